From an optimization exercise on the open Yosys and OpenROAD flow, aimed at small area and a short achievable clock period; shortcuts taken in it are not production practice. RTL that was checked went through simulation tests only; none was proved equivalent to the original. The runs stand in the order in which they began. Some may have run side by side, so a run need not build on the results above it, and the first need not be the original design. The series may have gaps, and a smaller design here may also do less where the tests do not look. Function not checked in runs 3 to 6, 9 to 13 and 21: the RTL went through the layout flow alone.

===== flow/design.v =====
`timescale 1ns / 1ps
module NCO_Update_Mu #(
    parameter MU_WIDTH = 10,         
    parameter MU_FRAC  = 9
)(
    input  wire                      clk,
    input  wire                      rst,
    input  wire signed [15:0]        v_k_in,       
    output reg  [MU_WIDTH-1:0]       mu,           
    output reg                       underflow
);
    localparam signed [MU_WIDTH-1:0] HALF = 10'sd256;  
    localparam        [MU_WIDTH-1:0] ONE  = 10'd512;   
    wire signed [MU_WIDTH-1:0] v_k_scaled = v_k_in >>> (15 - MU_FRAC);   
    reg signed [MU_WIDTH:0] mu_sum;
    always @(posedge clk or posedge rst) begin
    if (rst) begin
        mu         <= 10'd154;   
        underflow  <= 1'b0;
        mu_sum     <= 0;
    end else begin
        mu_sum <= $signed({1'b0, mu}) + HALF + v_k_scaled;
        if (mu_sum >= ONE) begin
            mu        <= mu_sum - ONE;
            underflow <= 1'b1;
        end else begin
            mu        <= mu_sum[MU_WIDTH-1:0];
            underflow <= 1'b0;
        end
    end
end
endmodule
`timescale 1ns / 1ps
module Loop_Filter_PI #(
    parameter DATA_WIDTH   = 16,     
    parameter COEFF_WIDTH  = 16,     
    parameter ACC_WIDTH    = 32      
)(
    input  wire                         clk,
    input  wire                         rst,
    input  wire                         zs_valid,            
    input  wire signed [DATA_WIDTH-1:0] e_k_zs,              
    output reg  signed [DATA_WIDTH-1:0] v_k                  
);
    localparam signed [COEFF_WIDTH-1:0] K1 = 16'sh0020;   
    localparam signed [COEFF_WIDTH-1:0] K2 = 16'sh0004;   
    reg signed [ACC_WIDTH-1:0] integrator_accum;
    always @(posedge clk or posedge rst) begin
        if (rst) begin
            integrator_accum <= 0;
            v_k              <= 0;
        end else begin
            if (zs_valid) begin
                integrator_accum <= integrator_accum + (e_k_zs * K2);
                v_k <= ((e_k_zs * K1) + integrator_accum) >>> 15;
            end else begin
                v_k <= v_k;
            end
        end
    end
endmodule
`timescale 1ns / 1ps
module Piecewise_Parabolic_Interpolator #(  
    parameter DATA_WIDTH = 16,
    parameter MU_WIDTH   = 10,   
    parameter MU_FRAC    = 9
)(
    input  wire                         clk,
    input  wire                         rst,
    input  wire signed [DATA_WIDTH-1:0] I_in,
    input  wire signed [DATA_WIDTH-1:0] Q_in,
    input  wire signed [MU_WIDTH-1:0]   mu,   
    output reg  signed [DATA_WIDTH-1:0] I_interp,
    output reg  signed [DATA_WIDTH-1:0] Q_interp,
    output reg                          valid_out   
);
    localparam signed [15:0] ALPHA = 16'sh4000;   
    localparam signed [15:0] BETA  = 16'sh4000;   
    reg signed [DATA_WIDTH-1:0] I_reg [0:3];
    reg signed [DATA_WIDTH-1:0] Q_reg [0:3];
    reg [1:0] warmup_counter;
    integer i;
    always @(posedge clk or posedge rst) begin
        if (rst) begin
            for (i = 0; i < 4; i = i + 1) begin
                I_reg[i] <= 0;
                Q_reg[i] <= 0;
            end
            warmup_counter <= 0;
            valid_out <= 0;
        end else begin
            I_reg[0] <= I_reg[1];
            I_reg[1] <= I_reg[2];
            I_reg[2] <= I_reg[3];
            I_reg[3] <= I_in;
            Q_reg[0] <= Q_reg[1];
            Q_reg[1] <= Q_reg[2];
            Q_reg[2] <= Q_reg[3];
            Q_reg[3] <= Q_in;
            if (warmup_counter < 3)
                warmup_counter <= warmup_counter + 1;
            valid_out <= (warmup_counter >= 3);
        end
    end
    wire signed [15:0] mu_frac = mu;   
    wire signed [31:0] mu_sq   = (mu_frac * mu_frac) >>> MU_FRAC;   
    wire signed [31:0] p21_I = ((I_reg[2] - I_reg[0]) * ALPHA) >>> 15;
    wire signed [31:0] p22_I = ((I_reg[3] - I_reg[1]) * BETA)  >>> 15;
    wire signed [31:0] parab_I = (mu_sq * (p21_I + p22_I)) >>> MU_FRAC;
    wire signed [31:0] linear_I = ((mu_frac * (I_reg[2] - I_reg[1])) >>> (MU_FRAC + 1));
    wire signed [31:0] interp_sum_I = parab_I + linear_I + (I_reg[2] <<< 15);
    wire signed [31:0] p21_Q = ((Q_reg[2] - Q_reg[0]) * ALPHA) >>> 15;
    wire signed [31:0] p22_Q = ((Q_reg[3] - Q_reg[1]) * BETA)  >>> 15;
    wire signed [31:0] parab_Q = (mu_sq * (p21_Q + p22_Q)) >>> MU_FRAC;
    wire signed [31:0] linear_Q = ((mu_frac * (Q_reg[2] - Q_reg[1])) >>> (MU_FRAC + 1));
    wire signed [31:0] interp_sum_Q = parab_Q + linear_Q + (Q_reg[2] <<< 15);
    always @(posedge clk or posedge rst) begin
        if (rst) begin
            I_interp <= 0;
            Q_interp <= 0;
        end else begin
            I_interp <= interp_sum_I[30:15];
            Q_interp <= interp_sum_Q[30:15];
        end
    end
endmodule
`timescale 1ns / 1ps
module Zero_Stuffer #(
    parameter DATA_WIDTH = 16
)(
    input  wire                         clk,
    input  wire                         rst,
    input  wire signed [DATA_WIDTH-1:0] e_k,         
    input  wire                         underflow,   
    output reg  signed [DATA_WIDTH-1:0] e_k_zs,      
    output reg                          zs_valid     
);
    always @(posedge clk or posedge rst) begin
        if (rst) begin
            e_k_zs   <= 0;
            zs_valid <= 0;
        end else begin
            if (underflow) begin
                e_k_zs   <= e_k;
                zs_valid <= 1;
            end else begin
                e_k_zs   <= 0;
                zs_valid <= e_k_zs;
            end
        end
    end
endmodule
`timescale 1ns / 1ps
module ZCTED #(
    parameter DATA_WIDTH = 16
)(
    input  wire                         clk,
    input  wire                         rst,
    input  wire                         valid_in,       
    input  wire signed [DATA_WIDTH-1:0] I_interp,       
    output reg  signed [DATA_WIDTH-1:0] e_k,            
    output reg                          zcted_valid     
);
    reg signed [DATA_WIDTH-1:0] I_d1, I_d2;
    wire signed [1:0] sgn_I_now = (I_interp > 0) ? 2'sd1 :
                                  (I_interp < 0) ? -2'sd1 : 2'sd0;
    wire signed [1:0] sgn_I_d2  = (I_d2 > 0) ? 2'sd1 :
                                  (I_d2 < 0) ? -2'sd1 : 2'sd0;
    wire signed [DATA_WIDTH-1:0] mult_error = I_d1 * (sgn_I_now - sgn_I_d2);
    reg [1:0] valid_count;
    always @(posedge clk or posedge rst) begin
        if (rst) begin
            I_d1         <= 0;
            I_d2         <= 0;
            e_k          <= 0;
            zcted_valid  <= 0;
            valid_count  <= 0;
        end else if (valid_in) begin
            I_d2 <= I_d1;
            I_d1 <= I_interp;
            e_k  <= mult_error;
            if (valid_count < 2)
                valid_count <= valid_count + 1;
            zcted_valid <= (valid_count >= 2);
        end
    end
endmodule
`timescale 1ns / 1ps
module QPSK_Symbol_Timing_Sync_Top #(
    parameter DATA_WIDTH   = 16,    
    parameter MU_WIDTH     = 10,    
    parameter MU_FRAC      = 9,
    parameter COEFF_WIDTH  = 16,    
    parameter ACC_WIDTH    = 32     
)(
    input  wire                         clk,
    input  wire                         rst,
    input  wire signed [DATA_WIDTH-1:0] I_in,
    input  wire signed [DATA_WIDTH-1:0] Q_in,
    output reg  signed [DATA_WIDTH-1:0] I_out,
    output reg  signed [DATA_WIDTH-1:0] Q_out,
    output reg                          valid_out   
);
    wire signed [DATA_WIDTH-1:0] I_interp, Q_interp;
    wire                          interp_valid;
    wire signed [DATA_WIDTH-1:0] e_k;
    wire                          zcted_valid;
    wire signed [DATA_WIDTH-1:0] e_k_zs;
    wire                          zs_valid;
    wire signed [15:0]           v_k;
    wire [MU_WIDTH-1:0]          mu;
    wire                          underflow;
    wire signed [DATA_WIDTH-1:0] I_interp_zcted = interp_valid ? I_interp : 0;
    wire signed [DATA_WIDTH-1:0] e_k_gated = (zcted_valid && underflow) ? e_k : 0;
    Piecewise_Parabolic_Interpolator #(
        .DATA_WIDTH(DATA_WIDTH),
        .MU_WIDTH(MU_WIDTH),
        .MU_FRAC(MU_FRAC)
    ) interpolator_inst (
        .clk(clk),
        .rst(rst),
        .I_in(I_in),
        .Q_in(Q_in),
        .mu(mu),
        .I_interp(I_interp),
        .Q_interp(Q_interp),
        .valid_out(interp_valid)
    );
    ZCTED #(
        .DATA_WIDTH(DATA_WIDTH)
    ) zcted_inst (
        .clk(clk),
        .rst(rst),
        .valid_in(interp_valid),
        .I_interp(I_interp_zcted),
        .e_k(e_k),
        .zcted_valid(zcted_valid)
    );
    Zero_Stuffer #(
        .DATA_WIDTH(DATA_WIDTH)
    ) zs_inst (
        .clk(clk),
        .rst(rst),
        .e_k(e_k_gated),
        .underflow(underflow),
        .e_k_zs(e_k_zs),
        .zs_valid(zs_valid)
    );
    Loop_Filter_PI #(
        .DATA_WIDTH(DATA_WIDTH),
        .COEFF_WIDTH(COEFF_WIDTH),
        .ACC_WIDTH(ACC_WIDTH)
    ) loop_filter_inst (
        .clk(clk),
        .rst(rst),
        .zs_valid(zs_valid),
        .e_k_zs(e_k_zs),
        .v_k(v_k)
    );
    NCO_Update_Mu #(
        .MU_WIDTH(MU_WIDTH),
        .MU_FRAC(MU_FRAC)
    ) nco_update_inst (
        .clk(clk),
        .rst(rst),
        .v_k_in(v_k),          
        .mu(mu),
        .underflow(underflow)
    );
reg signed [DATA_WIDTH-1:0] I_out_reg, Q_out_reg;
always @(posedge clk or posedge rst) begin
    if (rst) begin
        I_out_reg <= 0;
        Q_out_reg <= 0;
        valid_out <= 0;
    end else if (underflow) begin
        I_out_reg <= I_interp;
        Q_out_reg <= Q_interp;
        valid_out <= 1'b1;
    end else begin
        valid_out <= 1'b0;
    end
end
always @(*) begin
    I_out = I_out_reg;
    Q_out = Q_out_reg;
end
endmodule

===== flow/run.sh =====
#!/bin/bash
# synth_recipe.tcl (not shown) runs the flow's synth.tcl, then flattens the netlist and writes it again
# the make line also repeats each setting of config.mk as NAME=value (left out here)
make -C /OpenROAD-flow-scripts/flow DESIGN_CONFIG=/design/flow/config.mk WORK_HOME=/design/flow/orfs CLKGATE_MAP_FILE= SYNTH_SCRIPT=/design/flow/synth_recipe.tcl finish

===== flow/config.mk =====
export PLATFORM = sky130hd
export DESIGN_NAME = QPSK_Symbol_Timing_Sync_Top
export DESIGN_NICKNAME = QPSK_Symbol_Timing_Sync_Top
export VERILOG_FILES = /design/flow/design.v
export SDC_FILE = /design/flow/constraint.sdc
export NUM_CORES = 4
export LEC_CHECK = 0
export CAP_MARGIN = 20
export CORE_MARGIN = 2
export CORE_UTILIZATION = 40
export SLEW_MARGIN = 20

===== flow/constraint.sdc =====
create_clock -name core_clock -period 14.0 [get_ports {clk}]
set_input_delay 2.8000 -clock core_clock [delete_from_list [all_inputs] [get_ports {clk}]]
set_output_delay 2.8000 -clock core_clock [all_outputs]
set_load 0.01 [all_outputs]

==> reports/results.ini, run 1 <==
[critical_path]
cpMostUsedCell = fa_1
crit_path_max_fanout = 6
slowest_stage = dfstp_2
crit_arrival_ps = 13840
slowest_delay_ps = 560
required_ps = 14440
endpoint_kind = flop
crit_path_start_kind = flop
cp_top_family = adder cells
crit_buf_inv = 9
path_class = flop to flop

[timing]
min_period_ps = 13410
worst_pin_slew_ps = 1130
finalMaxSlewViolations = 0
clock_skew_ps = 40.6
fin_ws_ps = 595
slew_headroom = 0.243
setup-violations-final = 0
hold_viol = 0
period_share = 0.958
max_freq_ghz = 0.0746

[final_layout]
drive_above_1_share = 0.0760
final_util = 0.443
antenna_cells = 0
seq_area_mm2 = 0.00814
num-fill-cells = 11943
nets = 6754
syn_to_final_growth_pct = 9.97
multi_input_area_mm2 = 0.0378

[clock_network]
clock_path_buffers = 3
cts_buffers = 39
cts_hold_buf = 0
h-tree-depth = 2
clockRootBuffer = clkbuf_16
cts.sinks = 325
path_clk_slew_ps = 50
clock_latency_ps = 600
cts_tree = done

[yosys]
ys.flop_type = dfrtp_1
synth.cell_area_mm2 = 0.0499
yosysWarnings = 8
synthTopCellsByArea = fa_1 (30%), dfrtp_1 (16%), ha_1 (14%)
synth-edff-count = 0
ys_types = 91
seq_area_frac_synth = 0.163
netlist.area_leader.share = 0.296
synth-seq-cells = 325
synth_largest_area_cell = fa_1
synthArstFlopShare = 1.00
avgSynthCellArea_um2 = 9.35
synth_cells = 5335

[route]
vias = 36962
drtIter0Drc = 2046
drt-total-wl_um = 125000
drtPass1Iterations = 21
routedWlPerCell_um = 17.6
drc_errors = 0
via_per_inst = 5.22
ant_nets = 0

[global_route]
grtUsageTotal = 0.200
grt_max_degree = 150
grt_pass1_wl_um = 205000
grt_pass1_vias = 38479
grt_antenna_before_repair = 1
grt_overflow = 0

[min_path]
hold_class = flop to flop

[place]
dp_hpwl_um = 101000
place_ws_ps = -213
io_buffers = 66
gp_congestion = 0.899

[floorplanning]
io_pins = 67
core_region_area_mm2 = 0.124
fp.dieH_um = 357
rows = 129
die-area_mm2 = 0.128
initial_core_util = 0.403
die_width_um = 357

[run]
cap_violations = 0

[outcome]
outcome = finished clean

[logic make-up (layout without fill, tap and decap cells)]
kind of cell | count (synthesis) | after routing | synth area share
xor gates and xnor gates | 308 | 308 | 0.0541
and+or+nand+nor | 1434 | 1434 | 0.135
adders and majority gates | 1303 | 1303 | 0.438
AOI/OAI and AO/OA | 713 | 713 | 0.0988
muxes | 108 | 108 | 0.0243
buffers and inverters | 1144 | 1255 | 0.0869
DFF | 325 | 325 | 0.163
[final timing paths]
kind                                                          to                      start  slack (ps)  depth (start not counted)
setup reg to reg                  interpolator_inst.I_interp[15]      nco_update_inst.mu[1]         590                         55
min in group asynchronous  loop_filter_inst.integrator_accum[23]                        rst        2780                          2
hold reg to reg                            nco_update_inst.mu[6]  nco_update_inst.mu_sum[6]         350                          0
setup / recovery                  interpolator_inst.I_interp[15]      nco_update_inst.mu[1]         590                         55
hold / removal                             nco_update_inst.mu[6]  nco_update_inst.mu_sum[6]         350                          0
max in group asynchronous          interpolator_inst.Q_reg[0][3]                        rst        9680                          3
[synthesized netlist by cell type, drive strengths merged, types with 7 or more instances]
cell type	n
a2111oi	12
a211o	15
a211oi	25
a21boi	7
a21o	85
a21oi	191
a311oi	14
a31o	7
a31oi	35
and2	131
and3	63
buf	24
clkbuf	127
dfrtp	321
fa	737
ha	566
inv	987
mux2	102
nand2	456
nand2b	84
nand3	85
nand4	22
nor2	376
nor2b	57
nor3	72
nor4	20
o211ai	31
o21a	34
o21ai	106
o21bai	41
o221ai	10
o22ai	7
o311a	10
o311ai	11
o31a	11
o31ai	13
or2	24
or3	21
xnor2	228
xor2	80
[worst register-to-register path: cells and delay by family, from the launching register on]
| family | cells | cell delay, ps |
|---|---|---|
| fa+ha+maj | 14 | 6020 |
| flops | 1 | 560 |
| buf+inv | 9 | 850 |
| simple gates | 6 | 770 |
| compound gates | 22 | 4460 |
| xor+xnor | 4 | 560 |
[what timing repair did]
item,in CTS,in global routing
buffers inserted,0,28
pin swaps,0,22
gates cloned,0,2
setup endpoints to repair,3,21
gates resized for setup,8,78
[through the flow]
step / std cells / cell area (um^2) / setup TNS, ps / hold WS [ps]
floorplan: 5335 / 49900 / 0 / 331
global placement: 6983 / 52900 / 0 / 339
detailed placement: 6983 / 52900 / -292 / 336
CTS: 7053 / 54300 / 0 / 349
global route: 7083 / 54900 / -114 / 354
finish: 7083 / 54900 / 0 / 346
[layout make-up]
type,count,share of cell area
well taps,1637,0.0373
multi-input cells,3866,0.689
clock inverters,21,0.00447
clock buffers,49,0.0196
inverters,993,0.0681
flip-flops and latches,325,0.148
repair buffers,192,0.0328
[placed cells by master (no fill, tap or decap), drive strengths merged, types with 20 or more instances in the layout]
| cell | n |
|---|---|
| inv | 989 |
| fa | 737 |
| ha | 566 |
| nand2 | 456 |
| nor2 | 376 |
| dfrtp | 321 |
| xnor2 | 228 |
| a21oi | 191 |
| and2 | 131 |
| buf | 124 |
| o21ai | 106 |
| mux2 | 102 |
| nand3 | 85 |
| a21o | 85 |
| nand2b | 84 |
| xor2 | 80 |
| nor3 | 72 |
| clkdlybuf4s50 | 66 |
| and3 | 63 |
| nor2b | 57 |
| clkbuf | 51 |
| o21bai | 41 |
| a31oi | 35 |
| o21a | 34 |
| o211ai | 31 |
| a211oi | 25 |
| or2 | 24 |
| nand4 | 22 |
| or3 | 21 |
| nor4 | 20 |
| clkinv | 20 |
[routing by layer]
layer / vias to the layer above / part of all wire / GRT usage
met2: 905 / 0.49 / 0.345
met5: - / 0 / 0
met4: 0 / 0.024 / 0.0463
met3: 168 / 0.049 / 0.0216
li1: 17293 / - / -
met1: 18596 / 0.44 / 0.271
Power of run 1 is not shown: default switching activity piles up to over one toggle a cycle in this logic, so the estimate is an artifact.
==> inputs of run 2 (changes only) <==
==> flow/design.v (replaced) <==
module interp_core (
    input  wire [4:0]  aone, atwo, aneg,
    input  wire [4:0]  bone, btwo, bneg,
    input  wire [16:0] S,
    input  wire [16:0] D,
    output wire [2:0]  c
);
    wire w0 = ((aone[0] & S[0]) ^ aneg[0]);
    wire w1 = (((aone[0] & S[1]) | (atwo[0] & S[0])) ^ aneg[0]);
    wire w2 = (((aone[0] & S[2]) | (atwo[0] & S[1])) ^ aneg[0]);
    wire w3 = (((aone[0] & S[3]) | (atwo[0] & S[2])) ^ aneg[0]);
    wire w4 = (((aone[0] & S[4]) | (atwo[0] & S[3])) ^ aneg[0]);
    wire w5 = (((aone[0] & S[5]) | (atwo[0] & S[4])) ^ aneg[0]);
    wire w6 = (((aone[0] & S[6]) | (atwo[0] & S[5])) ^ aneg[0]);
    wire w7 = (((aone[0] & S[7]) | (atwo[0] & S[6])) ^ aneg[0]);
    wire w8 = (((aone[0] & S[8]) | (atwo[0] & S[7])) ^ aneg[0]);
    wire w9 = (((aone[0] & S[9]) | (atwo[0] & S[8])) ^ aneg[0]);
    wire w10 = (((aone[0] & S[10]) | (atwo[0] & S[9])) ^ aneg[0]);
    wire w11 = (((aone[0] & S[11]) | (atwo[0] & S[10])) ^ aneg[0]);
    wire w12 = (((aone[0] & S[12]) | (atwo[0] & S[11])) ^ aneg[0]);
    wire w13 = (((aone[0] & S[13]) | (atwo[0] & S[12])) ^ aneg[0]);
    wire w14 = (((aone[0] & S[14]) | (atwo[0] & S[13])) ^ aneg[0]);
    wire w15 = (((aone[0] & S[15]) | (atwo[0] & S[14])) ^ aneg[0]);
    wire w16 = (((aone[0] & S[16]) | (atwo[0] & S[15])) ^ aneg[0]);
    wire w17 = ~(((aone[0] & S[16]) | (atwo[0] & S[16])) ^ aneg[0]);
    wire w18 = ((aone[1] & S[0]) ^ aneg[1]);
    wire w19 = (((aone[1] & S[1]) | (atwo[1] & S[0])) ^ aneg[1]);
    wire w20 = (((aone[1] & S[2]) | (atwo[1] & S[1])) ^ aneg[1]);
    wire w21 = (((aone[1] & S[3]) | (atwo[1] & S[2])) ^ aneg[1]);
    wire w22 = (((aone[1] & S[4]) | (atwo[1] & S[3])) ^ aneg[1]);
    wire w23 = (((aone[1] & S[5]) | (atwo[1] & S[4])) ^ aneg[1]);
    wire w24 = (((aone[1] & S[6]) | (atwo[1] & S[5])) ^ aneg[1]);
    wire w25 = (((aone[1] & S[7]) | (atwo[1] & S[6])) ^ aneg[1]);
    wire w26 = (((aone[1] & S[8]) | (atwo[1] & S[7])) ^ aneg[1]);
    wire w27 = (((aone[1] & S[9]) | (atwo[1] & S[8])) ^ aneg[1]);
    wire w28 = (((aone[1] & S[10]) | (atwo[1] & S[9])) ^ aneg[1]);
    wire w29 = (((aone[1] & S[11]) | (atwo[1] & S[10])) ^ aneg[1]);
    wire w30 = (((aone[1] & S[12]) | (atwo[1] & S[11])) ^ aneg[1]);
    wire w31 = (((aone[1] & S[13]) | (atwo[1] & S[12])) ^ aneg[1]);
    wire w32 = (((aone[1] & S[14]) | (atwo[1] & S[13])) ^ aneg[1]);
    wire w33 = (((aone[1] & S[15]) | (atwo[1] & S[14])) ^ aneg[1]);
    wire w34 = (((aone[1] & S[16]) | (atwo[1] & S[15])) ^ aneg[1]);
    wire w35 = ~(((aone[1] & S[16]) | (atwo[1] & S[16])) ^ aneg[1]);
    wire w36 = ((aone[2] & S[0]) ^ aneg[2]);
    wire w37 = (((aone[2] & S[1]) | (atwo[2] & S[0])) ^ aneg[2]);
    wire w38 = (((aone[2] & S[2]) | (atwo[2] & S[1])) ^ aneg[2]);
    wire w39 = (((aone[2] & S[3]) | (atwo[2] & S[2])) ^ aneg[2]);
    wire w40 = (((aone[2] & S[4]) | (atwo[2] & S[3])) ^ aneg[2]);
    wire w41 = (((aone[2] & S[5]) | (atwo[2] & S[4])) ^ aneg[2]);
    wire w42 = (((aone[2] & S[6]) | (atwo[2] & S[5])) ^ aneg[2]);
    wire w43 = (((aone[2] & S[7]) | (atwo[2] & S[6])) ^ aneg[2]);
    wire w44 = (((aone[2] & S[8]) | (atwo[2] & S[7])) ^ aneg[2]);
    wire w45 = (((aone[2] & S[9]) | (atwo[2] & S[8])) ^ aneg[2]);
    wire w46 = (((aone[2] & S[10]) | (atwo[2] & S[9])) ^ aneg[2]);
    wire w47 = (((aone[2] & S[11]) | (atwo[2] & S[10])) ^ aneg[2]);
    wire w48 = (((aone[2] & S[12]) | (atwo[2] & S[11])) ^ aneg[2]);
    wire w49 = (((aone[2] & S[13]) | (atwo[2] & S[12])) ^ aneg[2]);
    wire w50 = (((aone[2] & S[14]) | (atwo[2] & S[13])) ^ aneg[2]);
    wire w51 = (((aone[2] & S[15]) | (atwo[2] & S[14])) ^ aneg[2]);
    wire w52 = (((aone[2] & S[16]) | (atwo[2] & S[15])) ^ aneg[2]);
    wire w53 = ~(((aone[2] & S[16]) | (atwo[2] & S[16])) ^ aneg[2]);
    wire w54 = ((aone[3] & S[0]) ^ aneg[3]);
    wire w55 = (((aone[3] & S[1]) | (atwo[3] & S[0])) ^ aneg[3]);
    wire w56 = (((aone[3] & S[2]) | (atwo[3] & S[1])) ^ aneg[3]);
    wire w57 = (((aone[3] & S[3]) | (atwo[3] & S[2])) ^ aneg[3]);
    wire w58 = (((aone[3] & S[4]) | (atwo[3] & S[3])) ^ aneg[3]);
    wire w59 = (((aone[3] & S[5]) | (atwo[3] & S[4])) ^ aneg[3]);
    wire w60 = (((aone[3] & S[6]) | (atwo[3] & S[5])) ^ aneg[3]);
    wire w61 = (((aone[3] & S[7]) | (atwo[3] & S[6])) ^ aneg[3]);
    wire w62 = (((aone[3] & S[8]) | (atwo[3] & S[7])) ^ aneg[3]);
    wire w63 = (((aone[3] & S[9]) | (atwo[3] & S[8])) ^ aneg[3]);
    wire w64 = (((aone[3] & S[10]) | (atwo[3] & S[9])) ^ aneg[3]);
    wire w65 = (((aone[3] & S[11]) | (atwo[3] & S[10])) ^ aneg[3]);
    wire w66 = (((aone[3] & S[12]) | (atwo[3] & S[11])) ^ aneg[3]);
    wire w67 = (((aone[3] & S[13]) | (atwo[3] & S[12])) ^ aneg[3]);
    wire w68 = (((aone[3] & S[14]) | (atwo[3] & S[13])) ^ aneg[3]);
    wire w69 = (((aone[3] & S[15]) | (atwo[3] & S[14])) ^ aneg[3]);
    wire w70 = (((aone[3] & S[16]) | (atwo[3] & S[15])) ^ aneg[3]);
    wire w71 = ~(((aone[3] & S[16]) | (atwo[3] & S[16])) ^ aneg[3]);
    wire w72 = (aone[4] & S[0]);
    wire w73 = ((aone[4] & S[1]) | (atwo[4] & S[0]));
    wire w74 = ((aone[4] & S[2]) | (atwo[4] & S[1]));
    wire w75 = ((aone[4] & S[3]) | (atwo[4] & S[2]));
    wire w76 = ((aone[4] & S[4]) | (atwo[4] & S[3]));
    wire w77 = ((aone[4] & S[5]) | (atwo[4] & S[4]));
    wire w78 = ((aone[4] & S[6]) | (atwo[4] & S[5]));
    wire w79 = ((aone[4] & S[7]) | (atwo[4] & S[6]));
    wire w80 = ((aone[4] & S[8]) | (atwo[4] & S[7]));
    wire w81 = ((aone[4] & S[9]) | (atwo[4] & S[8]));
    wire w82 = ((aone[4] & S[10]) | (atwo[4] & S[9]));
    wire w83 = ((aone[4] & S[11]) | (atwo[4] & S[10]));
    wire w84 = ((aone[4] & S[12]) | (atwo[4] & S[11]));
    wire w85 = ((aone[4] & S[13]) | (atwo[4] & S[12]));
    wire w86 = ((aone[4] & S[14]) | (atwo[4] & S[13]));
    wire w87 = ((aone[4] & S[15]) | (atwo[4] & S[14]));
    wire w88 = ((aone[4] & S[16]) | (atwo[4] & S[15]));
    wire w89 = ~((aone[4] & S[16]) | (atwo[4] & S[16]));
    wire w90 = ((bone[0] & D[0]) ^ bneg[0]);
    wire w91 = (((bone[0] & D[1]) | (btwo[0] & D[0])) ^ bneg[0]);
    wire w92 = (((bone[0] & D[2]) | (btwo[0] & D[1])) ^ bneg[0]);
    wire w93 = (((bone[0] & D[3]) | (btwo[0] & D[2])) ^ bneg[0]);
    wire w94 = (((bone[0] & D[4]) | (btwo[0] & D[3])) ^ bneg[0]);
    wire w95 = (((bone[0] & D[5]) | (btwo[0] & D[4])) ^ bneg[0]);
    wire w96 = (((bone[0] & D[6]) | (btwo[0] & D[5])) ^ bneg[0]);
    wire w97 = (((bone[0] & D[7]) | (btwo[0] & D[6])) ^ bneg[0]);
    wire w98 = (((bone[0] & D[8]) | (btwo[0] & D[7])) ^ bneg[0]);
    wire w99 = (((bone[0] & D[9]) | (btwo[0] & D[8])) ^ bneg[0]);
    wire w100 = (((bone[0] & D[10]) | (btwo[0] & D[9])) ^ bneg[0]);
    wire w101 = (((bone[0] & D[11]) | (btwo[0] & D[10])) ^ bneg[0]);
    wire w102 = (((bone[0] & D[12]) | (btwo[0] & D[11])) ^ bneg[0]);
    wire w103 = (((bone[0] & D[13]) | (btwo[0] & D[12])) ^ bneg[0]);
    wire w104 = (((bone[0] & D[14]) | (btwo[0] & D[13])) ^ bneg[0]);
    wire w105 = (((bone[0] & D[15]) | (btwo[0] & D[14])) ^ bneg[0]);
    wire w106 = (((bone[0] & D[16]) | (btwo[0] & D[15])) ^ bneg[0]);
    wire w107 = ~(((bone[0] & D[16]) | (btwo[0] & D[16])) ^ bneg[0]);
    wire w108 = ((bone[1] & D[0]) ^ bneg[1]);
    wire w109 = (((bone[1] & D[1]) | (btwo[1] & D[0])) ^ bneg[1]);
    wire w110 = (((bone[1] & D[2]) | (btwo[1] & D[1])) ^ bneg[1]);
    wire w111 = (((bone[1] & D[3]) | (btwo[1] & D[2])) ^ bneg[1]);
    wire w112 = (((bone[1] & D[4]) | (btwo[1] & D[3])) ^ bneg[1]);
    wire w113 = (((bone[1] & D[5]) | (btwo[1] & D[4])) ^ bneg[1]);
    wire w114 = (((bone[1] & D[6]) | (btwo[1] & D[5])) ^ bneg[1]);
    wire w115 = (((bone[1] & D[7]) | (btwo[1] & D[6])) ^ bneg[1]);
    wire w116 = (((bone[1] & D[8]) | (btwo[1] & D[7])) ^ bneg[1]);
    wire w117 = (((bone[1] & D[9]) | (btwo[1] & D[8])) ^ bneg[1]);
    wire w118 = (((bone[1] & D[10]) | (btwo[1] & D[9])) ^ bneg[1]);
    wire w119 = (((bone[1] & D[11]) | (btwo[1] & D[10])) ^ bneg[1]);
    wire w120 = (((bone[1] & D[12]) | (btwo[1] & D[11])) ^ bneg[1]);
    wire w121 = (((bone[1] & D[13]) | (btwo[1] & D[12])) ^ bneg[1]);
    wire w122 = (((bone[1] & D[14]) | (btwo[1] & D[13])) ^ bneg[1]);
    wire w123 = (((bone[1] & D[15]) | (btwo[1] & D[14])) ^ bneg[1]);
    wire w124 = (((bone[1] & D[16]) | (btwo[1] & D[15])) ^ bneg[1]);
    wire w125 = ~(((bone[1] & D[16]) | (btwo[1] & D[16])) ^ bneg[1]);
    wire w126 = ((bone[2] & D[0]) ^ bneg[2]);
    wire w127 = (((bone[2] & D[1]) | (btwo[2] & D[0])) ^ bneg[2]);
    wire w128 = (((bone[2] & D[2]) | (btwo[2] & D[1])) ^ bneg[2]);
    wire w129 = (((bone[2] & D[3]) | (btwo[2] & D[2])) ^ bneg[2]);
    wire w130 = (((bone[2] & D[4]) | (btwo[2] & D[3])) ^ bneg[2]);
    wire w131 = (((bone[2] & D[5]) | (btwo[2] & D[4])) ^ bneg[2]);
    wire w132 = (((bone[2] & D[6]) | (btwo[2] & D[5])) ^ bneg[2]);
    wire w133 = (((bone[2] & D[7]) | (btwo[2] & D[6])) ^ bneg[2]);
    wire w134 = (((bone[2] & D[8]) | (btwo[2] & D[7])) ^ bneg[2]);
    wire w135 = (((bone[2] & D[9]) | (btwo[2] & D[8])) ^ bneg[2]);
    wire w136 = (((bone[2] & D[10]) | (btwo[2] & D[9])) ^ bneg[2]);
    wire w137 = (((bone[2] & D[11]) | (btwo[2] & D[10])) ^ bneg[2]);
    wire w138 = (((bone[2] & D[12]) | (btwo[2] & D[11])) ^ bneg[2]);
    wire w139 = (((bone[2] & D[13]) | (btwo[2] & D[12])) ^ bneg[2]);
    wire w140 = (((bone[2] & D[14]) | (btwo[2] & D[13])) ^ bneg[2]);
    wire w141 = (((bone[2] & D[15]) | (btwo[2] & D[14])) ^ bneg[2]);
    wire w142 = (((bone[2] & D[16]) | (btwo[2] & D[15])) ^ bneg[2]);
    wire w143 = ~(((bone[2] & D[16]) | (btwo[2] & D[16])) ^ bneg[2]);
    wire w144 = ((bone[3] & D[0]) ^ bneg[3]);
    wire w145 = (((bone[3] & D[1]) | (btwo[3] & D[0])) ^ bneg[3]);
    wire w146 = (((bone[3] & D[2]) | (btwo[3] & D[1])) ^ bneg[3]);
    wire w147 = (((bone[3] & D[3]) | (btwo[3] & D[2])) ^ bneg[3]);
    wire w148 = (((bone[3] & D[4]) | (btwo[3] & D[3])) ^ bneg[3]);
    wire w149 = (((bone[3] & D[5]) | (btwo[3] & D[4])) ^ bneg[3]);
    wire w150 = (((bone[3] & D[6]) | (btwo[3] & D[5])) ^ bneg[3]);
    wire w151 = (((bone[3] & D[7]) | (btwo[3] & D[6])) ^ bneg[3]);
    wire w152 = (((bone[3] & D[8]) | (btwo[3] & D[7])) ^ bneg[3]);
    wire w153 = (((bone[3] & D[9]) | (btwo[3] & D[8])) ^ bneg[3]);
    wire w154 = (((bone[3] & D[10]) | (btwo[3] & D[9])) ^ bneg[3]);
    wire w155 = (((bone[3] & D[11]) | (btwo[3] & D[10])) ^ bneg[3]);
    wire w156 = (((bone[3] & D[12]) | (btwo[3] & D[11])) ^ bneg[3]);
    wire w157 = (((bone[3] & D[13]) | (btwo[3] & D[12])) ^ bneg[3]);
    wire w158 = (((bone[3] & D[14]) | (btwo[3] & D[13])) ^ bneg[3]);
    wire w159 = (((bone[3] & D[15]) | (btwo[3] & D[14])) ^ bneg[3]);
    wire w160 = (((bone[3] & D[16]) | (btwo[3] & D[15])) ^ bneg[3]);
    wire w161 = ~(((bone[3] & D[16]) | (btwo[3] & D[16])) ^ bneg[3]);
    wire w162 = ((bone[4] & D[0]) ^ bneg[4]);
    wire w163 = (((bone[4] & D[1]) | (btwo[4] & D[0])) ^ bneg[4]);
    wire w164 = (((bone[4] & D[2]) | (btwo[4] & D[1])) ^ bneg[4]);
    wire w165 = (((bone[4] & D[3]) | (btwo[4] & D[2])) ^ bneg[4]);
    wire w166 = (((bone[4] & D[4]) | (btwo[4] & D[3])) ^ bneg[4]);
    wire w167 = (((bone[4] & D[5]) | (btwo[4] & D[4])) ^ bneg[4]);
    wire w168 = (((bone[4] & D[6]) | (btwo[4] & D[5])) ^ bneg[4]);
    wire w169 = (((bone[4] & D[7]) | (btwo[4] & D[6])) ^ bneg[4]);
    wire w170 = (((bone[4] & D[8]) | (btwo[4] & D[7])) ^ bneg[4]);
    wire w171 = (((bone[4] & D[9]) | (btwo[4] & D[8])) ^ bneg[4]);
    wire w172 = (((bone[4] & D[10]) | (btwo[4] & D[9])) ^ bneg[4]);
    wire w173 = (((bone[4] & D[11]) | (btwo[4] & D[10])) ^ bneg[4]);
    wire w174 = (((bone[4] & D[12]) | (btwo[4] & D[11])) ^ bneg[4]);
    wire w175 = (((bone[4] & D[13]) | (btwo[4] & D[12])) ^ bneg[4]);
    wire w176 = (((bone[4] & D[14]) | (btwo[4] & D[13])) ^ bneg[4]);
    wire w177 = (((bone[4] & D[15]) | (btwo[4] & D[14])) ^ bneg[4]);
    wire w178 = (((bone[4] & D[16]) | (btwo[4] & D[15])) ^ bneg[4]);
    wire w179 = ~(((bone[4] & D[16]) | (btwo[4] & D[16])) ^ bneg[4]);
    wire s0 = w2 ^ w18 ^ aneg[1];
    wire k0 = (w2 & w18) | (aneg[1] & (w2 ^ w18));
    wire s1 = w3 ^ w19 ^ k0;
    wire k1 = (w3 & w19) | (k0 & (w3 ^ w19));
    wire s2 = w4 ^ w20 ^ w36;
    wire k2 = (w4 & w20) | (w36 & (w4 ^ w20));
    wire s3 = aneg[2] ^ s2 ^ k1;
    wire k3 = (aneg[2] & s2) | (k1 & (aneg[2] ^ s2));
    wire s4 = w5 ^ w21 ^ w37;
    wire k4 = (w5 & w21) | (w37 & (w5 ^ w21));
    wire s5 = k2 ^ s4 ^ k3;
    wire k5 = (k2 & s4) | (k3 & (k2 ^ s4));
    wire s6 = w6 ^ w22 ^ w38;
    wire k6 = (w6 & w22) | (w38 & (w6 ^ w22));
    wire s7 = w54 ^ aneg[3] ^ k4;
    wire k7 = (w54 & aneg[3]) | (k4 & (w54 ^ aneg[3]));
    wire s8 = s6 ^ s7 ^ k5;
    wire k8 = (s6 & s7) | (k5 & (s6 ^ s7));
    wire s9 = w7 ^ w23 ^ w39;
    wire k9 = (w7 & w23) | (w39 & (w7 ^ w23));
    wire s10 = w55 ^ k6 ^ s9;
    wire k10 = (w55 & k6) | (s9 & (w55 ^ k6));
    wire s11 = k7 ^ s10 ^ k8;
    wire k11 = (k7 & s10) | (k8 & (k7 ^ s10));
    wire s12 = w8 ^ w24 ^ w40;
    wire k12 = (w8 & w24) | (w40 & (w8 ^ w24));
    wire s13 = w56 ^ w72 ^ k9;
    wire k13 = (w56 & w72) | (k9 & (w56 ^ w72));
    wire s14 = s12 ^ k10 ^ s13;
    wire k14 = (s12 & k10) | (s13 & (s12 ^ k10));
    wire s15 = w92 ^ w108 ^ bneg[1];
    wire k15 = (w92 & w108) | (bneg[1] & (w92 ^ w108));
    wire s16 = w93 ^ w109 ^ k15;
    wire k16 = (w93 & w109) | (k15 & (w93 ^ w109));
    wire s17 = w94 ^ w110 ^ w126;
    wire k17 = (w94 & w110) | (w126 & (w94 ^ w110));
    wire s18 = bneg[2] ^ s17 ^ k16;
    wire k18 = (bneg[2] & s17) | (k16 & (bneg[2] ^ s17));
    wire s19 = w95 ^ w111 ^ w127;
    wire k19 = (w95 & w111) | (w127 & (w95 ^ w111));
    wire s20 = k17 ^ s19 ^ k18;
    wire k20 = (k17 & s19) | (k18 & (k17 ^ s19));
    wire s21 = w96 ^ w112 ^ w128;
    wire k21 = (w96 & w112) | (w128 & (w96 ^ w112));
    wire s22 = w144 ^ bneg[3] ^ k19;
    wire k22 = (w144 & bneg[3]) | (k19 & (w144 ^ bneg[3]));
    wire s23 = s21 ^ s22 ^ k20;
    wire k23 = (s21 & s22) | (k20 & (s21 ^ s22));
    wire s24 = w97 ^ w113 ^ w129;
    wire k24 = (w97 & w113) | (w129 & (w97 ^ w113));
    wire s25 = w145 ^ k21 ^ s24;
    wire k25 = (w145 & k21) | (s24 & (w145 ^ k21));
    wire s26 = k22 ^ s25 ^ k23;
    wire k26 = (k22 & s25) | (k23 & (k22 ^ s25));
    wire s27 = w98 ^ w114 ^ w130;
    wire k27 = (w98 & w114) | (w130 & (w98 ^ w114));
    wire s28 = w146 ^ w162 ^ bneg[4];
    wire k28 = (w146 & w162) | (bneg[4] & (w146 ^ w162));
    wire s29 = k24 ^ s27 ^ s28;
    wire k29 = (k24 & s27) | (s28 & (k24 ^ s27));
    wire s30 = k25 ^ s29 ^ k26;
    wire k30 = (k25 & s29) | (k26 & (k25 ^ s29));
    wire s31 = w99 ^ w115 ^ w131;
    wire k31 = (w99 & w115) | (w131 & (w99 ^ w115));
    wire s32 = w147 ^ w163 ^ k27;
    wire k32 = (w147 & w163) | (k27 & (w147 ^ w163));
    wire s33 = k28 ^ s31 ^ k29;
    wire k33 = (k28 & s31) | (k29 & (k28 ^ s31));
    wire s34 = s32 ^ s33 ^ k30;
    wire k34 = (s32 & s33) | (k30 & (s32 ^ s33));
    wire [10:0] cpa_a = {1'b0, k11, s11, s8, s5, s3, s1, s0, w1, w0, 1'b0} + {1'b0, s14, 1'b0, 1'b0, 1'b0, 1'b0, 1'b0, 1'b0, 1'b0, aneg[0], 1'b0};
    wire [10:0] cpa_b = {1'b0, s34, s30, s26, s23, s20, s18, s16, s15, w91, w90} + {1'b0, 1'b0, 1'b0, 1'b0, 1'b0, 1'b0, 1'b0, 1'b0, 1'b0, 1'b0, bneg[0]};
    wire s35 = w9 ^ w25 ^ w41;
    wire k35 = (w9 & w25) | (w41 & (w9 ^ w25));
    wire s36 = w57 ^ w73 ^ w100;
    wire k36 = (w57 & w73) | (w100 & (w57 ^ w73));
    wire s37 = w116 ^ w132 ^ w148;
    wire k37 = (w116 & w132) | (w148 & (w116 ^ w132));
    wire s38 = w164 ^ k12 ^ k31;
    wire k38 = (w164 & k12) | (k31 & (w164 ^ k12));
    wire s39 = s35 ^ s36 ^ s37;
    wire k39 = (s35 & s36) | (s37 & (s35 ^ s36));
    wire s40 = k13 ^ k32 ^ s38;
    wire k40 = (k13 & k32) | (s38 & (k13 ^ k32));
    wire s41 = s39 ^ k14 ^ k33;
    wire k41 = (s39 & k14) | (k33 & (s39 ^ k14));
    wire s42 = s40 ^ s41 ^ k34;
    wire k42 = (s40 & s41) | (k34 & (s40 ^ s41));
    wire s43 = cpa_a[10] ^ s42 ^ cpa_b[10];
    wire k43 = (cpa_a[10] & s42) | (cpa_b[10] & (cpa_a[10] ^ s42));
    wire s44 = w10 ^ w26 ^ w42;
    wire k44 = (w10 & w26) | (w42 & (w10 ^ w26));
    wire s45 = w58 ^ w74 ^ w101;
    wire k45 = (w58 & w74) | (w101 & (w58 ^ w74));
    wire s46 = w117 ^ w133 ^ w149;
    wire k46 = (w117 & w133) | (w149 & (w117 ^ w133));
    wire s47 = w165 ^ k35 ^ k36;
    wire k47 = (w165 & k35) | (k36 & (w165 ^ k35));
    wire s48 = k37 ^ s44 ^ s45;
    wire k48 = (k37 & s44) | (s45 & (k37 ^ s44));
    wire s49 = s46 ^ k38 ^ k39;
    wire k49 = (s46 & k38) | (k39 & (s46 ^ k38));
    wire s50 = s47 ^ s48 ^ k40;
    wire k50 = (s47 & s48) | (k40 & (s47 ^ s48));
    wire s51 = s49 ^ k41 ^ s50;
    wire k51 = (s49 & k41) | (s50 & (s49 ^ k41));
    wire s52 = s51 ^ k42 ^ k43;
    wire k52 = (s51 & k42) | (k43 & (s51 ^ k42));
    wire s53 = w11 ^ w27 ^ w43;
    wire k53 = (w11 & w27) | (w43 & (w11 ^ w27));
    wire s54 = w59 ^ w75 ^ w102;
    wire k54 = (w59 & w75) | (w102 & (w59 ^ w75));
    wire s55 = w118 ^ w134 ^ w150;
    wire k55 = (w118 & w134) | (w150 & (w118 ^ w134));
    wire s56 = w166 ^ k44 ^ k45;
    wire k56 = (w166 & k44) | (k45 & (w166 ^ k44));
    wire s57 = k46 ^ s53 ^ s54;
    wire k57 = (k46 & s53) | (s54 & (k46 ^ s53));
    wire s58 = s55 ^ k47 ^ k48;
    wire k58 = (s55 & k47) | (k48 & (s55 ^ k47));
    wire s59 = s56 ^ s57 ^ k49;
    wire k59 = (s56 & s57) | (k49 & (s56 ^ s57));
    wire s60 = s58 ^ k50 ^ s59;
    wire k60 = (s58 & k50) | (s59 & (s58 ^ k50));
    wire s61 = k51 ^ s60 ^ k52;
    wire k61 = (k51 & s60) | (k52 & (k51 ^ s60));
    wire s62 = w12 ^ w28 ^ w44;
    wire k62 = (w12 & w28) | (w44 & (w12 ^ w28));
    wire s63 = w60 ^ w76 ^ w103;
    wire k63 = (w60 & w76) | (w103 & (w60 ^ w76));
    wire s64 = w119 ^ w135 ^ w151;
    wire k64 = (w119 & w135) | (w151 & (w119 ^ w135));
    wire s65 = w167 ^ k53 ^ k54;
    wire k65 = (w167 & k53) | (k54 & (w167 ^ k53));
    wire s66 = k55 ^ s62 ^ s63;
    wire k66 = (k55 & s62) | (s63 & (k55 ^ s62));
    wire s67 = s64 ^ k56 ^ k57;
    wire k67 = (s64 & k56) | (k57 & (s64 ^ k56));
    wire s68 = s65 ^ s66 ^ k58;
    wire k68 = (s65 & s66) | (k58 & (s65 ^ s66));
    wire s69 = s67 ^ k59 ^ s68;
    wire k69 = (s67 & k59) | (s68 & (s67 ^ k59));
    wire s70 = k60 ^ s69 ^ k61;
    wire k70 = (k60 & s69) | (k61 & (k60 ^ s69));
    wire s71 = w13 ^ w29 ^ w45;
    wire k71 = (w13 & w29) | (w45 & (w13 ^ w29));
    wire s72 = w61 ^ w77 ^ w104;
    wire k72 = (w61 & w77) | (w104 & (w61 ^ w77));
    wire s73 = w120 ^ w136 ^ w152;
    wire k73 = (w120 & w136) | (w152 & (w120 ^ w136));
    wire s74 = w168 ^ k62 ^ k63;
    wire k74 = (w168 & k62) | (k63 & (w168 ^ k62));
    wire s75 = k64 ^ s71 ^ s72;
    wire k75 = (k64 & s71) | (s72 & (k64 ^ s71));
    wire s76 = s73 ^ k65 ^ k66;
    wire k76 = (s73 & k65) | (k66 & (s73 ^ k65));
    wire s77 = s74 ^ s75 ^ k67;
    wire k77 = (s74 & s75) | (k67 & (s74 ^ s75));
    wire s78 = s76 ^ k68 ^ s77;
    wire k78 = (s76 & k68) | (s77 & (s76 ^ k68));
    wire s79 = k69 ^ s78 ^ k70;
    wire k79 = (k69 & s78) | (k70 & (k69 ^ s78));
    wire s80 = w14 ^ w30 ^ w46;
    wire k80 = (w14 & w30) | (w46 & (w14 ^ w30));
    wire s81 = w62 ^ w78 ^ w105;
    wire k81 = (w62 & w78) | (w105 & (w62 ^ w78));
    wire s82 = w121 ^ w137 ^ w153;
    wire k82 = (w121 & w137) | (w153 & (w121 ^ w137));
    wire s83 = w169 ^ k71 ^ k72;
    wire k83 = (w169 & k71) | (k72 & (w169 ^ k71));
    wire s84 = k73 ^ s80 ^ s81;
    wire k84 = (k73 & s80) | (s81 & (k73 ^ s80));
    wire s85 = s82 ^ k74 ^ k75;
    wire k85 = (s82 & k74) | (k75 & (s82 ^ k74));
    wire s86 = s83 ^ s84 ^ k76;
    wire k86 = (s83 & s84) | (k76 & (s83 ^ s84));
    wire s87 = s85 ^ k77 ^ s86;
    wire k87 = (s85 & k77) | (s86 & (s85 ^ k77));
    wire s88 = k78 ^ s87 ^ k79;
    wire k88 = (k78 & s87) | (k79 & (k78 ^ s87));
    wire s89 = w15 ^ w31 ^ w47;
    wire k89 = (w15 & w31) | (w47 & (w15 ^ w31));
    wire s90 = w63 ^ w79 ^ w106;
    wire k90 = (w63 & w79) | (w106 & (w63 ^ w79));
    wire s91 = w122 ^ w138 ^ w154;
    wire k91 = (w122 & w138) | (w154 & (w122 ^ w138));
    wire s92 = w170 ^ k80 ^ k81;
    wire k92 = (w170 & k80) | (k81 & (w170 ^ k80));
    wire s93 = k82 ^ s89 ^ s90;
    wire k93 = (k82 & s89) | (s90 & (k82 ^ s89));
    wire s94 = s91 ^ k83 ^ k84;
    wire k94 = (s91 & k83) | (k84 & (s91 ^ k83));
    wire s95 = s92 ^ s93 ^ k85;
    wire k95 = (s92 & s93) | (k85 & (s92 ^ s93));
    wire s96 = s94 ^ k86 ^ s95;
    wire k96 = (s94 & k86) | (s95 & (s94 ^ k86));
    wire s97 = k87 ^ s96 ^ k88;
    wire k97 = (k87 & s96) | (k88 & (k87 ^ s96));
    wire s98 = w16 ^ w32 ^ w48;
    wire k98 = (w16 & w32) | (w48 & (w16 ^ w32));
    wire s99 = w64 ^ w80 ^ w107;
    wire k99 = (w64 & w80) | (w107 & (w64 ^ w80));
    wire s100 = w123 ^ w139 ^ w155;
    wire k100 = (w123 & w139) | (w155 & (w123 ^ w139));
    wire s101 = w171 ^ k89 ^ k90;
    wire k101 = (w171 & k89) | (k90 & (w171 ^ k89));
    wire s102 = k91 ^ s98 ^ s99;
    wire k102 = (k91 & s98) | (s99 & (k91 ^ s98));
    wire s103 = s100 ^ k92 ^ k93;
    wire k103 = (s100 & k92) | (k93 & (s100 ^ k92));
    wire s104 = s101 ^ s102 ^ k94;
    wire k104 = (s101 & s102) | (k94 & (s101 ^ s102));
    wire s105 = s103 ^ k95 ^ s104;
    wire k105 = (s103 & k95) | (s104 & (s103 ^ k95));
    wire s106 = k96 ^ s105 ^ k97;
    wire k106 = (k96 & s105) | (k97 & (k96 ^ s105));
    wire s107 = w17 ^ w33 ^ w49;
    wire k107 = (w17 & w33) | (w49 & (w17 ^ w33));
    wire s108 = w65 ^ w81 ^ w124;
    wire k108 = (w65 & w81) | (w124 & (w65 ^ w81));
    wire s109 = w140 ^ w156 ^ w172;
    wire k109 = (w140 & w156) | (w172 & (w140 ^ w156));
    wire s110 = k98 ^ k99 ^ k100;
    wire k110 = (k98 & k99) | (k100 & (k98 ^ k99));
    wire s111 = s107 ^ s108 ^ s109;
    wire k111 = (s107 & s108) | (s109 & (s107 ^ s108));
    wire s112 = k101 ^ k102 ^ s110;
    wire k112 = (k101 & k102) | (s110 & (k101 ^ k102));
    wire s113 = s111 ^ k103 ^ s112;
    wire k113 = (s111 & k103) | (s112 & (s111 ^ k103));
    wire s114 = k104 ^ s113 ^ k105;
    wire k114 = (k104 & s113) | (k105 & (k104 ^ s113));
    wire s115 = w34 ^ w50 ^ w66;
    wire k115 = (w34 & w50) | (w66 & (w34 ^ w50));
    wire s116 = w82 ^ w125 ^ w141;
    wire k116 = (w82 & w125) | (w141 & (w82 ^ w125));
    wire s117 = w157 ^ w173 ^ k107;
    wire k117 = (w157 & w173) | (k107 & (w157 ^ w173));
    wire s118 = k108 ^ k109 ^ s115;
    wire k118 = (k108 & k109) | (s115 & (k108 ^ k109));
    wire s119 = s116 ^ k110 ^ k111;
    wire k119 = (s116 & k110) | (k111 & (s116 ^ k110));
    wire s120 = s117 ^ s118 ^ k112;
    wire k120 = (s117 & s118) | (k112 & (s117 ^ s118));
    wire s121 = s119 ^ k113 ^ s120;
    wire k121 = (s119 & k113) | (s120 & (s119 ^ k113));
    wire s122 = w35 ^ w51 ^ w67;
    wire k122 = (w35 & w51) | (w67 & (w35 ^ w51));
    wire s123 = w83 ^ w142 ^ w158;
    wire k123 = (w83 & w142) | (w158 & (w83 ^ w142));
    wire s124 = w174 ^ k115 ^ k116;
    wire k124 = (w174 & k115) | (k116 & (w174 ^ k115));
    wire s125 = s122 ^ s123 ^ k117;
    wire k125 = (s122 & s123) | (k117 & (s122 ^ s123));
    wire s126 = k118 ^ s124 ^ k119;
    wire k126 = (k118 & s124) | (k119 & (k118 ^ s124));
    wire s127 = s125 ^ k120 ^ s126;
    wire k127 = (s125 & k120) | (s126 & (s125 ^ k120));
    wire s128 = w52 ^ w68 ^ w84;
    wire k128 = (w52 & w68) | (w84 & (w52 ^ w68));
    wire s129 = w143 ^ w159 ^ w175;
    wire k129 = (w143 & w159) | (w175 & (w143 ^ w159));
    wire s130 = k122 ^ k123 ^ s128;
    wire k130 = (k122 & k123) | (s128 & (k122 ^ k123));
    wire s131 = s129 ^ k124 ^ s130;
    wire k131 = (s129 & k124) | (s130 & (s129 ^ k124));
    wire s132 = k125 ^ s131 ^ k126;
    wire k132 = (k125 & s131) | (k126 & (k125 ^ s131));
    wire s133 = w53 ^ w69 ^ w85;
    wire k133 = (w53 & w69) | (w85 & (w53 ^ w69));
    wire s134 = w160 ^ w176 ^ k128;
    wire k134 = (w160 & w176) | (k128 & (w160 ^ w176));
    wire s135 = k129 ^ s133 ^ k130;
    wire k135 = (k129 & s133) | (k130 & (k129 ^ s133));
    wire s136 = s134 ^ k131 ^ s135;
    wire k136 = (s134 & k131) | (s135 & (s134 ^ k131));
    wire s137 = w70 ^ w86 ^ w161;
    wire k137 = (w70 & w86) | (w161 & (w70 ^ w86));
    wire s138 = w177 ^ k133 ^ s137;
    wire k138 = (w177 & k133) | (s137 & (w177 ^ k133));
    wire s139 = k134 ^ s138 ^ k135;
    wire k139 = (k134 & s138) | (k135 & (k134 ^ s138));
    wire s140 = w71 ^ w87 ^ w178;
    wire k140 = (w71 & w87) | (w178 & (w71 ^ w87));
    wire s141 = k137 ^ s140 ^ k138;
    wire k141 = (k137 & s140) | (k138 & (k137 ^ s140));
    wire s142 = w88 ^ w179 ^ k140;
    wire k142 = (w88 & w179) | (k140 & (w88 ^ w179));
    wire [17:0] hsum = {1'b0, w89, k141, k139, k136, k132, k127, k121, k114, k106, s106, s97, s88, s79, s70, s61, s52, s43} + {1'b0, k142, s142, s141, s139, s136, s132, s127, s121, s114, 1'b0, 1'b0, 1'b0, 1'b0, 1'b0, 1'b0, 1'b0, 1'b0} + 18'd131200;
    assign c = hsum[17:15];
endmodule
`timescale 1ns / 1ps
module QPSK_Symbol_Timing_Sync_Top #(
    parameter DATA_WIDTH   = 16,
    parameter MU_WIDTH     = 10,
    parameter MU_FRAC      = 9,
    parameter COEFF_WIDTH  = 16,
    parameter ACC_WIDTH    = 32
)(
    input  wire                         clk,
    input  wire                         rst,
    input  wire signed [DATA_WIDTH-1:0] I_in,
    input  wire signed [DATA_WIDTH-1:0] Q_in,
    output wire signed [DATA_WIDTH-1:0] I_out,
    output wire signed [DATA_WIDTH-1:0] Q_out,
    output reg                          valid_out
);
    reg        [9:0]  mu;
    reg signed [10:0] mu_sum;
    reg               uf;
    reg signed [9:0]  vk;        
    wire [9:0] mu_next = {mu_sum[10] & ~mu_sum[9], mu_sum[8:0]};
    always @(posedge clk or posedge rst) begin
        if (rst) begin
            mu     <= 10'd154;
            mu_sum <= 11'sd0;
            uf     <= 1'b0;
        end else begin
            mu_sum <= $signed({1'b0, mu}) + 11'sd256 + vk;
            uf     <= mu_sum[10] | mu_sum[9];
            mu     <= mu_next;
        end
    end
    wire [10:0] mx = {mu, 1'b0};
    wire [4:0]  bone, btwo, bneg;
    genvar k;
    generate for (k = 0; k < 5; k = k + 1) begin : benc
        assign bneg[k] = mx[2*k+2];
        assign bone[k] = mx[2*k+1] ^ mx[2*k];
        assign btwo[k] = (mx[2*k+2] & ~mx[2*k+1] & ~mx[2*k]) | (~mx[2*k+2] & mx[2*k+1] & mx[2*k]);
    end endgenerate
    wire signed [9:0]  musn = mu_next;
    wire        [18:0] mu2n = musn * musn;
    wire        [9:0]  q    = mu2n[18:9];            
    wire        [10:0] qx   = {q, 1'b0};
    reg  [4:0] aone, atwo, aneg;
    integer j;
    always @(posedge clk) begin
        for (j = 0; j < 4; j = j + 1) begin
            aneg[j] <= qx[2*j+2];
            aone[j] <= qx[2*j+1] ^ qx[2*j];
            atwo[j] <= (qx[2*j+2] & ~qx[2*j+1] & ~qx[2*j]) | (~qx[2*j+2] & qx[2*j+1] & qx[2*j]);
        end
        aneg[4] <= 1'b0;
        aone[4] <= q[8] ^ q[7];
        atwo[4] <= q[9] | (q[8] & q[7]);
    end
    reg signed [15:0] xi1, xi2, xi3, pi22;
    reg signed [15:0] xq1, xq2, xq3, pq22;
    reg signed [16:0] si, di, sq, dq;
    reg signed [2:0]  ci, cq;
    wire signed [16:0] hi_full = $signed({I_in[15], I_in}) - $signed({xi2[15], xi2});
    wire signed [16:0] hq_full = $signed({Q_in[15], Q_in}) - $signed({xq2[15], xq2});
    wire signed [15:0] hi = hi_full[16:1];
    wire signed [15:0] hq = hq_full[16:1];
    always @(posedge clk or posedge rst) begin
        if (rst) begin
            xi3 <= 16'sd0;
            xq3 <= 16'sd0;
        end else begin
            xi3 <= I_in;
            xq3 <= Q_in;
        end
    end
    always @(posedge clk) begin
        xi2  <= xi3;  xi1 <= xi2;
        xq2  <= xq3;  xq1 <= xq2;
        pi22 <= hi;
        pq22 <= hq;
        si   <= pi22 + hi;
        sq   <= pq22 + hq;
        di   <= xi3 - xi2;
        dq   <= xq3 - xq2;
    end
    wire [2:0] ci_n, cq_n;
    interp_core core_i (.aone(aone), .atwo(atwo), .aneg(aneg),
                        .bone(bone), .btwo(btwo), .bneg(bneg),
                        .S(si), .D(di), .c(ci_n));
    interp_core core_q (.aone(aone), .atwo(atwo), .aneg(aneg),
                        .bone(bone), .btwo(btwo), .bneg(bneg),
                        .S(sq), .D(dq), .c(cq_n));
    always @(posedge clk) begin
        ci <= ci_n;
        cq <= cq_n;
    end
    wire signed [15:0] I_interp = xi1 + ci;
    wire signed [15:0] Q_interp = xq1 + cq;
    reg signed [15:0] i_d1;      
    reg        [1:0]  s2;        
    reg signed [15:0] e_k;
    reg signed [15:0] q_o;
    reg        [2:0]  cnt;       
    wire now_p = ~I_interp[15] & (|I_interp);
    wire now_n = I_interp[15];
    wire signed [2:0] d = $signed({1'b0, now_p}) - $signed({1'b0, now_n})
                        - $signed({1'b0, s2[1]}) + $signed({1'b0, s2[0]});
    always @(posedge clk) begin
        i_d1 <= I_interp;
        q_o  <= Q_interp;
        s2   <= {~i_d1[15] & (|i_d1), i_d1[15]};
        e_k  <= i_d1 * d;
    end
    always @(posedge clk or posedge rst) begin
        if (rst)
            cnt <= 3'd0;
        else if (cnt != 3'd7)
            cnt <= cnt + 3'd1;
    end
    wire zcted_valid = (cnt == 3'd7);
    reg signed [15:0] e_k_zs;
    reg               zs_valid;
    always @(posedge clk)
        e_k_zs <= (uf & zcted_valid) ? e_k : 16'sd0;
    always @(posedge clk or posedge rst) begin
        if (rst)
            zs_valid <= 1'b0;
        else
            zs_valid <= uf | e_k_zs[0];
    end
    reg signed [28:0] integ;     
    wire signed [25:0] vsum = $signed(integ[28:3]) + e_k_zs;
    always @(posedge clk or posedge rst) begin
        if (rst) begin
            integ <= 29'sd0;
            vk    <= 10'sd0;
        end else if (zs_valid) begin
            integ <= integ + e_k_zs;
            vk    <= vsum[25:16];
        end
    end
    always @(posedge clk or posedge rst) begin
        if (rst)
            valid_out <= 1'b0;
        else
            valid_out <= uf;
    end
    assign I_out = i_d1;
    assign Q_out = q_o;
endmodule
==> run 2 against run 1 <==
First-iteration DRC count up 11%. Maximum frequency rose by 44%. Still clean on timing, DRC and antenna. Register-to-register slack gained 4100 ps. Via count is 22% lower. Non-clock buffer count is 62 lower. Synthesized cell count decreased by 23%. Design area decreased by 29%. Critical path depth is 23 lower. Clock-buffer cell count rose by 10. Largest cell class unchanged. Setup slack better by 4100 ps.
==> reports/results.ini, run 2 <==
[final_layout]
syn_to_final_growth_pct = 8.18
top_register = integ
final_common_cell = inv_1
final_cell_mix = inv_1 (385), fa_1 (363), nor2_1 (298)
num-fill-cells = 8780  ; -26%
largest_register_ffs = 29
drive_above_1_share = 0.0534  ; -0.0226
nets = 4665  ; -31%

[clock_network]
cts-resized-gates = 0  ; -8
cts.sinks = 348  ; +7.1%
path_clk_slew_ps = 60  ; about the same
cts_buffers = 42  ; +7.7%
clockRootBuffer = clkbuf_16
h-tree-depth = 2  ; unchanged
cts_tree = done
clock_latency_ps = 580  ; -20 ps
postCtsSetupBuffers = 0  ; unchanged
clock_path_buffers = 3  ; unchanged
cts_hold_buf = 0  ; unchanged

[critical_path]
crit_arrival_ps = 9800  ; -4040 ps
crit_path_start_kind = flop
path_class = flop to flop
endpoint_kind = flop
crit_path_max_fanout = 76  ; +70
cpMostUsedCell = fa_1
slowest_delay_ps = 650  ; +90 ps
reg2reg_depth = 32  ; -42%
required_ps = 14520  ; +80 ps
slowest_stage = and2_1

[timing]
finalMaxSlewViolations = 0  ; unchanged
hold_viol = 0  ; unchanged
worst_pin_slew_ps = 951  ; -176 ps
slew_headroom = 0.366  ; +0.122
clock_skew_ps = 33.8  ; -6.78 ps
period_share = 0.663  ; -0.294
max_freq_ghz = 0.108  ; +44%
setup-violations-final = 0  ; unchanged
fin_ws_ps = 4720  ; +4120 ps
rsz0062_at_grt = no
tns_ps = 0  ; unchanged
min_period_ps = 9280  ; -4120 ps

[route]
vias = 28846  ; -22%
drtIter0Drc = 2263  ; +11%
ant_nets = 0  ; unchanged
route.met2.wl_um = 41100  ; -32%
drt-met1-wl_um = 42600  ; -22%
wl_met3_um = 4810  ; -22%
routedWlPerCell_um = 17.5  ; -0.46%
drc_errors = 0  ; unchanged
drt-total-wl_um = 90900  ; -27%
routed.top_layer = met4
drtPass1Iterations = 6  ; -71%
via_per_inst = 5.56  ; +6.6%

[yosys]
yosysMostFrequentCell = inv_1
synth-seq-cells = 348  ; +7.1%
synth_cells = 4117  ; -23%
yosys-top-cells-count = inv_1 (386), fa_1 (363), nor2_1 (302)
ys_types = 74  ; -19%
netlist.area_leader.share = 0.201  ; -0.0951
synthTopCellsByArea = fa_1 (20%), dfxtp_1 (14%), ha_1 (10%)
yosysWarnings = 1  ; -7
synth_largest_area_cell = fa_1
seq_area_frac_synth = 0.206  ; +0.0429
ys.flop_type = dfxtp_1
synth-edff-count = 0  ; unchanged
synthArstFlopShare = 0.282  ; -0.718
avgSynthCellArea_um2 = 8.80  ; -5.9%
synth.cell_area_mm2 = 0.0362  ; -27%

[place]
gp_congestion = 0.827  ; -8.0%
dp_hpwl_um = 64800  ; -36%
place_ws_ps = 4750  ; +4960 ps
io_buffers = 66  ; unchanged

[min_path]
min_delay_path_depth = 0  ; unchanged
hold_class = flop to flop

[global_route]
grt_pass1_wl_um = 151000  ; -26%
grtUsageTotal = 0.197  ; -0.00334
grt_pass1_vias = 27687  ; -28%
grt_max_degree = 95  ; -37%
grt_antenna_before_repair = 1  ; unchanged
grt_overflow = 0  ; unchanged

[floorplanning]
die-area_mm2 = 0.0930  ; -27%
die_width_um = 305  ; -15%
core_region_area_mm2 = 0.0899  ; -27%
fp.dieH_um = 305  ; -15%
io_pins = 67  ; unchanged
rows = 110  ; -15%
initial_core_util = 0.403  ; about the same

[run]
cap_violations = 0  ; unchanged

[outcome]
outcome = finished clean

==> run 2: changes by cell type after synthesis, sizes merged, moves of 74 or more <==
cell,delta
o22ai,+119
a22oi,+178
and2,-79
dfrtp,-227
clkbuf,+156
nand2,-272
a21oi,+88
ha,-274
fa,-374
inv,-601
nor2,-74
dfxtp,+250
==> run 2: metal layers <==
layer | track usage | vias to the layer above
li1 | - | 13963
met5 | 0 | -
met1 | 0.281 | 13973
met2 | 0.312 | 786
met4 | 0.0570 | 0
met3 | 0.0248 | 124
==> run 2: per-stage QoR <==
step           hold WS, ps  instances  utilization  area, um^2
6_report               350       5186        0.436       39200
2_1_floorplan          331       4117            -       36200
3_5_place_dp           337       5108        0.419       37700
5_1_grt                356       5186        0.436       39200
4_1_cts                351       5185        0.436       39200
3_3_place_gp           338       5108        0.419       37700
==> run 2: area by class of cell <==
class                      count  area [um^2]  share of cell area
inverter                     388         1460              0.0372
antenna                        1         2.50           0.0000639
tap                         1176         1470              0.0376
clock inverter                18          284             0.00725
clock buffer                  59         1220              0.0310
sequential                   348         7480               0.191
timing repair buffer         130         1140              0.0291
multi-input combinational   3066        26100               0.667
==> run 2: worst paths after layout <==
kind                              start   endpoint  slack, ps
worst max-delay path              mu[3]      ci[1]       4720
worst min-delay path            xq2[10]    xq1[10]        350
worst max register to register    mu[3]      ci[1]       4720
worst min register to register  xq2[10]    xq1[10]        350
max in group asynchronous           rst      mu[5]      10120
min in group asynchronous           rst  valid_out       2740
==> run 2: critical path: cells and delay by family, from the launching register on <==
kind                       cells  cell delay (ps)
AOI/OAI and AO/OA             15             2440
and+or+nand+nor                2              750
buffers and inverters          4             1070
adders and majority gates     11             4430
DFF                            1              510
==> run 2: cells by family after synthesis <==
group                      Yosys count  share of synthesized area
and+or+nand+nor                    924                      0.123
xor gates and xnor gates           315                     0.0762
buffers and inverters              703                     0.0728
muxes                               50                     0.0150
adders and majority gates          687                      0.310
DFF                                348                      0.206
AOI/OAI and AO/OA                 1090                      0.197
Power of run 2 is left out for the same reason.
==> inputs of run 3 (changes only) <==
==> flow/design.v (replaced) <==
`timescale 1ns / 1ps
module add_sk #(
    parameter N = 16
)(
    input  wire [N-1:0] a,
    input  wire [N-1:0] b,
    input  wire         ci,
    output wire [N-1:0] s,
    output wire         co
);
    localparam L = (N > 1) ? $clog2(N) : 1;
    wire [N-1:0] p  = a ^ b;
    wire [N-1:0] g  = a & b;
    wire [N-1:0] g0 = {g[N-1:1], g[0] | (p[0] & ci)};
    wire [N-1:0] p0 = {p[N-1:1], 1'b0};
    genvar l, i;
    generate
        for (l = 0; l < L; l = l + 1) begin : lv
            wire [N-1:0] gi, pi, go, po;
            if (l == 0) begin : first
                assign gi = g0;
                assign pi = p0;
            end else begin : next
                assign gi = lv[l-1].go;
                assign pi = lv[l-1].po;
            end
            for (i = 0; i < N; i = i + 1) begin : bt
                if ((i >> l) & 1) begin : cmb
                    assign go[i] = gi[i] | (pi[i] & gi[((i >> l) << l) - 1]);
                    assign po[i] = pi[i] & pi[((i >> l) << l) - 1];
                end else begin : pas
                    assign go[i] = gi[i];
                    assign po[i] = pi[i];
                end
            end
        end
    endgenerate
    wire [N-1:0] gl = lv[L-1].go;
    wire [N-1:0] c  = {gl[N-2:0], ci};
    assign s  = p ^ c;
    assign co = gl[N-1];
endmodule
module interp_core (
    input  wire [4:0]  aone, atwo, aneg,
    input  wire [4:0]  bone, btwo, bneg,
    input  wire [16:0] S,
    input  wire [16:0] D,
    output wire [2:0]  c
);
    wire w0 = ((aone[0] & S[0]) ^ aneg[0]);
    wire w1 = (((aone[0] & S[1]) | (atwo[0] & S[0])) ^ aneg[0]);
    wire w2 = (((aone[0] & S[2]) | (atwo[0] & S[1])) ^ aneg[0]);
    wire w3 = (((aone[0] & S[3]) | (atwo[0] & S[2])) ^ aneg[0]);
    wire w4 = (((aone[0] & S[4]) | (atwo[0] & S[3])) ^ aneg[0]);
    wire w5 = (((aone[0] & S[5]) | (atwo[0] & S[4])) ^ aneg[0]);
    wire w6 = (((aone[0] & S[6]) | (atwo[0] & S[5])) ^ aneg[0]);
    wire w7 = (((aone[0] & S[7]) | (atwo[0] & S[6])) ^ aneg[0]);
    wire w8 = (((aone[0] & S[8]) | (atwo[0] & S[7])) ^ aneg[0]);
    wire w9 = (((aone[0] & S[9]) | (atwo[0] & S[8])) ^ aneg[0]);
    wire w10 = (((aone[0] & S[10]) | (atwo[0] & S[9])) ^ aneg[0]);
    wire w11 = (((aone[0] & S[11]) | (atwo[0] & S[10])) ^ aneg[0]);
    wire w12 = (((aone[0] & S[12]) | (atwo[0] & S[11])) ^ aneg[0]);
    wire w13 = (((aone[0] & S[13]) | (atwo[0] & S[12])) ^ aneg[0]);
    wire w14 = (((aone[0] & S[14]) | (atwo[0] & S[13])) ^ aneg[0]);
    wire w15 = (((aone[0] & S[15]) | (atwo[0] & S[14])) ^ aneg[0]);
    wire w16 = (((aone[0] & S[16]) | (atwo[0] & S[15])) ^ aneg[0]);
    wire w17 = ~(((aone[0] & S[16]) | (atwo[0] & S[16])) ^ aneg[0]);
    wire w18 = ((aone[1] & S[0]) ^ aneg[1]);
    wire w19 = (((aone[1] & S[1]) | (atwo[1] & S[0])) ^ aneg[1]);
    wire w20 = (((aone[1] & S[2]) | (atwo[1] & S[1])) ^ aneg[1]);
    wire w21 = (((aone[1] & S[3]) | (atwo[1] & S[2])) ^ aneg[1]);
    wire w22 = (((aone[1] & S[4]) | (atwo[1] & S[3])) ^ aneg[1]);
    wire w23 = (((aone[1] & S[5]) | (atwo[1] & S[4])) ^ aneg[1]);
    wire w24 = (((aone[1] & S[6]) | (atwo[1] & S[5])) ^ aneg[1]);
    wire w25 = (((aone[1] & S[7]) | (atwo[1] & S[6])) ^ aneg[1]);
    wire w26 = (((aone[1] & S[8]) | (atwo[1] & S[7])) ^ aneg[1]);
    wire w27 = (((aone[1] & S[9]) | (atwo[1] & S[8])) ^ aneg[1]);
    wire w28 = (((aone[1] & S[10]) | (atwo[1] & S[9])) ^ aneg[1]);
    wire w29 = (((aone[1] & S[11]) | (atwo[1] & S[10])) ^ aneg[1]);
    wire w30 = (((aone[1] & S[12]) | (atwo[1] & S[11])) ^ aneg[1]);
    wire w31 = (((aone[1] & S[13]) | (atwo[1] & S[12])) ^ aneg[1]);
    wire w32 = (((aone[1] & S[14]) | (atwo[1] & S[13])) ^ aneg[1]);
    wire w33 = (((aone[1] & S[15]) | (atwo[1] & S[14])) ^ aneg[1]);
    wire w34 = (((aone[1] & S[16]) | (atwo[1] & S[15])) ^ aneg[1]);
    wire w35 = ~(((aone[1] & S[16]) | (atwo[1] & S[16])) ^ aneg[1]);
    wire w36 = ((aone[2] & S[0]) ^ aneg[2]);
    wire w37 = (((aone[2] & S[1]) | (atwo[2] & S[0])) ^ aneg[2]);
    wire w38 = (((aone[2] & S[2]) | (atwo[2] & S[1])) ^ aneg[2]);
    wire w39 = (((aone[2] & S[3]) | (atwo[2] & S[2])) ^ aneg[2]);
    wire w40 = (((aone[2] & S[4]) | (atwo[2] & S[3])) ^ aneg[2]);
    wire w41 = (((aone[2] & S[5]) | (atwo[2] & S[4])) ^ aneg[2]);
    wire w42 = (((aone[2] & S[6]) | (atwo[2] & S[5])) ^ aneg[2]);
    wire w43 = (((aone[2] & S[7]) | (atwo[2] & S[6])) ^ aneg[2]);
    wire w44 = (((aone[2] & S[8]) | (atwo[2] & S[7])) ^ aneg[2]);
    wire w45 = (((aone[2] & S[9]) | (atwo[2] & S[8])) ^ aneg[2]);
    wire w46 = (((aone[2] & S[10]) | (atwo[2] & S[9])) ^ aneg[2]);
    wire w47 = (((aone[2] & S[11]) | (atwo[2] & S[10])) ^ aneg[2]);
    wire w48 = (((aone[2] & S[12]) | (atwo[2] & S[11])) ^ aneg[2]);
    wire w49 = (((aone[2] & S[13]) | (atwo[2] & S[12])) ^ aneg[2]);
    wire w50 = (((aone[2] & S[14]) | (atwo[2] & S[13])) ^ aneg[2]);
    wire w51 = (((aone[2] & S[15]) | (atwo[2] & S[14])) ^ aneg[2]);
    wire w52 = (((aone[2] & S[16]) | (atwo[2] & S[15])) ^ aneg[2]);
    wire w53 = ~(((aone[2] & S[16]) | (atwo[2] & S[16])) ^ aneg[2]);
    wire w54 = ((aone[3] & S[0]) ^ aneg[3]);
    wire w55 = (((aone[3] & S[1]) | (atwo[3] & S[0])) ^ aneg[3]);
    wire w56 = (((aone[3] & S[2]) | (atwo[3] & S[1])) ^ aneg[3]);
    wire w57 = (((aone[3] & S[3]) | (atwo[3] & S[2])) ^ aneg[3]);
    wire w58 = (((aone[3] & S[4]) | (atwo[3] & S[3])) ^ aneg[3]);
    wire w59 = (((aone[3] & S[5]) | (atwo[3] & S[4])) ^ aneg[3]);
    wire w60 = (((aone[3] & S[6]) | (atwo[3] & S[5])) ^ aneg[3]);
    wire w61 = (((aone[3] & S[7]) | (atwo[3] & S[6])) ^ aneg[3]);
    wire w62 = (((aone[3] & S[8]) | (atwo[3] & S[7])) ^ aneg[3]);
    wire w63 = (((aone[3] & S[9]) | (atwo[3] & S[8])) ^ aneg[3]);
    wire w64 = (((aone[3] & S[10]) | (atwo[3] & S[9])) ^ aneg[3]);
    wire w65 = (((aone[3] & S[11]) | (atwo[3] & S[10])) ^ aneg[3]);
    wire w66 = (((aone[3] & S[12]) | (atwo[3] & S[11])) ^ aneg[3]);
    wire w67 = (((aone[3] & S[13]) | (atwo[3] & S[12])) ^ aneg[3]);
    wire w68 = (((aone[3] & S[14]) | (atwo[3] & S[13])) ^ aneg[3]);
    wire w69 = (((aone[3] & S[15]) | (atwo[3] & S[14])) ^ aneg[3]);
    wire w70 = (((aone[3] & S[16]) | (atwo[3] & S[15])) ^ aneg[3]);
    wire w71 = ~(((aone[3] & S[16]) | (atwo[3] & S[16])) ^ aneg[3]);
    wire w72 = (aone[4] & S[0]);
    wire w73 = ((aone[4] & S[1]) | (atwo[4] & S[0]));
    wire w74 = ((aone[4] & S[2]) | (atwo[4] & S[1]));
    wire w75 = ((aone[4] & S[3]) | (atwo[4] & S[2]));
    wire w76 = ((aone[4] & S[4]) | (atwo[4] & S[3]));
    wire w77 = ((aone[4] & S[5]) | (atwo[4] & S[4]));
    wire w78 = ((aone[4] & S[6]) | (atwo[4] & S[5]));
    wire w79 = ((aone[4] & S[7]) | (atwo[4] & S[6]));
    wire w80 = ((aone[4] & S[8]) | (atwo[4] & S[7]));
    wire w81 = ((aone[4] & S[9]) | (atwo[4] & S[8]));
    wire w82 = ((aone[4] & S[10]) | (atwo[4] & S[9]));
    wire w83 = ((aone[4] & S[11]) | (atwo[4] & S[10]));
    wire w84 = ((aone[4] & S[12]) | (atwo[4] & S[11]));
    wire w85 = ((aone[4] & S[13]) | (atwo[4] & S[12]));
    wire w86 = ((aone[4] & S[14]) | (atwo[4] & S[13]));
    wire w87 = ((aone[4] & S[15]) | (atwo[4] & S[14]));
    wire w88 = ((aone[4] & S[16]) | (atwo[4] & S[15]));
    wire w89 = ~((aone[4] & S[16]) | (atwo[4] & S[16]));
    wire w90 = ((bone[0] & D[0]) ^ bneg[0]);
    wire w91 = (((bone[0] & D[1]) | (btwo[0] & D[0])) ^ bneg[0]);
    wire w92 = (((bone[0] & D[2]) | (btwo[0] & D[1])) ^ bneg[0]);
    wire w93 = (((bone[0] & D[3]) | (btwo[0] & D[2])) ^ bneg[0]);
    wire w94 = (((bone[0] & D[4]) | (btwo[0] & D[3])) ^ bneg[0]);
    wire w95 = (((bone[0] & D[5]) | (btwo[0] & D[4])) ^ bneg[0]);
    wire w96 = (((bone[0] & D[6]) | (btwo[0] & D[5])) ^ bneg[0]);
    wire w97 = (((bone[0] & D[7]) | (btwo[0] & D[6])) ^ bneg[0]);
    wire w98 = (((bone[0] & D[8]) | (btwo[0] & D[7])) ^ bneg[0]);
    wire w99 = (((bone[0] & D[9]) | (btwo[0] & D[8])) ^ bneg[0]);
    wire w100 = (((bone[0] & D[10]) | (btwo[0] & D[9])) ^ bneg[0]);
    wire w101 = (((bone[0] & D[11]) | (btwo[0] & D[10])) ^ bneg[0]);
    wire w102 = (((bone[0] & D[12]) | (btwo[0] & D[11])) ^ bneg[0]);
    wire w103 = (((bone[0] & D[13]) | (btwo[0] & D[12])) ^ bneg[0]);
    wire w104 = (((bone[0] & D[14]) | (btwo[0] & D[13])) ^ bneg[0]);
    wire w105 = (((bone[0] & D[15]) | (btwo[0] & D[14])) ^ bneg[0]);
    wire w106 = (((bone[0] & D[16]) | (btwo[0] & D[15])) ^ bneg[0]);
    wire w107 = (((bone[0] & D[16]) | (btwo[0] & D[16])) ^ bneg[0]);
    wire w108 = ~w107;
    wire w109 = ((bone[1] & D[0]) ^ bneg[1]);
    wire w110 = (((bone[1] & D[1]) | (btwo[1] & D[0])) ^ bneg[1]);
    wire w111 = (((bone[1] & D[2]) | (btwo[1] & D[1])) ^ bneg[1]);
    wire w112 = (((bone[1] & D[3]) | (btwo[1] & D[2])) ^ bneg[1]);
    wire w113 = (((bone[1] & D[4]) | (btwo[1] & D[3])) ^ bneg[1]);
    wire w114 = (((bone[1] & D[5]) | (btwo[1] & D[4])) ^ bneg[1]);
    wire w115 = (((bone[1] & D[6]) | (btwo[1] & D[5])) ^ bneg[1]);
    wire w116 = (((bone[1] & D[7]) | (btwo[1] & D[6])) ^ bneg[1]);
    wire w117 = (((bone[1] & D[8]) | (btwo[1] & D[7])) ^ bneg[1]);
    wire w118 = (((bone[1] & D[9]) | (btwo[1] & D[8])) ^ bneg[1]);
    wire w119 = (((bone[1] & D[10]) | (btwo[1] & D[9])) ^ bneg[1]);
    wire w120 = (((bone[1] & D[11]) | (btwo[1] & D[10])) ^ bneg[1]);
    wire w121 = (((bone[1] & D[12]) | (btwo[1] & D[11])) ^ bneg[1]);
    wire w122 = (((bone[1] & D[13]) | (btwo[1] & D[12])) ^ bneg[1]);
    wire w123 = (((bone[1] & D[14]) | (btwo[1] & D[13])) ^ bneg[1]);
    wire w124 = (((bone[1] & D[15]) | (btwo[1] & D[14])) ^ bneg[1]);
    wire w125 = (((bone[1] & D[16]) | (btwo[1] & D[15])) ^ bneg[1]);
    wire w126 = ~(((bone[1] & D[16]) | (btwo[1] & D[16])) ^ bneg[1]);
    wire w127 = ((bone[2] & D[0]) ^ bneg[2]);
    wire w128 = (((bone[2] & D[1]) | (btwo[2] & D[0])) ^ bneg[2]);
    wire w129 = (((bone[2] & D[2]) | (btwo[2] & D[1])) ^ bneg[2]);
    wire w130 = (((bone[2] & D[3]) | (btwo[2] & D[2])) ^ bneg[2]);
    wire w131 = (((bone[2] & D[4]) | (btwo[2] & D[3])) ^ bneg[2]);
    wire w132 = (((bone[2] & D[5]) | (btwo[2] & D[4])) ^ bneg[2]);
    wire w133 = (((bone[2] & D[6]) | (btwo[2] & D[5])) ^ bneg[2]);
    wire w134 = (((bone[2] & D[7]) | (btwo[2] & D[6])) ^ bneg[2]);
    wire w135 = (((bone[2] & D[8]) | (btwo[2] & D[7])) ^ bneg[2]);
    wire w136 = (((bone[2] & D[9]) | (btwo[2] & D[8])) ^ bneg[2]);
    wire w137 = (((bone[2] & D[10]) | (btwo[2] & D[9])) ^ bneg[2]);
    wire w138 = (((bone[2] & D[11]) | (btwo[2] & D[10])) ^ bneg[2]);
    wire w139 = (((bone[2] & D[12]) | (btwo[2] & D[11])) ^ bneg[2]);
    wire w140 = (((bone[2] & D[13]) | (btwo[2] & D[12])) ^ bneg[2]);
    wire w141 = (((bone[2] & D[14]) | (btwo[2] & D[13])) ^ bneg[2]);
    wire w142 = (((bone[2] & D[15]) | (btwo[2] & D[14])) ^ bneg[2]);
    wire w143 = (((bone[2] & D[16]) | (btwo[2] & D[15])) ^ bneg[2]);
    wire w144 = ~(((bone[2] & D[16]) | (btwo[2] & D[16])) ^ bneg[2]);
    wire w145 = ((bone[3] & D[0]) ^ bneg[3]);
    wire w146 = (((bone[3] & D[1]) | (btwo[3] & D[0])) ^ bneg[3]);
    wire w147 = (((bone[3] & D[2]) | (btwo[3] & D[1])) ^ bneg[3]);
    wire w148 = (((bone[3] & D[3]) | (btwo[3] & D[2])) ^ bneg[3]);
    wire w149 = (((bone[3] & D[4]) | (btwo[3] & D[3])) ^ bneg[3]);
    wire w150 = (((bone[3] & D[5]) | (btwo[3] & D[4])) ^ bneg[3]);
    wire w151 = (((bone[3] & D[6]) | (btwo[3] & D[5])) ^ bneg[3]);
    wire w152 = (((bone[3] & D[7]) | (btwo[3] & D[6])) ^ bneg[3]);
    wire w153 = (((bone[3] & D[8]) | (btwo[3] & D[7])) ^ bneg[3]);
    wire w154 = (((bone[3] & D[9]) | (btwo[3] & D[8])) ^ bneg[3]);
    wire w155 = (((bone[3] & D[10]) | (btwo[3] & D[9])) ^ bneg[3]);
    wire w156 = (((bone[3] & D[11]) | (btwo[3] & D[10])) ^ bneg[3]);
    wire w157 = (((bone[3] & D[12]) | (btwo[3] & D[11])) ^ bneg[3]);
    wire w158 = (((bone[3] & D[13]) | (btwo[3] & D[12])) ^ bneg[3]);
    wire w159 = (((bone[3] & D[14]) | (btwo[3] & D[13])) ^ bneg[3]);
    wire w160 = (((bone[3] & D[15]) | (btwo[3] & D[14])) ^ bneg[3]);
    wire w161 = (((bone[3] & D[16]) | (btwo[3] & D[15])) ^ bneg[3]);
    wire w162 = ~(((bone[3] & D[16]) | (btwo[3] & D[16])) ^ bneg[3]);
    wire w163 = ((bone[4] & D[0]) ^ bneg[4]);
    wire w164 = (((bone[4] & D[1]) | (btwo[4] & D[0])) ^ bneg[4]);
    wire w165 = (((bone[4] & D[2]) | (btwo[4] & D[1])) ^ bneg[4]);
    wire w166 = (((bone[4] & D[3]) | (btwo[4] & D[2])) ^ bneg[4]);
    wire w167 = (((bone[4] & D[4]) | (btwo[4] & D[3])) ^ bneg[4]);
    wire w168 = (((bone[4] & D[5]) | (btwo[4] & D[4])) ^ bneg[4]);
    wire w169 = (((bone[4] & D[6]) | (btwo[4] & D[5])) ^ bneg[4]);
    wire w170 = (((bone[4] & D[7]) | (btwo[4] & D[6])) ^ bneg[4]);
    wire w171 = (((bone[4] & D[8]) | (btwo[4] & D[7])) ^ bneg[4]);
    wire w172 = (((bone[4] & D[9]) | (btwo[4] & D[8])) ^ bneg[4]);
    wire w173 = (((bone[4] & D[10]) | (btwo[4] & D[9])) ^ bneg[4]);
    wire w174 = (((bone[4] & D[11]) | (btwo[4] & D[10])) ^ bneg[4]);
    wire w175 = (((bone[4] & D[12]) | (btwo[4] & D[11])) ^ bneg[4]);
    wire w176 = (((bone[4] & D[13]) | (btwo[4] & D[12])) ^ bneg[4]);
    wire w177 = (((bone[4] & D[14]) | (btwo[4] & D[13])) ^ bneg[4]);
    wire w178 = (((bone[4] & D[15]) | (btwo[4] & D[14])) ^ bneg[4]);
    wire w179 = (((bone[4] & D[16]) | (btwo[4] & D[15])) ^ bneg[4]);
    wire w180 = ~(((bone[4] & D[16]) | (btwo[4] & D[16])) ^ bneg[4]);
    wire hs0 = w6 ^ w22;
    wire hk0 = w6 & w22;
    wire hs1 = w7 ^ w23;
    wire hk1 = w7 & w23;
    wire s0 = w8 ^ w24 ^ w40;
    wire k0 = (w8 & w24) | (w40 & (w8 ^ w24));
    wire hs2 = w4 ^ w20;
    wire hk2 = w4 & w20;
    wire hs3 = w5 ^ w21;
    wire hk3 = w5 & w21;
    wire s1 = w38 ^ w54 ^ aneg[3];
    wire k1 = (w38 & w54) | (aneg[3] & (w38 ^ w54));
    wire s2 = w39 ^ w55 ^ hk0;
    wire k2 = (w39 & w55) | (hk0 & (w39 ^ w55));
    wire s3 = w56 ^ w72 ^ hk1;
    wire k3 = (w56 & w72) | (hk1 & (w56 ^ w72));
    wire hs4 = w2 ^ w18;
    wire hk4 = w2 & w18;
    wire hs5 = w3 ^ w19;
    wire hk5 = w3 & w19;
    wire s4 = w36 ^ aneg[2] ^ hs2;
    wire k4 = (w36 & aneg[2]) | (hs2 & (w36 ^ aneg[2]));
    wire s5 = w37 ^ hk2 ^ hs3;
    wire k5 = (w37 & hk2) | (hs3 & (w37 ^ hk2));
    wire s6 = hk3 ^ hs0 ^ s1;
    wire k6 = (hk3 & hs0) | (s1 & (hk3 ^ hs0));
    wire s7 = hs1 ^ k1 ^ s2;
    wire k7 = (hs1 & k1) | (s2 & (hs1 ^ k1));
    wire s8 = s0 ^ k2 ^ s3;
    wire k8 = (s0 & k2) | (s3 & (s0 ^ k2));
    wire hs6 = k0 ^ k3;
    wire hk6 = k0 & k3;
    wire hs7 = w96 ^ w113;
    wire hk7 = w96 & w113;
    wire hs8 = w97 ^ w114;
    wire hk8 = w97 & w114;
    wire s9 = w98 ^ w115 ^ w131;
    wire k9 = (w98 & w115) | (w131 & (w98 ^ w115));
    wire hs9 = w147 ^ w163;
    wire hk9 = w147 & w163;
    wire s10 = w99 ^ w116 ^ w132;
    wire k10 = (w99 & w116) | (w132 & (w99 ^ w116));
    wire hs10 = w148 ^ w164;
    wire hk10 = w148 & w164;
    wire hs11 = w94 ^ w111;
    wire hk11 = w94 & w111;
    wire hs12 = w95 ^ w112;
    wire hk12 = w95 & w112;
    wire s11 = w129 ^ w145 ^ bneg[3];
    wire k11 = (w129 & w145) | (bneg[3] & (w129 ^ w145));
    wire s12 = w130 ^ w146 ^ hk7;
    wire k12 = (w130 & w146) | (hk7 & (w130 ^ w146));
    wire s13 = bneg[4] ^ hk8 ^ hs9;
    wire k13 = (bneg[4] & hk8) | (hs9 & (bneg[4] ^ hk8));
    wire s14 = hk9 ^ hs10 ^ k9;
    wire k14 = (hk9 & hs10) | (k9 & (hk9 ^ hs10));
    wire hs13 = w92 ^ w109;
    wire hk13 = w92 & w109;
    wire hs14 = w93 ^ w110;
    wire hk14 = w93 & w110;
    wire s15 = w127 ^ bneg[2] ^ hs11;
    wire k15 = (w127 & bneg[2]) | (hs11 & (w127 ^ bneg[2]));
    wire s16 = w128 ^ hk11 ^ hs12;
    wire k16 = (w128 & hk11) | (hs12 & (w128 ^ hk11));
    wire s17 = hk12 ^ hs7 ^ s11;
    wire k17 = (hk12 & hs7) | (s11 & (hk12 ^ hs7));
    wire s18 = hs8 ^ k11 ^ s12;
    wire k18 = (hs8 & k11) | (s12 & (hs8 ^ k11));
    wire s19 = s9 ^ k12 ^ s13;
    wire k19 = (s9 & k12) | (s13 & (s9 ^ k12));
    wire s20 = s10 ^ k13 ^ s14;
    wire k20 = (s10 & k13) | (s14 & (s10 ^ k13));
    wire s21 = hk10 ^ k10 ^ k14;
    wire k21 = (hk10 & k10) | (k14 & (hk10 ^ k10));
    wire w181 = 1'b0 & 1'b0;
    wire w182 = w0 & aneg[0];
    wire w183 = w1 & 1'b0;
    wire w184 = hs4 & aneg[1];
    wire w185 = hk4 & hs5;
    wire w186 = hk5 & s4;
    wire w187 = k4 & s5;
    wire w188 = k5 & s6;
    wire w189 = k6 & s7;
    wire w190 = k7 & s8;
    wire w191 = 1'b0 | 1'b0;
    wire w192 = w0 | aneg[0];
    wire w193 = w1 | 1'b0;
    wire w194 = hs4 | aneg[1];
    wire w195 = hk4 | hs5;
    wire w196 = hk5 | s4;
    wire w197 = k4 | s5;
    wire w198 = k5 | s6;
    wire w199 = k6 | s7;
    wire w200 = k7 | s8;
    wire w201 = w182 | (w192 & w181);
    wire w202 = w192 & w191;
    wire w203 = w184 | (w194 & w183);
    wire w204 = w194 & w193;
    wire w205 = w186 | (w196 & w185);
    wire w206 = w196 & w195;
    wire w207 = w188 | (w198 & w187);
    wire w208 = w198 & w197;
    wire w209 = w190 | (w200 & w189);
    wire w210 = w200 & w199;
    wire w211 = w203 | (w204 & w201);
    wire w212 = w204 & w202;
    wire w213 = w207 | (w208 & w205);
    wire w214 = w208 & w206;
    wire w215 = w213 | (w214 & w211);
    wire w216 = w214 & w212;
    wire w217 = w209 | (w210 & w215);
    wire w218 = w210 & w216;
    wire w219 = w90 & bneg[0];
    wire w220 = w91 & 1'b0;
    wire w221 = hs13 & bneg[1];
    wire w222 = hk13 & hs14;
    wire w223 = hk14 & s15;
    wire w224 = k15 & s16;
    wire w225 = k16 & s17;
    wire w226 = k17 & s18;
    wire w227 = k18 & s19;
    wire w228 = k19 & s20;
    wire w229 = w90 | bneg[0];
    wire w230 = w91 | 1'b0;
    wire w231 = hs13 | bneg[1];
    wire w232 = hk13 | hs14;
    wire w233 = hk14 | s15;
    wire w234 = k15 | s16;
    wire w235 = k16 | s17;
    wire w236 = k17 | s18;
    wire w237 = k18 | s19;
    wire w238 = k19 | s20;
    wire w239 = w220 | (w230 & w219);
    wire w240 = w230 & w229;
    wire w241 = w222 | (w232 & w221);
    wire w242 = w232 & w231;
    wire w243 = w224 | (w234 & w223);
    wire w244 = w234 & w233;
    wire w245 = w226 | (w236 & w225);
    wire w246 = w236 & w235;
    wire w247 = w228 | (w238 & w227);
    wire w248 = w238 & w237;
    wire w249 = w241 | (w242 & w239);
    wire w250 = w242 & w240;
    wire w251 = w245 | (w246 & w243);
    wire w252 = w246 & w244;
    wire w253 = w251 | (w252 & w249);
    wire w254 = w252 & w250;
    wire w255 = w247 | (w248 & w253);
    wire w256 = w248 & w254;
    wire s22 = w9 ^ w25 ^ w41;
    wire k22 = (w9 & w25) | (w41 & (w9 ^ w25));
    wire hs15 = w57 ^ w73;
    wire hk15 = w57 & w73;
    wire hs16 = w10 ^ w26;
    wire hk16 = w10 & w26;
    wire s23 = hs15 ^ w100 ^ w117;
    wire k23 = (hs15 & w100) | (w117 & (hs15 ^ w100));
    wire s24 = w133 ^ w149 ^ w165;
    wire k24 = (w133 & w149) | (w165 & (w133 ^ w149));
    wire s25 = w42 ^ w58 ^ w74;
    wire k25 = (w42 & w58) | (w74 & (w42 ^ w58));
    wire s26 = hk15 ^ hs16 ^ w101;
    wire k26 = (hk15 & hs16) | (w101 & (hk15 ^ hs16));
    wire s27 = w118 ^ w134 ^ w150;
    wire k27 = (w118 & w134) | (w150 & (w118 ^ w134));
    wire s28 = w11 ^ w27 ^ w43;
    wire k28 = (w11 & w27) | (w43 & (w11 ^ w27));
    wire s29 = w59 ^ w75 ^ hk16;
    wire k29 = (w59 & w75) | (hk16 & (w59 ^ w75));
    wire hs17 = w102 ^ w119;
    wire hk17 = w102 & w119;
    wire s30 = w12 ^ w28 ^ w44;
    wire k30 = (w12 & w28) | (w44 & (w12 ^ w28));
    wire s31 = w60 ^ w76 ^ w103;
    wire k31 = (w60 & w76) | (w103 & (w60 ^ w76));
    wire s32 = w13 ^ w29 ^ w45;
    wire k32 = (w13 & w29) | (w45 & (w13 ^ w29));
    wire hs18 = w61 ^ w77;
    wire hk18 = w61 & w77;
    wire s33 = w14 ^ w30 ^ w46;
    wire k33 = (w14 & w30) | (w46 & (w14 ^ w30));
    wire hs19 = w62 ^ w78;
    wire hk19 = w62 & w78;
    wire s34 = w15 ^ w31 ^ w47;
    wire k34 = (w15 & w31) | (w47 & (w15 ^ w31));
    wire hs20 = w63 ^ w79;
    wire hk20 = w63 & w79;
    wire s35 = w16 ^ w32 ^ w48;
    wire k35 = (w16 & w32) | (w48 & (w16 ^ w32));
    wire hs21 = w64 ^ w80;
    wire hk21 = w64 & w80;
    wire s36 = w17 ^ w33 ^ w49;
    wire k36 = (w17 & w33) | (w49 & (w17 ^ w33));
    wire hs22 = w65 ^ w81;
    wire hk22 = w65 & w81;
    wire hs23 = w34 ^ w50;
    wire hk23 = w34 & w50;
    wire s37 = s22 ^ s23 ^ s24;
    wire k37 = (s22 & s23) | (s24 & (s22 ^ s23));
    wire hs24 = hs6 ^ k8;
    wire hk24 = hs6 & k8;
    wire s38 = w166 ^ k22 ^ s25;
    wire k38 = (w166 & k22) | (s25 & (w166 ^ k22));
    wire s39 = k23 ^ k24 ^ s26;
    wire k39 = (k23 & k24) | (s26 & (k23 ^ k24));
    wire hs25 = s27 ^ hk6;
    wire hk25 = s27 & hk6;
    wire s40 = w135 ^ w151 ^ w167;
    wire k40 = (w135 & w151) | (w167 & (w135 ^ w151));
    wire s41 = k25 ^ s28 ^ hs17;
    wire k41 = (k25 & s28) | (hs17 & (k25 ^ s28));
    wire s42 = k26 ^ k27 ^ s29;
    wire k42 = (k26 & k27) | (s29 & (k26 ^ k27));
    wire s43 = w120 ^ w136 ^ w152;
    wire k43 = (w120 & w136) | (w152 & (w120 ^ w136));
    wire s44 = w168 ^ k28 ^ s30;
    wire k44 = (w168 & k28) | (s30 & (w168 ^ k28));
    wire s45 = hk17 ^ k29 ^ s31;
    wire k45 = (hk17 & k29) | (s31 & (hk17 ^ k29));
    wire s46 = hs18 ^ w104 ^ w121;
    wire k46 = (hs18 & w104) | (w121 & (hs18 ^ w104));
    wire s47 = w137 ^ w153 ^ w169;
    wire k47 = (w137 & w153) | (w169 & (w137 ^ w153));
    wire s48 = k30 ^ s32 ^ k31;
    wire k48 = (k30 & s32) | (k31 & (k30 ^ s32));
    wire s49 = hk18 ^ hs19 ^ w105;
    wire k49 = (hk18 & hs19) | (w105 & (hk18 ^ hs19));
    wire s50 = w122 ^ w138 ^ w154;
    wire k50 = (w122 & w138) | (w154 & (w122 ^ w138));
    wire s51 = w170 ^ k32 ^ s33;
    wire k51 = (w170 & k32) | (s33 & (w170 ^ k32));
    wire s52 = hk19 ^ hs20 ^ w106;
    wire k52 = (hk19 & hs20) | (w106 & (hk19 ^ hs20));
    wire s53 = w123 ^ w139 ^ w155;
    wire k53 = (w123 & w139) | (w155 & (w123 ^ w139));
    wire s54 = w171 ^ k33 ^ s34;
    wire k54 = (w171 & k33) | (s34 & (w171 ^ k33));
    wire s55 = hk20 ^ hs21 ^ w107;
    wire k55 = (hk20 & hs21) | (w107 & (hk20 ^ hs21));
    wire s56 = w124 ^ w140 ^ w156;
    wire k56 = (w124 & w140) | (w156 & (w124 ^ w140));
    wire s57 = w172 ^ k34 ^ s35;
    wire k57 = (w172 & k34) | (s35 & (w172 ^ k34));
    wire s58 = hk21 ^ hs22 ^ w108;
    wire k58 = (hk21 & hs22) | (w108 & (hk21 ^ hs22));
    wire s59 = w125 ^ w141 ^ w157;
    wire k59 = (w125 & w141) | (w157 & (w125 ^ w141));
    wire s60 = w173 ^ k35 ^ s36;
    wire k60 = (w173 & k35) | (s36 & (w173 ^ k35));
    wire s61 = w66 ^ w82 ^ hk22;
    wire k61 = (w66 & w82) | (hk22 & (w66 ^ w82));
    wire s62 = hs23 ^ w126 ^ w142;
    wire k62 = (hs23 & w126) | (w142 & (hs23 ^ w126));
    wire s63 = w158 ^ w174 ^ k36;
    wire k63 = (w158 & w174) | (k36 & (w158 ^ w174));
    wire s64 = w35 ^ w51 ^ w67;
    wire k64 = (w35 & w51) | (w67 & (w35 ^ w51));
    wire s65 = w83 ^ hk23 ^ w143;
    wire k65 = (w83 & hk23) | (w143 & (w83 ^ hk23));
    wire hs26 = w159 ^ w175;
    wire hk26 = w159 & w175;
    wire s66 = w52 ^ w68 ^ w84;
    wire k66 = (w52 & w68) | (w84 & (w52 ^ w68));
    wire hs27 = w144 ^ w160;
    wire hk27 = w144 & w160;
    wire hs28 = w53 ^ w69;
    wire hk28 = w53 & w69;
    wire s67 = s37 ^ hs24 ^ k20;
    wire k67 = (s37 & hs24) | (k20 & (s37 ^ hs24));
    wire s68 = s38 ^ hs25 ^ k37;
    wire k68 = (s38 & hs25) | (k37 & (s38 ^ hs25));
    wire hs29 = s39 ^ hk24;
    wire hk29 = s39 & hk24;
    wire s69 = s40 ^ k38 ^ hk25;
    wire k69 = (s40 & k38) | (hk25 & (s40 ^ k38));
    wire s70 = s41 ^ k39 ^ s42;
    wire k70 = (s41 & k39) | (s42 & (s41 ^ k39));
    wire s71 = k40 ^ s43 ^ k41;
    wire k71 = (k40 & s43) | (k41 & (k40 ^ s43));
    wire s72 = s44 ^ k42 ^ s45;
    wire k72 = (s44 & k42) | (s45 & (s44 ^ k42));
    wire s73 = k43 ^ s46 ^ s47;
    wire k73 = (k43 & s46) | (s47 & (k43 ^ s46));
    wire s74 = k44 ^ s48 ^ k45;
    wire k74 = (k44 & s48) | (k45 & (k44 ^ s48));
    wire s75 = k46 ^ k47 ^ s49;
    wire k75 = (k46 & k47) | (s49 & (k46 ^ k47));
    wire s76 = s50 ^ s51 ^ k48;
    wire k76 = (s50 & s51) | (k48 & (s50 ^ s51));
    wire s77 = k49 ^ k50 ^ s52;
    wire k77 = (k49 & k50) | (s52 & (k49 ^ k50));
    wire s78 = s53 ^ k51 ^ s54;
    wire k78 = (s53 & k51) | (s54 & (s53 ^ k51));
    wire s79 = k52 ^ k53 ^ s55;
    wire k79 = (k52 & k53) | (s55 & (k52 ^ k53));
    wire s80 = s56 ^ k54 ^ s57;
    wire k80 = (s56 & k54) | (s57 & (s56 ^ k54));
    wire s81 = k55 ^ k56 ^ s58;
    wire k81 = (k55 & k56) | (s58 & (k55 ^ k56));
    wire s82 = s59 ^ k57 ^ s60;
    wire k82 = (s59 & k57) | (s60 & (s59 ^ k57));
    wire s83 = k58 ^ k59 ^ s61;
    wire k83 = (k58 & k59) | (s61 & (k58 ^ k59));
    wire s84 = s62 ^ k60 ^ s63;
    wire k84 = (s62 & k60) | (s63 & (s62 ^ k60));
    wire s85 = s64 ^ hs26 ^ k61;
    wire k85 = (s64 & hs26) | (k61 & (s64 ^ hs26));
    wire s86 = k62 ^ k63 ^ s65;
    wire k86 = (k62 & k63) | (s65 & (k62 ^ k63));
    wire s87 = w176 ^ k64 ^ s66;
    wire k87 = (w176 & k64) | (s66 & (w176 ^ k64));
    wire s88 = hk26 ^ hs27 ^ k65;
    wire k88 = (hk26 & hs27) | (k65 & (hk26 ^ hs27));
    wire s89 = w85 ^ hs28 ^ w161;
    wire k89 = (w85 & hs28) | (w161 & (w85 ^ hs28));
    wire s90 = w177 ^ k66 ^ hk27;
    wire k90 = (w177 & k66) | (hk27 & (w177 ^ k66));
    wire s91 = w70 ^ w86 ^ hk28;
    wire k91 = (w70 & w86) | (hk28 & (w70 ^ w86));
    wire hs30 = w162 ^ w178;
    wire hk30 = w162 & w178;
    wire hs31 = w71 ^ w87;
    wire hk31 = w71 & w87;
    wire hs32 = s21 ^ w217;
    wire hk32 = s21 & w217;
    wire s92 = k21 ^ hs29 ^ s68;
    wire k92 = (k21 & hs29) | (s68 & (k21 ^ hs29));
    wire s93 = hk29 ^ s69 ^ k68;
    wire k93 = (hk29 & s69) | (k68 & (hk29 ^ s69));
    wire s94 = k69 ^ s71 ^ k70;
    wire k94 = (k69 & s71) | (k70 & (k69 ^ s71));
    wire s95 = s73 ^ k71 ^ k72;
    wire k95 = (s73 & k71) | (k72 & (s73 ^ k71));
    wire s96 = k73 ^ s75 ^ k74;
    wire k96 = (k73 & s75) | (k74 & (k73 ^ s75));
    wire s97 = k75 ^ s77 ^ k76;
    wire k97 = (k75 & s77) | (k76 & (k75 ^ s77));
    wire s98 = k77 ^ s79 ^ k78;
    wire k98 = (k77 & s79) | (k78 & (k77 ^ s79));
    wire s99 = k79 ^ s81 ^ k80;
    wire k99 = (k79 & s81) | (k80 & (k79 ^ s81));
    wire s100 = k81 ^ s83 ^ k82;
    wire k100 = (k81 & s83) | (k82 & (k81 ^ s83));
    wire s101 = k83 ^ s85 ^ k84;
    wire k101 = (k83 & s85) | (k84 & (k83 ^ s85));
    wire s102 = s87 ^ k85 ^ s88;
    wire k102 = (s87 & k85) | (s88 & (s87 ^ k85));
    wire s103 = s89 ^ k87 ^ s90;
    wire k103 = (s89 & k87) | (s90 & (s89 ^ k87));
    wire s104 = hs30 ^ k89 ^ s91;
    wire k104 = (hs30 & k89) | (s91 & (hs30 ^ k89));
    wire s105 = hs31 ^ w179 ^ hk30;
    wire k105 = (hs31 & w179) | (hk30 & (hs31 ^ w179));
    wire hs33 = w88 ^ hk31;
    wire hk33 = w88 & hk31;
    wire hs34 = s67 ^ hs32;
    wire hk34 = s67 & hs32;
    wire s106 = k67 ^ s92 ^ hk32;
    wire k106 = (k67 & s92) | (hk32 & (k67 ^ s92));
    wire s107 = s70 ^ k92 ^ s93;
    wire k107 = (s70 & k92) | (s93 & (s70 ^ k92));
    wire s108 = s72 ^ k93 ^ s94;
    wire k108 = (s72 & k93) | (s94 & (s72 ^ k93));
    wire s109 = s74 ^ k94 ^ s95;
    wire k109 = (s74 & k94) | (s95 & (s74 ^ k94));
    wire s110 = s76 ^ k95 ^ s96;
    wire k110 = (s76 & k95) | (s96 & (s76 ^ k95));
    wire s111 = s78 ^ k96 ^ s97;
    wire k111 = (s78 & k96) | (s97 & (s78 ^ k96));
    wire s112 = s80 ^ k97 ^ s98;
    wire k112 = (s80 & k97) | (s98 & (s80 ^ k97));
    wire s113 = s82 ^ k98 ^ s99;
    wire k113 = (s82 & k98) | (s99 & (s82 ^ k98));
    wire s114 = s84 ^ k99 ^ s100;
    wire k114 = (s84 & k99) | (s100 & (s84 ^ k99));
    wire s115 = s86 ^ k100 ^ s101;
    wire k115 = (s86 & k100) | (s101 & (s86 ^ k100));
    wire s116 = k86 ^ s102 ^ k101;
    wire k116 = (k86 & s102) | (k101 & (k86 ^ s102));
    wire s117 = k88 ^ s103 ^ k102;
    wire k117 = (k88 & s103) | (k102 & (k88 ^ s103));
    wire s118 = k90 ^ s104 ^ k103;
    wire k118 = (k90 & s104) | (k103 & (k90 ^ s104));
    wire s119 = k91 ^ s105 ^ k104;
    wire k119 = (k91 & s105) | (k104 & (k91 ^ s105));
    wire s120 = w180 ^ hs33 ^ k105;
    wire k120 = (w180 & hs33) | (k105 & (w180 ^ hs33));
    wire hs35 = w89 ^ hk33;
    wire hk35 = w89 & hk33;
    wire w257 = hs34 & w255;
    wire w258 = hk34 & s106;
    wire w259 = k106 & s107;
    wire w260 = k107 & s108;
    wire w261 = k108 & s109;
    wire w262 = k109 & s110;
    wire w263 = k110 & s111;
    wire w264 = k111 & s112;
    wire w265 = k112 & s113;
    wire w266 = k113 & s114;
    wire w267 = k114 & s115;
    wire w268 = k115 & s116;
    wire w269 = k116 & s117;
    wire w270 = k117 & s118;
    wire w271 = k118 & s119;
    wire w272 = hs34 | w255;
    wire w273 = hk34 | s106;
    wire w274 = k106 | s107;
    wire w275 = k107 | s108;
    wire w276 = k108 | s109;
    wire w277 = k109 | s110;
    wire w278 = k110 | s111;
    wire w279 = k111 | s112;
    wire w280 = k112 | s113;
    wire w281 = k113 | s114;
    wire w282 = k114 | s115;
    wire w283 = k115 | s116;
    wire w284 = k116 | s117;
    wire w285 = k117 | s118;
    wire w286 = k118 | s119;
    wire w287 = w258 | (w273 & w257);
    wire w288 = w273 & w272;
    wire w289 = w260 | (w275 & w259);
    wire w290 = w275 & w274;
    wire w291 = w262 | (w277 & w261);
    wire w292 = w277 & w276;
    wire w293 = w264 | (w279 & w263);
    wire w294 = w279 & w278;
    wire w295 = w266 | (w281 & w265);
    wire w296 = w281 & w280;
    wire w297 = w268 | (w283 & w267);
    wire w298 = w283 & w282;
    wire w299 = w270 | (w285 & w269);
    wire w300 = w285 & w284;
    wire w301 = w289 | (w290 & w287);
    wire w302 = w290 & w288;
    wire w303 = w293 | (w294 & w291);
    wire w304 = w294 & w292;
    wire w305 = w297 | (w298 & w295);
    wire w306 = w298 & w296;
    wire w307 = w271 | (w286 & w299);
    wire w308 = w286 & w300;
    wire w309 = w303 | (w304 & w301);
    wire w310 = w304 & w302;
    wire w311 = w307 | (w308 & w305);
    wire w312 = w308 & w306;
    wire w313 = w311 | (w312 & w309);
    wire w314 = w312 & w310;
    wire [2:0] ra = {hk35, k120, k119};
    wire [2:0] rb = {1'b0, hs35, s120};
    wire [2:0] c0 = ra + rb + 3'd4;
    wire [2:0] c1 = ra + rb + 3'd5;
    assign c = w313 ? c1 : c0;
endmodule
`timescale 1ns / 1ps
module interp_chan (
    input  wire               clk,
    input  wire               rst,
    input  wire signed [15:0] x_in,
    input  wire [4:0]         aone, atwo, aneg,    
    input  wire [4:0]         bone, btwo, bneg,    
    output wire signed [15:0] x_interp
);
    reg signed [15:0] x3, x2, x1;    
    reg signed [15:0] h;             
    reg signed [16:0] S;             
    reg signed [16:0] D;             
    reg        [2:0]  c;
    always @(posedge clk or posedge rst) begin
        if (rst)
            x3 <= 16'sd0;
        else
            x3 <= x_in;
    end
    wire [15:0] inh = {x_in[15], x_in[15:1]};
    wire [15:0] x2h = {x2[15], x2[15:1]};
    wire        hci = x_in[0] | ~x2[0];
    wire [15:0] h_n;
    wire [16:0] zm, s_n, d_n;
    wire [2:0]  c_n;
    add_sk #(16) u_h (.a(inh), .b(~x2h), .ci(hci), .s(h_n), .co());
    add_sk #(17) u_z (.a({h[15], h}), .b(~{x2h[15], x2h}), .ci(1'b0), .s(zm), .co());
    add_sk #(17) u_s (.a(zm), .b({inh[15], inh}), .ci(hci), .s(s_n), .co());
    add_sk #(17) u_d (.a({x3[15], x3}), .b(~{x2[15], x2}), .ci(1'b1), .s(d_n), .co());
    interp_core u_core (.aone(aone), .atwo(atwo), .aneg(aneg),
                        .bone(bone), .btwo(btwo), .bneg(bneg),
                        .S(S), .D(D), .c(c_n));
    always @(posedge clk) begin
        x2 <= x3;
        x1 <= x2;
        h  <= h_n;
        S  <= s_n;
        D  <= d_n;
        c  <= c_n;
    end
    add_sk #(16) u_i (.a(x1), .b({{13{c[2]}}, c}), .ci(1'b0), .s(x_interp), .co());
endmodule
`timescale 1ns / 1ps
module QPSK_Symbol_Timing_Sync_Top #(
    parameter DATA_WIDTH   = 16,
    parameter MU_WIDTH     = 10,
    parameter MU_FRAC      = 9,
    parameter COEFF_WIDTH  = 16,
    parameter ACC_WIDTH    = 32
)(
    input  wire                         clk,
    input  wire                         rst,
    input  wire signed [DATA_WIDTH-1:0] I_in,
    input  wire signed [DATA_WIDTH-1:0] Q_in,
    output wire signed [DATA_WIDTH-1:0] I_out,
    output wire signed [DATA_WIDTH-1:0] Q_out,
    output reg                          valid_out
);
    reg        [9:0]  mu;
    reg signed [10:0] mu_sum;
    reg               uf;
    reg signed [9:0]  vk;        
    wire [9:0]  mu_next = {mu_sum[10] & ~mu_sum[9], mu_sum[8:0]};
    wire [10:0] mu_half = {1'b0, mu} + 11'd256;
    wire [10:0] ms_n;
    add_sk #(11) u_ms (.a(mu_half), .b({vk[9], vk}), .ci(1'b0), .s(ms_n), .co());
    always @(posedge clk or posedge rst) begin
        if (rst) begin
            mu     <= 10'd154;
            mu_sum <= 11'sd0;
            uf     <= 1'b0;
        end else begin
            mu_sum <= ms_n;
            uf     <= mu_sum[10] | mu_sum[9];
            mu     <= mu_next;
        end
    end
    wire [10:0] mx = {mu, 1'b0};
    wire [4:0]  bone, btwo, bneg;
    genvar k;
    generate for (k = 0; k < 5; k = k + 1) begin : benc
        assign bneg[k] = mx[2*k+2];
        assign bone[k] = mx[2*k+1] ^ mx[2*k];
        assign btwo[k] = (mx[2*k+2] & ~mx[2*k+1] & ~mx[2*k]) | (~mx[2*k+2] & mx[2*k+1] & mx[2*k]);
    end endgenerate
    wire signed [9:0]  musn = mu_next;
    wire        [18:0] mu2n = musn * musn;
    wire        [9:0]  q    = mu2n[18:9];            
    wire        [10:0] qx   = {q, 1'b0};
    reg  [4:0] aone, atwo, aneg;
    integer j;
    always @(posedge clk) begin
        for (j = 0; j < 4; j = j + 1) begin
            aneg[j] <= qx[2*j+2];
            aone[j] <= qx[2*j+1] ^ qx[2*j];
            atwo[j] <= (qx[2*j+2] & ~qx[2*j+1] & ~qx[2*j]) | (~qx[2*j+2] & qx[2*j+1] & qx[2*j]);
        end
        aneg[4] <= 1'b0;
        aone[4] <= q[8] ^ q[7];
        atwo[4] <= q[9] | (q[8] & q[7]);
    end
    wire signed [15:0] I_interp, Q_interp;
    interp_chan u_chi (.clk(clk), .rst(rst), .x_in(I_in),
                       .aone(aone), .atwo(atwo), .aneg(aneg),
                       .bone(bone), .btwo(btwo), .bneg(bneg), .x_interp(I_interp));
    interp_chan u_chq (.clk(clk), .rst(rst), .x_in(Q_in),
                       .aone(aone), .atwo(atwo), .aneg(aneg),
                       .bone(bone), .btwo(btwo), .bneg(bneg), .x_interp(Q_interp));
    reg signed [15:0] i_d1;      
    reg               s2p, s2n;  
    reg signed [15:0] e_k;
    reg signed [15:0] q_o;
    reg        [2:0]  cnt;       
    wire now_p = ~I_interp[15] & (|I_interp);
    wire now_n = I_interp[15];
    wire d_two  = (now_p & s2n) | (now_n & s2p);
    wire d_one  = ((now_p | now_n) & ~s2p & ~s2n) | (~now_p & ~now_n & (s2p | s2n));
    wire d_neg  = (now_n & ~s2n) | (~now_p & ~now_n & s2p);
    wire [15:0] e_mag = d_two ? {i_d1[14:0], 1'b0} : (d_one ? i_d1 : 16'd0);
    wire [15:0] e_n;
    add_sk #(16) u_e (.a(e_mag ^ {16{d_neg}}), .b(16'd0), .ci(d_neg), .s(e_n), .co());
    always @(posedge clk) begin
        i_d1 <= I_interp;
        q_o  <= Q_interp;
        s2p  <= ~i_d1[15] & (|i_d1);
        s2n  <= i_d1[15];
        e_k  <= e_n;
    end
    always @(posedge clk or posedge rst) begin
        if (rst)
            cnt <= 3'd0;
        else if (cnt != 3'd7)
            cnt <= cnt + 3'd1;
    end
    wire zcted_valid = (cnt == 3'd7);
    reg signed [15:0] e_k_zs;
    reg               zs_valid;
    always @(posedge clk)
        e_k_zs <= (uf & zcted_valid) ? e_k : 16'sd0;
    always @(posedge clk or posedge rst) begin
        if (rst)
            zs_valid <= 1'b0;
        else
            zs_valid <= uf | e_k_zs[0];
    end
    reg  [28:0] integ;           
    wire [28:0] integ_n;
    wire [25:0] vsum;
    add_sk #(29) u_int (.a(integ), .b({{13{e_k_zs[15]}}, e_k_zs}), .ci(1'b0), .s(integ_n), .co());
    add_sk #(26) u_v   (.a(integ[28:3]), .b({{10{e_k_zs[15]}}, e_k_zs}), .ci(1'b0), .s(vsum), .co());
    always @(posedge clk or posedge rst) begin
        if (rst) begin
            integ <= 29'd0;
            vk    <= 10'sd0;
        end else if (zs_valid) begin
            integ <= integ_n;
            vk    <= vsum[25:16];
        end
    end
    always @(posedge clk or posedge rst) begin
        if (rst)
            valid_out <= 1'b0;
        else
            valid_out <= uf;
    end
    assign I_out = i_d1;
    assign Q_out = q_o;
endmodule
==> run 3 against run 2 <==
Still clean. Wire length down 0.23%. Global-route usage increased by 0.097 points. Setup slack improved by 2100 ps. Clock skew rose by 1.3 ps. Sequential cell count did not move. Design area decreased by 0.66%. Critical path type unchanged. Highest routed layer unchanged.
==> reports/results.ini, run 3 <==
[yosys]
netlist.area_leader.share = 0.203  ; +0.00218
yosysMostFrequentCell = inv_1
avgSynthCellArea_um2 = 8.90  ; +1.1%
ys.flop_type = dfxtp_1
synth_cells = 4061  ; -1.4%
seq_area_frac_synth = 0.207  ; +0.000528
ys_types = 92  ; +24%
synth_largest_area_cell = fa_1
synth-edff-count = 0  ; unchanged
yosys-top-cells-count = inv_1 (547), fa_1 (366), ha_1 (321)
yosysWarnings = 2  ; +1
synthArstFlopShare = 0.282  ; unchanged
synth-seq-cells = 348  ; unchanged
synth.cell_area_mm2 = 0.0361  ; -0.26%
synthTopCellsByArea = fa_1 (20%), dfxtp_1 (14%), ha_1 (11%)

[place]
dp_hpwl_um = 65300  ; +0.79%
gp_congestion = 0.856  ; +3.5%
dp.cells = 5054  ; -1.1%
io_buffers = 66  ; unchanged

[route]
drtIter0Drc = 2044  ; -9.7%
drt-total-wl_um = 90700  ; -0.23%
routedWlPerCell_um = 17.7  ; +0.86%
drc_errors = 0  ; unchanged
drtPass1Iterations = 6  ; unchanged
via_per_inst = 5.45  ; -2.0%
vias = 27952  ; -3.1%
ant_nets = 0  ; unchanged

[final_layout]
antenna_cells = 0  ; -1
fin_cells = 5130  ; -1.1%
syn_to_final_growth_pct = 7.73
largest_register_ffs = 29  ; unchanged
num-fill-cells = 8854  ; +0.84%
seq_area_mm2 = 0.00747  ; about the same
multi_input_area_mm2 = 0.0255  ; -2.4%
top_register = integ
nets = 4642  ; -0.49%
final_common_cell = inv_1
final_cell_mix = inv_1 (546), fa_1 (366), ha_1 (321)
drive_above_1_share = 0.0465  ; -0.00684

[timing]
slew_headroom = 0.322  ; -0.0437
rsz0062_at_grt = no
min_period_ps = 7190  ; -2090 ps
setup-violations-final = 0  ; unchanged
period_share = 0.514  ; -0.150
max_freq_ghz = 0.139  ; +29%
finalMaxSlewViolations = 0  ; unchanged
clock_skew_ps = 35.1  ; +1.32 ps
tns_ps = 0  ; unchanged
worst_pin_slew_ps = 1010  ; +59.4 ps
hold_viol = 0  ; unchanged

[clock_network]
postCtsSetupBuffers = 0  ; unchanged
clock_path_buffers = 3  ; unchanged
clock_latency_ps = 590  ; about the same
cts.sinks = 348  ; unchanged
path_clk_slew_ps = 70  ; about the same
cts_buffers = 41  ; -2.4%
cts_tree = done
clockRootBuffer = clkbuf_16
cts_hold_buf = 0  ; unchanged
h-tree-depth = 2  ; unchanged
cts-resized-gates = 0  ; unchanged

[floorplanning]
core_region_area_mm2 = 0.0897  ; -0.15%
io_pins = 67  ; unchanged
rows = 110  ; unchanged
fp.dieH_um = 305  ; -0.13%
die_width_um = 305  ; -0.13%
die-area_mm2 = 0.0927  ; -0.25%
initial_core_util = 0.403  ; -0.000414

[critical_path]
crit_end = u_chi.c[0]
worstSetupStartpoint = mu[9]
crit_arrival_ps = 7620  ; -2180 ps
path_class = flop to flop
required_ps = 14430  ; -90 ps
crit_path_max_fanout = 34  ; -55%
crit_path_start_kind = flop
r2r-start = mu[9]
r2r-end = u_chi.c[0]
endpoint_kind = flop
reg2reg_depth = 22  ; -31%
r2r_setup_slack_ps = 6810  ; +2090 ps

[run]
cap_violations = 0  ; unchanged

[global_route]
grt_overflow = 0  ; unchanged
grtUsageTotal = 0.198  ; +0.000968
grt_pass1_vias = 27722  ; +0.13%
grt_max_degree = 78  ; -18%
grt_antenna_before_repair = 2  ; +1
grt_pass1_wl_um = 150000  ; -0.84%

[min_path]
hold_start = u_chq.x2[14]
hold_class = flop to flop

[outcome]
outcome = finished clean

-- run 3: changes by cell type after synthesis, moves of 22 or more --
cell	change
a21oi_1	-97
a22oi_1	+31
clkbuf_1	-22
ha_1	+29
inv_1	+161
nand2_1	-25
nand2b_1	-25
nand3_1	-24
o21a_1	+31
o21ai_0	-25
o22ai_1	-34
xor2_1	+24
-- run 3: worst min-delay path by stage --
stage | depth (start not counted) | endpoint
final | 0 | u_chq.x1[14]
after global routing | 0 | u_chq.x1[6]
after CTS | 0 | u_chq.x1[14]
after detailed placement | 0 | u_chq.x1[14]
after global placement | 0 | u_chq.x1[13]
after floorplan | 0 | u_chi.x1[10]
-- run 3: cell type report --
type                            instances  area share
Inverter                              551      0.0532
Clock buffer                           56      0.0293
Timing Repair Buffer                  110      0.0255
Multi-Input combinational cell       2869       0.655
Sequential cell                       348       0.192
Tap cell                             1176      0.0378
Clock inverter                         20     0.00678
-- run 3: metrics by stage --
stage	setup WS, ps	hold WS (ps)	util	instance area [um^2]
floorplan	8120	331	-	36100
global placement	6950	335	0.418	37500
detailed placement	6890	336	0.418	37500
CTS	6860	350	0.434	38900
global route	6330	360	0.434	38900
finish	6810	351	0.434	38900
-- run 3: metal layers --
layer | GRT usage | wire (um) | vias up
met1 | 0.270 | 40900 | 13635
met2 | 0.332 | 42800 | 751
met4 | 0.0486 | 2020 | 0
met3 | 0.0257 | 5080 | 115
met5 | 0 | 0 | -
li1 | - | - | 13451
-- run 3: logic make-up after synthesis --
family	share of synthesized area
flops	0.207
fa+ha+maj	0.319
buf+inv	0.0878
xor+xnor	0.0832
compound gates	0.184
simple gates	0.105
mux	0.0150
-- run 3: critical path, stage by stage (launching register included) --
cell and delay, ps:
dfrtp_1 320, buf_4 420, clkinv_1 870, ha_1 530, mux2_2 580, a22oi_1 320, xnor2_1 110, fa_1 500
inv_1 50, fa_1 340, inv_1 70, fa_1 400, inv_1 80, fa_1 400, inv_1 80, fa_1 430
nand3_1 80, o21ai_0 90, a311oi_1 420, o2111ai_1 280, and3_1 290, nor4b_1 250, a311oi_1 80
Power of run 3 is left out for the same reason.
==> inputs of run 4 (changes only) <==
--- a/flow/design.v
+++ b/flow/design.v
@@ -1 +1,221 @@
+module mu_square (
+    input  wire [9:0] m,
+    output wire [9:0] q
+);
+    wire w0 = m[0] & m[1];
+    wire w1 = m[0] & m[2];
+    wire w2 = m[0] & m[3];
+    wire w3 = m[0] & m[4];
+    wire w4 = m[0] & m[5];
+    wire w5 = m[0] & m[6];
+    wire w6 = m[0] & m[7];
+    wire w7 = m[0] & m[8];
+    wire w8 = ~(m[9] & m[0]);
+    wire w9 = m[1] & m[2];
+    wire w10 = m[1] & m[3];
+    wire w11 = m[1] & m[4];
+    wire w12 = m[1] & m[5];
+    wire w13 = m[1] & m[6];
+    wire w14 = m[1] & m[7];
+    wire w15 = m[1] & m[8];
+    wire w16 = ~(m[9] & m[1]);
+    wire w17 = m[2] & m[3];
+    wire w18 = m[2] & m[4];
+    wire w19 = m[2] & m[5];
+    wire w20 = m[2] & m[6];
+    wire w21 = m[2] & m[7];
+    wire w22 = m[2] & m[8];
+    wire w23 = ~(m[9] & m[2]);
+    wire w24 = m[3] & m[4];
+    wire w25 = m[3] & m[5];
+    wire w26 = m[3] & m[6];
+    wire w27 = m[3] & m[7];
+    wire w28 = m[3] & m[8];
+    wire w29 = ~(m[9] & m[3]);
+    wire w30 = m[4] & m[5];
+    wire w31 = m[4] & m[6];
+    wire w32 = m[4] & m[7];
+    wire w33 = m[4] & m[8];
+    wire w34 = ~(m[9] & m[4]);
+    wire w35 = m[5] & m[6];
+    wire w36 = m[5] & m[7];
+    wire w37 = m[5] & m[8];
+    wire w38 = ~(m[9] & m[5]);
+    wire w39 = m[6] & m[7];
+    wire w40 = m[6] & m[8];
+    wire w41 = ~(m[9] & m[6]);
+    wire w42 = m[7] & m[8];
+    wire w43 = ~(m[9] & m[7]);
+    wire w44 = ~(m[9] & m[8]);
+    wire hs0 = w8 ^ w15;
+    wire hk0 = w8 & w15;
+    wire hs1 = w6 ^ w13;
+    wire hk1 = w6 & w13;
+    wire hs2 = w7 ^ w14;
+    wire hk2 = w7 & w14;
+    wire s0 = w21 ^ w26 ^ w30;
+    wire k0 = (w21 & w26) | (w30 & (w21 ^ w26));
+    wire hs3 = m[5] ^ 1'b1;
+    wire hk3 = m[5] & 1'b1;
+    wire s1 = w16 ^ w22 ^ w27;
+    wire k1 = (w16 & w22) | (w27 & (w16 ^ w22));
+    wire hs4 = w31 ^ hk0;
+    wire hk4 = w31 & hk0;
+    wire s2 = w23 ^ w28 ^ w32;
+    wire k2 = (w23 & w28) | (w32 & (w23 ^ w28));
+    wire hs5 = w35 ^ m[6];
+    wire hk5 = w35 & m[6];
+    wire hs6 = w29 ^ w33;
+    wire hk6 = w29 & w33;
+    wire hs7 = w34 ^ w37;
+    wire hk7 = w34 & w37;
+    wire hs8 = w4 ^ w11;
+    wire hk8 = w4 & w11;
+    wire hs9 = w5 ^ w12;
+    wire hk9 = w5 & w12;
+    wire s3 = w19 ^ w24 ^ m[4];
+    wire k3 = (w19 & w24) | (m[4] & (w19 ^ w24));
+    wire s4 = w20 ^ w25 ^ hk1;
+    wire k4 = (w20 & w25) | (hk1 & (w20 ^ w25));
+    wire s5 = hk2 ^ hs3 ^ hs0;
+    wire k5 = (hk2 & hs3) | (hs0 & (hk2 ^ hs3));
+    wire s6 = hk3 ^ k0 ^ s1;
+    wire k6 = (hk3 & k0) | (s1 & (hk3 ^ k0));
+    wire s7 = hs5 ^ k1 ^ hk4;
+    wire k7 = (hs5 & k1) | (hk4 & (hs5 ^ k1));
+    wire s8 = w36 ^ hk5 ^ hs6;
+    wire k8 = (w36 & hk5) | (hs6 & (w36 ^ hk5));
+    wire s9 = w39 ^ m[7] ^ hk6;
+    wire k9 = (w39 & m[7]) | (hk6 & (w39 ^ m[7]));
+    wire hs10 = w38 ^ w40;
+    wire hk10 = w38 & w40;
+    wire hs11 = w41 ^ w42;
+    wire hk11 = w41 & w42;
+    wire hs12 = w2 ^ w9;
+    wire hk12 = w2 & w9;
+    wire hs13 = w3 ^ w10;
+    wire hk13 = w3 & w10;
+    wire s10 = w17 ^ m[3] ^ hs8;
+    wire k10 = (w17 & m[3]) | (hs8 & (w17 ^ m[3]));
+    wire s11 = w18 ^ hk8 ^ hs9;
+    wire k11 = (w18 & hk8) | (hs9 & (w18 ^ hk8));
+    wire s12 = hk9 ^ hs1 ^ s3;
+    wire k12 = (hk9 & hs1) | (s3 & (hk9 ^ hs1));
+    wire s13 = hs2 ^ k3 ^ s4;
+    wire k13 = (hs2 & k3) | (s4 & (hs2 ^ k3));
+    wire s14 = s0 ^ k4 ^ s5;
+    wire k14 = (s0 & k4) | (s5 & (s0 ^ k4));
+    wire s15 = hs4 ^ k5 ^ s6;
+    wire k15 = (hs4 & k5) | (s6 & (hs4 ^ k5));
+    wire s16 = s2 ^ k6 ^ s7;
+    wire k16 = (s2 & k6) | (s7 & (s2 ^ k6));
+    wire s17 = k2 ^ s8 ^ k7;
+    wire k17 = (k2 & s8) | (k7 & (k2 ^ s8));
+    wire s18 = hs7 ^ k8 ^ s9;
+    wire k18 = (hs7 & k8) | (s9 & (hs7 ^ k8));
+    wire s19 = hk7 ^ hs10 ^ k9;
+    wire k19 = (hk7 & hs10) | (k9 & (hk7 ^ hs10));
+    wire s20 = m[8] ^ hk10 ^ hs11;
+    wire k20 = (m[8] & hk10) | (hs11 & (m[8] ^ hk10));
+    wire hs14 = w43 ^ hk11;
+    wire hk14 = w43 & hk11;
+    wire hs15 = w44 ^ m[9];
+    wire hk15 = w44 & m[9];
+    wire w45 = m[0] & 1'b0;
+    wire w46 = 1'b0 & 1'b0;
+    wire w47 = w0 & m[1];
+    wire w48 = w1 & 1'b0;
+    wire w49 = hs12 & m[2];
+    wire w50 = hk12 & hs13;
+    wire w51 = hk13 & s10;
+    wire w52 = k10 & s11;
+    wire w53 = k11 & s12;
+    wire w54 = m[0] | 1'b0;
+    wire w55 = 1'b0 | 1'b0;
+    wire w56 = w0 | m[1];
+    wire w57 = w1 | 1'b0;
+    wire w58 = hs12 | m[2];
+    wire w59 = hk12 | hs13;
+    wire w60 = hk13 | s10;
+    wire w61 = k10 | s11;
+    wire w62 = k11 | s12;
+    wire w63 = w46 | (w55 & w45);
+    wire w64 = w55 & w54;
+    wire w65 = w48 | (w57 & w47);
+    wire w66 = w57 & w56;
+    wire w67 = w50 | (w59 & w49);
+    wire w68 = w59 & w58;
+    wire w69 = w52 | (w61 & w51);
+    wire w70 = w61 & w60;
+    wire w71 = w65 | (w66 & w63);
+    wire w72 = w66 & w64;
+    wire w73 = w69 | (w70 & w67);
+    wire w74 = w70 & w68;
+    wire w75 = w73 | (w74 & w71);
+    wire w76 = w74 & w72;
+    wire w77 = w53 | (w62 & w75);
+    wire w78 = w62 & w76;
+    wire w79 = k12 & s13;
+    wire w80 = k13 & s14;
+    wire w81 = k14 & s15;
+    wire w82 = k15 & s16;
+    wire w83 = k16 & s17;
+    wire w84 = k17 & s18;
+    wire w85 = k18 & s19;
+    wire w86 = k19 & s20;
+    wire w87 = k20 & hs14;
+    wire w88 = hk14 & hs15;
+    wire w89 = k12 ^ s13;
+    wire w90 = k13 ^ s14;
+    wire w91 = k14 ^ s15;
+    wire w92 = k15 ^ s16;
+    wire w93 = k16 ^ s17;
+    wire w94 = k17 ^ s18;
+    wire w95 = k18 ^ s19;
+    wire w96 = k19 ^ s20;
+    wire w97 = k20 ^ hs14;
+    wire w98 = hk14 ^ hs15;
+    wire w99 = w79 | (w89 & w77);
+    wire w100 = w80 | (w90 & w99);
+    wire w101 = w90 & 1'b0;
+    wire w102 = w82 | (w92 & w81);
+    wire w103 = w92 & w91;
+    wire w104 = w84 | (w94 & w83);
+    wire w105 = w94 & w93;
+    wire w106 = w86 | (w96 & w85);
+    wire w107 = w96 & w95;
+    wire w108 = w88 | (w98 & w87);
+    wire w109 = w98 & w97;
+    wire w110 = w81 | (w91 & w100);
+    wire w111 = w91 & w101;
+    wire w112 = w102 | (w103 & w100);
+    wire w113 = w103 & w101;
+    wire w114 = w85 | (w95 & w104);
+    wire w115 = w95 & w105;
+    wire w116 = w106 | (w107 & w104);
+    wire w117 = w107 & w105;
+    wire w118 = w83 | (w93 & w112);
+    wire w119 = w93 & w113;
+    wire w120 = w104 | (w105 & w112);
+    wire w121 = w105 & w113;
+    wire w122 = w114 | (w115 & w112);
+    wire w123 = w115 & w113;
+    wire w124 = w116 | (w117 & w112);
+    wire w125 = w117 & w113;
+    wire w126 = w87 | (w97 & w124);
+    wire w127 = w97 & w125;
+    wire w128 = w108 | (w109 & w124);
+    wire w129 = w109 & w125;
+    wire w130 = w89 ^ w77;
+    wire w131 = w90 ^ w99;
+    wire w132 = w91 ^ w100;
+    wire w133 = w92 ^ w110;
+    wire w134 = w93 ^ w112;
+    wire w135 = w94 ^ w118;
+    wire w136 = w95 ^ w120;
+    wire w137 = w96 ^ w122;
+    wire w138 = w97 ^ w124;
+    wire w139 = w98 ^ w126;
+    assign q = {w139, w138, w137, w136, w135, w134, w133, w132, w131, w130};
+endmodule
 `timescale 1ns / 1ps
@@ -691,3 +911,5 @@
     input  wire [4:0]         bone, btwo, bneg,    
-    output wire signed [15:0] x_interp
+    output wire signed [15:0] x_interp,
+    output wire signed [15:0] x1_o,
+    output wire        [2:0]  c_o
 );
@@ -726,2 +948,4 @@
     add_sk #(16) u_i (.a(x1), .b({{13{c[2]}}, c}), .ci(1'b0), .s(x_interp), .co());
+    assign x1_o = x1;
+    assign c_o  = c;
 endmodule
@@ -748,2 +972,3 @@
     wire [9:0]  mu_next = {mu_sum[10] & ~mu_sum[9], mu_sum[8:0]};
+    integer j;
     wire [10:0] mu_half = {1'b0, mu} + 11'd256;
@@ -762,16 +987,15 @@
     end
-    wire [10:0] mx = {mu, 1'b0};
-    wire [4:0]  bone, btwo, bneg;
-    genvar k;
-    generate for (k = 0; k < 5; k = k + 1) begin : benc
-        assign bneg[k] = mx[2*k+2];
-        assign bone[k] = mx[2*k+1] ^ mx[2*k];
-        assign btwo[k] = (mx[2*k+2] & ~mx[2*k+1] & ~mx[2*k]) | (~mx[2*k+2] & mx[2*k+1] & mx[2*k]);
-    end endgenerate
-    wire signed [9:0]  musn = mu_next;
-    wire        [18:0] mu2n = musn * musn;
-    wire        [9:0]  q    = mu2n[18:9];            
+    wire [10:0] mx = {mu_next, 1'b0};
+    reg  [4:0]  bone, btwo, bneg;
+    always @(posedge clk) begin
+        for (j = 0; j < 5; j = j + 1) begin
+            bneg[j] <= mx[2*j+2];
+            bone[j] <= mx[2*j+1] ^ mx[2*j];
+            btwo[j] <= (mx[2*j+2] & ~mx[2*j+1] & ~mx[2*j]) | (~mx[2*j+2] & mx[2*j+1] & mx[2*j]);
+        end
+    end
+    wire        [9:0]  q;                            
+    mu_square u_sq (.m(mu_next), .q(q));
     wire        [10:0] qx   = {q, 1'b0};
     reg  [4:0] aone, atwo, aneg;
-    integer j;
     always @(posedge clk) begin
@@ -786,16 +1010,25 @@
     end
-    wire signed [15:0] I_interp, Q_interp;
+    wire signed [15:0] I_interp, Q_interp, xi1;
+    wire        [2:0]  ci;
     interp_chan u_chi (.clk(clk), .rst(rst), .x_in(I_in),
                        .aone(aone), .atwo(atwo), .aneg(aneg),
-                       .bone(bone), .btwo(btwo), .bneg(bneg), .x_interp(I_interp));
+                       .bone(bone), .btwo(btwo), .bneg(bneg), .x_interp(I_interp),
+                       .x1_o(xi1), .c_o(ci));
     interp_chan u_chq (.clk(clk), .rst(rst), .x_in(Q_in),
                        .aone(aone), .atwo(atwo), .aneg(aneg),
-                       .bone(bone), .btwo(btwo), .bneg(bneg), .x_interp(Q_interp));
+                       .bone(bone), .btwo(btwo), .bneg(bneg), .x_interp(Q_interp),
+                       .x1_o(), .c_o());
     reg signed [15:0] i_d1;      
     reg               s2p, s2n;  
-    reg signed [15:0] e_k;
+    reg        [15:0] e_k;       
+    reg               e_kn;
     reg signed [15:0] q_o;
     reg        [2:0]  cnt;       
-    wire now_p = ~I_interp[15] & (|I_interp);
-    wire now_n = I_interp[15];
+    wire       x1_small = (xi1[15:3] == 13'd0) | (xi1[15:3] == 13'h1fff);
+    wire [3:0] y4    = xi1[3:0] + {ci[2], ci};
+    wire       now_z = x1_small & (y4 == 4'd0);
+    wire [2:0] lo2   = {1'b0, xi1[1:0]} + {1'b0, ci[1:0]};
+    wire       c15   = ci[2] ? ~((xi1[14:2] == 13'd0) & ~lo2[2]) : (lo2[2] & (&xi1[14:2]));
+    wire       now_n = xi1[15] ^ ci[2] ^ c15;
+    wire       now_p = ~now_n & ~now_z;
     wire d_two  = (now_p & s2n) | (now_n & s2p);
@@ -804,4 +1037,4 @@
     wire [15:0] e_mag = d_two ? {i_d1[14:0], 1'b0} : (d_one ? i_d1 : 16'd0);
-    wire [15:0] e_n;
-    add_sk #(16) u_e (.a(e_mag ^ {16{d_neg}}), .b(16'd0), .ci(d_neg), .s(e_n), .co());
+    wire e_min = d_two ? (i_d1[14:0] == 15'h4000) : (i_d1 == 16'h8000);
+    wire e_neg = d_neg & ~e_min;
     always @(posedge clk) begin
@@ -811,3 +1044,4 @@
         s2n  <= i_d1[15];
-        e_k  <= e_n;
+        e_k  <= e_mag ^ {16{e_neg}};
+        e_kn <= e_neg;
     end
@@ -820,6 +1054,9 @@
     wire zcted_valid = (cnt == 3'd7);
-    reg signed [15:0] e_k_zs;
+    reg        [15:0] e_k_zs;    
+    reg               zneg;
     reg               zs_valid;
-    always @(posedge clk)
-        e_k_zs <= (uf & zcted_valid) ? e_k : 16'sd0;
+    always @(posedge clk) begin
+        e_k_zs <= (uf & zcted_valid) ? e_k : 16'd0;
+        zneg   <= uf & zcted_valid & e_kn;
+    end
     always @(posedge clk or posedge rst) begin
@@ -828,3 +1065,3 @@
         else
-            zs_valid <= uf | e_k_zs[0];
+            zs_valid <= uf | (e_k_zs[0] ^ zneg);
     end
@@ -833,4 +1070,4 @@
     wire [25:0] vsum;
-    add_sk #(29) u_int (.a(integ), .b({{13{e_k_zs[15]}}, e_k_zs}), .ci(1'b0), .s(integ_n), .co());
-    add_sk #(26) u_v   (.a(integ[28:3]), .b({{10{e_k_zs[15]}}, e_k_zs}), .ci(1'b0), .s(vsum), .co());
+    add_sk #(29) u_int (.a(integ), .b({{13{e_k_zs[15]}}, e_k_zs}), .ci(zneg), .s(integ_n), .co());
+    add_sk #(26) u_v   (.a(integ[28:3]), .b({{10{e_k_zs[15]}}, e_k_zs}), .ci(zneg), .s(vsum), .co());
     always @(posedge clk or posedge rst) begin
--- a/flow/config.mk
+++ b/flow/config.mk
@@ -7,2 +7,3 @@
 export LEC_CHECK = 0
+export ABC_AREA = 1
 export CAP_MARGIN = 20
==> run 4 against run 3 <==
Final cell count down 4.2%. Worst hold slack worse by 3.2 ps. Sequential share of layout area up 2.6 points. Still clean. Area after synthesis down 10%. Critical path depth up 1. Global-route usage up 0.24 points. Design area down 8.1%. Largest cell class unchanged.
==> reports/results.ini, run 4 <==
[route]
ant_nets = 0  ; unchanged
via_per_inst = 5.05  ; -7.4%
drtPass1Iterations = 6  ; unchanged
drtIter0Drc = 1719  ; -16%
routedWlPerCell_um = 16.7  ; -5.8%
drt-total-wl_um = 81900  ; -9.8%
drc_errors = 0  ; unchanged
vias = 24808  ; -11%

[timing]
tns_ps = 0  ; unchanged
setup-violations-final = 0  ; unchanged
rsz0062_at_grt = no
clock_skew_ps = 50.6  ; +15.5 ps
slew_headroom = 0.408  ; +0.0860
worst_pin_slew_ps = 883  ; -128 ps
period_share = 0.410  ; -0.104
hold_viol = 0  ; unchanged
min_period_ps = 5740  ; -1450 ps
max_freq_ghz = 0.174  ; +25%
finalMaxSlewViolations = 0  ; unchanged

[clock_network]
clock_latency_ps = 620  ; +30 ps
postCtsSetupBuffers = 0  ; unchanged
cts.sinks = 365  ; +4.9%
cts_hold_buf = 0  ; unchanged
cts-resized-gates = 0  ; unchanged
cts_tree = done
clockRootBuffer = clkbuf_16
h-tree-depth = 2  ; unchanged
clock_path_buffers = 3  ; unchanged
path_clk_slew_ps = 70  ; about the same
cts_buffers = 43  ; +4.9%

[yosys]
synth_fa_ha_area_frac = 0.310  ; -0.00892
synth_largest_area_cell = fa_1
synth_top_family_by_area = adder cells
synth.cell_area_mm2 = 0.0324  ; -10%
yosysMostFrequentCell = inv_1
synthTopCellsByArea = fa_1 (19%), dfxtp_1 (16%), ha_1 (12%)
synthArstFlopShare = 0.268  ; -0.0131
avgSynthCellArea_um2 = 8.53  ; -4.1%
netlist.area_leader.share = 0.195  ; -0.00821
ys.flop_type = dfxtp_1
ys_types = 49  ; -47%
synth_cells = 3799  ; -6.5%
synth-edff-count = 0  ; unchanged
synth-seq-cells = 365  ; +4.9%
yosys.area_share.simple = 0.110  ; +0.00558
synthMuxAreaShare = 0.00170  ; -0.0133
synth_xor_area_frac = 0.122  ; +0.0384
yosys-top-cells-count = inv_1 (696), nand2_1 (559), xor2_1 (382)
yosysWarnings = 2  ; unchanged
seq_area_frac_synth = 0.241  ; +0.0342
synth_compound_area_frac = 0.112  ; -0.0713

[critical_path]
crit_arrival_ps = 6230  ; -1390 ps
crit_path_max_fanout = 25  ; -26%
required_ps = 14490  ; +60 ps
r2r-end = u_chq.c[2]
crit_path_start_kind = flop
r2r-start = aneg[1]
path_class = flop to flop
worstSetupStartpoint = aneg[1]
endpoint_kind = flop
r2r_setup_slack_ps = 8260  ; +1450 ps
reg2reg_depth = 23  ; +4.5%

[global_route]
grt_antenna_before_repair = 0  ; -2
grt_pass1_wl_um = 133000  ; -11%
grt_pass1_vias = 24875  ; -10%
grt_max_degree = 53  ; -32%
grtUsageTotal = 0.200  ; +0.00245
grt_overflow = 0  ; unchanged

[floorplanning]
rows = 104  ; -5.5%
fp.dieH_um = 289  ; -5.2%
core_region_area_mm2 = 0.0804  ; -10%
die-area_mm2 = 0.0833  ; -10%
initial_core_util = 0.403  ; about the same
die_width_um = 289  ; -5.2%
io_pins = 67  ; unchanged

[final_layout]
seq_area_mm2 = 0.00781  ; +4.5%
final_area_mm2 = 0.0358  ; -8.1%
top_register = integ
antenna_cells = 0  ; unchanged
num-fill-cells = 7938  ; -10%
syn_to_final_growth_pct = 10.4
final_cell_mix = inv_1 (694), nand2_1 (559), xor2_1 (382)
multi_input_area_mm2 = 0.0213  ; -17%
drive_above_1_share = 0.0386  ; -0.00789
nets = 4470  ; -3.7%
largest_register_ffs = 29  ; unchanged
final_common_cell = inv_1

[min_path]
min_delay_path_depth = 0  ; unchanged
min_to = u_chi.x2[0]
hold_class = flop to flop
hold_start = u_chi.x3[0]

[place]
place_area_mm2 = 0.0342  ; -8.9%
gp_congestion = 0.879  ; +2.7%
dp_hpwl_um = 60900  ; -6.7%
io_buffers = 66  ; unchanged

[outcome]
outcome = finished clean

[run]
cap_violations = 0  ; unchanged

## run 4: layout make-up
cell class / count / area share
multi-input cells: 2550 / 0.594
flip-flops and latches: 365 / 0.218
inverters: 765 / 0.0803
well taps: 1060 / 0.0371
clock buffers: 53 / 0.0328
repair buffers: 97 / 0.0250
clock inverters: 26 / 0.0123
## run 4: metrics by stage
| step | cells | util | hold slack, ps | setup WS [ps] |
|---|---|---|---|---|
| finish | 4916 | 0.445 | 348 | 8260 |
| detailed placement | 4837 | 0.425 | 336 | 7660 |
| CTS | 4916 | 0.445 | 339 | 8180 |
| floorplan | 3799 | - | 331 | 8640 |
| global placement | 4837 | 0.425 | 334 | 7690 |
| global route | 4916 | 0.445 | 353 | 7910 |
## run 4: cells by family after synthesis
| family | count (synthesis) |
|---|---|
| AOI/OAI and AO/OA | 612 |
| and+or+nand+nor | 869 |
| muxes | 5 |
| buffers and inverters | 884 |
| DFF | 365 |
| xor gates and xnor gates | 450 |
| adders and majority gates | 614 |
## run 4: layer usage
metal	vias up	share of wire	GRT usage
met4	0	0.031	0.0657
li1	12163	-	-
met1	11798	0.45	0.273
met2	688	0.46	0.329
met5	-	0	0.000568
met3	159	0.059	0.0271
## run 4: worst max-delay path by stage
stage	to	slack, ps	cells after the start
final	u_chq.c[2]	8260	23
after global routing	u_chq.c[2]	7910	17
after CTS	u_chq.c[0]	8180	17
after detailed placement	u_chq.h[9]	7660	12
after global placement	u_chq.h[8]	7690	12
after floorplan	cnt[0]	8640	1
## run 4: critical path, stage by stage, from the launching register on
cell and delay [ps]:
dfxtp_1 310, buf_4 400, clkinv_1 840, xor2_1 420, fa_1 530, inv_1 60, fa_1 530, ha_1 240
ha_1 270, inv_1 50, fa_1 500, inv_1 50, fa_1 460, o21a_1 190, nand2_1 60, nand2_1 40
nand2_1 50, nand2_1 70, nand2_1 70, nand2_1 80, nand2_1 130, nand2_1 100, nand2_1 90, nand2_1 50
Power of run 4 is left out for the same reason.
--- run 5: outline of the changes from run 4 ---
flow/design.v: 1090 -> 1128 lines; modules unchanged: 2
  interp_core: edited, 642 -> 399 lines, shown in part
  interp_btree: new, 273 lines, not shown
  interp_chan: edited, 46 -> 54 lines
  QPSK_Symbol_Timing_Sync_Top: edited, 138 -> 138 lines
==> module interp_core as of run 5, first 32 of 399 lines <==
module interp_core (
    input  wire [4:0]  aone, atwo, aneg,
    input  wire [16:0] S,
    input  wire [17:0] hb0, hb1,
    input  wire        cb,
    output wire [2:0]  c
);
    wire w0 = ((aone[0] & S[0]) ^ aneg[0]);
    wire w1 = (((aone[0] & S[1]) | (atwo[0] & S[0])) ^ aneg[0]);
    wire w2 = (((aone[0] & S[2]) | (atwo[0] & S[1])) ^ aneg[0]);
    wire w3 = (((aone[0] & S[3]) | (atwo[0] & S[2])) ^ aneg[0]);
    wire w4 = (((aone[0] & S[4]) | (atwo[0] & S[3])) ^ aneg[0]);
    wire w5 = (((aone[0] & S[5]) | (atwo[0] & S[4])) ^ aneg[0]);
    wire w6 = (((aone[0] & S[6]) | (atwo[0] & S[5])) ^ aneg[0]);
    wire w7 = (((aone[0] & S[7]) | (atwo[0] & S[6])) ^ aneg[0]);
    wire w8 = (((aone[0] & S[8]) | (atwo[0] & S[7])) ^ aneg[0]);
    wire w9 = (((aone[0] & S[9]) | (atwo[0] & S[8])) ^ aneg[0]);
    wire w10 = (((aone[0] & S[10]) | (atwo[0] & S[9])) ^ aneg[0]);
    wire w11 = (((aone[0] & S[11]) | (atwo[0] & S[10])) ^ aneg[0]);
    wire w12 = (((aone[0] & S[12]) | (atwo[0] & S[11])) ^ aneg[0]);
    wire w13 = (((aone[0] & S[13]) | (atwo[0] & S[12])) ^ aneg[0]);
    wire w14 = (((aone[0] & S[14]) | (atwo[0] & S[13])) ^ aneg[0]);
    wire w15 = (((aone[0] & S[15]) | (atwo[0] & S[14])) ^ aneg[0]);
    wire w16 = (((aone[0] & S[16]) | (atwo[0] & S[15])) ^ aneg[0]);
    wire w17 = ~(((aone[0] & S[16]) | (atwo[0] & S[16])) ^ aneg[0]);
    wire w18 = ((aone[1] & S[0]) ^ aneg[1]);
    wire w19 = (((aone[1] & S[1]) | (atwo[1] & S[0])) ^ aneg[1]);
    wire w20 = (((aone[1] & S[2]) | (atwo[1] & S[1])) ^ aneg[1]);
    wire w21 = (((aone[1] & S[3]) | (atwo[1] & S[2])) ^ aneg[1]);
    wire w22 = (((aone[1] & S[4]) | (atwo[1] & S[3])) ^ aneg[1]);
    wire w23 = (((aone[1] & S[5]) | (atwo[1] & S[4])) ^ aneg[1]);
    wire w24 = (((aone[1] & S[6]) | (atwo[1] & S[5])) ^ aneg[1]);
==> module interp_chan, changes in run 5 <==
@@ -13,3 +13,5 @@
     reg signed [16:0] S;             
-    reg signed [16:0] D;             
+    reg signed [16:0] Dn;            
+    reg        [17:0] hb0, hb1;      
+    reg               cb;            
     reg        [2:0]  c;
@@ -30,6 +32,9 @@
     add_sk #(17) u_s (.a(zm), .b({inh[15], inh}), .ci(hci), .s(s_n), .co());
-    add_sk #(17) u_d (.a({x3[15], x3}), .b(~{x2[15], x2}), .ci(1'b1), .s(d_n), .co());
-    interp_core u_core (.aone(aone), .atwo(atwo), .aneg(aneg),
-                        .bone(bone), .btwo(btwo), .bneg(bneg),
-                        .S(S), .D(D), .c(c_n));
+    add_sk #(17) u_d (.a({x_in[15], x_in}), .b(~{x3[15], x3}), .ci(1'b1), .s(d_n), .co());
+    wire [17:0] hb0_n, hb1_n;
+    wire        cb_n;
+    interp_btree u_bt (.bone(bone), .btwo(btwo), .bneg(bneg), .D(Dn),
+                       .hb0(hb0_n), .hb1(hb1_n), .cb(cb_n));
+    interp_core u_core (.aone(aone), .atwo(atwo), .aneg(aneg), .S(S),
+                        .hb0(hb0), .hb1(hb1), .cb(cb), .c(c_n));
     always @(posedge clk) begin
@@ -39,3 +44,6 @@
         S  <= s_n;
-        D  <= d_n;
+        Dn  <= d_n;
+        hb0 <= hb0_n;
+        hb1 <= hb1_n;
+        cb  <= cb_n;
         c  <= c_n;
==> module QPSK_Symbol_Timing_Sync_Top, changes in run 5 <==
@@ -35,3 +35,3 @@
     end
-    wire [10:0] mx = {mu_next, 1'b0};
+    wire [10:0] mx = {ms_n[10] & ~ms_n[9], ms_n[8:0], 1'b0};
     reg  [4:0]  bone, btwo, bneg;
--- a/flow/config.mk
+++ b/flow/config.mk
@@ -8,5 +8,5 @@
 export ABC_AREA = 1
-export CAP_MARGIN = 20
+export CAP_MARGIN = 60
 export CORE_MARGIN = 2
-export CORE_UTILIZATION = 40
-export SLEW_MARGIN = 20
+export CORE_UTILIZATION = 55
+export SLEW_MARGIN = 60
==> run 5 against run 4 <==
Non-clock buffer count is 4 higher. Global-route usage up 7.2 points. Synthesized cell count up 1.8%. Critical endpoint is now u_chq.h[8]. Highest routed layer unchanged.
==> reports/results.ini, run 5 <==
[outcome]
outcome = finished clean

[critical_path]
cpMostUsedCell = fa_1
worstSetupStartpoint = Q_in[0]
crit_buf_inv = 3  ; -2
cp_top_family = adder cells
required_ps = 14490  ; about the same
r2r-start = atwo[0]
endpoint_kind = flop
crit_chain = clkdlybuf4s50_1 -> nor2_1 -> fa_1 -> fa_1 -> nor2_1 -> a211oi_2 -> o21ai_0 -> a21oi_1 -> o21bai_1 -> inv_1 -> fa_1 -> inv_1
slowest_delay_ps = 550  ; -290 ps
path_class = input port to flop
crit_path_max_fanout = 4  ; -84%
crit_path_start_kind = input port
crit_arrival_ps = 6130  ; -100 ps
slowest_stage = fa_1

[yosys]
synthArstFlopShare = 0.228  ; -0.0401
seq_area_frac_synth = 0.268  ; +0.0272
ys.flop_type = dfxtp_1
synth-edff-count = 0  ; unchanged
synth_cells = 3866  ; +1.8%
avgSynthCellArea_um2 = 8.77  ; +2.8%
yosysWarnings = 2  ; unchanged
synth_largest_area_cell = dfxtp_1
synth.cell_area_mm2 = 0.0339  ; +4.6%
ys_types = 57  ; +16%
synth-seq-cells = 429  ; +18%
yosys-top-cells-count = inv_1 (688), nand2_1 (530), xor2_1 (388)
yosysMostFrequentCell = inv_1
synthTopCellsByArea = dfxtp_1 (20%), fa_1 (19%), ha_1 (11%)
netlist.area_leader.share = 0.195  ; +0.000859

[final_layout]
final_cell_mix = inv_1 (681), nand2_1 (529), xor2_1 (388)
largest_register_ffs = 29  ; unchanged
syn_to_final_growth_pct = 9.33
final_util = 0.604  ; +0.159
nets = 4558  ; +2.0%
drive_above_1_share = 0.0429  ; +0.00427
top_register = integ
final_area_mm2 = 0.0371  ; +3.6%
final_common_cell = inv_1
antenna_cells = 0  ; unchanged

[place]
gp_congestion = 0.922  ; +5.0%
place_area_mm2 = 0.0354  ; +3.6%
io_buffers = 66  ; unchanged
dp_hpwl_um = 64600  ; +6.1%

[global_route]
grt_pass1_wl_um = 138000  ; +3.8%
grt_pass1_vias = 26143  ; +5.1%
grt_max_degree = 67  ; +26%
grt_antenna_before_repair = 3  ; +3
grtUsageTotal = 0.272  ; +0.0720
grt_overflow = 0  ; unchanged

[timing]
slew_headroom = 0.577  ; +0.170
finalMaxSlewViolations = 0  ; unchanged
rsz0062_at_grt = no
max_freq_ghz = 0.177  ; +1.6%
worst_pin_slew_ps = 624  ; -259 ps
tns_ps = 0  ; unchanged
setup-violations-final = 0  ; unchanged
min_period_ps = 5650  ; -92.1 ps
hold_viol = 0  ; unchanged
period_share = 0.403  ; -0.00658
clock_skew_ps = 28.4  ; -22.2 ps

[clock_network]
clockRootBuffer = clkbuf_16
clock_latency_ps = 610  ; about the same
cts_tree = done
cts-resized-gates = 0  ; unchanged
cts.sinks = 429  ; +18%
cts_hold_buf = 0  ; unchanged
h-tree-depth = 2  ; unchanged
clock_path_buffers = 3  ; unchanged
path_clk_slew_ps = 60  ; about the same
postCtsSetupBuffers = 0  ; unchanged
cts_buffers = 48  ; +12%

[floorplanning]
fp.dieH_um = 252  ; -13%
rows = 91  ; -13%
initial_core_util = 0.552  ; +0.149
io_pins = 67  ; unchanged
core_region_area_mm2 = 0.0614  ; -24%
die_width_um = 252  ; -13%
die-area_mm2 = 0.0636  ; -24%

[min_path]
hold_class = flop to flop
hold_start = u_chq.x2[4]

[run]
cap_violations = 0  ; unchanged

[route]
drt-total-wl_um = 84400  ; +3.1%
routedWlPerCell_um = 17.9  ; +7.2%
drtIter0Drc = 1951  ; +13%
vias = 25712  ; +3.6%
drc_errors = 0  ; unchanged
drtPass1Iterations = 6  ; unchanged
ant_nets = 0  ; unchanged
via_per_inst = 5.44  ; +7.8%

[run 5: cells by family after synthesis]
family / Yosys count / share of synthesized area
xor+xnor: 457 / 0.118
fa+ha+maj: 625 / 0.300
flops: 429 / 0.268
simple gates: 848 / 0.103
buf+inv: 878 / 0.0980
mux: 5 / 0.00162
compound gates: 624 / 0.110
[run 5: area by class of cell]
class                      instances  area, um^2
sequential                       429        9090
clock inverter                    22         251
timing repair buffer             101         958
clock buffer                      67        1390
tap                              790         988
fill                            5394       24300
inverter                         760        2870
multi-input combinational       2559       21500
[run 5: through the flow]
step	worst slack, ps	hold WS [ps]	std cells
after floorplan	8640	331	3866
after global placement	7740	347	4636
after detailed placement	7730	340	4638
after CTS	8360	352	4727
after global routing	8170	363	4728
final	8350	352	4728
[run 5: routing by layer]
| metal | part of all wire | track usage |
|---|---|---|
| met5 | 0 | 0 |
| met4 | 0.021 | 0.0708 |
| met3 | 0.062 | 0.0400 |
| met2 | 0.45 | 0.429 |
| met1 | 0.47 | 0.393 |
[run 5: worst paths after layout]
check,end,slack (ps),depth (start not counted)
max,u_chq.h[8],8350,12
min,u_chq.x1[4],350,0
max reg2reg,u_chi.c[2],8990,20
min reg2reg,u_chq.x1[4],350,0
max in group asynchronous,mu[7],10510,4
min in group asynchronous,u_chi.x3[0],2590,2
Power of run 5 is left out for the same reason.
==> inputs of run 6 (changes only) <==
--- a/flow/config.mk
+++ b/flow/config.mk
@@ -8,5 +8,5 @@
 export ABC_AREA = 1
-export CAP_MARGIN = 60
+export CAP_MARGIN = 20
 export CORE_MARGIN = 2
-export CORE_UTILIZATION = 55
-export SLEW_MARGIN = 60
+export CORE_UTILIZATION = 40
+export SLEW_MARGIN = 20
==> run 6 against run 5 <==
Still clean. Global-route usage down 8.2 points. Die area up 37%. Final cell count up 7.1%. Clock-buffer cell count down 9. Highest routed layer unchanged.
==> reports/results.ini, run 6 <==
[outcome]
outcome = finished clean

[critical_path]
reg2reg_depth = 18  ; -10%
endpoint_kind = flop
crit_arrival_ps = 6230  ; +100 ps
crit_path_start_kind = input port
required_ps = 14440  ; -50 ps
slowest_delay_ps = 510  ; -40 ps
crit_chain = clkdlybuf4s50_1 -> nor2_1 -> fa_1 -> fa_1 -> nor2_1 -> a211oi_1 -> o21ai_0 -> a21oi_1 -> o21bai_1 -> inv_1 -> fa_1 -> xnor2_1
slowest_stage = clkdlybuf4s50_1
cp_top_family = adder cells
path_class = input port to flop
crit_path_max_fanout = 4  ; unchanged
worst-path-stages = 12  ; unchanged
cpMostUsedCell = fa_1
crit_buf_inv = 2  ; -1

[route]
via_per_inst = 4.97  ; -8.6%
drt-total-wl_um = 81200  ; -3.9%
routedWlPerCell_um = 16.0  ; -10%
vias = 25193  ; -2.0%
drtPass1Iterations = 5  ; -1
ant_nets = 0  ; unchanged
drc_errors = 0  ; unchanged
drtIter0Drc = 1691  ; -13%

[floorplanning]
die_width_um = 295  ; +17%
io_pins = 67  ; unchanged
fp.dieH_um = 295  ; +17%
core_region_area_mm2 = 0.0838  ; +37%
rows = 106  ; +16%
die-area_mm2 = 0.0871  ; +37%
initial_core_util = 0.404  ; -0.148

[final_layout]
nets = 4552  ; -0.13%
drive_above_1_share = 0.0394  ; -0.00350
top_register = integ
syn_to_final_growth_pct = 10.3
antenna_cells = 0  ; unchanged
final_cell_mix = inv_1 (687), nand2_1 (530), xor2_1 (388)
final_util = 0.446  ; -0.158
num-fill-cells = 8268  ; +53%
final_area_mm2 = 0.0374  ; +0.89%
final_common_cell = inv_1
largest_register_ffs = 29  ; unchanged

[place]
dp_hpwl_um = 61300  ; -5.2%
io_buffers = 66  ; unchanged
gp_congestion = 0.866  ; -6.1%
place_ws_ps = 7640  ; -90.1 ps
place_area_mm2 = 0.0357  ; +0.99%

[timing]
min_period_ps = 5790  ; +140 ps
rsz0062_at_grt = no
period_share = 0.413  ; +0.00997
finalMaxSlewViolations = 0  ; unchanged
fin_ws_ps = 8210  ; -140 ps
setup-violations-final = 0  ; unchanged
hold_viol = 0  ; unchanged
worst_pin_slew_ps = 1090  ; +463 ps
clock_skew_ps = 55.3  ; +26.9 ps
tns_ps = 0  ; unchanged
max_freq_ghz = 0.173  ; -2.4%
slew_headroom = 0.275  ; -0.303

[clock_network]
cts_buffers = 48  ; unchanged
clockRootBuffer = clkbuf_16
cts.sinks = 429  ; unchanged
postCtsSetupBuffers = 0  ; unchanged
cts-resized-gates = 0  ; unchanged
clock_latency_ps = 610  ; about the same
cts_tree = done
clock_path_buffers = 3  ; unchanged
cts_hold_buf = 0  ; unchanged
path_clk_slew_ps = 60  ; about the same
h-tree-depth = 2  ; unchanged

[run]
cap_violations = 0  ; unchanged

[yosys]
synth_top_family_by_area = adder cells
yosysWarnings = 2  ; unchanged
synth-edff-count = 0  ; unchanged
synthArstFlopShare = 0.228  ; unchanged
ys.flop_type = dfxtp_1
synthMuxAreaShare = 0.00162  ; unchanged
synth_cells = 3866  ; unchanged
seq_area_frac_synth = 0.268  ; unchanged
avgSynthCellArea_um2 = 8.77  ; unchanged
yosys-top-cells-count = inv_1 (688), nand2_1 (530), xor2_1 (388)
synth_fa_ha_area_frac = 0.300  ; unchanged
netlist.area_leader.share = 0.195  ; unchanged
synth_xor_area_frac = 0.118  ; unchanged
synth_largest_area_cell = dfxtp_1
synth-seq-cells = 429  ; unchanged
synthTopCellsByArea = dfxtp_1 (20%), fa_1 (19%), ha_1 (11%)
yosys.area_share.simple = 0.103  ; unchanged
synth.cell_area_mm2 = 0.0339  ; unchanged
ys_types = 57  ; unchanged
synth_compound_area_frac = 0.110  ; unchanged
yosysMostFrequentCell = inv_1

[min_path]
hold_class = flop to flop
min_delay_path_depth = 0  ; unchanged

[global_route]
grt_max_degree = 71  ; +6.0%
grtUsageTotal = 0.191  ; -0.0816
grt_antenna_before_repair = 0  ; -3
grt_overflow = 0  ; unchanged
grt_pass1_vias = 25017  ; -4.3%
grt_pass1_wl_um = 134000  ; -3.2%

==> run 6: cell counts after synthesis <==
No cell type changed its count.
==> run 6: cells by family (layout without fill, tap and decap cells) <==
logic type      count (synthesis)  count (layout)
mux                             5               5
simple gates                  848             848
flops                         429             429
buf+inv                       878             944
compound gates                624             624
fa+ha+maj                     625             625
xor+xnor                      457             457
==> run 6: layout make-up <==
type / instances / area, um^2 / area share
clock buffer: 58 / 1300 / 0.0348
sequential: 429 / 9090 / 0.243
tap: 1134 / 1420 / 0.0379
multi-input combinational: 2559 / 21500 / 0.575
timing repair buffer: 95 / 878 / 0.0235
clock inverter: 31 / 355 / 0.00950
inverter: 760 / 2860 / 0.0764
==> run 6: routing by layer <==
layer  up-vias  wire length [um]  GRT usage
met2       648             35800      0.299
met1     11996             39000      0.275
met4         0              2050     0.0561
met3       122              4360     0.0234
li1      12427                 -          -
met5         -                 0          0
==> run 6: worst paths after layout <==
kind / startpoint / endpoint / slack (ps)
worst max-delay path: Q_in[0] / u_chq.h[9] / 8210
worst min-delay path: u_chi.x2[6] / u_chi.x1[6] / 350
worst max register to register: mu_sum[9] / atwo[4] / 9040
worst min register to register: u_chi.x2[6] / u_chi.x1[6] / 350
max in group asynchronous: rst / integ[24] / 10150
min in group asynchronous: rst / u_chi.x3[5] / 2560
==> run 6: metrics by stage <==
stage,std cells,hold slack [ps]
floorplan,3866,331
global placement,4977,337
detailed placement,4977,335
CTS,5066,350
global route,5066,365
finish,5066,349
Power of run 6 is left out for the same reason.
## Run 7: large edit since run 6, in outline
flow/design.v: 1128 -> 1090 lines; modules unchanged: 1
  add_sk: edited, 41 -> 41 lines
  interp_core: edited, 399 -> 642 lines, shown in part
  interp_chan: edited, 54 -> 46 lines
  QPSK_Symbol_Timing_Sync_Top: edited, 138 -> 138 lines
  removed: interp_btree
==> module add_sk, changes in run 7 <==
@@ -9,3 +9,3 @@
 );
-    localparam L = (N > 1) ? $clog2(N) : 1;
+    localparam L = (N > 16) ? 5 : (N > 8) ? 4 : (N > 4) ? 3 : (N > 2) ? 2 : 1;
     wire [N-1:0] p  = a ^ b;
==> module interp_core, changes in run 7, first 32 of 793 lines <==
@@ -2,5 +2,5 @@
     input  wire [4:0]  aone, atwo, aneg,
+    input  wire [4:0]  bone, btwo, bneg,
     input  wire [16:0] S,
-    input  wire [17:0] hb0, hb1,
-    input  wire        cb,
+    input  wire [16:0] D,
     output wire [2:0]  c
@@ -97,2 +97,93 @@
     wire w89 = ~((aone[4] & S[16]) | (atwo[4] & S[16]));
+    wire w90 = ((bone[0] & D[0]) ^ bneg[0]);
+    wire w91 = (((bone[0] & D[1]) | (btwo[0] & D[0])) ^ bneg[0]);
+    wire w92 = (((bone[0] & D[2]) | (btwo[0] & D[1])) ^ bneg[0]);
+    wire w93 = (((bone[0] & D[3]) | (btwo[0] & D[2])) ^ bneg[0]);
+    wire w94 = (((bone[0] & D[4]) | (btwo[0] & D[3])) ^ bneg[0]);
+    wire w95 = (((bone[0] & D[5]) | (btwo[0] & D[4])) ^ bneg[0]);
+    wire w96 = (((bone[0] & D[6]) | (btwo[0] & D[5])) ^ bneg[0]);
+    wire w97 = (((bone[0] & D[7]) | (btwo[0] & D[6])) ^ bneg[0]);
+    wire w98 = (((bone[0] & D[8]) | (btwo[0] & D[7])) ^ bneg[0]);
+    wire w99 = (((bone[0] & D[9]) | (btwo[0] & D[8])) ^ bneg[0]);
+    wire w100 = (((bone[0] & D[10]) | (btwo[0] & D[9])) ^ bneg[0]);
+    wire w101 = (((bone[0] & D[11]) | (btwo[0] & D[10])) ^ bneg[0]);
+    wire w102 = (((bone[0] & D[12]) | (btwo[0] & D[11])) ^ bneg[0]);
+    wire w103 = (((bone[0] & D[13]) | (btwo[0] & D[12])) ^ bneg[0]);
+    wire w104 = (((bone[0] & D[14]) | (btwo[0] & D[13])) ^ bneg[0]);
+    wire w105 = (((bone[0] & D[15]) | (btwo[0] & D[14])) ^ bneg[0]);
+    wire w106 = (((bone[0] & D[16]) | (btwo[0] & D[15])) ^ bneg[0]);
+    wire w107 = (((bone[0] & D[16]) | (btwo[0] & D[16])) ^ bneg[0]);
+    wire w108 = ~w107;
+    wire w109 = ((bone[1] & D[0]) ^ bneg[1]);
+    wire w110 = (((bone[1] & D[1]) | (btwo[1] & D[0])) ^ bneg[1]);
+    wire w111 = (((bone[1] & D[2]) | (btwo[1] & D[1])) ^ bneg[1]);
==> module interp_chan as of run 7 <==
module interp_chan (
    input  wire               clk,
    input  wire               rst,
    input  wire signed [15:0] x_in,
    input  wire [4:0]         aone, atwo, aneg,    
    input  wire [4:0]         bone, btwo, bneg,    
    output wire signed [15:0] x_interp,
    output wire signed [15:0] x1_o,
    output wire        [2:0]  c_o
);
    reg signed [15:0] x3, x2, x1;    
    reg signed [15:0] h;             
    reg signed [16:0] S;             
    reg signed [16:0] D;             
    reg        [2:0]  c;
    always @(posedge clk or posedge rst) begin
        if (rst)
            x3 <= 16'sd0;
        else
            x3 <= x_in;
    end
    wire [15:0] inh = {x_in[15], x_in[15:1]};
    wire [15:0] x2h = {x2[15], x2[15:1]};
    wire        hci = x_in[0] | ~x2[0];
    wire [15:0] h_n;
    wire [16:0] zm, s_n, d_n;
    wire [2:0]  c_n;
    add_sk #(16) u_h (.a(inh), .b(~x2h), .ci(hci), .s(h_n), .co());
    add_sk #(17) u_z (.a({h[15], h}), .b(~{x2h[15], x2h}), .ci(1'b0), .s(zm), .co());
    add_sk #(17) u_s (.a(zm), .b({inh[15], inh}), .ci(hci), .s(s_n), .co());
    add_sk #(17) u_d (.a({x3[15], x3}), .b(~{x2[15], x2}), .ci(1'b1), .s(d_n), .co());
    interp_core u_core (.aone(aone), .atwo(atwo), .aneg(aneg),
                        .bone(bone), .btwo(btwo), .bneg(bneg),
                        .S(S), .D(D), .c(c_n));
    always @(posedge clk) begin
        x2 <= x3;
        x1 <= x2;
        h  <= h_n;
        S  <= s_n;
        D  <= d_n;
        c  <= c_n;
    end
    add_sk #(16) u_i (.a(x1), .b({{13{c[2]}}, c}), .ci(1'b0), .s(x_interp), .co());
    assign x1_o = x1;
    assign c_o  = c;
endmodule
==> module QPSK_Symbol_Timing_Sync_Top, changes in run 7 <==
@@ -35,3 +35,3 @@
     end
-    wire [10:0] mx = {ms_n[10] & ~ms_n[9], ms_n[8:0], 1'b0};
+    wire [10:0] mx = {mu_next, 1'b0};
     reg  [4:0]  bone, btwo, bneg;
==> run 7 against run 6 <==
Via count fell by 1.5%. Largest cell class unchanged. Still clean on timing, DRC and antenna. Maximum frequency up 0.83%. Utilization decreased by 0.12 points. Wire length grew 0.86%. Die area shrank 4.4%. Setup slack better by 47 ps. Final cell count down 3.0%.
==> reports/results.ini, run 7 <==
[critical_path]
crit_buf_inv = 5  ; +3
crit_path_max_fanout = 25  ; +21
path_class = flop to flop
crit_path_start_kind = flop
slowest_delay_ps = 840  ; +330 ps
r2r-end = u_chq.c[2]
slowest_stage = clkinv_1
worst-path-stages = 23  ; +11
r2r-start = aneg[1]
endpoint_kind = flop
cpMostUsedCell = nand2_1
reg2reg_depth = 23  ; +5
required_ps = 14490  ; +50 ps
crit_arrival_ps = 6230  ; about the same
r2r_setup_slack_ps = 8260  ; -780 ps
crit_chain = buf_4 -> clkinv_1 -> xor2_1 -> fa_1 -> inv_1 -> fa_1 -> ha_1 -> ha_1 -> inv_1 -> fa_1 -> inv_1 -> fa_1 -> o21a_1 -> nand2_1 -> nand2_1 -> nand2_1 -> nand2_1 -> nand2_1 -> nand2_1 -> nand2_1 -> nand2_1 -> nand2_1 -> nand2_1
cp_top_family = adder cells

[yosys]
netlist.area_leader.share = 0.195  ; -0.000859
ys_types = 49  ; -14%
synthTopCellsByArea = fa_1 (19%), dfxtp_1 (16%), ha_1 (12%)
synth_fa_ha_area_frac = 0.310  ; +0.00962
yosysMostFrequentCell = inv_1
synth.cell_area_mm2 = 0.0324  ; -4.4%
yosys-top-cells-count = inv_1 (696), nand2_1 (559), xor2_1 (382)
synthMuxAreaShare = 0.00170  ; +0.0000750
yosys.area_share.simple = 0.110  ; +0.00697
synth-seq-cells = 365  ; -15%
synth_xor_area_frac = 0.122  ; +0.00334
synth-edff-count = 0  ; unchanged
synthArstFlopShare = 0.268  ; +0.0401
seq_area_frac_synth = 0.241  ; -0.0272
yosysWarnings = 2  ; unchanged
ys.flop_type = dfxtp_1
synth_largest_area_cell = fa_1
synth_top_family_by_area = adder cells
synth_compound_area_frac = 0.112  ; +0.00201
synth_cells = 3799  ; -1.7%
avgSynthCellArea_um2 = 8.53  ; -2.7%

[final_layout]
final_util = 0.445  ; -0.00122
largest_register_ffs = 29  ; unchanged
drive_above_1_share = 0.0386  ; -0.000779
final_common_cell = inv_1
antenna_cells = 0  ; unchanged
syn_to_final_growth_pct = 10.4  ; about the same
final_cell_mix = inv_1 (694), nand2_1 (559), xor2_1 (382)
top_register = integ
nets = 4470  ; -1.8%

[floorplanning]
die-area_mm2 = 0.0833  ; -4.4%
rows = 104  ; -1.9%
core_region_area_mm2 = 0.0804  ; -4.1%
die_width_um = 289  ; -2.2%
io_pins = 67  ; unchanged
fp.dieH_um = 289  ; -2.2%
initial_core_util = 0.403  ; -0.00149

[global_route]
grtUsageTotal = 0.200  ; +0.00959
grt_pass1_vias = 24875  ; -0.57%
grt_pass1_wl_um = 133000  ; -0.49%
grt_max_degree = 53  ; -25%
grt_overflow = 0  ; unchanged
grt_antenna_before_repair = 0  ; unchanged

[timing]
clock_skew_ps = 50.6  ; -4.71 ps
finalMaxSlewViolations = 0  ; unchanged
period_share = 0.410  ; -0.00339
hold_viol = 0  ; unchanged
tns_ps = 0  ; unchanged
setup-violations-final = 0  ; unchanged
max_freq_ghz = 0.174  ; +0.83%
worst_pin_slew_ps = 883  ; -204 ps
rsz0062_at_grt = no
min_period_ps = 5740  ; -47.5 ps
slew_headroom = 0.408  ; +0.133

[route]
drtIter0Drc = 1719  ; +1.7%
vias = 24808  ; -1.5%
drc_errors = 0  ; unchanged
ant_nets = 0  ; unchanged
via_per_inst = 5.05  ; +1.5%
routedWlPerCell_um = 16.7  ; +3.9%
drtPass1Iterations = 6  ; +1
drt-total-wl_um = 81900  ; +0.86%

[clock_network]
cts_buffers = 43  ; -10%
cts_tree = done
clock_path_buffers = 3  ; unchanged
clockRootBuffer = clkbuf_16
cts-resized-gates = 0  ; unchanged
h-tree-depth = 2  ; unchanged
postCtsSetupBuffers = 0  ; unchanged
path_clk_slew_ps = 70  ; about the same
cts_hold_buf = 0  ; unchanged
clock_latency_ps = 620  ; about the same
cts.sinks = 365  ; -15%

[min_path]
hold_start = u_chi.x3[0]
hold_class = flop to flop
min_delay_path_depth = 0  ; unchanged
min_to = u_chi.x2[0]

[place]
gp_congestion = 0.879  ; +1.5%
dp_hpwl_um = 60900  ; -0.61%
io_buffers = 66  ; unchanged

[outcome]
outcome = finished clean

[run]
cap_violations = 0  ; unchanged

run 7: cell families (layout without fill, tap and decap cells):
family / count (synthesis) / count (layout)
buffers and inverters: 884 / 941
AND/OR/NAND/NOR: 869 / 869
adder cells (fa/ha/maj): 614 / 614
AO/OA/AOI/OAI: 612 / 612
XOR/XNOR: 450 / 450
flip-flops: 365 / 365
multiplexers: 5 / 5
run 7: final cells by class:
class | instances | area (um^2)
Timing Repair Buffer | 97 | 893
Tap cell | 1060 | 1330
Sequential cell | 365 | 7810
Clock inverter | 26 | 440
Clock buffer | 53 | 1170
Multi-Input combinational cell | 2550 | 21300
Inverter | 765 | 2870
Fill cell | 7938 | 44600
run 7: how the worst max path moves through the flow:
stage | start | end | slack [ps]
after floorplan | rst | cnt[0] | 8640
after global placement | Q_in[0] | u_chq.h[8] | 7690
after detailed placement | Q_in[0] | u_chq.h[9] | 7660
after CTS | aneg[1] | u_chq.c[0] | 8180
after global routing | aneg[1] | u_chq.c[2] | 7910
final | aneg[1] | u_chq.c[2] | 8260
run 7: routing by layer:
layer  vias to the layer above  wire (um)  global-route usage
met5                         -          0            0.000568
met4                         0       2500              0.0657
met3                       159       4870              0.0271
met2                       688      37700               0.329
met1                     11798      36800               0.273
li1                      12163          -                   -
run 7: per-stage QoR:
stage	hold WS [ps]	instances	setup WS (ps)	instance area [um^2]
floorplan	331	3799	8640	32400
global placement	334	4837	7690	34200
detailed placement	336	4837	7660	34200
CTS	339	4916	8180	35800
global route	353	4916	7910	35800
finish	348	4916	8260	35800
Power of run 7 is left out for the same reason.
==> inputs of run 8 (changes only) <==
==> flow/flow/run.sh (new file) <==
#!/bin/bash
# Standard synthesis and layout, with timing repair aimed at a shorter
# period than the clock (the constraints themselves are unchanged).
set -euo pipefail
bash standard.sh synth > synth.log 2>&1
bash standard.sh SETUP_SLACK_MARGIN=9 finish > layout.log 2>&1
==> flow/standard.sh (new file) <==
#!/bin/bash
# synth_recipe.tcl (not shown) runs the flow's synth.tcl, then flattens the netlist and writes it again
# the make line also repeats each setting of config.mk as NAME=value (left out here)
make -C /OpenROAD-flow-scripts/flow DESIGN_CONFIG=/design/flow/config.mk WORK_HOME=/design/flow/orfs CLKGATE_MAP_FILE= SYNTH_SCRIPT=/design/flow/synth_recipe.tcl "${@:-finish}"
removed: flow/run.sh
==> run 8 against run 7 <==
Global-route usage up 0.23 points. Setup slack improved by 860 ps. Sequential share of layout area decreased by 0.34 points. Critical path depth rose by 2. Non-clock buffer count is 42 higher. Wire length is 1.7% higher. Maximum frequency rose by 18%. Register-to-register slack better by 860 ps. Area after synthesis is the same. Die area unchanged. Sequential cell count unchanged.
==> reports/results.ini, run 8 <==
[outcome]
outcome = finished clean

[place]
place_area_mm2 = 0.0342  ; +0.23%
io_buffers = 66  ; unchanged
dp_hpwl_um = 61000  ; +0.19%
place_ws_ps = 7870  ; +206 ps
gp_congestion = 0.875  ; -0.36%

[clock_network]
cts_tree = done
cts_buffers = 45  ; +4.7%
clock_latency_ps = 600  ; -20 ps
cts.sinks = 365  ; unchanged
path_clk_slew_ps = 60  ; about the same
clock_path_buffers = 3  ; unchanged
cts_hold_buf = 0  ; unchanged
clockRootBuffer = clkbuf_16
h-tree-depth = 2  ; unchanged

[critical_path]
crit_end = u_chi.c[1]
r2r-start = aone[1]
r2r-end = u_chi.c[1]
r2r_setup_slack_ps = 9130  ; +860 ps
worstSetupStartpoint = aone[1]
crit_path_max_fanout = 8  ; -68%
endpoint_kind = flop
crit_path_start_kind = flop
reg2reg_depth = 25  ; +8.7%
crit_arrival_ps = 5360  ; -870 ps
path_class = flop to flop
required_ps = 14490  ; about the same

[yosys]
yosysMostFrequentCell = inv_1
synth_cells = 3799  ; unchanged
netlist.area_leader.share = 0.195  ; unchanged
synth-edff-count = 0  ; unchanged
yosysWarnings = 2  ; unchanged
synth.cell_area_mm2 = 0.0324  ; unchanged
yosys-top-cells-count = inv_1 (696), nand2_1 (559), xor2_1 (382)
synth_top_family_by_area = adder cells
synth_compound_area_frac = 0.112  ; unchanged
synth-seq-cells = 365  ; unchanged
ys.flop_type = dfxtp_1
ys_types = 49  ; unchanged
synthArstFlopShare = 0.268  ; unchanged
synth_fa_ha_area_frac = 0.310  ; unchanged
seq_area_frac_synth = 0.241  ; unchanged
synth_largest_area_cell = fa_1
synth_xor_area_frac = 0.122  ; unchanged
avgSynthCellArea_um2 = 8.53  ; unchanged
yosys.area_share.simple = 0.110  ; unchanged
synthMuxAreaShare = 0.00170  ; unchanged
synthTopCellsByArea = fa_1 (19%), dfxtp_1 (16%), ha_1 (12%)

[global_route]
grt_max_degree = 59  ; +11%
grt_pass1_vias = 25062  ; +0.75%
grt_antenna_before_repair = 0  ; unchanged
grt_pass1_wl_um = 134000  ; +0.83%
grt_overflow = 0  ; unchanged
grtUsageTotal = 0.202  ; +0.00226

[floorplanning]
io_pins = 67  ; unchanged
rows = 104  ; unchanged
die_width_um = 289  ; unchanged
initial_core_util = 0.403  ; unchanged
die-area_mm2 = 0.0833  ; unchanged
core_region_area_mm2 = 0.0804  ; unchanged
fp.dieH_um = 289  ; unchanged

[final_layout]
antenna_cells = 0  ; unchanged
top_register = integ
largest_register_ffs = 29  ; unchanged
seq_area_mm2 = 0.00783  ; +0.24%
multi_input_area_mm2 = 0.0214  ; +0.68%
drive_above_1_share = 0.0674  ; +0.0287
final_area_mm2 = 0.0364  ; +1.8%
final_common_cell = inv_1
final_cell_mix = inv_1 (683), nand2_1 (554), xor2_1 (382)
num-fill-cells = 7934  ; -0.050%
nets = 4514  ; +0.98%
syn_to_final_growth_pct = 12.4

[route]
drc_errors = 0  ; unchanged
drt-total-wl_um = 83300  ; +1.7%
routedWlPerCell_um = 16.8  ; +0.76%
drtIter0Drc = 1835  ; +6.7%
via_per_inst = 5.04  ; -0.17%
ant_nets = 0  ; unchanged
vias = 25002  ; +0.78%
drtPass1Iterations = 6  ; unchanged

[timing]
tns_ps = 0  ; unchanged
clock_skew_ps = 33.4  ; -17.2 ps
setup-violations-final = 0  ; unchanged
worst_pin_slew_ps = 905  ; +22.8 ps
min_period_ps = 4870  ; -864 ps
period_share = 0.348  ; -0.0617
rsz0062_at_grt = yes
fin_worst_hold_slack_ps = 350  ; +2.28 ps
fin_ws_ps = 9130  ; +864 ps
finalMaxSlewViolations = 0  ; unchanged
hold_viol = 0  ; unchanged
slew_headroom = 0.396  ; -0.0124
max_freq_ghz = 0.205  ; +18%

[run]
cap_violations = 0  ; unchanged

[min_path]
hold_start = u_chi.x2[15]
hold_class = flop to flop

==> run 8: cell types whose count changed in the layout (fill, tap and decap cells not counted), sizes merged <==
| cell | change |
|---|---|
| buf | +40 |
| bufinv | -6 |
| clkbuf | +19 |
| clkdlybuf4s50 | -4 |
| clkinv | -10 |
| clkinvlp | +19 |
| dlygate4sd2 | +1 |
| dlymetal6s2s | +1 |
| inv | -13 |
==> run 8: layer usage <==
metal | vias to the layer above | track usage | wire length, um
li1 | 12260 | - | -
met1 | 11826 | 0.268 | 36700
met2 | 749 | 0.334 | 38000
met3 | 167 | 0.0355 | 5480
met4 | 0 | 0.0695 | 3050
met5 | - | 0 | 0
==> run 8: cells by family after synthesis <==
logic type      count (synthesis)
buf+inv                       884
simple gates                  869
fa+ha+maj                     614
compound gates                612
xor+xnor                      450
flops                         365
mux                             5
==> run 8: how the worst min path moves through the flow <==
stage	cells after the start	slack (ps)	end
after floorplan	0	330	u_chi.x1[10]
final	0	350	u_chi.x1[15]
after global placement	0	340	u_chq.x1[14]
after CTS	0	350	u_chq.x1[11]
after detailed placement	0	340	u_chq.x1[11]
after global routing	0	360	u_chq.x1[6]
==> run 8: final cells by class <==
| class | instances | area share |
|---|---|---|
| Timing Repair Buffer | 139 | 0.0366 |
| Clock inverter | 16 | 0.00591 |
| Inverter | 765 | 0.0817 |
| Clock buffer | 68 | 0.0371 |
| Sequential cell | 365 | 0.215 |
| Multi-Input combinational cell | 2550 | 0.588 |
| Tap cell | 1060 | 0.0364 |
==> run 8: through the flow <==
| step | instances | utilization |
|---|---|---|
| detailed placement | 4839 | 0.426 |
| global route | 4963 | 0.453 |
| finish | 4963 | 0.453 |
| CTS | 4947 | 0.449 |
| global placement | 4838 | 0.426 |
| floorplan | 3799 | - |
==> run 8: worst max-delay path: stages, from the launching register on <==
cell	delay, ps
dfxtp_4	390
clkinvlp_4	230
buf_12	230
buf_4	140
o22ai_2	130
xor2_1	100
ha_1	210
fa_1	380
ha_1	210
ha_1	290
fa_1	500
inv_1	50
fa_1	480
inv_1	50
fa_1	460
o21a_1	200
nand2_1	60
nand2_1	40
nand2_1	50
nand2_1	70
nand2_1	80
nand2_1	110
nand2_2	130
nand2_1	90
nand2_1	70
nand2_1	40
==> run 8: repair_timing <==
action                                  in CTS  in global routing
resized for setup                           37                 60
endpoints found under the setup margin      27                 20
cloned                                       0                  2
pin swaps                                    8                 18
buffers inserted                            24                 14
Power of run 8 is left out for the same reason.
## Run 9: large edit since run 8, in outline
flow/design.v: 1090 -> 1152 lines; modules unchanged: 1
  add_sk: edited, 41 -> 46 lines
  add_c3: new, 18 lines
  interp_core: edited, 642 -> 399 lines, shown in part
  interp_btree: new, 273 lines, not shown
  interp_chan: edited, 46 -> 58 lines
  QPSK_Symbol_Timing_Sync_Top: edited, 138 -> 135 lines, not shown
==> module add_sk, changes in run 9 <==
@@ -13,3 +13,2 @@
     wire [N-1:0] g0 = {g[N-1:1], g[0] | (p[0] & ci)};
-    wire [N-1:0] p0 = {p[N-1:1], 1'b0};
     genvar l, i;
@@ -20,3 +19,3 @@
                 assign gi = g0;
-                assign pi = p0;
+                assign pi = p;
             end else begin : next
@@ -26,3 +25,9 @@
             for (i = 0; i < N; i = i + 1) begin : bt
-                if ((i >> l) & 1) begin : cmb
+                if (i == 1 && l == 0) begin : one
+                    assign go[i] = g[1] | (p[1] & g[0]) | (p[1] & p[0] & ci);
+                    assign po[i] = 1'b0;
+                end else if (i == (1 << l) && l > 0) begin : pow
+                    assign go[i] = g[i] | (p[i] & g[i-1]) | (p[i] & p[i-1] & gi[i-2]);
+                    assign po[i] = 1'b0;
+                end else if ((i >> l) & 1) begin : cmb
                     assign go[i] = gi[i] | (pi[i] & gi[((i >> l) << l) - 1]);
==> module add_c3 as of run 9 <==
module add_c3 (
    input  wire [15:0] x,
    input  wire [2:0]  c,
    output wire [15:0] s
);
    wire [2:0] lo  = {1'b0, x[1:0]} + {1'b0, c[1:0]};
    wire       inc = lo[2] & ~c[2];
    wire       dec = ~lo[2] & c[2];
    assign s[1:0] = lo[1:0];
    genvar i;
    generate for (i = 2; i < 16; i = i + 1) begin : up
        if (i == 2) begin : b0
            assign s[i] = x[i] ^ (inc | dec);
        end else begin : bn
            assign s[i] = x[i] ^ ((inc & (&x[i-1:2])) | (dec & ~(|x[i-1:2])));
        end
    end endgenerate
endmodule
==> module interp_core as of run 9, first 32 of 399 lines <==
module interp_core (
    input  wire [4:0]  aone, atwo, aneg,
    input  wire [16:0] S,
    input  wire [17:0] hb0, hb1,
    input  wire        cb,
    output wire [2:0]  c
);
    wire w0 = ((aone[0] & S[0]) ^ aneg[0]);
    wire w1 = (((aone[0] & S[1]) | (atwo[0] & S[0])) ^ aneg[0]);
    wire w2 = (((aone[0] & S[2]) | (atwo[0] & S[1])) ^ aneg[0]);
    wire w3 = (((aone[0] & S[3]) | (atwo[0] & S[2])) ^ aneg[0]);
    wire w4 = (((aone[0] & S[4]) | (atwo[0] & S[3])) ^ aneg[0]);
    wire w5 = (((aone[0] & S[5]) | (atwo[0] & S[4])) ^ aneg[0]);
    wire w6 = (((aone[0] & S[6]) | (atwo[0] & S[5])) ^ aneg[0]);
    wire w7 = (((aone[0] & S[7]) | (atwo[0] & S[6])) ^ aneg[0]);
    wire w8 = (((aone[0] & S[8]) | (atwo[0] & S[7])) ^ aneg[0]);
    wire w9 = (((aone[0] & S[9]) | (atwo[0] & S[8])) ^ aneg[0]);
    wire w10 = (((aone[0] & S[10]) | (atwo[0] & S[9])) ^ aneg[0]);
    wire w11 = (((aone[0] & S[11]) | (atwo[0] & S[10])) ^ aneg[0]);
    wire w12 = (((aone[0] & S[12]) | (atwo[0] & S[11])) ^ aneg[0]);
    wire w13 = (((aone[0] & S[13]) | (atwo[0] & S[12])) ^ aneg[0]);
    wire w14 = (((aone[0] & S[14]) | (atwo[0] & S[13])) ^ aneg[0]);
    wire w15 = (((aone[0] & S[15]) | (atwo[0] & S[14])) ^ aneg[0]);
    wire w16 = (((aone[0] & S[16]) | (atwo[0] & S[15])) ^ aneg[0]);
    wire w17 = ~(((aone[0] & S[16]) | (atwo[0] & S[16])) ^ aneg[0]);
    wire w18 = ((aone[1] & S[0]) ^ aneg[1]);
    wire w19 = (((aone[1] & S[1]) | (atwo[1] & S[0])) ^ aneg[1]);
    wire w20 = (((aone[1] & S[2]) | (atwo[1] & S[1])) ^ aneg[1]);
    wire w21 = (((aone[1] & S[3]) | (atwo[1] & S[2])) ^ aneg[1]);
    wire w22 = (((aone[1] & S[4]) | (atwo[1] & S[3])) ^ aneg[1]);
    wire w23 = (((aone[1] & S[5]) | (atwo[1] & S[4])) ^ aneg[1]);
    wire w24 = (((aone[1] & S[6]) | (atwo[1] & S[5])) ^ aneg[1]);
==> module interp_chan as of run 9 <==
module interp_chan (
    input  wire               clk,
    input  wire               rst,
    input  wire signed [15:0] x_in,
    input  wire [4:0]         aone_n, atwo_n, aneg_n,  
    input  wire [4:0]         bone_n, btwo_n, bneg_n,  
    output wire signed [15:0] x_interp,
    output wire signed [15:0] x1_o,
    output wire        [2:0]  c_o
);
    reg signed [15:0] x3, x2, x1;    
    reg signed [15:0] h;             
    reg signed [16:0] S;             
    reg signed [16:0] Dn;            
    reg        [17:0] hb0, hb1;      
    reg               cb;            
    reg        [2:0]  c;
    reg        [4:0]  aone, atwo, aneg;    
    reg        [4:0]  bone, btwo, bneg;
    always @(posedge clk or posedge rst) begin
        if (rst)
            x3 <= 16'sd0;
        else
            x3 <= x_in;
    end
    wire [15:0] inh = {x_in[15], x_in[15:1]};
    wire [15:0] x2h = {x2[15], x2[15:1]};
    wire        hci = x_in[0] | ~x2[0];
    wire [15:0] h_n;
    wire [16:0] zm, s_n, d_n;
    wire [2:0]  c_n;
    add_sk #(16) u_h (.a(inh), .b(~x2h), .ci(hci), .s(h_n), .co());
    add_sk #(17) u_z (.a({h[15], h}), .b(~{x2h[15], x2h}), .ci(1'b0), .s(zm), .co());
    add_sk #(17) u_s (.a(zm), .b({inh[15], inh}), .ci(hci), .s(s_n), .co());
    add_sk #(17) u_d (.a({x_in[15], x_in}), .b(~{x3[15], x3}), .ci(1'b1), .s(d_n), .co());
    wire [17:0] hb0_n, hb1_n;
    wire        cb_n;
    interp_btree u_bt (.bone(bone), .btwo(btwo), .bneg(bneg), .D(Dn),
                       .hb0(hb0_n), .hb1(hb1_n), .cb(cb_n));
    interp_core u_core (.aone(aone), .atwo(atwo), .aneg(aneg), .S(S),
                        .hb0(hb0), .hb1(hb1), .cb(cb), .c(c_n));
    always @(posedge clk) begin
        aone <= aone_n;  atwo <= atwo_n;  aneg <= aneg_n;
        bone <= bone_n;  btwo <= btwo_n;  bneg <= bneg_n;
        x2 <= x3;
        x1 <= x2;
        h  <= h_n;
        S  <= s_n;
        Dn  <= d_n;
        hb0 <= hb0_n;
        hb1 <= hb1_n;
        cb  <= cb_n;
        c  <= c_n;
    end
    add_c3 u_i (.x(x1), .c(c), .s(x_interp));
    assign x1_o = x1;
    assign c_o  = c;
endmodule
--- a/flow/flow/run.sh
+++ b/flow/flow/run.sh
@@ -5,2 +5,2 @@
 bash standard.sh synth > synth.log 2>&1
-bash standard.sh SETUP_SLACK_MARGIN=9 finish > layout.log 2>&1
+bash standard.sh SETUP_SLACK_MARGIN=9.5 finish > layout.log 2>&1
==> run 9 against run 8 <==
Design area is 5.3% higher. Sequential cell count up 64. Register-to-register slack better by 550 ps. Clock-buffer cell count decreased by 1. Critical path depth shrank 24. Synthesized cell count is 4.6% higher. Largest cell class unchanged. Wire length up 1.2%. Via count up 4.9%. First-iteration DRC count rose by 2.2%. Area after synthesis rose by 4.8%. Sequential share of layout area rose by 2.3 points.
==> reports/results.ini, run 9 <==
[outcome]
outcome = finished clean

[timing]
period_share = 0.318  ; -0.0298
tns_ps = 0  ; unchanged
hold_viol = 0  ; unchanged
finalMaxSlewViolations = 0  ; unchanged
max_freq_ghz = 0.224  ; +9.4%
rsz0062_at_grt = no
worst_pin_slew_ps = 988  ; +82.9 ps
slew_headroom = 0.341  ; -0.0544
setup-violations-final = 0  ; unchanged
clock_skew_ps = 39.4  ; +5.91 ps
min_period_ps = 4460  ; -418 ps

[yosys]
synth_cells = 3974  ; +4.6%
synthTopCellsByArea = dfxtp_1 (20%), fa_1 (16%), ha_1 (11%)
synth_largest_area_cell = dfxtp_1
synth-edff-count = 0  ; unchanged
yosys.area_share.simple = 0.117  ; +0.00663
ys.flop_type = dfxtp_1
synthMuxAreaShare = 0.00129  ; -0.000409
yosysMostFrequentCell = inv_1
yosys-top-cells-count = inv_1 (672), nand2_1 (540), xor2_1 (427)
synth_xor_area_frac = 0.131  ; +0.00906
synth_top_family_by_area = adder cells
avgSynthCellArea_um2 = 8.54  ; +0.15%
seq_area_frac_synth = 0.268  ; +0.0268
synth-seq-cells = 429  ; +18%
yosysWarnings = 2  ; unchanged
synth_fa_ha_area_frac = 0.272  ; -0.0381
synthArstFlopShare = 0.228  ; -0.0401
synth_compound_area_frac = 0.115  ; +0.00240
ys_types = 59  ; +20%
synth.cell_area_mm2 = 0.0340  ; +4.8%
netlist.area_leader.share = 0.195  ; +0.000586

[min_path]
hold_class = flop to flop
min_to = u_chq.x1[5]
hold_start = u_chq.x2[5]
min_delay_path_depth = 0  ; unchanged

[route]
drt-total-wl_um = 84300  ; +1.2%
drtIter0Drc = 1876  ; +2.2%
drc_errors = 0  ; unchanged
ant_nets = 0  ; unchanged
via_per_inst = 5.02  ; -0.39%
routedWlPerCell_um = 16.1  ; -3.9%
vias = 26225  ; +4.9%
drtPass1Iterations = 5  ; -1

[critical_path]
endpoint_kind = output pin
path_class = flop to output pin
crit_buf_inv = 1  ; -4
slowest_stage = clkdlybuf4s50_1
required_ps = 11200  ; -3290 ps
r2r_setup_slack_ps = 9680  ; +550 ps
r2r-start = u_chq.atwo[2]
cp_top_family = buffers and inverters
reg2reg_depth = 18  ; -28%
crit_path_start_kind = flop
crit_arrival_ps = 1660  ; -3700 ps
crit_chain = clkdlybuf4s50_1
crit_path_max_fanout = 5  ; -3
r2r-end = u_chq.c[1]
slowest_delay_ps = 630  ; +130 ps

[run]
cap_violations = 0  ; unchanged

[floorplanning]
die_width_um = 295  ; +2.3%
rows = 106  ; +1.9%
initial_core_util = 0.405  ; +0.00206
io_pins = 67  ; unchanged
core_region_area_mm2 = 0.0838  ; +4.2%
die-area_mm2 = 0.0872  ; +4.7%
fp.dieH_um = 295  ; +2.3%

[global_route]
grt_pass1_vias = 25895  ; +3.3%
grt_overflow = 0  ; unchanged
grt_antenna_before_repair = 1  ; +1
grtUsageTotal = 0.195  ; -0.00755
grt_pass1_wl_um = 137000  ; +2.0%
grt_max_degree = 67  ; +14%

[final_layout]
final_common_cell = inv_1
syn_to_final_growth_pct = 13.0
nets = 4660  ; +3.2%
top_register = integ
largest_register_ffs = 29  ; unchanged
fin_cells = 5226  ; +5.3%
final_cell_mix = inv_1 (662), nand2_1 (536), xor2_1 (427)
drive_above_1_share = 0.0716  ; +0.00422
antenna_cells = 0  ; unchanged

[clock_network]
h-tree-depth = 2  ; unchanged
cts_tree = done
clock_latency_ps = 610  ; about the same
cts_buffers = 50  ; +11%
cts.sinks = 429  ; +18%
clock_path_buffers = 3  ; unchanged
cts_hold_buf = 0  ; unchanged
path_clk_slew_ps = 60  ; about the same
clockRootBuffer = clkbuf_16

[place]
dp_hpwl_um = 62200  ; +1.9%
dp.cells = 5084  ; +5.1%
io_buffers = 66  ; unchanged
gp_congestion = 0.858  ; -1.9%

==> run 9: cell count changes in the layout (fill, tap and decap cells not counted), moves of 10 or more <==
cell and delta:
a21oi_1 +28, buf_4 +11, dfxtp_1 +63, fa_1 -35, fa_2 -10, inv_1 -21
nand2_1 -18, nand3_1 +49, nand4_1 +10, nor2_1 +17, or2_2 +15, xor2_1 +45
==> run 9: cell type report <==
cell class / instances / area (um^2)
timing repair inverter: 3 / 20.0
multi-input combinational: 2684 / 21800
tap: 1134 / 1420
clock inverter: 27 / 377
clock buffer: 67 / 1480
inverter: 741 / 2840
sequential: 429 / 9110
timing repair buffer: 141 / 1300
fill: 8192 / 45500
==> run 9: worst max path at each step <==
stage,from,cells after the start,to,slack (ps)
2_1_floorplan,I_in[2],11,u_chi.h[14],9520
3_3_place_gp,Q_in[2],12,u_chq.h[14],8680
3_5_place_dp,Q_in[2],12,u_chq.h[14],8650
4_1_cts,I_in[1],12,u_chi.Dn[14],9500
5_1_grt,mu_sum[10],19,u_chq.atwo[4],9480
6_report,i_d1[14],1,I_out[14],9540
==> run 9: logic make-up (layout without fill, tap and decap cells) <==
kind of cell	Yosys count	count (layout)
buffers and inverters	861	979
DFF	429	429
AOI/OAI and AO/OA	656	656
and+or+nand+nor	944	944
xor gates and xnor gates	504	504
muxes	4	4
adders and majority gates	576	576
==> run 9: what timing repair did <==
action,CTS,global route
endpoints found under the setup margin,43,48
pin swaps,1,14
gates resized for setup,34,62
setup buffers,13,31
gates cloned,2,1
==> run 9: worst reg2reg max path, cell delays in order (launching register included) <==
cell        delay (ps)
dfxtp_1            410
clkinvlp_4         190
buf_4              220
o22ai_1            170
xor2_1             210
fa_1               490
fa_1               400
fa_1               510
fa_1               470
nor2_2             150
a21oi_1             50
inv_1               50
nor2_1              40
a221oi_1           240
nand2_1            140
nand2_1            140
nand2_1            110
nand2_1             70
nand2_1            130
==> run 9: per-layer routing <==
metal / up-vias / routed length (um) / GRT usage
met5: - / 0 / 0
met4: 0 / 1600 / 0.0489
met3: 104 / 5290 / 0.0357
met2: 655 / 38200 / 0.310
met1: 12516 / 39300 / 0.273
li1: 12950 / - / -
==> run 9: through the flow <==
step	worst slack [ps]	hold WS [ps]	utilization	cell area [um^2]
after floorplan	9520	331	-	34000
after global placement	8680	336	0.427	35800
after detailed placement	8650	337	0.427	35800
after CTS	9500	350	0.452	37900
after global routing	9480	362	0.458	38400
final	9540	347	0.458	38400
Power of run 9 is left out for the same reason.
==> inputs of run 10 (changes only) <==
--- a/flow/flow/run.sh
+++ b/flow/flow/run.sh
@@ -5,2 +5,2 @@
 bash standard.sh synth > synth.log 2>&1
-bash standard.sh SETUP_SLACK_MARGIN=9.5 finish > layout.log 2>&1
+bash standard.sh SETUP_SLACK_MARGIN=10.5 finish > layout.log 2>&1
==> run 10 against run 9 <==
Wire length up 6.9%. Area after synthesis stayed put. Clock-buffer cell count shrank 5. First-iteration DRC count shrank 11%. Non-clock buffer count up 114. Global-route usage increased by 1.2 points. Design area up 7.9%. Sequential share of layout area decreased by 1.5 points. Via count rose by 3.4%. Register-to-register slack improved by 140 ps. Critical path depth increased by 18. Sequential cell count is the same. Highest routed layer unchanged.
==> reports/results.ini, run 10 <==
[yosys]
synthTopCellsByArea = dfxtp_1 (20%), fa_1 (16%), ha_1 (11%)
synth-seq-cells = 429  ; unchanged
synth_fa_ha_area_frac = 0.272  ; unchanged
synth.cell_area_mm2 = 0.0340  ; unchanged
synth_cells = 3974  ; unchanged
synth_largest_area_cell = dfxtp_1
seq_area_frac_synth = 0.268  ; unchanged
netlist.area_leader.share = 0.195  ; unchanged
ys.flop_type = dfxtp_1
avgSynthCellArea_um2 = 8.54  ; unchanged
synthArstFlopShare = 0.228  ; unchanged
ys_types = 59  ; unchanged
synth_top_family_by_area = adder cells
yosys-top-cells-count = inv_1 (672), nand2_1 (540), xor2_1 (427)
yosysWarnings = 2  ; unchanged
yosys.area_share.simple = 0.117  ; unchanged
synthMuxAreaShare = 0.00129  ; unchanged
synth-edff-count = 0  ; unchanged
yosysMostFrequentCell = inv_1
synth_compound_area_frac = 0.115  ; unchanged
synth_xor_area_frac = 0.131  ; unchanged

[timing]
rsz0062_at_grt = yes
hold_viol = 0  ; unchanged
worst_pin_slew_ps = 861  ; -127 ps
slew_headroom = 0.424  ; +0.0826
max_freq_ghz = 0.239  ; +6.7%
tns_ps = 0  ; unchanged
setup-violations-final = 0  ; unchanged
min_period_ps = 4180  ; -281 ps
clock_skew_ps = 40.7  ; +1.38 ps
finalMaxSlewViolations = 0  ; unchanged
period_share = 0.298  ; -0.0200
fin_worst_hold_slack_ps = 350  ; +2.74 ps

[floorplanning]
initial_core_util = 0.405  ; unchanged
die-area_mm2 = 0.0872  ; unchanged
io_pins = 67  ; unchanged
core_region_area_mm2 = 0.0838  ; unchanged
fp.dieH_um = 295  ; unchanged
die_width_um = 295  ; unchanged
rows = 106  ; unchanged

[critical_path]
r2r_setup_slack_ps = 9820  ; +140 ps
required_ps = 14500  ; +3300 ps
path_class = flop to flop
reg2reg_depth = 19  ; +1
crit_chain = buf_6 -> nand2_1 -> inv_1 -> fa_1 -> inv_2 -> fa_2 -> inv_2 -> fa_2 -> ha_4 -> nand2_2 -> o21ai_2 -> nand3_1 -> nand2_2 -> a21o_1 -> a21oi_2 -> fa_1 -> inv_2 -> ha_4 -> or2_4
slowest_stage = fa_2
crit_arrival_ps = 4680  ; +3020 ps
crit_path_start_kind = flop
r2r-end = u_chq.atwo[4]
cpMostUsedCell = inv_2
endpoint_kind = flop
r2r-start = mu_sum[2]
crit_path_max_fanout = 4  ; -1
slowest_delay_ps = 540  ; -90 ps

[route]
drtPass1Iterations = 6  ; +1
via_per_inst = 5.08  ; +1.3%
vias = 27127  ; +3.4%
routedWlPerCell_um = 16.9  ; +4.7%
drc_errors = 0  ; unchanged
drt-total-wl_um = 90100  ; +6.9%
ant_nets = 0  ; unchanged
drtIter0Drc = 1661  ; -11%

[place]
io_buffers = 66  ; unchanged
dp_hpwl_um = 62500  ; +0.55%
place_area_mm2 = 0.0366  ; +2.3%
gp_congestion = 0.874  ; +1.8%

[final_layout]
syn_to_final_growth_pct = 21.9
final_area_mm2 = 0.0414  ; +7.9%
final_cell_mix = inv_1 (643), nand2_1 (490), xor2_1 (418)
top_register = integ
nets = 4774  ; +2.4%
drive_above_1_share = 0.191  ; +0.119
antenna_cells = 0  ; unchanged
final_common_cell = inv_1
num-fill-cells = 7821  ; -4.5%
largest_register_ffs = 29  ; unchanged

[clock_network]
clock_path_buffers = 3  ; unchanged
path_clk_slew_ps = 60  ; about the same
cts_hold_buf = 0  ; unchanged
h-tree-depth = 2  ; unchanged
cts_tree = done
cts.sinks = 429  ; unchanged
clock_latency_ps = 610  ; about the same
cts_buffers = 49  ; -2.0%
clockRootBuffer = clkbuf_16

[global_route]
grt_pass1_vias = 26939  ; +4.0%
grt_overflow = 0  ; unchanged
grt_max_degree = 64  ; -4.5%
grtUsageTotal = 0.207  ; +0.0120
grt_antenna_before_repair = 1  ; unchanged
grt_pass1_wl_um = 145000  ; +6.0%

[min_path]
min_delay_path_depth = 0  ; unchanged
min_to = u_chq.x1[7]
hold_start = u_chq.x2[7]
hold_class = flop to flop

[run]
cap_violations = 0  ; unchanged

[outcome]
outcome = finished clean

[run 10: final cells by class]
| cell class | instances | area (um^2) | share of cell area |
|---|---|---|---|
| Clock buffer | 62 | 1360 | 0.0327 |
| Timing Repair inverter | 4 | 32.5 | 0.000786 |
| Tap cell | 1134 | 1420 | 0.0343 |
| Inverter | 741 | 2980 | 0.0721 |
| Multi-Input combinational cell | 2684 | 23500 | 0.568 |
| Clock inverter | 28 | 290 | 0.00701 |
| Sequential cell | 429 | 9210 | 0.223 |
| Timing Repair Buffer | 255 | 2580 | 0.0623 |
[run 10: timing repair]
| item | in CTS | in global routing |
|---|---|---|
| gates resized for setup | 612 | 139 |
| pin swaps | 117 | 105 |
| gates cloned | 9 | 0 |
| buffers inserted | 110 | 46 |
| endpoints found under the setup margin | 211 | 151 |
[run 10: per-stage QoR]
stage	cells	util	setup WS [ps]
floorplan	3974	-	9740
global placement	5082	0.436	8820
detailed placement	5082	0.436	8770
CTS	5291	0.483	9820
global route	5337	0.494	9690
finish	5337	0.494	9820
[run 10: per-layer routing]
layer / part of all wire / up-vias / track usage
met2: 0.46 / 690 / 0.331
met1: 0.46 / 13089 / 0.288
met3: 0.059 / 155 / 0.0344
met4: 0.026 / 0 / 0.0574
met5: 0 / - / 0
li1: - / 13193 / -
[run 10: cells by family after synthesis]
group,Yosys count
AO/OA/AOI/OAI,656
XOR/XNOR,504
adder cells (fa/ha/maj),576
buffers and inverters,861
flip-flops,429
multiplexers,4
AND/OR/NAND/NOR,944
[run 10: critical path, delay by kind of cell, from the launching register on]
family,cells,cell delay (ps)
AO/OA/AOI/OAI,3,380
adder cells (fa/ha/maj),6,2430
buffers and inverters,5,320
flip-flops,1,440
AND/OR/NAND/NOR,5,500
[run 10: worst max path at each step]
stage	cells past startpoint	slack [ps]	endpoint	start
detailed placement	12	8770	u_chq.h[14]	Q_in[2]
floorplan	11	9740	u_chi.h[14]	I_in[2]
finish	19	9820	u_chq.atwo[4]	mu_sum[2]
CTS	18	9820	u_chq.atwo[4]	mu_sum[9]
global route	18	9690	u_chq.atwo[4]	mu_sum[9]
global placement	12	8820	u_chq.h[14]	Q_in[2]
Power of run 10 is left out for the same reason.
--- run 11: outline of the changes from run 10 ---
flow/design.v: 1152 -> 1113 lines; modules unchanged: 3
  interp_core: edited, 399 -> 642 lines, shown in part
  interp_chan: edited, 58 -> 46 lines
  QPSK_Symbol_Timing_Sync_Top: edited, 135 -> 138 lines
  removed: interp_btree
==> module interp_core, changes in run 11, first 32 of 793 lines <==
@@ -2,5 +2,5 @@
     input  wire [4:0]  aone, atwo, aneg,
+    input  wire [4:0]  bone, btwo, bneg,
     input  wire [16:0] S,
-    input  wire [17:0] hb0, hb1,
-    input  wire        cb,
+    input  wire [16:0] D,
     output wire [2:0]  c
@@ -97,2 +97,93 @@
     wire w89 = ~((aone[4] & S[16]) | (atwo[4] & S[16]));
+    wire w90 = ((bone[0] & D[0]) ^ bneg[0]);
+    wire w91 = (((bone[0] & D[1]) | (btwo[0] & D[0])) ^ bneg[0]);
+    wire w92 = (((bone[0] & D[2]) | (btwo[0] & D[1])) ^ bneg[0]);
+    wire w93 = (((bone[0] & D[3]) | (btwo[0] & D[2])) ^ bneg[0]);
+    wire w94 = (((bone[0] & D[4]) | (btwo[0] & D[3])) ^ bneg[0]);
+    wire w95 = (((bone[0] & D[5]) | (btwo[0] & D[4])) ^ bneg[0]);
+    wire w96 = (((bone[0] & D[6]) | (btwo[0] & D[5])) ^ bneg[0]);
+    wire w97 = (((bone[0] & D[7]) | (btwo[0] & D[6])) ^ bneg[0]);
+    wire w98 = (((bone[0] & D[8]) | (btwo[0] & D[7])) ^ bneg[0]);
+    wire w99 = (((bone[0] & D[9]) | (btwo[0] & D[8])) ^ bneg[0]);
+    wire w100 = (((bone[0] & D[10]) | (btwo[0] & D[9])) ^ bneg[0]);
+    wire w101 = (((bone[0] & D[11]) | (btwo[0] & D[10])) ^ bneg[0]);
+    wire w102 = (((bone[0] & D[12]) | (btwo[0] & D[11])) ^ bneg[0]);
+    wire w103 = (((bone[0] & D[13]) | (btwo[0] & D[12])) ^ bneg[0]);
+    wire w104 = (((bone[0] & D[14]) | (btwo[0] & D[13])) ^ bneg[0]);
+    wire w105 = (((bone[0] & D[15]) | (btwo[0] & D[14])) ^ bneg[0]);
+    wire w106 = (((bone[0] & D[16]) | (btwo[0] & D[15])) ^ bneg[0]);
+    wire w107 = (((bone[0] & D[16]) | (btwo[0] & D[16])) ^ bneg[0]);
+    wire w108 = ~w107;
+    wire w109 = ((bone[1] & D[0]) ^ bneg[1]);
+    wire w110 = (((bone[1] & D[1]) | (btwo[1] & D[0])) ^ bneg[1]);
+    wire w111 = (((bone[1] & D[2]) | (btwo[1] & D[1])) ^ bneg[1]);
==> module interp_chan as of run 11 <==
module interp_chan (
    input  wire               clk,
    input  wire               rst,
    input  wire signed [15:0] x_in,
    input  wire [4:0]         aone, atwo, aneg,    
    input  wire [4:0]         bone, btwo, bneg,    
    output wire signed [15:0] x_interp,
    output wire signed [15:0] x1_o,
    output wire        [2:0]  c_o
);
    reg signed [15:0] x3, x2, x1;    
    reg signed [16:0] S;             
    reg signed [16:0] D;             
    reg        [2:0]  c;
    always @(posedge clk or posedge rst) begin
        if (rst)
            x3 <= 16'sd0;
        else
            x3 <= x_in;
    end
    wire [15:0] inh = {x_in[15], x_in[15:1]};
    wire [16:0] x1h = {x1[15], x1[15], x1[15:1]};
    wire [16:0] x2h = {x2[15], x2[15], x2[15:1]};
    wire [16:0] x3h = {x3[15], x3[15], x3[15:1]};
    wire [16:0] za  = x3h ^ ~x1h ^ ~x2h;
    wire [16:0] zb  = (x3h & ~x1h) | (~x2h & (x3h ^ ~x1h));
    wire        hci = x_in[0] | ~x2[0];
    wire [16:0] zm, s_n, d_n;
    wire [2:0]  c_n;
    add_sk #(17) u_z (.a(za), .b({zb[15:0], 1'b0}), .ci(x3[0] | ~x1[0]), .s(zm), .co());
    add_sk #(17) u_s (.a(zm), .b({inh[15], inh}), .ci(hci), .s(s_n), .co());
    add_sk #(17) u_d (.a({x3[15], x3}), .b(~{x2[15], x2}), .ci(1'b1), .s(d_n), .co());
    interp_core u_core (.aone(aone), .atwo(atwo), .aneg(aneg),
                        .bone(bone), .btwo(btwo), .bneg(bneg),
                        .S(S), .D(D), .c(c_n));
    always @(posedge clk) begin
        x2 <= x3;
        x1 <= x2;
        S  <= s_n;
        D  <= d_n;
        c  <= c_n;
    end
    add_c3 u_i (.x(x1), .c(c), .s(x_interp));
    assign x1_o = x1;
    assign c_o  = c;
endmodule
==> module QPSK_Symbol_Timing_Sync_Top, changes in run 11 <==
@@ -20,2 +20,3 @@
     wire [9:0]  mu_next = {mu_sum[10] & ~mu_sum[9], mu_sum[8:0]};
+    integer j;
     wire [10:0] mu_half = {1'b0, mu} + 11'd256;
@@ -34,23 +35,25 @@
     end
-    wire [10:0] mx = {ms_n[10] & ~ms_n[9], ms_n[8:0], 1'b0};
-    wire [4:0]  bone_n, btwo_n, bneg_n;
-    wire [9:0]  q;                                   
+    wire [10:0] mx = {mu_next, 1'b0};
+    reg  [4:0]  bone, btwo, bneg;
+    always @(posedge clk) begin
+        for (j = 0; j < 5; j = j + 1) begin
+            bneg[j] <= mx[2*j+2];
+            bone[j] <= mx[2*j+1] ^ mx[2*j];
+            btwo[j] <= (mx[2*j+2] & ~mx[2*j+1] & ~mx[2*j]) | (~mx[2*j+2] & mx[2*j+1] & mx[2*j]);
+        end
+    end
+    wire        [9:0]  q;                            
     mu_square u_sq (.m(mu_next), .q(q));
-    wire [10:0] qx = {q, 1'b0};
-    wire [4:0]  aone_n, atwo_n, aneg_n;
-    genvar k;
-    generate for (k = 0; k < 5; k = k + 1) begin : enc
-        assign bneg_n[k] = mx[2*k+2];
-        assign bone_n[k] = mx[2*k+1] ^ mx[2*k];
-        assign btwo_n[k] = (mx[2*k+2] & ~mx[2*k+1] & ~mx[2*k]) | (~mx[2*k+2] & mx[2*k+1] & mx[2*k]);
-        if (k < 4) begin : lo
-            assign aneg_n[k] = qx[2*k+2];
-            assign aone_n[k] = qx[2*k+1] ^ qx[2*k];
-            assign atwo_n[k] = (qx[2*k+2] & ~qx[2*k+1] & ~qx[2*k]) | (~qx[2*k+2] & qx[2*k+1] & qx[2*k]);
-        end else begin : hi
-            assign aneg_n[k] = 1'b0;
-            assign aone_n[k] = q[8] ^ q[7];
-            assign atwo_n[k] = q[9] | (q[8] & q[7]);
+    wire        [10:0] qx   = {q, 1'b0};
+    reg  [4:0] aone, atwo, aneg;
+    always @(posedge clk) begin
+        for (j = 0; j < 4; j = j + 1) begin
+            aneg[j] <= qx[2*j+2];
+            aone[j] <= qx[2*j+1] ^ qx[2*j];
+            atwo[j] <= (qx[2*j+2] & ~qx[2*j+1] & ~qx[2*j]) | (~qx[2*j+2] & qx[2*j+1] & qx[2*j]);
         end
-    end endgenerate
+        aneg[4] <= 1'b0;
+        aone[4] <= q[8] ^ q[7];
+        atwo[4] <= q[9] | (q[8] & q[7]);
+    end
     wire signed [15:0] I_interp, Q_interp, xi1;
@@ -58,8 +61,8 @@
     interp_chan u_chi (.clk(clk), .rst(rst), .x_in(I_in),
-                       .aone_n(aone_n), .atwo_n(atwo_n), .aneg_n(aneg_n),
-                       .bone_n(bone_n), .btwo_n(btwo_n), .bneg_n(bneg_n), .x_interp(I_interp),
+                       .aone(aone), .atwo(atwo), .aneg(aneg),
+                       .bone(bone), .btwo(btwo), .bneg(bneg), .x_interp(I_interp),
                        .x1_o(xi1), .c_o(ci));
     interp_chan u_chq (.clk(clk), .rst(rst), .x_in(Q_in),
-                       .aone_n(aone_n), .atwo_n(atwo_n), .aneg_n(aneg_n),
-                       .bone_n(bone_n), .btwo_n(btwo_n), .bneg_n(bneg_n), .x_interp(Q_interp),
+                       .aone(aone), .atwo(atwo), .aneg(aneg),
+                       .bone(bone), .btwo(btwo), .bneg(bneg), .x_interp(Q_interp),
                        .x1_o(), .c_o());
--- a/flow/flow/run.sh
+++ b/flow/flow/run.sh
@@ -5,2 +5,2 @@
 bash standard.sh synth > synth.log 2>&1
-bash standard.sh SETUP_SLACK_MARGIN=10.5 finish > layout.log 2>&1
+bash standard.sh SETUP_SLACK_MARGIN=9.5 finish > layout.log 2>&1
==> run 11 against run 10 <==
Global-route usage increased by 1.3 points. Maximum frequency decreased by 11%. Clock-buffer cell count decreased by 11. Die area decreased by 6.6%. Critical path type unchanged. Critical endpoint is now u_chq.c[1]. Highest routed layer is now met5.
==> reports/results.ini, run 11 <==
[timing]
worst_pin_slew_ps = 813  ; -48.0 ps
hold_viol = 0  ; unchanged
clock_skew_ps = 24.9  ; -15.9 ps
rsz0062_at_grt = yes
tns_ps = 0  ; unchanged
finalMaxSlewViolations = 0  ; unchanged
min_period_ps = 4670  ; +498 ps
period_share = 0.334  ; +0.0356
setup-violations-final = 0  ; unchanged
slew_headroom = 0.458  ; +0.0339
max_freq_ghz = 0.214  ; -11%
fin_worst_hold_slack_ps = 389  ; +38.8 ps

[place]
place_area_mm2 = 0.0334  ; -8.7%
io_buffers = 66  ; unchanged
dp_hpwl_um = 63500  ; +1.6%
dp.cells = 4877  ; -4.0%
gp_congestion = 0.866  ; -0.94%

[yosys]
yosys-top-cells-count = inv_1 (736), nand2_1 (566), xor2_1 (407)
synthTopCellsByArea = fa_1 (19%), dfxtp_1 (15%), xor2_1 (11%)
yosysWarnings = 2  ; unchanged
synthArstFlopShare = 0.294  ; +0.0659
synth.cell_area_mm2 = 0.0317  ; -6.7%
synth-edff-count = 0  ; unchanged
seq_area_frac_synth = 0.226  ; -0.0415
synth_largest_area_cell = fa_1
ys_types = 53  ; -10%
avgSynthCellArea_um2 = 8.22  ; -3.8%
yosysMostFrequentCell = inv_1
netlist.area_leader.share = 0.187  ; -0.00815
synth_cells = 3856  ; -3.0%
synth-seq-cells = 333  ; -22%
ys.flop_type = dfxtp_1

[floorplanning]
io_pins = 67  ; unchanged
die_width_um = 285  ; -3.4%
core_region_area_mm2 = 0.0787  ; -6.1%
fp.dieH_um = 285  ; -3.4%
initial_core_util = 0.402  ; -0.00267
die-area_mm2 = 0.0815  ; -6.6%
rows = 103  ; -2.8%

[route]
routedWlPerCell_um = 17.6  ; +4.1%
wl_met3_um = 5890  ; +11%
drc_errors = 0  ; unchanged
drt-total-wl_um = 88700  ; -1.6%
via_per_inst = 5.11  ; +0.52%
drtPass1Iterations = 8  ; +2
drtIter0Drc = 1728  ; +4.0%
drt-met1-wl_um = 38900  ; -5.4%
ant_nets = 0  ; unchanged
routed.top_layer = met5
route.met2.wl_um = 40500  ; -2.0%
vias = 25780  ; -5.0%

[critical_path]
endpoint_kind = flop
crit_path_max_fanout = 6  ; +2
path_class = flop to flop
reg2reg_depth = 25  ; +6
r2r-end = u_chq.c[1]
r2r-start = aone[1]
required_ps = 14460  ; -40 ps
crit_path_start_kind = flop
r2r_setup_slack_ps = 9330  ; -500 ps
crit_arrival_ps = 5140  ; +460 ps

[min_path]
hold_start = u_chq.x3[0]
min_delay_path_depth = 0  ; unchanged
min_to = u_chq.x2[0]
hold_class = flop to flop

[global_route]
grt_pass1_vias = 25574  ; -5.1%
grt_pass1_wl_um = 142000  ; -2.4%
grtUsageTotal = 0.220  ; +0.0128
grt_antenna_before_repair = 5  ; +4
grt_overflow = 0  ; unchanged
grt_max_degree = 62  ; -3.1%

[clock_network]
cts_tree = done
path_clk_slew_ps = 60  ; about the same
clock_path_buffers = 3  ; unchanged
cts_buffers = 37  ; -24%
cts.sinks = 333  ; -22%
clock_latency_ps = 570  ; -40 ps
h-tree-depth = 2  ; unchanged
clockRootBuffer = clkbuf_16
cts_hold_buf = 0  ; unchanged

[final_layout]
final_area_mm2 = 0.0365  ; -12%
syn_to_final_growth_pct = 15.3
final_cell_mix = inv_1 (707), nand2_1 (557), xor2_1 (400)
nets = 4562  ; -4.4%
drive_above_1_share = 0.109  ; -0.0817
final_common_cell = inv_1
top_register = integ
antenna_cells = 0  ; unchanged
fin_cells = 5046  ; -5.5%
largest_register_ffs = 29  ; unchanged

[outcome]
outcome = finished clean

[run]
cap_violations = 0  ; unchanged

[run 11: changes by cell type in the layout (fill, tap and decap cells not counted), sizes merged, moves of 27 or more]
| cell | delta |
|---|---|
| nand2 | +27 |
| inv | +50 |
| ha | -41 |
| buf | -117 |
| dfxtp | -96 |
| clkdlybuf4s50 | +63 |
[run 11: worst max-delay path: stages (launching register included)]
cell and delay [ps]:
dfxtp_4 390, buf_12 120, clkinvlp_4 90, buf_4 170, o22ai_2 140, xor2_1 180
ha_2 220, fa_2 480, fa_2 370, ha_1 210, ha_1 280, inv_1 50
fa_1 470, inv_1 50, fa_1 530, o21a_1 110, nand2_1 50, nand2_1 60
nand2_1 50, nand2_1 50, nand2_1 50, nand2_1 70, nand2_2 100, buf_4 170
nand3_1 60, nand2_1 50
[run 11: cells by family (layout without fill, tap and decap cells)]
kind of cell	after synthesis	count (layout)	share of synthesized area
multiplexers	7	7	0.00241
AND/OR/NAND/NOR	938	938	0.124
AO/OA/AOI/OAI	621	621	0.117
adder cells (fa/ha/maj)	561	561	0.292
buffers and inverters	934	1074	0.112
flip-flops	333	333	0.226
XOR/XNOR	462	462	0.128
[run 11: timing repair]
item,CTS,global route
resized for setup,184,86
cloned,9,1
setup buffers,63,28
pin swaps,35,40
setup endpoints to repair,19,20
[run 11: worst max path at each step]
stage | cells after the start | start | end
after floorplan | 23 | aneg[3] | u_chi.c[0]
after global placement | 22 | bneg[2] | u_chi.c[0]
after detailed placement | 22 | bneg[2] | u_chi.c[1]
after CTS | 21 | aone[2] | u_chi.c[1]
after global routing | 25 | aone[1] | u_chq.c[2]
final | 25 | aone[1] | u_chq.c[1]
[run 11: per-stage QoR]
stage,utilization,worst slack [ps]
floorplan,-,9510
finish,0.464,9330
global placement,0.424,8370
CTS,0.456,9350
global route,0.464,9100
detailed placement,0.424,8360
[run 11: layout make-up]
cell class | instances | area, um^2
Clock inverter | 17 | 190
Sequential cell | 333 | 7240
Clock buffer | 51 | 1050
Timing Repair Buffer | 191 | 1990
Fill cell | 7593 | 42200
Multi-Input combinational cell | 2589 | 21500
Inverter | 811 | 3220
Tap cell | 1050 | 1310
Timing Repair inverter | 4 | 30.0
[run 11: metal layers]
metal  up-vias  GRT usage
li1      12458          -
met1     12286      0.293
met2       810      0.358
met3       216     0.0372
met4        10     0.0825
met5         -          0
Power of run 11 is left out for the same reason.
==> inputs of run 12 (changes only) <==
==> flow/flow/run.sh (replaced) <==
#!/bin/bash
# Standard synthesis, then the standard layout with plain buffers on the
# ports and timing repair aimed at a shorter period than the clock (the
# constraints themselves are unchanged).
set -euo pipefail
bash standard.sh synth > synth.log 2>&1
export BUFFER_PORTS_ARGS="-buffer_cell sky130_fd_sc_hd__buf_2"
bash standard.sh SETUP_SLACK_MARGIN=9.8 finish > layout.log 2>&1
==> run 12 against run 11 <==
Largest cell class unchanged. Critical path depth is 6 lower. Non-clock buffer count decreased by 24. Final cell count decreased by 0.30%. Highest routed layer unchanged. Design area shrank 0.89%. Worst hold slack got worse by 3.1 ps.
==> reports/results.ini, run 12 <==
[outcome]
outcome = finished clean

[route]
ant_nets = 0  ; unchanged
drtPass1Iterations = 5  ; -3
drc_errors = 0  ; unchanged
via_per_inst = 5.11  ; about the same
routedWlPerCell_um = 17.9  ; +1.8%
drt-total-wl_um = 90000  ; +1.5%
drtIter0Drc = 1840  ; +6.5%
vias = 25705  ; -0.29%

[critical_path]
slowest_stage = fa_1
required_ps = 14470  ; about the same
slowest_delay_ps = 520  ; about the same
crit_arrival_ps = 5040  ; -100 ps
endpoint_kind = flop
path_class = flop to flop
cpMostUsedCell = fa_1
crit_chain = buf_12 -> clkinv_8 -> xor2_1 -> fa_1 -> inv_1 -> fa_1 -> inv_1 -> fa_1 -> fa_1 -> inv_1 -> fa_1 -> o211ai_1 -> a21oi_1 -> a211oi_2 -> nand2_4 -> nand2_4 -> nand2_2 -> nand2_1 -> nand2_1
crit_path_max_fanout = 27  ; +21
crit_path_start_kind = flop

[timing]
min_period_ps = 4560  ; -111 ps
rsz0062_at_grt = yes
max_freq_ghz = 0.219  ; +2.4%
worst_pin_slew_ps = 965  ; +152 ps
tns_ps = 0  ; unchanged
slew_headroom = 0.356  ; -0.101
hold_viol = 0  ; unchanged
clock_skew_ps = 27.3  ; +2.38 ps
period_share = 0.326  ; -0.00795
finalMaxSlewViolations = 0  ; unchanged
setup-violations-final = 0  ; unchanged

[clock_network]
h-tree-depth = 2  ; unchanged
clock_latency_ps = 580  ; about the same
cts_hold_buf = 0  ; unchanged
clockRootBuffer = clkbuf_16
cts_tree = done
path_clk_slew_ps = 60  ; about the same
cts.sinks = 333  ; unchanged
clock_path_buffers = 3  ; unchanged
cts_buffers = 39  ; +5.4%

[place]
dp_hpwl_um = 65100  ; +2.5%
gp_congestion = 0.933  ; +7.8%
io_buffers = 66  ; unchanged

[global_route]
grt_pass1_wl_um = 143000  ; +0.71%
grt_pass1_vias = 25577  ; +0.012%
grt_overflow = 0  ; unchanged
grt_max_degree = 61  ; -1.6%
grt_antenna_before_repair = 5  ; unchanged
grtUsageTotal = 0.222  ; +0.00196

[yosys]
synthMuxAreaShare = 0.00241  ; unchanged
synth_fa_ha_area_frac = 0.292  ; unchanged
yosysMostFrequentCell = inv_1
seq_area_frac_synth = 0.226  ; unchanged
netlist.area_leader.share = 0.187  ; unchanged
synth_compound_area_frac = 0.117  ; unchanged
synth_top_family_by_area = adder cells
ys_types = 53  ; unchanged
synthTopCellsByArea = fa_1 (19%), dfxtp_1 (15%), xor2_1 (11%)
synth-edff-count = 0  ; unchanged
synth_cells = 3856  ; unchanged
avgSynthCellArea_um2 = 8.22  ; unchanged
synth_largest_area_cell = fa_1
yosysWarnings = 2  ; unchanged
synth_xor_area_frac = 0.128  ; unchanged
yosys-top-cells-count = inv_1 (736), nand2_1 (566), xor2_1 (407)
ys.flop_type = dfxtp_1
synth-seq-cells = 333  ; unchanged
yosys.area_share.simple = 0.124  ; unchanged
synth.cell_area_mm2 = 0.0317  ; unchanged
synthArstFlopShare = 0.294  ; unchanged

[floorplanning]
rows = 103  ; unchanged
initial_core_util = 0.402  ; unchanged
die-area_mm2 = 0.0815  ; unchanged
core_region_area_mm2 = 0.0787  ; unchanged
fp.dieH_um = 285  ; unchanged
die_width_um = 285  ; unchanged
io_pins = 67  ; unchanged

[final_layout]
largest_register_ffs = 29  ; unchanged
num-fill-cells = 7651  ; +0.76%
final_common_cell = inv_1
syn_to_final_growth_pct = 14.2
top_register = integ
final_cell_mix = inv_1 (713), nand2_1 (550), xor2_1 (403)
drive_above_1_share = 0.123  ; +0.0140
nets = 4544  ; -0.39%

[min_path]
hold_class = flop to flop

[run]
cap_violations = 0  ; unchanged

==> run 12: cell types whose count changed in the layout (fill, tap and decap cells not counted), moves of 8 or more <==
cell and change:
o22ai_1 +9, ha_1 -9, buf_2 +66, buf_4 -18, clkinvlp_4 -12, inv_2 -8, clkdlybuf4s50_1 -64, ha_4 +8
==> run 12: layout make-up <==
class	count	area (um^2)	share of cell area
multi-input cells	2589	21600	0.596
flip-flops and latches	333	7240	0.200
inverters	811	3250	0.0899
repair buffers	167	1400	0.0386
well taps	1050	1310	0.0363
clock buffers	56	1110	0.0307
clock inverters	16	249	0.00688
repair inverters	8	55.1	0.00152
diodes	1	2.50	0.0000691
==> run 12: cells by family after synthesis <==
| logic type | after synthesis |
|---|---|
| simple gates | 938 |
| buf+inv | 934 |
| compound gates | 621 |
| fa+ha+maj | 561 |
| xor+xnor | 462 |
| flops | 333 |
| mux | 7 |
==> run 12: timing repair <==
action | 4_1_cts | 5_1_grt
resized for setup | 189 | 47
pin swaps | 33 | 31
gates cloned | 11 | 1
buffers inserted | 59 | 17
endpoints found under the hold margin | 0 | 0
setup endpoints to repair | 18 | 15
==> run 12: worst max-delay path, delay by kind of cell, from the launching register on <==
kind	cells	cell delay [ps]
xor+xnor	1	210
buf+inv	5	570
fa+ha+maj	5	2370
flops	1	360
compound gates	3	540
simple gates	5	400
==> run 12: worst paths after layout <==
check	start	endpoint	slack, ps	cells past startpoint
setup reg to reg	aneg[1]	u_chi.c[1]	9440	19
setup / recovery	aneg[1]	u_chi.c[1]	9440	19
hold reg to reg	u_chi.x2[6]	u_chi.x1[6]	390	0
hold / removal	u_chi.x2[6]	u_chi.x1[6]	390	0
min in group asynchronous	rst	integ[25]	2360	2
max in group asynchronous	rst	u_chq.x3[3]	10160	3
==> run 12: metrics by stage <==
step           instances  hold WS (ps)   util  cell area [um^2]  setup slack [ps]
6_report            5031           386  0.460             36200              9440
5_1_grt             5030           397  0.460             36200              9230
4_1_cts             5012           393  0.455             35900              9500
3_5_place_dp        4870           385  0.423             33300              8760
3_3_place_gp        4870           382  0.423             33300              8810
2_1_floorplan       3856           362      -             32200              9740
==> run 12: per-layer routing <==
layer  up-vias  share of wire  GRT usage
met5         -        0.00042          0
met4         6          0.053      0.105
met3       251          0.068     0.0344
met2       878           0.46      0.358
met1     12115           0.42      0.291
li1      12455              -          -
Power of run 12 is left out for the same reason.
==> inputs of run 13 (changes only) <==
--- a/flow/config.mk
+++ b/flow/config.mk
@@ -12 +12,2 @@
 export SLEW_MARGIN = 20
+export TNS_END_PERCENT = 20
==> run 13 against run 12 <==
Non-clock buffer count is 3 lower. Synthesized cell count unchanged. Register-to-register slack got worse by 90 ps. Sequential share of layout area up 0.12 points. Worst hold slack better by 4.0 ps. Wire length fell by 0.68%. Critical endpoint is now u_chi.c[2].
==> reports/results.ini, run 13 <==
[critical_path]
path_class = flop to flop
cp_top_family = adder cells
crit_chain = inv_1 -> o22ai_1 -> xor2_1 -> ha_1 -> fa_1 -> inv_1 -> fa_1 -> fa_1 -> fa_1 -> inv_1 -> nand3_1 -> o21ai_0 -> a31oi_4 -> nor2_2 -> a2111oi_4 -> buf_4 -> nand2_4 -> nand2_1 -> nand2_1
required_ps = 14430  ; -40 ps
cpMostUsedCell = fa_1
crit_path_max_fanout = 6  ; -78%
crit_path_start_kind = flop
slowest_delay_ps = 550  ; +30 ps
slowest_stage = fa_1
crit_buf_inv = 4  ; -1
endpoint_kind = flop
crit_arrival_ps = 5080  ; +40 ps

[yosys]
synth_cells = 3856  ; unchanged
synth-edff-count = 0  ; unchanged
synth_largest_area_cell = fa_1
ys.flop_type = dfxtp_1
yosys.area_share.simple = 0.124  ; unchanged
synth-seq-cells = 333  ; unchanged
synthArstFlopShare = 0.294  ; unchanged
synth_compound_area_frac = 0.117  ; unchanged
netlist.area_leader.share = 0.187  ; unchanged
synth_xor_area_frac = 0.128  ; unchanged
synth.cell_area_mm2 = 0.0317  ; unchanged
avgSynthCellArea_um2 = 8.22  ; unchanged
synth_fa_ha_area_frac = 0.292  ; unchanged
seq_area_frac_synth = 0.226  ; unchanged
yosysWarnings = 2  ; unchanged
synthMuxAreaShare = 0.00241  ; unchanged
synthTopCellsByArea = fa_1 (19%), dfxtp_1 (15%), xor2_1 (11%)
yosys-top-cells-count = inv_1 (736), nand2_1 (566), xor2_1 (407)
synth_top_family_by_area = adder cells
ys_types = 53  ; unchanged
yosysMostFrequentCell = inv_1

[floorplanning]
initial_core_util = 0.402  ; unchanged
die_width_um = 285  ; unchanged
fp.dieH_um = 285  ; unchanged
die-area_mm2 = 0.0815  ; unchanged
rows = 103  ; unchanged
io_pins = 67  ; unchanged
core_region_area_mm2 = 0.0787  ; unchanged

[final_layout]
final_area_mm2 = 0.0359  ; -0.92%
final_cell_mix = inv_1 (715), nand2_1 (556), xor2_1 (403)
nets = 4535  ; -0.20%
drive_above_1_share = 0.108  ; -0.0145
syn_to_final_growth_pct = 13.2
fin_cells = 5021  ; -0.20%
seq_area_mm2 = 0.00722  ; -0.31%
top_register = integ
num-fill-cells = 7721  ; +0.91%
largest_register_ffs = 29  ; unchanged
final_common_cell = inv_1
multi_input_area_mm2 = 0.0214  ; -1.0%

[timing]
fin_ws_ps = 9350  ; -85.3 ps
slew_headroom = 0.345  ; -0.0110
rsz0062_at_grt = yes
setup-violations-final = 0  ; unchanged
clock_skew_ps = 22.8  ; -4.45 ps
min_period_ps = 4650  ; +85.3 ps
hold_viol = 0  ; unchanged
tns_ps = 0  ; unchanged
max_freq_ghz = 0.215  ; -1.8%
period_share = 0.332  ; +0.00609
worst_pin_slew_ps = 982  ; +16.5 ps
finalMaxSlewViolations = 0  ; unchanged

[route]
routedWlPerCell_um = 17.8  ; -0.49%
ant_nets = 0  ; unchanged
drt-total-wl_um = 89400  ; -0.68%
drc_errors = 0  ; unchanged
via_per_inst = 5.16  ; +0.99%
drtIter0Drc = 1924  ; +4.6%
vias = 25908  ; +0.79%
drtPass1Iterations = 5  ; unchanged

[place]
dp_hpwl_um = 63200  ; -3.0%
dp.cells = 4879  ; +0.18%
gp_congestion = 0.889  ; -4.7%
io_buffers = 66  ; unchanged
place_ws_ps = 8240  ; -526 ps
place_area_mm2 = 0.0331  ; -0.64%

[global_route]
grtUsageTotal = 0.219  ; -0.00213
grt_pass1_wl_um = 142000  ; -0.74%
grt_max_degree = 64  ; +4.9%
grt_pass1_vias = 25771  ; +0.76%
grt_antenna_before_repair = 5  ; unchanged
grt_overflow = 0  ; unchanged

[clock_network]
path_clk_slew_ps = 70  ; about the same
cts_tree = done
clock_latency_ps = 540  ; -40 ps
clock_path_buffers = 3  ; unchanged
cts.sinks = 333  ; unchanged
h-tree-depth = 2  ; unchanged
clockRootBuffer = clkbuf_16
cts_buffers = 37  ; -5.1%

[min_path]
hold_class = flop to flop

[run]
cap_violations = 0  ; unchanged

[outcome]
outcome = finished clean

## run 13: changes by cell type in the layout (fill, tap and decap cells not counted), sizes merged
cell	before	now
buf	163	158
bufbuf	4	6
clkbuf	56	49
clkinv	64	70
clkinvlp	22	16
diode	1	2
inv	745	744
## run 13: worst paths after layout
check	from	endpoint	slack (ps)	cells after the start
setup reg to reg	u_chi.S[16]	u_chi.c[2]	9350	19
setup / recovery	u_chi.S[16]	u_chi.c[2]	9350	19
min in group asynchronous	rst	integ[27]	2410	2
hold reg to reg	u_chq.x2[6]	u_chq.x1[6]	390	0
hold / removal	u_chq.x2[6]	u_chq.x1[6]	390	0
max in group asynchronous	rst	u_chi.x3[8]	10120	3
## run 13: cell type report
class	instances	share of cell area
sequential	333	0.201
clock buffer	49	0.0294
clock inverter	19	0.00642
timing repair buffer	164	0.0414
multi-input combinational	2589	0.596
antenna	2	0.000140
tap	1050	0.0366
timing repair inverter	4	0.000837
inverter	811	0.0883
## run 13: logic make-up after synthesis
| kind of cell | Yosys count |
|---|---|
| AOI/OAI and AO/OA | 621 |
| xor gates and xnor gates | 462 |
| adders and majority gates | 561 |
| buffers and inverters | 934 |
| DFF | 333 |
| muxes | 7 |
| and+or+nand+nor | 938 |
## run 13: stage by stage
stage           util  hold WS [ps]
3_5_place_dp   0.420           382
5_1_grt        0.455           398
2_1_floorplan      -           362
3_3_place_gp   0.420           383
4_1_cts        0.452           391
6_report       0.455           390
## run 13: per-layer routing
| metal | up-vias | share of wire | GRT usage |
|---|---|---|---|
| met2 | 852 | 0.46 | 0.359 |
| li1 | 12420 | - | - |
| met5 | - | 0.00051 | 0 |
| met3 | 213 | 0.079 | 0.0478 |
| met4 | 8 | 0.041 | 0.0810 |
| met1 | 12415 | 0.42 | 0.285 |
## run 13: timing repair
item | CTS | global route
cloned | 10 | 0
setup buffers | 55 | 7
endpoints found under the setup margin | 23 | 27
gates resized for setup | 186 | 46
hold buffers | 0 | 0
pin swaps | 33 | 36
Power of run 13 is left out for the same reason.
## Run 14: large edit since run 13, in outline
flow/design.v: 1113 -> 1239 lines; modules unchanged: 2
  mu_square: edited, 220 -> 315 lines, not shown
  interp_core: edited, 642 -> 399 lines, shown in part
  interp_btree: new, 273 lines, not shown
  interp_chan: edited, 46 -> 58 lines
  QPSK_Symbol_Timing_Sync_Top: edited, 138 -> 127 lines
==> module interp_core as of run 14, first 32 of 399 lines <==
module interp_core (
    input  wire [4:0]  aone, atwo, aneg,
    input  wire [16:0] S,
    input  wire [17:0] hb0, hb1,
    input  wire        cb,
    output wire [2:0]  c
);
    wire w0 = ((aone[0] & S[0]) ^ aneg[0]);
    wire w1 = (((aone[0] & S[1]) | (atwo[0] & S[0])) ^ aneg[0]);
    wire w2 = (((aone[0] & S[2]) | (atwo[0] & S[1])) ^ aneg[0]);
    wire w3 = (((aone[0] & S[3]) | (atwo[0] & S[2])) ^ aneg[0]);
    wire w4 = (((aone[0] & S[4]) | (atwo[0] & S[3])) ^ aneg[0]);
    wire w5 = (((aone[0] & S[5]) | (atwo[0] & S[4])) ^ aneg[0]);
    wire w6 = (((aone[0] & S[6]) | (atwo[0] & S[5])) ^ aneg[0]);
    wire w7 = (((aone[0] & S[7]) | (atwo[0] & S[6])) ^ aneg[0]);
    wire w8 = (((aone[0] & S[8]) | (atwo[0] & S[7])) ^ aneg[0]);
    wire w9 = (((aone[0] & S[9]) | (atwo[0] & S[8])) ^ aneg[0]);
    wire w10 = (((aone[0] & S[10]) | (atwo[0] & S[9])) ^ aneg[0]);
    wire w11 = (((aone[0] & S[11]) | (atwo[0] & S[10])) ^ aneg[0]);
    wire w12 = (((aone[0] & S[12]) | (atwo[0] & S[11])) ^ aneg[0]);
    wire w13 = (((aone[0] & S[13]) | (atwo[0] & S[12])) ^ aneg[0]);
    wire w14 = (((aone[0] & S[14]) | (atwo[0] & S[13])) ^ aneg[0]);
    wire w15 = (((aone[0] & S[15]) | (atwo[0] & S[14])) ^ aneg[0]);
    wire w16 = (((aone[0] & S[16]) | (atwo[0] & S[15])) ^ aneg[0]);
    wire w17 = ~(((aone[0] & S[16]) | (atwo[0] & S[16])) ^ aneg[0]);
    wire w18 = ((aone[1] & S[0]) ^ aneg[1]);
    wire w19 = (((aone[1] & S[1]) | (atwo[1] & S[0])) ^ aneg[1]);
    wire w20 = (((aone[1] & S[2]) | (atwo[1] & S[1])) ^ aneg[1]);
    wire w21 = (((aone[1] & S[3]) | (atwo[1] & S[2])) ^ aneg[1]);
    wire w22 = (((aone[1] & S[4]) | (atwo[1] & S[3])) ^ aneg[1]);
    wire w23 = (((aone[1] & S[5]) | (atwo[1] & S[4])) ^ aneg[1]);
    wire w24 = (((aone[1] & S[6]) | (atwo[1] & S[5])) ^ aneg[1]);
==> module interp_chan as of run 14 <==
module interp_chan (
    input  wire               clk,
    input  wire               rst,
    input  wire signed [15:0] x_in,
    input  wire [4:0]         aone_n, atwo_n, aneg_n,  
    input  wire [4:0]         bone_n, btwo_n, bneg_n,  
    output wire signed [15:0] x_interp,
    output wire signed [15:0] x1_o,
    output wire        [2:0]  c_o
);
    reg signed [15:0] x3, x2, x1;    
    reg signed [16:0] S;             
    reg signed [16:0] Dn;            
    reg        [17:0] hb0, hb1;      
    reg               cb;            
    reg        [2:0]  c;
    reg        [4:0]  aone, atwo, aneg;    
    reg        [4:0]  bone, btwo, bneg;
    always @(posedge clk or posedge rst) begin
        if (rst)
            x3 <= 16'sd0;
        else
            x3 <= x_in;
    end
    wire [15:0] inh = {x_in[15], x_in[15:1]};
    wire [16:0] x1h = {x1[15], x1[15], x1[15:1]};
    wire [16:0] x2h = {x2[15], x2[15], x2[15:1]};
    wire [16:0] x3h = {x3[15], x3[15], x3[15:1]};
    wire [16:0] za  = x3h ^ ~x1h ^ ~x2h;
    wire [16:0] zb  = (x3h & ~x1h) | (~x2h & (x3h ^ ~x1h));
    wire        hci = x_in[0] | ~x2[0];
    wire [16:0] zm, s_n, d_n;
    wire [2:0]  c_n;
    add_sk #(17) u_z (.a(za), .b({zb[15:0], 1'b0}), .ci(x3[0] | ~x1[0]), .s(zm), .co());
    add_sk #(17) u_s (.a(zm), .b({inh[15], inh}), .ci(hci), .s(s_n), .co());
    add_sk #(17) u_d (.a({x_in[15], x_in}), .b(~{x3[15], x3}), .ci(1'b1), .s(d_n), .co());
    wire [17:0] hb0_n, hb1_n;
    wire        cb_n;
    interp_btree u_bt (.bone(bone), .btwo(btwo), .bneg(bneg), .D(Dn),
                       .hb0(hb0_n), .hb1(hb1_n), .cb(cb_n));
    interp_core u_core (.aone(aone), .atwo(atwo), .aneg(aneg), .S(S),
                        .hb0(hb0), .hb1(hb1), .cb(cb), .c(c_n));
    always @(posedge clk) begin
        aone <= aone_n;  atwo <= atwo_n;  aneg <= aneg_n;
        bone <= bone_n;  btwo <= btwo_n;  bneg <= bneg_n;
        x2 <= x3;
        x1 <= x2;
        S  <= s_n;
        Dn  <= d_n;
        hb0 <= hb0_n;
        hb1 <= hb1_n;
        cb  <= cb_n;
        c  <= c_n;
    end
    add_c3 u_i (.x(x1), .c(c), .s(x_interp));
    assign x1_o = x1;
    assign c_o  = c;
endmodule
==> module QPSK_Symbol_Timing_Sync_Top, changes in run 14 <==
@@ -18,5 +18,5 @@
     reg               uf;
+    reg               mu_nx9;    
     reg signed [9:0]  vk;        
     wire [9:0]  mu_next = {mu_sum[10] & ~mu_sum[9], mu_sum[8:0]};
-    integer j;
     wire [10:0] mu_half = {1'b0, mu} + 11'd256;
@@ -28,2 +28,3 @@
             mu_sum <= 11'sd0;
+            mu_nx9 <= 1'b0;
             uf     <= 1'b0;
@@ -31,2 +32,3 @@
             mu_sum <= ms_n;
+            mu_nx9 <= ms_n[10] & ~ms_n[9];
             uf     <= mu_sum[10] | mu_sum[9];
@@ -35,25 +37,12 @@
     end
-    wire [10:0] mx = {mu_next, 1'b0};
-    reg  [4:0]  bone, btwo, bneg;
-    always @(posedge clk) begin
-        for (j = 0; j < 5; j = j + 1) begin
-            bneg[j] <= mx[2*j+2];
-            bone[j] <= mx[2*j+1] ^ mx[2*j];
-            btwo[j] <= (mx[2*j+2] & ~mx[2*j+1] & ~mx[2*j]) | (~mx[2*j+2] & mx[2*j+1] & mx[2*j]);
-        end
-    end
-    wire        [9:0]  q;                            
-    mu_square u_sq (.m(mu_next), .q(q));
-    wire        [10:0] qx   = {q, 1'b0};
-    reg  [4:0] aone, atwo, aneg;
-    always @(posedge clk) begin
-        for (j = 0; j < 4; j = j + 1) begin
-            aneg[j] <= qx[2*j+2];
-            aone[j] <= qx[2*j+1] ^ qx[2*j];
-            atwo[j] <= (qx[2*j+2] & ~qx[2*j+1] & ~qx[2*j]) | (~qx[2*j+2] & qx[2*j+1] & qx[2*j]);
-        end
-        aneg[4] <= 1'b0;
-        aone[4] <= q[8] ^ q[7];
-        atwo[4] <= q[9] | (q[8] & q[7]);
-    end
+    wire [10:0] mx = {ms_n[10] & ~ms_n[9], ms_n[8:0], 1'b0};
+    wire [4:0]  aone_n, atwo_n, aneg_n;
+    mu_square u_sq (.m({mu_nx9, mu_sum[8:0]}), .aone(aone_n), .atwo(atwo_n), .aneg(aneg_n));
+    wire [4:0]  bone_n, btwo_n, bneg_n;
+    genvar k;
+    generate for (k = 0; k < 5; k = k + 1) begin : enc
+        assign bneg_n[k] = mx[2*k+2];
+        assign bone_n[k] = mx[2*k+1] ^ mx[2*k];
+        assign btwo_n[k] = (mx[2*k+2] & ~mx[2*k+1] & ~mx[2*k]) | (~mx[2*k+2] & mx[2*k+1] & mx[2*k]);
+    end endgenerate
     wire signed [15:0] I_interp, Q_interp, xi1;
@@ -61,8 +50,8 @@
     interp_chan u_chi (.clk(clk), .rst(rst), .x_in(I_in),
-                       .aone(aone), .atwo(atwo), .aneg(aneg),
-                       .bone(bone), .btwo(btwo), .bneg(bneg), .x_interp(I_interp),
+                       .aone_n(aone_n), .atwo_n(atwo_n), .aneg_n(aneg_n),
+                       .bone_n(bone_n), .btwo_n(btwo_n), .bneg_n(bneg_n), .x_interp(I_interp),
                        .x1_o(xi1), .c_o(ci));
     interp_chan u_chq (.clk(clk), .rst(rst), .x_in(Q_in),
-                       .aone(aone), .atwo(atwo), .aneg(aneg),
-                       .bone(bone), .btwo(btwo), .bneg(bneg), .x_interp(Q_interp),
+                       .aone_n(aone_n), .atwo_n(atwo_n), .aneg_n(aneg_n),
+                       .bone_n(bone_n), .btwo_n(btwo_n), .bneg_n(bneg_n), .x_interp(Q_interp),
                        .x1_o(), .c_o());
--- a/flow/config.mk
+++ b/flow/config.mk
@@ -12,2 +12 @@
 export SLEW_MARGIN = 20
-export TNS_END_PERCENT = 20
==> run 14 against run 13 <==
Still clean. Critical path depth decreased by 2. Sequential share of layout area increased by 2.3 points. Final cell count is 2.8% higher. Non-clock buffer count rose by 3. Area after synthesis grew 5.6%. Global-route usage down 2.1 points. Worst hold slack got worse by 35 ps.
==> reports/results.ini, run 14 <==
[global_route]
grt_pass1_wl_um = 138000  ; -2.6%
grt_max_degree = 69  ; +7.8%
grtUsageTotal = 0.198  ; -0.0210
grt_overflow = 0  ; unchanged
grt_pass1_vias = 25804  ; +0.13%
grt_antenna_before_repair = 0  ; -5

[critical_path]
r2r-start = u_chq.aone[1]
crit_path_max_fanout = 4  ; -2
cpMostUsedCell = fa_1
worstSetupStartpoint = u_chq.aone[1]
slowest_delay_ps = 500  ; -50 ps
endpoint_kind = flop
r2r_setup_slack_ps = 9910  ; +560 ps
required_ps = 14510  ; +80 ps
reg2reg_depth = 17  ; -2
r2r-end = u_chq.c[1]
path_class = flop to flop
crit_arrival_ps = 4600  ; -480 ps
crit_path_start_kind = flop
slowest_stage = fa_1
crit_chain = clkinvlp_4 -> buf_6 -> o22ai_2 -> xor2_1 -> fa_1 -> fa_2 -> inv_2 -> fa_1 -> fa_1 -> inv_1 -> o21a_1 -> a31oi_1 -> o211ai_1 -> a41oi_2 -> buf_4 -> nand3_2 -> nand2_2

[final_layout]
num-fill-cells = 8007  ; +3.7%
drive_above_1_share = 0.114  ; +0.00555
final_common_cell = inv_1
multi_input_area_mm2 = 0.0221  ; +3.4%
syn_to_final_growth_pct = 13.7
largest_register_ffs = 29  ; unchanged
nets = 4658  ; +2.7%
seq_area_mm2 = 0.00852  ; +18%
top_register = integ
final_cell_mix = inv_1 (694), nand2_1 (542), xor2_1 (409)
final_util = 0.457  ; +0.00197

[min_path]
hold_start = u_chq.x2[0]
min_to = u_chq.x1[0]
hold_class = flop to flop
min_delay_path_depth = 0  ; unchanged

[timing]
max_freq_ghz = 0.245  ; +14%
tns_ps = 0  ; unchanged
setup-violations-final = 0  ; unchanged
min_period_ps = 4090  ; -561 ps
hold_viol = 0  ; unchanged
period_share = 0.292  ; -0.0401
fin_ws_ps = 9910  ; +561 ps
slew_headroom = 0.392  ; +0.0466
worst_pin_slew_ps = 912  ; -70.0 ps
rsz0062_at_grt = yes
finalMaxSlewViolations = 0  ; unchanged
clock_skew_ps = 53.9  ; +31.1 ps

[route]
drt-total-wl_um = 85200  ; -4.7%
drtIter0Drc = 1524  ; -21%
ant_nets = 0  ; unchanged
via_per_inst = 5.02  ; -2.6%
drc_errors = 0  ; unchanged
drtPass1Iterations = 5  ; unchanged
vias = 25946  ; +0.15%
routedWlPerCell_um = 16.5  ; -7.4%

[yosys]
ys.flop_type = dfxtp_1
ys_types = 58  ; +9.4%
synthTopCellsByArea = dfxtp_1 (18%), fa_1 (18%), xor2_1 (11%)
netlist.area_leader.share = 0.179  ; -0.00805
yosys-top-cells-count = inv_1 (710), nand2_1 (553), xor2_1 (415)
yosysWarnings = 2  ; unchanged
synth-edff-count = 0  ; unchanged
synth_largest_area_cell = dfxtp_1
seq_area_frac_synth = 0.253  ; +0.0272
synth-seq-cells = 398  ; +20%
synthArstFlopShare = 0.249  ; -0.0456
synth.cell_area_mm2 = 0.0334  ; +5.6%
synth_cells = 3945  ; +2.3%
yosysMostFrequentCell = inv_1
avgSynthCellArea_um2 = 8.48  ; +3.2%

[clock_network]
cts_hold_buf = 0  ; unchanged
clock_latency_ps = 620  ; +80 ps
h-tree-depth = 2  ; unchanged
cts_buffers = 48  ; +30%
path_clk_slew_ps = 60  ; about the same
cts_tree = done
clockRootBuffer = clkbuf_16
cts.sinks = 398  ; +20%
clock_path_buffers = 3  ; unchanged

[floorplanning]
die-area_mm2 = 0.0859  ; +5.5%
io_pins = 67  ; unchanged
core_region_area_mm2 = 0.0832  ; +5.6%
initial_core_util = 0.402  ; about the same
fp.dieH_um = 293  ; +2.7%
rows = 106  ; +2.9%
die_width_um = 293  ; +2.7%

[outcome]
outcome = finished clean

[place]
io_buffers = 66  ; unchanged
place_ws_ps = 9150  ; +918 ps
dp_hpwl_um = 62500  ; -1.0%
gp_congestion = 0.865  ; -2.7%

[run]
cap_violations = 0  ; unchanged

## run 14: cell types whose count changed in the layout (fill, tap and decap cells not counted), sizes merged, moves of 18 or more
cell	change
clkinvlp	+21
inv	-24
clkbuf	+22
dfxtp	+64
clkinv	-28
o21ai	+18
## run 14: metal layers
metal | vias up | share of wire | GRT usage
li1 | 12792 | - | -
met1 | 12272 | 0.45 | 0.275
met2 | 742 | 0.45 | 0.314
met3 | 140 | 0.069 | 0.0359
met4 | 0 | 0.029 | 0.0609
met5 | - | 0 | 0
## run 14: worst max-delay path by stage
stage | slack, ps | cells past startpoint | endpoint
after floorplan | 9730 | 11 | u_chq.Dn[15]
after global placement | 9200 | 17 | u_chq.c[2]
after detailed placement | 9150 | 18 | u_chi.c[2]
after CTS | 9800 | 18 | u_chq.c[1]
after global routing | 9730 | 24 | u_chq.S[16]
final | 9910 | 17 | u_chq.c[1]
## run 14: critical path, delay by kind of cell, from the launching register on
kind / cells / cell delay, ps
fa+ha+maj: 4 / 1710
compound gates: 5 / 950
buf+inv: 5 / 590
flops: 1 / 370
xor+xnor: 1 / 200
simple gates: 2 / 160
## run 14: area by class of cell
class,count,area share
antenna,1,0.0000658
clock buffer,69,0.0377
clock inverter,19,0.00789
inverter,781,0.0802
multi-input combinational,2644,0.581
sequential,398,0.224
tap,1080,0.0355
timing repair buffer,167,0.0331
timing repair inverter,5,0.000987
## run 14: what timing repair did
action / 4_1_cts / 5_1_grt
gates resized for setup: 34 / 140
cloned: 4 / 3
setup buffers: 17 / 51
pin swaps: 1 / 31
setup endpoints to repair: 12 / 23
## run 14: cells by family (layout without fill, tap and decap cells)
logic type | Yosys count | count (layout) | share of synthesized area
mux | 5 | 5 | 0.00161
compound gates | 641 | 641 | 0.114
xor+xnor | 483 | 483 | 0.128
buf+inv | 903 | 1041 | 0.103
flops | 398 | 398 | 0.253
simple gates | 936 | 936 | 0.117
other cells | 0 | 1 | 0
fa+ha+maj | 579 | 579 | 0.284
## run 14: per-stage QoR
stage | cell area (um^2) | instances | hold slack, ps
2_1_floorplan | 33700 | 3945 | 331
5_1_grt | 38000 | 5163 | 370
4_1_cts | 37100 | 5108 | 354
3_5_place_dp | 35100 | 4999 | 343
3_3_place_gp | 35100 | 4999 | 341
6_report | 38000 | 5164 | 355
Power of run 14 is left out for the same reason.
==> inputs of run 15 (changes only) <==
--- a/flow/design.v
+++ b/flow/design.v
@@ -2,3 +2,3 @@
     input  wire [9:0] m,
-    output wire [4:0] aone, atwo, aneg
+    output wire [9:0] q
 );
@@ -177,3 +177,3 @@
     wire w98 = hk14 ^ hs15;
-    wire w99 = w79 | (w89 & 1'b0);
+    wire w99 = w79 | (w89 & w77);
     wire w100 = w80 | (w90 & w99);
@@ -208,3 +208,3 @@
     wire w129 = w109 & w125;
-    wire w130 = w89 ^ 1'b0;
+    wire w130 = w89 ^ w77;
     wire w131 = w90 ^ w99;
@@ -218,98 +218,3 @@
     wire w139 = w98 ^ w126;
-    wire w140 = w130 ^ 1'b0;
-    wire w141 = (w131 & ~w130 & ~1'b0) | (~w131 & w130 & 1'b0);
-    wire w142 = w132 ^ w131;
-    wire w143 = (w133 & ~w132 & ~w131) | (~w133 & w132 & w131);
-    wire w144 = w134 ^ w133;
-    wire w145 = (w135 & ~w134 & ~w133) | (~w135 & w134 & w133);
-    wire w146 = w136 ^ w135;
-    wire w147 = (w137 & ~w136 & ~w135) | (~w137 & w136 & w135);
-    wire w148 = w138 ^ w137;
-    wire w149 = w139 | (w138 & w137);
-    wire w150 = k12 & s13;
-    wire w151 = k13 & s14;
-    wire w152 = k14 & s15;
-    wire w153 = k15 & s16;
-    wire w154 = k16 & s17;
-    wire w155 = k17 & s18;
-    wire w156 = k18 & s19;
-    wire w157 = k19 & s20;
-    wire w158 = k20 & hs14;
-    wire w159 = hk14 & hs15;
-    wire w160 = k12 ^ s13;
-    wire w161 = k13 ^ s14;
-    wire w162 = k14 ^ s15;
-    wire w163 = k15 ^ s16;
-    wire w164 = k16 ^ s17;
-    wire w165 = k17 ^ s18;
-    wire w166 = k18 ^ s19;
-    wire w167 = k19 ^ s20;
-    wire w168 = k20 ^ hs14;
-    wire w169 = hk14 ^ hs15;
-    wire w170 = w150 | (w160 & 1'b1);
-    wire w171 = w151 | (w161 & w170);
-    wire w172 = w161 & 1'b0;
-    wire w173 = w153 | (w163 & w152);
-    wire w174 = w163 & w162;
-    wire w175 = w155 | (w165 & w154);
-    wire w176 = w165 & w164;
-    wire w177 = w157 | (w167 & w156);
-    wire w178 = w167 & w166;
-    wire w179 = w159 | (w169 & w158);
-    wire w180 = w169 & w168;
-    wire w181 = w152 | (w162 & w171);
-    wire w182 = w162 & w172;
-    wire w183 = w173 | (w174 & w171);
-    wire w184 = w174 & w172;
-    wire w185 = w156 | (w166 & w175);
-    wire w186 = w166 & w176;
-    wire w187 = w177 | (w178 & w175);
-    wire w188 = w178 & w176;
-    wire w189 = w154 | (w164 & w183);
-    wire w190 = w164 & w184;
-    wire w191 = w175 | (w176 & w183);
-    wire w192 = w176 & w184;
-    wire w193 = w185 | (w186 & w183);
-    wire w194 = w186 & w184;
-    wire w195 = w187 | (w188 & w183);
-    wire w196 = w188 & w184;
-    wire w197 = w158 | (w168 & w195);
-    wire w198 = w168 & w196;
-    wire w199 = w179 | (w180 & w195);
-    wire w200 = w180 & w196;
-    wire w201 = w160 ^ 1'b1;
-    wire w202 = w161 ^ w170;
-    wire w203 = w162 ^ w171;
-    wire w204 = w163 ^ w181;
-    wire w205 = w164 ^ w183;
-    wire w206 = w165 ^ w189;
-    wire w207 = w166 ^ w191;
-    wire w208 = w167 ^ w193;
-    wire w209 = w168 ^ w195;
-    wire w210 = w169 ^ w197;
-    wire w211 = w201 ^ 1'b0;
-    wire w212 = (w202 & ~w201 & ~1'b0) | (~w202 & w201 & 1'b0);
-    wire w213 = w203 ^ w202;
-    wire w214 = (w204 & ~w203 & ~w202) | (~w204 & w203 & w202);
-    wire w215 = w205 ^ w204;
-    wire w216 = (w206 & ~w205 & ~w204) | (~w206 & w205 & w204);
-    wire w217 = w207 ^ w206;
-    wire w218 = (w208 & ~w207 & ~w206) | (~w208 & w207 & w206);
-    wire w219 = w209 ^ w208;
-    wire w220 = w210 | (w209 & w208);
-    assign aone[0] = w77 ? w211 : w140;
-    assign atwo[0] = w77 ? w212 : w141;
-    assign aneg[0] = w77 ? w202 : w131;
-    assign aone[1] = w77 ? w213 : w142;
-    assign atwo[1] = w77 ? w214 : w143;
-    assign aneg[1] = w77 ? w204 : w133;
-    assign aone[2] = w77 ? w215 : w144;
-    assign atwo[2] = w77 ? w216 : w145;
-    assign aneg[2] = w77 ? w206 : w135;
-    assign aone[3] = w77 ? w217 : w146;
-    assign atwo[3] = w77 ? w218 : w147;
-    assign aneg[3] = w77 ? w208 : w137;
-    assign aone[4] = w77 ? w219 : w148;
-    assign atwo[4] = w77 ? w220 : w149;
-    assign aneg[4] = 1'b0;
+    assign q = {w139, w138, w137, w136, w135, w134, w133, w132, w131, w130};
 endmodule
@@ -1130,3 +1035,2 @@
     reg               uf;
-    reg               mu_nx9;    
     reg signed [9:0]  vk;        
@@ -1140,3 +1044,2 @@
             mu_sum <= 11'sd0;
-            mu_nx9 <= 1'b0;
             uf     <= 1'b0;
@@ -1144,3 +1047,2 @@
             mu_sum <= ms_n;
-            mu_nx9 <= ms_n[10] & ~ms_n[9];
             uf     <= mu_sum[10] | mu_sum[9];
@@ -1150,5 +1052,7 @@
     wire [10:0] mx = {ms_n[10] & ~ms_n[9], ms_n[8:0], 1'b0};
-    wire [4:0]  aone_n, atwo_n, aneg_n;
-    mu_square u_sq (.m({mu_nx9, mu_sum[8:0]}), .aone(aone_n), .atwo(atwo_n), .aneg(aneg_n));
     wire [4:0]  bone_n, btwo_n, bneg_n;
+    wire [9:0]  q;                                   
+    mu_square u_sq (.m(mu_next), .q(q));
+    wire [10:0] qx = {q, 1'b0};
+    wire [4:0]  aone_n, atwo_n, aneg_n;
     genvar k;
@@ -1158,2 +1062,11 @@
         assign btwo_n[k] = (mx[2*k+2] & ~mx[2*k+1] & ~mx[2*k]) | (~mx[2*k+2] & mx[2*k+1] & mx[2*k]);
+        if (k < 4) begin : lo
+            assign aneg_n[k] = qx[2*k+2];
+            assign aone_n[k] = qx[2*k+1] ^ qx[2*k];
+            assign atwo_n[k] = (qx[2*k+2] & ~qx[2*k+1] & ~qx[2*k]) | (~qx[2*k+2] & qx[2*k+1] & qx[2*k]);
+        end else begin : hi
+            assign aneg_n[k] = 1'b0;
+            assign aone_n[k] = q[8] ^ q[7];
+            assign atwo_n[k] = q[9] | (q[8] & q[7]);
+        end
     end endgenerate
==> run 15 against run 14 <==
Critical path depth rose by 4. Still clean. Area after synthesis is 0.88% lower. Largest cell class unchanged. Setup slack worse by 110 ps. Design area shrank 0.61%. Clock-buffer cell count is 7 lower. Final cell count down 0.76%. Register-to-register slack got worse by 110 ps. Die area is 0.87% lower. Sequential cell count is 1 lower. Worst hold slack about the same.
==> reports/results.ini, run 15 <==
[critical_path]
slowest_stage = fa_1
crit_path_max_fanout = 9  ; +5
crit_arrival_ps = 4690  ; +90 ps
cpMostUsedCell = nand2_1
crit_chain = clkinvlp_4 -> buf_12 -> buf_4 -> o22ai_1 -> xor2_1 -> ha_1 -> inv_1 -> fa_1 -> inv_1 -> fa_1 -> fa_1 -> nor2_2 -> a21oi_1 -> inv_1 -> nor2_2 -> a221oi_2 -> nand2_1 -> nand2_1 -> nand2_1 -> nand2_1 -> nand2_1
worstSetupStartpoint = u_chq.aone[3]
crit_path_start_kind = flop
crit_buf_inv = 6  ; +1
required_ps = 14490  ; -20 ps
crit_end = u_chi.c[2]
slowest_delay_ps = 540  ; +40 ps
reg2reg_depth = 21  ; +4
worst-path-stages = 21  ; +4
endpoint_kind = flop
r2r_setup_slack_ps = 9800  ; -110 ps
r2r-end = u_chi.c[2]
cp_top_family = adder cells
r2r-start = u_chq.aone[3]
path_class = flop to flop

[place]
place_ws_ps = 9080  ; -78.6 ps
io_buffers = 66  ; unchanged
dp_hpwl_um = 61000  ; -2.5%
gp_congestion = 0.860  ; -0.65%
dp.cells = 4943  ; -1.1%

[yosys]
synthArstFlopShare = 0.247  ; -0.00189
synth_xor_area_frac = 0.122  ; -0.00528
synth-seq-cells = 397  ; -0.25%
synth_compound_area_frac = 0.117  ; +0.00290
ys.flop_type = dfxtp_1
synth_cells = 3899  ; -1.2%
synth_top_family_by_area = adder cells
seq_area_frac_synth = 0.255  ; +0.00149
synth_fa_ha_area_frac = 0.283  ; -0.000503
yosys.area_share.simple = 0.115  ; -0.00202
netlist.area_leader.share = 0.181  ; +0.00159
synth-edff-count = 0  ; unchanged
synth.cell_area_mm2 = 0.0332  ; -0.88%
yosysWarnings = 2  ; unchanged
synthMuxAreaShare = 0.00230  ; +0.000694
synth_largest_area_cell = dfxtp_1
yosysMostFrequentCell = inv_1
avgSynthCellArea_um2 = 8.50  ; +0.29%
ys_types = 60  ; +3.4%
synthTopCellsByArea = dfxtp_1 (18%), fa_1 (18%), xor2_1 (11%)
yosys-top-cells-count = inv_1 (724), nand2_1 (518), xor2_1 (410)

[global_route]
grtUsageTotal = 0.198  ; -0.000651
grt_overflow = 0  ; unchanged
grt_pass1_wl_um = 136000  ; -1.1%
grt_max_degree = 68  ; -1.4%
grt_antenna_before_repair = 0  ; unchanged
grt_pass1_vias = 25505  ; -1.2%

[outcome]
outcome = finished clean

[run]
cap_violations = 0  ; unchanged

[final_layout]
final_util = 0.460  ; +0.00300
antenna_cells = 0  ; -1
nets = 4620  ; -0.82%
top_register = integ
final_cell_mix = inv_1 (704), nand2_1 (504), xor2_1 (407)
drive_above_1_share = 0.123  ; +0.00942
final_common_cell = inv_1
syn_to_final_growth_pct = 14.0
fin_cells = 5125  ; -0.76%
largest_register_ffs = 29  ; unchanged

[timing]
rsz0062_at_grt = yes
setup-violations-final = 0  ; unchanged
period_share = 0.300  ; +0.00797
min_period_ps = 4200  ; +112 ps
max_freq_ghz = 0.238  ; -2.7%
finalMaxSlewViolations = 0  ; unchanged
worst_pin_slew_ps = 1130  ; +215 ps
fin_ws_ps = 9800  ; -112 ps
clock_skew_ps = 38.7  ; -15.2 ps
hold_viol = 0  ; unchanged
tns_ps = 0  ; unchanged
slew_headroom = 0.248  ; -0.144

[clock_network]
cts.sinks = 397  ; -0.25%
path_clk_slew_ps = 60  ; about the same
clockRootBuffer = clkbuf_16
h-tree-depth = 2  ; unchanged
clock_latency_ps = 600  ; -20 ps
cts_buffers = 50  ; +4.2%
cts_tree = done
clock_path_buffers = 3  ; unchanged

[floorplanning]
die_width_um = 292  ; -0.43%
fp.dieH_um = 292  ; -0.43%
io_pins = 67  ; unchanged
die-area_mm2 = 0.0852  ; -0.87%
rows = 105  ; -0.94%
initial_core_util = 0.404  ; +0.00155
core_region_area_mm2 = 0.0821  ; -1.3%

[route]
ant_nets = 0  ; unchanged
drc_errors = 0  ; unchanged
via_per_inst = 5.04  ; +0.39%
drtIter0Drc = 1931  ; +27%
vias = 25850  ; -0.37%
drtPass1Iterations = 5  ; unchanged
routedWlPerCell_um = 16.5  ; about the same
drt-total-wl_um = 84400  ; -0.83%

[min_path]
hold_class = flop to flop

## run 15: cells by family after synthesis
kind of cell               after synthesis
AOI/OAI and AO/OA                      647
xor gates and xnor gates               463
adders and majority gates              573
buffers and inverters                  916
DFF                                    397
muxes                                    7
and+or+nand+nor                        896
## run 15: worst min-delay path by stage
stage	startpoint	endpoint	cells after the start
6_report	u_chi.x2[0]	u_chi.x1[0]	0
3_3_place_gp	u_chi.x2[0]	u_chi.x1[0]	0
5_1_grt	u_chq.x3[10]	u_chq.x2[10]	0
4_1_cts	u_chi.x2[0]	u_chi.x1[0]	0
2_1_floorplan	u_chi.x2[0]	u_chi.x1[0]	0
3_5_place_dp	u_chi.x2[0]	u_chi.x1[0]	0
## run 15: timing repair
action,4_1_cts,5_1_grt
resized for setup,52,98
setup buffers,37,44
hold buffers,0,0
pin swaps,13,30
setup endpoints to repair,8,21
cloned,5,3
## run 15: per-layer routing
layer / vias to the layer above / share of wire / GRT usage / wire (um)
met5: - / 0 / 0 / 0
met2: 691 / 0.45 / 0.311 / 37700
li1: 12692 / - / - / -
met4: 0 / 0.022 / 0.0507 / 1830
met1: 12338 / 0.46 / 0.280 / 39100
met3: 129 / 0.068 / 0.0359 / 5780
## run 15: stage by stage
stage	instance area, um^2	hold WS [ps]
after floorplan	33400	331
after global placement	34800	341
after detailed placement	34800	348
after CTS	37000	358
after global routing	37800	371
final	37800	355
## run 15: final cells by class
class                           count  area, um^2
Fill cell                        7894       44300
Timing Repair Buffer              176        1330
Clock inverter                     31         365
Tap cell                         1070        1340
Timing Repair inverter              6        42.5
Clock buffer                       62        1430
Multi-Input combinational cell   2586       21700
Inverter                          797        3120
Sequential cell                   397        8490
Power of run 15 is left out for the same reason.
==> inputs of run 16 (changes only) <==
==> flow/design.v: back to that of run 14 <==
--- a/flow/flow/run.sh
+++ b/flow/flow/run.sh
@@ -7,2 +7,2 @@
 export BUFFER_PORTS_ARGS="-buffer_cell sky130_fd_sc_hd__buf_2"
-bash standard.sh SETUP_SLACK_MARGIN=9.8 finish > layout.log 2>&1
+bash standard.sh SETUP_SLACK_MARGIN=10.0 finish > layout.log 2>&1
--- a/flow/config.mk
+++ b/flow/config.mk
@@ -10,3 +10,3 @@
 export CORE_MARGIN = 2
-export CORE_UTILIZATION = 40
+export CORE_UTILIZATION = 55
 export SLEW_MARGIN = 20
==> run 16 against run 15 <==
Still clean on timing, DRC and antenna. Register-to-register slack better by 150 ps. Clock skew decreased by 7.5 ps. Global-route usage grew 8.6 points. Worst hold slack gained 6.9 ps. Critical path depth decreased by 3. Maximum frequency up 3.6%. Sequential cell count is 1 higher. First-iteration DRC count is 2.9% higher. Design area up 1.6%. Area after synthesis increased by 0.89%. Wire length up 5.7%.
==> reports/results.ini, run 16 <==
[outcome]
outcome = finished clean

[clock_network]
cts_buffers = 49  ; -2.0%
cts_tree = done
clock_path_buffers = 3  ; unchanged
h-tree-depth = 2  ; unchanged
clockRootBuffer = clkbuf_16
clock_latency_ps = 610  ; about the same
cts.sinks = 398  ; +0.25%
path_clk_slew_ps = 60  ; about the same

[global_route]
grt_pass1_wl_um = 143000  ; +4.8%
grt_overflow = 0  ; unchanged
grt_antenna_before_repair = 0  ; unchanged
grtUsageTotal = 0.284  ; +0.0862
grt_max_degree = 61  ; -10%
grt_pass1_vias = 27115  ; +6.3%

[floorplanning]
die-area_mm2 = 0.0628  ; -26%
core_region_area_mm2 = 0.0602  ; -27%
io_pins = 67  ; unchanged
fp.dieH_um = 251  ; -14%
initial_core_util = 0.555  ; +0.151
die_width_um = 251  ; -14%
rows = 90  ; -14%

[final_layout]
syn_to_final_growth_pct = 14.8
final_common_cell = inv_1
num-fill-cells = 5159  ; -35%
drive_above_1_share = 0.146  ; +0.0227
seq_area_mm2 = 0.00854  ; +0.57%
multi_input_area_mm2 = 0.0225  ; +4.0%
largest_register_ffs = 29  ; unchanged
nets = 4681  ; +1.3%
top_register = integ
fin_cells = 4892  ; -4.5%
final_cell_mix = inv_1 (688), nand2_1 (523), xor2_1 (407)

[yosys]
synth_compound_area_frac = 0.114  ; -0.00290
yosysWarnings = 2  ; unchanged
netlist.area_leader.share = 0.179  ; -0.00159
synthMuxAreaShare = 0.00161  ; -0.000694
yosysMostFrequentCell = inv_1
ys.flop_type = dfxtp_1
synthTopCellsByArea = dfxtp_1 (18%), fa_1 (18%), xor2_1 (11%)
synth_cells = 3945  ; +1.2%
synth_fa_ha_area_frac = 0.284  ; +0.000503
seq_area_frac_synth = 0.253  ; -0.00149
synth-seq-cells = 398  ; +0.25%
synth_largest_area_cell = dfxtp_1
synth.cell_area_mm2 = 0.0334  ; +0.89%
ys_types = 58  ; -3.3%
synth_xor_area_frac = 0.128  ; +0.00528
synth-edff-count = 0  ; unchanged
synth_top_family_by_area = adder cells
synthArstFlopShare = 0.249  ; +0.00189
yosys-top-cells-count = inv_1 (710), nand2_1 (553), xor2_1 (415)
yosys.area_share.simple = 0.117  ; +0.00202
avgSynthCellArea_um2 = 8.48  ; -0.29%

[timing]
max_freq_ghz = 0.247  ; +3.6%
min_period_ps = 4050  ; -145 ps
hold_viol = 0  ; unchanged
clock_skew_ps = 31.2  ; -7.50 ps
tns_ps = 0  ; unchanged
period_share = 0.289  ; -0.0104
finalMaxSlewViolations = 0  ; unchanged
slew_headroom = 0.229  ; -0.0186
setup-violations-final = 0  ; unchanged
rsz0062_at_grt = yes
worst_pin_slew_ps = 1150  ; +27.9 ps

[critical_path]
crit_path_start_kind = flop
slowest_stage = fa_1
path_class = flop to flop
crit_chain = clkinvlp_4 -> buf_12 -> o22ai_2 -> xor2_1 -> fa_2 -> fa_2 -> fa_1 -> fa_1 -> nor2_1 -> a21oi_1 -> inv_1 -> nor2_2 -> a221oi_2 -> nand2_4 -> nand2_4 -> nand2_4 -> nand2_2 -> nand2_2
crit_arrival_ps = 4540  ; -150 ps
crit_path_max_fanout = 16  ; +7
crit_buf_inv = 3  ; -3
required_ps = 14490  ; about the same
worstSetupStartpoint = u_chq.aone[2]
r2r-start = u_chq.aone[2]
cp_top_family = adder cells
cpMostUsedCell = nand2_4
endpoint_kind = flop
slowest_delay_ps = 500  ; -40 ps

[run]
cap_violations = 0  ; unchanged

[place]
dp.cells = 4698  ; -5.0%
dp_hpwl_um = 65400  ; +7.3%
gp_congestion = 0.926  ; +7.7%
io_buffers = 66  ; unchanged

[route]
vias = 27001  ; +4.5%
drtPass1Iterations = 6  ; +1
drc_errors = 0  ; unchanged
drt-total-wl_um = 89300  ; +5.7%
drtIter0Drc = 1987  ; +2.9%
routedWlPerCell_um = 18.2  ; +11%
ant_nets = 0  ; unchanged
via_per_inst = 5.52  ; +9.4%

[min_path]
hold_start = u_chi.x2[12]
hold_class = flop to flop

## run 16: cell count changes in the layout (fill, tap and decap cells not counted), sizes merged, moves of 6 or more
cell,before,now
xnor2,53,67
buf,173,186
a31oi,14,22
nand2,543,556
xor2,410,416
inv,731,722
nor2,132,152
clkinv,55,69
clkinvlp,43,21
## run 16: cell type report
cell class                      count  area share
Timing Repair Buffer              188      0.0385
Inverter                          781      0.0796
Timing Repair inverter              6     0.00117
Clock inverter                     31      0.0100
Sequential cell                   398       0.222
Multi-Input combinational cell   2644       0.587
Tap cell                          782      0.0255
Antenna cell                        1   0.0000652
Clock buffer                       61      0.0355
## run 16: per-stage QoR
| stage | worst slack (ps) | util | hold slack (ps) | instance area [um^2] |
|---|---|---|---|---|
| floorplan | 9730 | - | 331 | 33800 |
| global placement | 9420 | 0.577 | 346 | 34800 |
| detailed placement | 9290 | 0.577 | 351 | 34800 |
| CTS | 9990 | 0.619 | 362 | 37300 |
| global route | 9750 | 0.637 | 366 | 38400 |
| finish | 9950 | 0.637 | 362 | 38400 |
## run 16: logic make-up (layout without fill, tap and decap cells)
kind of cell               count (synthesis)  count (layout)
AOI/OAI and AO/OA                        641             641
buffers and inverters                    903            1067
and+or+nand+nor                          936             936
adders and majority gates                579             579
muxes                                      5               5
other                                      0               1
DFF                                      398             398
xor gates and xnor gates                 483             483
## run 16: final timing paths
| path | endpoint | slack, ps | cells past startpoint |
|---|---|---|---|
| max | u_chq.c[2] | 9950 | 18 |
| min | u_chi.x1[12] | 360 | 0 |
| max reg2reg | u_chq.c[2] | 9950 | 18 |
| min reg2reg | u_chi.x1[12] | 360 | 0 |
| max in group asynchronous | mu_nx9 | 10720 | 3 |
| min in group asynchronous | integ[2] | 2170 | 2 |
## run 16: per-layer routing
metal | vias to the layer above | wire length [um] | GRT usage
li1 | 12857 | - | -
met1 | 13078 | 41000 | 0.405
met2 | 862 | 39600 | 0.444
met3 | 204 | 5990 | 0.0452
met4 | 0 | 2620 | 0.0857
met5 | - | 0 | 0
## run 16: repair_timing
action	CTS	global route
setup buffers	40	52
cloned	7	1
gates resized for setup	133	161
hold buffers	0	0
pin swaps	11	68
setup endpoints to repair	23	46
Power of run 16 is left out for the same reason.
==> inputs of run 17 (changes only) <==
--- a/flow/flow/run.sh
+++ b/flow/flow/run.sh
@@ -7,2 +7,2 @@
 export BUFFER_PORTS_ARGS="-buffer_cell sky130_fd_sc_hd__buf_2"
-bash standard.sh SETUP_SLACK_MARGIN=10.0 finish > layout.log 2>&1
+bash standard.sh SETUP_SLACK_MARGIN=9.8 finish > layout.log 2>&1
--- a/flow/config.mk
+++ b/flow/config.mk
@@ -7,6 +7,6 @@
 export LEC_CHECK = 0
-export ABC_AREA = 1
+export ABC_AREA = 0
 export CAP_MARGIN = 20
 export CORE_MARGIN = 2
-export CORE_UTILIZATION = 55
+export CORE_UTILIZATION = 40
 export SLEW_MARGIN = 20
==> run 17 against run 16 <==
Highest routed layer is now met5. First-iteration DRC count fell by 29%. Register-to-register slack got worse by 630 ps. Maximum frequency fell by 13%. Via count fell by 12%. Final cell count fell by 7.5%. Global-route usage fell by 9.7 points. Wire length fell by 11%.
==> reports/results.ini, run 17 <==
[outcome]
outcome = finished clean

[clock_network]
clock_path_buffers = 3  ; unchanged
cts_hold_buf = 0  ; unchanged
cts_tree = done
h-tree-depth = 2  ; unchanged
clock_latency_ps = 590  ; -20 ps
cts_buffers = 45  ; -8.2%
clockRootBuffer = clkbuf_16
path_clk_slew_ps = 70  ; about the same
cts.sinks = 398  ; unchanged

[timing]
rsz0062_at_grt = yes
max_freq_ghz = 0.214  ; -13%
worst_pin_slew_ps = 1060  ; -97.3 ps
hold_viol = 0  ; unchanged
setup-violations-final = 0  ; unchanged
slew_headroom = 0.295  ; +0.0657
tns_ps = 0  ; unchanged
finalMaxSlewViolations = 0  ; unchanged
clock_skew_ps = 27.0  ; -4.21 ps
period_share = 0.334  ; +0.0448
min_period_ps = 4680  ; +628 ps

[yosys]
avgSynthCellArea_um2 = 9.72  ; +15%
netlist.area_leader.share = 0.181  ; +0.00164
yosysMostFrequentCell = inv_1
yosys-top-cells-count = inv_1 (426), xnor2_1 (353), a22oi_1 (308)
yosysWarnings = 2  ; unchanged
synth_cells = 3411  ; -14%
ys.flop_type = dfxtp_1
synth-seq-cells = 398  ; unchanged
synth-edff-count = 0  ; unchanged
ys_types = 85  ; +47%
synth_largest_area_cell = dfxtp_1
synthArstFlopShare = 0.249  ; unchanged
seq_area_frac_synth = 0.256  ; +0.00231
synth.cell_area_mm2 = 0.0331  ; -0.91%
synthTopCellsByArea = dfxtp_1 (18%), fa_1 (18%), ha_1 (11%)

[route]
ant_nets = 0  ; unchanged
vias = 23730  ; -12%
drtIter0Drc = 1403  ; -29%
drt-met1-wl_um = 36700  ; -11%
drtPass1Iterations = 5  ; -1
route.met2.wl_um = 37300  ; -5.9%
drt-total-wl_um = 79600  ; -11%
wl_met3_um = 3730  ; -38%
via_per_inst = 5.25  ; -5.0%
routed.top_layer = met5
routedWlPerCell_um = 17.6  ; -3.6%
drc_errors = 0  ; unchanged

[min_path]
hold_class = flop to flop

[global_route]
grt_antenna_before_repair = 1  ; +1
grt_pass1_wl_um = 130000  ; -9.4%
grt_max_degree = 64  ; +4.9%
grt_overflow = 0  ; unchanged
grtUsageTotal = 0.187  ; -0.0974
grt_pass1_vias = 23973  ; -12%

[final_layout]
nets = 4032  ; -14%
drive_above_1_share = 0.162  ; +0.0155
final_common_cell = inv_1
antenna_cells = 0  ; -1
final_cell_mix = inv_1 (413), xnor2_1 (339), a22oi_1 (282)
top_register = integ
syn_to_final_growth_pct = 14.8  ; about the same
final_util = 0.463  ; -0.174
largest_register_ffs = 29  ; unchanged

[critical_path]
cpMostUsedCell = fa_1
crit_arrival_ps = 5160  ; +620 ps
slowest_delay_ps = 550  ; +50 ps
endpoint_kind = flop
crit_chain = buf_12 -> a22oi_2 -> xnor2_2 -> fa_1 -> inv_1 -> fa_1 -> inv_1 -> fa_1 -> fa_1 -> inv_1 -> maj3_2 -> o221ai_4 -> o221ai_2 -> o21a_1 -> a311oi_2 -> a211o_1 -> mux2_4
crit_path_start_kind = flop
required_ps = 14480  ; about the same
slowest_stage = fa_1
path_class = flop to flop
crit_path_max_fanout = 16  ; unchanged

[floorplanning]
die-area_mm2 = 0.0852  ; +36%
die_width_um = 292  ; +16%
io_pins = 67  ; unchanged
initial_core_util = 0.404  ; -0.152
core_region_area_mm2 = 0.0821  ; +36%
fp.dieH_um = 292  ; +16%
rows = 105  ; +17%

[place]
gp_congestion = 0.830  ; -10%
dp_hpwl_um = 56400  ; -14%
io_buffers = 66  ; unchanged

[run]
cap_violations = 0  ; unchanged

run 17: cell type report:
cell class | instances | area [um^2]
flip-flops and latches | 398 | 8560
clock inverters | 20 | 234
inverters | 427 | 1630
fillers | 7658 | 44100
multi-input cells | 2369 | 23400
repair buffers | 178 | 1630
clock buffers | 62 | 1290
well taps | 1070 | 1340
run 17: repair_timing:
action                                  4_1_cts  5_1_grt
pin swaps                                    69       54
endpoints found under the setup margin       34       36
gates cloned                                  8        0
resized for setup                           177      107
buffers inserted                             53       20
run 17: final timing paths:
path                                     end  slack (ps)     startpoint  cells past startpoint
max in group asynchronous          mu_sum[1]       10210            rst                      3
worst max register to register    u_chi.c[1]        9320  u_chq.aone[0]                     17
min in group asynchronous        u_chq.x3[6]        2400            rst                      2
worst max-delay path              u_chi.c[1]        9320  u_chq.aone[0]                     17
worst min-delay path            u_chq.x2[12]         340   u_chq.x3[12]                      0
worst min register to register  u_chq.x2[12]         340   u_chq.x3[12]                      0
run 17: logic make-up after synthesis:
logic type | Yosys count | synth area share
AOI/OAI and AO/OA | 747 | 0.159
and+or+nand+nor | 486 | 0.0740
DFF | 398 | 0.256
xor gates and xnor gates | 500 | 0.133
adders and majority gates | 593 | 0.291
buffers and inverters | 644 | 0.0740
muxes | 43 | 0.0142
run 17: worst max-delay path: cells and delay by family (launching register included):
| family | cells | cell delay (ps) |
|---|---|---|
| compound gates | 6 | 1210 |
| mux | 1 | 300 |
| fa+ha+maj | 5 | 2290 |
| xor+xnor | 1 | 110 |
| flops | 1 | 350 |
| buf+inv | 4 | 310 |
run 17: metrics by stage:
step	cells	setup slack [ps]	instance area [um^2]	hold slack [ps]
final	4524	9320	38100	342
after global routing	4524	9170	38100	349
after CTS	4504	9350	37500	345
after detailed placement	4361	8710	34600	332
after global placement	4361	8810	34600	327
after floorplan	3411	9200	33800	324
run 17: routing by layer:
metal,global-route usage,vias up
li1,-,11515
met1,0.256,11574
met2,0.309,530
met3,0.0249,109
met4,0.0512,2
met5,0,-
Power of run 17 is left out for the same reason.
==> inputs of run 18 (changes only) <==
--- a/flow/config.mk
+++ b/flow/config.mk
@@ -7,6 +7,6 @@
 export LEC_CHECK = 0
-export ABC_AREA = 0
-export CAP_MARGIN = 20
+export ABC_AREA = 1
+export CAP_MARGIN = 0
 export CORE_MARGIN = 2
-export CORE_UTILIZATION = 40
-export SLEW_MARGIN = 20
+export CORE_UTILIZATION = 55
+export SLEW_MARGIN = 0
==> run 18 against run 17 <==
Worst hold slack improved by 19 ps. First-iteration DRC count is 51% higher. Via count is 13% higher. Design area down 0.58%. Die area decreased by 26%. Setup slack improved by 560 ps. Global-route usage is 9.3 points higher. Wire length increased by 12%. Area after synthesis increased by 0.91%. Maximum frequency grew 14%. Critical endpoint is now u_chi.c[0]. Highest routed layer is now met4.
==> reports/results.ini, run 18 <==
[route]
drtPass1Iterations = 8  ; +3
drtIter0Drc = 2120  ; +51%
vias = 26849  ; +13%
drt-total-wl_um = 89300  ; +12%
via_per_inst = 5.49  ; +4.7%
drc_errors = 0  ; unchanged
routedWlPerCell_um = 18.3  ; +3.9%
ant_nets = 0  ; unchanged

[floorplanning]
die_width_um = 251  ; -14%
die-area_mm2 = 0.0628  ; -26%
initial_core_util = 0.555  ; +0.152
io_pins = 67  ; unchanged
rows = 90  ; -14%
core_region_area_mm2 = 0.0602  ; -27%
fp.dieH_um = 251  ; -14%

[yosys]
avgSynthCellArea_um2 = 8.48  ; -13%
yosys-top-cells-count = inv_1 (710), nand2_1 (553), xor2_1 (415)
synth-edff-count = 0  ; unchanged
synth-seq-cells = 398  ; unchanged
synthTopCellsByArea = dfxtp_1 (18%), fa_1 (18%), xor2_1 (11%)
ys_types = 58  ; -32%
yosysMostFrequentCell = inv_1
netlist.area_leader.share = 0.179  ; -0.00164
synth_cells = 3945  ; +16%
synth.cell_area_mm2 = 0.0334  ; +0.91%
synthArstFlopShare = 0.249  ; unchanged
synth_largest_area_cell = dfxtp_1
yosysWarnings = 2  ; unchanged
seq_area_frac_synth = 0.253  ; -0.00231
ys.flop_type = dfxtp_1

[final_layout]
drive_above_1_share = 0.124  ; -0.0380
top_register = integ
num-fill-cells = 5212  ; -32%
seq_area_mm2 = 0.00854  ; -0.25%
multi_input_area_mm2 = 0.0221  ; -5.3%
syn_to_final_growth_pct = 13.1
nets = 4682  ; +16%
final_cell_mix = inv_1 (694), nand2_1 (541), xor2_1 (408)
largest_register_ffs = 29  ; unchanged
final_util = 0.628  ; +0.165
final_common_cell = inv_1

[place]
gp_congestion = 0.928  ; +12%
io_buffers = 66  ; unchanged
dp_hpwl_um = 65500  ; +16%

[timing]
clock_skew_ps = 14.7  ; -12.2 ps
rsz0062_at_grt = yes
setup-violations-final = 0  ; unchanged
slew_headroom = 0.179  ; -0.116
finalMaxSlewViolations = 0  ; unchanged
max_freq_ghz = 0.243  ; +14%
hold_viol = 0  ; unchanged
tns_ps = 0  ; unchanged
worst_pin_slew_ps = 1230  ; +172 ps
period_share = 0.294  ; -0.0401
min_period_ps = 4120  ; -562 ps

[outcome]
outcome = finished clean

[critical_path]
r2r-end = u_chi.c[0]
reg2reg_depth = 18  ; +1
worstSetupStartpoint = u_chq.aone[1]
path_class = flop to flop
required_ps = 14530  ; +50 ps
endpoint_kind = flop
crit_path_max_fanout = 16  ; unchanged
crit_arrival_ps = 4650  ; -510 ps
r2r_setup_slack_ps = 9880  ; +560 ps
crit_path_start_kind = flop
r2r-start = u_chq.aone[1]

[global_route]
grt_pass1_wl_um = 141000  ; +8.5%
grt_overflow = 0  ; unchanged
grt_pass1_vias = 26618  ; +11%
grt_antenna_before_repair = 0  ; -1
grt_max_degree = 68  ; +6.3%
grtUsageTotal = 0.280  ; +0.0934

[clock_network]
path_clk_slew_ps = 60  ; about the same
h-tree-depth = 2  ; unchanged
clock_latency_ps = 580  ; about the same
cts_buffers = 46  ; +2.2%
clock_path_buffers = 3  ; unchanged
clockRootBuffer = clkbuf_16
cts_tree = done
cts.sinks = 398  ; unchanged

[run]
cap_violations = 0  ; unchanged

[min_path]
min_to = u_chq.x1[0]
hold_start = u_chq.x2[0]
min_delay_path_depth = 0  ; unchanged
hold_class = flop to flop

## run 18: cell count changes after synthesis, sizes merged, moves of 120 or more
cell | before | now
nand2 | 108 | 556
a22oi | 308 | 1
nand3 | 35 | 155
xnor2 | 354 | 67
o22ai | 8 | 322
inv | 426 | 719
xor2 | 145 | 416
## run 18: what timing repair did
action,CTS,global route
gates resized for setup,49,154
hold endpoints to repair,0,0
gates cloned,6,7
hold buffers,0,0
pin swaps,0,42
setup buffers,23,69
setup endpoints to repair,12,20
## run 18: final cells by class
type,instances,area share
diodes,1,0.0000661
clock buffers,57,0.0342
clock inverters,26,0.00840
inverters,781,0.0814
multi-input cells,2644,0.585
flip-flops and latches,398,0.226
well taps,782,0.0259
repair buffers,187,0.0375
repair inverters,11,0.00185
## run 18: metal layers
metal | global-route usage | vias up | share of wire
met5 | 0 | - | 0
met4 | 0.0879 | 0 | 0.033
met3 | 0.0481 | 195 | 0.078
met2 | 0.430 | 971 | 0.43
met1 | 0.403 | 12828 | 0.46
li1 | - | 12855 | -
## run 18: worst max-delay path by stage
stage	to	slack, ps	cells past startpoint
6_report	u_chi.c[0]	9880	18
5_1_grt	u_chq.c[1]	9700	21
4_1_cts	u_chq.aone[2]	9800	13
3_5_place_dp	u_chq.c[0]	9350	17
3_3_place_gp	u_chq.c[2]	9370	20
2_1_floorplan	u_chq.Dn[15]	9730	11
## run 18: through the flow
| stage | cell area (um^2) | cells | hold WS [ps] | setup slack, ps |
|---|---|---|---|---|
| 6_report | 37800 | 4887 | 360 | 9880 |
| 3_3_place_gp | 34700 | 4698 | 346 | 9370 |
| 4_1_cts | 36700 | 4810 | 364 | 9800 |
| 5_1_grt | 37800 | 4886 | 366 | 9700 |
| 3_5_place_dp | 34700 | 4698 | 352 | 9350 |
| 2_1_floorplan | 33700 | 3945 | 331 | 9730 |
## run 18: kinds of logic after synthesis
group,Yosys count,share of synthesized area
and+or+nand+nor,936,0.117
buffers and inverters,903,0.103
AOI/OAI and AO/OA,641,0.114
adders and majority gates,579,0.284
xor gates and xnor gates,483,0.128
DFF,398,0.253
muxes,5,0.00161
## run 18: critical path, cell delays in order, from the launching register on
cell and delay [ps]:
dfxtp_4 400, clkinvlp_4 110, buf_12 170, o22ai_2 170, xor2_1 210, fa_1 470, fa_2 370, inv_2 60
fa_1 430, fa_1 540, inv_2 50, o21ai_2 160, a211oi_2 70, a311oi_2 260, nor2_1 90, nor2_2 230
buf_4 160, nand3_2 60, nand2_1 60
Power of run 18 is left out for the same reason.
==> inputs of run 19 (changes only) <==
--- a/flow/flow/run.sh
+++ b/flow/flow/run.sh
@@ -7,2 +7,2 @@
 export BUFFER_PORTS_ARGS="-buffer_cell sky130_fd_sc_hd__buf_2"
-bash standard.sh SETUP_SLACK_MARGIN=9.8 finish > layout.log 2>&1
+bash standard.sh SETUP_SLACK_MARGIN=9.9 finish > layout.log 2>&1
--- a/flow/config.mk
+++ b/flow/config.mk
@@ -10,3 +10,3 @@
 export CORE_MARGIN = 2
-export CORE_UTILIZATION = 55
+export CORE_UTILIZATION = 40
 export SLEW_MARGIN = 0
==> run 19 against run 18 <==
Clock skew increased by 33 ps. Global-route usage fell by 8.2 points. Final cell count increased by 6.3%. Critical path depth shrank 17. Clock-buffer cell count up 8. Wire length shrank 3.2%. Critical endpoint is now I_out[14]. Largest cell class unchanged. Critical path type is now flop to output pin. Register-to-register slack improved by 30 ps. Still clean.
==> reports/results.ini, run 19 <==
[yosys]
avgSynthCellArea_um2 = 8.48  ; unchanged
ys.flop_type = dfxtp_1
synth-edff-count = 0  ; unchanged
synth_largest_area_cell = dfxtp_1
netlist.area_leader.share = 0.179  ; unchanged
seq_area_frac_synth = 0.253  ; unchanged
ys_types = 58  ; unchanged
synth_cells = 3945  ; unchanged
synthTopCellsByArea = dfxtp_1 (18%), fa_1 (18%), xor2_1 (11%)
synth-seq-cells = 398  ; unchanged
yosys-top-cells-count = inv_1 (710), nand2_1 (553), xor2_1 (415)
synthArstFlopShare = 0.249  ; unchanged
yosysWarnings = 2  ; unchanged
synth.cell_area_mm2 = 0.0334  ; unchanged
yosysMostFrequentCell = inv_1

[clock_network]
clock_latency_ps = 620  ; +40 ps
h-tree-depth = 2  ; unchanged
cts.sinks = 398  ; unchanged
path_clk_slew_ps = 70  ; about the same
cts_tree = done
cts_buffers = 50  ; +8.7%
clockRootBuffer = clkbuf_16
clock_path_buffers = 3  ; unchanged

[outcome]
outcome = finished clean

[global_route]
grt_max_degree = 61  ; -10%
grt_overflow = 0  ; unchanged
grtUsageTotal = 0.198  ; -0.0823
grt_antenna_before_repair = 0  ; unchanged
grt_pass1_wl_um = 137000  ; -2.4%
grt_pass1_vias = 25834  ; -2.9%

[floorplanning]
initial_core_util = 0.402  ; -0.153
core_region_area_mm2 = 0.0832  ; +38%
fp.dieH_um = 293  ; +17%
die-area_mm2 = 0.0859  ; +37%
die_width_um = 293  ; +17%
rows = 106  ; +18%
io_pins = 67  ; unchanged

[route]
via_per_inst = 5.06  ; -7.9%
drtPass1Iterations = 6  ; -2
vias = 26300  ; -2.0%
ant_nets = 0  ; unchanged
drt-total-wl_um = 86400  ; -3.2%
drc_errors = 0  ; unchanged
drtIter0Drc = 1728  ; -18%
routedWlPerCell_um = 16.6  ; -9.0%

[final_layout]
drive_above_1_share = 0.131  ; +0.00745
final_common_cell = inv_1
syn_to_final_growth_pct = 14.9
largest_register_ffs = 29  ; unchanged
nets = 4687  ; +0.11%
final_util = 0.462  ; -0.166
top_register = integ
final_cell_mix = inv_1 (693), nand2_1 (533), xor2_1 (405)
num-fill-cells = 7937  ; +52%

[place]
gp_congestion = 0.866  ; -6.6%
io_buffers = 66  ; unchanged
dp_hpwl_um = 62200  ; -5.1%

[critical_path]
crit_arrival_ps = 1280  ; -3370 ps
slowest_delay_ps = 480  ; -60 ps
endpoint_kind = output pin
crit_chain = buf_2
crit_buf_inv = 1  ; -4
required_ps = 11200  ; -3330 ps
slowest_stage = dfxtp_1
path_class = flop to output pin
crit_path_start_kind = flop
crit_path_max_fanout = 5  ; -11
cp_top_family = flip-flops

[run]
cap_violations = 0  ; unchanged

[timing]
hold_viol = 0  ; unchanged
min_period_ps = 4080  ; -33.8 ps
tns_ps = 0  ; unchanged
worst_pin_slew_ps = 1100  ; -132 ps
period_share = 0.292  ; -0.00241
max_freq_ghz = 0.245  ; +0.83%
slew_headroom = 0.267  ; +0.0880
rsz0062_at_grt = yes
finalMaxSlewViolations = 0  ; unchanged
clock_skew_ps = 47.6  ; +32.9 ps
setup-violations-final = 0  ; unchanged

[min_path]
hold_class = flop to flop

run 19: cell counts after synthesis:
No cell type changed its count.
run 19: area by class of cell:
cell class	count	area, um^2	area share
Inverter	781	3060	0.0797
Antenna cell	2	5.00	0.000130
Timing Repair Buffer	192	1480	0.0386
Sequential cell	398	8530	0.222
Multi-Input combinational cell	2644	22300	0.579
Tap cell	1080	1350	0.0352
Clock buffer	65	1410	0.0367
Timing Repair inverter	7	45.0	0.00117
Clock inverter	28	270	0.00704
run 19: kinds of logic after synthesis:
family                   after synthesis  synth area share
adder cells (fa/ha/maj)              579             0.284
flip-flops                           398             0.253
buffers and inverters                903             0.103
AND/OR/NAND/NOR                      936             0.117
multiplexers                           5           0.00161
AO/OA/AOI/OAI                        641             0.114
XOR/XNOR                             483             0.128
run 19: repair_timing:
item / CTS / global route
resized for setup: 58 / 175
endpoints found under the setup margin: 17 / 75
hold buffers: 0 / 0
setup buffers: 29 / 63
gates cloned: 4 / 7
pin swaps: 1 / 59
endpoints found under the hold margin: 0 / 0
run 19: metrics by stage:
stage	instances	hold slack [ps]	worst slack (ps)	instance area, um^2
after floorplan	3945	331	9730	33700
after detailed placement	4999	341	9320	35100
after CTS	5125	354	9890	37200
final	5197	355	9920	38400
after global placement	4999	339	9370	35100
after global routing	5195	362	9760	38400
run 19: routing by layer:
metal  wire length, um  track usage  up-vias
li1                  -            -    12888
met3              5510       0.0309      164
met1             38900        0.272    12459
met5                 0            0        -
met4              2490       0.0555        0
met2             39500        0.323      789
run 19: worst paths after layout:
path | start | end | slack [ps] | depth (start not counted)
worst max register to register | u_chq.aone[1] | u_chq.c[0] | 9920 | 18
worst min register to register | u_chq.x2[0] | u_chq.x1[0] | 350 | 0
max in group asynchronous | rst | mu_nx9 | 10430 | 3
worst max-delay path | i_d1[14] | I_out[14] | 9920 | 1
min in group asynchronous | rst | valid_out | 2370 | 2
worst min-delay path | u_chq.x2[0] | u_chq.x1[0] | 350 | 0
run 19: worst reg2reg max path, stage by stage (launching register included):
cell and delay, ps:
dfxtp_4 390, clkinvlp_4 150, buf_4 180, o22ai_2 170, xor2_1 120, fa_2 550
inv_1 50, fa_1 360, inv_1 80, fa_1 430, fa_2 540, inv_1 50
o21ai_0 160, a31oi_1 110, o211ai_1 220, a41oi_2 100, buf_4 200, nand3_1 70
nand2_1 60
Power of run 19 is left out for the same reason.
==> inputs of run 20 (changes only) <==
--- a/flow/flow/run.sh
+++ b/flow/flow/run.sh
@@ -7,2 +7,2 @@
 export BUFFER_PORTS_ARGS="-buffer_cell sky130_fd_sc_hd__buf_2"
-bash standard.sh SETUP_SLACK_MARGIN=9.9 finish > layout.log 2>&1
+bash standard.sh SETUP_SLACK_MARGIN=9.8 finish > layout.log 2>&1
==> run 20 against run 19 <==
Area after synthesis unchanged. Wire length down 1.3%. First-iteration DRC count down 9.6%. Global-route usage up 0.073 points. Still clean on timing, DRC and antenna. Register-to-register slack about the same.
==> reports/results.ini, run 20 <==
[yosys]
synth_cells = 3945  ; unchanged
synthArstFlopShare = 0.249  ; unchanged
ys.flop_type = dfxtp_1
yosysWarnings = 2  ; unchanged
synthTopCellsByArea = dfxtp_1 (18%), fa_1 (18%), xor2_1 (11%)
netlist.area_leader.share = 0.179  ; unchanged
avgSynthCellArea_um2 = 8.48  ; unchanged
seq_area_frac_synth = 0.253  ; unchanged
synth_largest_area_cell = dfxtp_1
synth-seq-cells = 398  ; unchanged
synth.cell_area_mm2 = 0.0334  ; unchanged
synth-edff-count = 0  ; unchanged
yosysMostFrequentCell = inv_1
ys_types = 58  ; unchanged
yosys-top-cells-count = inv_1 (710), nand2_1 (553), xor2_1 (415)

[timing]
period_share = 0.292  ; +0.000604
max_freq_ghz = 0.244  ; -0.21%
min_period_ps = 4090  ; +8.46 ps
hold_viol = 0  ; unchanged
tns_ps = 0  ; unchanged
worst_pin_slew_ps = 1140  ; +40.0 ps
rsz0062_at_grt = yes
setup-violations-final = 0  ; unchanged
clock_skew_ps = 50.8  ; +3.16 ps
slew_headroom = 0.240  ; -0.0267
finalMaxSlewViolations = 0  ; unchanged

[floorplanning]
rows = 106  ; unchanged
io_pins = 67  ; unchanged
core_region_area_mm2 = 0.0832  ; unchanged
fp.dieH_um = 293  ; unchanged
die-area_mm2 = 0.0859  ; unchanged
initial_core_util = 0.402  ; unchanged
die_width_um = 293  ; unchanged

[global_route]
met2_usage = 0.314  ; -0.00821
grt_overflow = 0  ; unchanged
grt.busiest_layer = met2
grtUsageMet1 = 0.275  ; +0.00370
grt_pass1_wl_um = 138000  ; +0.61%
grt_max_degree = 69  ; +13%
use_met3 = 0.0359  ; +0.00507
grt_antenna_before_repair = 0  ; unchanged
grt_pass1_vias = 25804  ; -0.12%
grtUsageTotal = 0.198  ; +0.000734

[min_path]
hold_start = u_chq.x2[0]
hold_class = flop to flop

[route]
drt-total-wl_um = 85300  ; -1.3%
ant_nets = 0  ; unchanged
drtIter0Drc = 1562  ; -9.6%
drtPass1Iterations = 5  ; -1
vias = 25944  ; -1.4%
drc_errors = 0  ; unchanged
routedWlPerCell_um = 16.5  ; -0.70%
via_per_inst = 5.02  ; -0.72%

[clock_network]
path_clk_slew_ps = 60  ; about the same
cts.sinks = 398  ; unchanged
cts_tree = done
h-tree-depth = 2  ; unchanged
cts_buffers = 48  ; -4.0%
cts_hold_buf = 0  ; unchanged
clock_path_buffers = 3  ; unchanged
clock_latency_ps = 610  ; about the same
clockRootBuffer = clkbuf_16

[place]
gp_congestion = 0.865  ; -0.10%
dp_hpwl_um = 62500  ; +0.52%
io_buffers = 66  ; unchanged

[final_layout]
nets = 4657  ; -0.64%
top_register = integ
syn_to_final_growth_pct = 13.7
num-fill-cells = 8009  ; +0.91%
drive_above_1_share = 0.114  ; -0.0173
final_common_cell = inv_1
final_cell_mix = inv_1 (694), nand2_1 (542), xor2_1 (409)
largest_register_ffs = 29  ; unchanged

[run]
cap_violations = 0  ; unchanged

[critical_path]
crit_end = I_out[6]
r2r-start = u_chq.aone[1]
r2r-end = u_chq.c[1]
crit_arrival_ps = 1290  ; about the same
crit_path_max_fanout = 4  ; -1
worstSetupStartpoint = i_d1[6]
crit_buf_inv = 1  ; unchanged
required_ps = 11200  ; about the same
crit_chain = buf_2
cp_top_family = flip-flops
endpoint_kind = output pin
crit_path_start_kind = flop
r2r_setup_slack_ps = 9910  ; about the same
worst-path-stages = 1  ; unchanged
reg2reg_depth = 17  ; -1
slowest_delay_ps = 490  ; about the same
path_class = flop to output pin
slowest_stage = dfxtp_1

[outcome]
outcome = finished clean

==> run 20: logic make-up (layout without fill, tap and decap cells) <==
logic type / after synthesis / count (layout) / share of synthesized area
adders and majority gates: 579 / 579 / 0.284
and+or+nand+nor: 936 / 936 / 0.117
xor gates and xnor gates: 483 / 483 / 0.128
muxes: 5 / 5 / 0.00161
buffers and inverters: 903 / 1040 / 0.103
other: 0 / 2 / 0
DFF: 398 / 398 / 0.253
AOI/OAI and AO/OA: 641 / 641 / 0.114
==> run 20: final cells by class <==
class                      instances  area [um^2]  area share
antenna                            2         5.00    0.000132
clock buffer                      69         1430      0.0377
clock inverter                    19          300     0.00790
inverter                         781         3050      0.0803
multi-input combinational       2644        22100       0.581
sequential                       398         8520       0.224
tap                             1080         1350      0.0355
timing repair buffer             166         1230      0.0324
timing repair inverter             5         37.5    0.000987
==> run 20: per-stage QoR <==
stage	std cells	util	instance area, um^2	hold WS, ps	setup WS [ps]
2_1_floorplan	3945	-	33700	331	9730
3_3_place_gp	4999	0.422	35100	341	9200
3_5_place_dp	4999	0.422	35100	343	9150
4_1_cts	5108	0.446	37100	354	9800
5_1_grt	5162	0.457	38000	370	9730
6_report	5164	0.457	38000	355	9910
==> run 20: worst min-delay path by stage <==
stage | endpoint | slack (ps) | cells past startpoint
after floorplan | u_chi.x1[0] | 330 | 0
after global placement | u_chq.x1[0] | 340 | 0
after detailed placement | u_chq.x1[0] | 340 | 0
after CTS | u_chq.x1[0] | 350 | 0
after global routing | u_chq.x1[0] | 370 | 0
final | u_chq.x1[0] | 350 | 0
==> run 20: layer usage <==
layer	share of wire	wire length, um
met1	0.45	38500
met2	0.45	38500
met3	0.068	5810
met4	0.029	2460
met5	0	0
==> run 20: repair_timing <==
action,in CTS,in global routing
buffers inserted,17,51
setup endpoints to repair,12,23
pin swaps,1,31
cloned,4,3
gates resized for setup,34,140
Power of run 20 is left out for the same reason.
==> inputs of run 21 (changes only) <==
--- a/flow/design.v
+++ b/flow/design.v
@@ -547,200 +547,200 @@
     wire w127 = w119 & w125;
-    wire s9 = w9 ^ w25 ^ w41;
-    wire k9 = (w9 & w25) | (w41 & (w9 ^ w25));
-    wire s10 = w57 ^ w73 ^ hb0[0];
-    wire k10 = (w57 & w73) | (hb0[0] & (w57 ^ w73));
-    wire hs7 = hb1[0] ^ cb;
-    wire hk7 = hb1[0] & cb;
-    wire s11 = w10 ^ w26 ^ w42;
-    wire k11 = (w10 & w26) | (w42 & (w10 ^ w26));
-    wire s12 = w58 ^ w74 ^ hb0[1];
-    wire k12 = (w58 & w74) | (hb0[1] & (w58 ^ w74));
-    wire hs8 = hb1[1] ^ k9;
-    wire hk8 = hb1[1] & k9;
-    wire s13 = w11 ^ w27 ^ w43;
-    wire k13 = (w11 & w27) | (w43 & (w11 ^ w27));
-    wire s14 = w59 ^ w75 ^ hb0[2];
-    wire k14 = (w59 & w75) | (hb0[2] & (w59 ^ w75));
-    wire s15 = w12 ^ w28 ^ w44;
-    wire k15 = (w12 & w28) | (w44 & (w12 ^ w28));
-    wire hs9 = w60 ^ w76;
-    wire hk9 = w60 & w76;
-    wire s16 = w13 ^ w29 ^ w45;
-    wire k16 = (w13 & w29) | (w45 & (w13 ^ w29));
-    wire hs10 = w61 ^ w77;
-    wire hk10 = w61 & w77;
-    wire s17 = w14 ^ w30 ^ w46;
-    wire k17 = (w14 & w30) | (w46 & (w14 ^ w30));
-    wire hs11 = w62 ^ w78;
-    wire hk11 = w62 & w78;
-    wire s18 = w15 ^ w31 ^ w47;
-    wire k18 = (w15 & w31) | (w47 & (w15 ^ w31));
-    wire hs12 = w63 ^ w79;
-    wire hk12 = w63 & w79;
-    wire s19 = w16 ^ w32 ^ w48;
-    wire k19 = (w16 & w32) | (w48 & (w16 ^ w32));
-    wire hs13 = w64 ^ w80;
-    wire hk13 = w64 & w80;
-    wire s20 = w17 ^ w33 ^ w49;
-    wire k20 = (w17 & w33) | (w49 & (w17 ^ w33));
-    wire hs14 = w65 ^ w81;
-    wire hk14 = w65 & w81;
-    wire s21 = w34 ^ w50 ^ w66;
-    wire k21 = (w34 & w50) | (w66 & (w34 ^ w50));
-    wire hs15 = w35 ^ w51;
-    wire hk15 = w35 & w51;
-    wire s22 = hs7 ^ s10 ^ s9;
-    wire k22 = (hs7 & s10) | (s9 & (hs7 ^ s10));
-    wire s23 = hk7 ^ k10 ^ s11;
-    wire k23 = (hk7 & k10) | (s11 & (hk7 ^ k10));
-    wire hs16 = s12 ^ hs8;
-    wire hk16 = s12 & hs8;
-    wire s24 = hb1[2] ^ k11 ^ k12;
-    wire k24 = (hb1[2] & k11) | (k12 & (hb1[2] ^ k11));
-    wire s25 = s13 ^ s14 ^ hk8;
-    wire k25 = (s13 & s14) | (hk8 & (s13 ^ s14));
-    wire s26 = hb0[3] ^ hb1[3] ^ hs9;
-    wire k26 = (hb0[3] & hb1[3]) | (hs9 & (hb0[3] ^ hb1[3]));
-    wire s27 = k13 ^ k14 ^ s15;
-    wire k27 = (k13 & k14) | (s15 & (k13 ^ k14));
-    wire s28 = hb0[4] ^ hb1[4] ^ hk9;
-    wire k28 = (hb0[4] & hb1[4]) | (hk9 & (hb0[4] ^ hb1[4]));
-    wire s29 = hs10 ^ k15 ^ s16;
-    wire k29 = (hs10 & k15) | (s16 & (hs10 ^ k15));
-    wire s30 = hb0[5] ^ hb1[5] ^ hk10;
-    wire k30 = (hb0[5] & hb1[5]) | (hk10 & (hb0[5] ^ hb1[5]));
-    wire s31 = hs11 ^ k16 ^ s17;
-    wire k31 = (hs11 & k16) | (s17 & (hs11 ^ k16));
-    wire s32 = hb0[6] ^ hb1[6] ^ hk11;
-    wire k32 = (hb0[6] & hb1[6]) | (hk11 & (hb0[6] ^ hb1[6]));
-    wire s33 = hs12 ^ k17 ^ s18;
-    wire k33 = (hs12 & k17) | (s18 & (hs12 ^ k17));
-    wire s34 = hb0[7] ^ hb1[7] ^ hk12;
-    wire k34 = (hb0[7] & hb1[7]) | (hk12 & (hb0[7] ^ hb1[7]));
-    wire s35 = hs13 ^ k18 ^ s19;
-    wire k35 = (hs13 & k18) | (s19 & (hs13 ^ k18));
-    wire s36 = hb0[8] ^ hb1[8] ^ hk13;
-    wire k36 = (hb0[8] & hb1[8]) | (hk13 & (hb0[8] ^ hb1[8]));
-    wire s37 = hs14 ^ k19 ^ s20;
-    wire k37 = (hs14 & k19) | (s20 & (hs14 ^ k19));
-    wire s38 = w82 ^ hb0[9] ^ hb1[9];
-    wire k38 = (w82 & hb0[9]) | (hb1[9] & (w82 ^ hb0[9]));
-    wire s39 = hk14 ^ k20 ^ s21;
-    wire k39 = (hk14 & k20) | (s21 & (hk14 ^ k20));
-    wire s40 = w67 ^ w83 ^ hb0[10];
-    wire k40 = (w67 & w83) | (hb0[10] & (w67 ^ w83));
-    wire s41 = hb1[10] ^ hs15 ^ k21;
-    wire k41 = (hb1[10] & hs15) | (k21 & (hb1[10] ^ hs15));
-    wire s42 = w52 ^ w68 ^ w84;
-    wire k42 = (w52 & w68) | (w84 & (w52 ^ w68));
-    wire s43 = hb0[11] ^ hb1[11] ^ hk15;
-    wire k43 = (hb0[11] & hb1[11]) | (hk15 & (hb0[11] ^ hb1[11]));
-    wire s44 = w53 ^ w69 ^ w85;
-    wire k44 = (w53 & w69) | (w85 & (w53 ^ w69));
-    wire hs17 = hb0[12] ^ hb1[12];
-    wire hk17 = hb0[12] & hb1[12];
-    wire s45 = w70 ^ w86 ^ hb0[13];
-    wire k45 = (w70 & w86) | (hb0[13] & (w70 ^ w86));
-    wire hs18 = w71 ^ w87;
-    wire hk18 = w71 & w87;
-    wire hs19 = hs6 ^ s22;
-    wire hk19 = hs6 & s22;
-    wire s46 = hk6 ^ k22 ^ s23;
-    wire k46 = (hk6 & k22) | (s23 & (hk6 ^ k22));
-    wire s47 = k23 ^ s24 ^ hk16;
-    wire k47 = (k23 & s24) | (hk16 & (k23 ^ s24));
-    wire s48 = k24 ^ s26 ^ s27;
-    wire k48 = (k24 & s26) | (s27 & (k24 ^ s26));
-    wire s49 = k26 ^ s28 ^ k27;
-    wire k49 = (k26 & s28) | (k27 & (k26 ^ s28));
-    wire s50 = k28 ^ s30 ^ k29;
-    wire k50 = (k28 & s30) | (k29 & (k28 ^ s30));
-    wire s51 = k30 ^ s32 ^ k31;
-    wire k51 = (k30 & s32) | (k31 & (k30 ^ s32));
-    wire s52 = k32 ^ s34 ^ k33;
-    wire k52 = (k32 & s34) | (k33 & (k32 ^ s34));
-    wire s53 = k34 ^ s36 ^ k35;
-    wire k53 = (k34 & s36) | (k35 & (k34 ^ s36));
-    wire s54 = s38 ^ k36 ^ k37;
-    wire k54 = (s38 & k36) | (k37 & (s38 ^ k36));
-    wire s55 = k38 ^ s40 ^ k39;
-    wire k55 = (k38 & s40) | (k39 & (k38 ^ s40));
-    wire s56 = k40 ^ s42 ^ s43;
-    wire k56 = (k40 & s42) | (s43 & (k40 ^ s42));
-    wire s57 = hs17 ^ k42 ^ s44;
-    wire k57 = (hs17 & k42) | (s44 & (hs17 ^ k42));
-    wire s58 = hb1[13] ^ hk17 ^ k44;
-    wire k58 = (hb1[13] & hk17) | (k44 & (hb1[13] ^ hk17));
-    wire s59 = hb0[14] ^ hb1[14] ^ hs18;
-    wire k59 = (hb0[14] & hb1[14]) | (hs18 & (hb0[14] ^ hb1[14]));
-    wire s60 = w88 ^ hb0[15] ^ hb1[15];
-    wire k60 = (w88 & hb0[15]) | (hb1[15] & (w88 ^ hb0[15]));
-    wire hs20 = w89 ^ hb0[16];
-    wire hk20 = w89 & hb0[16];
-    wire hs21 = k8 ^ hs19;
-    wire hk21 = k8 & hs19;
-    wire s61 = hs16 ^ hk19 ^ s46;
-    wire k61 = (hs16 & hk19) | (s46 & (hs16 ^ hk19));
-    wire s62 = s25 ^ k46 ^ s47;
-    wire k62 = (s25 & k46) | (s47 & (s25 ^ k46));
-    wire s63 = k25 ^ k47 ^ s48;
-    wire k63 = (k25 & k47) | (s48 & (k25 ^ k47));
-    wire s64 = s29 ^ k48 ^ s49;
-    wire k64 = (s29 & k48) | (s49 & (s29 ^ k48));
-    wire s65 = s31 ^ k49 ^ s50;
-    wire k65 = (s31 & k49) | (s50 & (s31 ^ k49));
-    wire s66 = s33 ^ k50 ^ s51;
-    wire k66 = (s33 & k50) | (s51 & (s33 ^ k50));
-    wire s67 = s35 ^ k51 ^ s52;
-    wire k67 = (s35 & k51) | (s52 & (s35 ^ k51));
-    wire s68 = s37 ^ k52 ^ s53;
-    wire k68 = (s37 & k52) | (s53 & (s37 ^ k52));
-    wire s69 = s39 ^ k53 ^ s54;
-    wire k69 = (s39 & k53) | (s54 & (s39 ^ k53));
-    wire s70 = s41 ^ k54 ^ s55;
-    wire k70 = (s41 & k54) | (s55 & (s41 ^ k54));
-    wire s71 = k41 ^ s56 ^ k55;
-    wire k71 = (k41 & s56) | (k55 & (k41 ^ s56));
-    wire s72 = k43 ^ s57 ^ k56;
-    wire k72 = (k43 & s57) | (k56 & (k43 ^ s57));
-    wire s73 = s45 ^ k57 ^ s58;
-    wire k73 = (s45 & k57) | (s58 & (s45 ^ k57));
-    wire s74 = k45 ^ k58 ^ s59;
-    wire k74 = (k45 & k58) | (s59 & (k45 ^ k58));
-    wire s75 = hk18 ^ s60 ^ k59;
-    wire k75 = (hk18 & s60) | (k59 & (hk18 ^ s60));
-    wire s76 = hb1[16] ^ hs20 ^ k60;
-    wire k76 = (hb1[16] & hs20) | (k60 & (hb1[16] ^ hs20));
-    wire s77 = hb0[17] ^ hb1[17] ^ hk20;
-    wire k77 = (hb0[17] & hb1[17]) | (hk20 & (hb0[17] ^ hb1[17]));
-    wire w128 = hs21 & w126;
-    wire w129 = hk21 & s61;
-    wire w130 = k61 & s62;
-    wire w131 = k62 & s63;
-    wire w132 = k63 & s64;
-    wire w133 = k64 & s65;
-    wire w134 = k65 & s66;
-    wire w135 = k66 & s67;
-    wire w136 = k67 & s68;
-    wire w137 = k68 & s69;
-    wire w138 = k69 & s70;
-    wire w139 = k70 & s71;
-    wire w140 = k71 & s72;
-    wire w141 = k72 & s73;
-    wire w142 = k73 & s74;
-    wire w143 = hs21 | w126;
-    wire w144 = hk21 | s61;
-    wire w145 = k61 | s62;
-    wire w146 = k62 | s63;
-    wire w147 = k63 | s64;
-    wire w148 = k64 | s65;
-    wire w149 = k65 | s66;
-    wire w150 = k66 | s67;
-    wire w151 = k67 | s68;
-    wire w152 = k68 | s69;
-    wire w153 = k69 | s70;
-    wire w154 = k70 | s71;
-    wire w155 = k71 | s72;
-    wire w156 = k72 | s73;
-    wire w157 = k73 | s74;
+    wire hs7 = w9 ^ w25;
+    wire hk7 = w9 & w25;
+    wire s9 = w41 ^ w57 ^ w73;
+    wire k9 = (w41 & w57) | (w73 & (w41 ^ w57));
+    wire hs8 = hb0[0] ^ hb1[0];
+    wire hk8 = hb0[0] & hb1[0];
+    wire s10 = w10 ^ w26 ^ w42;
+    wire k10 = (w10 & w26) | (w42 & (w10 ^ w26));
+    wire s11 = w58 ^ w74 ^ hb0[1];
+    wire k11 = (w58 & w74) | (hb0[1] & (w58 ^ w74));
+    wire hs9 = hb1[1] ^ hk7;
+    wire hk9 = hb1[1] & hk7;
+    wire s12 = w11 ^ w27 ^ w43;
+    wire k12 = (w11 & w27) | (w43 & (w11 ^ w27));
+    wire s13 = w59 ^ w75 ^ hb0[2];
+    wire k13 = (w59 & w75) | (hb0[2] & (w59 ^ w75));
+    wire s14 = w12 ^ w28 ^ w44;
+    wire k14 = (w12 & w28) | (w44 & (w12 ^ w28));
+    wire hs10 = w60 ^ w76;
+    wire hk10 = w60 & w76;
+    wire s15 = w13 ^ w29 ^ w45;
+    wire k15 = (w13 & w29) | (w45 & (w13 ^ w29));
+    wire hs11 = w61 ^ w77;
+    wire hk11 = w61 & w77;
+    wire s16 = w14 ^ w30 ^ w46;
+    wire k16 = (w14 & w30) | (w46 & (w14 ^ w30));
+    wire hs12 = w62 ^ w78;
+    wire hk12 = w62 & w78;
+    wire s17 = w15 ^ w31 ^ w47;
+    wire k17 = (w15 & w31) | (w47 & (w15 ^ w31));
+    wire hs13 = w63 ^ w79;
+    wire hk13 = w63 & w79;
+    wire s18 = w16 ^ w32 ^ w48;
+    wire k18 = (w16 & w32) | (w48 & (w16 ^ w32));
+    wire hs14 = w64 ^ w80;
+    wire hk14 = w64 & w80;
+    wire s19 = w17 ^ w33 ^ w49;
+    wire k19 = (w17 & w33) | (w49 & (w17 ^ w33));
+    wire hs15 = w65 ^ w81;
+    wire hk15 = w65 & w81;
+    wire s20 = w34 ^ w50 ^ w66;
+    wire k20 = (w34 & w50) | (w66 & (w34 ^ w50));
+    wire hs16 = w35 ^ w51;
+    wire hk16 = w35 & w51;
+    wire s21 = cb ^ hs8 ^ hs7;
+    wire k21 = (cb & hs8) | (hs7 & (cb ^ hs8));
+    wire s22 = hk8 ^ k9 ^ s10;
+    wire k22 = (hk8 & k9) | (s10 & (hk8 ^ k9));
+    wire hs17 = s11 ^ hs9;
+    wire hk17 = s11 & hs9;
+    wire s23 = hb1[2] ^ k10 ^ k11;
+    wire k23 = (hb1[2] & k10) | (k11 & (hb1[2] ^ k10));
+    wire s24 = hk9 ^ s12 ^ s13;
+    wire k24 = (hk9 & s12) | (s13 & (hk9 ^ s12));
+    wire s25 = hb0[3] ^ hb1[3] ^ hs10;
+    wire k25 = (hb0[3] & hb1[3]) | (hs10 & (hb0[3] ^ hb1[3]));
+    wire s26 = k12 ^ k13 ^ s14;
+    wire k26 = (k12 & k13) | (s14 & (k12 ^ k13));
+    wire s27 = hb0[4] ^ hb1[4] ^ hk10;
+    wire k27 = (hb0[4] & hb1[4]) | (hk10 & (hb0[4] ^ hb1[4]));
+    wire s28 = hs11 ^ k14 ^ s15;
+    wire k28 = (hs11 & k14) | (s15 & (hs11 ^ k14));
+    wire s29 = hb0[5] ^ hb1[5] ^ hk11;
+    wire k29 = (hb0[5] & hb1[5]) | (hk11 & (hb0[5] ^ hb1[5]));
+    wire s30 = hs12 ^ k15 ^ s16;
+    wire k30 = (hs12 & k15) | (s16 & (hs12 ^ k15));
+    wire s31 = hb0[6] ^ hb1[6] ^ hk12;
+    wire k31 = (hb0[6] & hb1[6]) | (hk12 & (hb0[6] ^ hb1[6]));
+    wire s32 = hs13 ^ k16 ^ s17;
+    wire k32 = (hs13 & k16) | (s17 & (hs13 ^ k16));
+    wire s33 = hb0[7] ^ hb1[7] ^ hk13;
+    wire k33 = (hb0[7] & hb1[7]) | (hk13 & (hb0[7] ^ hb1[7]));
+    wire s34 = hs14 ^ k17 ^ s18;
+    wire k34 = (hs14 & k17) | (s18 & (hs14 ^ k17));
+    wire s35 = hb0[8] ^ hb1[8] ^ hk14;
+    wire k35 = (hb0[8] & hb1[8]) | (hk14 & (hb0[8] ^ hb1[8]));
+    wire s36 = hs15 ^ k18 ^ s19;
+    wire k36 = (hs15 & k18) | (s19 & (hs15 ^ k18));
+    wire s37 = w82 ^ hb0[9] ^ hb1[9];
+    wire k37 = (w82 & hb0[9]) | (hb1[9] & (w82 ^ hb0[9]));
+    wire s38 = hk15 ^ k19 ^ s20;
+    wire k38 = (hk15 & k19) | (s20 & (hk15 ^ k19));
+    wire s39 = w67 ^ w83 ^ hb0[10];
+    wire k39 = (w67 & w83) | (hb0[10] & (w67 ^ w83));
+    wire s40 = hb1[10] ^ hs16 ^ k20;
+    wire k40 = (hb1[10] & hs16) | (k20 & (hb1[10] ^ hs16));
+    wire s41 = w52 ^ w68 ^ w84;
+    wire k41 = (w52 & w68) | (w84 & (w52 ^ w68));
+    wire s42 = hb0[11] ^ hb1[11] ^ hk16;
+    wire k42 = (hb0[11] & hb1[11]) | (hk16 & (hb0[11] ^ hb1[11]));
+    wire s43 = w53 ^ w69 ^ w85;
+    wire k43 = (w53 & w69) | (w85 & (w53 ^ w69));
+    wire hs18 = hb0[12] ^ hb1[12];
+    wire hk18 = hb0[12] & hb1[12];
+    wire s44 = w70 ^ w86 ^ hb0[13];
+    wire k44 = (w70 & w86) | (hb0[13] & (w70 ^ w86));
+    wire hs19 = w71 ^ w87;
+    wire hk19 = w71 & w87;
+    wire hs20 = s9 ^ s21;
+    wire hk20 = s9 & s21;
+    wire s45 = k21 ^ hs17 ^ hk6;
+    wire k45 = (k21 & hs17) | (hk6 & (k21 ^ hs17));
+    wire s46 = hk17 ^ k22 ^ s23;
+    wire k46 = (hk17 & k22) | (s23 & (hk17 ^ k22));
+    wire s47 = k23 ^ s25 ^ k24;
+    wire k47 = (k23 & s25) | (k24 & (k23 ^ s25));
+    wire s48 = k25 ^ s27 ^ k26;
+    wire k48 = (k25 & s27) | (k26 & (k25 ^ s27));
+    wire s49 = k27 ^ s29 ^ k28;
+    wire k49 = (k27 & s29) | (k28 & (k27 ^ s29));
+    wire s50 = k29 ^ s31 ^ k30;
+    wire k50 = (k29 & s31) | (k30 & (k29 ^ s31));
+    wire s51 = k31 ^ s33 ^ k32;
+    wire k51 = (k31 & s33) | (k32 & (k31 ^ s33));
+    wire s52 = k33 ^ s35 ^ k34;
+    wire k52 = (k33 & s35) | (k34 & (k33 ^ s35));
+    wire s53 = s37 ^ k35 ^ k36;
+    wire k53 = (s37 & k35) | (k36 & (s37 ^ k35));
+    wire s54 = k37 ^ s39 ^ k38;
+    wire k54 = (k37 & s39) | (k38 & (k37 ^ s39));
+    wire s55 = k39 ^ s41 ^ s42;
+    wire k55 = (k39 & s41) | (s42 & (k39 ^ s41));
+    wire s56 = hs18 ^ k41 ^ s43;
+    wire k56 = (hs18 & k41) | (s43 & (hs18 ^ k41));
+    wire s57 = hb1[13] ^ hk18 ^ k43;
+    wire k57 = (hb1[13] & hk18) | (k43 & (hb1[13] ^ hk18));
+    wire s58 = hb0[14] ^ hb1[14] ^ hs19;
+    wire k58 = (hb0[14] & hb1[14]) | (hs19 & (hb0[14] ^ hb1[14]));
+    wire s59 = w88 ^ hb0[15] ^ hb1[15];
+    wire k59 = (w88 & hb0[15]) | (hb1[15] & (w88 ^ hb0[15]));
+    wire hs21 = w89 ^ hb0[16];
+    wire hk21 = w89 & hb0[16];
+    wire hs22 = hs6 ^ hs20;
+    wire hk22 = hs6 & hs20;
+    wire s60 = s22 ^ hk20 ^ s45;
+    wire k60 = (s22 & hk20) | (s45 & (s22 ^ hk20));
+    wire s61 = s24 ^ k45 ^ s46;
+    wire k61 = (s24 & k45) | (s46 & (s24 ^ k45));
+    wire s62 = s26 ^ k46 ^ s47;
+    wire k62 = (s26 & k46) | (s47 & (s26 ^ k46));
+    wire s63 = s28 ^ k47 ^ s48;
+    wire k63 = (s28 & k47) | (s48 & (s28 ^ k47));
+    wire s64 = s30 ^ k48 ^ s49;
+    wire k64 = (s30 & k48) | (s49 & (s30 ^ k48));
+    wire s65 = s32 ^ k49 ^ s50;
+    wire k65 = (s32 & k49) | (s50 & (s32 ^ k49));
+    wire s66 = s34 ^ k50 ^ s51;
+    wire k66 = (s34 & k50) | (s51 & (s34 ^ k50));
+    wire s67 = s36 ^ k51 ^ s52;
+    wire k67 = (s36 & k51) | (s52 & (s36 ^ k51));
+    wire s68 = s38 ^ k52 ^ s53;
+    wire k68 = (s38 & k52) | (s53 & (s38 ^ k52));
+    wire s69 = s40 ^ k53 ^ s54;
+    wire k69 = (s40 & k53) | (s54 & (s40 ^ k53));
+    wire s70 = k40 ^ s55 ^ k54;
+    wire k70 = (k40 & s55) | (k54 & (k40 ^ s55));
+    wire s71 = k42 ^ s56 ^ k55;
+    wire k71 = (k42 & s56) | (k55 & (k42 ^ s56));
+    wire s72 = s44 ^ k56 ^ s57;
+    wire k72 = (s44 & k56) | (s57 & (s44 ^ k56));
+    wire s73 = k44 ^ k57 ^ s58;
+    wire k73 = (k44 & k57) | (s58 & (k44 ^ k57));
+    wire s74 = hk19 ^ s59 ^ k58;
+    wire k74 = (hk19 & s59) | (k58 & (hk19 ^ s59));
+    wire s75 = hb1[16] ^ hs21 ^ k59;
+    wire k75 = (hb1[16] & hs21) | (k59 & (hb1[16] ^ hs21));
+    wire s76 = hb0[17] ^ hb1[17] ^ hk21;
+    wire k76 = (hb0[17] & hb1[17]) | (hk21 & (hb0[17] ^ hb1[17]));
+    wire w128 = hs22 & k8;
+    wire w129 = hk22 & s60;
+    wire w130 = k60 & s61;
+    wire w131 = k61 & s62;
+    wire w132 = k62 & s63;
+    wire w133 = k63 & s64;
+    wire w134 = k64 & s65;
+    wire w135 = k65 & s66;
+    wire w136 = k66 & s67;
+    wire w137 = k67 & s68;
+    wire w138 = k68 & s69;
+    wire w139 = k69 & s70;
+    wire w140 = k70 & s71;
+    wire w141 = k71 & s72;
+    wire w142 = k72 & s73;
+    wire w143 = hs22 | k8;
+    wire w144 = hk22 | s60;
+    wire w145 = k60 | s61;
+    wire w146 = k61 | s62;
+    wire w147 = k62 | s63;
+    wire w148 = k63 | s64;
+    wire w149 = k64 | s65;
+    wire w150 = k65 | s66;
+    wire w151 = k66 | s67;
+    wire w152 = k67 | s68;
+    wire w153 = k68 | s69;
+    wire w154 = k69 | s70;
+    wire w155 = k70 | s71;
+    wire w156 = k71 | s72;
+    wire w157 = k72 | s73;
     wire w158 = w129 | (w144 & w128);
@@ -773,7 +773,8 @@
     wire w185 = w183 & w181;
-    wire [2:0] ra = {k76, k75, k74};
-    wire [2:0] rb = {s77, s76, s75};
+    wire w186 = w184 | (w185 & w126);
+    wire [2:0] ra = {k75, k74, k73};
+    wire [2:0] rb = {s76, s75, s74};
     wire [2:0] c0 = ra + rb + 3'd4;
     wire [2:0] c1 = ra + rb + 3'd5;
-    assign c = w184 ? c1 : c0;
+    assign c = w186 ? c1 : c0;
 endmodule
==> run 21 against run 20 <==
Sequential share of layout area fell by 0.12 points. Setup slack better by 20 ps. Die area rose by 1.8%. Critical path type is now flop to flop. Critical path depth rose by 16. Final cell count up 4.5%. First-iteration DRC count rose by 22%. Clock-buffer cell count is 1 higher. Worst hold slack got worse by 6.5 ps. Synthesized cell count grew 4.8%. Non-clock buffer count shrank 17.
==> reports/results.ini, run 21 <==
[timing]
min_period_ps = 4070  ; -19.8 ps
finalMaxSlewViolations = 0  ; unchanged
max_freq_ghz = 0.245  ; +0.49%
tns_ps = 0  ; unchanged
period_share = 0.291  ; -0.00141
hold_viol = 0  ; unchanged
fin_worst_hold_slack_ps = 348  ; -6.53 ps
setup-violations-final = 0  ; unchanged
worst_pin_slew_ps = 1160  ; +24.3 ps
rsz0062_at_grt = yes
clock_skew_ps = 15.1  ; -35.7 ps
slew_headroom = 0.224  ; -0.0162

[critical_path]
crit_path_max_fanout = 4  ; unchanged
cpMostUsedCell = inv_1
crit_path_start_kind = flop
crit_arrival_ps = 4530  ; +3240 ps
cp_top_family = adder cells
slowest_stage = fa_2
required_ps = 14460  ; +3260 ps
path_class = flop to flop
crit_chain = nand2_1 -> inv_1 -> fa_1 -> inv_1 -> fa_1 -> inv_1 -> fa_2 -> inv_1 -> ha_1 -> nand2_2 -> o21ai_4 -> a21oi_1 -> fa_1 -> inv_1 -> ha_1 -> o21ai_1 -> o21ai_0
slowest_delay_ps = 550  ; +60 ps
crit_buf_inv = 5  ; +4
endpoint_kind = flop

[run]
cap_violations = 0  ; unchanged

[global_route]
grt_overflow = 0  ; unchanged
grt_antenna_before_repair = 0  ; unchanged
grtUsageTotal = 0.202  ; +0.00376
grt_max_degree = 58  ; -16%
grt_pass1_vias = 26402  ; +2.3%
grt_pass1_wl_um = 141000  ; +2.3%

[route]
drtPass1Iterations = 6  ; +1
ant_nets = 0  ; unchanged
wl_met3_um = 5750  ; -0.93%
route.met2.wl_um = 38800  ; +0.69%
via_per_inst = 5.02  ; -0.13%
drt-met1-wl_um = 41200  ; +7.2%
routedWlPerCell_um = 16.3  ; -1.3%
vias = 27073  ; +4.4%
drc_errors = 0  ; unchanged
drtIter0Drc = 1906  ; +22%
drt-total-wl_um = 87900  ; +3.1%
routed.top_layer = met4

[yosys]
netlist.area_leader.share = 0.176  ; -0.00326
yosysWarnings = 2  ; unchanged
yosys-top-cells-count = inv_1 (730), nand2_1 (672), xor2_1 (409)
synth_largest_area_cell = dfxtp_1
synth_cells = 4136  ; +4.8%
ys.flop_type = dfxtp_1
yosysMostFrequentCell = inv_1
synth-seq-cells = 398  ; unchanged
seq_area_frac_synth = 0.249  ; -0.00461
synth.cell_area_mm2 = 0.0341  ; +1.9%
avgSynthCellArea_um2 = 8.24  ; -2.8%
synthMuxAreaShare = 0.00187  ; +0.000265
yosys.area_share.simple = 0.137  ; +0.0201
synth_compound_area_frac = 0.115  ; +0.00130
synth_fa_ha_area_frac = 0.278  ; -0.00561
synth-edff-count = 0  ; unchanged
synth_xor_area_frac = 0.116  ; -0.0117
ys_types = 55  ; -5.2%
synth_top_family_by_area = adder cells
synthArstFlopShare = 0.249  ; unchanged
synthTopCellsByArea = dfxtp_1 (18%), fa_1 (17%), xor2_1 (11%)

[clock_network]
clockRootBuffer = clkbuf_16
clock_latency_ps = 610  ; about the same
h-tree-depth = 2  ; unchanged
cts_hold_buf = 0  ; unchanged
cts_tree = done
cts_buffers = 47  ; -2.1%
clock_path_buffers = 3  ; unchanged
path_clk_slew_ps = 60  ; about the same
cts.sinks = 398  ; unchanged

[floorplanning]
io_pins = 67  ; unchanged
initial_core_util = 0.402  ; about the same
core_region_area_mm2 = 0.0847  ; +1.9%
die-area_mm2 = 0.0875  ; +1.8%
fp.dieH_um = 296  ; +0.91%
rows = 107  ; +0.94%
die_width_um = 296  ; +0.91%

[place]
gp_congestion = 0.863  ; -0.29%
io_buffers = 66  ; unchanged
dp_hpwl_um = 64600  ; +3.4%
dp.cells = 5252  ; +5.1%

[final_layout]
nets = 4825  ; +3.6%
top_register = integ
largest_register_ffs = 29  ; unchanged
fin_cells = 5396  ; +4.5%
final_util = 0.451  ; -0.00582
final_common_cell = inv_1
final_cell_mix = inv_1 (724), nand2_1 (668), xor2_1 (405)
drive_above_1_share = 0.0903  ; -0.0233
syn_to_final_growth_pct = 12.3

[outcome]
outcome = finished clean

[min_path]
hold_class = flop to flop

## run 21: cell count changes after synthesis, sizes merged, moves of 14 or more
cell / before / now
xnor2: 67 / 42
a21oi: 130 / 155
inv: 719 / 737
nand3: 155 / 197
nand2: 556 / 680
or2: 23 / 9
## run 21: metrics by stage
| stage | setup slack, ps | cell area, um^2 |
|---|---|---|
| after floorplan | 9800 | 34100 |
| after global placement | 9170 | 35600 |
| after detailed placement | 9090 | 35600 |
| after CTS | 9740 | 37400 |
| after global routing | 9740 | 38200 |
| final | 9930 | 38200 |
## run 21: cell type report
| class | instances | area, um^2 |
|---|---|---|
| flip-flops and latches | 398 | 8520 |
| fillers | 8334 | 46500 |
| inverters | 800 | 3110 |
| diodes | 1 | 2.50 |
| repair buffers | 149 | 1190 |
| clock inverters | 18 | 221 |
| repair inverters | 2 | 12.5 |
| well taps | 1144 | 1430 |
| clock buffers | 70 | 1390 |
| multi-input cells | 2814 | 22400 |
## run 21: worst reg2reg max path, delay by kind of cell, from the launching register on
kind,cells,cell delay [ps]
AO/OA/AOI/OAI,4,550
adder cells (fa/ha/maj),6,2570
buffers and inverters,5,250
flip-flops,1,410
AND/OR/NAND/NOR,2,140
## run 21: path summary, 6_finish.rpt
check / start / to / slack [ps] / cells after the start
setup / recovery: mu_nx9 / u_chq.atwo[4] / 9930 / 17
hold / removal: u_chi.x2[0] / u_chi.x1[0] / 350 / 0
setup reg to reg: mu_nx9 / u_chq.atwo[4] / 9930 / 17
hold reg to reg: u_chi.x2[0] / u_chi.x1[0] / 350 / 0
max in group asynchronous: rst / mu_sum[7] / 10310 / 4
min in group asynchronous: rst / integ[4] / 2420 / 3
## run 21: kinds of logic (layout without fill, tap and decap cells)
| family | Yosys count | in the layout |
|---|---|---|
| flops | 398 | 398 |
| mux | 6 | 6 |
| compound gates | 670 | 670 |
| simple gates | 1108 | 1108 |
| xor+xnor | 451 | 451 |
| other cells | 0 | 1 |
| fa+ha+maj | 579 | 579 |
| buf+inv | 924 | 1039 |
## run 21: metal layers
layer,GRT usage,vias to the layer above
met5,0,-
met2,0.316,715
met4,0.0560,0
met3,0.0359,123
li1,-,13380
met1,0.286,12855
## run 21: timing repair
item	4_1_cts	5_1_grt
resized for setup	53	122
endpoints found under the setup margin	13	20
endpoints found under the hold margin	0	0
gates cloned	1	4
pin swaps	3	20
setup buffers	11	39
Power of run 21 is left out for the same reason.
==> inputs of run 22 (changes only) <==
==> flow/design.v: back to that of run 14 <==
--- a/flow/config.mk
+++ b/flow/config.mk
@@ -11,2 +11,4 @@
 export CORE_UTILIZATION = 40
+export CTS_BUF_LIST = sky130_fd_sc_hd__clkbuf_8
+export CTS_CLUSTER_SIZE = 20
 export SLEW_MARGIN = 0
==> run 22 against run 21 <==
Still clean. Synthesized cell count down 4.6%. Non-clock buffer count grew 14. Final cell count shrank 3.4%. First-iteration DRC count shrank 13%. Design area down 0.95%. Utilization up 0.43 points. Setup slack got worse by 98 ps. Worst hold slack worse by 25 ps. Critical path type is now flop to output pin. Critical endpoint is now I_out[12]. Largest cell class unchanged.
==> reports/results.ini, run 22 <==
[timing]
clock_skew_ps = 57.4  ; +42.3 ps
period_share = 0.298  ; +0.00701
min_period_ps = 4170  ; +98.2 ps
tns_ps = 0  ; unchanged
rsz0062_at_grt = yes
worst_pin_slew_ps = 1110  ; -50.6 ps
setup-violations-final = 0  ; unchanged
finalMaxSlewViolations = 0  ; unchanged
hold_viol = 0  ; unchanged
slew_headroom = 0.258  ; +0.0338
max_freq_ghz = 0.240  ; -2.4%

[global_route]
grt_antenna_before_repair = 1  ; +1
grt_overflow = 0  ; unchanged
grt_pass1_wl_um = 139000  ; -1.3%
grt_pass1_vias = 26107  ; -1.1%
grt_max_degree = 69  ; +19%
grtUsageTotal = 0.201  ; -0.00150

[yosys]
synth_compound_area_frac = 0.114  ; -0.00130
synth-edff-count = 0  ; unchanged
synth_cells = 3945  ; -4.6%
synth_top_family_by_area = adder cells
yosysWarnings = 2  ; unchanged
yosys.area_share.simple = 0.117  ; -0.0201
synthArstFlopShare = 0.249  ; unchanged
yosysMostFrequentCell = inv_1
netlist.area_leader.share = 0.179  ; +0.00326
synthTopCellsByArea = dfxtp_1 (18%), fa_1 (18%), xor2_1 (11%)
yosys-top-cells-count = inv_1 (710), nand2_1 (553), xor2_1 (415)
ys.flop_type = dfxtp_1
seq_area_frac_synth = 0.253  ; +0.00461
avgSynthCellArea_um2 = 8.48  ; +2.9%
synth_fa_ha_area_frac = 0.284  ; +0.00561
ys_types = 58  ; +5.5%
synth_xor_area_frac = 0.128  ; +0.0117
synthMuxAreaShare = 0.00161  ; -0.000265
synth_largest_area_cell = dfxtp_1
synth-seq-cells = 398  ; unchanged
synth.cell_area_mm2 = 0.0334  ; -1.8%

[clock_network]
clock_path_buffers = 3  ; unchanged
clockRootBuffer = clkbuf_8
clock_latency_ps = 700  ; +90 ps
path_clk_slew_ps = 60  ; about the same
h-tree-depth = 3  ; +1
cts_tree = done
cts_buffers = 75  ; +60%
cts.sinks = 398  ; unchanged

[route]
drtPass1Iterations = 7  ; +1
drc_errors = 0  ; unchanged
drtIter0Drc = 1657  ; -13%
via_per_inst = 5.04  ; +0.44%
vias = 26260  ; -3.0%
routedWlPerCell_um = 16.4  ; +0.53%
ant_nets = 0  ; unchanged
drt-total-wl_um = 85400  ; -2.9%

[final_layout]
top_register = integ
num-fill-cells = 8035  ; -3.6%
syn_to_final_growth_pct = 13.3
largest_register_ffs = 29  ; unchanged
drive_above_1_share = 0.124  ; +0.0334
final_common_cell = inv_1
nets = 4683  ; -2.9%
final_cell_mix = inv_1 (710), nand2_1 (544), xor2_1 (410)

[floorplanning]
io_pins = 67  ; unchanged
fp.dieH_um = 293  ; -0.90%
core_region_area_mm2 = 0.0832  ; -1.9%
rows = 106  ; -0.93%
initial_core_util = 0.402  ; about the same
die_width_um = 293  ; -0.90%
die-area_mm2 = 0.0859  ; -1.8%

[min_path]
min_to = u_chi.x1[14]
hold_class = flop to flop
min_delay_path_depth = 0  ; unchanged
hold_start = u_chi.x2[14]

[critical_path]
endpoint_kind = output pin
slowest_delay_ps = 480  ; -70 ps
crit_chain = buf_2
r2r-end = u_chi.c[2]
slowest_stage = dfxtp_1
r2r-start = u_chq.aone[1]
reg2reg_depth = 18  ; +1
crit_path_start_kind = flop
crit_arrival_ps = 1370  ; -3160 ps
r2r_setup_slack_ps = 9900  ; -30 ps
required_ps = 11200  ; -3260 ps
crit_buf_inv = 1  ; -4
cp_top_family = flip-flops
crit_path_max_fanout = 4  ; unchanged
path_class = flop to output pin

[place]
io_buffers = 66  ; unchanged
gp_congestion = 0.865  ; +0.29%
dp_hpwl_um = 62500  ; -3.3%

[run]
cap_violations = 0  ; unchanged

[outcome]
outcome = finished clean

[run 22: timing repair]
action / in CTS / in global routing
gates cloned: 4 / 4
endpoints found under the setup margin: 16 / 25
pin swaps: 0 / 25
hold buffers: 0 / 0
resized for setup: 37 / 138
setup buffers: 18 / 48
[run 22: layer usage]
layer | track usage | vias to the layer above | part of all wire
met5 | 0 | - | 0
met1 | 0.281 | 12449 | 0.45
met4 | 0.0594 | 0 | 0.023
met3 | 0.0337 | 143 | 0.069
li1 | - | 12863 | -
met2 | 0.318 | 805 | 0.46
[run 22: worst max-delay path by stage]
stage | slack [ps] | startpoint | to | depth (start not counted)
2_1_floorplan | 9730 | Q_in[1] | u_chq.Dn[15] | 11
3_3_place_gp | 9200 | u_chq.aneg[1] | u_chq.c[2] | 17
3_5_place_dp | 9150 | u_chq.aneg[1] | u_chi.c[2] | 18
4_1_cts | 9800 | i_d1[13] | I_out[13] | 1
5_1_grt | 9710 | u_chq.aone[1] | u_chi.c[1] | 18
6_report | 9830 | i_d1[12] | I_out[12] | 1
[run 22: cell families (layout without fill, tap and decap cells)]
logic type | Yosys count | count (layout)
other | 0 | 2
and+or+nand+nor | 936 | 936
xor gates and xnor gates | 483 | 483
DFF | 398 | 398
adders and majority gates | 579 | 579
AOI/OAI and AO/OA | 641 | 641
buffers and inverters | 903 | 1087
muxes | 5 | 5
[run 22: layout make-up]
class | count | area, um^2 | share of cell area
Timing Repair inverter | 7 | 45.0 | 0.00119
Tap cell | 1080 | 1350 | 0.0357
Clock inverter | 50 | 464 | 0.0123
Clock buffer | 86 | 1180 | 0.0312
Multi-Input combinational cell | 2644 | 22100 | 0.582
Sequential cell | 398 | 8520 | 0.225
Antenna cell | 2 | 5.00 | 0.000132
Timing Repair Buffer | 163 | 1180 | 0.0311
Inverter | 781 | 3070 | 0.0810
[run 22: through the flow]
step                setup slack (ps)  area [um^2]  cells   util  hold slack, ps
floorplan                       9730        33700   3945      -             331
global placement                9200        35100   4999  0.422             341
detailed placement              9150        35100   4999  0.422             343
CTS                             9800        37000   5157  0.445             317
global route                    9710        37900   5210  0.456             334
finish                          9830        37900   5211  0.456             323
Power of run 22 is left out for the same reason.
==> inputs of run 23 (changes only) <==
--- a/flow/config.mk
+++ b/flow/config.mk
@@ -11,4 +11,3 @@
 export CORE_UTILIZATION = 40
-export CTS_BUF_LIST = sky130_fd_sc_hd__clkbuf_8
-export CTS_CLUSTER_SIZE = 20
+export CTS_BUF_LIST = sky130_fd_sc_hd__clkbuf_4 sky130_fd_sc_hd__clkbuf_8
 export SLEW_MARGIN = 0
==> run 23 against run 22 <==
Design area grew 0.63%. Setup slack gained 45 ps. Maximum frequency grew 1.1%. Final cell count grew 0.15%. Highest routed layer unchanged.
==> reports/results.ini, run 23 <==
[outcome]
outcome = finished clean

[min_path]
hold_class = flop to flop
min_to = u_chi.x1[14]
min_delay_path_depth = 0  ; unchanged
hold_start = u_chi.x2[14]

[critical_path]
endpoint_kind = output pin
crit_path_start_kind = flop
crit_arrival_ps = 1330  ; -40 ps
crit_path_max_fanout = 5  ; +1
slowest_delay_ps = 440  ; -40 ps
reg2reg_depth = 17  ; -1
r2r_setup_slack_ps = 9910  ; about the same
r2r-end = u_chi.c[2]
r2r-start = u_chi.S[15]
crit_buf_inv = 1  ; unchanged
slowest_stage = dfxtp_1
cp_top_family = flip-flops
crit_chain = buf_2
required_ps = 11200  ; about the same
path_class = flop to output pin

[route]
drt-total-wl_um = 86100  ; +0.84%
routed.top_layer = met4
vias = 26203  ; -0.22%
wl_met3_um = 5570  ; -5.3%
drtPass1Iterations = 5  ; -2
drt-met1-wl_um = 39100  ; +1.5%
route.met2.wl_um = 39500  ; +1.5%
drtIter0Drc = 1563  ; -5.7%
drc_errors = 0  ; unchanged
routedWlPerCell_um = 16.5  ; +0.69%
via_per_inst = 5.02  ; -0.37%
ant_nets = 0  ; unchanged

[clock_network]
clock_latency_ps = 700  ; about the same
h-tree-depth = 3  ; unchanged
cts_tree = done
cts.sinks = 398  ; unchanged
cts_hold_buf = 0  ; unchanged
cts_buffers = 75  ; unchanged
clockRootBuffer = clkbuf_8
path_clk_slew_ps = 60  ; about the same
clock_path_buffers = 3  ; unchanged

[timing]
finalMaxSlewViolations = 0  ; unchanged
worst_pin_slew_ps = 1120  ; +11.5 ps
tns_ps = 0  ; unchanged
min_period_ps = 4130  ; -44.9 ps
rsz0062_at_grt = yes
slew_headroom = 0.250  ; -0.00766
max_freq_ghz = 0.242  ; +1.1%
setup-violations-final = 0  ; unchanged
period_share = 0.295  ; -0.00320
clock_skew_ps = 47.7  ; -9.64 ps
hold_viol = 0  ; unchanged

[final_layout]
final_common_cell = inv_1
nets = 4690  ; +0.15%
final_area_mm2 = 0.0381  ; +0.63%
multi_input_area_mm2 = 0.0221  ; +0.20%
syn_to_final_growth_pct = 14.0
final_cell_mix = inv_1 (693), nand2_1 (545), xor2_1 (408)
top_register = integ
num-fill-cells = 7989  ; -0.57%
drive_above_1_share = 0.131  ; +0.00704
largest_register_ffs = 29  ; unchanged
seq_area_mm2 = 0.00853  ; +0.10%

[yosys]
synth-edff-count = 0  ; unchanged
ys_types = 58  ; unchanged
synthTopCellsByArea = dfxtp_1 (18%), fa_1 (18%), xor2_1 (11%)
yosysWarnings = 2  ; unchanged
synth_cells = 3945  ; unchanged
yosys-top-cells-count = inv_1 (710), nand2_1 (553), xor2_1 (415)
synthArstFlopShare = 0.249  ; unchanged
synth.cell_area_mm2 = 0.0334  ; unchanged
avgSynthCellArea_um2 = 8.48  ; unchanged
yosysMostFrequentCell = inv_1
seq_area_frac_synth = 0.253  ; unchanged
netlist.area_leader.share = 0.179  ; unchanged
ys.flop_type = dfxtp_1
synth-seq-cells = 398  ; unchanged
synth_largest_area_cell = dfxtp_1

[global_route]
grtUsageTotal = 0.201  ; +0.000347
grt_overflow = 0  ; unchanged
grt_pass1_vias = 26027  ; -0.31%
grt_pass1_wl_um = 139000  ; -0.12%
grt_max_degree = 69  ; unchanged
grt_antenna_before_repair = 1  ; unchanged

[floorplanning]
die_width_um = 293  ; unchanged
rows = 106  ; unchanged
core_region_area_mm2 = 0.0832  ; unchanged
initial_core_util = 0.402  ; unchanged
fp.dieH_um = 293  ; unchanged
io_pins = 67  ; unchanged
die-area_mm2 = 0.0859  ; unchanged

[place]
dp_hpwl_um = 62500  ; unchanged
place_area_mm2 = 0.0351  ; unchanged
io_buffers = 66  ; unchanged
gp_congestion = 0.865  ; unchanged

[run]
cap_violations = 0  ; unchanged

## run 23: cell families (layout without fill, tap and decap cells)
group | Yosys count | count (layout) | share of synthesized area
AND/OR/NAND/NOR | 936 | 936 | 0.117
buffers and inverters | 903 | 1094 | 0.103
AO/OA/AOI/OAI | 641 | 641 | 0.114
adder cells (fa/ha/maj) | 579 | 579 | 0.284
XOR/XNOR | 483 | 483 | 0.128
flip-flops | 398 | 398 | 0.253
multiplexers | 5 | 5 | 0.00161
other | 0 | 3 | 0
## run 23: final cells by class
class                   instances  share of cell area
multi-input cells            2644               0.580
flip-flops and latches        398               0.224
inverters                     781              0.0804
well taps                    1080              0.0354
clock buffers                 102              0.0344
repair buffers                170              0.0335
clock inverters                34              0.0112
repair inverters                7             0.00118
diodes                          3            0.000197
## run 23: per-stage QoR
stage	setup WS [ps]	utilization	std cells	hold slack [ps]
floorplan	9730	-	3945	331
global placement	9200	0.422	4999	341
detailed placement	9150	0.422	4999	343
CTS	9800	0.446	5157	335
global route	9750	0.458	5217	343
finish	9870	0.458	5219	346
## run 23: how the worst max path moves through the flow
stage / from / end / slack (ps) / cells past startpoint
floorplan: Q_in[1] / u_chq.Dn[15] / 9730 / 11
finish: i_d1[15] / I_out[15] / 9870 / 1
CTS: i_d1[5] / I_out[5] / 9800 / 1
global route: u_chi.S[15] / u_chi.c[1] / 9750 / 17
detailed placement: u_chq.aneg[1] / u_chi.c[2] / 9150 / 18
global placement: u_chq.aneg[1] / u_chq.c[2] / 9200 / 17
## run 23: what timing repair did
action	in CTS	in global routing
pin swaps	0	27
resized for setup	42	144
buffers inserted	18	53
gates cloned	4	6
setup endpoints to repair	20	24
## run 23: per-layer routing
| metal | GRT usage | vias up |
|---|---|---|
| li1 | - | 12872 |
| met1 | 0.281 | 12458 |
| met2 | 0.318 | 743 |
| met3 | 0.0348 | 130 |
| met4 | 0.0599 | 0 |
| met5 | 0 | - |
Power of run 23 is left out for the same reason.
==> inputs of run 24 (changes only) <==
--- a/flow/flow/run.sh
+++ b/flow/flow/run.sh
@@ -7,2 +7,2 @@
 export BUFFER_PORTS_ARGS="-buffer_cell sky130_fd_sc_hd__buf_2"
-bash standard.sh SETUP_SLACK_MARGIN=9.8 finish > layout.log 2>&1
+bash standard.sh SETUP_SLACK_MARGIN=9.8 SKIP_GATE_CLONING=1 finish > layout.log 2>&1
--- a/flow/config.mk
+++ b/flow/config.mk
@@ -11,3 +11,2 @@
 export CORE_UTILIZATION = 40
-export CTS_BUF_LIST = sky130_fd_sc_hd__clkbuf_4 sky130_fd_sc_hd__clkbuf_8
 export SLEW_MARGIN = 0
==> run 24 against run 23 <==
Sequential share of layout area barely moved. Register-to-register slack barely moved. Wire length fell by 1.3%. Global-route usage fell by 0.24 points. Critical path type is now flop to flop. Largest cell class unchanged.
==> reports/results.ini, run 24 <==
[outcome]
outcome = finished clean

[critical_path]
crit_arrival_ps = 4550  ; +3220 ps
endpoint_kind = flop
path_class = flop to flop
crit_path_max_fanout = 10  ; +5
required_ps = 14460  ; +3260 ps
crit_path_start_kind = flop
reg2reg_depth = 17  ; unchanged

[global_route]
grt_pass1_vias = 25840  ; -0.72%
grt_overflow = 0  ; unchanged
grtUsageTotal = 0.199  ; -0.00244
grt_antenna_before_repair = 1  ; unchanged
grt_pass1_wl_um = 138000  ; -0.70%
grt_max_degree = 69  ; unchanged

[final_layout]
top_register = integ
drive_above_1_share = 0.113  ; -0.0181
final_cell_mix = inv_1 (698), nand2_1 (544), xor2_1 (408)
final_common_cell = inv_1
syn_to_final_growth_pct = 13.6
nets = 4656  ; -0.72%
largest_register_ffs = 29  ; unchanged

[yosys]
yosysWarnings = 2  ; unchanged
ys.flop_type = dfxtp_1
synth-seq-cells = 398  ; unchanged
synth_cells = 3945  ; unchanged
synth_largest_area_cell = dfxtp_1
netlist.area_leader.share = 0.179  ; unchanged
yosys-top-cells-count = inv_1 (710), nand2_1 (553), xor2_1 (415)
synth-edff-count = 0  ; unchanged
synthArstFlopShare = 0.249  ; unchanged
synthTopCellsByArea = dfxtp_1 (18%), fa_1 (18%), xor2_1 (11%)
seq_area_frac_synth = 0.253  ; unchanged
avgSynthCellArea_um2 = 8.48  ; unchanged
synth.cell_area_mm2 = 0.0334  ; unchanged
ys_types = 58  ; unchanged
yosysMostFrequentCell = inv_1

[place]
place_ws_ps = 9150  ; unchanged
io_buffers = 66  ; unchanged
gp_congestion = 0.865  ; unchanged
dp_hpwl_um = 62500  ; unchanged

[route]
routedWlPerCell_um = 16.5  ; -0.21%
drtIter0Drc = 1603  ; +2.6%
drtPass1Iterations = 5  ; unchanged
vias = 26013  ; -0.73%
via_per_inst = 5.04  ; +0.37%
drt-total-wl_um = 85000  ; -1.3%
ant_nets = 0  ; unchanged
drc_errors = 0  ; unchanged

[timing]
fin_ws_ps = 9920  ; +43.1 ps
clock_skew_ps = 54.5  ; +6.80 ps
period_share = 0.292  ; -0.00308
tns_ps = 0  ; unchanged
worst_pin_slew_ps = 1120  ; +0.606 ps
fin_worst_hold_slack_ps = 355  ; +8.34 ps
min_period_ps = 4080  ; -43.1 ps
slew_headroom = 0.250  ; -0.000404
rsz0062_at_grt = yes
finalMaxSlewViolations = 0  ; unchanged
setup-violations-final = 0  ; unchanged
max_freq_ghz = 0.245  ; +1.1%
hold_viol = 0  ; unchanged

[floorplanning]
die-area_mm2 = 0.0859  ; unchanged
rows = 106  ; unchanged
core_region_area_mm2 = 0.0832  ; unchanged
die_width_um = 293  ; unchanged
io_pins = 67  ; unchanged
fp.dieH_um = 293  ; unchanged
initial_core_util = 0.402  ; unchanged

[clock_network]
cts_tree = done
clockRootBuffer = clkbuf_16
clock_latency_ps = 620  ; -80 ps
clock_path_buffers = 3  ; unchanged
path_clk_slew_ps = 60  ; about the same
cts.sinks = 398  ; unchanged
cts_buffers = 48  ; -36%
h-tree-depth = 2  ; -1
cts_hold_buf = 0  ; unchanged

[run]
cap_violations = 0  ; unchanged

[min_path]
min_delay_path_depth = 0  ; unchanged
hold_class = flop to flop

run 24: stage by stage:
step | area, um^2 | std cells | util
floorplan | 33700 | 3945 | -
global placement | 35100 | 4999 | 0.422
detailed placement | 35100 | 4999 | 0.422
CTS | 37100 | 5109 | 0.446
global route | 38000 | 5161 | 0.457
finish | 38000 | 5162 | 0.457
run 24: logic make-up (layout without fill, tap and decap cells):
logic type | count (synthesis) | after routing | share of synthesized area
flip-flops | 398 | 398 | 0.253
AO/OA/AOI/OAI | 641 | 641 | 0.114
AND/OR/NAND/NOR | 936 | 936 | 0.117
adder cells (fa/ha/maj) | 579 | 579 | 0.284
XOR/XNOR | 483 | 483 | 0.128
multiplexers | 5 | 5 | 0.00161
buffers and inverters | 903 | 1039 | 0.103
other | 0 | 1 | 0
run 24: repair_timing:
| action | 4_1_cts | 5_1_grt |
|---|---|---|
| buffers inserted | 22 | 52 |
| setup endpoints to repair | 12 | 23 |
| gates resized for setup | 28 | 140 |
| pin swaps | 1 | 23 |
run 24: worst max-delay path, cell delays in order, from the launching register on:
cell and delay (ps):
dfxtp_4 360, clkinvlp_4 100, buf_4 180, o22ai_2 180, xor2_1 220, fa_1 470, fa_2 340, inv_1 70
fa_1 420, fa_1 500, inv_1 50, o21a_1 170, a31oi_1 200, o211ai_1 110, a41oi_2 280, nand2_1 150
nand2_1 80, nand2_1 50
run 24: path summary, 6_finish.rpt:
check	startpoint	slack [ps]	end
worst max-delay path	u_chq.aone[1]	9920	u_chq.c[2]
worst min register to register	u_chq.x2[0]	350	u_chq.x1[0]
worst min-delay path	u_chq.x2[0]	350	u_chq.x1[0]
worst max register to register	u_chq.aone[1]	9920	u_chq.c[2]
min in group asynchronous	rst	2470	integ[4]
max in group asynchronous	rst	10320	u_chq.x3[15]
run 24: layout make-up:
class	count	area [um^2]
clock inverters	19	300
multi-input cells	2644	22100
flip-flops and latches	398	8520
diodes	1	2.50
inverters	781	3060
clock buffers	69	1430
fillers	8010	45200
well taps	1080	1350
repair buffers	170	1240
run 24: layer usage:
metal	global-route usage	vias up	share of wire
li1	-	12793	-
met1	0.276	12345	0.45
met2	0.315	735	0.46
met3	0.0345	138	0.067
met4	0.0600	2	0.026
met5	0	-	0.00012
Power of run 24 is left out for the same reason.
==> inputs of run 25 (changes only) <==
--- a/flow/flow/run.sh
+++ b/flow/flow/run.sh
@@ -7,2 +7,2 @@
 export BUFFER_PORTS_ARGS="-buffer_cell sky130_fd_sc_hd__buf_2"
-bash standard.sh SETUP_SLACK_MARGIN=9.8 SKIP_GATE_CLONING=1 finish > layout.log 2>&1
+bash standard.sh SETUP_SLACK_MARGIN=9.8 REMOVE_ABC_BUFFERS=1 finish > layout.log 2>&1
==> run 25 against run 24 <==
Still clean on timing, DRC and antenna. Via count is 0.81% higher. Utilization down 0.25 points. Area after synthesis did not move. Global-route usage down 0.078 points. Wire length up 0.27%. Design area fell by 0.55%. Maximum frequency fell by 1.6%. Register-to-register slack got worse by 70 ps. Sequential cell count unchanged. Sequential share of layout area grew 0.13 points. Clock-buffer cell count down 4. Critical path depth is 4 higher. Critical path type unchanged.
==> reports/results.ini, run 25 <==
[place]
dp.cells = 4996  ; -0.060%
dp_hpwl_um = 62900  ; +0.64%
io_buffers = 66  ; unchanged
place_ws_ps = 9010  ; -143 ps
gp_congestion = 0.870  ; +0.53%

[yosys]
synth.cell_area_mm2 = 0.0334  ; unchanged
yosys-top-cells-count = inv_1 (710), nand2_1 (553), xor2_1 (415)
yosysWarnings = 2  ; unchanged
synth-seq-cells = 398  ; unchanged
seq_area_frac_synth = 0.253  ; unchanged
synth_cells = 3945  ; unchanged
synthTopCellsByArea = dfxtp_1 (18%), fa_1 (18%), xor2_1 (11%)
netlist.area_leader.share = 0.179  ; unchanged
synth-edff-count = 0  ; unchanged
yosysMostFrequentCell = inv_1
avgSynthCellArea_um2 = 8.48  ; unchanged
ys_types = 58  ; unchanged
synthArstFlopShare = 0.249  ; unchanged
synth_largest_area_cell = dfxtp_1
ys.flop_type = dfxtp_1

[route]
drtPass1Iterations = 6  ; +1
drtIter0Drc = 1662  ; +3.7%
drc_errors = 0  ; unchanged
via_per_inst = 5.07  ; +0.65%
drt-total-wl_um = 85200  ; +0.27%
routedWlPerCell_um = 16.5  ; +0.12%
vias = 26223  ; +0.81%
ant_nets = 0  ; unchanged

[timing]
clock_skew_ps = 27.3  ; -27.2 ps
period_share = 0.296  ; +0.00470
slew_headroom = 0.160  ; -0.0895
fin_ws_ps = 9850  ; -65.8 ps
worst_pin_slew_ps = 1260  ; +134 ps
setup-violations-final = 0  ; unchanged
hold_viol = 0  ; unchanged
tns_ps = 0  ; unchanged
min_period_ps = 4150  ; +65.8 ps
max_freq_ghz = 0.241  ; -1.6%
finalMaxSlewViolations = 0  ; unchanged
rsz0062_at_grt = yes

[final_layout]
final_cell_mix = inv_1 (695), nand2_1 (539), xor2_1 (407)
final_common_cell = inv_1
top_register = integ
largest_register_ffs = 29  ; unchanged
nets = 4664  ; +0.17%
final_util = 0.454  ; -0.00250
fin_cells = 5170  ; +0.15%
drive_above_1_share = 0.108  ; -0.00465
syn_to_final_growth_pct = 13.0
antenna_cells = 0  ; -1

[clock_network]
cts_buffers = 47  ; -2.1%
clock_path_buffers = 3  ; unchanged
cts.sinks = 398  ; unchanged
clock_latency_ps = 610  ; about the same
h-tree-depth = 2  ; unchanged
cts_tree = done
clockRootBuffer = clkbuf_16
path_clk_slew_ps = 60  ; about the same

[critical_path]
path_class = flop to flop
cp_top_family = adder cells
required_ps = 14480  ; +20 ps
crit_chain = clkinvlp_4 -> buf_12 -> buf_6 -> o22ai_4 -> xor2_2 -> fa_1 -> inv_2 -> fa_1 -> inv_2 -> fa_1 -> fa_1 -> o21ai_1 -> inv_1 -> nand2_1 -> nand2_2 -> nand2_1 -> nand2_1 -> nand2_2 -> nand2_2 -> nand2_1 -> nand2_1
endpoint_kind = flop
slowest_delay_ps = 540  ; +40 ps
crit_path_max_fanout = 7  ; -3
r2r-start = u_chq.aone[2]
crit_path_start_kind = flop
slowest_stage = fa_1
crit_arrival_ps = 4630  ; +80 ps
worstSetupStartpoint = u_chq.aone[2]
cpMostUsedCell = nand2_1
crit_buf_inv = 6  ; +2

[outcome]
outcome = finished clean

[global_route]
grt_pass1_wl_um = 138000  ; -0.45%
grt_pass1_vias = 25656  ; -0.71%
grt_max_degree = 57  ; -17%
grt_overflow = 0  ; unchanged
grtUsageTotal = 0.198  ; -0.000783
grt_antenna_before_repair = 1  ; unchanged

[floorplanning]
rows = 106  ; unchanged
die_width_um = 293  ; unchanged
core_region_area_mm2 = 0.0832  ; unchanged
fp.dieH_um = 293  ; unchanged
io_pins = 67  ; unchanged
die-area_mm2 = 0.0859  ; unchanged
initial_core_util = 0.402  ; unchanged

[min_path]
hold_class = flop to flop
hold_start = u_chi.x2[0]

[run]
cap_violations = 0  ; unchanged

-- run 25: cell counts after synthesis --
No cell type changed its count.
-- run 25: what timing repair did --
action                                 4_1_cts  5_1_grt
endpoints found under the hold margin        0        0
hold buffers                                 0        0
gates resized for setup                     58      142
setup endpoints to repair                   32       41
pin swaps                                    2       40
buffers inserted                            24       53
gates cloned                                 7        2
-- run 25: cells by family (layout without fill, tap and decap cells) --
logic type	count (synthesis)	count (layout)	synth area share
xor+xnor	483	483	0.128
flops	398	398	0.253
fa+ha+maj	579	579	0.284
simple gates	936	936	0.117
buf+inv	903	1048	0.103
compound gates	641	641	0.114
mux	5	5	0.00161
-- run 25: metal layers --
metal / global-route usage / routed length [um]
met1: 0.285 / 40600
met3: 0.0277 / 4650
met2: 0.308 / 37600
met5: 0 / 0
met4: 0.0588 / 2320
-- run 25: final cells by class --
class | count | area, um^2
clock inverters | 23 | 313
inverters | 781 | 3030
fillers | 7945 | 45400
flip-flops and latches | 398 | 8520
repair buffers | 171 | 1260
well taps | 1080 | 1350
repair inverters | 8 | 57.6
clock buffers | 65 | 1300
multi-input cells | 2644 | 22000
-- run 25: worst paths after layout --
path / slack [ps] / cells past startpoint / end
max: 9850 / 21 / u_chq.c[2]
min: 360 / 0 / u_chi.x1[0]
max reg2reg: 9850 / 21 / u_chq.c[2]
min reg2reg: 360 / 0 / u_chi.x1[0]
max in group asynchronous: 10390 / 3 / mu_nx9
min in group asynchronous: 2280 / 2 / integ[1]
-- run 25: stage by stage --
| stage | instance area, um^2 | hold WS (ps) |
|---|---|---|
| floorplan | 32900 | 331 |
| finish | 37800 | 360 |
| global placement | 34800 | 340 |
| global route | 37800 | 369 |
| CTS | 36800 | 357 |
| detailed placement | 34800 | 344 |
Power of run 25 is left out for the same reason.
==> inputs of run 26 (changes only) <==
==> flow/flow/run.sh (replaced) <==
#!/bin/bash
# Standard synthesis; then full-adder polarities chosen so that fewer
# inverters sit between full adders (flow/polar.py, registers untouched);
# then the standard layout with plain buffers on the ports and timing repair
# aimed at a shorter period than the clock (the constraints themselves are
# unchanged).
set -euo pipefail
bash standard.sh synth > synth.log 2>&1
R=orfs/results/${FLOW_PLATFORM:-sky130hd}/QPSK_Symbol_Timing_Sync_Top/base
cp "$R/1_2_yosys.v" "$R/1_2_yosys.std.v"
python3 flow/polar.py "$R/1_2_yosys.std.v" "$R/1_2_yosys.v" > polar.log 2>&1
export BUFFER_PORTS_ARGS="-buffer_cell sky130_fd_sc_hd__buf_2"
bash standard.sh SETUP_SLACK_MARGIN=9.8 finish > layout.log 2>&1
==> flow/flow/polar.py (new file) <==
#!/usr/bin/env python3
"""Remove inverters between full adders by choosing each full adder's
polarity: a full adder is self-dual, FA(~a, ~b, ~c) = (~sum, ~carry), so a
full adder may take its three inputs inverted and hand on inverted outputs.
Reads a flat gate-level netlist of sky130_fd_sc_hd cells (as Yosys writes
it), picks polarities greedily so that fewer signals need an inverter,
rewires every input pin to the source signal or to one shared inverter of
it, and writes the netlist back.  Registers and all other cells keep their
names and types.

usage: polar.py NETLIST_IN NETLIST_OUT
"""
import re
import sys
import collections

CELL_RE = re.compile(r'^(\s*)(sky130_fd_sc_hd__\w+)\s+(\S+)\s*\((.*?)\);\s*$', re.S | re.M)
PIN_RE = re.compile(r'\.(\w+)\(([^()]*)\)')
OUT_PINS = {'X', 'Y', 'SUM', 'COUT', 'Q', 'Q_N', 'HI', 'LO'}


def is_inv(t):
    return re.match(r'sky130_fd_sc_hd__(inv|clkinv)_\d+$', t) is not None


def is_fa(t):
    return re.match(r'sky130_fd_sc_hd__fa_\d+$', t) is not None


def main():
    src, dst = sys.argv[1], sys.argv[2]
    txt = open(src).read()
    mod_start = txt.index('module ')
    mod_end = txt.index('endmodule', mod_start)
    header_end = txt.index(';', mod_start) + 1
    ports = set()
    for m in re.finditer(r'^\s*(input|output|inout)\s+(\[[^\]]*\]\s*)?(\w+)\s*;', txt[mod_start:mod_end], re.M):
        ports.add(m.group(3))

    cells = []
    for m in CELL_RE.finditer(txt, mod_start, mod_end):
        typ, name, conns = m.group(2), m.group(3), m.group(4)
        pins = [(p, n.strip()) for p, n in PIN_RE.findall(conns)]
        cells.append({'type': typ, 'name': name, 'pins': pins, 'span': m.span(), 'indent': m.group(1)})

    def base(net):
        return re.sub(r'\[\d+\]$', '', net).lstrip('\\').strip()

    drv = {}
    for i, c in enumerate(cells):
        for p, n in c['pins']:
            if p in OUT_PINS:
                assert n not in drv, n
                drv[n] = i
    # an inverter that drives a port must stay as it is
    for i, c in enumerate(cells):
        if is_inv(c['type']):
            y = dict(c['pins'])['Y']
            if base(y) in ports:
                sys.stderr.write(f"inverter {c['name']} drives port net {y}: leaving netlist unchanged\n")
                open(dst, 'w').write(txt)
                return

    def resolve(net):
        par = 0
        while net in drv and is_inv(cells[drv[net]]['type']):
            net = dict(cells[drv[net]]['pins'])['A']
            par ^= 1
        return net, par

    sinks = []          # (cell, pin index, source net, parity)
    for i, c in enumerate(cells):
        if is_inv(c['type']):
            continue
        for k, (p, n) in enumerate(c['pins']):
            if p in OUT_PINS or n == '':
                continue
            s, par = resolve(n)
            sinks.append((i, k, s, par))

    fas = [i for i, c in enumerate(cells) if is_fa(c['type'])]
    flip = [0] * len(cells)
    fa_src = {}
    for s in set(x[2] for x in sinks):
        d = drv.get(s)
        fa_src[s] = d if d is not None and is_fa(cells[d]['type']) else None

    # sinks grouped by source, and the sources each full adder touches
    by_src = collections.defaultdict(list)
    for x in sinks:
        by_src[x[2]].append(x)
    touch = collections.defaultdict(set)
    for x in sinks:
        if is_fa(cells[x[0]]['type']):
            touch[x[0]].add(x[2])
    for s, d in fa_src.items():
        if d is not None:
            touch[d].add(s)

    def needs(s):
        d = fa_src[s]
        sf = flip[d] if d is not None else 0
        for (i, k, _, par) in by_src[s]:
            if par ^ sf ^ (flip[i] if is_fa(cells[i]['type']) else 0):
                return True
        return False

    for _ in range(20):
        changed = False
        for f in fas:
            before = sum(needs(s) for s in touch[f])
            flip[f] ^= 1
            after = sum(needs(s) for s in touch[f])
            if after < before:
                changed = True
            else:
                flip[f] ^= 1
        if not changed:
            break

    n_old = sum(1 for c in cells if is_inv(c['type']))
    # rewire
    inv_of = {}
    new_cells = []
    new_wires = []
    for (i, k, s, par) in sinks:
        d = fa_src[s]
        q = par ^ (flip[d] if d is not None else 0) ^ (flip[i] if is_fa(cells[i]['type']) else 0)
        if q:
            if s not in inv_of:
                w = f"polnet_{len(inv_of)}"
                inv_of[s] = w
                new_wires.append(w)
                sa = s + (' ' if s.startswith(chr(92)) else '')
                new_cells.append(f"  sky130_fd_sc_hd__inv_1 polinv_{len(inv_of) - 1} (\n    .A({sa}),\n    .Y({w})\n  );\n")
            net = inv_of[s]
        else:
            net = s
        p, _ = cells[i]['pins'][k]
        cells[i]['pins'][k] = (p, net)

    out = []
    pos = 0
    for c in cells:
        a, b = c['span']
        out.append(txt[pos:a])
        if not is_inv(c['type']):
            body = ",\n".join(f"    .{p}({n}{' ' if n.startswith(chr(92)) else ''})" for p, n in c['pins'])
            out.append(f"{c['indent']}{c['type']} {c['name']} (\n{body}\n  );")
        pos = b
    out.append(txt[pos:mod_end])
    out.append("".join(new_cells))
    out.append(txt[mod_end:])
    res = "".join(out)
    # declare the new nets after the port list
    decl = "".join(f"  wire {w};\n" for w in new_wires)
    res = res[:header_end] + "\n" + decl + res[header_end:]
    open(dst, 'w').write(res)
    sys.stderr.write(f"polar: {len(fas)} full adders, {sum(flip[f] for f in fas)} flipped; "
                     f"inverters {n_old} -> {len(inv_of)}\n")


if __name__ == "__main__":
    main()
==> run 26 against run 25 <==
Critical path depth is 3 lower. Final cell count is 4.5% lower. Die area down 2.3%. Clock-buffer cell count up 1. Highest routed layer unchanged. First-iteration DRC count grew 3.5%. Global-route usage shrank 0.22 points. Utilization increased by 0.47 points. Critical path type unchanged. Critical endpoint is now u_chq.c[1]. Sequential share of layout area rose by 0.42 points. Design area decreased by 2.0%.
==> reports/results.ini, run 26 <==
[critical_path]
r2r-start = u_chq.aneg[0]
reg2reg_depth = 18  ; -14%
r2r-end = u_chq.c[1]
crit_chain = buf_12 -> clkinvlp_4 -> xor2_1 -> fa_1 -> inv_1 -> fa_1 -> fa_1 -> fa_1 -> nand2_1 -> o21ai_0 -> o21ai_1 -> nand2_2 -> nand2_2 -> nand2_2 -> nand2_4 -> nand2_2 -> nand2_2 -> nand2_1
required_ps = 14450  ; -30 ps
crit_arrival_ps = 4540  ; -90 ps
crit_path_start_kind = flop
crit_buf_inv = 3  ; -3
slowest_delay_ps = 570  ; +30 ps
cpMostUsedCell = nand2_2
path_class = flop to flop
slowest_stage = fa_1
crit_path_max_fanout = 27  ; +20
r2r_setup_slack_ps = 9900  ; +50 ps
cp_top_family = adder cells
endpoint_kind = flop

[route]
via_per_inst = 5.13  ; +1.1%
drc_errors = 0  ; unchanged
drt-total-wl_um = 83000  ; -2.6%
drtIter0Drc = 1720  ; +3.5%
vias = 25314  ; -3.5%
drtPass1Iterations = 6  ; unchanged
routedWlPerCell_um = 16.8  ; +2.0%
ant_nets = 0  ; unchanged

[min_path]
hold_start = u_chq.x2[4]
min_delay_path_depth = 0  ; unchanged
hold_class = flop to flop
min_to = u_chq.x1[4]

[final_layout]
nets = 4450  ; -4.6%
final_common_cell = inv_1
final_cell_mix = inv_1 (562), nand2_1 (536), xor2_1 (409)
antenna_cells = 0  ; unchanged
drive_above_1_share = 0.110  ; +0.00207
top_register = integ
syn_to_final_growth_pct = 13.4
largest_register_ffs = 29  ; unchanged

[clock_network]
clockRootBuffer = clkbuf_16
clock_latency_ps = 610  ; about the same
cts_tree = done
cts.sinks = 398  ; unchanged
clock_path_buffers = 3  ; unchanged
cts_buffers = 48  ; +2.1%
path_clk_slew_ps = 60  ; about the same
h-tree-depth = 2  ; unchanged

[global_route]
grt_overflow = 0  ; unchanged
grt_antenna_before_repair = 1  ; unchanged
grt_pass1_wl_um = 134000  ; -2.5%
grtUsageTotal = 0.196  ; -0.00223
grt_pass1_vias = 25109  ; -2.1%
grt_max_degree = 68  ; +19%

[outcome]
outcome = finished clean

[timing]
rsz0062_at_grt = yes
min_period_ps = 4100  ; -52.3 ps
hold_viol = 0  ; unchanged
max_freq_ghz = 0.244  ; +1.3%
fin_worst_hold_slack_ps = 345  ; -15.1 ps
finalMaxSlewViolations = 0  ; unchanged
worst_pin_slew_ps = 1120  ; -136 ps
clock_skew_ps = 61.4  ; +34.1 ps
period_share = 0.293  ; -0.00374
setup-violations-final = 0  ; unchanged
slew_headroom = 0.251  ; +0.0905
tns_ps = 0  ; unchanged

[place]
io_buffers = 66  ; unchanged
gp_congestion = 0.882  ; +1.4%
dp_hpwl_um = 60600  ; -3.7%

[floorplanning]
initial_core_util = 0.405  ; +0.00281
die-area_mm2 = 0.0840  ; -2.3%
rows = 104  ; -1.9%
io_pins = 67  ; unchanged
fp.dieH_um = 290  ; -1.1%
die_width_um = 290  ; -1.1%
core_region_area_mm2 = 0.0807  ; -3.0%

[yosys]
synth.cell_area_mm2 = 0.0327  ; -2.3%
avgSynthCellArea_um2 = 8.74  ; +3.1%
synth_cells = 3740  ; -5.2%
yosysWarnings = 2  ; unchanged

[run]
cap_violations = 0  ; unchanged

run 26: cell type report:
cell class                      count  area (um^2)
Clock buffer                       66         1380
Clock inverter                     24          275
Fill cell                        7778        43600
Inverter                          576         2200
Multi-Input combinational cell   2644        22100
Sequential cell                   398         8510
Tap cell                         1060         1330
Timing Repair Buffer              165         1240
Timing Repair inverter              4         30.0
run 26: timing repair:
| action | CTS | global route |
|---|---|---|
| gates cloned | 4 | 2 |
| pin swaps | 0 | 39 |
| buffers inserted | 15 | 51 |
| setup endpoints to repair | 12 | 23 |
| hold buffers | 0 | 0 |
| resized for setup | 33 | 107 |
run 26: worst max path at each step:
stage	startpoint	cells after the start	end
3_3_place_gp	u_chq.aone[1]	17	u_chi.c[1]
4_1_cts	u_chq.aone[3]	20	u_chq.c[1]
6_report	u_chq.aneg[0]	18	u_chq.c[1]
2_1_floorplan	Q_in[1]	11	u_chq.Dn[15]
5_1_grt	u_chq.aone[1]	18	u_chq.c[1]
3_5_place_dp	u_chq.aone[1]	17	u_chi.c[0]
run 26: layer usage:
layer	global-route usage	vias up	routed length, um	share of wire
met2	0.311	702	37700	0.45
met1	0.270	12078	37900	0.46
li1	-	12401	-	-
met3	0.0349	133	5210	0.063
met5	0	-	0	0
met4	0.0628	0	2180	0.026
run 26: metrics by stage:
stage | cell area (um^2) | std cells | util | setup WS, ps
3_5_place_dp | 34300 | 4775 | 0.425 | 9330
2_1_floorplan | 32900 | 3740 | - | 9730
6_report | 37000 | 4937 | 0.459 | 9900
4_1_cts | 36200 | 4884 | 0.449 | 9790
3_3_place_gp | 34300 | 4775 | 0.425 | 9400
5_1_grt | 37000 | 4937 | 0.459 | 9710
Power of run 26 is left out for the same reason.
==> inputs of run 27 (changes only) <==
--- a/flow/flow/run.sh
+++ b/flow/flow/run.sh
@@ -12,2 +12,2 @@
 export BUFFER_PORTS_ARGS="-buffer_cell sky130_fd_sc_hd__buf_2"
-bash standard.sh SETUP_SLACK_MARGIN=9.8 finish > layout.log 2>&1
+bash standard.sh SETUP_SLACK_MARGIN=9.9 finish > layout.log 2>&1
==> run 27 against run 26 <==
Die area did not move. Sequential share of layout area shrank 0.20 points. Critical path depth fell by 2. Area after synthesis stayed put. Synthesized cell count is the same. Non-clock buffer count grew 13. Via count is 0.26% higher. Critical path type unchanged. Maximum frequency rose by 0.57%. Utilization up 0.40 points.
==> reports/results.ini, run 27 <==
[outcome]
outcome = finished clean

[run]
cap_violations = 0  ; unchanged

[critical_path]
reg2reg_depth = 16  ; -2
crit_path_start_kind = flop
path_class = flop to flop
worstSetupStartpoint = u_chi.S[12]
crit_end = u_chi.c[1]
r2r-end = u_chi.c[1]
r2r-start = u_chi.S[12]
endpoint_kind = flop
required_ps = 14490  ; +40 ps
crit_arrival_ps = 4570  ; +30 ps
crit_path_max_fanout = 6  ; -78%
r2r_setup_slack_ps = 9930  ; +20 ps

[yosys]
synth.cell_area_mm2 = 0.0327  ; unchanged
avgSynthCellArea_um2 = 8.74  ; unchanged
synth_cells = 3740  ; unchanged
yosysWarnings = 2  ; unchanged

[floorplanning]
initial_core_util = 0.405  ; unchanged
fp.dieH_um = 290  ; unchanged
rows = 104  ; unchanged
die-area_mm2 = 0.0840  ; unchanged
core_region_area_mm2 = 0.0807  ; unchanged
die_width_um = 290  ; unchanged
io_pins = 67  ; unchanged

[global_route]
grt_pass1_vias = 25288  ; +0.71%
met2_usage = 0.313  ; +0.00129
grt_antenna_before_repair = 2  ; +1
grt_overflow = 0  ; unchanged
grt_pass1_wl_um = 134000  ; -0.21%
grt.busiest_layer = met2
grtUsageMet1 = 0.269  ; about the same
grtUsageTotal = 0.195  ; -0.000640
use_met3 = 0.0343  ; -0.000613
grt_max_degree = 57  ; -16%

[final_layout]
nets = 4460  ; +0.22%
final_common_cell = inv_1
final_cell_mix = inv_1 (560), nand2_1 (535), xor2_1 (403)
num-fill-cells = 7764  ; -0.18%
syn_to_final_growth_pct = 14.4
drive_above_1_share = 0.126  ; +0.0160
largest_register_ffs = 29  ; unchanged
top_register = integ

[route]
ant_nets = 0  ; unchanged
drc_errors = 0  ; unchanged
drtPass1Iterations = 5  ; -1
drt-total-wl_um = 83000  ; about the same
vias = 25381  ; +0.26%
via_per_inst = 5.13  ; about the same
drtIter0Drc = 1422  ; -17%
routedWlPerCell_um = 16.8  ; -0.11%

[timing]
tns_ps = 0  ; unchanged
period_share = 0.291  ; -0.00166
finalMaxSlewViolations = 0  ; unchanged
setup-violations-final = 0  ; unchanged
rsz0062_at_grt = yes
slew_headroom = 0.205  ; -0.0456
min_period_ps = 4070  ; -23.2 ps
worst_pin_slew_ps = 1190  ; +68.4 ps
clock_skew_ps = 24.1  ; -37.4 ps
hold_viol = 0  ; unchanged
max_freq_ghz = 0.245  ; +0.57%

[place]
gp_congestion = 0.874  ; -0.88%
dp_hpwl_um = 60900  ; +0.58%
io_buffers = 66  ; unchanged

[clock_network]
cts_tree = done
cts_buffers = 48  ; unchanged
cts.sinks = 398  ; unchanged
clock_path_buffers = 3  ; unchanged
clock_latency_ps = 600  ; about the same
path_clk_slew_ps = 60  ; about the same
clockRootBuffer = clkbuf_16
h-tree-depth = 2  ; unchanged

[min_path]
hold_class = flop to flop

-- run 27: cell types whose count changed in the layout (fill, tap and decap cells not counted), moves of 7 or more --
| cell | change |
|---|---|
| fa_1 | -12 |
| fa_2 | +12 |
| a21oi_1 | -8 |
| buf_4 | +8 |
| a21oi_2 | +7 |
| o22ai_1 | -7 |
-- run 27: final cells by class --
type / instances / area, um^2 / area share
flip-flops and latches: 398 / 8510 / 0.228
multi-input cells: 2644 / 22300 / 0.598
well taps: 1060 / 1330 / 0.0355
repair buffers: 178 / 1370 / 0.0366
clock buffers: 62 / 1360 / 0.0363
clock inverters: 26 / 251 / 0.00673
repair inverters: 1 / 7.51 / 0.000201
diodes: 1 / 2.50 / 0.0000670
inverters: 576 / 2210 / 0.0591
-- run 27: metal layers --
layer	up-vias	routed length, um
met2	636	37600
li1	12405	-
met1	12182	38000
met3	158	5030
met4	0	2430
met5	-	0
-- run 27: timing repair --
item	CTS	global route
buffers inserted	17	59
pin swaps	2	45
endpoints found under the setup margin	13	34
hold buffers	0	0
gates resized for setup	43	142
cloned	1	3
endpoints found under the hold margin	0	0
-- run 27: worst max-delay path, cell delays in order, from the launching register on --
cell and delay [ps]:
dfxtp_1 360, clkinvlp_4 190, buf_2 220, o22ai_1 170
xor2_1 220, fa_1 450, fa_1 400, fa_1 480
fa_1 510, nor2_2 140, nor2_2 60, a221oi_2 310
nand2_1 150, nand2_2 130, nand2_2 70, nand2_1 60
nand2_1 40
-- run 27: per-stage QoR --
| stage | utilization | hold WS, ps | std cells | instance area (um^2) | setup slack, ps |
|---|---|---|---|---|---|
| finish | 0.463 | 348 | 4946 | 37400 | 9930 |
| global route | 0.463 | 353 | 4946 | 37400 | 9810 |
| CTS | 0.450 | 350 | 4883 | 36300 | 9900 |
| detailed placement | 0.426 | 337 | 4777 | 34400 | 9390 |
| global placement | 0.426 | 336 | 4777 | 34400 | 9390 |
| floorplan | - | 331 | 3740 | 33000 | 9730 |
-- run 27: worst min path at each step --
stage	from	slack, ps	cells past startpoint	end
final	u_chi.x2[7]	350	0	u_chi.x1[7]
after global routing	u_chi.x2[1]	350	0	u_chi.x1[1]
after CTS	u_chi.x2[7]	350	0	u_chi.x1[7]
after detailed placement	u_chi.x2[4]	340	0	u_chi.x1[4]
after global placement	u_chi.x2[5]	340	0	u_chi.x1[5]
after floorplan	u_chi.x2[10]	330	0	u_chi.x1[10]
Power of run 27 is left out for the same reason.
==> inputs of run 28 (changes only) <==
--- a/flow/flow/run.sh
+++ b/flow/flow/run.sh
@@ -12,2 +12,2 @@
 export BUFFER_PORTS_ARGS="-buffer_cell sky130_fd_sc_hd__buf_2"
-bash standard.sh SETUP_SLACK_MARGIN=9.9 finish > layout.log 2>&1
+bash standard.sh SETUP_SLACK_MARGIN=9.5 finish > layout.log 2>&1
==> run 28 against run 27 <==
Still clean on timing, DRC and antenna. First-iteration DRC count rose by 13%. Critical path depth grew 2. Worst hold slack got worse by 5.7 ps. Via count fell by 1.7%. Setup slack worse by 250 ps. Clock skew grew 13 ps. Wire length decreased by 3.4%. Maximum frequency fell by 5.8%. Critical path type unchanged.
==> reports/results.ini, run 28 <==
[global_route]
grt_max_degree = 58  ; +1.8%
grt_overflow = 0  ; unchanged
grt_pass1_wl_um = 132000  ; -1.1%
grt_pass1_vias = 24756  ; -2.1%
grtUsageTotal = 0.192  ; -0.00267
grt_antenna_before_repair = 0  ; -2

[floorplanning]
io_pins = 67  ; unchanged
core_region_area_mm2 = 0.0807  ; unchanged
die_width_um = 290  ; unchanged
rows = 104  ; unchanged
die-area_mm2 = 0.0840  ; unchanged
fp.dieH_um = 290  ; unchanged
initial_core_util = 0.405  ; unchanged

[place]
place_area_mm2 = 0.0341  ; -0.83%
io_buffers = 66  ; unchanged
dp_hpwl_um = 60200  ; -1.2%
gp_congestion = 0.839  ; -4.0%

[clock_network]
cts_tree = done
cts.sinks = 398  ; unchanged
cts_buffers = 47  ; -2.1%
h-tree-depth = 2  ; unchanged
clockRootBuffer = clkbuf_16
clock_latency_ps = 610  ; about the same
cts_hold_buf = 0  ; unchanged
path_clk_slew_ps = 60  ; about the same
clock_path_buffers = 3  ; unchanged

[min_path]
min_delay_path_depth = 0  ; unchanged
hold_class = flop to flop
hold_start = u_chq.x2[4]
min_to = u_chq.x1[4]

[critical_path]
slowest_stage = fa_1
crit_path_start_kind = flop
path_class = flop to flop
r2r-end = u_chi.c[1]
crit_path_max_fanout = 16  ; +10
slowest_delay_ps = 510  ; about the same
reg2reg_depth = 18  ; +2
crit_arrival_ps = 4790  ; +220 ps
r2r-start = u_chq.aone[0]
crit_chain = clkinvlp_4 -> buf_4 -> o22ai_1 -> xor2_1 -> fa_1 -> fa_1 -> fa_1 -> fa_1 -> nor2_1 -> a21oi_1 -> inv_1 -> nor2_1 -> a221oi_1 -> nand2_1 -> nand2_1 -> nand2_1 -> nand2_1 -> nand2_1
crit_buf_inv = 3  ; +1
endpoint_kind = flop
r2r_setup_slack_ps = 9680  ; -250 ps
cp_top_family = adder cells
cpMostUsedCell = nand2_1
required_ps = 14470  ; -20 ps

[timing]
min_period_ps = 4320  ; +249 ps
clock_skew_ps = 37.5  ; +13.4 ps
hold_viol = 0  ; unchanged
tns_ps = 0  ; unchanged
fin_worst_hold_slack_ps = 343  ; -5.68 ps
slew_headroom = 0.190  ; -0.0150
max_freq_ghz = 0.231  ; -5.8%
period_share = 0.309  ; +0.0178
finalMaxSlewViolations = 0  ; unchanged
worst_pin_slew_ps = 1210  ; +22.4 ps
rsz0062_at_grt = yes
setup-violations-final = 0  ; unchanged

[final_layout]
top_register = integ
drive_above_1_share = 0.0705  ; -0.0557
final_common_cell = inv_1
largest_register_ffs = 29  ; unchanged
final_util = 0.446  ; -0.0176
antenna_cells = 0  ; -1
num-fill-cells = 7965  ; +2.6%
syn_to_final_growth_pct = 10.0
multi_input_area_mm2 = 0.0216  ; -3.4%
final_area_mm2 = 0.0360  ; -3.8%
seq_area_mm2 = 0.00848  ; -0.31%
final_cell_mix = inv_1 (569), nand2_1 (552), xor2_1 (415)
nets = 4391  ; -1.5%

[route]
via_per_inst = 5.12  ; -0.26%
routedWlPerCell_um = 16.5  ; -2.0%
drc_errors = 0  ; unchanged
drt-total-wl_um = 80200  ; -3.4%
ant_nets = 0  ; unchanged
drtPass1Iterations = 5  ; unchanged
route.met2.wl_um = 36200  ; -3.7%
drtIter0Drc = 1603  ; +13%
routed.top_layer = met4
wl_met3_um = 4840  ; -3.7%
drt-met1-wl_um = 37300  ; -1.9%
vias = 24962  ; -1.7%

[yosys]
avgSynthCellArea_um2 = 8.74  ; unchanged
synth.cell_area_mm2 = 0.0327  ; unchanged
synth_cells = 3740  ; unchanged
yosysWarnings = 2  ; unchanged

[outcome]
outcome = finished clean

[run]
cap_violations = 0  ; unchanged

==> run 28: cell type report <==
class	count	area share
repair inverters	1	0.000209
flip-flops and latches	398	0.236
clock buffers	59	0.0369
multi-input cells	2644	0.600
repair buffers	110	0.0190
well taps	1060	0.0369
inverters	576	0.0609
clock inverters	29	0.00978
==> run 28: worst max-delay path by stage <==
stage,cells past startpoint,slack [ps],startpoint,endpoint
after detailed placement,12,9030,I_in[1],u_chi.Dn[15]
final,18,9680,u_chq.aone[0],u_chi.c[1]
after global routing,12,9470,Q_in[2],u_chq.S[15]
after CTS,17,9490,u_chq.aone[1],u_chi.c[1]
after floorplan,11,9510,I_in[1],u_chi.Dn[14]
after global placement,12,9080,I_in[1],u_chi.Dn[14]
==> run 28: worst register-to-register path, stage by stage (launching register included) <==
cell	delay, ps
dfxtp_2	410
clkinvlp_4	120
buf_4	200
o22ai_1	230
xor2_1	240
fa_1	460
fa_1	400
fa_1	510
fa_1	440
nor2_1	150
a21oi_1	50
inv_1	50
nor2_1	40
a221oi_1	330
nand2_1	170
nand2_1	180
nand2_1	120
nand2_1	80
nand2_1	40
==> run 28: per-layer routing <==
layer / global-route usage / vias to the layer above
li1: - / 12283
met1: 0.270 / 11947
met2: 0.306 / 603
met3: 0.0318 / 129
met4: 0.0531 / 0
met5: 0 / -
==> run 28: stage by stage <==
step	setup slack, ps	std cells
after floorplan	9510	3740
after global placement	9080	4777
after detailed placement	9030	4777
after CTS	9490	4866
after global routing	9470	4877
final	9680	4877
==> run 28: what timing repair did <==
item,CTS,global route
gates resized for setup,2,29
endpoints found under the hold margin,0,0
buffers inserted,0,11
gates cloned,1,0
endpoints found under the setup margin,6,27
Power of run 28 is left out for the same reason.
==> inputs of run 29 (changes only) <==
--- a/flow/flow/run.sh
+++ b/flow/flow/run.sh
@@ -12,2 +12,2 @@
 export BUFFER_PORTS_ARGS="-buffer_cell sky130_fd_sc_hd__buf_2"
-bash standard.sh SETUP_SLACK_MARGIN=9.5 finish > layout.log 2>&1
+bash standard.sh SETUP_SLACK_MARGIN=9.6 finish > layout.log 2>&1
==> run 29 against run 28 <==
Setup slack better by 130 ps. Global-route usage up 0.30 points. Largest cell class unchanged. Utilization up 0.25 points. Critical path depth up 2. Maximum frequency up 3.1%. Sequential cell count unchanged. Clock skew up 8.6 ps. Critical endpoint unchanged. Worst hold slack better by 3.1 ps.
==> reports/results.ini, run 29 <==
[yosys]
yosysWarnings = 2  ; unchanged
avgSynthCellArea_um2 = 8.74  ; unchanged
synth.cell_area_mm2 = 0.0327  ; unchanged
synth_cells = 3740  ; unchanged

[timing]
worst_pin_slew_ps = 1240  ; +24.1 ps
rsz0062_at_grt = no
slew_headroom = 0.174  ; -0.0161
setup-violations-final = 0  ; unchanged
tns_ps = 0  ; unchanged
max_freq_ghz = 0.238  ; +3.1%
period_share = 0.300  ; -0.00921
finalMaxSlewViolations = 0  ; unchanged
clock_skew_ps = 46.1  ; +8.61 ps
min_period_ps = 4190  ; -129 ps
hold_viol = 0  ; unchanged

[place]
dp_hpwl_um = 60400  ; +0.31%
gp_congestion = 0.855  ; +1.9%
io_buffers = 66  ; unchanged

[floorplanning]
die-area_mm2 = 0.0840  ; unchanged
fp.dieH_um = 290  ; unchanged
rows = 104  ; unchanged
io_pins = 67  ; unchanged
core_region_area_mm2 = 0.0807  ; unchanged
initial_core_util = 0.405  ; unchanged
die_width_um = 290  ; unchanged

[final_layout]
nets = 4401  ; +0.23%
num-fill-cells = 7896  ; -0.87%
drive_above_1_share = 0.0766  ; +0.00611
final_cell_mix = inv_1 (567), nand2_1 (551), xor2_1 (415)
largest_register_ffs = 29  ; unchanged
top_register = integ
syn_to_final_growth_pct = 10.6
final_common_cell = inv_1

[global_route]
grt_max_degree = 52  ; -10%
grt_pass1_vias = 25228  ; +1.9%
grt_pass1_wl_um = 135000  ; +1.7%
grt_overflow = 0  ; unchanged
grtUsageTotal = 0.195  ; +0.00300
grt_antenna_before_repair = 1  ; +1

[critical_path]
crit_arrival_ps = 4680  ; -110 ps
crit_path_max_fanout = 27  ; +11
path_class = flop to flop
required_ps = 14490  ; +20 ps
endpoint_kind = flop
crit_path_start_kind = flop

[outcome]
outcome = finished clean

[clock_network]
cts.sinks = 398  ; unchanged
clockRootBuffer = clkbuf_16
cts_tree = done
cts_hold_buf = 0  ; unchanged
cts_buffers = 46  ; -2.1%
path_clk_slew_ps = 70  ; about the same
h-tree-depth = 2  ; unchanged
clock_latency_ps = 600  ; about the same
clock_path_buffers = 3  ; unchanged

[route]
via_per_inst = 5.11  ; -0.10%
drt-total-wl_um = 80900  ; +0.81%
drc_errors = 0  ; unchanged
drtIter0Drc = 1639  ; +2.2%
ant_nets = 0  ; unchanged
vias = 24987  ; +0.10%
routedWlPerCell_um = 16.6  ; +0.60%
drtPass1Iterations = 5  ; unchanged

[min_path]
hold_class = flop to flop

[run]
cap_violations = 0  ; unchanged

run 29: final cells by class:
type,instances,area (um^2),area share
multi-input combinational,2644,21600,0.598
antenna,1,2.50,0.0000692
sequential,398,8490,0.235
clock buffer,57,1290,0.0358
timing repair inverter,1,7.51,0.000208
tap,1060,1330,0.0367
inverter,576,2200,0.0607
clock inverter,29,439,0.0121
timing repair buffer,121,783,0.0217
run 29: metal layers:
metal,vias up,share of wire,global-route usage
met5,-,0,0
met4,0,0.020,0.0530
met3,111,0.056,0.0304
met2,627,0.45,0.312
met1,11942,0.47,0.275
li1,12307,-,-
run 29: critical path, stage by stage (launching register included):
cell and delay [ps]:
dfxtp_1 340, buf_6 320, clkinvlp_4 220, buf_4 200
xor2_1 180, fa_1 550, inv_1 50, fa_1 380
fa_1 530, fa_1 430, o21a_1 200, nand2_1 60
nand2_1 50, nand2_1 50, nand2_1 50, nand2_1 60
nand2_1 90, nand2_2 120, nand2_1 100, nand2_1 80
nand2_1 40
run 29: per-stage QoR:
step / instance area (um^2) / hold slack (ps) / setup WS [ps] / utilization / cells
floorplan: 32700 / 331 / 9600 / - / 3740
global placement: 34100 / 334 / 9220 / 0.423 / 4778
detailed placement: 34100 / 336 / 9210 / 0.423 / 4778
CTS: 36000 / 346 / 9610 / 0.446 / 4876
global route: 36100 / 351 / 9580 / 0.448 / 4886
finish: 36200 / 346 / 9810 / 0.448 / 4887
run 29: path summary, 6_finish.rpt:
check                      cells past startpoint          start     endpoint  slack, ps
max in group asynchronous                      4            rst    mu_sum[3]      10280
max                                           20  u_chq.aneg[0]   u_chi.c[1]       9810
min reg2reg                                    0    u_chq.x2[4]  u_chq.x1[4]        350
max reg2reg                                   20  u_chq.aneg[0]   u_chi.c[1]       9810
min in group asynchronous                      3            rst    integ[18]       2420
min                                            0    u_chq.x2[4]  u_chq.x1[4]        350
run 29: timing repair:
item                                    CTS  global route
gates cloned                              1             0
pin swaps                                 0             1
gates resized for setup                  10            32
buffers inserted                         11            10
endpoints found under the setup margin    9            17
Power of run 29 is left out for the same reason.
==> inputs of run 30 (changes only) <==
--- a/flow/flow/run.sh
+++ b/flow/flow/run.sh
@@ -12,2 +12,2 @@
 export BUFFER_PORTS_ARGS="-buffer_cell sky130_fd_sc_hd__buf_2"
-bash standard.sh SETUP_SLACK_MARGIN=9.6 finish > layout.log 2>&1
+bash standard.sh SETUP_SLACK_MARGIN=9.7 finish > layout.log 2>&1
==> run 30 against run 29 <==
Still clean. Final cell count about the same. Worst hold slack worse by 7.8 ps. Die area did not move. Via count up 0.25%. Wire length increased by 0.90%. Synthesized cell count did not move.
==> reports/results.ini, run 30 <==
[clock_network]
h-tree-depth = 2  ; unchanged
cts_tree = done
clock_path_buffers = 3  ; unchanged
path_clk_slew_ps = 60  ; about the same
cts_buffers = 46  ; unchanged
clockRootBuffer = clkbuf_16
clock_latency_ps = 620  ; +20 ps
cts.sinks = 398  ; unchanged
cts_hold_buf = 0  ; unchanged

[route]
drtIter0Drc = 1574  ; -4.0%
ant_nets = 0  ; unchanged
drtPass1Iterations = 7  ; +2
via_per_inst = 5.12  ; +0.21%
drc_errors = 0  ; unchanged
routedWlPerCell_um = 16.7  ; +0.85%
vias = 25049  ; +0.25%
drt-total-wl_um = 81600  ; +0.90%

[yosys]
avgSynthCellArea_um2 = 8.74  ; unchanged
yosysWarnings = 2  ; unchanged
synth_cells = 3740  ; unchanged
synth.cell_area_mm2 = 0.0327  ; unchanged

[timing]
period_share = 0.296  ; -0.00351
clock_skew_ps = 66.2  ; +20.1 ps
setup-violations-final = 0  ; unchanged
min_period_ps = 4150  ; -49.2 ps
worst_pin_slew_ps = 1120  ; -120 ps
slew_headroom = 0.254  ; +0.0798
rsz0062_at_grt = yes
max_freq_ghz = 0.241  ; +1.2%
finalMaxSlewViolations = 0  ; unchanged
tns_ps = 0  ; unchanged
hold_viol = 0  ; unchanged

[floorplanning]
rows = 104  ; unchanged
io_pins = 67  ; unchanged
die-area_mm2 = 0.0840  ; unchanged
fp.dieH_um = 290  ; unchanged
core_region_area_mm2 = 0.0807  ; unchanged
die_width_um = 290  ; unchanged
initial_core_util = 0.405  ; unchanged

[final_layout]
largest_register_ffs = 29  ; unchanged
top_register = integ
final_common_cell = inv_1
drive_above_1_share = 0.0817  ; +0.00516
final_cell_mix = inv_1 (568), nand2_1 (550), xor2_1 (413)
syn_to_final_growth_pct = 10.9
fin_cells = 4889  ; +0.041%
antenna_cells = 0  ; -1
nets = 4404  ; +0.068%

[critical_path]
cpMostUsedCell = nand2_1
required_ps = 14490  ; about the same
slowest_delay_ps = 510  ; -40 ps
crit_path_max_fanout = 32  ; +19%
crit_path_start_kind = flop
crit_arrival_ps = 4630  ; -50 ps
slowest_stage = fa_1
path_class = flop to flop
endpoint_kind = flop
crit_chain = inv_1 -> buf_8 -> o22ai_1 -> xor2_1 -> fa_1 -> fa_1 -> fa_1 -> fa_1 -> nor2_1 -> a21oi_1 -> inv_1 -> nor2_1 -> a221oi_2 -> nand2_1 -> nand2_1 -> nand2_1 -> nand2_1 -> nand2_1

[global_route]
grt_overflow = 0  ; unchanged
grt.busiest_layer = met2
grt_max_degree = 55  ; +5.8%
use_met3 = 0.0374  ; +0.00697
grtUsageMet1 = 0.266  ; -0.00896
grt_antenna_before_repair = 1  ; unchanged
grtUsageTotal = 0.196  ; +0.000334
grt_pass1_wl_um = 135000  ; +0.14%
met2_usage = 0.317  ; +0.00504
grt_pass1_vias = 25203  ; -0.099%

[place]
dp.cells = 4776  ; -0.042%
dp_hpwl_um = 60800  ; +0.63%
io_buffers = 66  ; unchanged
gp_congestion = 0.860  ; +0.57%

[min_path]
hold_class = flop to flop

[run]
cap_violations = 0  ; unchanged

[outcome]
outcome = finished clean

[run 30: worst paths after layout]
check	start	cells past startpoint	slack, ps	endpoint
min in group asynchronous	rst	3	2390	integ[25]
hold / removal	u_chi.x2[14]	0	340	u_chi.x1[14]
setup reg to reg	u_chq.aone[2]	18	9850	u_chi.c[2]
hold reg to reg	u_chi.x2[14]	0	340	u_chi.x1[14]
setup / recovery	u_chq.aone[2]	18	9850	u_chi.c[2]
max in group asynchronous	rst	4	10270	mu_sum[1]
[run 30: critical path, delay by kind of cell, from the launching register on]
kind,cells,cell delay (ps)
xor+xnor,1,200
fa+ha+maj,4,1830
simple gates,7,750
buf+inv,3,310
flops,1,390
compound gates,3,590
[run 30: layout make-up]
type / instances / area [um^2]
clock buffers: 66 / 1360
clock inverters: 20 / 248
fillers: 7900 / 44500
inverters: 576 / 2190
multi-input cells: 2644 / 21700
flip-flops and latches: 398 / 8500
well taps: 1060 / 1330
repair buffers: 123 / 848
repair inverters: 2 / 15.0
[run 30: through the flow]
stage,util,hold slack [ps],cell area (um^2),worst slack [ps]
2_1_floorplan,-,331,32800,9720
3_3_place_gp,0.424,335,34200,9400
3_5_place_dp,0.424,337,34200,9360
4_1_cts,0.445,343,35900,9700
5_1_grt,0.449,342,36200,9680
6_report,0.449,338,36200,9850
[run 30: timing repair]
item                       in CTS  in global routing
gates resized for setup        16                 57
cloned                          2                  0
pin swaps                       0                  1
setup buffers                   8                 17
setup endpoints to repair      11                 20
[run 30: metal layers]
metal / vias to the layer above / wire length, um
li1: 12310 / -
met1: 11943 / 37000
met2: 669 / 37200
met3: 127 / 5380
met4: 0 / 2070
met5: - / 0
Power of run 30 is left out for the same reason.
==> inputs of run 31 (changes only) <==
--- a/flow/flow/polar.py
+++ b/flow/flow/polar.py
@@ -27,2 +27,6 @@
     return re.match(r'sky130_fd_sc_hd__fa_\d+$', t) is not None
+
+
+def is_xor(t):
+    return re.match(r'sky130_fd_sc_hd__x(n?)or2_\d+$', t) is not None
 
@@ -103,2 +107,4 @@
         for (i, k, _, par) in by_src[s]:
+            if is_xor(cells[i]['type']):
+                continue        # an xor2 / xnor2 takes either polarity
             if par ^ sf ^ (flip[i] if is_fa(cells[i]['type']) else 0):
@@ -121,2 +127,37 @@
     n_old = sum(1 for c in cells if is_inv(c['type']))
+    # polarity each sink pin needs of its source signal
+    qs = []
+    for (i, k, s, par) in sinks:
+        d = fa_src[s]
+        q = par ^ (flip[d] if d is not None else 0) ^ (flip[i] if is_fa(cells[i]['type']) else 0)
+        qs.append(q)
+    # a half adder whose two inputs are both inverted becomes xor2 + nor2
+    # (sum = a ^ b, carry = ~a & ~b) on the plain inputs
+    ha_pins = collections.defaultdict(list)
+    for j, (i, k, s, par) in enumerate(sinks):
+        if re.match(r'sky130_fd_sc_hd__ha_1$', cells[i]['type']):
+            ha_pins[i].append(j)
+    split_ha = set()
+    for i, js in ha_pins.items():
+        if len(js) == 2 and all(qs[j] for j in js):
+            split_ha.add(i)
+            for j in js:
+                qs[j] = 0
+    # an xor2 / xnor2 input takes either polarity: swap xor2 and xnor2
+    xpar = collections.defaultdict(int)
+    for j, (i, k, s, par) in enumerate(sinks):
+        if qs[j] and is_xor(cells[i]['type']):
+            xpar[i] ^= 1
+            qs[j] = 0
+    # a signal driven by an xor2 / xnor2 and wanted only inverted: swap
+    # its driver instead of adding an inverter
+    want = collections.defaultdict(set)
+    for j, (i, k, s, par) in enumerate(sinks):
+        want[s].add(qs[j])
+    for src, w in want.items():
+        d = drv.get(src)
+        if w == {1} and d is not None and is_xor(cells[d]['type']):
+            xpar[d] ^= 1
+            for j in [j for j, x in enumerate(sinks) if x[2] == src]:
+                qs[j] = 0
     # rewire
@@ -125,6 +166,4 @@
     new_wires = []
-    for (i, k, s, par) in sinks:
-        d = fa_src[s]
-        q = par ^ (flip[d] if d is not None else 0) ^ (flip[i] if is_fa(cells[i]['type']) else 0)
-        if q:
+    for j, (i, k, s, par) in enumerate(sinks):
+        if qs[j]:
             if s not in inv_of:
@@ -141,2 +180,29 @@
 
+    for i, t in xpar.items():
+        if not t:
+            continue
+        c = cells[i]
+        m = re.match(r'sky130_fd_sc_hd__(x(n?)or2)_(\d+)$', c['type'])
+        if m.group(2):      # xnor2 (output Y) -> xor2 (output X)
+            c['type'] = f"sky130_fd_sc_hd__xor2_{m.group(3)}"
+            c['pins'] = [('X' if p == 'Y' else p, n) for p, n in c['pins']]
+        else:
+            c['type'] = f"sky130_fd_sc_hd__xnor2_{m.group(3)}"
+            c['pins'] = [('Y' if p == 'X' else p, n) for p, n in c['pins']]
+
+    def esc(n):
+        return n + (' ' if n.startswith(chr(92)) else '')
+
+    for i in split_ha:
+        c = cells[i]
+        pins = dict(c['pins'])
+        a, b = esc(pins['A']), esc(pins['B'])
+        body = []
+        if pins.get('SUM'):
+            body.append(f"  sky130_fd_sc_hd__xor2_1 polhx_{len(new_cells)} (\n    .A({a}),\n    .B({b}),\n    .X({esc(pins['SUM'])})\n  );\n")
+        if pins.get('COUT'):
+            body.append(f"  sky130_fd_sc_hd__nor2_1 polhn_{len(new_cells)} (\n    .A({a}),\n    .B({b}),\n    .Y({esc(pins['COUT'])})\n  );\n")
+        new_cells.extend(body)
+        c['type'] = 'REMOVED'
+
     out = []
@@ -146,3 +212,3 @@
         out.append(txt[pos:a])
-        if not is_inv(c['type']):
+        if not is_inv(c['type']) and c['type'] != 'REMOVED':
             body = ",\n".join(f"    .{p}({n}{' ' if n.startswith(chr(92)) else ''})" for p, n in c['pins'])
@@ -159,3 +225,3 @@
     sys.stderr.write(f"polar: {len(fas)} full adders, {sum(flip[f] for f in fas)} flipped; "
-                     f"inverters {n_old} -> {len(inv_of)}\n")
+                     f"inverters {n_old} -> {len(inv_of)}; {len(split_ha)} half adders split\n")
 
==> run 31 against run 30 <==
Die area fell by 0.95%. Critical path depth shrank 5. Design area down 1.1%. Sequential share of layout area up 0.28 points. Synthesized cell count fell by 1.7%. Global-route usage down 0.13 points. Sequential cell count unchanged. Clock skew decreased by 38 ps. Worst hold slack improved by 11 ps. Still clean on timing, DRC and antenna. Final cell count down 1.4%.
==> reports/results.ini, run 31 <==
[critical_path]
crit_path_max_fanout = 8  ; -75%
path_class = input port to flop
crit_path_start_kind = input port
cpMostUsedCell = nand2_1
r2r-end = u_chq.c[1]
crit_chain = buf_2 -> inv_1 -> ha_1 -> nand2_1 -> nand2_1 -> nand3_1 -> and2_4 -> o21ai_2 -> a21oi_2 -> o21bai_4 -> nand3_1 -> nand2_1 -> xor2_1
slowest_stage = ha_1
crit_end = u_chi.Dn[15]
worstSetupStartpoint = I_in[0]
r2r_setup_slack_ps = 9920  ; +60 ps
crit_arrival_ps = 4580  ; -50 ps
reg2reg_depth = 21  ; +3
required_ps = 14500  ; about the same
slowest_delay_ps = 290  ; -220 ps
endpoint_kind = flop
r2r-start = u_chq.atwo[0]

[timing]
finalMaxSlewViolations = 0  ; unchanged
fin_worst_hold_slack_ps = 349  ; +10.8 ps
rsz0062_at_grt = yes
hold_viol = 0  ; unchanged
clock_skew_ps = 27.9  ; -38.3 ps
tns_ps = 0  ; unchanged
slew_headroom = 0.220  ; -0.0343
max_freq_ghz = 0.245  ; +1.5%
min_period_ps = 4080  ; -61.5 ps
worst_pin_slew_ps = 1170  ; +51.3 ps
setup-violations-final = 0  ; unchanged
period_share = 0.292  ; -0.00439

[place]
dp_hpwl_um = 59800  ; -1.6%
gp_congestion = 0.885  ; +2.9%
dp.cells = 4715  ; -1.3%
io_buffers = 66  ; unchanged

[global_route]
grt_antenna_before_repair = 3  ; +2
grt_overflow = 0  ; unchanged
grt_max_degree = 58  ; +5.5%
grt_pass1_wl_um = 130000  ; -3.3%
grt_pass1_vias = 24752  ; -1.8%
grtUsageTotal = 0.194  ; -0.00135

[floorplanning]
die_width_um = 288  ; -0.48%
core_region_area_mm2 = 0.0803  ; -0.48%
die-area_mm2 = 0.0832  ; -0.95%
initial_core_util = 0.403  ; -0.00196
fp.dieH_um = 288  ; -0.48%
rows = 104  ; unchanged
io_pins = 67  ; unchanged

[yosys]
yosysWarnings = 2  ; unchanged
avgSynthCellArea_um2 = 8.80  ; +0.73%
synth.cell_area_mm2 = 0.0324  ; -0.96%
synth_cells = 3677  ; -1.7%

[final_layout]
final_cell_mix = nand2_1 (549), inv_1 (488), xor2_1 (374)
syn_to_final_growth_pct = 10.7
final_common_cell = nand2_1
drive_above_1_share = 0.0806  ; -0.00110
fin_cells = 4819  ; -1.4%
nets = 4309  ; -2.2%
top_register = integ
largest_register_ffs = 29  ; unchanged

[route]
drtPass1Iterations = 5  ; -2
drt-total-wl_um = 79800  ; -2.2%
via_per_inst = 5.15  ; +0.48%
vias = 24810  ; -0.95%
drc_errors = 0  ; unchanged
drtIter0Drc = 1524  ; -3.2%
routedWlPerCell_um = 16.6  ; -0.78%
ant_nets = 0  ; unchanged

[clock_network]
h-tree-depth = 2  ; unchanged
cts.sinks = 398  ; unchanged
cts_buffers = 49  ; +6.5%
cts_tree = done
clock_latency_ps = 600  ; -20 ps
cts_hold_buf = 0  ; unchanged
path_clk_slew_ps = 60  ; about the same
clockRootBuffer = clkbuf_16
clock_path_buffers = 3  ; unchanged

[run]
cap_violations = 0  ; unchanged

[min_path]
hold_class = flop to flop

[outcome]
outcome = finished clean

-- run 31: routing by layer --
layer | wire [um] | vias up | GRT usage
li1 | - | 12193 | -
met1 | 36300 | 11807 | 0.268
met2 | 35800 | 669 | 0.307
met3 | 5280 | 141 | 0.0366
met4 | 2470 | 0 | 0.0633
met5 | 0 | - | 0
-- run 31: per-stage QoR --
step	setup WS (ps)	instance area, um^2	utilization
2_1_floorplan	9720	32500	-
3_3_place_gp	9370	33900	0.422
3_5_place_dp	9360	33900	0.422
4_1_cts	9730	35600	0.444
5_1_grt	9670	35800	0.446
6_report	9920	35800	0.446
-- run 31: area by class of cell --
type | count | area, um^2
Antenna cell | 2 | 5.00
Clock buffer | 64 | 1330
Clock inverter | 27 | 334
Fill cell | 7783 | 44500
Inverter | 493 | 1870
Multi-Input combinational cell | 2664 | 21700
Sequential cell | 398 | 8500
Tap cell | 1060 | 1330
Timing Repair Buffer | 111 | 717
-- run 31: what timing repair did --
| item | in CTS | in global routing |
|---|---|---|
| pin swaps | 0 | 6 |
| setup endpoints to repair | 7 | 22 |
| buffers inserted | 7 | 4 |
| cloned | 0 | 0 |
| gates resized for setup | 5 | 55 |
-- run 31: how the worst min path moves through the flow --
stage / start / to / slack [ps] / cells after the start
floorplan: u_chi.x2[10] / u_chi.x1[10] / 330 / 0
global placement: u_chi.x2[1] / u_chi.x1[1] / 330 / 0
detailed placement: u_chi.x2[7] / u_chi.x1[7] / 340 / 0
CTS: u_chi.x2[7] / u_chi.x1[7] / 350 / 0
global route: u_chi.x2[8] / u_chi.x1[8] / 350 / 0
finish: u_chi.x2[7] / u_chi.x1[7] / 350 / 0
-- run 31: critical path, delay by kind of cell --
family,cells,cell delay (ps)
simple gates,6,580
xor+xnor,1,160
buf+inv,2,170
fa+ha+maj,1,290
compound gates,3,580
Power of run 31 is left out for the same reason.
==> inputs of run 32 (changes only) <==
--- a/flow/flow/polar.py
+++ b/flow/flow/polar.py
@@ -7,4 +7,6 @@
 rewires every input pin to the source signal or to one shared inverter of
-it, and writes the netlist back.  Registers and all other cells keep their
-names and types.
+it, and writes the netlist back.  Where it saves an inverter, an xor2 and an
+xnor2 trade places (an inverted xor2 input or output), and a half adder
+whose inputs are both inverted becomes an xor2 and a nor2 on the plain
+inputs.  Registers and all other cells keep their names and types.
 
==> run 32 against run 31 <==
Critical path depth did not move. Largest cell class unchanged. Design area did not move. Highest routed layer unchanged. Setup slack did not move.
==> reports/results.ini, run 32 <==
[clock_network]
cts_buffers = 49  ; unchanged
cts_tree = done
h-tree-depth = 2  ; unchanged
path_clk_slew_ps = 60  ; about the same
cts.sinks = 398  ; unchanged
clock_latency_ps = 600  ; about the same
clockRootBuffer = clkbuf_16
clock_path_buffers = 3  ; unchanged

[final_layout]
drive_above_1_share = 0.0806  ; unchanged
fin_cells = 4819  ; unchanged
num-fill-cells = 7783  ; unchanged
syn_to_final_growth_pct = 10.7  ; unchanged
final_cell_mix = nand2_1 (549), inv_1 (488), xor2_1 (374)
final_common_cell = nand2_1
largest_register_ffs = 29  ; unchanged
nets = 4309  ; unchanged
top_register = integ

[timing]
hold_viol = 0  ; unchanged
clock_skew_ps = 27.9  ; unchanged
finalMaxSlewViolations = 0  ; unchanged
max_freq_ghz = 0.245  ; unchanged
tns_ps = 0  ; unchanged
setup-violations-final = 0  ; unchanged
min_period_ps = 4080  ; unchanged
slew_headroom = 0.220  ; unchanged
rsz0062_at_grt = yes
period_share = 0.292  ; unchanged
worst_pin_slew_ps = 1170  ; unchanged

[floorplanning]
core_region_area_mm2 = 0.0803  ; unchanged
io_pins = 67  ; unchanged
die_width_um = 288  ; unchanged
initial_core_util = 0.403  ; unchanged
die-area_mm2 = 0.0832  ; unchanged
rows = 104  ; unchanged
fp.dieH_um = 288  ; unchanged

[yosys]
yosysWarnings = 2  ; unchanged
synth.cell_area_mm2 = 0.0324  ; unchanged
synth_cells = 3677  ; unchanged
avgSynthCellArea_um2 = 8.80  ; unchanged

[route]
ant_nets = 0  ; unchanged
drtPass1Iterations = 5  ; unchanged
routedWlPerCell_um = 16.6  ; unchanged
vias = 24810  ; unchanged
drtIter0Drc = 1524  ; unchanged
drt-total-wl_um = 79800  ; unchanged
drc_errors = 0  ; unchanged
via_per_inst = 5.15  ; unchanged

[place]
io_buffers = 66  ; unchanged
dp_hpwl_um = 59800  ; unchanged
dp.cells = 4715  ; unchanged
gp_congestion = 0.885  ; unchanged

[critical_path]
endpoint_kind = flop
crit_arrival_ps = 4580  ; about the same
required_ps = 14500  ; about the same
crit_path_start_kind = input port
crit_path_max_fanout = 8  ; unchanged
path_class = input port to flop

[min_path]
hold_class = flop to flop

[global_route]
grt_overflow = 0  ; unchanged
grt_max_degree = 58  ; unchanged
grt_pass1_vias = 24752  ; unchanged
grtUsageTotal = 0.194  ; unchanged
grt_antenna_before_repair = 3  ; unchanged
grt_pass1_wl_um = 130000  ; unchanged

[run]
cap_violations = 0  ; unchanged

[outcome]
outcome = finished clean

-- run 32: cell counts in the layout (fill, tap and decap cells not counted) --
No cell type changed its count.
-- run 32: final timing paths --
path                               start            to  slack [ps]  cells after the start
setup / recovery                 I_in[0]  u_chi.Dn[15]        9920                     13
hold / removal               u_chi.x2[7]   u_chi.x1[7]         350                      0
setup reg to reg           u_chq.atwo[0]    u_chq.c[1]        9920                     21
hold reg to reg              u_chi.x2[7]   u_chi.x1[7]         350                      0
max in group asynchronous            rst        mu_nx9       10220                      4
min in group asynchronous            rst     valid_out        2400                      3
-- run 32: final cells by class --
type	count	area, um^2	area share
multi-input cells	2664	21700	0.607
flip-flops and latches	398	8500	0.237
inverters	493	1870	0.0522
clock buffers	64	1330	0.0372
well taps	1060	1330	0.0370
repair buffers	111	717	0.0200
clock inverters	27	334	0.00933
diodes	2	5.00	0.000140
-- run 32: per-stage QoR --
stage / util / hold slack [ps] / setup slack, ps / cell area, um^2
after floorplan: - / 331 / 9720 / 32500
after global placement: 0.422 / 334 / 9370 / 33900
after detailed placement: 0.422 / 336 / 9360 / 33900
after CTS: 0.444 / 348 / 9730 / 35600
after global routing: 0.446 / 354 / 9670 / 35800
final: 0.446 / 349 / 9920 / 35800
-- run 32: timing repair --
item / CTS / global route
pin swaps: 0 / 6
setup buffers: 7 / 4
gates resized for setup: 5 / 55
hold buffers: 0 / 0
endpoints found under the setup margin: 7 / 22
-- run 32: worst max-delay path: stages --
cell and delay [ps]:
buf_2 110, inv_1 60, ha_1 290, nand2_1 60
nand2_1 90, nand3_1 70, and2_4 150, o21ai_2 180
a21oi_2 120, o21bai_4 280, nand3_1 110, nand2_1 100
xor2_1 160
-- run 32: per-layer routing --
layer / share of wire / GRT usage / wire [um] / vias to the layer above
met5: 0 / 0 / 0 / -
met1: 0.45 / 0.268 / 36300 / 11807
met2: 0.45 / 0.307 / 35800 / 669
li1: - / - / - / 12193
met3: 0.066 / 0.0366 / 5280 / 141
met4: 0.031 / 0.0633 / 2470 / 0
Power of run 32 is left out for the same reason.
==> inputs of run 33 (changes only) <==
--- a/flow/flow/run.sh
+++ b/flow/flow/run.sh
@@ -12,2 +12,2 @@
 export BUFFER_PORTS_ARGS="-buffer_cell sky130_fd_sc_hd__buf_2"
-bash standard.sh SETUP_SLACK_MARGIN=9.7 finish > layout.log 2>&1
+bash standard.sh SETUP_SLACK_MARGIN=9.8 finish > layout.log 2>&1
==> run 33 against run 32 <==
Register-to-register slack worse by 20 ps. Still clean on timing, DRC and antenna. Die area unchanged. Critical path depth rose by 6. Via count rose by 0.50%. Critical endpoint is now u_chq.c[2]. Synthesized cell count is the same. Largest cell class unchanged.
==> reports/results.ini, run 33 <==
[yosys]
synth.cell_area_mm2 = 0.0324  ; unchanged
yosysWarnings = 2  ; unchanged
avgSynthCellArea_um2 = 8.80  ; unchanged
synth_cells = 3677  ; unchanged

[clock_network]
clockRootBuffer = clkbuf_16
cts_buffers = 47  ; -4.1%
cts.sinks = 398  ; unchanged
path_clk_slew_ps = 60  ; about the same
clock_latency_ps = 610  ; about the same
h-tree-depth = 2  ; unchanged
clock_path_buffers = 3  ; unchanged
cts_tree = done

[critical_path]
crit_arrival_ps = 4580  ; about the same
path_class = flop to flop
crit_path_max_fanout = 7  ; -1
crit_path_start_kind = flop
endpoint_kind = flop
r2r-start = u_chq.atwo[0]
r2r-end = u_chq.c[2]
reg2reg_depth = 19  ; -9.5%
required_ps = 14470  ; -30 ps
r2r_setup_slack_ps = 9890  ; -20 ps

[timing]
tns_ps = 0  ; unchanged
hold_viol = 0  ; unchanged
period_share = 0.293  ; +0.00176
setup-violations-final = 0  ; unchanged
finalMaxSlewViolations = 0  ; unchanged
worst_pin_slew_ps = 802  ; -367 ps
clock_skew_ps = 40.5  ; +12.7 ps
rsz0062_at_grt = yes
max_freq_ghz = 0.243  ; -0.60%
slew_headroom = 0.457  ; +0.237
min_period_ps = 4110  ; +24.6 ps
fin_ws_ps = 9890  ; -24.6 ps

[final_layout]
antenna_cells = 0  ; -2
final_cell_mix = nand2_1 (542), inv_1 (484), xor2_1 (375)
nets = 4319  ; +0.23%
syn_to_final_growth_pct = 12.1
top_register = integ
num-fill-cells = 7751  ; -0.41%
final_area_mm2 = 0.0363  ; +1.2%
final_common_cell = nand2_1
largest_register_ffs = 29  ; unchanged
drive_above_1_share = 0.0937  ; +0.0131

[route]
drtIter0Drc = 1431  ; -6.1%
via_per_inst = 5.17  ; +0.36%
ant_nets = 0  ; unchanged
drtPass1Iterations = 5  ; unchanged
vias = 24935  ; +0.50%
routedWlPerCell_um = 16.8  ; +1.2%
drt-total-wl_um = 80900  ; +1.3%
drc_errors = 0  ; unchanged

[floorplanning]
core_region_area_mm2 = 0.0803  ; unchanged
die_width_um = 288  ; unchanged
initial_core_util = 0.403  ; unchanged
io_pins = 67  ; unchanged
die-area_mm2 = 0.0832  ; unchanged
fp.dieH_um = 288  ; unchanged
rows = 104  ; unchanged

[min_path]
min_to = u_chq.x1[13]
hold_class = flop to flop
hold_start = u_chq.x2[13]
min_delay_path_depth = 0  ; unchanged

[global_route]
grt_antenna_before_repair = 1  ; -2
grt_pass1_vias = 24657  ; -0.38%
grt_overflow = 0  ; unchanged
grt_pass1_wl_um = 132000  ; +1.4%
grtUsageTotal = 0.197  ; +0.00238
grt_max_degree = 48  ; -17%

[place]
gp_congestion = 0.868  ; -1.9%
io_buffers = 66  ; unchanged
place_ws_ps = 9340  ; -25.3 ps
place_area_mm2 = 0.0340  ; +0.37%
dp_hpwl_um = 59900  ; +0.20%

[outcome]
outcome = finished clean

[run]
cap_violations = 0  ; unchanged

==> run 33: cell types whose count changed in the layout (fill, tap and decap cells not counted), moves of 5 or more <==
cell / delta
ha_4: +5
ha_1: -6
clkbuf_1: -5
nand2_1: -7
o21ai_0: -5
buf_4: +12
nand2_2: +7
a21oi_2: +5
a21oi_1: -8
==> run 33: how the worst max path moves through the flow <==
stage | slack, ps | startpoint | end
after floorplan | 9720 | I_in[1] | u_chi.Dn[15]
after global placement | 9360 | I_in[1] | u_chi.Dn[15]
after detailed placement | 9340 | I_in[1] | u_chi.Dn[13]
after CTS | 9810 | u_chq.S[16] | u_chq.c[2]
after global routing | 9690 | u_chq.atwo[0] | u_chq.c[2]
final | 9890 | u_chq.atwo[0] | u_chq.c[2]
==> run 33: final cells by class <==
| cell class | instances | area (um^2) | share of cell area |
|---|---|---|---|
| flip-flops and latches | 398 | 8510 | 0.235 |
| repair buffers | 121 | 807 | 0.0223 |
| clock inverters | 27 | 439 | 0.0121 |
| inverters | 493 | 1870 | 0.0517 |
| clock buffers | 61 | 1330 | 0.0367 |
| well taps | 1060 | 1330 | 0.0366 |
| repair inverters | 2 | 15.0 | 0.000414 |
| multi-input cells | 2664 | 22000 | 0.606 |
==> run 33: metrics by stage <==
stage,util,hold WS [ps],cells
floorplan,-,331,3677
global placement,0.424,337,4714
detailed placement,0.424,337,4714
CTS,0.448,350,4814
global route,0.452,360,4826
finish,0.452,349,4826
==> run 33: per-layer routing <==
| metal | vias up | track usage | part of all wire |
|---|---|---|---|
| li1 | 12173 | - | - |
| met2 | 624 | 0.316 | 0.46 |
| met4 | 0 | 0.0460 | 0.020 |
| met1 | 12019 | 0.273 | 0.46 |
| met3 | 119 | 0.0387 | 0.063 |
| met5 | - | 0 | 0 |
==> run 33: timing repair <==
item / in CTS / in global routing
setup endpoints to repair: 11 / 22
gates cloned: 2 / 0
hold buffers: 0 / 0
pin swaps: 1 / 26
gates resized for setup: 24 / 66
setup buffers: 10 / 12
==> run 33: critical path, stage by stage (launching register included) <==
cell	delay (ps)
dfxtp_4	390
clkinvlp_4	220
buf_12	210
o22ai_4	110
xor2_1	210
fa_1	460
fa_1	500
fa_1	550
fa_1	440
o21a_1	180
nand2_1	50
nand2_1	50
nand2_1	70
nand2_2	80
nand2_2	80
nand2_2	70
nand2_2	120
nand2_2	70
nand2_1	70
nand2_1	50
Power of run 33 is left out for the same reason.
==> inputs of run 34 (changes only) <==
--- a/flow/flow/run.sh
+++ b/flow/flow/run.sh
@@ -12,2 +12,2 @@
 export BUFFER_PORTS_ARGS="-buffer_cell sky130_fd_sc_hd__buf_2"
-bash standard.sh SETUP_SLACK_MARGIN=9.8 finish > layout.log 2>&1
+bash standard.sh SETUP_SLACK_MARGIN=9.6 finish > layout.log 2>&1
==> run 34 against run 33 <==
Still clean on timing, DRC and antenna. Global-route usage down 0.16 points. Utilization decreased by 0.70 points. First-iteration DRC count grew 10%. Design area fell by 1.6%. Clock-buffer cell count fell by 1. Area after synthesis is the same. Setup slack worse by 120 ps. Clock skew grew 37 ps. Sequential share of layout area is 0.33 points higher. Final cell count down 0.29%. Non-clock buffer count shrank 14. Via count shrank 0.40%. Critical endpoint is now u_chq.S[11].
==> reports/results.ini, run 34 <==
[timing]
min_period_ps = 4230  ; +120 ps
worst_pin_slew_ps = 899  ; +96.9 ps
slew_headroom = 0.391  ; -0.0656
period_share = 0.302  ; +0.00857
clock_skew_ps = 77.9  ; +37.4 ps
rsz0062_at_grt = yes
tns_ps = 0  ; unchanged
finalMaxSlewViolations = 0  ; unchanged
hold_viol = 0  ; unchanged
setup-violations-final = 0  ; unchanged
fin_worst_hold_slack_ps = 339  ; -9.76 ps
max_freq_ghz = 0.237  ; -2.8%

[route]
drc_errors = 0  ; unchanged
drt-total-wl_um = 79700  ; -1.5%
via_per_inst = 5.16  ; -0.11%
drtIter0Drc = 1579  ; +10%
drtPass1Iterations = 6  ; +1
routedWlPerCell_um = 16.6  ; -1.2%
vias = 24836  ; -0.40%
ant_nets = 0  ; unchanged

[floorplanning]
die_width_um = 288  ; unchanged
fp.dieH_um = 288  ; unchanged
core_region_area_mm2 = 0.0803  ; unchanged
die-area_mm2 = 0.0832  ; unchanged
io_pins = 67  ; unchanged
initial_core_util = 0.403  ; unchanged
rows = 104  ; unchanged

[clock_network]
h-tree-depth = 2  ; unchanged
cts_buffers = 47  ; unchanged
cts.sinks = 398  ; unchanged
clockRootBuffer = clkbuf_16
cts_tree = done
path_clk_slew_ps = 60  ; about the same
cts_hold_buf = 0  ; unchanged
clock_path_buffers = 3  ; unchanged
clock_latency_ps = 630  ; +20 ps

[critical_path]
crit_arrival_ps = 4680  ; +100 ps
required_ps = 14450  ; -20 ps
endpoint_kind = flop
crit_path_max_fanout = 5  ; -2
crit_path_start_kind = input port
path_class = input port to flop

[yosys]
avgSynthCellArea_um2 = 8.80  ; unchanged
synth.cell_area_mm2 = 0.0324  ; unchanged
yosysWarnings = 2  ; unchanged
synth_cells = 3677  ; unchanged

[final_layout]
final_common_cell = nand2_1
syn_to_final_growth_pct = 10.3
final_cell_mix = nand2_1 (552), inv_1 (485), xor2_1 (376)
antenna_cells = 0  ; unchanged
largest_register_ffs = 29  ; unchanged
top_register = integ
nets = 4305  ; -0.32%
drive_above_1_share = 0.0744  ; -0.0194

[min_path]
hold_class = flop to flop

[global_route]
grt_pass1_vias = 24625  ; -0.13%
grt_antenna_before_repair = 0  ; -1
grtUsageTotal = 0.195  ; -0.00156
grt_max_degree = 59  ; +23%
grt_overflow = 0  ; unchanged
grt_pass1_wl_um = 131000  ; -0.74%

[place]
gp_congestion = 0.856  ; -1.4%
io_buffers = 66  ; unchanged
dp_hpwl_um = 59700  ; -0.37%

[outcome]
outcome = finished clean

[run]
cap_violations = 0  ; unchanged

[run 34: cell count changes in the layout (fill, tap and decap cells not counted), moves of 6 or more]
| cell | delta |
|---|---|
| nand2_1 | +10 |
| nand2_2 | -10 |
| ha_1 | +9 |
| a21oi_1 | +8 |
| buf_4 | -8 |
| ha_4 | -8 |
| fa_1 | +6 |
| fa_2 | -6 |
| o21ai_0 | +6 |
| o22ai_1 | +6 |
[run 34: area by class of cell]
type | count | area [um^2]
clock buffer | 60 | 1350
clock inverter | 28 | 378
fill | 7743 | 44600
inverter | 493 | 1880
multi-input combinational | 2664 | 21600
sequential | 398 | 8490
tap | 1060 | 1330
timing repair buffer | 107 | 658
timing repair inverter | 2 | 15.0
[run 34: critical path, cell delays in order]
cell	delay (ps)
buf_2	130
ha_1	360
nand3_1	110
nand2_1	120
a31oi_2	120
o21ai_1	260
nand3_1	110
nand2_1	260
nand3_1	110
nand2_1	110
a21oi_1	80
xnor2_1	120
[run 34: per-layer routing]
| metal | wire length [um] | share of wire | vias up | GRT usage |
|---|---|---|---|---|
| li1 | - | - | 12170 | - |
| met1 | 36900 | 0.46 | 11901 | 0.276 |
| met2 | 35900 | 0.45 | 637 | 0.310 |
| met3 | 4970 | 0.062 | 128 | 0.0301 |
| met4 | 1810 | 0.023 | 0 | 0.0528 |
| met5 | 0 | 0 | - | 0 |
[run 34: final timing paths]
kind	start	endpoint	slack, ps	depth (start not counted)
min in group asynchronous	rst	integ[24]	2350	3
max in group asynchronous	rst	u_chq.x3[15]	10280	4
max	Q_in[2]	u_chq.S[11]	9770	12
max reg2reg	u_chq.aneg[2]	u_chi.c[2]	9800	20
min	u_chi.x2[5]	u_chi.x1[5]	340	0
min reg2reg	u_chi.x2[5]	u_chi.x1[5]	340	0
[run 34: repair_timing]
| action | 4_1_cts | 5_1_grt |
|---|---|---|
| endpoints found under the setup margin | 6 | 24 |
| cloned | 2 | 0 |
| gates resized for setup | 4 | 29 |
| buffers inserted | 2 | 6 |
| endpoints found under the hold margin | 0 | 0 |
[run 34: metrics by stage]
| step | setup slack [ps] | utilization | area (um^2) | cells |
|---|---|---|---|---|
| after detailed placement | 9170 | 0.421 | 33800 | 4714 |
| after CTS | 9610 | 0.443 | 35600 | 4806 |
| after global routing | 9580 | 0.445 | 35700 | 4812 |
| final | 9770 | 0.445 | 35700 | 4812 |
| after floorplan | 9600 | - | 32400 | 3677 |
| after global placement | 9180 | 0.421 | 33800 | 4714 |
Power of run 34 is left out for the same reason.
==> inputs of run 35 (changes only) <==
--- a/flow/flow/run.sh
+++ b/flow/flow/run.sh
@@ -12,2 +12,2 @@
 export BUFFER_PORTS_ARGS="-buffer_cell sky130_fd_sc_hd__buf_2"
-bash standard.sh SETUP_SLACK_MARGIN=9.6 finish > layout.log 2>&1
+bash standard.sh SETUP_SLACK_MARGIN=9.7 finish > layout.log 2>&1
--- a/flow/config.mk
+++ b/flow/config.mk
@@ -10,3 +10,3 @@
 export CORE_MARGIN = 2
-export CORE_UTILIZATION = 40
+export CORE_UTILIZATION = 48
 export SLEW_MARGIN = 0
==> run 35 against run 34 <==
Maximum frequency is 3.5% higher. Utilization is 8.7 points higher. Design area is 0.41% lower. Final cell count is 3.7% lower. Critical path depth is 6 higher. Die area is 16% lower. Register-to-register slack better by 110 ps. Sequential cell count stayed put. Global-route usage is 4.2 points higher. Wire length is 1.7% higher. First-iteration DRC count is 14% higher. Synthesized cell count stayed put. Critical path type is now flop to flop. Critical endpoint is now u_chi.c[0]. Highest routed layer unchanged.
==> reports/results.ini, run 35 <==
[outcome]
outcome = finished clean

[floorplanning]
rows = 95  ; -8.7%
die_width_um = 264  ; -8.6%
core_region_area_mm2 = 0.0669  ; -17%
initial_core_util = 0.484  ; +0.0805
io_pins = 67  ; unchanged
die-area_mm2 = 0.0695  ; -16%
fp.dieH_um = 264  ; -8.6%

[yosys]
synth.cell_area_mm2 = 0.0324  ; unchanged
synth_cells = 3677  ; unchanged
yosysWarnings = 2  ; unchanged
avgSynthCellArea_um2 = 8.80  ; unchanged

[place]
dp.cells = 4525  ; -4.0%
io_buffers = 66  ; unchanged
dp_hpwl_um = 59700  ; about the same
gp_congestion = 0.873  ; +2.0%

[clock_network]
clock_latency_ps = 600  ; -30 ps
path_clk_slew_ps = 60  ; about the same
cts.sinks = 398  ; unchanged
cts_hold_buf = 0  ; unchanged
cts_tree = done
clock_path_buffers = 3  ; unchanged
clockRootBuffer = clkbuf_16
cts_buffers = 47  ; unchanged
h-tree-depth = 2  ; unchanged

[timing]
finalMaxSlewViolations = 0  ; unchanged
period_share = 0.292  ; -0.0102
min_period_ps = 4090  ; -143 ps
hold_viol = 0  ; unchanged
worst_pin_slew_ps = 1290  ; +392 ps
setup-violations-final = 0  ; unchanged
slew_headroom = 0.138  ; -0.253
clock_skew_ps = 30.5  ; -47.4 ps
rsz0062_at_grt = yes
max_freq_ghz = 0.245  ; +3.5%
tns_ps = 0  ; unchanged

[final_layout]
drive_above_1_share = 0.0806  ; +0.00622
final_cell_mix = nand2_1 (550), inv_1 (486), xor2_1 (375)
nets = 4315  ; +0.23%
seq_area_mm2 = 0.00850  ; +0.13%
num-fill-cells = 6234  ; -19%
final_common_cell = nand2_1
multi_input_area_mm2 = 0.0217  ; +0.48%
top_register = integ
fin_cells = 4633  ; -3.7%
syn_to_final_growth_pct = 9.86
largest_register_ffs = 29  ; unchanged
antenna_cells = 0  ; unchanged

[global_route]
grt_pass1_wl_um = 133000  ; +1.2%
grtUsageTotal = 0.237  ; +0.0421
grt_pass1_vias = 24629  ; +0.016%
grt_max_degree = 55  ; -6.8%
grt_antenna_before_repair = 0  ; unchanged
grt_overflow = 0  ; unchanged

[critical_path]
crit_arrival_ps = 4570  ; -110 ps
r2r-end = u_chi.c[0]
crit_end = u_chi.c[0]
endpoint_kind = flop
r2r_setup_slack_ps = 9910  ; +110 ps
crit_path_start_kind = flop
worstSetupStartpoint = u_chq.aone[1]
reg2reg_depth = 18  ; -10%
crit_path_max_fanout = 16  ; +11
path_class = flop to flop
required_ps = 14490  ; +40 ps
r2r-start = u_chq.aone[1]

[route]
drtPass1Iterations = 5  ; -1
drc_errors = 0  ; unchanged
ant_nets = 0  ; unchanged
vias = 24756  ; -0.32%
via_per_inst = 5.34  ; +3.5%
routedWlPerCell_um = 17.5  ; +5.6%
drtIter0Drc = 1794  ; +14%
drt-total-wl_um = 81000  ; +1.7%

[min_path]
hold_class = flop to flop

[run]
cap_violations = 0  ; unchanged

==> run 35: changes by cell type in the layout (fill, tap and decap cells not counted), moves of 5 or more <==
cell and delta:
buf_4 +6, clkbuf_1 +6, clkinv_4 -5, clkinv_2 +7
==> run 35: per-stage QoR <==
| stage | cell area, um^2 | util | hold slack (ps) | worst slack, ps |
|---|---|---|---|---|
| 6_report | 35600 | 0.531 | 338 | 9910 |
| 3_3_place_gp | 33600 | 0.502 | 336 | 9410 |
| 3_5_place_dp | 33600 | 0.502 | 335 | 9380 |
| 5_1_grt | 35600 | 0.531 | 342 | 9660 |
| 2_1_floorplan | 32500 | - | 331 | 9720 |
| 4_1_cts | 35300 | 0.528 | 340 | 9730 |
==> run 35: repair_timing <==
action,4_1_cts,5_1_grt
setup endpoints to repair,10,18
cloned,2,0
pin swaps,0,3
buffers inserted,10,10
gates resized for setup,17,39
==> run 35: layout make-up <==
class / instances / area share
Multi-Input combinational cell: 2664 / 0.611
Sequential cell: 398 / 0.239
Inverter: 493 / 0.0528
Clock buffer: 62 / 0.0367
Tap cell: 873 / 0.0307
Timing Repair Buffer: 117 / 0.0213
Clock inverter: 24 / 0.00827
Timing Repair inverter: 2 / 0.000422
==> run 35: worst min path at each step <==
stage	start	to	cells after the start
2_1_floorplan	u_chi.x2[10]	u_chi.x1[10]	0
6_report	u_chi.x2[6]	u_chi.x1[6]	0
3_3_place_gp	u_chi.x2[6]	u_chi.x1[6]	0
3_5_place_dp	u_chi.x2[5]	u_chi.x1[5]	0
5_1_grt	u_chi.x2[6]	u_chi.x1[6]	0
4_1_cts	u_chi.x2[6]	u_chi.x1[6]	0
==> run 35: routing by layer <==
layer / part of all wire / GRT usage
met4: 0.023 / 0.0661
met5: 0 / 0
met1: 0.47 / 0.338
met3: 0.068 / 0.0523
met2: 0.44 / 0.362
==> run 35: critical path, stage by stage (launching register included) <==
cell	delay [ps]
dfxtp_2	380
clkinvlp_4	120
buf_4	210
o22ai_1	190
xor2_1	210
fa_1	470
fa_1	390
fa_1	510
fa_1	450
nor2_1	170
a21oi_1	50
inv_1	50
nor2_1	50
a221oi_2	260
nand2_1	150
nand2_2	110
nand2_1	100
nand2_1	80
nand2_1	40
Power of run 35 is left out for the same reason.

## re-timing with driven ports
The results above use ideal ports. As a check the final layouts listed here were re-extracted and re-timed, cells and wires unchanged. Step 1: set_driving_cell puts a clkbuf_16 on clk and a buf_2 on each other input, an assumption about the parent block. Step 2 also shifts input and output timing later by t, the mid clock arrival at the registers, as if the neighbouring blocks saw the same clock. a / b / c = ideal ports / drivers / drivers and shift; a / b = the first two.
run	t (ns)	slack for setup (ns)	worst slew at a driven data input, ns
run 1	0.644	0.595 / 0.595 / 0.595	0.06
run 2	0.635	4.717 / 4.717 / 4.717	0.07
run 3	0.641	6.811 / 6.811 / 6.811	0.06
run 4	0.657	8.262 / 8.262 / 7.666	0.04
run 5	0.654	8.354 / 8.392 / 7.738	0.06
run 6	0.639	8.215 / 8.237 / 7.598	0.06
run 7	0.657	8.262 / 8.262 / 7.666	0.04
run 8	0.649	9.126 / 9.126 / 8.627	0.04
run 9	0.649	9.544 / 9.482 / 9.053	0.04
run 10	0.653	9.824 / 9.824 / 9.363	0.08
run 11	0.623	9.326 / 9.326 / 9.027	0.09
run 12	0.629	9.438 / 9.438 / 9.363	0.11
run 13	0.603	9.352 / 9.352 / 8.969	0.10
run 14	0.649	9.914 / 9.858 / 9.367	0.05
run 15	0.645	9.802 / 9.802 / 9.356	0.05
run 16	0.655	9.947 / 9.947 / 9.460	0.05
run 17	0.640	9.319 / 9.319 / 8.850	0.10
run 18	0.640	9.881 / 9.881 / 9.348	0.05
run 19	0.659	9.915 / 9.850 / 9.408	0.05
run 20	0.647	9.907 / 9.843 / 9.380	0.05
run 21	0.672	9.927 / 9.875 / 9.380	0.07
run 22	0.732	9.828 / 9.768 / 9.350	0.05
run 23	0.736	9.873 / 9.812 / 9.350	0.05
run 24	0.649	9.916 / 9.866 / 9.369	0.05
run 25	0.663	9.851 / 9.851 / 9.347	0.05
run 26	0.644	9.903 / 9.903 / 9.369	0.07
run 27	0.652	9.926 / 9.907 / 9.361	0.06
run 28	0.653	9.677 / 9.677 / 9.073	0.07
run 29	0.645	9.806 / 9.806 / 9.189	0.06
run 30	0.645	9.855 / 9.855 / 9.360	0.05
run 31	0.651	9.916 / 9.907 / 9.256	0.07
run 32	0.651	9.916 / 9.907 / 9.256	0.07
run 33	0.645	9.892 / 9.892 / 9.295	0.05
run 34	0.657	9.772 / 9.795 / 9.158	0.05
run 35	0.647	9.915 / 9.915 / 9.341	0.05
After both steps setup and hold are still met in every run listed.
